Context: an optimization exercise on an open-source flow, tuned for small area and a short achievable clock period. The choices shown serve that exercise and are no tape-out recipe. RTL that was checked went through simulation tests only; none was proved equivalent to the original. Order is by start time. A run may have started before the one above it ended, and the first run may already hold edits. The series may have gaps, and a smaller design here may also do less where the tests do not look. Function not checked in runs 3, 5 to 10, 18, 19, 23 and 27: the RTL went through the layout flow alone.

==> flow/design.v <==
module adc_mul                   
(
    input  logic         clk_i,                                                
    input  logic         rst_i,                                                
    input  logic [11:0]  x_i,                                                  
    input  logic [11:0]  y_i,                                                  
    input  logic [11:0]  z_i,                                                  
    output logic [11:0]  fp_o                                                  
); 
    logic [31:0]    x_fp;                                                        
    logic [31:0]    y_fp;                                                        
    logic [31:0]    z_fp;                                                        
    logic [31:0]    mul_o_fp;                                                    
    logic [31:0]    div_o_fp;                                                    
    logic [31:0]    x_ffp;                                                       
    fixed_to_float converter1 (	
								.clk_i	    (clk_i) ,
								.rst_i	    (rst_i) ,
                                .fixed_in   (x_i)  ,
                                .float_out  (x_fp)  
                               );    
    fixed_to_float converter2 (
	 							.clk_i	    (clk_i) ,
								.rst_i	    (rst_i) ,
                                .fixed_in   (y_i)   ,
                                .float_out  (y_fp)  
                              );
    fixed_to_float converter3 (
	 							.clk_i      (clk_i) ,
								.rst_i		(rst_i) ,
                                .fixed_in   (z_i)   ,
                                .float_out  (z_fp)  
                              );
    qdiv_f div1 (
		.clk_i		    (clk_i)		    ,
		.rst_i			(rst_i)		    ,
        .a_i            (y_fp)          ,
        .b_i            (z_fp)          ,
        .result_o       (div_o_fp)
    );
    always_ff @( posedge clk_i or posedge rst_i ) begin 
        if(rst_i)begin
            x_ffp <= '0;
        end
        else  begin
            x_ffp <= x_fp;
        end
    end    
    qmul_f mul1 (
		.clk_i 	    	(clk_i)			,
		.rst_i   		(rst_i)		    ,
        .a_i            (x_ffp)         ,
        .b_i            (div_o_fp)      ,
        .result_o       (mul_o_fp)
    );
    float_to_fixed converter4 (	
								.clk_i 		    (clk_i)		     ,
								.rst_i			(rst_i)			 ,
                                .float_input    (mul_o_fp)       ,
                                .fixed_out      (fp_o)
                              );
endmodule
module fixed_to_float ( 
                            input  logic        clk_i       ,
                            input  logic        rst_i       ,
                            input  logic [11:0] fixed_in    ,                                    
                            output logic [31:0] float_out                                        
                      );
    logic [7:0]  exponent;                                                                       
    logic [22:0] mantissa;                                                                       
    logic [11:0] temp_fixed;                                                                     
    logic [4:0]  leading_zeros;                                                                  
    always_comb begin
        temp_fixed = 12'b0;         
        leading_zeros = 5'b0;
        exponent = 8'b0;
        mantissa = 23'b0;
        if (fixed_in == 12'b0) begin
            leading_zeros = 5'd12;                                                                 
        end else begin
    if (fixed_in[11:6] != 6'b000000) begin
        if (fixed_in[11:9] != 3'b000)
            leading_zeros = (fixed_in[11]) ? 5'd0 : (fixed_in[10]) ? 5'd1 : 5'd2;
        else
            leading_zeros = (fixed_in[8]) ? 5'd3 : (fixed_in[7]) ? 5'd4 : 5'd5;
    end else begin
        if (fixed_in[5:3] != 3'b000)
            leading_zeros = (fixed_in[5]) ? 5'd6 : (fixed_in[4]) ? 5'd7 : 5'd8;
        else
            leading_zeros = (fixed_in[2]) ? 5'd9 : (fixed_in[1]) ? 5'd10 : 5'd11;
    end
        end
        if (fixed_in != 0) begin
            exponent = 8'd127 + (5'd11 - leading_zeros);
            temp_fixed = fixed_in << leading_zeros;                                            
            mantissa = temp_fixed[10:0] << 23'd12;    
        end
    end
    always_ff @( posedge clk_i or posedge rst_i ) begin 
        if  (rst_i) begin
            float_out <= 32'b0;
        end
        else  begin
            float_out <=  {1'b0, exponent, mantissa};                                                   
        end
    end
endmodule
 module qdiv_f #(
    parameter I = 9,
    parameter F = 23,
    parameter bias = 8'd127
)
(
    input  logic             clk_i,
    input  logic             rst_i,
    input  logic [(I+F-1):0] a_i,                                                
    input  logic [(I+F-1):0] b_i,                                                
    output logic [(I+F-1):0] result_o                                            
);
    logic                 sign_a;
    logic   [(I-2):0]     exp_a;
    logic   [(F-1):0]     mant_a;
    logic   [F:0]         mant_a_extended;
    logic                 sign_b;
    logic   [(I-2):0]     exp_b;
    logic   [(F-1):0]     mant_b;
    logic   [F:0]         mant_b_extended;
    logic                 result_sign;
    logic   [(I-2):0]     exp_diff;
    logic   [(2*F)+1:0]   mant_quotient;                                         
    logic   [(F-1):0]     result_mant;
    logic   [(I-2):0]     result_exp;
    logic   [(I+F-1):0]   result;
    logic   [(I+F-1):0] zero_result, infinity_result, NaN;
    assign zero_result     = {result_sign, 31'b0};                               
    assign infinity_result = {result_sign, 8'b11111111, 23'b0};                  
    assign NaN             = 32'h7FC00000;                                       
    assign sign_a          = a_i[(I+F-1)];
    assign exp_a           = a_i[(I+F-2):F];
    assign mant_a          = a_i[(F-1):0];
    assign mant_a_extended = (exp_a == 0) ? {1'b0, mant_a} : {1'b1, mant_a};
    assign sign_b          = b_i[(I+F-1)];
    assign exp_b           = b_i[(I+F-2):F];
    assign mant_b          = b_i[(F-1):0];
    assign mant_b_extended = (exp_b == 0) ? {1'b0, mant_b} : {1'b1, mant_b};
    assign result_sign = sign_a ^ sign_b;
    always_comb begin
        exp_diff = '0;
        mant_quotient = '0;                                        
        result_mant = '0;
        result_exp = '0;
        if (exp_a == 0 && mant_a == 0 && exp_b == 0 && mant_b == 0) begin
            result = NaN;
        end else if (exp_a == 0 && mant_a == 0) begin
            result = zero_result;
        end else if (exp_b == 0 && mant_b == 0) begin
            result = infinity_result;
        end else if (exp_a == 8'b11111111 || exp_b == 8'b11111111) begin
            if (exp_a == 8'b11111111 && exp_b == 8'b11111111) begin
                result = NaN;                                                    
            end else begin
                result = infinity_result;                                        
            end
        end else begin
            exp_diff = exp_a - exp_b + bias;
            mant_quotient = {mant_a_extended, {(F+1){1'b0}}} / mant_b_extended;    
            if (mant_quotient[F+1]) begin
                result_mant = mant_quotient[F:1];                                
                result_exp = exp_diff;                                           
            end else begin
                result_mant = mant_quotient[F-1:0];                              
                result_exp = exp_diff - 8'd1;                                    
            end
            if (result_exp >= 8'b11111111) begin         
                result = infinity_result;                                        
            end else if (result_exp <= 0) begin     
                result = zero_result;                                            
            end else begin
                result = {result_sign, result_exp, result_mant};                 
            end
        end
    end
    always_ff @( posedge clk_i or posedge rst_i ) begin 
        if (rst_i) begin
            result_o    <=   '0;            
        end
        else begin
            result_o    <=   result;
        end
    end
endmodule
module qmul_f #(
    parameter I     = 9,                                                                                            
    parameter F     = 23,                                                                                           
    parameter bias  = 8'd127                                                                                           
)(
    input  logic             clk_i,                                                                                 
    input  logic             rst_i,
    input  logic [(I+F-1):0] a_i,                                                                                   
    input  logic [(I+F-1):0] b_i,                                                                                   
    output logic [(I+F-1):0] result_o                                                                               
);
    logic sign_a;
    logic [(I-2):0] exp_a;
    logic [(F-1):0] mant_a;
    logic [F:0]     mant_a_extended;
    logic sign_b;
    logic [(I-2):0] exp_b;
    logic [(F-1):0] mant_b;
    logic [F:0]     mant_b_extended;
    logic               result_sign;
    logic [(I-2):0]     exp_sum;                                                                                     
    logic [(F*2)+1:0]   mant_product;                                                                                
    logic [(F-1):0]     result_mant;
    logic [(I-2):0]     result_exp;
    logic [(I+F-1):0]   result;
    logic [(I+F-1):0] zero_result, infinity_result, NaN;
    assign zero_result     = {1'b0, {(I+F-1){1'b0}}};                                                                
    assign infinity_result = {1'b0, 8'b11111111, {F{1'b0}}};                                                        
    assign NaN             = {1'b0, 8'b11111111, 23'b10000000};                                                      
    assign sign_a          = a_i[(I+F-1)];
    assign exp_a           = a_i[(I+F-2):F];
    assign mant_a          = a_i[(F-1):0];
    assign mant_a_extended = (exp_a == 0) ? {1'b0, mant_a} : {1'b1, mant_a};                                         
    assign sign_b          = b_i[(I+F-1)];
    assign exp_b           = b_i[(I+F-2):F];
    assign mant_b          = b_i[(F-1):0];
    assign mant_b_extended = (exp_b == 0) ? {1'b0, mant_b} : {1'b1, mant_b};                                         
    assign result_sign = sign_a ^ sign_b;
    always_comb begin
        exp_sum = '0;
        mant_product = '0;
        result_mant = '0;
        result_exp = '0;
        if ((exp_a == 0 && mant_a == 0) || (exp_b == 0 && mant_b == 0)) begin
            result = zero_result;                                                                                    
        end 
        else if ((exp_a == 8'b11111111 && mant_a == 0) || (exp_b == 8'b11111111 && mant_b == 0)) begin
            result = infinity_result;                                                                                
        end 
        else if ((exp_a == 8'b11111111 && mant_a != 0) || (exp_b == 8'b11111111 && mant_b != 0)) begin
            result = NaN;                                                                                            
        end 
        else begin
            exp_sum = exp_a + exp_b - bias;
            mant_product = mant_a_extended * mant_b_extended;
            if (mant_product[(2*F) + 1]) begin
                result_mant = mant_product[(2*F):(F+1)];                                                               
                result_exp = exp_sum + 8'd1;                                                                            
            end 
            else begin
                result_mant = mant_product[(2*F)-1:F];                                                               
                result_exp = exp_sum;                                                                                
            end
            if (result_exp >= 8'b11111111) begin
                result = infinity_result;                                                                            
            end 
            else if (result_exp <= 0) begin
                result = zero_result;                                                                                
            end 
            else begin
                result = {result_sign, result_exp, result_mant};                                                     
            end
        end
    end
    always_ff @( posedge clk_i or posedge rst_i ) begin
        if (rst_i) 
            result_o    <=   '0;
        else
            result_o    <=   result;
    end 
endmodule
module float_to_fixed
(
    input   logic        clk_i,
    input   logic        rst_i,
    input   logic [31:0] float_input,                                                                         
    output  logic [11:0] fixed_out                                                                            
);
    logic        sign;
    logic [7:0]  exponent;
    logic [23:0] mantissa;
    logic [23:0] temp_fixed;                                                                                  
    logic [7:0]  exponent_bias;                                                                               
    logic [8:0]  actual_exponent;
    logic [11:0] fixed_output;
    always_comb begin
        actual_exponent = 9'b0;
        exponent_bias = 8'd127;
        sign        = float_input[31];                                                                      
        exponent    = float_input[30:23];
        mantissa    = {1'b1, float_input[22:0]};                                                              
        temp_fixed  = 24'b0;
        if (exponent < exponent_bias) begin
            fixed_output = 12'b0;
        end else if (exponent == 8'hFF) begin
            fixed_output = (float_input[22:0] == 23'b0) ? 12'b111111111111 : 12'b000000000000;                        
        end else begin
            actual_exponent = exponent - exponent_bias;
            if (actual_exponent < 0 && sign == 1'b1 ) begin                                                                   
                fixed_output = 12'b0;                                                                        
            end else if (actual_exponent >= 12) begin                                                        
                fixed_output    = 12'b111111111111;                                                             
            end else begin                                                                                   
                temp_fixed = mantissa >> (9'd23 - actual_exponent);                                          
                fixed_output = temp_fixed[11:0];                                                             
            end
        end
    end
    always_ff @( posedge clk_i or posedge rst_i ) begin
        if (rst_i) begin
            fixed_out     <=   12'b0;
        end
        else begin
            fixed_out     <=   fixed_output;
        end        
    end
endmodule
==> flow/run.sh <==
#!/bin/bash
# synth_recipe.tcl (not shown) runs the flow's synth.tcl, then flattens the netlist and writes it again
# the make line also repeats each setting of config.mk as NAME=value (left out here)
make -C /OpenROAD-flow-scripts/flow DESIGN_CONFIG=/design/flow/config.mk WORK_HOME=/design/flow/orfs CLKGATE_MAP_FILE= SYNTH_SCRIPT=/design/flow/synth_recipe.tcl finish
==> flow/config.mk <==
export PLATFORM = sky130hd
export DESIGN_NAME = adc_mul
export DESIGN_NICKNAME = adc_mul
export VERILOG_FILES = /design/flow/design.v
export SDC_FILE = /design/flow/constraint.sdc
export NUM_CORES = 4
export LEC_CHECK = 0
export CAP_MARGIN = 20
export CORE_MARGIN = 2
export CORE_UTILIZATION = 40
export SLEW_MARGIN = 20
==> flow/constraint.sdc <==
create_clock -name core_clock -period 95.0 [get_ports {clk_i}]
set_input_delay 19.0000 -clock core_clock [delete_from_list [all_inputs] [get_ports {clk_i}]]
set_output_delay 19.0000 -clock core_clock [all_outputs]
set_load 0.01 [all_outputs]
==> reports/results.txt, run 1 <==
Cell Area, Synth - 49700 µm²
ANT cells - 0
share of cells above drive strength 1 - 0.183
CTS max path bufs - 2
Critical path origin - converter3.float_out[29]
Starting Density - 0.403
Root Driver - clkbuf_16
vias in the first global route - 47600
Hold Path Origin - converter1.float_out[18]
met2 GRT Util - 0.425
drt wl/cell - 19.9 µm
Buffers on Ports - 49
largest family of logic cells by synthesized area - simple AND/OR/NAND/NOR gates
CP Depth - 502
Ys Warns - 5
cell family with most CP delay - compound AO/OA/AOI/OAI gates
worst path bufs/invs - 22
Achievable Freq - 11.1 MHz
FF+latch count, synth - 146
post-DP HPWL - 127 mm
crit path DAT - 90480 ps
antenna violations before repair - 3
CTS H-tree depth - 4
sequential element share of the synthesized area - 0.0735
status - complete, no violations
top-area cell type share of the netlist area - 0.136
synth top area cells - ha_1, fa_1, dfrtp_1
Post-Synth Adder-Cell Area - 0.226
Hold EP - x_ffp[18]
total wire length - 166 mm
Num CTS Buffers - 17
full die area - 127000 µm²
clock latency on the worst-skew pair - 460 ps
RePlAce Congestion - 0.969
DRT iter0 DRCs - 3875
crit share post-route - 0.949
Hold Buf Count CTS - 0
Setup crit end - div1.result_o[0]
Register-to-Register Path Depth - 502
total grt overflow - 0
CP Data Required Time - 95360 ps
largest net degree at the start of global routing - 81
Via-to-Cell Ratio - 6.02
Max Fanout on Critical Path - 17
Core Box Area - 123000 µm²
GR Layer Usage met3 - 0.0208
CTS tree - built
die height - 357 µm
Synth Area in XOR/XNOR - 0.0632
Post-Place Setup Slack - -1850 ps
# DRC - 0
Ports - 50
r2r endpoint - div1.result_o[0]
actual slew at the worst max-slew pin - 1170 ps
clk slew on worst S/H paths - 90 ps
Yosys cell types - 186
post-synthesis compound-gate area fraction - 0.261
total track usage - 0.248
Synth Instances - 6465
MaxCap Viol Count - 0
setup ws final - 4870 ps
FF-to-FF Start - converter3.float_out[29]
mux cell area share after synthesis - 0.0450
crit path time final - 90130 ps
Largest stage delay, worst path - 600 ps
most numerous cell in the Yosys netlist - nor2_1
Setup violations, final - 0
Worst slew margin - 0.217
Async SR Flop Fraction - 1.00
max-slew violation count - 0
Final Hold Fails - 0
largest area contributor in the netlist - ha_1
R2R setup slack - 4870 ps
synth cell count leaders - nor2_1, nand2_1, ha_1
skew final - 26.2 ps
Setup CP Type - reg2reg
worst min path class - reg2reg
Slowest-stage cell, CP - or4_4
EDFF count, synth - 0
Antenna Violating Nets Remaining - 0
first drt pass iteration count - 6
syn avg cell area - 7.69 µm²
Worst Setup End Kind - register
layer with the highest usage - met2
hold depth - 0
DIE WIDTH - 357 µm
first-pass GRT wire length - 259 mm
cell mode on critical path - o21a_1
Via Count - 50200
Std-Cell Rows - 129
Setup crit start kind - register
final net count - 7492
Synth Flop Type - dfrtp_1
Post-Synth Simple-Gate Area - 0.271
Layout Area Growth over Synthesis - 12.8%
# clock sinks - 146
GR Util met1 - 0.329
==> layout by cell type, fill, tap and decap left out, types with 64 or more instances in the layout <==
| cell type | instances |
|---|---|
| nor2_1 | 570 |
| nand3_1 | 173 |
| nand4_1 | 85 |
| o31ai_1 | 64 |
| mux2_2 | 77 |
| nand2_1 | 560 |
| ha_1 | 503 |
| o21ai_0 | 272 |
| o21a_1 | 176 |
| xor2_1 | 125 |
| xnor2_1 | 208 |
| nand2b_1 | 94 |
| nor3_1 | 221 |
| a21o_1 | 165 |
| mux2i_1 | 98 |
| and2_1 | 171 |
| inv_1 | 390 |
| buf_4 | 372 |
| nor4_1 | 70 |
| dfrtp_1 | 143 |
| fa_1 | 223 |
| a21oi_1 | 368 |
| or2_2 | 78 |
==> layer usage <==
layer	wire length [µm]	part of all wire
met5	34	0.00021
met1	73100	0.44
met4	5150	0.031
met2	78800	0.48
met3	8540	0.052
==> final cells by class <==
type                            instances  area (µm²)
Timing Repair Buffer                  433        3420
Clock inverter                         10        77.6
Clock buffer                           20         457
Sequential cell                       146        3660
Inverter                              405        1530
Multi-Input combinational cell       5686       44900
Tap cell                             1637        2050
Fill cell                           12500       67400
==> sequential cells by signal, summed over array words and instances (netlist names) <==
register              count
x_ffp                    18
mul1.result_o            31
div1.result_o            31
converter1.float_out     18
converter4.fixed_out     12
converter2.float_out     18
converter3.float_out     18
==> worst max-delay path by stage <==
stage,end,slack (ps),cells past startpoint
after global placement,div1.result_o[0],-140,491
after detailed placement,div1.result_o[0],-1850,495
after floorplan,div1.result_o[0],2,556
==> metrics by stage <==
stage          cell area (µm²)  hold WS [ps]  utilization  setup TNS [ps]  cells
2_1_floorplan            50100           331            -               0   6465
3_3_place_gp             52600           332        0.426            -137   8112
3_5_place_dp             52600           335        0.426           -1850   8112
4_1_cts                  53300           349        0.431               0   8152
5_1_grt                  56100           354        0.454            -708   8337
6_report                 56100           345        0.454               0   8337
==> cell families after synthesis <==
family	Yosys count
xor+xnor	348
compound gates	1833
flops	146
mux	203
fa+ha+maj	765
simple gates	2530
buf+inv	640
==> repair_timing <==
action,in CTS,in global routing
resized for setup,18,280
setup endpoints to repair,1,3
pin swaps,5,150
buffers inserted,10,177
cloned,0,8
Power of run 1 is not shown: the default activity estimate is doubtful for this run.
==> run 2, diff against run 1 <==
==> flow/design.v (replaced) <==
module adc_mul
(
    input  logic         clk_i,
    input  logic         rst_i,
    input  logic [11:0]  x_i,
    input  logic [11:0]  y_i,
    input  logic [11:0]  z_i,
    output logic [11:0]  fp_o
);
    localparam int C2 = 10;    
    localparam int C3 = 20;    
    function automatic logic [3:0] lzc12(input logic [11:0] v);
        lzc12 = 4'd12;
        for (int i = 0; i < 12; i++)
            if (v[i]) lzc12 = 4'(11 - i);
    endfunction
    function automatic logic [29:0] srow(input logic [13:0] s, input logic [13:0] c,
                                         input logic [10:0] z);
        logic [3:0]  e;
        logic        qp, qn;
        logic [13:0] a, s2, c2, so, co;
        e  = s[13:10] + c[13:10];
        qp = ~e[3];
        qn = e[3] & ~(&e);
        a  = {qp, qp, qn, ({11{qp}} & ~z) | ({11{qn}} & z)};
        s2 = {s[12:0], 1'b0};
        c2 = {c[12:0], 1'b0};
        so = s2 ^ c2 ^ a;
        co = {(s2[12:0] & c2[12:0]) | (s2[12:0] & a[12:0]) | (c2[12:0] & a[12:0]), qp};
        srow = {qp, qn, so, co};
    endfunction
    logic [11:0] x1, y1, z1;
    always_ff @(posedge clk_i) begin
        x1 <= x_i;
        y1 <= y_i;
        z1 <= z_i;
    end
    logic [2:0] vld;
    always_ff @(posedge clk_i or posedge rst_i) begin
        if (rst_i) vld <= '0;
        else       vld <= {vld[1:0], 1'b1};
    end
    logic [3:0]  lzy, lzz;
    logic [11:0] ny, nz;
    logic [4:0]  s1;             
    always_comb begin
        lzy = lzc12(y1);
        lzz = lzc12(z1);
        ny  = y1 << lzy[3:0];
        nz  = z1 << lzz[3:0];
        if (y1 == 12'd0)      s1 = 5'd31;     
        else if (z1 == 12'd0) s1 = 5'd0;      
        else                  s1 = 5'(5'd12 + lzy - lzz);
    end
    logic [10:0] zf1;
    assign zf1 = nz[10:0];
    logic [13:0] ws [1:25];
    logic [13:0] wc [1:25];
    logic [24:0] dp, dn;         
    logic [13:0] yy1, zz1;
    assign yy1   = {2'b00, 1'b1, ny[10:0]};
    assign zz1   = ~{2'b00, 1'b1, zf1};
    assign ws[1] = yy1 ^ zz1;
    assign wc[1] = {yy1[12:0] & zz1[12:0], 1'b1};
    assign dp[24] = 1'b1;
    assign dn[24] = 1'b0;
    generate
        for (genvar j = 2; j <= C2; j++) begin : g_a
            logic [29:0] o;
            assign o = srow(ws[j-1], wc[j-1], zf1);
            assign {dp[25-j], dn[25-j], ws[j], wc[j]} = o;
        end
    endgenerate
    logic [11:0] x2;
    logic [13:0] s2r, c2r;
    logic [10:0] z2;
    logic [4:0]  sh2;
    logic [24:25-C2] p2, n2;
    always_ff @(posedge clk_i) begin
        x2  <= x1;
        s2r <= ws[C2];
        c2r <= wc[C2];
        z2  <= zf1;
        sh2 <= s1;
        p2  <= dp[24:25-C2];
        n2  <= dn[24:25-C2];
    end
    logic [13:0] wsb [C2:25];
    logic [13:0] wcb [C2:25];
    logic [24:0] dpb, dnb;
    assign wsb[C2] = s2r;
    assign wcb[C2] = c2r;
    generate
        for (genvar j = C2 + 1; j <= C3; j++) begin : g_b
            logic [29:0] o;
            assign o = srow(wsb[j-1], wcb[j-1], z2);
            assign {dpb[25-j], dnb[25-j], wsb[j], wcb[j]} = o;
        end
    endgenerate
    logic [11:0] x3;
    logic [13:0] s3r, c3r;
    logic [10:0] z3;
    logic [4:0]  sh3;
    logic [24:25-C3] p3, n3;
    always_ff @(posedge clk_i) begin
        x3  <= x2;
        s3r <= wsb[C3];
        c3r <= wcb[C3];
        z3  <= z2;
        sh3 <= sh2;
        p3  <= {p2, dpb[24-C2:25-C3]};
        n3  <= {n2, dnb[24-C2:25-C3]};
    end
    logic [13:0] wsc [C3:25];
    logic [13:0] wcc [C3:25];
    logic [24:0] pp, nn;
    assign wsc[C3] = s3r;
    assign wcc[C3] = c3r;
    assign pp[24:25-C3] = p3;
    assign nn[24:25-C3] = n3;
    generate
        for (genvar j = C3 + 1; j <= 25; j++) begin : g_c
            logic [29:0] o;
            assign o = srow(wsc[j-1], wcc[j-1], z3);
            assign {pp[25-j], nn[25-j], wsc[j], wcc[j]} = o;
        end
    endgenerate
    logic [13:0] wf;
    logic [24:0] q, qt;
    logic [36:0] p;
    logic [11:0] res;
    always_comb begin
        wf  = wsc[25] + wcc[25];
        q   = pp + ~nn + {24'd0, ~wf[13]};
        qt  = {q[24:1], q[0] & ~q[24]};
        p   = x3 * qt;
        res = ((p >> (6'd24 + 6'(sh3))) != 0) ? 12'hFFF : 12'(p >> (6'd12 + 6'(sh3)));
    end
    always_ff @(posedge clk_i or posedge rst_i) begin
        if (rst_i)       fp_o <= '0;
        else if (vld[2]) fp_o <= res;
        else             fp_o <= '0;
    end
endmodule
==> run 2 against run 1 <==
  * Clock skew decreased by 5.0 ps
  * Worst setup slack gained 63000 ps
  * Final cell count is 44% lower
  * Via count decreased by 50%
  * Design area is 39% lower
  * Register-to-register slack gained 63000 ps
==> reports/results.txt, run 2 <==
footprint of the multi-input gates - 24500 µm² (-45%)
Async SR Flop Fraction - 0.0698 (-0.930)
Hold Buf Count CTS - 0 (unchanged)
syn avg cell area - 8.53 µm² (+11%)
Std-Cell Rows - 103 (-20%)
largest net degree at the start of global routing - 44 (-46%)
max-slew violation count - 0 (unchanged)
Synth Area in XOR/XNOR - 0.0416 (-0.0216)
crit path DAT - 27820 ps (-62660 ps)
FF-to-FF Start - s2r[11]
dpl cells - 4657 (-43%)
Post-CTS Setup Bufs - 0 (-10)
Synth Flop Type - dfxtp_1
most numerous cell in the Yosys netlist - inv_1
worst min path class - reg2reg
Synth Instances - 3723 (-42%)
actual slew at the worst max-slew pin - 1130 ps (-39.6 ps)
CP Data Required Time - 95470 ps (+110 ps)
top-area cell type share of the netlist area - 0.312 (+0.176)
Setup CP Type - reg2reg
MaxCap Viol Count - 0 (unchanged)
worst path bufs/invs - 18 (-18%)
Via-to-Cell Ratio - 5.30 (-12%)
Largest regs - n3: 19 flops, p3: 19 flops
total track usage - 0.196 (-0.0517)
CTS max path bufs - 3 (+1)
largest family of logic cells by synthesized area - adder cells
setup ws final - 67650 ps (+62780 ps)
EDFF count, synth - 0 (unchanged)
fin util - 0.433 (-0.0207)
RePlAce Congestion - 0.947 (-2.3%)
commonest non-fill, non-tap cell in the layout - inv_1
final instance count without filler cells - 4705 (-44%)
total grt overflow - 0 (unchanged)
Ys Warns - 7 (+2)
Yosys cell types - 86 (-54%)
Largest stage delay, worst path - 810 ps (+210 ps)
Via Count - 24900 (-50%)
vias in the first global route - 25300 (-47%)
Critical path origin - s2r[11]
Final Hold Fails - 0 (unchanged)
drt wl/cell - 16.7 µm (-16%)
FF+latch count, synth - 215 (+47%)
# clock sinks - 215 (+47%)
crit path time final - 27350 ps (-62780 ps)
largest area contributor in the netlist - fa_1
Core Box Area - 78700 µm² (-36%)
Cell Area, Synth - 31800 µm² (-36%)
Max Fanout on Critical Path - 15 (-2)
Starting Density - 0.403 (+0.000735)
DRT iter0 DRCs - 1658 (-57%)
final net count - 4383 (-41%)
CTS H-tree depth - 1 (-3)
full die area - 81700 µm² (-36%)
CTS tree - built
synth cell count leaders - inv_1, fa_1, nand2_1
first-pass GRT wire length - 132 mm (-49%)
Worst slew margin - 0.239 (+0.0219)
Worst Setup End Kind - register
Num CTS Buffers - 26 (+9)
clk slew on worst S/H paths - 70 ps (-20 ps)
share of cells above drive strength 1 - 0.0427 (-0.141)
Post-Synth Simple-Gate Area - 0.149 (-0.122)
antenna violations before repair - 0 (-3)
crit share post-route - 0.288 (-0.661)
Ports - 50 (unchanged)
Post-Place Setup Slack - 67420 ps (+69270 ps)
die height - 286 µm (-20%)
Slowest-stage cell, CP - xnor2_1
ANT cells - 0 (unchanged)
Post-Synth Adder-Cell Area - 0.397 (+0.170)
sequential element share of the synthesized area - 0.138 (+0.0644)
total wire length - 78.7 mm (-53%)
commonest cells after routing, fill and taps aside - inv_1, fa_1, nand2_1
post-DP HPWL - 64.3 mm (-49%)
Setup crit start kind - register
Root Driver - clkbuf_16
Achievable Freq - 36.6 MHz (+230%)
synth top area cells - fa_1, dfxtp_1, ha_1
first drt pass iteration count - 5 (-1)
clock latency on the worst-skew pair - 580 ps (+120 ps)
total negative setup slack - 0 ps (unchanged)
skew final - 21.2 ps (-5.01 ps)
Buffers on Ports - 49 (unchanged)
# DRC - 0 (unchanged)
Layout Area Growth over Synthesis - 7.45%
Antenna Violating Nets Remaining - 0 (unchanged)
unrepaired setup endpoints after global routing - false
Reg area - 4380 µm² (+20%)
post_cts resized - 0 (-18)
Hold Path Origin - n2[2]
cell family with most CP delay - adder cells
status - complete, no violations
post-synthesis compound-gate area fraction - 0.140 (-0.121)
mux cell area share after synthesis - 0.0416 (-0.00335)
Setup violations, final - 0 (unchanged)
layout filler cell count - 7810 (-38%)
DIE WIDTH - 286 µm (-20%)
-- run 2: cell types whose count changed after synthesis, moves of 157 or more --
cell and change:
inv_1 +157, nor3_1 -196, ha_1 -327, a21oi_1 -184, dfxtp_1 +200, fa_1 +272, nor2_1 -371, o21a_1 -160
-- run 2: final timing paths --
| check | end | slack (ps) | cells after the start |
|---|---|---|---|
| max reg2reg | s3r[4] | 67650 | 99 |
| min in group asynchronous | vld[0] | 18770 | 2 |
| min | n3[12] | 320 | 0 |
| max in group asynchronous | fp_o[9] | 75870 | 2 |
| min reg2reg | n3[12] | 320 | 0 |
| max | s3r[4] | 67650 | 99 |
-- run 2: logic make-up (layout without fill, tap and decap cells) --
logic type	Yosys count	count (layout)
xor gates and xnor gates	151	151
adders and majority gates	710	710
and+or+nand+nor	1033	1033
AOI/OAI and AO/OA	707	707
other	1	1
buffers and inverters	787	719
muxes	119	119
DFF	215	215
-- run 2: area by class of cell --
| cell class | instances | share of cell area |
|---|---|---|
| Multi-Input combinational cell | 2721 | 0.717 |
| Sequential cell | 215 | 0.128 |
| Inverter | 563 | 0.0619 |
| Tap cell | 1050 | 0.0385 |
| Timing Repair Buffer | 108 | 0.0274 |
| Clock buffer | 34 | 0.0214 |
| Clock inverter | 14 | 0.00550 |
-- run 2: layer usage --
layer,vias up,wire length [µm],track usage
li1,11900,-,-
met3,90,3220,0.0189
met1,12300,36300,0.272
met5,-,0,0
met2,587,37700,0.333
met4,0,1500,0.0420
-- run 2: worst register-to-register path: cells and delay by family (launching register included) --
kind,cells,cell delay (ps)
compound gates,29,5050
flops,1,340
xor+xnor,23,7320
simple gates,9,4330
fa+ha+maj,20,7880
buf+inv,18,2350
-- run 2: stage by stage --
stage,hold WS [ps],instance area (µm²)
after CTS,317,34100
after global placement,309,33200
after floorplan,310,31800
after detailed placement,312,33200
final,317,34100
after global routing,327,34100
Power of run 2 is left out: the tool's default activity adds up to more than one toggle a clock period on the data nets, which glitch-free logic cannot reach.
==> run 3, diff against run 2 <==
==> flow/design.v (replaced) <==
module adc_mul
(
    input  logic         clk_i,
    input  logic         rst_i,
    input  logic [11:0]  x_i,
    input  logic [11:0]  y_i,
    input  logic [11:0]  z_i,
    output logic [11:0]  fp_o
);
    localparam int C2 = 10;    
    localparam int C3 = 20;    
    logic [11:0] x1, y1, z1;
    always_ff @(posedge clk_i) begin
        x1 <= x_i;
        y1 <= y_i;
        z1 <= z_i;
    end
    logic [2:0] vld;
    always_ff @(posedge clk_i or posedge rst_i) begin
        if (rst_i) vld <= '0;
        else       vld <= {vld[1:0], 1'b1};
    end
    logic [10:0] ny1, nz1;
    logic [4:0]  sh1;
    logic        ge1;
    adc_norm u_norm (.y(y1), .z(z1), .ny(ny1), .nz(nz1), .sh(sh1), .ge(ge1));
    logic [13:0] ws [1:25];
    logic [13:0] wc [1:25];
    logic [13:0] yy1, zz1;
    assign yy1   = {3'b001, ny1};
    assign zz1   = ~{3'b001, nz1};
    assign ws[1] = yy1 ^ zz1;
    assign wc[1] = {yy1[12:0] & zz1[12:0], 1'b1};
    logic [10:0] zt [1:3];
    logic [10:0] zb [1:3];
    assign zt[1] = nz1;
    assign zb[1] = ~nz1;
    logic [24:0] dp, dn;
    assign dp[24] = 1'b1;
    assign dn[24] = 1'b0;
    logic [13:0] rs [1:25];
    logic [13:0] rc [1:25];
    generate
        for (genvar j = 2; j <= 25; j++) begin : g_row
            localparam int ST = (j <= C2) ? 1 : (j <= C3) ? 2 : 3;
            srt_row #(.FIRST(j == 2)) u_row (
                .s(rs[j-1]), .c(rc[j-1]), .z(zt[ST]), .zb(zb[ST]),
                .qp(dp[25-j]), .qn(dn[25-j]), .so(ws[j]),
                .co({wc[j][13:2], wc[j][0]}));
            assign wc[j][1] = 1'b0;
        end
        for (genvar k = 1; k <= 25; k++) begin : g_in
            if (k != C2 && k != C3) begin : g_w
                assign rs[k] = ws[k];
                assign rc[k] = wc[k];
            end
        end
    endgenerate
    logic [11:0] x2;
    logic [13:0] s2r, c2r;
    logic [10:0] z2;
    logic [4:0]  sh2;
    logic        ge2;
    logic [24:25-C2] p2, n2;
    always_ff @(posedge clk_i) begin
        x2  <= x1;
        s2r <= ws[C2];
        c2r <= wc[C2];
        z2  <= nz1;
        sh2 <= sh1;
        ge2 <= ge1;
        p2  <= dp[24:25-C2];
        n2  <= dn[24:25-C2];
    end
    assign rs[C2] = s2r;
    assign rc[C2] = c2r;
    assign zt[2]  = z2;
    assign zb[2]  = ~z2;
    logic [11:0] x3;
    logic [13:0] s3r, c3r;
    logic [10:0] z3;
    logic [4:0]  sh3;
    logic        ge3;
    logic [24:25-C3] p3, n3;
    always_ff @(posedge clk_i) begin
        x3  <= x2;
        s3r <= ws[C3];
        c3r <= wc[C3];
        z3  <= z2;
        sh3 <= sh2;
        ge3 <= ge2;
        p3  <= {p2, dp[24-C2:25-C3]};
        n3  <= {n2, dn[24-C2:25-C3]};
    end
    assign rs[C3] = s3r;
    assign rc[C3] = c3r;
    assign zt[3]  = z3;
    assign zb[3]  = ~z3;
    logic [24:0] pp, nn, q;
    logic        neg;
    logic [36:0] p;
    logic [11:0] res;
    assign pp = {p3, dp[24-C3:0]};
    assign nn = {n3, dn[24-C3:0]};
    adc_sign  u_sign (.s(ws[25]), .c(wc[25]), .neg(neg));
    adc_conv #(.K(25 - C3)) u_conv (.p(pp[23:0]), .n(nn[23:0]), .neg(neg), .ge(ge3), .q(q));
    mul12x25  u_mul  (.x(x3), .q(q), .p(p));
    adc_shift u_shf  (.p(p[36:12]), .sh(sh3), .res(res));
    always_ff @(posedge clk_i or posedge rst_i) begin
        if (rst_i)       fp_o <= '0;
        else if (vld[2]) fp_o <= res;
        else             fp_o <= '0;
    end
endmodule
module adc_norm (input logic [11:0] y, input logic [11:0] z,
                 output logic [10:0] ny, output logic [10:0] nz,
                 output logic [4:0] sh, output logic ge);
    logic [3:0]  lzy, lzz;
    logic [11:0] ty, tz;
    adc_nrm12 u_y (.v(y), .n(ty), .lz(lzy));
    adc_nrm12 u_z (.v(z), .n(tz), .lz(lzz));
    assign ny = ty[10:0];
    assign nz = tz[10:0];
    assign ge = ny >= nz;
    always_comb begin
        if (y == 12'd0)      sh = 5'd31;     
        else if (z == 12'd0) sh = 5'd0;      
        else                 sh = 5'(5'd12 + lzy - lzz);
    end
endmodule
module adc_nrm12 (input logic [11:0] v, output logic [11:0] n, output logic [3:0] lz);
    logic [11:0] a, b, c;
    assign lz[3] = v[11:4] == 8'd0;
    assign a     = lz[3] ? {v[3:0], 8'd0} : v;
    assign lz[2] = a[11:8] == 4'd0;
    assign b     = lz[2] ? {a[7:0], 4'd0} : a;
    assign lz[1] = b[11:10] == 2'd0;
    assign c     = lz[1] ? {b[9:0], 2'd0} : b;
    assign lz[0] = ~c[11];
    assign n     = lz[0] ? {c[10:0], 1'b0} : c;
endmodule
module srt_row #(parameter bit FIRST = 0)
    (input  logic [13:0] s, input logic [13:0] c,
     input  logic [10:0] z, input logic [10:0] zb,
     output logic qp, output logic qn,
     output logic [13:0] so, output logic [12:0] co);
    srt_sel u_sel (.s(s[13:10]), .c(c[13:10]), .qp(qp), .qn(qn));
    logic [13:0] cw;
    assign co = {cw[13:2], cw[0]};
    assign so[0] = (qp & zb[0]) | (qn & z[0]);
    assign cw[0] = qp;
    srt_bit u_b1 (.s(s[0]), .c(c[0]), .z(z[1]), .zb(zb[1]), .qp(qp), .qn(qn),
                  .so(so[1]), .co(cw[2]));
    if (FIRST) begin : g_first
        srt_bit u_b2 (.s(s[1]), .c(c[1]), .z(z[2]), .zb(zb[2]), .qp(qp), .qn(qn),
                      .so(so[2]), .co(cw[3]));
    end else begin : g_next
        srt_bith u_b2 (.s(s[1]), .z(z[2]), .zb(zb[2]), .qp(qp), .qn(qn),
                       .so(so[2]), .co(cw[3]));
    end
    for (genvar i = 3; i <= 10; i++) begin : g_b
        srt_bit u_b (.s(s[i-1]), .c(c[i-1]), .z(z[i]), .zb(zb[i]), .qp(qp), .qn(qn),
                     .so(so[i]), .co(cw[i+1]));
    end
    adc_fa u_b11 (.a(s[10]), .b(c[10]), .c(qn), .s(so[11]), .co(cw[12]));
    adc_fa u_b12 (.a(s[11]), .b(c[11]), .c(qp), .s(so[12]), .co(cw[13]));
    assign so[13] = s[12] ^ c[12] ^ qp;
endmodule
module srt_sel (input logic [3:0] s, input logic [3:0] c, output logic qp, output logic qn);
    logic c3, x3, lo, e3;
    srt_cy3 u_cy (.s(s[2:0]), .c(c[2:0]), .cy(c3));
    srt_ne3 u_ne (.s(s[2:0]), .c(c[2:0]), .ne(lo));
    assign x3 = s[3] ^ c[3];
    assign e3 = x3 ^ c3;
    assign qp = ~e3;
    assign qn = e3 & ~(x3 & lo);
endmodule
module srt_cy3 (input logic [2:0] s, input logic [2:0] c, output logic cy);
    logic [2:0] g, t;
    assign g  = s & c;
    assign t  = s | c;
    assign cy = g[2] | (t[2] & (g[1] | (t[1] & g[0])));
endmodule
module srt_ne3 (input logic [2:0] s, input logic [2:0] c, output logic ne);
    assign ne = &(s ^ c);
endmodule
module srt_bit (input logic s, input logic c, input logic z, input logic zb,
                input logic qp, input logic qn, output logic so, output logic co);
    logic a;
    assign a = (qp & zb) | (qn & z);
    adc_fa u_fa (.a(s), .b(c), .c(a), .s(so), .co(co));
endmodule
module srt_bith (input logic s, input logic z, input logic zb,
                 input logic qp, input logic qn, output logic so, output logic co);
    logic a;
    assign a = (qp & zb) | (qn & z);
    adc_ha u_ha (.a(s), .b(a), .s(so), .co(co));
endmodule
module adc_sign (input logic [13:0] s, input logic [13:0] c, output logic neg);
    logic [12:0] g, t;
    logic [3:0]  g4, t4;
    logic        cy;
    assign g = s[12:0] & c[12:0];
    assign t = s[12:0] | c[12:0];
    always_comb begin
        for (int k = 0; k < 3; k++) begin
            g4[k] = g[4*k+3] | (t[4*k+3] & (g[4*k+2] | (t[4*k+2] & (g[4*k+1] | (t[4*k+1] & g[4*k])))));
            t4[k] = &t[4*k +: 4];
        end
        g4[3] = g[12];
        t4[3] = t[12];
        cy = g4[3] | (t4[3] & (g4[2] | (t4[2] & (g4[1] | (t4[1] & g4[0])))));
    end
    assign neg = s[13] ^ c[13] ^ cy;
endmodule
module adc_conv #(parameter int K = 5)
    (input logic [23:0] p, input logic [23:0] n, input logic neg,
     input logic ge, output logic [24:0] q);
    logic [23:0] t;
    logic [24:0] cy, gg, tt;
    assign t = ~(p | n);
    always_comb begin
        cy[0] = ~neg;
        for (int i = 0; i < K; i++)
            cy[i+1] = p[i] | (t[i] & cy[i]);
        gg[K] = 1'b0;
        tt[K] = 1'b1;
        for (int i = K; i < 24; i++) begin
            gg[i+1] = p[i] | (t[i] & gg[i]);
            tt[i+1] = t[i] & tt[i];
            cy[i+1] = gg[i+1] | (tt[i+1] & cy[K]);
        end
        for (int i = 0; i < K; i++) begin
            gg[i] = 1'b0;
            tt[i] = 1'b0;
        end
    end
    assign q = {cy[24], t[23:1] ^ cy[23:1], (t[0] ^ cy[0]) & ~ge};
endmodule
module adc_shift (input logic [36:12] p, input logic [4:0] sh, output logic [11:0] res);
    logic [55:0] t;
    logic        ovf;
    always_comb begin
        t   = {31'd0, p} >> sh;
        ovf = t[24:12] != 13'd0;
        res = ovf ? 12'hFFF : t[11:0];
    end
endmodule
module mul12x25 (input logic [11:0] x, input logic [24:0] q, output logic [36:0] p);
    logic [36:0] sb, cb;
    wire pb0_0 = ~(x[0] & q[0]);
    wire pb0_1 = ~(x[0] & q[1]);
    wire pb0_2 = ~(x[0] & q[2]);
    wire pb0_3 = ~(x[0] & q[3]);
    wire pb0_4 = ~(x[0] & q[4]);
    wire pb0_5 = ~(x[0] & q[5]);
    wire pb0_6 = ~(x[0] & q[6]);
    wire pb0_7 = ~(x[0] & q[7]);
    wire pb0_8 = ~(x[0] & q[8]);
    wire pb0_9 = ~(x[0] & q[9]);
    wire pb0_10 = ~(x[0] & q[10]);
    wire pb0_11 = ~(x[0] & q[11]);
    wire pb0_12 = ~(x[0] & q[12]);
    wire pb0_13 = ~(x[0] & q[13]);
    wire pb0_14 = ~(x[0] & q[14]);
    wire pb0_15 = ~(x[0] & q[15]);
    wire pb0_16 = ~(x[0] & q[16]);
    wire pb0_17 = ~(x[0] & q[17]);
    wire pb0_18 = ~(x[0] & q[18]);
    wire pb0_19 = ~(x[0] & q[19]);
    wire pb0_20 = ~(x[0] & q[20]);
    wire pb0_21 = ~(x[0] & q[21]);
    wire pb0_22 = ~(x[0] & q[22]);
    wire pb0_23 = ~(x[0] & q[23]);
    wire pb0_24 = ~(x[0] & q[24]);
    wire pb1_0 = ~(x[1] & q[0]);
    wire pb1_1 = ~(x[1] & q[1]);
    wire pb1_2 = ~(x[1] & q[2]);
    wire pb1_3 = ~(x[1] & q[3]);
    wire pb1_4 = ~(x[1] & q[4]);
    wire pb1_5 = ~(x[1] & q[5]);
    wire pb1_6 = ~(x[1] & q[6]);
    wire pb1_7 = ~(x[1] & q[7]);
    wire pb1_8 = ~(x[1] & q[8]);
    wire pb1_9 = ~(x[1] & q[9]);
    wire pb1_10 = ~(x[1] & q[10]);
    wire pb1_11 = ~(x[1] & q[11]);
    wire pb1_12 = ~(x[1] & q[12]);
    wire pb1_13 = ~(x[1] & q[13]);
    wire pb1_14 = ~(x[1] & q[14]);
    wire pb1_15 = ~(x[1] & q[15]);
    wire pb1_16 = ~(x[1] & q[16]);
    wire pb1_17 = ~(x[1] & q[17]);
    wire pb1_18 = ~(x[1] & q[18]);
    wire pb1_19 = ~(x[1] & q[19]);
    wire pb1_20 = ~(x[1] & q[20]);
    wire pb1_21 = ~(x[1] & q[21]);
    wire pb1_22 = ~(x[1] & q[22]);
    wire pb1_23 = ~(x[1] & q[23]);
    wire pb1_24 = ~(x[1] & q[24]);
    wire pb2_0 = ~(x[2] & q[0]);
    wire pb2_1 = ~(x[2] & q[1]);
    wire pb2_2 = ~(x[2] & q[2]);
    wire pb2_3 = ~(x[2] & q[3]);
    wire pb2_4 = ~(x[2] & q[4]);
    wire pb2_5 = ~(x[2] & q[5]);
    wire pb2_6 = ~(x[2] & q[6]);
    wire pb2_7 = ~(x[2] & q[7]);
    wire pb2_8 = ~(x[2] & q[8]);
    wire pb2_9 = ~(x[2] & q[9]);
    wire pb2_10 = ~(x[2] & q[10]);
    wire pb2_11 = ~(x[2] & q[11]);
    wire pb2_12 = ~(x[2] & q[12]);
    wire pb2_13 = ~(x[2] & q[13]);
    wire pb2_14 = ~(x[2] & q[14]);
    wire pb2_15 = ~(x[2] & q[15]);
    wire pb2_16 = ~(x[2] & q[16]);
    wire pb2_17 = ~(x[2] & q[17]);
    wire pb2_18 = ~(x[2] & q[18]);
    wire pb2_19 = ~(x[2] & q[19]);
    wire pb2_20 = ~(x[2] & q[20]);
    wire pb2_21 = ~(x[2] & q[21]);
    wire pb2_22 = ~(x[2] & q[22]);
    wire pb2_23 = ~(x[2] & q[23]);
    wire pb2_24 = ~(x[2] & q[24]);
    wire pb3_0 = ~(x[3] & q[0]);
    wire pb3_1 = ~(x[3] & q[1]);
    wire pb3_2 = ~(x[3] & q[2]);
    wire pb3_3 = ~(x[3] & q[3]);
    wire pb3_4 = ~(x[3] & q[4]);
    wire pb3_5 = ~(x[3] & q[5]);
    wire pb3_6 = ~(x[3] & q[6]);
    wire pb3_7 = ~(x[3] & q[7]);
    wire pb3_8 = ~(x[3] & q[8]);
    wire pb3_9 = ~(x[3] & q[9]);
    wire pb3_10 = ~(x[3] & q[10]);
    wire pb3_11 = ~(x[3] & q[11]);
    wire pb3_12 = ~(x[3] & q[12]);
    wire pb3_13 = ~(x[3] & q[13]);
    wire pb3_14 = ~(x[3] & q[14]);
    wire pb3_15 = ~(x[3] & q[15]);
    wire pb3_16 = ~(x[3] & q[16]);
    wire pb3_17 = ~(x[3] & q[17]);
    wire pb3_18 = ~(x[3] & q[18]);
    wire pb3_19 = ~(x[3] & q[19]);
    wire pb3_20 = ~(x[3] & q[20]);
    wire pb3_21 = ~(x[3] & q[21]);
    wire pb3_22 = ~(x[3] & q[22]);
    wire pb3_23 = ~(x[3] & q[23]);
    wire pb3_24 = ~(x[3] & q[24]);
    wire pb4_0 = ~(x[4] & q[0]);
    wire pb4_1 = ~(x[4] & q[1]);
    wire pb4_2 = ~(x[4] & q[2]);
    wire pb4_3 = ~(x[4] & q[3]);
    wire pb4_4 = ~(x[4] & q[4]);
    wire pb4_5 = ~(x[4] & q[5]);
    wire pb4_6 = ~(x[4] & q[6]);
    wire pb4_7 = ~(x[4] & q[7]);
    wire pb4_8 = ~(x[4] & q[8]);
    wire pb4_9 = ~(x[4] & q[9]);
    wire pb4_10 = ~(x[4] & q[10]);
    wire pb4_11 = ~(x[4] & q[11]);
    wire pb4_12 = ~(x[4] & q[12]);
    wire pb4_13 = ~(x[4] & q[13]);
    wire pb4_14 = ~(x[4] & q[14]);
    wire pb4_15 = ~(x[4] & q[15]);
    wire pb4_16 = ~(x[4] & q[16]);
    wire pb4_17 = ~(x[4] & q[17]);
    wire pb4_18 = ~(x[4] & q[18]);
    wire pb4_19 = ~(x[4] & q[19]);
    wire pb4_20 = ~(x[4] & q[20]);
    wire pb4_21 = ~(x[4] & q[21]);
    wire pb4_22 = ~(x[4] & q[22]);
    wire pb4_23 = ~(x[4] & q[23]);
    wire pb4_24 = ~(x[4] & q[24]);
    wire pb5_0 = ~(x[5] & q[0]);
    wire pb5_1 = ~(x[5] & q[1]);
    wire pb5_2 = ~(x[5] & q[2]);
    wire pb5_3 = ~(x[5] & q[3]);
    wire pb5_4 = ~(x[5] & q[4]);
    wire pb5_5 = ~(x[5] & q[5]);
    wire pb5_6 = ~(x[5] & q[6]);
    wire pb5_7 = ~(x[5] & q[7]);
    wire pb5_8 = ~(x[5] & q[8]);
    wire pb5_9 = ~(x[5] & q[9]);
    wire pb5_10 = ~(x[5] & q[10]);
    wire pb5_11 = ~(x[5] & q[11]);
    wire pb5_12 = ~(x[5] & q[12]);
    wire pb5_13 = ~(x[5] & q[13]);
    wire pb5_14 = ~(x[5] & q[14]);
    wire pb5_15 = ~(x[5] & q[15]);
    wire pb5_16 = ~(x[5] & q[16]);
    wire pb5_17 = ~(x[5] & q[17]);
    wire pb5_18 = ~(x[5] & q[18]);
    wire pb5_19 = ~(x[5] & q[19]);
    wire pb5_20 = ~(x[5] & q[20]);
    wire pb5_21 = ~(x[5] & q[21]);
    wire pb5_22 = ~(x[5] & q[22]);
    wire pb5_23 = ~(x[5] & q[23]);
    wire pb5_24 = ~(x[5] & q[24]);
    wire pb6_0 = ~(x[6] & q[0]);
    wire pb6_1 = ~(x[6] & q[1]);
    wire pb6_2 = ~(x[6] & q[2]);
    wire pb6_3 = ~(x[6] & q[3]);
    wire pb6_4 = ~(x[6] & q[4]);
    wire pb6_5 = ~(x[6] & q[5]);
    wire pb6_6 = ~(x[6] & q[6]);
    wire pb6_7 = ~(x[6] & q[7]);
    wire pb6_8 = ~(x[6] & q[8]);
    wire pb6_9 = ~(x[6] & q[9]);
    wire pb6_10 = ~(x[6] & q[10]);
    wire pb6_11 = ~(x[6] & q[11]);
    wire pb6_12 = ~(x[6] & q[12]);
    wire pb6_13 = ~(x[6] & q[13]);
    wire pb6_14 = ~(x[6] & q[14]);
    wire pb6_15 = ~(x[6] & q[15]);
    wire pb6_16 = ~(x[6] & q[16]);
    wire pb6_17 = ~(x[6] & q[17]);
    wire pb6_18 = ~(x[6] & q[18]);
    wire pb6_19 = ~(x[6] & q[19]);
    wire pb6_20 = ~(x[6] & q[20]);
    wire pb6_21 = ~(x[6] & q[21]);
    wire pb6_22 = ~(x[6] & q[22]);
    wire pb6_23 = ~(x[6] & q[23]);
    wire pb6_24 = ~(x[6] & q[24]);
    wire pb7_0 = ~(x[7] & q[0]);
    wire pb7_1 = ~(x[7] & q[1]);
    wire pb7_2 = ~(x[7] & q[2]);
    wire pb7_3 = ~(x[7] & q[3]);
    wire pb7_4 = ~(x[7] & q[4]);
    wire pb7_5 = ~(x[7] & q[5]);
    wire pb7_6 = ~(x[7] & q[6]);
    wire pb7_7 = ~(x[7] & q[7]);
    wire pb7_8 = ~(x[7] & q[8]);
    wire pb7_9 = ~(x[7] & q[9]);
    wire pb7_10 = ~(x[7] & q[10]);
    wire pb7_11 = ~(x[7] & q[11]);
    wire pb7_12 = ~(x[7] & q[12]);
    wire pb7_13 = ~(x[7] & q[13]);
    wire pb7_14 = ~(x[7] & q[14]);
    wire pb7_15 = ~(x[7] & q[15]);
    wire pb7_16 = ~(x[7] & q[16]);
    wire pb7_17 = ~(x[7] & q[17]);
    wire pb7_18 = ~(x[7] & q[18]);
    wire pb7_19 = ~(x[7] & q[19]);
    wire pb7_20 = ~(x[7] & q[20]);
    wire pb7_21 = ~(x[7] & q[21]);
    wire pb7_22 = ~(x[7] & q[22]);
    wire pb7_23 = ~(x[7] & q[23]);
    wire pb7_24 = ~(x[7] & q[24]);
    wire pb8_0 = ~(x[8] & q[0]);
    wire pb8_1 = ~(x[8] & q[1]);
    wire pb8_2 = ~(x[8] & q[2]);
    wire pb8_3 = ~(x[8] & q[3]);
    wire pb8_4 = ~(x[8] & q[4]);
    wire pb8_5 = ~(x[8] & q[5]);
    wire pb8_6 = ~(x[8] & q[6]);
    wire pb8_7 = ~(x[8] & q[7]);
    wire pb8_8 = ~(x[8] & q[8]);
    wire pb8_9 = ~(x[8] & q[9]);
    wire pb8_10 = ~(x[8] & q[10]);
    wire pb8_11 = ~(x[8] & q[11]);
    wire pb8_12 = ~(x[8] & q[12]);
    wire pb8_13 = ~(x[8] & q[13]);
    wire pb8_14 = ~(x[8] & q[14]);
    wire pb8_15 = ~(x[8] & q[15]);
    wire pb8_16 = ~(x[8] & q[16]);
    wire pb8_17 = ~(x[8] & q[17]);
    wire pb8_18 = ~(x[8] & q[18]);
    wire pb8_19 = ~(x[8] & q[19]);
    wire pb8_20 = ~(x[8] & q[20]);
    wire pb8_21 = ~(x[8] & q[21]);
    wire pb8_22 = ~(x[8] & q[22]);
    wire pb8_23 = ~(x[8] & q[23]);
    wire pb8_24 = ~(x[8] & q[24]);
    wire pb9_0 = ~(x[9] & q[0]);
    wire pb9_1 = ~(x[9] & q[1]);
    wire pb9_2 = ~(x[9] & q[2]);
    wire pb9_3 = ~(x[9] & q[3]);
    wire pb9_4 = ~(x[9] & q[4]);
    wire pb9_5 = ~(x[9] & q[5]);
    wire pb9_6 = ~(x[9] & q[6]);
    wire pb9_7 = ~(x[9] & q[7]);
    wire pb9_8 = ~(x[9] & q[8]);
    wire pb9_9 = ~(x[9] & q[9]);
    wire pb9_10 = ~(x[9] & q[10]);
    wire pb9_11 = ~(x[9] & q[11]);
    wire pb9_12 = ~(x[9] & q[12]);
    wire pb9_13 = ~(x[9] & q[13]);
    wire pb9_14 = ~(x[9] & q[14]);
    wire pb9_15 = ~(x[9] & q[15]);
    wire pb9_16 = ~(x[9] & q[16]);
    wire pb9_17 = ~(x[9] & q[17]);
    wire pb9_18 = ~(x[9] & q[18]);
    wire pb9_19 = ~(x[9] & q[19]);
    wire pb9_20 = ~(x[9] & q[20]);
    wire pb9_21 = ~(x[9] & q[21]);
    wire pb9_22 = ~(x[9] & q[22]);
    wire pb9_23 = ~(x[9] & q[23]);
    wire pb9_24 = ~(x[9] & q[24]);
    wire pb10_0 = ~(x[10] & q[0]);
    wire pb10_1 = ~(x[10] & q[1]);
    wire pb10_2 = ~(x[10] & q[2]);
    wire pb10_3 = ~(x[10] & q[3]);
    wire pb10_4 = ~(x[10] & q[4]);
    wire pb10_5 = ~(x[10] & q[5]);
    wire pb10_6 = ~(x[10] & q[6]);
    wire pb10_7 = ~(x[10] & q[7]);
    wire pb10_8 = ~(x[10] & q[8]);
    wire pb10_9 = ~(x[10] & q[9]);
    wire pb10_10 = ~(x[10] & q[10]);
    wire pb10_11 = ~(x[10] & q[11]);
    wire pb10_12 = ~(x[10] & q[12]);
    wire pb10_13 = ~(x[10] & q[13]);
    wire pb10_14 = ~(x[10] & q[14]);
    wire pb10_15 = ~(x[10] & q[15]);
    wire pb10_16 = ~(x[10] & q[16]);
    wire pb10_17 = ~(x[10] & q[17]);
    wire pb10_18 = ~(x[10] & q[18]);
    wire pb10_19 = ~(x[10] & q[19]);
    wire pb10_20 = ~(x[10] & q[20]);
    wire pb10_21 = ~(x[10] & q[21]);
    wire pb10_22 = ~(x[10] & q[22]);
    wire pb10_23 = ~(x[10] & q[23]);
    wire pb10_24 = ~(x[10] & q[24]);
    wire pb11_0 = ~(x[11] & q[0]);
    wire pb11_1 = ~(x[11] & q[1]);
    wire pb11_2 = ~(x[11] & q[2]);
    wire pb11_3 = ~(x[11] & q[3]);
    wire pb11_4 = ~(x[11] & q[4]);
    wire pb11_5 = ~(x[11] & q[5]);
    wire pb11_6 = ~(x[11] & q[6]);
    wire pb11_7 = ~(x[11] & q[7]);
    wire pb11_8 = ~(x[11] & q[8]);
    wire pb11_9 = ~(x[11] & q[9]);
    wire pb11_10 = ~(x[11] & q[10]);
    wire pb11_11 = ~(x[11] & q[11]);
    wire pb11_12 = ~(x[11] & q[12]);
    wire pb11_13 = ~(x[11] & q[13]);
    wire pb11_14 = ~(x[11] & q[14]);
    wire pb11_15 = ~(x[11] & q[15]);
    wire pb11_16 = ~(x[11] & q[16]);
    wire pb11_17 = ~(x[11] & q[17]);
    wire pb11_18 = ~(x[11] & q[18]);
    wire pb11_19 = ~(x[11] & q[19]);
    wire pb11_20 = ~(x[11] & q[20]);
    wire pb11_21 = ~(x[11] & q[21]);
    wire pb11_22 = ~(x[11] & q[22]);
    wire pb11_23 = ~(x[11] & q[23]);
    wire pb11_24 = ~(x[11] & q[24]);
    wire fs0, fc0;
    adc_fa u_fa0 (.a(pb0_9), .b(pb1_8), .c(1'b1), .s(fs0), .co(fc0));
    wire fs1, fc1;
    adc_fa u_fa1 (.a(pb0_10), .b(pb1_9), .c(pb2_8), .s(fs1), .co(fc1));
    wire fs2, fc2;
    adc_fa u_fa2 (.a(pb3_7), .b(pb4_6), .c(1'b1), .s(fs2), .co(fc2));
    wire fs3, fc3;
    adc_fa u_fa3 (.a(pb0_11), .b(pb1_10), .c(pb2_9), .s(fs3), .co(fc3));
    wire fs4, fc4;
    adc_fa u_fa4 (.a(pb3_8), .b(pb4_7), .c(pb5_6), .s(fs4), .co(fc4));
    wire fs5, fc5;
    adc_fa u_fa5 (.a(pb6_5), .b(pb7_4), .c(1'b1), .s(fs5), .co(fc5));
    wire fs6, fc6;
    adc_fa u_fa6 (.a(pb0_12), .b(pb1_11), .c(pb2_10), .s(fs6), .co(fc6));
    wire fs7, fc7;
    adc_fa u_fa7 (.a(pb3_9), .b(pb4_8), .c(pb5_7), .s(fs7), .co(fc7));
    wire fs8, fc8;
    adc_fa u_fa8 (.a(pb6_6), .b(pb7_5), .c(pb8_4), .s(fs8), .co(fc8));
    wire fs9, fc9;
    adc_fa u_fa9 (.a(pb0_13), .b(pb1_12), .c(pb2_11), .s(fs9), .co(fc9));
    wire fs10, fc10;
    adc_fa u_fa10 (.a(pb3_10), .b(pb4_9), .c(pb5_8), .s(fs10), .co(fc10));
    wire fs11, fc11;
    adc_fa u_fa11 (.a(pb6_7), .b(pb7_6), .c(pb8_5), .s(fs11), .co(fc11));
    wire fs12, fc12;
    adc_fa u_fa12 (.a(pb0_14), .b(pb1_13), .c(pb2_12), .s(fs12), .co(fc12));
    wire fs13, fc13;
    adc_fa u_fa13 (.a(pb3_11), .b(pb4_10), .c(pb5_9), .s(fs13), .co(fc13));
    wire fs14, fc14;
    adc_fa u_fa14 (.a(pb6_8), .b(pb7_7), .c(pb8_6), .s(fs14), .co(fc14));
    wire fs15, fc15;
    adc_fa u_fa15 (.a(pb0_15), .b(pb1_14), .c(pb2_13), .s(fs15), .co(fc15));
    wire fs16, fc16;
    adc_fa u_fa16 (.a(pb3_12), .b(pb4_11), .c(pb5_10), .s(fs16), .co(fc16));
    wire fs17, fc17;
    adc_fa u_fa17 (.a(pb6_9), .b(pb7_8), .c(pb8_7), .s(fs17), .co(fc17));
    wire fs18, fc18;
    adc_fa u_fa18 (.a(pb0_16), .b(pb1_15), .c(pb2_14), .s(fs18), .co(fc18));
    wire fs19, fc19;
    adc_fa u_fa19 (.a(pb3_13), .b(pb4_12), .c(pb5_11), .s(fs19), .co(fc19));
    wire fs20, fc20;
    adc_fa u_fa20 (.a(pb6_10), .b(pb7_9), .c(pb8_8), .s(fs20), .co(fc20));
    wire fs21, fc21;
    adc_fa u_fa21 (.a(pb0_17), .b(pb1_16), .c(pb2_15), .s(fs21), .co(fc21));
    wire fs22, fc22;
    adc_fa u_fa22 (.a(pb3_14), .b(pb4_13), .c(pb5_12), .s(fs22), .co(fc22));
    wire fs23, fc23;
    adc_fa u_fa23 (.a(pb6_11), .b(pb7_10), .c(pb8_9), .s(fs23), .co(fc23));
    wire fs24, fc24;
    adc_fa u_fa24 (.a(pb0_18), .b(pb1_17), .c(pb2_16), .s(fs24), .co(fc24));
    wire fs25, fc25;
    adc_fa u_fa25 (.a(pb3_15), .b(pb4_14), .c(pb5_13), .s(fs25), .co(fc25));
    wire fs26, fc26;
    adc_fa u_fa26 (.a(pb6_12), .b(pb7_11), .c(pb8_10), .s(fs26), .co(fc26));
    wire fs27, fc27;
    adc_fa u_fa27 (.a(pb0_19), .b(pb1_18), .c(pb2_17), .s(fs27), .co(fc27));
    wire fs28, fc28;
    adc_fa u_fa28 (.a(pb3_16), .b(pb4_15), .c(pb5_14), .s(fs28), .co(fc28));
    wire fs29, fc29;
    adc_fa u_fa29 (.a(pb6_13), .b(pb7_12), .c(pb8_11), .s(fs29), .co(fc29));
    wire fs30, fc30;
    adc_fa u_fa30 (.a(pb0_20), .b(pb1_19), .c(pb2_18), .s(fs30), .co(fc30));
    wire fs31, fc31;
    adc_fa u_fa31 (.a(pb3_17), .b(pb4_16), .c(pb5_15), .s(fs31), .co(fc31));
    wire fs32, fc32;
    adc_fa u_fa32 (.a(pb6_14), .b(pb7_13), .c(pb8_12), .s(fs32), .co(fc32));
    wire fs33, fc33;
    adc_fa u_fa33 (.a(pb0_21), .b(pb1_20), .c(pb2_19), .s(fs33), .co(fc33));
    wire fs34, fc34;
    adc_fa u_fa34 (.a(pb3_18), .b(pb4_17), .c(pb5_16), .s(fs34), .co(fc34));
    wire fs35, fc35;
    adc_fa u_fa35 (.a(pb6_15), .b(pb7_14), .c(pb8_13), .s(fs35), .co(fc35));
    wire fs36, fc36;
    adc_fa u_fa36 (.a(pb0_22), .b(pb1_21), .c(pb2_20), .s(fs36), .co(fc36));
    wire fs37, fc37;
    adc_fa u_fa37 (.a(pb3_19), .b(pb4_18), .c(pb5_17), .s(fs37), .co(fc37));
    wire fs38, fc38;
    adc_fa u_fa38 (.a(pb6_16), .b(pb7_15), .c(pb8_14), .s(fs38), .co(fc38));
    wire fs39, fc39;
    adc_fa u_fa39 (.a(pb0_23), .b(pb1_22), .c(pb2_21), .s(fs39), .co(fc39));
    wire fs40, fc40;
    adc_fa u_fa40 (.a(pb3_20), .b(pb4_19), .c(pb5_18), .s(fs40), .co(fc40));
    wire fs41, fc41;
    adc_fa u_fa41 (.a(pb6_17), .b(pb7_16), .c(pb8_15), .s(fs41), .co(fc41));
    wire fs42, fc42;
    adc_fa u_fa42 (.a(pb0_24), .b(pb1_23), .c(pb2_22), .s(fs42), .co(fc42));
    wire fs43, fc43;
    adc_fa u_fa43 (.a(pb3_21), .b(pb4_20), .c(pb5_19), .s(fs43), .co(fc43));
    wire fs44, fc44;
    adc_fa u_fa44 (.a(pb6_18), .b(pb7_17), .c(pb8_16), .s(fs44), .co(fc44));
    wire fs45, fc45;
    adc_fa u_fa45 (.a(pb1_24), .b(pb2_23), .c(pb3_22), .s(fs45), .co(fc45));
    wire fs46, fc46;
    adc_fa u_fa46 (.a(pb4_21), .b(pb5_20), .c(pb6_19), .s(fs46), .co(fc46));
    wire fs47, fc47;
    adc_fa u_fa47 (.a(pb7_18), .b(pb8_17), .c(1'b1), .s(fs47), .co(fc47));
    wire fs48, fc48;
    adc_fa u_fa48 (.a(pb2_24), .b(pb3_23), .c(pb4_22), .s(fs48), .co(fc48));
    wire fs49, fc49;
    adc_fa u_fa49 (.a(pb5_21), .b(pb6_20), .c(pb7_19), .s(fs49), .co(fc49));
    wire fs50, fc50;
    adc_fa u_fa50 (.a(pb3_24), .b(pb4_23), .c(pb5_22), .s(fs50), .co(fc50));
    wire fs51, fc51;
    adc_fa u_fa51 (.a(pb0_6), .b(pb1_5), .c(1'b1), .s(fs51), .co(fc51));
    wire fs52, fc52;
    adc_fa u_fa52 (.a(pb0_7), .b(pb1_6), .c(pb2_5), .s(fs52), .co(fc52));
    wire fs53, fc53;
    adc_fa u_fa53 (.a(pb3_4), .b(pb4_3), .c(1'b1), .s(fs53), .co(fc53));
    wire fs54, fc54;
    adc_fa u_fa54 (.a(pb0_8), .b(pb1_7), .c(pb2_6), .s(fs54), .co(fc54));
    wire fs55, fc55;
    adc_fa u_fa55 (.a(pb3_5), .b(pb4_4), .c(pb5_3), .s(fs55), .co(fc55));
    wire fs56, fc56;
    adc_fa u_fa56 (.a(pb6_2), .b(pb7_1), .c(1'b1), .s(fs56), .co(fc56));
    wire fs57, fc57;
    adc_fa u_fa57 (.a(fs0), .b(pb2_7), .c(pb3_6), .s(fs57), .co(fc57));
    wire fs58, fc58;
    adc_fa u_fa58 (.a(pb4_5), .b(pb5_4), .c(pb6_3), .s(fs58), .co(fc58));
    wire fs59, fc59;
    adc_fa u_fa59 (.a(pb7_2), .b(pb8_1), .c(pb9_0), .s(fs59), .co(fc59));
    wire fs60, fc60;
    adc_fa u_fa60 (.a(fc0), .b(fs1), .c(fs2), .s(fs60), .co(fc60));
    wire fs61, fc61;
    adc_fa u_fa61 (.a(pb5_5), .b(pb6_4), .c(pb7_3), .s(fs61), .co(fc61));
    wire fs62, fc62;
    adc_fa u_fa62 (.a(pb8_2), .b(pb9_1), .c(pb10_0), .s(fs62), .co(fc62));
    wire fs63, fc63;
    adc_fa u_fa63 (.a(fc1), .b(fc2), .c(fs3), .s(fs63), .co(fc63));
    wire fs64, fc64;
    adc_fa u_fa64 (.a(fs4), .b(fs5), .c(pb8_3), .s(fs64), .co(fc64));
    wire fs65, fc65;
    adc_fa u_fa65 (.a(pb9_2), .b(pb10_1), .c(pb11_0), .s(fs65), .co(fc65));
    wire fs66, fc66;
    adc_fa u_fa66 (.a(fc3), .b(fc4), .c(fc5), .s(fs66), .co(fc66));
    wire fs67, fc67;
    adc_fa u_fa67 (.a(fs6), .b(fs7), .c(fs8), .s(fs67), .co(fc67));
    wire fs68, fc68;
    adc_fa u_fa68 (.a(pb9_3), .b(pb10_2), .c(pb11_1), .s(fs68), .co(fc68));
    wire fs69, fc69;
    adc_fa u_fa69 (.a(fc6), .b(fc7), .c(fc8), .s(fs69), .co(fc69));
    wire fs70, fc70;
    adc_fa u_fa70 (.a(fs9), .b(fs10), .c(fs11), .s(fs70), .co(fc70));
    wire fs71, fc71;
    adc_fa u_fa71 (.a(pb9_4), .b(pb10_3), .c(pb11_2), .s(fs71), .co(fc71));
    wire fs72, fc72;
    adc_fa u_fa72 (.a(fc9), .b(fc10), .c(fc11), .s(fs72), .co(fc72));
    wire fs73, fc73;
    adc_fa u_fa73 (.a(fs12), .b(fs13), .c(fs14), .s(fs73), .co(fc73));
    wire fs74, fc74;
    adc_fa u_fa74 (.a(pb9_5), .b(pb10_4), .c(pb11_3), .s(fs74), .co(fc74));
    wire fs75, fc75;
    adc_fa u_fa75 (.a(fc12), .b(fc13), .c(fc14), .s(fs75), .co(fc75));
    wire fs76, fc76;
    adc_fa u_fa76 (.a(fs15), .b(fs16), .c(fs17), .s(fs76), .co(fc76));
    wire fs77, fc77;
    adc_fa u_fa77 (.a(pb9_6), .b(pb10_5), .c(pb11_4), .s(fs77), .co(fc77));
    wire fs78, fc78;
    adc_fa u_fa78 (.a(fc15), .b(fc16), .c(fc17), .s(fs78), .co(fc78));
    wire fs79, fc79;
    adc_fa u_fa79 (.a(fs18), .b(fs19), .c(fs20), .s(fs79), .co(fc79));
    wire fs80, fc80;
    adc_fa u_fa80 (.a(pb9_7), .b(pb10_6), .c(pb11_5), .s(fs80), .co(fc80));
    wire fs81, fc81;
    adc_fa u_fa81 (.a(fc18), .b(fc19), .c(fc20), .s(fs81), .co(fc81));
    wire fs82, fc82;
    adc_fa u_fa82 (.a(fs21), .b(fs22), .c(fs23), .s(fs82), .co(fc82));
    wire fs83, fc83;
    adc_fa u_fa83 (.a(pb9_8), .b(pb10_7), .c(pb11_6), .s(fs83), .co(fc83));
    wire fs84, fc84;
    adc_fa u_fa84 (.a(fc21), .b(fc22), .c(fc23), .s(fs84), .co(fc84));
    wire fs85, fc85;
    adc_fa u_fa85 (.a(fs24), .b(fs25), .c(fs26), .s(fs85), .co(fc85));
    wire fs86, fc86;
    adc_fa u_fa86 (.a(pb9_9), .b(pb10_8), .c(pb11_7), .s(fs86), .co(fc86));
    wire fs87, fc87;
    adc_fa u_fa87 (.a(fc24), .b(fc25), .c(fc26), .s(fs87), .co(fc87));
    wire fs88, fc88;
    adc_fa u_fa88 (.a(fs27), .b(fs28), .c(fs29), .s(fs88), .co(fc88));
    wire fs89, fc89;
    adc_fa u_fa89 (.a(pb9_10), .b(pb10_9), .c(pb11_8), .s(fs89), .co(fc89));
    wire fs90, fc90;
    adc_fa u_fa90 (.a(fc27), .b(fc28), .c(fc29), .s(fs90), .co(fc90));
    wire fs91, fc91;
    adc_fa u_fa91 (.a(fs30), .b(fs31), .c(fs32), .s(fs91), .co(fc91));
    wire fs92, fc92;
    adc_fa u_fa92 (.a(pb9_11), .b(pb10_10), .c(pb11_9), .s(fs92), .co(fc92));
    wire fs93, fc93;
    adc_fa u_fa93 (.a(fc30), .b(fc31), .c(fc32), .s(fs93), .co(fc93));
    wire fs94, fc94;
    adc_fa u_fa94 (.a(fs33), .b(fs34), .c(fs35), .s(fs94), .co(fc94));
    wire fs95, fc95;
    adc_fa u_fa95 (.a(pb9_12), .b(pb10_11), .c(pb11_10), .s(fs95), .co(fc95));
    wire fs96, fc96;
    adc_fa u_fa96 (.a(fc33), .b(fc34), .c(fc35), .s(fs96), .co(fc96));
    wire fs97, fc97;
    adc_fa u_fa97 (.a(fs36), .b(fs37), .c(fs38), .s(fs97), .co(fc97));
    wire fs98, fc98;
    adc_fa u_fa98 (.a(pb9_13), .b(pb10_12), .c(pb11_11), .s(fs98), .co(fc98));
    wire fs99, fc99;
    adc_fa u_fa99 (.a(fc36), .b(fc37), .c(fc38), .s(fs99), .co(fc99));
    wire fs100, fc100;
    adc_fa u_fa100 (.a(fs39), .b(fs40), .c(fs41), .s(fs100), .co(fc100));
    wire fs101, fc101;
    adc_fa u_fa101 (.a(pb9_14), .b(pb10_13), .c(pb11_12), .s(fs101), .co(fc101));
    wire fs102, fc102;
    adc_fa u_fa102 (.a(fc39), .b(fc40), .c(fc41), .s(fs102), .co(fc102));
    wire fs103, fc103;
    adc_fa u_fa103 (.a(fs42), .b(fs43), .c(fs44), .s(fs103), .co(fc103));
    wire fs104, fc104;
    adc_fa u_fa104 (.a(pb9_15), .b(pb10_14), .c(pb11_13), .s(fs104), .co(fc104));
    wire fs105, fc105;
    adc_fa u_fa105 (.a(fc42), .b(fc43), .c(fc44), .s(fs105), .co(fc105));
    wire fs106, fc106;
    adc_fa u_fa106 (.a(fs45), .b(fs46), .c(fs47), .s(fs106), .co(fc106));
    wire fs107, fc107;
    adc_fa u_fa107 (.a(pb9_16), .b(pb10_15), .c(pb11_14), .s(fs107), .co(fc107));
    wire fs108, fc108;
    adc_fa u_fa108 (.a(fc45), .b(fc46), .c(fc47), .s(fs108), .co(fc108));
    wire fs109, fc109;
    adc_fa u_fa109 (.a(fs48), .b(fs49), .c(pb8_18), .s(fs109), .co(fc109));
    wire fs110, fc110;
    adc_fa u_fa110 (.a(pb9_17), .b(pb10_16), .c(pb11_15), .s(fs110), .co(fc110));
    wire fs111, fc111;
    adc_fa u_fa111 (.a(fc48), .b(fc49), .c(fs50), .s(fs111), .co(fc111));
    wire fs112, fc112;
    adc_fa u_fa112 (.a(pb6_21), .b(pb7_20), .c(pb8_19), .s(fs112), .co(fc112));
    wire fs113, fc113;
    adc_fa u_fa113 (.a(pb9_18), .b(pb10_17), .c(pb11_16), .s(fs113), .co(fc113));
    wire fs114, fc114;
    adc_fa u_fa114 (.a(fc50), .b(pb4_24), .c(pb5_23), .s(fs114), .co(fc114));
    wire fs115, fc115;
    adc_fa u_fa115 (.a(pb6_22), .b(pb7_21), .c(pb8_20), .s(fs115), .co(fc115));
    wire fs116, fc116;
    adc_fa u_fa116 (.a(pb9_19), .b(pb10_18), .c(pb11_17), .s(fs116), .co(fc116));
    wire fs117, fc117;
    adc_fa u_fa117 (.a(pb5_24), .b(pb6_23), .c(pb7_22), .s(fs117), .co(fc117));
    wire fs118, fc118;
    adc_fa u_fa118 (.a(pb8_21), .b(pb9_20), .c(pb10_19), .s(fs118), .co(fc118));
    wire fs119, fc119;
    adc_fa u_fa119 (.a(pb6_24), .b(pb7_23), .c(pb8_22), .s(fs119), .co(fc119));
    wire fs120, fc120;
    adc_fa u_fa120 (.a(pb0_4), .b(pb1_3), .c(1'b1), .s(fs120), .co(fc120));
    wire fs121, fc121;
    adc_fa u_fa121 (.a(pb0_5), .b(pb1_4), .c(pb2_3), .s(fs121), .co(fc121));
    wire fs122, fc122;
    adc_fa u_fa122 (.a(pb3_2), .b(pb4_1), .c(1'b1), .s(fs122), .co(fc122));
    wire fs123, fc123;
    adc_fa u_fa123 (.a(fs51), .b(pb2_4), .c(pb3_3), .s(fs123), .co(fc123));
    wire fs124, fc124;
    adc_fa u_fa124 (.a(pb4_2), .b(pb5_1), .c(pb6_0), .s(fs124), .co(fc124));
    wire fs125, fc125;
    adc_fa u_fa125 (.a(fc51), .b(fs52), .c(fs53), .s(fs125), .co(fc125));
    wire fs126, fc126;
    adc_fa u_fa126 (.a(pb5_2), .b(pb6_1), .c(pb7_0), .s(fs126), .co(fc126));
    wire fs127, fc127;
    adc_fa u_fa127 (.a(fc52), .b(fc53), .c(fs54), .s(fs127), .co(fc127));
    wire fs128, fc128;
    adc_fa u_fa128 (.a(fs55), .b(fs56), .c(pb8_0), .s(fs128), .co(fc128));
    wire fs129, fc129;
    adc_fa u_fa129 (.a(fc54), .b(fc55), .c(fc56), .s(fs129), .co(fc129));
    wire fs130, fc130;
    adc_fa u_fa130 (.a(fs57), .b(fs58), .c(fs59), .s(fs130), .co(fc130));
    wire fs131, fc131;
    adc_fa u_fa131 (.a(fc57), .b(fc58), .c(fc59), .s(fs131), .co(fc131));
    wire fs132, fc132;
    adc_fa u_fa132 (.a(fs60), .b(fs61), .c(fs62), .s(fs132), .co(fc132));
    wire fs133, fc133;
    adc_fa u_fa133 (.a(fc60), .b(fc61), .c(fc62), .s(fs133), .co(fc133));
    wire fs134, fc134;
    adc_fa u_fa134 (.a(fs63), .b(fs64), .c(fs65), .s(fs134), .co(fc134));
    wire fs135, fc135;
    adc_fa u_fa135 (.a(fc63), .b(fc64), .c(fc65), .s(fs135), .co(fc135));
    wire fs136, fc136;
    adc_fa u_fa136 (.a(fs66), .b(fs67), .c(fs68), .s(fs136), .co(fc136));
    wire fs137, fc137;
    adc_fa u_fa137 (.a(fc66), .b(fc67), .c(fc68), .s(fs137), .co(fc137));
    wire fs138, fc138;
    adc_fa u_fa138 (.a(fs69), .b(fs70), .c(fs71), .s(fs138), .co(fc138));
    wire fs139, fc139;
    adc_fa u_fa139 (.a(fc69), .b(fc70), .c(fc71), .s(fs139), .co(fc139));
    wire fs140, fc140;
    adc_fa u_fa140 (.a(fs72), .b(fs73), .c(fs74), .s(fs140), .co(fc140));
    wire fs141, fc141;
    adc_fa u_fa141 (.a(fc72), .b(fc73), .c(fc74), .s(fs141), .co(fc141));
    wire fs142, fc142;
    adc_fa u_fa142 (.a(fs75), .b(fs76), .c(fs77), .s(fs142), .co(fc142));
    wire fs143, fc143;
    adc_fa u_fa143 (.a(fc75), .b(fc76), .c(fc77), .s(fs143), .co(fc143));
    wire fs144, fc144;
    adc_fa u_fa144 (.a(fs78), .b(fs79), .c(fs80), .s(fs144), .co(fc144));
    wire fs145, fc145;
    adc_fa u_fa145 (.a(fc78), .b(fc79), .c(fc80), .s(fs145), .co(fc145));
    wire fs146, fc146;
    adc_fa u_fa146 (.a(fs81), .b(fs82), .c(fs83), .s(fs146), .co(fc146));
    wire fs147, fc147;
    adc_fa u_fa147 (.a(fc81), .b(fc82), .c(fc83), .s(fs147), .co(fc147));
    wire fs148, fc148;
    adc_fa u_fa148 (.a(fs84), .b(fs85), .c(fs86), .s(fs148), .co(fc148));
    wire fs149, fc149;
    adc_fa u_fa149 (.a(fc84), .b(fc85), .c(fc86), .s(fs149), .co(fc149));
    wire fs150, fc150;
    adc_fa u_fa150 (.a(fs87), .b(fs88), .c(fs89), .s(fs150), .co(fc150));
    wire fs151, fc151;
    adc_fa u_fa151 (.a(fc87), .b(fc88), .c(fc89), .s(fs151), .co(fc151));
    wire fs152, fc152;
    adc_fa u_fa152 (.a(fs90), .b(fs91), .c(fs92), .s(fs152), .co(fc152));
    wire fs153, fc153;
    adc_fa u_fa153 (.a(fc90), .b(fc91), .c(fc92), .s(fs153), .co(fc153));
    wire fs154, fc154;
    adc_fa u_fa154 (.a(fs93), .b(fs94), .c(fs95), .s(fs154), .co(fc154));
    wire fs155, fc155;
    adc_fa u_fa155 (.a(fc93), .b(fc94), .c(fc95), .s(fs155), .co(fc155));
    wire fs156, fc156;
    adc_fa u_fa156 (.a(fs96), .b(fs97), .c(fs98), .s(fs156), .co(fc156));
    wire fs157, fc157;
    adc_fa u_fa157 (.a(fc96), .b(fc97), .c(fc98), .s(fs157), .co(fc157));
    wire fs158, fc158;
    adc_fa u_fa158 (.a(fs99), .b(fs100), .c(fs101), .s(fs158), .co(fc158));
    wire fs159, fc159;
    adc_fa u_fa159 (.a(fc99), .b(fc100), .c(fc101), .s(fs159), .co(fc159));
    wire fs160, fc160;
    adc_fa u_fa160 (.a(fs102), .b(fs103), .c(fs104), .s(fs160), .co(fc160));
    wire fs161, fc161;
    adc_fa u_fa161 (.a(fc102), .b(fc103), .c(fc104), .s(fs161), .co(fc161));
    wire fs162, fc162;
    adc_fa u_fa162 (.a(fs105), .b(fs106), .c(fs107), .s(fs162), .co(fc162));
    wire fs163, fc163;
    adc_fa u_fa163 (.a(fc105), .b(fc106), .c(fc107), .s(fs163), .co(fc163));
    wire fs164, fc164;
    adc_fa u_fa164 (.a(fs108), .b(fs109), .c(fs110), .s(fs164), .co(fc164));
    wire fs165, fc165;
    adc_fa u_fa165 (.a(fc108), .b(fc109), .c(fc110), .s(fs165), .co(fc165));
    wire fs166, fc166;
    adc_fa u_fa166 (.a(fs111), .b(fs112), .c(fs113), .s(fs166), .co(fc166));
    wire fs167, fc167;
    adc_fa u_fa167 (.a(fc111), .b(fc112), .c(fc113), .s(fs167), .co(fc167));
    wire fs168, fc168;
    adc_fa u_fa168 (.a(fs114), .b(fs115), .c(fs116), .s(fs168), .co(fc168));
    wire fs169, fc169;
    adc_fa u_fa169 (.a(fc114), .b(fc115), .c(fc116), .s(fs169), .co(fc169));
    wire fs170, fc170;
    adc_fa u_fa170 (.a(fs117), .b(fs118), .c(pb11_18), .s(fs170), .co(fc170));
    wire fs171, fc171;
    adc_fa u_fa171 (.a(fc117), .b(fc118), .c(fs119), .s(fs171), .co(fc171));
    wire fs172, fc172;
    adc_fa u_fa172 (.a(pb9_21), .b(pb10_20), .c(pb11_19), .s(fs172), .co(fc172));
    wire fs173, fc173;
    adc_fa u_fa173 (.a(fc119), .b(pb7_24), .c(pb8_23), .s(fs173), .co(fc173));
    wire fs174, fc174;
    adc_fa u_fa174 (.a(pb9_22), .b(pb10_21), .c(pb11_20), .s(fs174), .co(fc174));
    wire fs175, fc175;
    adc_fa u_fa175 (.a(pb8_24), .b(pb9_23), .c(pb10_22), .s(fs175), .co(fc175));
    wire fs176, fc176;
    adc_fa u_fa176 (.a(pb0_3), .b(pb1_2), .c(1'b1), .s(fs176), .co(fc176));
    wire fs177, fc177;
    adc_fa u_fa177 (.a(fs120), .b(pb2_2), .c(pb3_1), .s(fs177), .co(fc177));
    wire fs178, fc178;
    adc_fa u_fa178 (.a(fc120), .b(fs121), .c(fs122), .s(fs178), .co(fc178));
    wire fs179, fc179;
    adc_fa u_fa179 (.a(fc121), .b(fc122), .c(fs123), .s(fs179), .co(fc179));
    wire fs180, fc180;
    adc_fa u_fa180 (.a(fc123), .b(fc124), .c(fs125), .s(fs180), .co(fc180));
    wire fs181, fc181;
    adc_fa u_fa181 (.a(fc125), .b(fc126), .c(fs127), .s(fs181), .co(fc181));
    wire fs182, fc182;
    adc_fa u_fa182 (.a(fc127), .b(fc128), .c(fs129), .s(fs182), .co(fc182));
    wire fs183, fc183;
    adc_fa u_fa183 (.a(fc129), .b(fc130), .c(fs131), .s(fs183), .co(fc183));
    wire fs184, fc184;
    adc_fa u_fa184 (.a(fc131), .b(fc132), .c(fs133), .s(fs184), .co(fc184));
    wire fs185, fc185;
    adc_fa u_fa185 (.a(fc133), .b(fc134), .c(fs135), .s(fs185), .co(fc185));
    wire fs186, fc186;
    adc_fa u_fa186 (.a(fc135), .b(fc136), .c(fs137), .s(fs186), .co(fc186));
    wire fs187, fc187;
    adc_fa u_fa187 (.a(fc137), .b(fc138), .c(fs139), .s(fs187), .co(fc187));
    wire fs188, fc188;
    adc_fa u_fa188 (.a(fc139), .b(fc140), .c(fs141), .s(fs188), .co(fc188));
    wire fs189, fc189;
    adc_fa u_fa189 (.a(fc141), .b(fc142), .c(fs143), .s(fs189), .co(fc189));
    wire fs190, fc190;
    adc_fa u_fa190 (.a(fc143), .b(fc144), .c(fs145), .s(fs190), .co(fc190));
    wire fs191, fc191;
    adc_fa u_fa191 (.a(fc145), .b(fc146), .c(fs147), .s(fs191), .co(fc191));
    wire fs192, fc192;
    adc_fa u_fa192 (.a(fc147), .b(fc148), .c(fs149), .s(fs192), .co(fc192));
    wire fs193, fc193;
    adc_fa u_fa193 (.a(fc149), .b(fc150), .c(fs151), .s(fs193), .co(fc193));
    wire fs194, fc194;
    adc_fa u_fa194 (.a(fc151), .b(fc152), .c(fs153), .s(fs194), .co(fc194));
    wire fs195, fc195;
    adc_fa u_fa195 (.a(fc153), .b(fc154), .c(fs155), .s(fs195), .co(fc195));
    wire fs196, fc196;
    adc_fa u_fa196 (.a(fc155), .b(fc156), .c(fs157), .s(fs196), .co(fc196));
    wire fs197, fc197;
    adc_fa u_fa197 (.a(fc157), .b(fc158), .c(fs159), .s(fs197), .co(fc197));
    wire fs198, fc198;
    adc_fa u_fa198 (.a(fc159), .b(fc160), .c(fs161), .s(fs198), .co(fc198));
    wire fs199, fc199;
    adc_fa u_fa199 (.a(fc161), .b(fc162), .c(fs163), .s(fs199), .co(fc199));
    wire fs200, fc200;
    adc_fa u_fa200 (.a(fc163), .b(fc164), .c(fs165), .s(fs200), .co(fc200));
    wire fs201, fc201;
    adc_fa u_fa201 (.a(fc165), .b(fc166), .c(fs167), .s(fs201), .co(fc201));
    wire fs202, fc202;
    adc_fa u_fa202 (.a(fc167), .b(fc168), .c(fs169), .s(fs202), .co(fc202));
    wire fs203, fc203;
    adc_fa u_fa203 (.a(fc169), .b(fc170), .c(fs171), .s(fs203), .co(fc203));
    wire fs204, fc204;
    adc_fa u_fa204 (.a(fc171), .b(fc172), .c(fs173), .s(fs204), .co(fc204));
    wire fs205, fc205;
    adc_fa u_fa205 (.a(fc173), .b(fc174), .c(fs175), .s(fs205), .co(fc205));
    wire fs206, fc206;
    adc_fa u_fa206 (.a(fc175), .b(pb9_24), .c(pb10_23), .s(fs206), .co(fc206));
    wire fs207, fc207;
    adc_fa u_fa207 (.a(pb0_2), .b(pb1_1), .c(1'b1), .s(fs207), .co(fc207));
    wire fs208, fc208;
    adc_fa u_fa208 (.a(fs176), .b(pb2_1), .c(pb3_0), .s(fs208), .co(fc208));
    wire fs209, fc209;
    adc_fa u_fa209 (.a(fc176), .b(fs177), .c(pb4_0), .s(fs209), .co(fc209));
    wire fs210, fc210;
    adc_fa u_fa210 (.a(fc177), .b(fs178), .c(pb5_0), .s(fs210), .co(fc210));
    wire fs211, fc211;
    adc_fa u_fa211 (.a(fc178), .b(fs179), .c(fs124), .s(fs211), .co(fc211));
    wire fs212, fc212;
    adc_fa u_fa212 (.a(fc179), .b(fs180), .c(fs126), .s(fs212), .co(fc212));
    wire fs213, fc213;
    adc_fa u_fa213 (.a(fc180), .b(fs181), .c(fs128), .s(fs213), .co(fc213));
    wire fs214, fc214;
    adc_fa u_fa214 (.a(fc181), .b(fs182), .c(fs130), .s(fs214), .co(fc214));
    wire fs215, fc215;
    adc_fa u_fa215 (.a(fc182), .b(fs183), .c(fs132), .s(fs215), .co(fc215));
    wire fs216, fc216;
    adc_fa u_fa216 (.a(fc183), .b(fs184), .c(fs134), .s(fs216), .co(fc216));
    wire fs217, fc217;
    adc_fa u_fa217 (.a(fc184), .b(fs185), .c(fs136), .s(fs217), .co(fc217));
    wire fs218, fc218;
    adc_fa u_fa218 (.a(fc185), .b(fs186), .c(fs138), .s(fs218), .co(fc218));
    wire fs219, fc219;
    adc_fa u_fa219 (.a(fc186), .b(fs187), .c(fs140), .s(fs219), .co(fc219));
    wire fs220, fc220;
    adc_fa u_fa220 (.a(fc187), .b(fs188), .c(fs142), .s(fs220), .co(fc220));
    wire fs221, fc221;
    adc_fa u_fa221 (.a(fc188), .b(fs189), .c(fs144), .s(fs221), .co(fc221));
    wire fs222, fc222;
    adc_fa u_fa222 (.a(fc189), .b(fs190), .c(fs146), .s(fs222), .co(fc222));
    wire fs223, fc223;
    adc_fa u_fa223 (.a(fc190), .b(fs191), .c(fs148), .s(fs223), .co(fc223));
    wire fs224, fc224;
    adc_fa u_fa224 (.a(fc191), .b(fs192), .c(fs150), .s(fs224), .co(fc224));
    wire fs225, fc225;
    adc_fa u_fa225 (.a(fc192), .b(fs193), .c(fs152), .s(fs225), .co(fc225));
    wire fs226, fc226;
    adc_fa u_fa226 (.a(fc193), .b(fs194), .c(fs154), .s(fs226), .co(fc226));
    wire fs227, fc227;
    adc_fa u_fa227 (.a(fc194), .b(fs195), .c(fs156), .s(fs227), .co(fc227));
    wire fs228, fc228;
    adc_fa u_fa228 (.a(fc195), .b(fs196), .c(fs158), .s(fs228), .co(fc228));
    wire fs229, fc229;
    adc_fa u_fa229 (.a(fc196), .b(fs197), .c(fs160), .s(fs229), .co(fc229));
    wire fs230, fc230;
    adc_fa u_fa230 (.a(fc197), .b(fs198), .c(fs162), .s(fs230), .co(fc230));
    wire fs231, fc231;
    adc_fa u_fa231 (.a(fc198), .b(fs199), .c(fs164), .s(fs231), .co(fc231));
    wire fs232, fc232;
    adc_fa u_fa232 (.a(fc199), .b(fs200), .c(fs166), .s(fs232), .co(fc232));
    wire fs233, fc233;
    adc_fa u_fa233 (.a(fc200), .b(fs201), .c(fs168), .s(fs233), .co(fc233));
    wire fs234, fc234;
    adc_fa u_fa234 (.a(fc201), .b(fs202), .c(fs170), .s(fs234), .co(fc234));
    wire fs235, fc235;
    adc_fa u_fa235 (.a(fc202), .b(fs203), .c(fs172), .s(fs235), .co(fc235));
    wire fs236, fc236;
    adc_fa u_fa236 (.a(fc203), .b(fs204), .c(fs174), .s(fs236), .co(fc236));
    wire fs237, fc237;
    adc_fa u_fa237 (.a(fc204), .b(fs205), .c(pb11_21), .s(fs237), .co(fc237));
    wire fs238, fc238;
    adc_fa u_fa238 (.a(fc205), .b(fs206), .c(pb11_22), .s(fs238), .co(fc238));
    wire fs239, fc239;
    adc_fa u_fa239 (.a(fc206), .b(pb10_24), .c(pb11_23), .s(fs239), .co(fc239));
    assign sb[0] = pb0_0;
    assign cb[0] = 1'b1;
    assign sb[1] = pb0_1;
    assign cb[1] = pb1_0;
    assign sb[2] = fs207;
    assign cb[2] = pb2_0;
    assign sb[3] = fc207;
    assign cb[3] = fs208;
    assign sb[4] = fc208;
    assign cb[4] = fs209;
    assign sb[5] = fc209;
    assign cb[5] = fs210;
    assign sb[6] = fc210;
    assign cb[6] = fs211;
    assign sb[7] = fc211;
    assign cb[7] = fs212;
    assign sb[8] = fc212;
    assign cb[8] = fs213;
    assign sb[9] = fc213;
    assign cb[9] = fs214;
    assign sb[10] = fc214;
    assign cb[10] = fs215;
    assign sb[11] = fc215;
    assign cb[11] = fs216;
    assign sb[12] = fc216;
    assign cb[12] = fs217;
    assign sb[13] = fc217;
    assign cb[13] = fs218;
    assign sb[14] = fc218;
    assign cb[14] = fs219;
    assign sb[15] = fc219;
    assign cb[15] = fs220;
    assign sb[16] = fc220;
    assign cb[16] = fs221;
    assign sb[17] = fc221;
    assign cb[17] = fs222;
    assign sb[18] = fc222;
    assign cb[18] = fs223;
    assign sb[19] = fc223;
    assign cb[19] = fs224;
    assign sb[20] = fc224;
    assign cb[20] = fs225;
    assign sb[21] = fc225;
    assign cb[21] = fs226;
    assign sb[22] = fc226;
    assign cb[22] = fs227;
    assign sb[23] = fc227;
    assign cb[23] = fs228;
    assign sb[24] = fc228;
    assign cb[24] = fs229;
    assign sb[25] = fc229;
    assign cb[25] = fs230;
    assign sb[26] = fc230;
    assign cb[26] = fs231;
    assign sb[27] = fc231;
    assign cb[27] = fs232;
    assign sb[28] = fc232;
    assign cb[28] = fs233;
    assign sb[29] = fc233;
    assign cb[29] = fs234;
    assign sb[30] = fc234;
    assign cb[30] = fs235;
    assign sb[31] = fc235;
    assign cb[31] = fs236;
    assign sb[32] = fc236;
    assign cb[32] = fs237;
    assign sb[33] = fc237;
    assign cb[33] = fs238;
    assign sb[34] = fc238;
    assign cb[34] = fs239;
    assign sb[35] = fc239;
    assign cb[35] = pb11_24;
    assign sb[36] = 1'b1;
    assign cb[36] = 1'b1;
    assign p = ~(sb + cb + 37'd1);
endmodule
module adc_fa (input logic a, input logic b, input logic c, output logic s, output logic co);
    assign s  = a ^ b ^ c;
    assign co = (a & b) | (a & c) | (b & c);
endmodule
module adc_ha (input logic a, input logic b, output logic s, output logic co);
    assign s  = a ^ b;
    assign co = a & b;
endmodule
--- a/flow/config.mk
+++ b/flow/config.mk
@@ -9,3 +9,5 @@
 export CORE_MARGIN = 2
 export CORE_UTILIZATION = 40
 export SLEW_MARGIN = 20
+export SYNTH_HIERARCHICAL = 1
+export SYNTH_MINIMUM_KEEP_SIZE = 0
==> run 3 against run 2 <==
  * Register-to-register slack better by 6400 ps
  * Critical path depth fell by 26
  * Core utilization is 0.16 points higher
  * Synthesized cell count fell by 33%
  * Via count shrank 21%
  * Global-route usage is 1.3 points lower
  * Routed wire length decreased by 19%
  * First-iteration DRC count decreased by 32%
  * Largest cell class unchanged
==> reports/results.txt, run 3 <==
# clock sinks - 219 (+1.9%)
RePlAce Congestion - 0.878 (-7.3%)
actual slew at the worst max-slew pin - 1110 ps (-23.7 ps)
full die area - 71100 µm² (-13%)
Starting Density - 0.403 (-0.000572)
total grt overflow - 0 (unchanged)
DRT iter0 DRCs - 1130 (-32%)
Hold Buf Count CTS - 0 (unchanged)
CTS max path bufs - 3 (unchanged)
Via-to-Cell Ratio - 5.73 (+8.0%)
CTS tree - built
DIE WIDTH - 267 µm (-6.7%)
vias in the first global route - 21500 (-15%)
Post-Place Setup Slack - 73990 ps (+6570 ps)
Core Box Area - 68500 µm² (-13%)
clock latency on the worst-skew pair - 520 ps (-60 ps)
fin util - 0.435 (+0.00160)
Ys Warns - 23 (+16)
Achievable Freq - 47.6 MHz (+30%)
Largest stage delay, worst path - 810 ps (about the same)
crit path time final - 20990 ps (-6360 ps)
clk slew on worst S/H paths - 60 ps (about the same)
Std-Cell Rows - 96 (-6.8%)
worst min path class - reg2reg
Via Count - 19600 (-21%)
total wire length - 63.4 mm (-19%)
R2R setup slack - 74010 ps (+6360 ps)
Antenna Violating Nets Remaining - 0 (unchanged)
Root Driver - clkbuf_16
post_cts resized - 0 (unchanged)
r2r endpoint - fp_o[3]
Setup violations, final - 0 (unchanged)
Synth Instances - 2503 (-33%)
Layout Area Growth over Synthesis - 7.99%
footprint of the multi-input gates - 22400 µm² (-8.6%)
syn avg cell area - 11.0 µm² (+29%)
first-pass GRT wire length - 109 mm (-17%)
Worst slew margin - 0.259 (+0.0194)
Ports - 50 (unchanged)
final instance count without filler cells - 3425 (-27%)
total track usage - 0.183 (-0.0127)
Cell Area, Synth - 27600 µm² (-13%)
CTS H-tree depth - 1 (unchanged)
status - complete, no violations
Final Hold Fails - 0 (unchanged)
Hold EP - p3[12]
# DRC - 0 (unchanged)
drt wl/cell - 18.5 µm (+11%)
Largest regs - n3: 19 flops, p3: 19 flops
final net count - 3167 (-28%)
Post-CTS Setup Bufs - 0 (unchanged)
dpl cells - 3386 (-27%)
Reg area - 4470 µm² (+2.0%)
cell mode on critical path - fa_1
post-DP HPWL - 51.7 mm (-20%)
crit path DAT - 21400 ps (-6420 ps)
FF-to-FF Start - c3r[11]
commonest non-fill, non-tap cell in the layout - fa_1
crit share post-route - 0.221 (-0.0670)
max-slew violation count - 0 (unchanged)
Slowest-stage cell, CP - xor2_1
total negative setup slack - 0 ps (unchanged)
Hold Path Origin - p2[2]
first drt pass iteration count - 5 (unchanged)
commonest cells after routing, fill and taps aside - fa_1, nand2_1, a22o_1
Buffers on Ports - 49 (unchanged)
hold depth - 0 (unchanged)
Max Fanout on Critical Path - 13 (-2)
Setup crit start kind - register
share of cells above drive strength 1 - 0.106 (+0.0631)
MaxCap Viol Count - 0 (unchanged)
Setup CP Type - reg2reg
die height - 267 µm (-6.7%)
antenna violations before repair - 0 (unchanged)
Worst Setup End Kind - register
Num CTS Buffers - 23 (-12%)
CP Data Required Time - 95410 ps (-60 ps)
largest net degree at the start of global routing - 34 (-23%)
Register-to-Register Path Depth - 73 (-26%)
ANT cells - 0 (unchanged)
layout filler cell count - 6433 (-18%)
unrepaired setup endpoints after global routing - false
setup ws final - 74010 ps (+6360 ps)
skew final - 10.2 ps (-10.9 ps)
-- run 3: critical path, delay by kind of cell (launching register included) --
family	cells	cell delay, ps
fa+ha+maj	19	7500
xor+xnor	3	1150
mux	7	2700
flops	1	420
compound gates	22	4770
simple gates	20	4160
buf+inv	2	160
-- run 3: how the worst max path moves through the flow --
stage | cells after the start | to | startpoint | slack (ps)
after floorplan | 71 | fp_o[5] | s3r[11] | 75080
after global placement | 73 | fp_o[5] | s3r[11] | 74530
after detailed placement | 73 | fp_o[5] | c3r[11] | 73990
after CTS | 73 | fp_o[5] | c3r[11] | 73900
after global routing | 73 | fp_o[1] | c3r[11] | 72760
final | 73 | fp_o[3] | c3r[11] | 74010
-- run 3: layout make-up --
cell class | count | area share
Clock inverter | 10 | 0.00324
Multi-Input combinational cell | 2110 | 0.751
Sequential cell | 219 | 0.150
Inverter | 80 | 0.0101
Timing Repair Buffer | 95 | 0.0281
Clock buffer | 29 | 0.0211
Tap cell | 882 | 0.0371
-- run 3: per-layer routing --
metal | global-route usage | routed length (µm)
met5 | 0 | 0
met4 | 0.0418 | 1090
met1 | 0.247 | 27900
met3 | 0.0224 | 3110
met2 | 0.316 | 31300
-- run 3: metrics by stage --
step                cell area (µm²)  hold slack, ps
finish                        29800             320
global route                  29800             323
CTS                           29700             322
detailed placement            29000             312
global placement              29000             310
floorplan                     27700             310
Power of run 3 is left out for the same reason.
==> run 4, diff against run 3 <==
--- a/flow/design.v
+++ b/flow/design.v
@@ -144,7 +144,10 @@
      input  logic [10:0] z, input logic [10:0] zb,
      output logic qp, output logic qn,
      output logic [13:0] so, output logic [12:0] co);
-    srt_sel u_sel (.s(s[13:10]), .c(c[13:10]), .qp(qp), .qn(qn));
+    logic e3, nz3, qp1, qn1;
+    srt_sel u_sel (.s(s[13:10]), .c(c[13:10]), .e3(e3), .nz(nz3));
+    srt_drv u_d0 (.e3(e3), .nz(nz3), .qp(qp), .qn(qn));
+    srt_drv u_d1 (.e3(e3), .nz(nz3), .qp(qp1), .qn(qn1));
     logic [13:0] cw;
     assign co = {cw[13:2], cw[0]};
     assign so[0] = (qp & zb[0]) | (qn & z[0]);
@@ -159,21 +162,25 @@
                        .so(so[2]), .co(cw[3]));
     end
     for (genvar i = 3; i <= 10; i++) begin : g_b
-        srt_bit u_b (.s(s[i-1]), .c(c[i-1]), .z(z[i]), .zb(zb[i]), .qp(qp), .qn(qn),
+        srt_bit u_b (.s(s[i-1]), .c(c[i-1]), .z(z[i]), .zb(zb[i]),
+                     .qp(i < 7 ? qp : qp1), .qn(i < 7 ? qn : qn1),
                      .so(so[i]), .co(cw[i+1]));
     end
-    adc_fa u_b11 (.a(s[10]), .b(c[10]), .c(qn), .s(so[11]), .co(cw[12]));
-    adc_fa u_b12 (.a(s[11]), .b(c[11]), .c(qp), .s(so[12]), .co(cw[13]));
-    assign so[13] = s[12] ^ c[12] ^ qp;
+    adc_fa u_b11 (.a(s[10]), .b(c[10]), .c(qn1), .s(so[11]), .co(cw[12]));
+    adc_fa u_b12 (.a(s[11]), .b(c[11]), .c(qp1), .s(so[12]), .co(cw[13]));
+    assign so[13] = s[12] ^ c[12] ^ qp1;
 endmodule
-module srt_sel (input logic [3:0] s, input logic [3:0] c, output logic qp, output logic qn);
-    logic c3, x3, lo, e3;
+module srt_sel (input logic [3:0] s, input logic [3:0] c, output logic e3, output logic nz);
+    logic c3, x3, lo;
     srt_cy3 u_cy (.s(s[2:0]), .c(c[2:0]), .cy(c3));
     srt_ne3 u_ne (.s(s[2:0]), .c(c[2:0]), .ne(lo));
     assign x3 = s[3] ^ c[3];
     assign e3 = x3 ^ c3;
+    assign nz = ~(x3 & lo);
+endmodule
+module srt_drv (input logic e3, input logic nz, output logic qp, output logic qn);
     assign qp = ~e3;
-    assign qn = e3 & ~(x3 & lo);
+    assign qn = e3 & nz;
 endmodule
 module srt_cy3 (input logic [2:0] s, input logic [2:0] c, output logic cy);
     logic [2:0] g, t;
@@ -217,25 +224,39 @@
     (input logic [23:0] p, input logic [23:0] n, input logic neg,
      input logic ge, output logic [24:0] q);
     logic [23:0] t;
-    logic [24:0] cy, gg, tt;
+    logic [K:0]  c0, c1;
+    logic [24:0] gg, tt, h;
+    logic        ck;
     assign t = ~(p | n);
     always_comb begin
-        cy[0] = ~neg;
-        for (int i = 0; i < K; i++)
-            cy[i+1] = p[i] | (t[i] & cy[i]);
-        gg[K] = 1'b0;
+        c0[0] = 1'b0;           
+        c1[0] = 1'b1;           
+        for (int i = 0; i < K; i++) begin
+            c0[i+1] = p[i] | (t[i] & c0[i]);
+            c1[i+1] = p[i] | (t[i] & c1[i]);
+        end
+        gg = '0;
+        tt = '0;
         tt[K] = 1'b1;
         for (int i = K; i < 24; i++) begin
             gg[i+1] = p[i] | (t[i] & gg[i]);
             tt[i+1] = t[i] & tt[i];
-            cy[i+1] = gg[i+1] | (tt[i+1] & cy[K]);
-        end
-        for (int i = 0; i < K; i++) begin
-            gg[i] = 1'b0;
-            tt[i] = 1'b0;
         end
     end
-    assign q = {cy[24], t[23:1] ^ cy[23:1], (t[0] ^ cy[0]) & ~ge};
+    assign ck = neg ? c0[K] : c1[K];
+    always_comb begin
+        h = '0;
+        for (int i = 0; i < K; i++)
+            h[i] = neg ? c0[i] : c1[i];
+        for (int i = K; i <= 24; i++)
+            h[i] = gg[i] | (tt[i] & ck);
+    end
+    logic [24:0] d;
+    adc_xor25 u_x (.a({1'b0, t}), .b(h), .y(d));
+    assign q = {d[24:1], d[0] & ~ge};
+endmodule
+module adc_xor25 (input logic [24:0] a, input logic [24:0] b, output logic [24:0] y);
+    assign y = a ^ b;
 endmodule
 module adc_shift (input logic [36:12] p, input logic [4:0] sh, output logic [11:0] res);
     logic [55:0] t;
==> run 4 against run 3 <==
  * Critical path type is now reg2out
  * Via count is 1.2% higher
  * Fmax is 2.8% higher
  * Register-to-register slack better by 1500 ps
  * First-iteration DRC count is 1.1% lower
  * Still clean on timing, DRC and antenna
  * Clock skew is 3.7 ps higher
  * Worst setup slack better by 570 ps
  * Critical path depth is 72 lower
  * Synthesized cell count is 3.6% higher
  * Area after synthesis is 1.0% higher
  * Routed wire length is 1.0% higher
==> reports/results.txt, run 4 <==
status - complete, no violations
r2r endpoint - fp_o[8]
Cell Area, Synth - 27900 µm² (+1.0%)
drt wl/cell - 18.1 µm (-2.4%)
Ports - 50 (unchanged)
Synth Instances - 2593 (+3.6%)
Root Driver - clkbuf_16
largest net degree at the start of global routing - 34 (unchanged)
total wire length - 64.0 mm (+1.0%)
crit share post-route - 0.215 (-0.00600)
# DRC - 0 (unchanged)
actual slew at the worst max-slew pin - 1170 ps (+60.7 ps)
skew final - 14.0 ps (+3.72 ps)
Layout Area Growth over Synthesis - 8.08% (about the same)
Slowest-stage cell, CP - clkdlybuf4s50_1
Via-to-Cell Ratio - 5.60 (-2.3%)
max-slew violation count - 0 (unchanged)
CTS max path bufs - 3 (unchanged)
R2R setup slack - 75480 ps (+1470 ps)
Std-Cell Rows - 96 (unchanged)
first drt pass iteration count - 8 (+3)
Largest regs - n3: 19 flops, p3: 19 flops
Worst slew margin - 0.216 (-0.0421)
Setup CP Type - reg2out
vias in the first global route - 21800 (+1.2%)
CTS H-tree depth - 1 (unchanged)
clk slew on worst S/H paths - 60 ps (about the same)
Largest stage delay, worst path - 540 ps (-270 ps)
total grt overflow - 0 (unchanged)
Hold Slack - 324 ps (+4.63 ps)
final net count - 3228 (+1.9%)
CTS tree - built
share of cells above drive strength 1 - 0.0757 (-0.0301)
DIE WIDTH - 268 µm (+0.51%)
Buffers on Ports - 49 (unchanged)
Final Hold Fails - 0 (unchanged)
ANT cells - 0 (unchanged)
commonest non-fill, non-tap cell in the layout - fa_1
crit path DAT - 1420 ps (-19980 ps)
Ys Warns - 23 (unchanged)
Hold Buf Count CTS - 0 (unchanged)
clock latency on the worst-skew pair - 550 ps (+30 ps)
crit path time final - 20420 ps (-570 ps)
total track usage - 0.184 (+0.000750)
Register-to-Register Path Depth - 63 (-14%)
Antenna Violating Nets Remaining - 0 (unchanged)
DRT iter0 DRCs - 1118 (-1.1%)
cell family with most CP delay - buffers and inverters
Critical path origin - fp_o[6]
Worst Setup End Kind - primary output
Achievable Freq - 49.0 MHz (+2.8%)
worst min path class - reg2reg
first-pass GRT wire length - 110 mm (+0.97%)
Max Fanout on Critical Path - 1 (-12)
Setup crit end - fp_o[6]
commonest cells after routing, fill and taps aside - fa_1, nand2_1, a22o_1
Starting Density - 0.405 (+0.00204)
Num CTS Buffers - 25 (+8.7%)
full die area - 71800 µm² (+1.0%)
CP Depth - 1 (-99%)
Setup violations, final - 0 (unchanged)
Post-CTS Setup Bufs - 0 (unchanged)
# clock sinks - 219 (unchanged)
layout filler cell count - 6446 (+0.20%)
unrepaired setup endpoints after global routing - false
die height - 268 µm (+0.51%)
antenna violations before repair - 0 (unchanged)
FF-to-FF Start - s3r[11]
worst-path cell chain - clkdlybuf4s50_1
syn avg cell area - 10.7 µm² (-2.5%)
Via Count - 19800 (+1.2%)
Core Box Area - 68800 µm² (+0.53%)
Setup crit start kind - register
CP Data Required Time - 76000 ps (-19410 ps)
MaxCap Viol Count - 0 (unchanged)
post_cts resized - 0 (unchanged)
worst path bufs/invs - 1 (-1)
RePlAce Congestion - 0.855 (-2.5%)
post-DP HPWL - 52.4 mm (+1.3%)
total negative setup slack - 0 ps (unchanged)
## run 4: final cells by class
| type | instances | area, µm² | area share |
|---|---|---|---|
| tap | 931 | 1160 | 0.0387 |
| clock buffer | 35 | 713 | 0.0237 |
| sequential | 219 | 4470 | 0.148 |
| inverter | 138 | 518 | 0.0172 |
| clock inverter | 11 | 128 | 0.00424 |
| multi-input combinational | 2142 | 22500 | 0.746 |
| timing repair buffer | 70 | 648 | 0.0215 |
## run 4: per-stage QoR
step	util	setup slack, ps	instance area, µm²	std cells
after global placement	0.423	75160	29100	3499
after CTS	0.436	74540	30000	3546
final	0.438	74580	30100	3546
after global routing	0.438	74170	30100	3546
after floorplan	-	75620	28000	2619
after detailed placement	0.424	75140	29200	3500
## run 4: metal layers
metal	global-route usage	part of all wire	vias to the layer above
met5	0	0	-
met4	0.0349	0.016	0
met3	0.0177	0.037	85
met2	0.325	0.51	465
met1	0.248	0.44	10300
li1	-	-	8973
## run 4: worst min-delay path by stage
stage,from,to,cells after the start
finish,p2[6],p3[16],0
global route,p2[6],p3[16],0
global placement,p2[6],p3[16],0
CTS,p2[6],p3[16],0
floorplan,ge2,ge3,0
detailed placement,n2[6],n3[16],0
Power of run 4 is left out for the same reason.
==> run 5, diff against run 4 <==
==> flow/design.v (replaced) <==
module adc_mul
(
    input  logic         clk_i,
    input  logic         rst_i,
    input  logic [11:0]  x_i,
    input  logic [11:0]  y_i,
    input  logic [11:0]  z_i,
    output logic [11:0]  fp_o
);
    localparam int C2 = 9;     
    localparam int C3 = 20;    
    logic [11:0] x1, y1, z1;
    always_ff @(posedge clk_i) begin
        x1 <= x_i;
        y1 <= y_i;
        z1 <= z_i;
    end
    logic [2:0] vld;
    always_ff @(posedge clk_i or posedge rst_i) begin
        if (rst_i) vld <= '0;
        else       vld <= {vld[1:0], 1'b1};
    end
    logic [10:0] ny1, nz1;
    logic [4:0]  sh1;
    logic        ge1;
    adc_norm u_norm (.x(x1), .y(y1), .z(z1), .ny(ny1), .nz(nz1), .sh(sh1), .ge(ge1));
    logic [13:0] ws [1:24];
    logic [13:0] wc [1:24];
    logic [13:0] yy1, zz1;
    assign yy1   = ge1 ? {3'b001, ny1} : {2'b01, ny1, 1'b0};
    assign zz1   = ~{3'b001, nz1};
    assign ws[1] = yy1 ^ zz1;
    assign wc[1] = {yy1[12:0] & zz1[12:0], 1'b1};
    logic [10:0] zt [1:3];
    logic [10:0] zb [1:3];
    assign zt[1] = nz1;
    assign zb[1] = ~nz1;
    logic [22:0] dp, dn;
    logic [13:0] rs [1:24];
    logic [13:0] rc [1:24];
    generate
        for (genvar j = 2; j <= 24; j++) begin : g_row
            localparam int ST = (j <= C2) ? 1 : (j <= C3) ? 2 : 3;
            srt_row #(.FIRST(j == 2)) u_row (
                .s(rs[j-1]), .c(rc[j-1]), .z(zt[ST]), .zb(zb[ST]),
                .qp(dp[24-j]), .qn(dn[24-j]), .so(ws[j]),
                .co({wc[j][13:2], wc[j][0]}));
            assign wc[j][1] = 1'b0;
        end
        for (genvar k = 1; k <= 24; k++) begin : g_in
            if (k != C2 && k != C3) begin : g_w
                assign rs[k] = ws[k];
                assign rc[k] = wc[k];
            end
        end
    endgenerate
    logic [11:0] x2;
    logic [13:0] s2r, c2r;
    logic [10:0] z2;
    logic [4:0]  sh2;
    logic [22:24-C2] p2, n2;
    always_ff @(posedge clk_i) begin
        x2  <= x1;
        s2r <= ws[C2];
        c2r <= wc[C2];
        z2  <= nz1;
        sh2 <= sh1;
        p2  <= dp[22:24-C2];
        n2  <= dn[22:24-C2];
    end
    assign rs[C2] = s2r;
    assign rc[C2] = c2r;
    assign zt[2]  = z2;
    assign zb[2]  = ~z2;
    logic [11:0] x3;
    logic [13:0] s3r, c3r;
    logic [10:0] z3;
    logic [4:0]  sh3;
    logic [22:24-C3] p3, n3;
    always_ff @(posedge clk_i) begin
        x3  <= x2;
        s3r <= ws[C3];
        c3r <= wc[C3];
        z3  <= z2;
        sh3 <= sh2;
        p3  <= {p2, dp[23-C2:24-C3]};
        n3  <= {n2, dn[23-C2:24-C3]};
    end
    assign rs[C3] = s3r;
    assign rc[C3] = c3r;
    assign zt[3]  = z3;
    assign zb[3]  = ~z3;
    logic [22:0] pp, nn, m;
    logic        neg;
    logic [35:12] p;
    logic [11:0] res;
    assign pp = {p3, dp[23-C3:0]};
    assign nn = {n3, dn[23-C3:0]};
    adc_sign  u_sign (.s(ws[24]), .c(wc[24]), .neg(neg));
    adc_conv #(.K(24 - C3)) u_conv (.p(pp), .n(nn), .neg(neg), .m(m));
    mul12x24  u_mul  (.x(x3), .m(m), .p(p));
    adc_shift u_shf  (.p(p), .sh(sh3), .res(res));
    always_ff @(posedge clk_i or posedge rst_i) begin
        if (rst_i)       fp_o <= '0;
        else if (vld[2]) fp_o <= res;
        else             fp_o <= '0;
    end
endmodule
module adc_norm (input logic [11:0] x, input logic [11:0] y, input logic [11:0] z,
                 output logic [10:0] ny, output logic [10:0] nz,
                 output logic [4:0] sh, output logic ge);
    logic [3:0]  lzy, lzz;
    logic [11:0] ty, tz;
    adc_nrm12 u_y (.v(y), .n(ty), .lz(lzy));
    adc_nrm12 u_z (.v(z), .n(tz), .lz(lzz));
    assign ny = ty[10:0];
    assign nz = tz[10:0];
    assign ge = ny >= nz;
    always_comb begin
        if (x == 12'd0 || y == 12'd0) sh = 5'd31;
        else if (z == 12'd0)           sh = 5'd30;
        else                           sh = 5'(5'd12 + lzy - lzz - {4'd0, ge});
    end
endmodule
module adc_nrm12 (input logic [11:0] v, output logic [11:0] n, output logic [3:0] lz);
    logic [11:0] a, b, c;
    assign lz[3] = v[11:4] == 8'd0;
    assign a     = lz[3] ? {v[3:0], 8'd0} : v;
    assign lz[2] = a[11:8] == 4'd0;
    assign b     = lz[2] ? {a[7:0], 4'd0} : a;
    assign lz[1] = b[11:10] == 2'd0;
    assign c     = lz[1] ? {b[9:0], 2'd0} : b;
    assign lz[0] = ~c[11];
    assign n     = lz[0] ? {c[10:0], 1'b0} : c;
endmodule
module srt_row #(parameter bit FIRST = 0)
    (input  logic [13:0] s, input logic [13:0] c,
     input  logic [10:0] z, input logic [10:0] zb,
     output logic qp, output logic qn,
     output logic [13:0] so, output logic [12:0] co);
    logic e3, nz3, qp1, qn1;
    srt_sel u_sel (.s(s[13:10]), .c(c[13:10]), .e3(e3), .nz(nz3));
    srt_drv u_d0 (.e3(e3), .nz(nz3), .qp(qp), .qn(qn));
    srt_drv u_d1 (.e3(e3), .nz(nz3), .qp(qp1), .qn(qn1));
    logic [13:0] cw;
    assign co = {cw[13:2], cw[0]};
    assign so[0] = (qp & zb[0]) | (qn & z[0]);
    assign cw[0] = qp;
    srt_bit u_b1 (.s(s[0]), .c(c[0]), .z(z[1]), .zb(zb[1]), .qp(qp), .qn(qn),
                  .so(so[1]), .co(cw[2]));
    if (FIRST) begin : g_first
        srt_bit u_b2 (.s(s[1]), .c(c[1]), .z(z[2]), .zb(zb[2]), .qp(qp), .qn(qn),
                      .so(so[2]), .co(cw[3]));
    end else begin : g_next
        srt_bith u_b2 (.s(s[1]), .z(z[2]), .zb(zb[2]), .qp(qp), .qn(qn),
                       .so(so[2]), .co(cw[3]));
    end
    for (genvar i = 3; i <= 10; i++) begin : g_b
        srt_bit u_b (.s(s[i-1]), .c(c[i-1]), .z(z[i]), .zb(zb[i]),
                     .qp(i < 7 ? qp : qp1), .qn(i < 7 ? qn : qn1),
                     .so(so[i]), .co(cw[i+1]));
    end
    adc_fa u_b11 (.a(s[10]), .b(c[10]), .c(qn1), .s(so[11]), .co(cw[12]));
    adc_fa u_b12 (.a(s[11]), .b(c[11]), .c(qp1), .s(so[12]), .co(cw[13]));
    assign so[13] = s[12] ^ c[12] ^ qp1;
endmodule
module srt_sel (input logic [3:0] s, input logic [3:0] c, output logic e3, output logic nz);
    logic c3, x3, lo;
    srt_cy3 u_cy (.s(s[2:0]), .c(c[2:0]), .cy(c3));
    srt_ne3 u_ne (.s(s[2:0]), .c(c[2:0]), .ne(lo));
    assign x3 = s[3] ^ c[3];
    assign e3 = x3 ^ c3;
    assign nz = ~(x3 & lo);
endmodule
module srt_drv (input logic e3, input logic nz, output logic qp, output logic qn);
    assign qp = ~e3;
    assign qn = e3 & nz;
endmodule
module srt_cy3 (input logic [2:0] s, input logic [2:0] c, output logic cy);
    logic [2:0] g, t;
    assign g  = s & c;
    assign t  = s | c;
    assign cy = g[2] | (t[2] & (g[1] | (t[1] & g[0])));
endmodule
module srt_ne3 (input logic [2:0] s, input logic [2:0] c, output logic ne);
    assign ne = &(s ^ c);
endmodule
module srt_bit (input logic s, input logic c, input logic z, input logic zb,
                input logic qp, input logic qn, output logic so, output logic co);
    logic a;
    assign a = (qp & zb) | (qn & z);
    adc_fa u_fa (.a(s), .b(c), .c(a), .s(so), .co(co));
endmodule
module srt_bith (input logic s, input logic z, input logic zb,
                 input logic qp, input logic qn, output logic so, output logic co);
    logic a;
    assign a = (qp & zb) | (qn & z);
    adc_ha u_ha (.a(s), .b(a), .s(so), .co(co));
endmodule
module adc_sign (input logic [13:0] s, input logic [13:0] c, output logic neg);
    logic [12:0] g, t;
    logic [3:0]  g4, t4;
    logic        cy;
    assign g = s[12:0] & c[12:0];
    assign t = s[12:0] | c[12:0];
    always_comb begin
        for (int k = 0; k < 3; k++) begin
            g4[k] = g[4*k+3] | (t[4*k+3] & (g[4*k+2] | (t[4*k+2] & (g[4*k+1] | (t[4*k+1] & g[4*k])))));
            t4[k] = &t[4*k +: 4];
        end
        g4[3] = g[12];
        t4[3] = t[12];
        cy = g4[3] | (t4[3] & (g4[2] | (t4[2] & (g4[1] | (t4[1] & g4[0])))));
    end
    assign neg = s[13] ^ c[13] ^ cy;
endmodule
module adc_conv #(parameter int K = 5)
    (input logic [22:0] p, input logic [22:0] n, input logic neg,
     output logic [22:0] m);
    logic [22:0] t, gg, tt, h;
    logic [K:0]  c0, c1;
    logic        ck;
    assign t = ~(p | n);
    always_comb begin
        c0[0] = 1'b0;           
        c1[0] = 1'b1;           
        for (int i = 0; i < K; i++) begin
            c0[i+1] = p[i] | (t[i] & c0[i]);
            c1[i+1] = p[i] | (t[i] & c1[i]);
        end
        gg = '0;
        tt = '0;
        tt[K] = 1'b1;
        for (int i = K; i < 22; i++) begin
            gg[i+1] = p[i] | (t[i] & gg[i]);
            tt[i+1] = t[i] & tt[i];
        end
    end
    assign ck = neg ? c0[K] : c1[K];
    always_comb begin
        h = '0;
        for (int i = 0; i < K; i++)
            h[i] = neg ? c0[i] : c1[i];
        for (int i = K; i < 23; i++)
            h[i] = gg[i] | (tt[i] & ck);
    end
    adc_xor23 u_x (.a(t), .b(h), .y(m));
endmodule
module adc_xor23 (input logic [22:0] a, input logic [22:0] b, output logic [22:0] y);
    assign y = a ^ b;
endmodule
module adc_shift (input logic [35:12] p, input logic [4:0] sh, output logic [11:0] res);
    logic [26:0] a;      
    logic [18:0] b;      
    logic [14:0] c;      
    logic [12:0] d;      
    logic [11:0] e;      
    logic [11:0] o;      
    logic        ovf;
    always_comb begin
        for (int k = 0; k < 27; k++)
            a[k] = sh[4] ? ((k + 16 <= 23) ? p[28 + k] : 1'b0) : ((k <= 23) ? p[12 + k] : 1'b0);
        for (int k = 0; k < 19; k++) b[k] = sh[3] ? a[k + 8] : a[k];
        for (int k = 0; k < 15; k++) c[k] = sh[2] ? b[k + 4] : b[k];
        for (int k = 0; k < 13; k++) d[k] = sh[1] ? c[k + 2] : c[k];
        for (int k = 0; k < 12; k++) e[k] = sh[0] ? d[k + 1] : d[k];
        o[11] = p[35];
        for (int k = 10; k >= 0; k--) o[k] = o[k + 1] | p[24 + k];
        ovf = ((sh <= 5'd11) && o[sh[3:0]]) || (sh == 5'd30);
        res = e | {12{ovf}};
    end
endmodule
module mul12x24 (input logic [11:0] x, input logic [22:0] m, output logic [35:12] p);
    logic [35:0] sb, cb, xs, g, t, ps;
    wire pb0_0 = ~(x[0] & m[0]);
    wire pb0_1 = ~(x[0] & m[1]);
    wire pb0_2 = ~(x[0] & m[2]);
    wire pb0_3 = ~(x[0] & m[3]);
    wire pb0_4 = ~(x[0] & m[4]);
    wire pb0_5 = ~(x[0] & m[5]);
    wire pb0_6 = ~(x[0] & m[6]);
    wire pb0_7 = ~(x[0] & m[7]);
    wire pb0_8 = ~(x[0] & m[8]);
    wire pb0_9 = ~(x[0] & m[9]);
    wire pb0_10 = ~(x[0] & m[10]);
    wire pb0_11 = ~(x[0] & m[11]);
    wire pb0_12 = ~(x[0] & m[12]);
    wire pb0_13 = ~(x[0] & m[13]);
    wire pb0_14 = ~(x[0] & m[14]);
    wire pb0_15 = ~(x[0] & m[15]);
    wire pb0_16 = ~(x[0] & m[16]);
    wire pb0_17 = ~(x[0] & m[17]);
    wire pb0_18 = ~(x[0] & m[18]);
    wire pb0_19 = ~(x[0] & m[19]);
    wire pb0_20 = ~(x[0] & m[20]);
    wire pb0_21 = ~(x[0] & m[21]);
    wire pb0_22 = ~(x[0] & m[22]);
    wire pb0_23 = ~x[0];
    wire pb1_0 = ~(x[1] & m[0]);
    wire pb1_1 = ~(x[1] & m[1]);
    wire pb1_2 = ~(x[1] & m[2]);
    wire pb1_3 = ~(x[1] & m[3]);
    wire pb1_4 = ~(x[1] & m[4]);
    wire pb1_5 = ~(x[1] & m[5]);
    wire pb1_6 = ~(x[1] & m[6]);
    wire pb1_7 = ~(x[1] & m[7]);
    wire pb1_8 = ~(x[1] & m[8]);
    wire pb1_9 = ~(x[1] & m[9]);
    wire pb1_10 = ~(x[1] & m[10]);
    wire pb1_11 = ~(x[1] & m[11]);
    wire pb1_12 = ~(x[1] & m[12]);
    wire pb1_13 = ~(x[1] & m[13]);
    wire pb1_14 = ~(x[1] & m[14]);
    wire pb1_15 = ~(x[1] & m[15]);
    wire pb1_16 = ~(x[1] & m[16]);
    wire pb1_17 = ~(x[1] & m[17]);
    wire pb1_18 = ~(x[1] & m[18]);
    wire pb1_19 = ~(x[1] & m[19]);
    wire pb1_20 = ~(x[1] & m[20]);
    wire pb1_21 = ~(x[1] & m[21]);
    wire pb1_22 = ~(x[1] & m[22]);
    wire pb1_23 = ~x[1];
    wire pb2_0 = ~(x[2] & m[0]);
    wire pb2_1 = ~(x[2] & m[1]);
    wire pb2_2 = ~(x[2] & m[2]);
    wire pb2_3 = ~(x[2] & m[3]);
    wire pb2_4 = ~(x[2] & m[4]);
    wire pb2_5 = ~(x[2] & m[5]);
    wire pb2_6 = ~(x[2] & m[6]);
    wire pb2_7 = ~(x[2] & m[7]);
    wire pb2_8 = ~(x[2] & m[8]);
    wire pb2_9 = ~(x[2] & m[9]);
    wire pb2_10 = ~(x[2] & m[10]);
    wire pb2_11 = ~(x[2] & m[11]);
    wire pb2_12 = ~(x[2] & m[12]);
    wire pb2_13 = ~(x[2] & m[13]);
    wire pb2_14 = ~(x[2] & m[14]);
    wire pb2_15 = ~(x[2] & m[15]);
    wire pb2_16 = ~(x[2] & m[16]);
    wire pb2_17 = ~(x[2] & m[17]);
    wire pb2_18 = ~(x[2] & m[18]);
    wire pb2_19 = ~(x[2] & m[19]);
    wire pb2_20 = ~(x[2] & m[20]);
    wire pb2_21 = ~(x[2] & m[21]);
    wire pb2_22 = ~(x[2] & m[22]);
    wire pb2_23 = ~x[2];
    wire pb3_0 = ~(x[3] & m[0]);
    wire pb3_1 = ~(x[3] & m[1]);
    wire pb3_2 = ~(x[3] & m[2]);
    wire pb3_3 = ~(x[3] & m[3]);
    wire pb3_4 = ~(x[3] & m[4]);
    wire pb3_5 = ~(x[3] & m[5]);
    wire pb3_6 = ~(x[3] & m[6]);
    wire pb3_7 = ~(x[3] & m[7]);
    wire pb3_8 = ~(x[3] & m[8]);
    wire pb3_9 = ~(x[3] & m[9]);
    wire pb3_10 = ~(x[3] & m[10]);
    wire pb3_11 = ~(x[3] & m[11]);
    wire pb3_12 = ~(x[3] & m[12]);
    wire pb3_13 = ~(x[3] & m[13]);
    wire pb3_14 = ~(x[3] & m[14]);
    wire pb3_15 = ~(x[3] & m[15]);
    wire pb3_16 = ~(x[3] & m[16]);
    wire pb3_17 = ~(x[3] & m[17]);
    wire pb3_18 = ~(x[3] & m[18]);
    wire pb3_19 = ~(x[3] & m[19]);
    wire pb3_20 = ~(x[3] & m[20]);
    wire pb3_21 = ~(x[3] & m[21]);
    wire pb3_22 = ~(x[3] & m[22]);
    wire pb3_23 = ~x[3];
    wire pb4_0 = ~(x[4] & m[0]);
    wire pb4_1 = ~(x[4] & m[1]);
    wire pb4_2 = ~(x[4] & m[2]);
    wire pb4_3 = ~(x[4] & m[3]);
    wire pb4_4 = ~(x[4] & m[4]);
    wire pb4_5 = ~(x[4] & m[5]);
    wire pb4_6 = ~(x[4] & m[6]);
    wire pb4_7 = ~(x[4] & m[7]);
    wire pb4_8 = ~(x[4] & m[8]);
    wire pb4_9 = ~(x[4] & m[9]);
    wire pb4_10 = ~(x[4] & m[10]);
    wire pb4_11 = ~(x[4] & m[11]);
    wire pb4_12 = ~(x[4] & m[12]);
    wire pb4_13 = ~(x[4] & m[13]);
    wire pb4_14 = ~(x[4] & m[14]);
    wire pb4_15 = ~(x[4] & m[15]);
    wire pb4_16 = ~(x[4] & m[16]);
    wire pb4_17 = ~(x[4] & m[17]);
    wire pb4_18 = ~(x[4] & m[18]);
    wire pb4_19 = ~(x[4] & m[19]);
    wire pb4_20 = ~(x[4] & m[20]);
    wire pb4_21 = ~(x[4] & m[21]);
    wire pb4_22 = ~(x[4] & m[22]);
    wire pb4_23 = ~x[4];
    wire pb5_0 = ~(x[5] & m[0]);
    wire pb5_1 = ~(x[5] & m[1]);
    wire pb5_2 = ~(x[5] & m[2]);
    wire pb5_3 = ~(x[5] & m[3]);
    wire pb5_4 = ~(x[5] & m[4]);
    wire pb5_5 = ~(x[5] & m[5]);
    wire pb5_6 = ~(x[5] & m[6]);
    wire pb5_7 = ~(x[5] & m[7]);
    wire pb5_8 = ~(x[5] & m[8]);
    wire pb5_9 = ~(x[5] & m[9]);
    wire pb5_10 = ~(x[5] & m[10]);
    wire pb5_11 = ~(x[5] & m[11]);
    wire pb5_12 = ~(x[5] & m[12]);
    wire pb5_13 = ~(x[5] & m[13]);
    wire pb5_14 = ~(x[5] & m[14]);
    wire pb5_15 = ~(x[5] & m[15]);
    wire pb5_16 = ~(x[5] & m[16]);
    wire pb5_17 = ~(x[5] & m[17]);
    wire pb5_18 = ~(x[5] & m[18]);
    wire pb5_19 = ~(x[5] & m[19]);
    wire pb5_20 = ~(x[5] & m[20]);
    wire pb5_21 = ~(x[5] & m[21]);
    wire pb5_22 = ~(x[5] & m[22]);
    wire pb5_23 = ~x[5];
    wire pb6_0 = ~(x[6] & m[0]);
    wire pb6_1 = ~(x[6] & m[1]);
    wire pb6_2 = ~(x[6] & m[2]);
    wire pb6_3 = ~(x[6] & m[3]);
    wire pb6_4 = ~(x[6] & m[4]);
    wire pb6_5 = ~(x[6] & m[5]);
    wire pb6_6 = ~(x[6] & m[6]);
    wire pb6_7 = ~(x[6] & m[7]);
    wire pb6_8 = ~(x[6] & m[8]);
    wire pb6_9 = ~(x[6] & m[9]);
    wire pb6_10 = ~(x[6] & m[10]);
    wire pb6_11 = ~(x[6] & m[11]);
    wire pb6_12 = ~(x[6] & m[12]);
    wire pb6_13 = ~(x[6] & m[13]);
    wire pb6_14 = ~(x[6] & m[14]);
    wire pb6_15 = ~(x[6] & m[15]);
    wire pb6_16 = ~(x[6] & m[16]);
    wire pb6_17 = ~(x[6] & m[17]);
    wire pb6_18 = ~(x[6] & m[18]);
    wire pb6_19 = ~(x[6] & m[19]);
    wire pb6_20 = ~(x[6] & m[20]);
    wire pb6_21 = ~(x[6] & m[21]);
    wire pb6_22 = ~(x[6] & m[22]);
    wire pb6_23 = ~x[6];
    wire pb7_0 = ~(x[7] & m[0]);
    wire pb7_1 = ~(x[7] & m[1]);
    wire pb7_2 = ~(x[7] & m[2]);
    wire pb7_3 = ~(x[7] & m[3]);
    wire pb7_4 = ~(x[7] & m[4]);
    wire pb7_5 = ~(x[7] & m[5]);
    wire pb7_6 = ~(x[7] & m[6]);
    wire pb7_7 = ~(x[7] & m[7]);
    wire pb7_8 = ~(x[7] & m[8]);
    wire pb7_9 = ~(x[7] & m[9]);
    wire pb7_10 = ~(x[7] & m[10]);
    wire pb7_11 = ~(x[7] & m[11]);
    wire pb7_12 = ~(x[7] & m[12]);
    wire pb7_13 = ~(x[7] & m[13]);
    wire pb7_14 = ~(x[7] & m[14]);
    wire pb7_15 = ~(x[7] & m[15]);
    wire pb7_16 = ~(x[7] & m[16]);
    wire pb7_17 = ~(x[7] & m[17]);
    wire pb7_18 = ~(x[7] & m[18]);
    wire pb7_19 = ~(x[7] & m[19]);
    wire pb7_20 = ~(x[7] & m[20]);
    wire pb7_21 = ~(x[7] & m[21]);
    wire pb7_22 = ~(x[7] & m[22]);
    wire pb7_23 = ~x[7];
    wire pb8_0 = ~(x[8] & m[0]);
    wire pb8_1 = ~(x[8] & m[1]);
    wire pb8_2 = ~(x[8] & m[2]);
    wire pb8_3 = ~(x[8] & m[3]);
    wire pb8_4 = ~(x[8] & m[4]);
    wire pb8_5 = ~(x[8] & m[5]);
    wire pb8_6 = ~(x[8] & m[6]);
    wire pb8_7 = ~(x[8] & m[7]);
    wire pb8_8 = ~(x[8] & m[8]);
    wire pb8_9 = ~(x[8] & m[9]);
    wire pb8_10 = ~(x[8] & m[10]);
    wire pb8_11 = ~(x[8] & m[11]);
    wire pb8_12 = ~(x[8] & m[12]);
    wire pb8_13 = ~(x[8] & m[13]);
    wire pb8_14 = ~(x[8] & m[14]);
    wire pb8_15 = ~(x[8] & m[15]);
    wire pb8_16 = ~(x[8] & m[16]);
    wire pb8_17 = ~(x[8] & m[17]);
    wire pb8_18 = ~(x[8] & m[18]);
    wire pb8_19 = ~(x[8] & m[19]);
    wire pb8_20 = ~(x[8] & m[20]);
    wire pb8_21 = ~(x[8] & m[21]);
    wire pb8_22 = ~(x[8] & m[22]);
    wire pb8_23 = ~x[8];
    wire pb9_0 = ~(x[9] & m[0]);
    wire pb9_1 = ~(x[9] & m[1]);
    wire pb9_2 = ~(x[9] & m[2]);
    wire pb9_3 = ~(x[9] & m[3]);
    wire pb9_4 = ~(x[9] & m[4]);
    wire pb9_5 = ~(x[9] & m[5]);
    wire pb9_6 = ~(x[9] & m[6]);
    wire pb9_7 = ~(x[9] & m[7]);
    wire pb9_8 = ~(x[9] & m[8]);
    wire pb9_9 = ~(x[9] & m[9]);
    wire pb9_10 = ~(x[9] & m[10]);
    wire pb9_11 = ~(x[9] & m[11]);
    wire pb9_12 = ~(x[9] & m[12]);
    wire pb9_13 = ~(x[9] & m[13]);
    wire pb9_14 = ~(x[9] & m[14]);
    wire pb9_15 = ~(x[9] & m[15]);
    wire pb9_16 = ~(x[9] & m[16]);
    wire pb9_17 = ~(x[9] & m[17]);
    wire pb9_18 = ~(x[9] & m[18]);
    wire pb9_19 = ~(x[9] & m[19]);
    wire pb9_20 = ~(x[9] & m[20]);
    wire pb9_21 = ~(x[9] & m[21]);
    wire pb9_22 = ~(x[9] & m[22]);
    wire pb9_23 = ~x[9];
    wire pb10_0 = ~(x[10] & m[0]);
    wire pb10_1 = ~(x[10] & m[1]);
    wire pb10_2 = ~(x[10] & m[2]);
    wire pb10_3 = ~(x[10] & m[3]);
    wire pb10_4 = ~(x[10] & m[4]);
    wire pb10_5 = ~(x[10] & m[5]);
    wire pb10_6 = ~(x[10] & m[6]);
    wire pb10_7 = ~(x[10] & m[7]);
    wire pb10_8 = ~(x[10] & m[8]);
    wire pb10_9 = ~(x[10] & m[9]);
    wire pb10_10 = ~(x[10] & m[10]);
    wire pb10_11 = ~(x[10] & m[11]);
    wire pb10_12 = ~(x[10] & m[12]);
    wire pb10_13 = ~(x[10] & m[13]);
    wire pb10_14 = ~(x[10] & m[14]);
    wire pb10_15 = ~(x[10] & m[15]);
    wire pb10_16 = ~(x[10] & m[16]);
    wire pb10_17 = ~(x[10] & m[17]);
    wire pb10_18 = ~(x[10] & m[18]);
    wire pb10_19 = ~(x[10] & m[19]);
    wire pb10_20 = ~(x[10] & m[20]);
    wire pb10_21 = ~(x[10] & m[21]);
    wire pb10_22 = ~(x[10] & m[22]);
    wire pb10_23 = ~x[10];
    wire pb11_0 = ~(x[11] & m[0]);
    wire pb11_1 = ~(x[11] & m[1]);
    wire pb11_2 = ~(x[11] & m[2]);
    wire pb11_3 = ~(x[11] & m[3]);
    wire pb11_4 = ~(x[11] & m[4]);
    wire pb11_5 = ~(x[11] & m[5]);
    wire pb11_6 = ~(x[11] & m[6]);
    wire pb11_7 = ~(x[11] & m[7]);
    wire pb11_8 = ~(x[11] & m[8]);
    wire pb11_9 = ~(x[11] & m[9]);
    wire pb11_10 = ~(x[11] & m[10]);
    wire pb11_11 = ~(x[11] & m[11]);
    wire pb11_12 = ~(x[11] & m[12]);
    wire pb11_13 = ~(x[11] & m[13]);
    wire pb11_14 = ~(x[11] & m[14]);
    wire pb11_15 = ~(x[11] & m[15]);
    wire pb11_16 = ~(x[11] & m[16]);
    wire pb11_17 = ~(x[11] & m[17]);
    wire pb11_18 = ~(x[11] & m[18]);
    wire pb11_19 = ~(x[11] & m[19]);
    wire pb11_20 = ~(x[11] & m[20]);
    wire pb11_21 = ~(x[11] & m[21]);
    wire pb11_22 = ~(x[11] & m[22]);
    wire pb11_23 = ~x[11];
    wire fs0, fc0;
    adc_fa u_fa0 (.a(pb0_9), .b(pb1_8), .c(1'b1), .s(fs0), .co(fc0));
    wire fs1, fc1;
    adc_fa u_fa1 (.a(pb0_10), .b(pb1_9), .c(pb2_8), .s(fs1), .co(fc1));
    wire fs2, fc2;
    adc_fa u_fa2 (.a(pb3_7), .b(pb4_6), .c(1'b1), .s(fs2), .co(fc2));
    wire fs3, fc3;
    adc_fa u_fa3 (.a(pb0_11), .b(pb1_10), .c(pb2_9), .s(fs3), .co(fc3));
    wire fs4, fc4;
    adc_fa u_fa4 (.a(pb3_8), .b(pb4_7), .c(pb5_6), .s(fs4), .co(fc4));
    wire fs5, fc5;
    adc_fa u_fa5 (.a(pb6_5), .b(pb7_4), .c(1'b1), .s(fs5), .co(fc5));
    wire fs6, fc6;
    adc_fa u_fa6 (.a(pb0_12), .b(pb1_11), .c(pb2_10), .s(fs6), .co(fc6));
    wire fs7, fc7;
    adc_fa u_fa7 (.a(pb3_9), .b(pb4_8), .c(pb5_7), .s(fs7), .co(fc7));
    wire fs8, fc8;
    adc_fa u_fa8 (.a(pb6_6), .b(pb7_5), .c(pb8_4), .s(fs8), .co(fc8));
    wire fs9, fc9;
    adc_fa u_fa9 (.a(pb0_13), .b(pb1_12), .c(pb2_11), .s(fs9), .co(fc9));
    wire fs10, fc10;
    adc_fa u_fa10 (.a(pb3_10), .b(pb4_9), .c(pb5_8), .s(fs10), .co(fc10));
    wire fs11, fc11;
    adc_fa u_fa11 (.a(pb6_7), .b(pb7_6), .c(pb8_5), .s(fs11), .co(fc11));
    wire fs12, fc12;
    adc_fa u_fa12 (.a(pb0_14), .b(pb1_13), .c(pb2_12), .s(fs12), .co(fc12));
    wire fs13, fc13;
    adc_fa u_fa13 (.a(pb3_11), .b(pb4_10), .c(pb5_9), .s(fs13), .co(fc13));
    wire fs14, fc14;
    adc_fa u_fa14 (.a(pb6_8), .b(pb7_7), .c(pb8_6), .s(fs14), .co(fc14));
    wire fs15, fc15;
    adc_fa u_fa15 (.a(pb0_15), .b(pb1_14), .c(pb2_13), .s(fs15), .co(fc15));
    wire fs16, fc16;
    adc_fa u_fa16 (.a(pb3_12), .b(pb4_11), .c(pb5_10), .s(fs16), .co(fc16));
    wire fs17, fc17;
    adc_fa u_fa17 (.a(pb6_9), .b(pb7_8), .c(pb8_7), .s(fs17), .co(fc17));
    wire fs18, fc18;
    adc_fa u_fa18 (.a(pb0_16), .b(pb1_15), .c(pb2_14), .s(fs18), .co(fc18));
    wire fs19, fc19;
    adc_fa u_fa19 (.a(pb3_13), .b(pb4_12), .c(pb5_11), .s(fs19), .co(fc19));
    wire fs20, fc20;
    adc_fa u_fa20 (.a(pb6_10), .b(pb7_9), .c(pb8_8), .s(fs20), .co(fc20));
    wire fs21, fc21;
    adc_fa u_fa21 (.a(pb0_17), .b(pb1_16), .c(pb2_15), .s(fs21), .co(fc21));
    wire fs22, fc22;
    adc_fa u_fa22 (.a(pb3_14), .b(pb4_13), .c(pb5_12), .s(fs22), .co(fc22));
    wire fs23, fc23;
    adc_fa u_fa23 (.a(pb6_11), .b(pb7_10), .c(pb8_9), .s(fs23), .co(fc23));
    wire fs24, fc24;
    adc_fa u_fa24 (.a(pb0_18), .b(pb1_17), .c(pb2_16), .s(fs24), .co(fc24));
    wire fs25, fc25;
    adc_fa u_fa25 (.a(pb3_15), .b(pb4_14), .c(pb5_13), .s(fs25), .co(fc25));
    wire fs26, fc26;
    adc_fa u_fa26 (.a(pb6_12), .b(pb7_11), .c(pb8_10), .s(fs26), .co(fc26));
    wire fs27, fc27;
    adc_fa u_fa27 (.a(pb0_19), .b(pb1_18), .c(pb2_17), .s(fs27), .co(fc27));
    wire fs28, fc28;
    adc_fa u_fa28 (.a(pb3_16), .b(pb4_15), .c(pb5_14), .s(fs28), .co(fc28));
    wire fs29, fc29;
    adc_fa u_fa29 (.a(pb6_13), .b(pb7_12), .c(pb8_11), .s(fs29), .co(fc29));
    wire fs30, fc30;
    adc_fa u_fa30 (.a(pb0_20), .b(pb1_19), .c(pb2_18), .s(fs30), .co(fc30));
    wire fs31, fc31;
    adc_fa u_fa31 (.a(pb3_17), .b(pb4_16), .c(pb5_15), .s(fs31), .co(fc31));
    wire fs32, fc32;
    adc_fa u_fa32 (.a(pb6_14), .b(pb7_13), .c(pb8_12), .s(fs32), .co(fc32));
    wire fs33, fc33;
    adc_fa u_fa33 (.a(pb0_21), .b(pb1_20), .c(pb2_19), .s(fs33), .co(fc33));
    wire fs34, fc34;
    adc_fa u_fa34 (.a(pb3_18), .b(pb4_17), .c(pb5_16), .s(fs34), .co(fc34));
    wire fs35, fc35;
    adc_fa u_fa35 (.a(pb6_15), .b(pb7_14), .c(pb8_13), .s(fs35), .co(fc35));
    wire fs36, fc36;
    adc_fa u_fa36 (.a(pb0_22), .b(pb1_21), .c(pb2_20), .s(fs36), .co(fc36));
    wire fs37, fc37;
    adc_fa u_fa37 (.a(pb3_19), .b(pb4_18), .c(pb5_17), .s(fs37), .co(fc37));
    wire fs38, fc38;
    adc_fa u_fa38 (.a(pb6_16), .b(pb7_15), .c(pb8_14), .s(fs38), .co(fc38));
    wire fs39, fc39;
    adc_fa u_fa39 (.a(pb0_23), .b(pb1_22), .c(pb2_21), .s(fs39), .co(fc39));
    wire fs40, fc40;
    adc_fa u_fa40 (.a(pb3_20), .b(pb4_19), .c(pb5_18), .s(fs40), .co(fc40));
    wire fs41, fc41;
    adc_fa u_fa41 (.a(pb6_17), .b(pb7_16), .c(pb8_15), .s(fs41), .co(fc41));
    wire fs42, fc42;
    adc_fa u_fa42 (.a(pb1_23), .b(pb2_22), .c(pb3_21), .s(fs42), .co(fc42));
    wire fs43, fc43;
    adc_fa u_fa43 (.a(pb4_20), .b(pb5_19), .c(pb6_18), .s(fs43), .co(fc43));
    wire fs44, fc44;
    adc_fa u_fa44 (.a(pb7_17), .b(pb8_16), .c(1'b1), .s(fs44), .co(fc44));
    wire fs45, fc45;
    adc_fa u_fa45 (.a(pb2_23), .b(pb3_22), .c(pb4_21), .s(fs45), .co(fc45));
    wire fs46, fc46;
    adc_fa u_fa46 (.a(pb5_20), .b(pb6_19), .c(pb7_18), .s(fs46), .co(fc46));
    wire fs47, fc47;
    adc_fa u_fa47 (.a(pb3_23), .b(pb4_22), .c(pb5_21), .s(fs47), .co(fc47));
    wire fs48, fc48;
    adc_fa u_fa48 (.a(pb0_6), .b(pb1_5), .c(1'b1), .s(fs48), .co(fc48));
    wire fs49, fc49;
    adc_fa u_fa49 (.a(pb0_7), .b(pb1_6), .c(pb2_5), .s(fs49), .co(fc49));
    wire fs50, fc50;
    adc_fa u_fa50 (.a(pb3_4), .b(pb4_3), .c(1'b1), .s(fs50), .co(fc50));
    wire fs51, fc51;
    adc_fa u_fa51 (.a(pb0_8), .b(pb1_7), .c(pb2_6), .s(fs51), .co(fc51));
    wire fs52, fc52;
    adc_fa u_fa52 (.a(pb3_5), .b(pb4_4), .c(pb5_3), .s(fs52), .co(fc52));
    wire fs53, fc53;
    adc_fa u_fa53 (.a(pb6_2), .b(pb7_1), .c(1'b1), .s(fs53), .co(fc53));
    wire fs54, fc54;
    adc_fa u_fa54 (.a(fs0), .b(pb2_7), .c(pb3_6), .s(fs54), .co(fc54));
    wire fs55, fc55;
    adc_fa u_fa55 (.a(pb4_5), .b(pb5_4), .c(pb6_3), .s(fs55), .co(fc55));
    wire fs56, fc56;
    adc_fa u_fa56 (.a(pb7_2), .b(pb8_1), .c(pb9_0), .s(fs56), .co(fc56));
    wire fs57, fc57;
    adc_fa u_fa57 (.a(fc0), .b(fs1), .c(fs2), .s(fs57), .co(fc57));
    wire fs58, fc58;
    adc_fa u_fa58 (.a(pb5_5), .b(pb6_4), .c(pb7_3), .s(fs58), .co(fc58));
    wire fs59, fc59;
    adc_fa u_fa59 (.a(pb8_2), .b(pb9_1), .c(pb10_0), .s(fs59), .co(fc59));
    wire fs60, fc60;
    adc_fa u_fa60 (.a(fc1), .b(fc2), .c(fs3), .s(fs60), .co(fc60));
    wire fs61, fc61;
    adc_fa u_fa61 (.a(fs4), .b(fs5), .c(pb8_3), .s(fs61), .co(fc61));
    wire fs62, fc62;
    adc_fa u_fa62 (.a(pb9_2), .b(pb10_1), .c(pb11_0), .s(fs62), .co(fc62));
    wire fs63, fc63;
    adc_fa u_fa63 (.a(fc3), .b(fc4), .c(fc5), .s(fs63), .co(fc63));
    wire fs64, fc64;
    adc_fa u_fa64 (.a(fs6), .b(fs7), .c(fs8), .s(fs64), .co(fc64));
    wire fs65, fc65;
    adc_fa u_fa65 (.a(pb9_3), .b(pb10_2), .c(pb11_1), .s(fs65), .co(fc65));
    wire fs66, fc66;
    adc_fa u_fa66 (.a(fc6), .b(fc7), .c(fc8), .s(fs66), .co(fc66));
    wire fs67, fc67;
    adc_fa u_fa67 (.a(fs9), .b(fs10), .c(fs11), .s(fs67), .co(fc67));
    wire fs68, fc68;
    adc_fa u_fa68 (.a(pb9_4), .b(pb10_3), .c(pb11_2), .s(fs68), .co(fc68));
    wire fs69, fc69;
    adc_fa u_fa69 (.a(fc9), .b(fc10), .c(fc11), .s(fs69), .co(fc69));
    wire fs70, fc70;
    adc_fa u_fa70 (.a(fs12), .b(fs13), .c(fs14), .s(fs70), .co(fc70));
    wire fs71, fc71;
    adc_fa u_fa71 (.a(pb9_5), .b(pb10_4), .c(pb11_3), .s(fs71), .co(fc71));
    wire fs72, fc72;
    adc_fa u_fa72 (.a(fc12), .b(fc13), .c(fc14), .s(fs72), .co(fc72));
    wire fs73, fc73;
    adc_fa u_fa73 (.a(fs15), .b(fs16), .c(fs17), .s(fs73), .co(fc73));
    wire fs74, fc74;
    adc_fa u_fa74 (.a(pb9_6), .b(pb10_5), .c(pb11_4), .s(fs74), .co(fc74));
    wire fs75, fc75;
    adc_fa u_fa75 (.a(fc15), .b(fc16), .c(fc17), .s(fs75), .co(fc75));
    wire fs76, fc76;
    adc_fa u_fa76 (.a(fs18), .b(fs19), .c(fs20), .s(fs76), .co(fc76));
    wire fs77, fc77;
    adc_fa u_fa77 (.a(pb9_7), .b(pb10_6), .c(pb11_5), .s(fs77), .co(fc77));
    wire fs78, fc78;
    adc_fa u_fa78 (.a(fc18), .b(fc19), .c(fc20), .s(fs78), .co(fc78));
    wire fs79, fc79;
    adc_fa u_fa79 (.a(fs21), .b(fs22), .c(fs23), .s(fs79), .co(fc79));
    wire fs80, fc80;
    adc_fa u_fa80 (.a(pb9_8), .b(pb10_7), .c(pb11_6), .s(fs80), .co(fc80));
    wire fs81, fc81;
    adc_fa u_fa81 (.a(fc21), .b(fc22), .c(fc23), .s(fs81), .co(fc81));
    wire fs82, fc82;
    adc_fa u_fa82 (.a(fs24), .b(fs25), .c(fs26), .s(fs82), .co(fc82));
    wire fs83, fc83;
    adc_fa u_fa83 (.a(pb9_9), .b(pb10_8), .c(pb11_7), .s(fs83), .co(fc83));
    wire fs84, fc84;
    adc_fa u_fa84 (.a(fc24), .b(fc25), .c(fc26), .s(fs84), .co(fc84));
    wire fs85, fc85;
    adc_fa u_fa85 (.a(fs27), .b(fs28), .c(fs29), .s(fs85), .co(fc85));
    wire fs86, fc86;
    adc_fa u_fa86 (.a(pb9_10), .b(pb10_9), .c(pb11_8), .s(fs86), .co(fc86));
    wire fs87, fc87;
    adc_fa u_fa87 (.a(fc27), .b(fc28), .c(fc29), .s(fs87), .co(fc87));
    wire fs88, fc88;
    adc_fa u_fa88 (.a(fs30), .b(fs31), .c(fs32), .s(fs88), .co(fc88));
    wire fs89, fc89;
    adc_fa u_fa89 (.a(pb9_11), .b(pb10_10), .c(pb11_9), .s(fs89), .co(fc89));
    wire fs90, fc90;
    adc_fa u_fa90 (.a(fc30), .b(fc31), .c(fc32), .s(fs90), .co(fc90));
    wire fs91, fc91;
    adc_fa u_fa91 (.a(fs33), .b(fs34), .c(fs35), .s(fs91), .co(fc91));
    wire fs92, fc92;
    adc_fa u_fa92 (.a(pb9_12), .b(pb10_11), .c(pb11_10), .s(fs92), .co(fc92));
    wire fs93, fc93;
    adc_fa u_fa93 (.a(fc33), .b(fc34), .c(fc35), .s(fs93), .co(fc93));
    wire fs94, fc94;
    adc_fa u_fa94 (.a(fs36), .b(fs37), .c(fs38), .s(fs94), .co(fc94));
    wire fs95, fc95;
    adc_fa u_fa95 (.a(pb9_13), .b(pb10_12), .c(pb11_11), .s(fs95), .co(fc95));
    wire fs96, fc96;
    adc_fa u_fa96 (.a(fc36), .b(fc37), .c(fc38), .s(fs96), .co(fc96));
    wire fs97, fc97;
    adc_fa u_fa97 (.a(fs39), .b(fs40), .c(fs41), .s(fs97), .co(fc97));
    wire fs98, fc98;
    adc_fa u_fa98 (.a(pb9_14), .b(pb10_13), .c(pb11_12), .s(fs98), .co(fc98));
    wire fs99, fc99;
    adc_fa u_fa99 (.a(fc39), .b(fc40), .c(fc41), .s(fs99), .co(fc99));
    wire fs100, fc100;
    adc_fa u_fa100 (.a(fs42), .b(fs43), .c(fs44), .s(fs100), .co(fc100));
    wire fs101, fc101;
    adc_fa u_fa101 (.a(pb9_15), .b(pb10_14), .c(pb11_13), .s(fs101), .co(fc101));
    wire fs102, fc102;
    adc_fa u_fa102 (.a(fc42), .b(fc43), .c(fc44), .s(fs102), .co(fc102));
    wire fs103, fc103;
    adc_fa u_fa103 (.a(fs45), .b(fs46), .c(pb8_17), .s(fs103), .co(fc103));
    wire fs104, fc104;
    adc_fa u_fa104 (.a(pb9_16), .b(pb10_15), .c(pb11_14), .s(fs104), .co(fc104));
    wire fs105, fc105;
    adc_fa u_fa105 (.a(fc45), .b(fc46), .c(fs47), .s(fs105), .co(fc105));
    wire fs106, fc106;
    adc_fa u_fa106 (.a(pb6_20), .b(pb7_19), .c(pb8_18), .s(fs106), .co(fc106));
    wire fs107, fc107;
    adc_fa u_fa107 (.a(pb9_17), .b(pb10_16), .c(pb11_15), .s(fs107), .co(fc107));
    wire fs108, fc108;
    adc_fa u_fa108 (.a(fc47), .b(pb4_23), .c(pb5_22), .s(fs108), .co(fc108));
    wire fs109, fc109;
    adc_fa u_fa109 (.a(pb6_21), .b(pb7_20), .c(pb8_19), .s(fs109), .co(fc109));
    wire fs110, fc110;
    adc_fa u_fa110 (.a(pb9_18), .b(pb10_17), .c(pb11_16), .s(fs110), .co(fc110));
    wire fs111, fc111;
    adc_fa u_fa111 (.a(pb5_23), .b(pb6_22), .c(pb7_21), .s(fs111), .co(fc111));
    wire fs112, fc112;
    adc_fa u_fa112 (.a(pb8_20), .b(pb9_19), .c(pb10_18), .s(fs112), .co(fc112));
    wire fs113, fc113;
    adc_fa u_fa113 (.a(pb6_23), .b(pb7_22), .c(pb8_21), .s(fs113), .co(fc113));
    wire fs114, fc114;
    adc_fa u_fa114 (.a(pb0_4), .b(pb1_3), .c(1'b1), .s(fs114), .co(fc114));
    wire fs115, fc115;
    adc_fa u_fa115 (.a(pb0_5), .b(pb1_4), .c(pb2_3), .s(fs115), .co(fc115));
    wire fs116, fc116;
    adc_fa u_fa116 (.a(pb3_2), .b(pb4_1), .c(1'b1), .s(fs116), .co(fc116));
    wire fs117, fc117;
    adc_fa u_fa117 (.a(fs48), .b(pb2_4), .c(pb3_3), .s(fs117), .co(fc117));
    wire fs118, fc118;
    adc_fa u_fa118 (.a(pb4_2), .b(pb5_1), .c(pb6_0), .s(fs118), .co(fc118));
    wire fs119, fc119;
    adc_fa u_fa119 (.a(fc48), .b(fs49), .c(fs50), .s(fs119), .co(fc119));
    wire fs120, fc120;
    adc_fa u_fa120 (.a(pb5_2), .b(pb6_1), .c(pb7_0), .s(fs120), .co(fc120));
    wire fs121, fc121;
    adc_fa u_fa121 (.a(fc49), .b(fc50), .c(fs51), .s(fs121), .co(fc121));
    wire fs122, fc122;
    adc_fa u_fa122 (.a(fs52), .b(fs53), .c(pb8_0), .s(fs122), .co(fc122));
    wire fs123, fc123;
    adc_fa u_fa123 (.a(fc51), .b(fc52), .c(fc53), .s(fs123), .co(fc123));
    wire fs124, fc124;
    adc_fa u_fa124 (.a(fs54), .b(fs55), .c(fs56), .s(fs124), .co(fc124));
    wire fs125, fc125;
    adc_fa u_fa125 (.a(fc54), .b(fc55), .c(fc56), .s(fs125), .co(fc125));
    wire fs126, fc126;
    adc_fa u_fa126 (.a(fs57), .b(fs58), .c(fs59), .s(fs126), .co(fc126));
    wire fs127, fc127;
    adc_fa u_fa127 (.a(fc57), .b(fc58), .c(fc59), .s(fs127), .co(fc127));
    wire fs128, fc128;
    adc_fa u_fa128 (.a(fs60), .b(fs61), .c(fs62), .s(fs128), .co(fc128));
    wire fs129, fc129;
    adc_fa u_fa129 (.a(fc60), .b(fc61), .c(fc62), .s(fs129), .co(fc129));
    wire fs130, fc130;
    adc_fa u_fa130 (.a(fs63), .b(fs64), .c(fs65), .s(fs130), .co(fc130));
    wire fs131, fc131;
    adc_fa u_fa131 (.a(fc63), .b(fc64), .c(fc65), .s(fs131), .co(fc131));
    wire fs132, fc132;
    adc_fa u_fa132 (.a(fs66), .b(fs67), .c(fs68), .s(fs132), .co(fc132));
    wire fs133, fc133;
    adc_fa u_fa133 (.a(fc66), .b(fc67), .c(fc68), .s(fs133), .co(fc133));
    wire fs134, fc134;
    adc_fa u_fa134 (.a(fs69), .b(fs70), .c(fs71), .s(fs134), .co(fc134));
    wire fs135, fc135;
    adc_fa u_fa135 (.a(fc69), .b(fc70), .c(fc71), .s(fs135), .co(fc135));
    wire fs136, fc136;
    adc_fa u_fa136 (.a(fs72), .b(fs73), .c(fs74), .s(fs136), .co(fc136));
    wire fs137, fc137;
    adc_fa u_fa137 (.a(fc72), .b(fc73), .c(fc74), .s(fs137), .co(fc137));
    wire fs138, fc138;
    adc_fa u_fa138 (.a(fs75), .b(fs76), .c(fs77), .s(fs138), .co(fc138));
    wire fs139, fc139;
    adc_fa u_fa139 (.a(fc75), .b(fc76), .c(fc77), .s(fs139), .co(fc139));
    wire fs140, fc140;
    adc_fa u_fa140 (.a(fs78), .b(fs79), .c(fs80), .s(fs140), .co(fc140));
    wire fs141, fc141;
    adc_fa u_fa141 (.a(fc78), .b(fc79), .c(fc80), .s(fs141), .co(fc141));
    wire fs142, fc142;
    adc_fa u_fa142 (.a(fs81), .b(fs82), .c(fs83), .s(fs142), .co(fc142));
    wire fs143, fc143;
    adc_fa u_fa143 (.a(fc81), .b(fc82), .c(fc83), .s(fs143), .co(fc143));
    wire fs144, fc144;
    adc_fa u_fa144 (.a(fs84), .b(fs85), .c(fs86), .s(fs144), .co(fc144));
    wire fs145, fc145;
    adc_fa u_fa145 (.a(fc84), .b(fc85), .c(fc86), .s(fs145), .co(fc145));
    wire fs146, fc146;
    adc_fa u_fa146 (.a(fs87), .b(fs88), .c(fs89), .s(fs146), .co(fc146));
    wire fs147, fc147;
    adc_fa u_fa147 (.a(fc87), .b(fc88), .c(fc89), .s(fs147), .co(fc147));
    wire fs148, fc148;
    adc_fa u_fa148 (.a(fs90), .b(fs91), .c(fs92), .s(fs148), .co(fc148));
    wire fs149, fc149;
    adc_fa u_fa149 (.a(fc90), .b(fc91), .c(fc92), .s(fs149), .co(fc149));
    wire fs150, fc150;
    adc_fa u_fa150 (.a(fs93), .b(fs94), .c(fs95), .s(fs150), .co(fc150));
    wire fs151, fc151;
    adc_fa u_fa151 (.a(fc93), .b(fc94), .c(fc95), .s(fs151), .co(fc151));
    wire fs152, fc152;
    adc_fa u_fa152 (.a(fs96), .b(fs97), .c(fs98), .s(fs152), .co(fc152));
    wire fs153, fc153;
    adc_fa u_fa153 (.a(fc96), .b(fc97), .c(fc98), .s(fs153), .co(fc153));
    wire fs154, fc154;
    adc_fa u_fa154 (.a(fs99), .b(fs100), .c(fs101), .s(fs154), .co(fc154));
    wire fs155, fc155;
    adc_fa u_fa155 (.a(fc99), .b(fc100), .c(fc101), .s(fs155), .co(fc155));
    wire fs156, fc156;
    adc_fa u_fa156 (.a(fs102), .b(fs103), .c(fs104), .s(fs156), .co(fc156));
    wire fs157, fc157;
    adc_fa u_fa157 (.a(fc102), .b(fc103), .c(fc104), .s(fs157), .co(fc157));
    wire fs158, fc158;
    adc_fa u_fa158 (.a(fs105), .b(fs106), .c(fs107), .s(fs158), .co(fc158));
    wire fs159, fc159;
    adc_fa u_fa159 (.a(fc105), .b(fc106), .c(fc107), .s(fs159), .co(fc159));
    wire fs160, fc160;
    adc_fa u_fa160 (.a(fs108), .b(fs109), .c(fs110), .s(fs160), .co(fc160));
    wire fs161, fc161;
    adc_fa u_fa161 (.a(fc108), .b(fc109), .c(fc110), .s(fs161), .co(fc161));
    wire fs162, fc162;
    adc_fa u_fa162 (.a(fs111), .b(fs112), .c(pb11_17), .s(fs162), .co(fc162));
    wire fs163, fc163;
    adc_fa u_fa163 (.a(fc111), .b(fc112), .c(fs113), .s(fs163), .co(fc163));
    wire fs164, fc164;
    adc_fa u_fa164 (.a(pb9_20), .b(pb10_19), .c(pb11_18), .s(fs164), .co(fc164));
    wire fs165, fc165;
    adc_fa u_fa165 (.a(fc113), .b(pb7_23), .c(pb8_22), .s(fs165), .co(fc165));
    wire fs166, fc166;
    adc_fa u_fa166 (.a(pb9_21), .b(pb10_20), .c(pb11_19), .s(fs166), .co(fc166));
    wire fs167, fc167;
    adc_fa u_fa167 (.a(pb8_23), .b(pb9_22), .c(pb10_21), .s(fs167), .co(fc167));
    wire fs168, fc168;
    adc_fa u_fa168 (.a(pb0_3), .b(pb1_2), .c(1'b1), .s(fs168), .co(fc168));
    wire fs169, fc169;
    adc_fa u_fa169 (.a(fs114), .b(pb2_2), .c(pb3_1), .s(fs169), .co(fc169));
    wire fs170, fc170;
    adc_fa u_fa170 (.a(fc114), .b(fs115), .c(fs116), .s(fs170), .co(fc170));
    wire fs171, fc171;
    adc_fa u_fa171 (.a(fc115), .b(fc116), .c(fs117), .s(fs171), .co(fc171));
    wire fs172, fc172;
    adc_fa u_fa172 (.a(fc117), .b(fc118), .c(fs119), .s(fs172), .co(fc172));
    wire fs173, fc173;
    adc_fa u_fa173 (.a(fc119), .b(fc120), .c(fs121), .s(fs173), .co(fc173));
    wire fs174, fc174;
    adc_fa u_fa174 (.a(fc121), .b(fc122), .c(fs123), .s(fs174), .co(fc174));
    wire fs175, fc175;
    adc_fa u_fa175 (.a(fc123), .b(fc124), .c(fs125), .s(fs175), .co(fc175));
    wire fs176, fc176;
    adc_fa u_fa176 (.a(fc125), .b(fc126), .c(fs127), .s(fs176), .co(fc176));
    wire fs177, fc177;
    adc_fa u_fa177 (.a(fc127), .b(fc128), .c(fs129), .s(fs177), .co(fc177));
    wire fs178, fc178;
    adc_fa u_fa178 (.a(fc129), .b(fc130), .c(fs131), .s(fs178), .co(fc178));
    wire fs179, fc179;
    adc_fa u_fa179 (.a(fc131), .b(fc132), .c(fs133), .s(fs179), .co(fc179));
    wire fs180, fc180;
    adc_fa u_fa180 (.a(fc133), .b(fc134), .c(fs135), .s(fs180), .co(fc180));
    wire fs181, fc181;
    adc_fa u_fa181 (.a(fc135), .b(fc136), .c(fs137), .s(fs181), .co(fc181));
    wire fs182, fc182;
    adc_fa u_fa182 (.a(fc137), .b(fc138), .c(fs139), .s(fs182), .co(fc182));
    wire fs183, fc183;
    adc_fa u_fa183 (.a(fc139), .b(fc140), .c(fs141), .s(fs183), .co(fc183));
    wire fs184, fc184;
    adc_fa u_fa184 (.a(fc141), .b(fc142), .c(fs143), .s(fs184), .co(fc184));
    wire fs185, fc185;
    adc_fa u_fa185 (.a(fc143), .b(fc144), .c(fs145), .s(fs185), .co(fc185));
    wire fs186, fc186;
    adc_fa u_fa186 (.a(fc145), .b(fc146), .c(fs147), .s(fs186), .co(fc186));
    wire fs187, fc187;
    adc_fa u_fa187 (.a(fc147), .b(fc148), .c(fs149), .s(fs187), .co(fc187));
    wire fs188, fc188;
    adc_fa u_fa188 (.a(fc149), .b(fc150), .c(fs151), .s(fs188), .co(fc188));
    wire fs189, fc189;
    adc_fa u_fa189 (.a(fc151), .b(fc152), .c(fs153), .s(fs189), .co(fc189));
    wire fs190, fc190;
    adc_fa u_fa190 (.a(fc153), .b(fc154), .c(fs155), .s(fs190), .co(fc190));
    wire fs191, fc191;
    adc_fa u_fa191 (.a(fc155), .b(fc156), .c(fs157), .s(fs191), .co(fc191));
    wire fs192, fc192;
    adc_fa u_fa192 (.a(fc157), .b(fc158), .c(fs159), .s(fs192), .co(fc192));
    wire fs193, fc193;
    adc_fa u_fa193 (.a(fc159), .b(fc160), .c(fs161), .s(fs193), .co(fc193));
    wire fs194, fc194;
    adc_fa u_fa194 (.a(fc161), .b(fc162), .c(fs163), .s(fs194), .co(fc194));
    wire fs195, fc195;
    adc_fa u_fa195 (.a(fc163), .b(fc164), .c(fs165), .s(fs195), .co(fc195));
    wire fs196, fc196;
    adc_fa u_fa196 (.a(fc165), .b(fc166), .c(fs167), .s(fs196), .co(fc196));
    wire fs197, fc197;
    adc_fa u_fa197 (.a(fc167), .b(pb9_23), .c(pb10_22), .s(fs197), .co(fc197));
    wire fs198, fc198;
    adc_fa u_fa198 (.a(pb0_2), .b(pb1_1), .c(1'b1), .s(fs198), .co(fc198));
    wire fs199, fc199;
    adc_fa u_fa199 (.a(fs168), .b(pb2_1), .c(pb3_0), .s(fs199), .co(fc199));
    wire fs200, fc200;
    adc_fa u_fa200 (.a(fc168), .b(fs169), .c(pb4_0), .s(fs200), .co(fc200));
    wire fs201, fc201;
    adc_fa u_fa201 (.a(fc169), .b(fs170), .c(pb5_0), .s(fs201), .co(fc201));
    wire fs202, fc202;
    adc_fa u_fa202 (.a(fc170), .b(fs171), .c(fs118), .s(fs202), .co(fc202));
    wire fs203, fc203;
    adc_fa u_fa203 (.a(fc171), .b(fs172), .c(fs120), .s(fs203), .co(fc203));
    wire fs204, fc204;
    adc_fa u_fa204 (.a(fc172), .b(fs173), .c(fs122), .s(fs204), .co(fc204));
    wire fs205, fc205;
    adc_fa u_fa205 (.a(fc173), .b(fs174), .c(fs124), .s(fs205), .co(fc205));
    wire fs206, fc206;
    adc_fa u_fa206 (.a(fc174), .b(fs175), .c(fs126), .s(fs206), .co(fc206));
    wire fs207, fc207;
    adc_fa u_fa207 (.a(fc175), .b(fs176), .c(fs128), .s(fs207), .co(fc207));
    wire fs208, fc208;
    adc_fa u_fa208 (.a(fc176), .b(fs177), .c(fs130), .s(fs208), .co(fc208));
    wire fs209, fc209;
    adc_fa u_fa209 (.a(fc177), .b(fs178), .c(fs132), .s(fs209), .co(fc209));
    wire fs210, fc210;
    adc_fa u_fa210 (.a(fc178), .b(fs179), .c(fs134), .s(fs210), .co(fc210));
    wire fs211, fc211;
    adc_fa u_fa211 (.a(fc179), .b(fs180), .c(fs136), .s(fs211), .co(fc211));
    wire fs212, fc212;
    adc_fa u_fa212 (.a(fc180), .b(fs181), .c(fs138), .s(fs212), .co(fc212));
    wire fs213, fc213;
    adc_fa u_fa213 (.a(fc181), .b(fs182), .c(fs140), .s(fs213), .co(fc213));
    wire fs214, fc214;
    adc_fa u_fa214 (.a(fc182), .b(fs183), .c(fs142), .s(fs214), .co(fc214));
    wire fs215, fc215;
    adc_fa u_fa215 (.a(fc183), .b(fs184), .c(fs144), .s(fs215), .co(fc215));
    wire fs216, fc216;
    adc_fa u_fa216 (.a(fc184), .b(fs185), .c(fs146), .s(fs216), .co(fc216));
    wire fs217, fc217;
    adc_fa u_fa217 (.a(fc185), .b(fs186), .c(fs148), .s(fs217), .co(fc217));
    wire fs218, fc218;
    adc_fa u_fa218 (.a(fc186), .b(fs187), .c(fs150), .s(fs218), .co(fc218));
    wire fs219, fc219;
    adc_fa u_fa219 (.a(fc187), .b(fs188), .c(fs152), .s(fs219), .co(fc219));
    wire fs220, fc220;
    adc_fa u_fa220 (.a(fc188), .b(fs189), .c(fs154), .s(fs220), .co(fc220));
    wire fs221, fc221;
    adc_fa u_fa221 (.a(fc189), .b(fs190), .c(fs156), .s(fs221), .co(fc221));
    wire fs222, fc222;
    adc_fa u_fa222 (.a(fc190), .b(fs191), .c(fs158), .s(fs222), .co(fc222));
    wire fs223, fc223;
    adc_fa u_fa223 (.a(fc191), .b(fs192), .c(fs160), .s(fs223), .co(fc223));
    wire fs224, fc224;
    adc_fa u_fa224 (.a(fc192), .b(fs193), .c(fs162), .s(fs224), .co(fc224));
    wire fs225, fc225;
    adc_fa u_fa225 (.a(fc193), .b(fs194), .c(fs164), .s(fs225), .co(fc225));
    wire fs226, fc226;
    adc_fa u_fa226 (.a(fc194), .b(fs195), .c(fs166), .s(fs226), .co(fc226));
    wire fs227, fc227;
    adc_fa u_fa227 (.a(fc195), .b(fs196), .c(pb11_20), .s(fs227), .co(fc227));
    wire fs228, fc228;
    adc_fa u_fa228 (.a(fc196), .b(fs197), .c(pb11_21), .s(fs228), .co(fc228));
    wire fs229, fc229;
    adc_fa u_fa229 (.a(fc197), .b(pb10_23), .c(pb11_22), .s(fs229), .co(fc229));
    assign sb[0] = pb0_0;
    assign cb[0] = 1'b1;
    assign sb[1] = pb0_1;
    assign cb[1] = pb1_0;
    assign sb[2] = fs198;
    assign cb[2] = pb2_0;
    assign sb[3] = fc198;
    assign cb[3] = fs199;
    assign sb[4] = fc199;
    assign cb[4] = fs200;
    assign sb[5] = fc200;
    assign cb[5] = fs201;
    assign sb[6] = fc201;
    assign cb[6] = fs202;
    assign sb[7] = fc202;
    assign cb[7] = fs203;
    assign sb[8] = fc203;
    assign cb[8] = fs204;
    assign sb[9] = fc204;
    assign cb[9] = fs205;
    assign sb[10] = fc205;
    assign cb[10] = fs206;
    assign sb[11] = fc206;
    assign cb[11] = fs207;
    assign sb[12] = fc207;
    assign cb[12] = fs208;
    assign sb[13] = fc208;
    assign cb[13] = fs209;
    assign sb[14] = fc209;
    assign cb[14] = fs210;
    assign sb[15] = fc210;
    assign cb[15] = fs211;
    assign sb[16] = fc211;
    assign cb[16] = fs212;
    assign sb[17] = fc212;
    assign cb[17] = fs213;
    assign sb[18] = fc213;
    assign cb[18] = fs214;
    assign sb[19] = fc214;
    assign cb[19] = fs215;
    assign sb[20] = fc215;
    assign cb[20] = fs216;
    assign sb[21] = fc216;
    assign cb[21] = fs217;
    assign sb[22] = fc217;
    assign cb[22] = fs218;
    assign sb[23] = fc218;
    assign cb[23] = fs219;
    assign sb[24] = fc219;
    assign cb[24] = fs220;
    assign sb[25] = fc220;
    assign cb[25] = fs221;
    assign sb[26] = fc221;
    assign cb[26] = fs222;
    assign sb[27] = fc222;
    assign cb[27] = fs223;
    assign sb[28] = fc223;
    assign cb[28] = fs224;
    assign sb[29] = fc224;
    assign cb[29] = fs225;
    assign sb[30] = fc225;
    assign cb[30] = fs226;
    assign sb[31] = fc226;
    assign cb[31] = fs227;
    assign sb[32] = fc227;
    assign cb[32] = fs228;
    assign sb[33] = fc228;
    assign cb[33] = fs229;
    assign sb[34] = fc229;
    assign cb[34] = pb11_23;
    assign sb[35] = 1'b1;
    assign cb[35] = 1'b1;
    always_comb begin
        xs = sb ^ cb;
        g  = sb & cb;
        t  = xs;
        g[0] = g[0] | t[0];
        for (int d = 1; d < 36; d = d * 2)
            for (int i = 2 * d - 1; i < 36; i = i + 2 * d) begin
                g[i] = g[i] | (t[i] & g[i - d]);
                t[i] = t[i] & t[i - d];
            end
        for (int d = 16; d >= 1; d = d / 2)
            for (int i = 3 * d - 1; i < 36; i = i + 2 * d) begin
                g[i] = g[i] | (t[i] & g[i - d]);
                t[i] = t[i] & t[i - d];
            end
        ps = xs ^ {g[34:0], 1'b1};
    end
    assign p = ~ps[35:12];
endmodule
module adc_fa (input logic a, input logic b, input logic c, output logic s, output logic co);
    assign s  = a ^ b ^ c;
    assign co = (a & b) | (a & c) | (b & c);
endmodule
module adc_ha (input logic a, input logic b, output logic s, output logic co);
    assign s  = a ^ b;
    assign co = a & b;
endmodule
==> run 5 against run 4 <==
  * Still clean on timing, DRC and antenna
  * Non-clock buffer count increased by 3
  * Register-to-register slack improved by 1500 ps
  * Final cell count decreased by 5.5%
  * First-iteration DRC count decreased by 3.2%
  * Count of clock-buffer cells in the layout decreased by 5
  * Clock skew decreased by 1.2 ps
  * Die area decreased by 5.3%
  * Sequential share of layout area increased by 0.48 points
  * Core utilization decreased by 0.062 points
  * Global-route usage about the same
==> reports/results.txt, run 5 <==
status - complete, no violations
total grt overflow - 0 (unchanged)
Via Count - 18700 (-5.8%)
Largest stage delay, worst path - 530 ps (about the same)
crit share post-route - 0.215 (-0.000298)
cell family with most CP delay - buffers and inverters
Setup crit start kind - register
worst path bufs/invs - 1 (unchanged)
first drt pass iteration count - 5 (-3)
crit path DAT - 1390 ps (-30 ps)
Root Driver - clkbuf_16
RePlAce Congestion - 0.845 (-1.2%)
Setup CP Type - reg2out
worst min path class - reg2reg
post-DP HPWL - 49.3 mm (-5.8%)
Layout Area Growth over Synthesis - 8.52%
GR Layer Usage met3 - 0.0195 (+0.00184)
max-slew violation count - 0 (unchanged)
unrepaired setup endpoints after global routing - false
footprint of the multi-input gates - 21000 µm² (-6.6%)
Num CTS Buffers - 24 (-4.0%)
Achievable Freq - 49.0 MHz (+0.14%)
setup ws final - 74610 ps (+28.3 ps)
Worst Setup End Kind - primary output
antenna violations before repair - 0 (unchanged)
layout filler cell count - 6046 (-6.2%)
die height - 261 µm (-2.7%)
Antenna Violating Nets Remaining - 0 (unchanged)
MaxCap Viol Count - 0 (unchanged)
total track usage - 0.184 (-0.000424)
# clock sinks - 215 (-1.8%)
fin util - 0.437 (-0.000622)
Post-CTS Setup Bufs - 0 (unchanged)
clock latency on the worst-skew pair - 530 ps (-20 ps)
total wire length - 61.0 mm (-4.8%)
Largest regs - n3: 19 flops, p3: 19 flops
CP Data Required Time - 76000 ps (about the same)
total negative setup slack - 0 ps (unchanged)
Buffers on Ports - 49 (unchanged)
syn avg cell area - 10.8 µm² (+0.23%)
commonest cells after routing, fill and taps aside - fa_1, nand2_1, a22o_1
met2 GRT Util - 0.321 (-0.00335)
DRT iter0 DRCs - 1082 (-3.2%)
Max Fanout on Critical Path - 1 (unchanged)
CTS max path bufs - 3 (unchanged)
Hold Buf Count CTS - 0 (unchanged)
post_cts resized - 0 (unchanged)
first-pass GRT wire length - 104 mm (-5.2%)
Cell Area, Synth - 26400 µm² (-5.3%)
CTS H-tree depth - 1 (unchanged)
CTS tree - built
crit path time final - 20390 ps (-28.3 ps)
actual slew at the worst max-slew pin - 1190 ps (+14.9 ps)
Slowest-stage cell, CP - clkdlybuf4s50_1
commonest non-fill, non-tap cell in the layout - fa_1
drt wl/cell - 18.2 µm (+0.76%)
Via-to-Cell Ratio - 5.58 (-0.27%)
post-route cell area - 28600 µm² (-5.0%)
Ys Warns - 24 (+4.3%)
layer with the highest usage - met2
DIE WIDTH - 261 µm (-2.7%)
final net count - 3086 (-4.4%)
largest net degree at the start of global routing - 29 (-15%)
Reg area - 4380 µm² (-1.9%)
# DRC - 0 (unchanged)
clk slew on worst S/H paths - 60 ps (about the same)
skew final - 12.7 ps (-1.21 ps)
Setup violations, final - 0 (unchanged)
GR Util met1 - 0.244 (-0.00374)
Post-Place Setup Slack - 75150 ps (+11.6 ps)
share of cells above drive strength 1 - 0.0692 (-0.00656)
full die area - 68000 µm² (-5.3%)
Final Hold Fails - 0 (unchanged)
Synth Instances - 2449 (-5.6%)
Starting Density - 0.403 (-0.00222)
Ports - 50 (unchanged)
Std-Cell Rows - 94 (-2.1%)
worst-path cell chain - clkdlybuf4s50_1
vias in the first global route - 20800 (-4.3%)
ANT cells - 0 (unchanged)
Worst slew margin - 0.208 (-0.00837)
Core Box Area - 65500 µm² (-4.8%)
placed cell area - 27700 µm² (-5.0%)
==> run 5: stage by stage <==
| stage | cells | hold slack, ps |
|---|---|---|
| final | 3351 | 324 |
| after global routing | 3351 | 327 |
| after CTS | 3351 | 325 |
| after detailed placement | 3308 | 312 |
| after global placement | 3307 | 311 |
| after floorplan | 2466 | 310 |
==> run 5: path summary, 6_finish.rpt <==
| path | cells past startpoint | from | to | slack, ps |
|---|---|---|---|---|
| max in group asynchronous | 2 | rst_i | fp_o[3] | 75820 |
| min reg2reg | 0 | x2[11] | x3[11] | 320 |
| max | 1 | fp_o[9] | fp_o[9] | 74610 |
| min in group asynchronous | 2 | rst_i | fp_o[0] | 18820 |
| max reg2reg | 63 | z2[10] | s3r[1] | 76970 |
| min | 0 | x2[11] | x3[11] | 320 |
==> run 5: routing by layer <==
metal  wire (µm)  vias to the layer above
li1            -                     8424
met1       26600                     9656
met2       30500                      526
met3        2860                       97
met4         984                        0
met5           0                        -
==> run 5: area by class of cell <==
class | count | share of cell area
Sequential cell | 215 | 0.153
Timing Repair Buffer | 73 | 0.0237
Clock inverter | 13 | 0.00673
Tap cell | 864 | 0.0378
Clock buffer | 30 | 0.0236
Multi-Input combinational cell | 1990 | 0.733
Inverter | 166 | 0.0218
Power of run 5 is left out for the same reason.
==> run 6, diff against run 5 <==
--- a/flow/config.mk
+++ b/flow/config.mk
@@ -8,6 +8,7 @@
 export CAP_MARGIN = 20
 export CORE_MARGIN = 2
 export CORE_UTILIZATION = 40
+export CTS_BUF_LIST = sky130_fd_sc_hd__clkbuf_8
 export SLEW_MARGIN = 20
 export SYNTH_HIERARCHICAL = 1
 export SYNTH_MINIMUM_KEEP_SIZE = 0
==> run 6 against run 5 <==
  * Worst setup slack worse by 0.80 ps
  * Sequential cell count unchanged
  * Final cell count increased by 0.45%
  * Critical path depth stayed put
  * Register-to-register slack lost 60 ps
==> reports/results.txt, run 6 <==
Starting Density - 0.403 (unchanged)
hold depth - 0 (unchanged)
Setup violations, final - 0 (unchanged)
total track usage - 0.185 (+0.00153)
first-pass GRT wire length - 105 mm (+0.24%)
DRT iter0 DRCs - 1044 (-3.5%)
Layout Area Growth over Synthesis - 8.12%
Hold Slack - 322 ps (-1.66 ps)
Largest regs - n3: 19 flops, p3: 19 flops
Ys Warns - 24 (unchanged)
Register-to-Register Path Depth - 63 (unchanged)
commonest non-fill, non-tap cell in the layout - fa_1
Num CTS Buffers - 36 (+50%)
# clock sinks - 215 (unchanged)
Via Count - 18800 (+0.43%)
status - complete, no violations
r2r endpoint - s3r[1]
CTS H-tree depth - 2 (+1)
die height - 261 µm (unchanged)
Setup crit start kind - register
Post-Place Setup Slack - 75150 ps (unchanged)
post_cts resized - 0 (unchanged)
syn avg cell area - 10.8 µm² (unchanged)
largest net degree at the start of global routing - 29 (unchanged)
Root Driver - clkbuf_8
Post-CTS Setup Bufs - 0 (unchanged)
Via-to-Cell Ratio - 5.58 (about the same)
Core Box Area - 65500 µm² (unchanged)
Reg area - 4380 µm² (unchanged)
full die area - 68000 µm² (unchanged)
drt wl/cell - 18.2 µm (about the same)
antenna violations before repair - 0 (unchanged)
Worst slew margin - 0.209 (+0.000758)
CTS tree - built
FF-to-FF Start - z2[10]
CTS max path bufs - 3 (unchanged)
crit share post-route - 0.215 (about the same)
worst min path class - reg2reg
Max Fanout on Critical Path - 1 (unchanged)
Hold EP - x3[6]
max-slew violation count - 0 (unchanged)
GR Util met1 - 0.243 (-0.000644)
footprint of the multi-input gates - 21000 µm² (unchanged)
actual slew at the worst max-slew pin - 1190 ps (-1.13 ps)
Ports - 50 (unchanged)
Buffers on Ports - 49 (unchanged)
Setup CP Type - reg2out
crit path DAT - 1390 ps (about the same)
Worst Setup End Kind - primary output
total grt overflow - 0 (unchanged)
total wire length - 61.2 mm (+0.35%)
crit path time final - 20390 ps (+0.800 ps)
layout filler cell count - 6063 (+0.28%)
worst-path cell chain - clkdlybuf4s50_1
Achievable Freq - 49.0 MHz (about the same)
met2 GRT Util - 0.322 (about the same)
DIE WIDTH - 261 µm (unchanged)
ANT cells - 0 (unchanged)
post-DP HPWL - 49.3 mm (unchanged)
CP Data Required Time - 76000 ps (about the same)
Largest stage delay, worst path - 530 ps (about the same)
Antenna Violating Nets Remaining - 0 (unchanged)
setup ws final - 74610 ps (-0.800 ps)
vias in the first global route - 20900 (+0.32%)
Cell Area, Synth - 26400 µm² (unchanged)
R2R setup slack - 76910 ps (-60 ps)
clock latency on the worst-skew pair - 560 ps (+30 ps)
RePlAce Congestion - 0.845 (unchanged)
Hold Path Origin - x2[6]
Slowest-stage cell, CP - clkdlybuf4s50_1
MaxCap Viol Count - 0 (unchanged)
share of cells above drive strength 1 - 0.0727 (+0.00358)
total negative setup slack - 0 ps (unchanged)
unrepaired setup endpoints after global routing - false
layer with the highest usage - met2
clk slew on worst S/H paths - 60 ps (about the same)
first drt pass iteration count - 5 (unchanged)
Std-Cell Rows - 94 (unchanged)
skew final - 25.9 ps (+13.1 ps)
Hold Buf Count CTS - 0 (unchanged)
CP Depth - 1 (unchanged)
Final Hold Fails - 0 (unchanged)
Synth Instances - 2449 (unchanged)
commonest cells after routing, fill and taps aside - fa_1, nand2_1, a22o_1
final net count - 3098 (+0.39%)
worst path bufs/invs - 1 (unchanged)
cell family with most CP delay - buffers and inverters
GR Layer Usage met3 - 0.0240 (+0.00447)
# DRC - 0 (unchanged)
## run 6: cell types whose count changed in the layout (fill, tap and decap cells not counted)
| cell | before | now |
|---|---|---|
| inv_4 | 1 | 0 |
| clkbuf_1 | 2 | 0 |
| inv_1 | 162 | 169 |
| inv_8 | 3 | 0 |
| clkbuf_8 | 3 | 43 |
| clkbuf_16 | 25 | 0 |
| clkinv_4 | 2 | 1 |
## run 6: layout make-up
cell class / count / area share
Multi-Input combinational cell: 1990 / 0.736
Sequential cell: 215 / 0.154
Tap cell: 864 / 0.0379
Timing Repair Buffer: 73 / 0.0238
Inverter: 166 / 0.0219
Clock buffer: 43 / 0.0208
Clock inverter: 15 / 0.00597
## run 6: layer usage
| layer | wire length (µm) | share of wire |
|---|---|---|
| met1 | 26700 | 0.44 |
| met2 | 30600 | 0.50 |
| met3 | 2950 | 0.048 |
| met4 | 962 | 0.016 |
| met5 | 0 | 0 |
## run 6: worst reg2reg max path: cells and delay by family (launching register included)
kind,cells,cell delay [ps]
AO/OA/AOI/OAI,31,6030
adder cells (fa/ha/maj),11,5630
XOR/XNOR,10,2940
buffers and inverters,10,2260
flip-flops,1,710
AND/OR/NAND/NOR,1,360
## run 6: how the worst max path moves through the flow
stage	start	end	slack, ps
floorplan	fp_o[0]	fp_o[0]	75620
global placement	fp_o[2]	fp_o[2]	75170
detailed placement	fp_o[9]	fp_o[9]	75150
CTS	fp_o[9]	fp_o[9]	74550
global route	fp_o[9]	fp_o[9]	74530
finish	fp_o[9]	fp_o[9]	74610
## run 6: stage by stage
stage	cell area, µm²	utilization	cells
floorplan	26400	-	2466
finish	28500	0.435	3366
global placement	27700	0.423	3307
global route	28500	0.435	3366
detailed placement	27700	0.423	3308
CTS	28500	0.435	3366
Power of run 6 is left out for the same reason.
==> run 7, diff against run 6 <==
--- a/flow/config.mk
+++ b/flow/config.mk
@@ -8,7 +8,7 @@
 export CAP_MARGIN = 20
 export CORE_MARGIN = 2
 export CORE_UTILIZATION = 40
-export CTS_BUF_LIST = sky130_fd_sc_hd__clkbuf_8
+export CTS_BUF_LIST = sky130_fd_sc_hd__clkbuf_4
 export SLEW_MARGIN = 20
 export SYNTH_HIERARCHICAL = 1
 export SYNTH_MINIMUM_KEEP_SIZE = 0
==> run 7 against run 6 <==
  * Sequential cell count is the same
  * Via count rose by 0.50%
  * Die area unchanged
  * Critical path depth unchanged
  * Area after synthesis did not move
==> reports/results.txt, run 7 <==
Worst slew margin - 0.192 (-0.0167)
crit share post-route - 0.216 (+0.00159)
total wire length - 61.2 mm (about the same)
actual slew at the worst max-slew pin - 1210 ps (+25.1 ps)
Post-Place Setup Slack - 75150 ps (unchanged)
Slowest-stage cell, CP - clkdlybuf4s50_1
Setup violations, final - 0 (unchanged)
placed cell area - 27700 µm² (unchanged)
post-DP HPWL - 49.3 mm (unchanged)
worst min path class - reg2reg
die height - 261 µm (unchanged)
CP Data Required Time - 76000 ps (about the same)
worst-path cell chain - clkdlybuf4s50_1
worst path bufs/invs - 1 (unchanged)
full die area - 68000 µm² (unchanged)
Buffers on Ports - 49 (unchanged)
max-slew violation count - 0 (unchanged)
Achievable Freq - 48.7 MHz (-0.74%)
total negative setup slack - 0 ps (unchanged)
MaxCap Viol Count - 0 (unchanged)
total track usage - 0.185 (-0.000231)
Max Fanout on Critical Path - 1 (unchanged)
Critical path origin - fp_o[9]
Ys Warns - 24 (unchanged)
antenna violations before repair - 2 (+2)
Setup crit start kind - register
Hold Buf Count CTS - 0 (unchanged)
Ports - 50 (unchanged)
commonest cells after routing, fill and taps aside - fa_1, nand2_1, a22o_1
Post-CTS Setup Bufs - 0 (unchanged)
Layout Area Growth over Synthesis - 7.98%
Final Hold Fails - 0 (unchanged)
Via Count - 18900 (+0.50%)
Num CTS Buffers - 54 (+50%)
Via-to-Cell Ratio - 5.54 (-0.74%)
post_cts resized - 0 (unchanged)
total grt overflow - 0 (unchanged)
CTS max path bufs - 3 (unchanged)
crit path DAT - 1540 ps (+150 ps)
clk slew on worst S/H paths - 60 ps (about the same)
first-pass GRT wire length - 105 mm (about the same)
DIE WIDTH - 261 µm (unchanged)
FF-to-FF Start - z2[10]
status - complete, no violations
unrepaired setup endpoints after global routing - false
Worst Setup End Kind - primary output
Cell Area, Synth - 26400 µm² (unchanged)
Largest stage delay, worst path - 530 ps (about the same)
cell family with most CP delay - buffers and inverters
# clock sinks - 215 (unchanged)
DRT iter0 DRCs - 993 (-4.9%)
RePlAce Congestion - 0.845 (unchanged)
Setup CP Type - reg2out
Std-Cell Rows - 94 (unchanged)
syn avg cell area - 10.8 µm² (unchanged)
CTS H-tree depth - 2 (unchanged)
first drt pass iteration count - 5 (unchanged)
# DRC - 0 (unchanged)
Core Box Area - 65500 µm² (unchanged)
Hold Path Origin - p2[18]
Antenna Violating Nets Remaining - 0 (unchanged)
CTS tree - built
skew final - 77.3 ps (+51.4 ps)
clock latency on the worst-skew pair - 750 ps (+190 ps)
Root Driver - clkbuf_4
Largest regs - n3: 19 flops, p3: 19 flops
Synth Instances - 2449 (unchanged)
share of cells above drive strength 1 - 0.0862 (+0.0134)
Starting Density - 0.403 (unchanged)
post-route cell area - 28500 µm² (-0.13%)
final net count - 3116 (+0.58%)
drt wl/cell - 18.0 µm (-1.2%)
commonest non-fill, non-tap cell in the layout - fa_1
largest net degree at the start of global routing - 29 (unchanged)
vias in the first global route - 21000 (+0.69%)
crit path time final - 20540 ps (+151 ps)
setup ws final - 74460 ps (-151 ps)
-- run 7: changes by cell type in the layout (fill, tap and decap cells not counted) --
cell,previous run,this run
bufinv_16,4,2
clkbuf_4,0,78
clkbuf_8,43,0
clkinv_1,1,10
clkinv_2,3,7
clkinv_4,1,0
diode_2,0,3
inv_1,169,162
inv_2,3,4
-- run 7: per-layer routing --
layer | global-route usage | up-vias | routed length, µm
met5 | 0 | - | 0
li1 | - | 8535 | -
met3 | 0.0247 | 76 | 2780
met4 | 0.0465 | 0 | 854
met1 | 0.242 | 9774 | 26800
met2 | 0.323 | 492 | 30800
-- run 7: path summary, 6_finish.rpt --
kind                       cells after the start  slack [ps]        to
setup / recovery                               1       74460   fp_o[9]
hold / removal                                 0         270    p3[18]
setup reg to reg                              63       76910    s3r[1]
hold reg to reg                                0         270    p3[18]
max in group asynchronous                      2       75960   fp_o[1]
min in group asynchronous                      2       18660  fp_o[11]
-- run 7: through the flow --
| step | util | hold slack [ps] | instances |
|---|---|---|---|
| detailed placement | 0.423 | 312 | 3308 |
| floorplan | - | 310 | 2466 |
| global placement | 0.423 | 311 | 3307 |
| CTS | 0.434 | 270 | 3405 |
| global route | 0.435 | 305 | 3407 |
| finish | 0.435 | 270 | 3408 |
-- run 7: final cells by class --
cell class | instances | area [µm²]
clock inverters | 19 | 133
diodes | 3 | 7.51
clock buffers | 78 | 586
flip-flops and latches | 215 | 4380
inverters | 166 | 623
repair buffers | 73 | 678
well taps | 864 | 1080
fillers | 6091 | 37000
multi-input cells | 1990 | 21000
Power of run 7 is left out for the same reason.
==> run 8, diff against run 7 <==
==> flow/flow/run.sh (new file) <==
#!/bin/bash
# The standard layout (standard.sh), with the input and output ports
# buffered by sky130_fd_sc_hd__buf_2 cells instead of the cell buffer_ports picks
# by default. Everything else, synthesis included, is the standard flow.
set -euo pipefail
export BUFFER_PORTS_ARGS="-buffer_cell sky130_fd_sc_hd__buf_2"
bash standard.sh > standard.log 2>&1
==> flow/standard.sh (new file) <==
#!/bin/bash
# synth_recipe.tcl (not shown) runs the flow's synth.tcl, then flattens the netlist and writes it again
# the make line also repeats each setting of config.mk as NAME=value (left out here)
make -C /OpenROAD-flow-scripts/flow DESIGN_CONFIG=/design/flow/config.mk WORK_HOME=/design/flow/orfs CLKGATE_MAP_FILE= SYNTH_SCRIPT=/design/flow/synth_recipe.tcl "${@:-finish}"
--- a/flow/config.mk
+++ b/flow/config.mk
@@ -8,7 +8,7 @@
 export CAP_MARGIN = 20
 export CORE_MARGIN = 2
 export CORE_UTILIZATION = 40
-export CTS_BUF_LIST = sky130_fd_sc_hd__clkbuf_4
+export CTS_BUF_LIST = sky130_fd_sc_hd__clkbuf_8
 export SLEW_MARGIN = 20
 export SYNTH_HIERARCHICAL = 1
 export SYNTH_MINIMUM_KEEP_SIZE = 0
removed: flow/run.sh
==> run 8 against run 7 <==
  * Design area fell by 0.66%
  * Area after synthesis did not move
  * Critical endpoint is now fp_o[5]
  * Die area did not move
  * Largest cell class unchanged
  * Clock skew fell by 46 ps
  * Sequential cell count did not move
==> reports/results.txt, run 8 <==
Largest regs - n3: 19 flops, p3: 19 flops
Starting Density - 0.403 (unchanged)
Largest stage delay, worst path - 370 ps (-160 ps)
drt wl/cell - 18.4 µm (+2.6%)
worst min path class - reg2reg
status - complete, no violations
crit path time final - 20080 ps (-456 ps)
Ys Warns - 24 (unchanged)
Root Driver - clkbuf_8
total negative setup slack - 0 ps (unchanged)
total wire length - 62.0 mm (+1.4%)
CTS H-tree depth - 2 (unchanged)
clk slew on worst S/H paths - 70 ps (about the same)
CTS tree - built
die height - 261 µm (unchanged)
Slowest-stage cell, CP - dfrtp_1
skew final - 31.5 ps (-45.7 ps)
unrepaired setup endpoints after global routing - false
full die area - 68000 µm² (unchanged)
Setup crit start kind - register
crit path DAT - 1080 ps (-460 ps)
vias in the first global route - 20700 (-1.3%)
Achievable Freq - 49.8 MHz (+2.3%)
post-route cell area - 28300 µm² (-0.66%)
worst-path cell chain - buf_2
clock latency on the worst-skew pair - 590 ps (-160 ps)
largest net degree at the start of global routing - 29 (unchanged)
Hold Buf Count CTS - 0 (unchanged)
Final Hold Fails - 0 (unchanged)
max-slew violation count - 0 (unchanged)
worst path bufs/invs - 1 (unchanged)
Layout Area Growth over Synthesis - 7.27%
Antenna Violating Nets Remaining - 0 (unchanged)
CP Depth - 1 (unchanged)
total grt overflow - 0 (unchanged)
post_cts resized - 0 (unchanged)
CTS max path bufs - 3 (unchanged)
Ports - 50 (unchanged)
first drt pass iteration count - 5 (unchanged)
r2r endpoint - s3r[3]
DIE WIDTH - 261 µm (unchanged)
syn avg cell area - 10.8 µm² (unchanged)
Setup CP Type - reg2out
crit share post-route - 0.211 (-0.00480)
Cell Area, Synth - 26400 µm² (unchanged)
Register-to-Register Path Depth - 63 (unchanged)
Via-to-Cell Ratio - 5.58 (+0.72%)
ANT cells - 0 (-3)
Core Box Area - 65500 µm² (unchanged)
cell family with most CP delay - flip-flops
Via Count - 18800 (-0.41%)
Std-Cell Rows - 94 (unchanged)
Setup crit end - fp_o[5]
Critical path origin - fp_o[5]
placed cell area - 27400 µm² (-1.0%)
final net count - 3096 (-0.64%)
Num CTS Buffers - 37 (-31%)
MaxCap Viol Count - 0 (unchanged)
antenna violations before repair - 0 (-2)
R2R setup slack - 76820 ps (-90 ps)
DRT iter0 DRCs - 1095 (+10%)
Buffers on Ports - 49 (unchanged)
commonest non-fill, non-tap cell in the layout - fa_1
Worst Setup End Kind - primary output
first-pass GRT wire length - 105 mm (+0.48%)
# DRC - 0 (unchanged)
commonest cells after routing, fill and taps aside - fa_1, nand2_1, a22o_1
Max Fanout on Critical Path - 1 (unchanged)
Synth Instances - 2449 (unchanged)
total track usage - 0.187 (+0.00240)
Post-CTS Setup Bufs - 0 (unchanged)
RePlAce Congestion - 0.842 (-0.40%)
CP Data Required Time - 76000 ps (about the same)
FF-to-FF Start - z2[10]
Setup violations, final - 0 (unchanged)
Hold Slack - 304 ps (+34.1 ps)
post-DP HPWL - 49.8 mm (+0.97%)
Worst slew margin - 0.216 (+0.0242)
share of cells above drive strength 1 - 0.0938 (+0.00759)
actual slew at the worst max-slew pin - 1170 ps (-38.5 ps)
layout filler cell count - 6118 (+0.44%)
# clock sinks - 215 (unchanged)
==> run 8: final cells by class <==
cell class / instances / area, µm² / share of cell area
clock buffers: 42 / 578 / 0.0204
clock inverters: 23 / 230 / 0.00814
inverters: 166 / 623 / 0.0220
multi-input cells: 1990 / 21000 / 0.742
flip-flops and latches: 215 / 4390 / 0.155
well taps: 864 / 1080 / 0.0382
repair buffers: 70 / 403 / 0.0142
==> run 8: through the flow <==
| step | std cells | utilization | setup slack, ps |
|---|---|---|---|
| final | 3370 | 0.432 | 74920 |
| after global routing | 3370 | 0.432 | 74880 |
| after CTS | 3369 | 0.431 | 74870 |
| after detailed placement | 3304 | 0.419 | 75510 |
| after global placement | 3304 | 0.419 | 75530 |
| after floorplan | 2466 | - | 75620 |
==> run 8: worst min-delay path by stage <==
stage | startpoint | to | slack [ps] | cells past startpoint
detailed placement | n2[22] | n3[22] | 310 | 0
finish | sh2[3] | sh3[3] | 300 | 0
global placement | p2[22] | p3[22] | 310 | 0
CTS | sh2[3] | sh3[3] | 300 | 0
global route | p2[22] | p3[22] | 310 | 0
floorplan | n2[15] | n3[15] | 310 | 0
==> run 8: routing by layer <==
| layer | vias to the layer above | share of wire | track usage | wire length, µm |
|---|---|---|---|---|
| met5 | - | 0 | 0 | 0 |
| met4 | 0 | 0.021 | 0.0548 | 1280 |
| met3 | 107 | 0.046 | 0.0245 | 2830 |
| met2 | 492 | 0.50 | 0.324 | 30800 |
| met1 | 9751 | 0.44 | 0.245 | 27200 |
| li1 | 8450 | - | - | - |
Power of run 8 is left out for the same reason.
==> run 9, diff against run 8 <==
==> flow/flow/run.sh (replaced) <==
#!/bin/bash
# The standard layout (standard.sh), with the input and output ports
# buffered by sky130_fd_sc_hd__buf_1 cells instead of the cell buffer_ports picks
# by default. Everything else, synthesis included, is the standard flow.
set -euo pipefail
export BUFFER_PORTS_ARGS="-buffer_cell sky130_fd_sc_hd__buf_1"
bash standard.sh > standard.log 2>&1
==> run 9 against run 8 <==
  * Critical path type unchanged
  * Design area is essentially flat
  * Sequential cell count unchanged
  * Non-clock buffer count rose by 1
  * Critical path depth unchanged
  * Clock skew grew 15 ps
  * Via count is essentially flat
  * Sequential share of layout area about the same
  * Fmax is essentially flat
  * First-iteration DRC count rose by 5.7%
==> reports/results.txt, run 9 <==
largest net degree at the start of global routing - 29 (unchanged)
Worst slew margin - 0.221 (+0.00496)
first-pass GRT wire length - 104 mm (-0.60%)
Core Box Area - 65500 µm² (unchanged)
Post-Place Setup Slack - 75520 ps (+14.4 ps)
Via-to-Cell Ratio - 5.57 (-0.13%)
Starting Density - 0.403 (unchanged)
vias in the first global route - 20600 (-0.56%)
total track usage - 0.186 (-0.00108)
status - complete, no violations
Via Count - 18800 (-0.016%)
crit share post-route - 0.211 (about the same)
commonest non-fill, non-tap cell in the layout - fa_1
# DRC - 0 (unchanged)
max-slew violation count - 0 (unchanged)
unrepaired setup endpoints after global routing - false
commonest cells after routing, fill and taps aside - fa_1, nand2_1, a22o_1
antenna violations before repair - 0 (unchanged)
Cell Area, Synth - 26400 µm² (unchanged)
worst path bufs/invs - 1 (unchanged)
Slowest-stage cell, CP - dfrtp_1
crit path DAT - 1070 ps (about the same)
post_cts resized - 0 (unchanged)
share of cells above drive strength 1 - 0.0769 (-0.0169)
drt wl/cell - 18.3 µm (-0.84%)
actual slew at the worst max-slew pin - 1170 ps (-5.06 ps)
Final Hold Fails - 0 (unchanged)
Hold Slack - 318 ps (+13.7 ps)
worst min path class - reg2reg
Root Driver - clkbuf_8
Ys Warns - 24 (unchanged)
Hold Buf Count CTS - 0 (unchanged)
Achievable Freq - 49.8 MHz (about the same)
total wire length - 61.6 mm (-0.72%)
post-DP HPWL - 49.4 mm (-0.78%)
CP Data Required Time - 76000 ps (about the same)
Synth Instances - 2449 (unchanged)
first drt pass iteration count - 5 (unchanged)
total grt overflow - 0 (unchanged)
RePlAce Congestion - 0.841 (-0.12%)
CTS H-tree depth - 2 (unchanged)
crit path time final - 20070 ps (-11.6 ps)
skew final - 46.5 ps (+15.0 ps)
MaxCap Viol Count - 0 (unchanged)
Num CTS Buffers - 37 (unchanged)
Setup crit start kind - register
Antenna Violating Nets Remaining - 0 (unchanged)
Ports - 50 (unchanged)
full die area - 68000 µm² (unchanged)
final net count - 3097 (+0.032%)
DRT iter0 DRCs - 1157 (+5.7%)
Largest stage delay, worst path - 370 ps (about the same)
Setup CP Type - reg2out
Buffers on Ports - 49 (unchanged)
Layout Area Growth over Synthesis - 7.33% (about the same)
DIE WIDTH - 261 µm (unchanged)
syn avg cell area - 10.8 µm² (unchanged)
Largest regs - n3: 19 flops, p3: 19 flops
Setup violations, final - 0 (unchanged)
setup ws final - 74930 ps (+11.6 ps)
clk slew on worst S/H paths - 70 ps (about the same)
Post-CTS Setup Bufs - 0 (unchanged)
CTS tree - built
total negative setup slack - 0 ps (unchanged)
Worst Setup End Kind - primary output
# clock sinks - 215 (unchanged)
Max Fanout on Critical Path - 1 (unchanged)
cell family with most CP delay - flip-flops
CTS max path bufs - 3 (unchanged)
Std-Cell Rows - 94 (unchanged)
layout filler cell count - 6099 (-0.31%)
worst-path cell chain - buf_1
clock latency on the worst-skew pair - 590 ps (about the same)
die height - 261 µm (unchanged)
-- run 9: layout make-up --
cell class | instances | area [µm²] | share of cell area
Antenna cell | 1 | 2.50 | 0.0000884
Tap cell | 864 | 1080 | 0.0382
Sequential cell | 215 | 4390 | 0.155
Inverter | 166 | 623 | 0.0220
Clock buffer | 49 | 674 | 0.0238
Multi-Input combinational cell | 1990 | 21000 | 0.742
Timing Repair Buffer | 71 | 349 | 0.0123
Clock inverter | 18 | 198 | 0.00698
-- run 9: stage by stage --
step / utilization / instance area, µm² / std cells
6_report: 0.432 / 28300 / 3374
2_1_floorplan: - / 26400 / 2466
4_1_cts: 0.431 / 28200 / 3371
5_1_grt: 0.432 / 28300 / 3373
3_3_place_gp: 0.418 / 27400 / 3304
3_5_place_dp: 0.418 / 27400 / 3304
-- run 9: final timing paths --
kind / slack (ps) / endpoint / from / cells after the start
setup / recovery: 74930 / fp_o[5] / fp_o[5] / 1
hold / removal: 320 / sh3[3] / sh2[3] / 0
setup reg to reg: 77010 / s3r[6] / s2r[11] / 66
hold reg to reg: 320 / sh3[3] / sh2[3] / 0
max in group asynchronous: 76150 / fp_o[0] / rst_i / 2
min in group asynchronous: 18460 / fp_o[7] / rst_i / 2
-- run 9: metal layers --
metal | routed length (µm) | global-route usage
met1 | 27100 | 0.246
met2 | 30800 | 0.325
met3 | 2680 | 0.0234
met4 | 967 | 0.0452
met5 | 0 | 0
Power of run 9 is left out for the same reason.
==> run 10, diff against run 9 <==
--- a/flow/design.v
+++ b/flow/design.v
@@ -7,8 +7,8 @@
     input  logic [11:0]  z_i,
     output logic [11:0]  fp_o
 );
-    localparam int C2 = 9;     
-    localparam int C3 = 20;    
+    localparam int C2 = 8;     
+    localparam int C3 = 19;    
     logic [11:0] x1, y1, z1;
     always_ff @(posedge clk_i) begin
         x1 <= x_i;
@@ -55,39 +55,41 @@
         end
     endgenerate
     logic [11:0] x2;
-    logic [13:0] s2r, c2r;
+    logic [13:0] s2r;
+    logic [13:1] c2r;
     logic [10:0] z2;
     logic [4:0]  sh2;
     logic [22:24-C2] p2, n2;
     always_ff @(posedge clk_i) begin
         x2  <= x1;
         s2r <= ws[C2];
-        c2r <= wc[C2];
+        c2r <= wc[C2][13:1];
         z2  <= nz1;
         sh2 <= sh1;
         p2  <= dp[22:24-C2];
         n2  <= dn[22:24-C2];
     end
     assign rs[C2] = s2r;
-    assign rc[C2] = c2r;
+    assign rc[C2] = {c2r, p2[24-C2]};     
     assign zt[2]  = z2;
     assign zb[2]  = ~z2;
     logic [11:0] x3;
-    logic [13:0] s3r, c3r;
+    logic [13:0] s3r;
+    logic [13:1] c3r;
     logic [10:0] z3;
     logic [4:0]  sh3;
     logic [22:24-C3] p3, n3;
     always_ff @(posedge clk_i) begin
         x3  <= x2;
         s3r <= ws[C3];
-        c3r <= wc[C3];
+        c3r <= wc[C3][13:1];
         z3  <= z2;
         sh3 <= sh2;
         p3  <= {p2, dp[23-C2:24-C3]};
         n3  <= {n2, dn[23-C2:24-C3]};
     end
     assign rs[C3] = s3r;
-    assign rc[C3] = c3r;
+    assign rc[C3] = {c3r, p3[24-C3]};
     assign zt[3]  = z3;
     assign zb[3]  = ~z3;
     logic [22:0] pp, nn, m;
==> flow/flow/run.sh (replaced) <==
#!/bin/bash
# The standard layout (standard.sh), with the input and output ports
# buffered by sky130_fd_sc_hd__buf_2 cells instead of the cell buffer_ports picks
# by default. Everything else, synthesis included, is the standard flow.
set -euo pipefail
export BUFFER_PORTS_ARGS="-buffer_cell sky130_fd_sc_hd__buf_2"
bash standard.sh > standard.log 2>&1
==> run 10 against run 9 <==
  * Still clean on timing, DRC and antenna
  * Core utilization grew 0.17 points
  * Design area is 1.0% lower
  * Fmax is 0.12% higher
  * Critical path depth unchanged
  * Critical path type unchanged
  * Highest routed layer unchanged
==> reports/results.txt, run 10 <==
R2R setup slack - 75930 ps (-1080 ps)
Hold EP - p3[17]
Starting Density - 0.405 (+0.00217)
commonest non-fill, non-tap cell in the layout - fa_1
Slowest-stage cell, CP - dfrtp_1
max-slew violation count - 0 (unchanged)
Core Box Area - 64600 µm² (-1.4%)
commonest cells after routing, fill and taps aside - fa_1, nand2_1, a22o_1
CP Data Required Time - 76000 ps (about the same)
fin util - 0.434 (+0.00169)
DRT iter0 DRCs - 956 (-17%)
first drt pass iteration count - 6 (+1)
Post-CTS Setup Bufs - 0 (unchanged)
MaxCap Viol Count - 0 (unchanged)
Buffers on Ports - 49 (unchanged)
r2r endpoint - fp_o[2]
die height - 260 µm (-0.44%)
total wire length - 61.7 mm (+0.17%)
FF-to-FF Start - s3r[11]
clk slew on worst S/H paths - 60 ps (about the same)
Ys Warns - 24 (unchanged)
antenna violations before repair - 0 (unchanged)
setup ws final - 74950 ps (+23.7 ps)
share of cells above drive strength 1 - 0.0911 (+0.0142)
Worst Setup End Kind - primary output
Hold Slack - 305 ps (-12.7 ps)
Hold Buf Count CTS - 0 (unchanged)
layout filler cell count - 6082 (-0.28%)
post_cts resized - 0 (unchanged)
Std-Cell Rows - 93 (-1.1%)
clock latency on the worst-skew pair - 550 ps (-40 ps)
worst path bufs/invs - 1 (unchanged)
total track usage - 0.188 (+0.00178)
worst min path class - reg2reg
Ports - 50 (unchanged)
Cell Area, Synth - 26100 µm² (-0.89%)
Antenna Violating Nets Remaining - 0 (unchanged)
full die area - 67400 µm² (-0.88%)
Via Count - 18700 (-0.41%)
worst-path cell chain - buf_2
drt wl/cell - 18.4 µm (+1.0%)
crit share post-route - 0.211 (-0.000249)
Setup violations, final - 0 (unchanged)
crit path time final - 20050 ps (-23.7 ps)
total negative setup slack - 0 ps (unchanged)
status - complete, no violations
Post-Place Setup Slack - 75520 ps (-5.10 ps)
Max Fanout on Critical Path - 1 (unchanged)
vias in the first global route - 20800 (+0.98%)
Num CTS Buffers - 35 (-5.4%)
cell family with most CP delay - flip-flops
crit path DAT - 1050 ps (-20 ps)
Largest stage delay, worst path - 370 ps (about the same)
ANT cells - 0 (-1)
Largest regs - n3: 18 flops, p3: 18 flops
CTS max path bufs - 3 (unchanged)
CP Depth - 1 (unchanged)
# DRC - 0 (unchanged)
largest net degree at the start of global routing - 29 (unchanged)
actual slew at the worst max-slew pin - 1130 ps (-38.3 ps)
Setup CP Type - reg2out
Layout Area Growth over Synthesis - 7.17%
CTS tree - built
RePlAce Congestion - 0.844 (+0.33%)
Hold Path Origin - p2[17]
first-pass GRT wire length - 105 mm (+0.47%)
Root Driver - clkbuf_8
Final Hold Fails - 0 (unchanged)
Achievable Freq - 49.9 MHz (+0.12%)
unrepaired setup endpoints after global routing - false
Register-to-Register Path Depth - 66 (unchanged)
syn avg cell area - 10.7 µm² (-0.24%)
final net count - 3084 (-0.42%)
Via-to-Cell Ratio - 5.59 (+0.42%)
post-DP HPWL - 49.6 mm (+0.34%)
Worst slew margin - 0.245 (+0.0240)
skew final - 25.1 ps (-21.4 ps)
Setup crit start kind - register
Synth Instances - 2433 (-0.65%)
# clock sinks - 209 (-2.8%)
DIE WIDTH - 260 µm (-0.44%)
total grt overflow - 0 (unchanged)
CTS H-tree depth - 2 (unchanged)
hold depth - 0 (unchanged)
run 10: cell types whose count changed in the layout (fill, tap and decap cells not counted), sizes merged, moves of 3 or more:
cell,change
clkinv,+4
a21oi,-4
dfxtp,-6
nor2,-8
buf,+3
clkbuf,-10
nand2b,+4
run 10: worst max-delay path by stage:
stage                     slack, ps        to     from
after floorplan               75620   fp_o[0]  fp_o[0]
after global placement        75530   fp_o[2]  fp_o[2]
after detailed placement      75520  fp_o[10]    rst_i
after CTS                     74890   fp_o[5]  fp_o[5]
after global routing          74570   fp_o[6]  s3r[11]
final                         74950   fp_o[5]  fp_o[5]
run 10: final cells by class:
| cell class | instances | area (µm²) | share of cell area |
|---|---|---|---|
| clock inverters | 21 | 174 | 0.00621 |
| multi-input cells | 1983 | 20900 | 0.747 |
| repair buffers | 74 | 433 | 0.0155 |
| flip-flops and latches | 209 | 4260 | 0.152 |
| well taps | 855 | 1070 | 0.0382 |
| clock buffers | 39 | 537 | 0.0192 |
| inverters | 165 | 619 | 0.0221 |
run 10: stage by stage:
step	instances	area (µm²)
after floorplan	2450	26200
after global placement	3283	27200
after detailed placement	3284	27200
after CTS	3344	27900
after global routing	3346	28000
final	3346	28000
run 10: per-layer routing:
metal,global-route usage,up-vias,wire [µm]
li1,-,8408,-
met5,0,-,0
met1,0.246,9758,26800
met4,0.0495,0,1040
met2,0.327,463,31000
met3,0.0267,90,2820
Power of run 10 is left out for the same reason.
==> run 11, diff against run 10 <==
--- a/flow/design.v
+++ b/flow/design.v
@@ -7,7 +7,7 @@
     input  logic [11:0]  z_i,
     output logic [11:0]  fp_o
 );
-    localparam int C2 = 8;     
+    localparam int C2 = 9;     
     localparam int C3 = 19;    
     logic [11:0] x1, y1, z1;
     always_ff @(posedge clk_i) begin
@@ -101,11 +101,10 @@
     adc_sign  u_sign (.s(ws[24]), .c(wc[24]), .neg(neg));
     adc_conv #(.K(24 - C3)) u_conv (.p(pp), .n(nn), .neg(neg), .m(m));
     mul12x24  u_mul  (.x(x3), .m(m), .p(p));
-    adc_shift u_shf  (.p(p), .sh(sh3), .res(res));
+    adc_shift u_shf  (.p(p), .sh(sh3), .vld(vld[2]), .res(res));
     always_ff @(posedge clk_i or posedge rst_i) begin
         if (rst_i)       fp_o <= '0;
-        else if (vld[2]) fp_o <= res;
-        else             fp_o <= '0;
+        else             fp_o <= res;
     end
 endmodule
 module adc_norm (input logic [11:0] x, input logic [11:0] y, input logic [11:0] z,
@@ -251,7 +250,8 @@
 module adc_xor23 (input logic [22:0] a, input logic [22:0] b, output logic [22:0] y);
     assign y = a ^ b;
 endmodule
-module adc_shift (input logic [35:12] p, input logic [4:0] sh, output logic [11:0] res);
+module adc_shift (input logic [35:12] p, input logic [4:0] sh, input logic vld,
+                  output logic [11:0] res);
     logic [26:0] a;      
     logic [18:0] b;      
     logic [14:0] c;      
@@ -269,7 +269,7 @@
         o[11] = p[35];
         for (int k = 10; k >= 0; k--) o[k] = o[k + 1] | p[24 + k];
         ovf = ((sh <= 5'd11) && o[sh[3:0]]) || (sh == 5'd30);
-        res = e | {12{ovf}};
+        res = (e | {12{ovf}}) & {12{vld}};
     end
 endmodule
 module mul12x24 (input logic [11:0] x, input logic [22:0] m, output logic [35:12] p);
==> flow/run.sh (new file) <==
#!/bin/bash
# synth_recipe.tcl (not shown) runs the flow's synth.tcl, then flattens the netlist and writes it again
# the make line also repeats each setting of config.mk as NAME=value (left out here)
make -C /OpenROAD-flow-scripts/flow DESIGN_CONFIG=/design/flow/config.mk WORK_HOME=/design/flow/orfs CLKGATE_MAP_FILE= SYNTH_SCRIPT=/design/flow/synth_recipe.tcl finish
removed: flow/flow/run.sh
removed: flow/standard.sh
==> run 11 against run 10 <==
  * Sequential share of layout area barely moved
  * Worst setup slack got worse by 360 ps
  * Design area rose by 1.1%
  * Synthesized cell count fell by 0.99%
  * Critical path depth did not move
  * Fmax fell by 1.7%
  * Clock skew rose by 18 ps
  * First-iteration DRC count rose by 5.0%
  * Critical path type unchanged
  * Still clean
==> reports/results.txt, run 11 <==
total wire length - 61.0 mm (-1.1%)
Buffers on Ports - 49 (unchanged)
crit share post-route - 0.215 (+0.00375)
Worst slew margin - 0.201 (-0.0438)
Via-to-Cell Ratio - 5.60 (about the same)
DRT iter0 DRCs - 1004 (+5.0%)
# DRC - 0 (unchanged)
worst path bufs/invs - 1 (unchanged)
clock latency on the worst-skew pair - 570 ps (+20 ps)
total track usage - 0.184 (-0.00382)
post-DP HPWL - 49.3 mm (-0.56%)
Post-CTS Setup Bufs - 0 (unchanged)
syn avg cell area - 10.9 µm² (+1.2%)
total negative setup slack - 0 ps (unchanged)
CP Data Required Time - 76000 ps (about the same)
Antenna Violating Nets Remaining - 0 (unchanged)
Hold Path Origin - n2[22]
Slowest-stage cell, CP - clkdlybuf4s50_1
actual slew at the worst max-slew pin - 1190 ps (+65.4 ps)
CTS H-tree depth - 2 (unchanged)
crit path time final - 20410 ps (+356 ps)
dpl cells - 3267 (-0.52%)
commonest cells after routing, fill and taps aside - fa_1, nand2_1, a22o_1
first drt pass iteration count - 5 (-1)
DIE WIDTH - 260 µm (about the same)
clk slew on worst S/H paths - 60 ps (about the same)
cell family with most CP delay - buffers and inverters
hold depth - 0 (unchanged)
RePlAce Congestion - 0.850 (+0.77%)
max-slew violation count - 0 (unchanged)
Setup violations, final - 0 (unchanged)
Final Hold Fails - 0 (unchanged)
Num CTS Buffers - 35 (unchanged)
Starting Density - 0.405 (+0.000697)
Ys Warns - 24 (unchanged)
antenna violations before repair - 0 (unchanged)
Setup CP Type - reg2out
Via Count - 18600 (-0.45%)
worst-path cell chain - clkdlybuf4s50_1
Worst Setup End Kind - primary output
drt wl/cell - 18.3 µm (-0.62%)
worst min path class - reg2reg
Max Fanout on Critical Path - 1 (unchanged)
largest net degree at the start of global routing - 31 (+6.9%)
Synth Instances - 2409 (-0.99%)
MaxCap Viol Count - 0 (unchanged)
Achievable Freq - 49.0 MHz (-1.7%)
crit path DAT - 1410 ps (+360 ps)
commonest non-fill, non-tap cell in the layout - fa_1
final instance count without filler cells - 3330 (-0.48%)
Ports - 50 (unchanged)
Hold Buf Count CTS - 0 (unchanged)
r2r endpoint - fp_o[0]
Layout Area Growth over Synthesis - 8.19%
Largest regs - n3: 18 flops, p3: 18 flops
R2R setup slack - 76140 ps (+210 ps)
# clock sinks - 211 (+0.96%)
total grt overflow - 0 (unchanged)
Core Box Area - 64600 µm² (unchanged)
CTS max path bufs - 3 (unchanged)
Register-to-Register Path Depth - 64 (-3.0%)
share of cells above drive strength 1 - 0.0744 (-0.0168)
unrepaired setup endpoints after global routing - false
status - complete, no violations
Setup crit start kind - register
post_cts resized - 0 (unchanged)
Std-Cell Rows - 93 (unchanged)
Cell Area, Synth - 26200 µm² (+0.17%)
FF-to-FF Start - s3r[11]
Largest stage delay, worst path - 530 ps (+160 ps)
Hold EP - n3[22]
die height - 260 µm (about the same)
Root Driver - clkbuf_8
final net count - 3065 (-0.62%)
full die area - 67500 µm² (+0.17%)
CTS tree - built
first-pass GRT wire length - 103 mm (-2.0%)
skew final - 42.8 ps (+17.7 ps)
fin util - 0.439 (+0.00488)
vias in the first global route - 20200 (-2.9%)
[run 11: stage by stage]
step	instance area [µm²]	hold WS (ps)	worst slack (ps)
floorplan	26200	310	75620
global placement	27500	311	75170
detailed placement	27500	312	75150
CTS	28300	317	74530
global route	28300	318	74520
finish	28300	319	74590
[run 11: how the worst max path moves through the flow]
stage / cells past startpoint / start / slack [ps] / endpoint
after global routing: 1 / fp_o[5] / 74520 / fp_o[5]
after global placement: 1 / fp_o[1] / 75170 / fp_o[1]
after CTS: 1 / fp_o[6] / 74530 / fp_o[6]
after detailed placement: 1 / fp_o[1] / 75150 / fp_o[1]
final: 1 / fp_o[11] / 74590 / fp_o[11]
after floorplan: 0 / fp_o[0] / 75620 / fp_o[0]
[run 11: per-layer routing]
metal  vias to the layer above  global-route usage  part of all wire
li1                       8350                   -                 -
met4                         0              0.0447             0.016
met1                      9733               0.244              0.44
met2                       462               0.320              0.51
met5                         -                   0                 0
met3                        89              0.0227             0.041
[run 11: final cells by class]
type	instances	area (µm²)
Sequential cell	211	4300
Clock buffer	40	551
Multi-Input combinational cell	1960	20900
Fill cell	6007	36300
Antenna cell	1	2.50
Clock inverter	22	205
Tap cell	855	1070
Inverter	163	612
Timing Repair Buffer	78	708
Power of run 11 is left out for the same reason.
==> run 12, diff against run 11 <==
==> flow/flow/run.sh (new file) <==
#!/bin/bash
# The standard layout (standard.sh), with the input and output ports
# buffered by sky130_fd_sc_hd__buf_2 cells instead of the cell buffer_ports picks
# by default. Everything else, synthesis included, is the standard flow.
set -euo pipefail
export BUFFER_PORTS_ARGS="-buffer_cell sky130_fd_sc_hd__buf_2"
bash standard.sh > standard.log 2>&1
==> flow/standard.sh (new file) <==
#!/bin/bash
# synth_recipe.tcl (not shown) runs the flow's synth.tcl, then flattens the netlist and writes it again
# the make line also repeats each setting of config.mk as NAME=value (left out here)
make -C /OpenROAD-flow-scripts/flow DESIGN_CONFIG=/design/flow/config.mk WORK_HOME=/design/flow/orfs CLKGATE_MAP_FILE= SYNTH_SCRIPT=/design/flow/synth_recipe.tcl "${@:-finish}"
removed: flow/run.sh
==> run 12 against run 11 <==
  * Still clean
  * Non-clock buffer count rose by 5
  * Global-route usage barely moved
  * Area after synthesis did not move
  * Critical path depth did not move
  * Register-to-register slack got worse by 120 ps
  * Design area fell by 0.72%
  * Critical path type unchanged
==> reports/results.txt, run 12 <==
setup ws final - 74950 ps (+354 ps)
total track usage - 0.184 (about the same)
Post-CTS Setup Bufs - 0 (unchanged)
Setup crit start kind - register
dpl cells - 3270 (+0.092%)
Setup CP Type - reg2out
Std-Cell Rows - 93 (unchanged)
Root Driver - clkbuf_8
post_cts resized - 0 (unchanged)
Max Fanout on Critical Path - 1 (unchanged)
Post-Place Setup Slack - 75510 ps (+361 ps)
die height - 260 µm (unchanged)
status - complete, no violations
syn avg cell area - 10.9 µm² (unchanged)
final net count - 3071 (+0.20%)
Setup violations, final - 0 (unchanged)
Hold Buf Count CTS - 0 (unchanged)
cell family with most CP delay - flip-flops
Slowest-stage cell, CP - dfrtp_1
worst path bufs/invs - 1 (unchanged)
CTS H-tree depth - 2 (unchanged)
Buffers on Ports - 49 (unchanged)
Antenna Violating Nets Remaining - 0 (unchanged)
# clock sinks - 211 (unchanged)
skew final - 27.6 ps (-15.2 ps)
commonest non-fill, non-tap cell in the layout - fa_1
Core Box Area - 64600 µm² (unchanged)
Layout Area Growth over Synthesis - 7.42%
RePlAce Congestion - 0.869 (+2.2%)
placed cell area - 27300 µm² (-0.83%)
vias in the first global route - 20400 (+0.67%)
commonest cells after routing, fill and taps aside - fa_1, nand2_1, a22o_1
share of cells above drive strength 1 - 0.0957 (+0.0213)
Ports - 50 (unchanged)
MaxCap Viol Count - 0 (unchanged)
Worst slew margin - 0.239 (+0.0379)
crit share post-route - 0.211 (-0.00373)
drt wl/cell - 18.3 µm (about the same)
layout filler cell count - 6059 (+0.87%)
first drt pass iteration count - 5 (unchanged)
Ys Warns - 24 (unchanged)
# DRC - 0 (unchanged)
Largest regs - n3: 18 flops, p3: 18 flops
clk slew on worst S/H paths - 60 ps (about the same)
worst-path cell chain - buf_2
clock latency on the worst-skew pair - 560 ps (about the same)
CP Data Required Time - 76000 ps (about the same)
Num CTS Buffers - 36 (+2.9%)
antenna violations before repair - 1 (+1)
Synth Instances - 2409 (unchanged)
Final Hold Fails - 0 (unchanged)
crit path time final - 20050 ps (-354 ps)
total wire length - 61.1 mm (about the same)
full die area - 67500 µm² (unchanged)
post-DP HPWL - 49.3 mm (about the same)
CTS tree - built
first-pass GRT wire length - 103 mm (about the same)
unrepaired setup endpoints after global routing - false
final instance count without filler cells - 3333 (+0.090%)
total grt overflow - 0 (unchanged)
Cell Area, Synth - 26200 µm² (unchanged)
worst min path class - reg2reg
post-route cell area - 28100 µm² (-0.72%)
Via-to-Cell Ratio - 5.57 (-0.43%)
Achievable Freq - 49.9 MHz (+1.8%)
Via Count - 18600 (-0.34%)
largest net degree at the start of global routing - 31 (unchanged)
actual slew at the worst max-slew pin - 1140 ps (-56.7 ps)
DIE WIDTH - 260 µm (unchanged)
Largest stage delay, worst path - 370 ps (-160 ps)
max-slew violation count - 0 (unchanged)
DRT iter0 DRCs - 998 (-0.60%)
CTS max path bufs - 3 (unchanged)
total negative setup slack - 0 ps (unchanged)
crit path DAT - 1050 ps (-360 ps)
Worst Setup End Kind - primary output
Starting Density - 0.405 (unchanged)
==> run 12: through the flow <==
step | hold WS, ps | util
2_1_floorplan | 310 | -
3_3_place_gp | 311 | 0.423
3_5_place_dp | 313 | 0.423
4_1_cts | 319 | 0.435
5_1_grt | 329 | 0.436
6_report | 322 | 0.436
==> run 12: layout make-up <==
type / count / area [µm²] / share of cell area
diodes: 1 / 2.50 / 0.0000890
repair buffers: 83 / 498 / 0.0177
well taps: 855 / 1070 / 0.0380
inverters: 163 / 612 / 0.0218
flip-flops and latches: 211 / 4300 / 0.153
clock buffers: 45 / 619 / 0.0220
clock inverters: 15 / 159 / 0.00565
multi-input cells: 1960 / 20900 / 0.742
==> run 12: metal layers <==
metal	global-route usage	part of all wire	up-vias
li1	-	-	8354
met1	0.243	0.44	9667
met2	0.321	0.50	461
met3	0.0207	0.039	88
met4	0.0479	0.018	0
met5	0	0	-
==> run 12: path summary, 6_finish.rpt <==
| path | to | depth (start not counted) | slack [ps] | start |
|---|---|---|---|---|
| worst max-delay path | fp_o[7] | 1 | 74950 | fp_o[7] |
| worst min-delay path | x3[8] | 0 | 320 | x2[8] |
| worst max register to register | fp_o[0] | 64 | 76020 | s3r[11] |
| worst min register to register | x3[8] | 0 | 320 | x2[8] |
| max in group asynchronous | fp_o[11] | 2 | 76110 | rst_i |
| min in group asynchronous | fp_o[7] | 2 | 18510 | rst_i |
Power of run 12 is left out for the same reason.
==> run 13, diff against run 12 <==
--- a/flow/design.v
+++ b/flow/design.v
@@ -101,10 +101,11 @@
     adc_sign  u_sign (.s(ws[24]), .c(wc[24]), .neg(neg));
     adc_conv #(.K(24 - C3)) u_conv (.p(pp), .n(nn), .neg(neg), .m(m));
     mul12x24  u_mul  (.x(x3), .m(m), .p(p));
-    adc_shift u_shf  (.p(p), .sh(sh3), .vld(vld[2]), .res(res));
+    adc_shift u_shf  (.p(p), .sh(sh3), .res(res));
     always_ff @(posedge clk_i or posedge rst_i) begin
         if (rst_i)       fp_o <= '0;
-        else             fp_o <= res;
+        else if (vld[2]) fp_o <= res;
+        else             fp_o <= '0;
     end
 endmodule
 module adc_norm (input logic [11:0] x, input logic [11:0] y, input logic [11:0] z,
@@ -250,8 +251,7 @@
 module adc_xor23 (input logic [22:0] a, input logic [22:0] b, output logic [22:0] y);
     assign y = a ^ b;
 endmodule
-module adc_shift (input logic [35:12] p, input logic [4:0] sh, input logic vld,
-                  output logic [11:0] res);
+module adc_shift (input logic [35:12] p, input logic [4:0] sh, output logic [11:0] res);
     logic [26:0] a;      
     logic [18:0] b;      
     logic [14:0] c;      
@@ -269,7 +269,7 @@
         o[11] = p[35];
         for (int k = 10; k >= 0; k--) o[k] = o[k + 1] | p[24 + k];
         ovf = ((sh <= 5'd11) && o[sh[3:0]]) || (sh == 5'd30);
-        res = (e | {12{ovf}}) & {12{vld}};
+        res = e | {12{ovf}};
     end
 endmodule
 module mul12x24 (input logic [11:0] x, input logic [22:0] m, output logic [35:12] p);
==> run 13 against run 12 <==
  * Worst setup slack gained 10 ps
  * Final cell count grew 0.24%
  * Routed wire length is 0.38% higher
  * Critical path depth did not move
  * Synthesized cell count rose by 1.1%
  * Clock skew up 4.4 ps
  * Count of clock-buffer cells in the layout decreased by 1
  * Sequential share of layout area is 0.085 points higher
  * Design area down 0.41%
  * First-iteration DRC count decreased by 5.0%
  * Register-to-register slack got worse by 330 ps
  * Critical endpoint is now fp_o[10]
==> reports/results.txt, run 13 <==
Max Fanout on Critical Path - 1 (unchanged)
Achievable Freq - 49.9 MHz (about the same)
total track usage - 0.188 (+0.00327)
Hold Buf Count CTS - 0 (unchanged)
worst-path cell chain - buf_2
Buffers on Ports - 49 (unchanged)
MaxCap Viol Count - 0 (unchanged)
Highest Signal Layer - met4
Setup crit start kind - register
final net count - 3078 (+0.23%)
placed cell area - 27200 µm² (-0.29%)
Core Box Area - 64600 µm² (unchanged)
full die area - 67500 µm² (about the same)
Synth Instances - 2435 (+1.1%)
Worst Setup End Kind - primary output
Worst slew margin - 0.201 (-0.0383)
unrepaired setup endpoints after global routing - false
Ys Warns - 24 (unchanged)
Setup CP Type - reg2out
cell family with most CP delay - flip-flops
actual slew at the worst max-slew pin - 1190 ps (+57.3 ps)
largest net degree at the start of global routing - 29 (-6.5%)
crit path DAT - 1040 ps (about the same)
post-route cell area - 28000 µm² (-0.41%)
post-DP HPWL - 49.9 mm (+1.2%)
Largest regs - n3: 18 flops, p3: 18 flops
Largest stage delay, worst path - 370 ps (about the same)
DIE WIDTH - 260 µm (about the same)
commonest cells after routing, fill and taps aside - fa_1, nand2_1, a22o_1
# DRC - 0 (unchanged)
Post-Place Setup Slack - 75520 ps (+10.6 ps)
setup ws final - 74960 ps (+10.3 ps)
skew final - 32.0 ps (+4.40 ps)
Num CTS Buffers - 35 (-2.8%)
first-pass GRT wire length - 105 mm (+2.1%)
worst min path class - reg2reg
Via-to-Cell Ratio - 5.60 (+0.47%)
drt wl/cell - 18.3 µm (+0.14%)
CTS max path bufs - 3 (unchanged)
crit share post-route - 0.211 (about the same)
DRT iter0 DRCs - 948 (-5.0%)
Final Hold Fails - 0 (unchanged)
DR WL met3 - 2.77 mm (+16%)
status - complete, no violations
Starting Density - 0.405 (about the same)
DRT met1 WL - 26.6 mm (-1.7%)
die height - 260 µm (about the same)
total negative setup slack - 0 ps (unchanged)
RePlAce Congestion - 0.847 (-2.6%)
commonest non-fill, non-tap cell in the layout - fa_1
max-slew violation count - 0 (unchanged)
Post-CTS Setup Bufs - 0 (unchanged)
first drt pass iteration count - 7 (+2)
final instance count without filler cells - 3341 (+0.24%)
syn avg cell area - 10.8 µm² (-1.1%)
# clock sinks - 211 (unchanged)
post_cts resized - 0 (unchanged)
antenna violations before repair - 1 (unchanged)
clk slew on worst S/H paths - 60 ps (about the same)
Slowest-stage cell, CP - dfrtp_1
Root Driver - clkbuf_8
CP Data Required Time - 76000 ps (about the same)
metal2 WL - 30.7 mm (+0.62%)
Cell Area, Synth - 26200 µm² (about the same)
dpl cells - 3280 (+0.31%)
total wire length - 61.3 mm (+0.38%)
crit path time final - 20040 ps (-10.3 ps)
total grt overflow - 0 (unchanged)
Via Count - 18700 (+0.71%)
Std-Cell Rows - 93 (unchanged)
R2R setup slack - 75690 ps (-330 ps)
CTS tree - built
worst path bufs/invs - 1 (unchanged)
CTS H-tree depth - 2 (unchanged)
share of cells above drive strength 1 - 0.0901 (-0.00554)
Layout Area Growth over Synthesis - 7.00%
vias in the first global route - 20600 (+0.94%)
clock latency on the worst-skew pair - 570 ps (about the same)
Antenna Violating Nets Remaining - 0 (unchanged)
Ports - 50 (unchanged)
Setup violations, final - 0 (unchanged)
-- run 13: cell count changes in the layout (fill, tap and decap cells not counted), sizes merged, moves of 4 or more --
cell and change:
and2 +12, a21boi -13, buf -16, o22ai +6
mux4 -9, a22oi +4, a211oi +5
-- run 13: layout make-up --
| type | instances | area (µm²) |
|---|---|---|
| multi-input cells | 1983 | 20900 |
| clock buffers | 44 | 606 |
| inverters | 165 | 619 |
| fillers | 6122 | 36600 |
| flip-flops and latches | 211 | 4310 |
| well taps | 855 | 1070 |
| clock inverters | 16 | 138 |
| repair buffers | 66 | 373 |
| diodes | 1 | 2.50 |
-- run 13: per-layer routing --
metal	track usage	up-vias
met5	0	-
met4	0.0504	0
met3	0.0249	94
met2	0.326	483
met1	0.245	9723
li1	-	8402
-- run 13: worst paths after layout --
kind / from / to / depth (start not counted)
max: fp_o[10] / fp_o[10] / 1
min: x2[4] / x3[4] / 0
max reg2reg: s3r[11] / fp_o[2] / 66
min reg2reg: x2[4] / x3[4] / 0
max in group asynchronous: rst_i / vld[2] / 2
min in group asynchronous: rst_i / fp_o[5] / 2
-- run 13: stage by stage --
step                      hold slack [ps]  utilization
final                                 319        0.434
after global routing                  328        0.434
after CTS                             323        0.433
after detailed placement              312        0.422
after global placement                312        0.421
after floorplan                       310            -
Power of run 13 is left out for the same reason.
==> run 14, diff against run 13 <==
--- a/flow/config.mk
+++ b/flow/config.mk
@@ -8,7 +8,8 @@
 export CAP_MARGIN = 20
 export CORE_MARGIN = 2
 export CORE_UTILIZATION = 40
-export CTS_BUF_LIST = sky130_fd_sc_hd__clkbuf_8
+export CTS_BUF_LIST = sky130_fd_sc_hd__clkbuf_16
+export CTS_CLUSTER_SIZE = 20
 export SLEW_MARGIN = 20
 export SYNTH_HIERARCHICAL = 1
 export SYNTH_MINIMUM_KEEP_SIZE = 0
==> run 14 against run 13 <==
  * Register-to-register slack better by 30 ps
  * Non-clock buffer count did not move
  * Sequential cell count did not move
  * Count of clock-buffer cells in the layout is 18 lower
  * First-iteration DRC count increased by 4.0%
  * Sequential share of layout area down 0.053 points
  * Critical path depth did not move
==> reports/results.txt, run 14 <==
Num CTS Buffers - 24 (-31%)
crit share post-route - 0.211 (about the same)
actual slew at the worst max-slew pin - 1210 ps (+17.2 ps)
Via-to-Cell Ratio - 5.61 (+0.30%)
Hold Slack - 322 ps (+2.69 ps)
full die area - 67500 µm² (unchanged)
commonest non-fill, non-tap cell in the layout - fa_1
CTS max path bufs - 3 (unchanged)
cell family with most CP delay - flip-flops
# DRC - 0 (unchanged)
vias in the first global route - 20500 (-0.26%)
post-DP HPWL - 49.9 mm (unchanged)
MaxCap Viol Count - 0 (unchanged)
drt wl/cell - 18.5 µm (+0.93%)
total negative setup slack - 0 ps (unchanged)
Synth Instances - 2435 (unchanged)
Register-to-Register Path Depth - 66 (unchanged)
max-slew violation count - 0 (unchanged)
footprint of the multi-input gates - 20900 µm² (unchanged)
Largest regs - n3: 18 flops, p3: 18 flops
post_cts resized - 0 (unchanged)
ANT cells - 0 (-1)
Std-Cell Rows - 93 (unchanged)
final net count - 3067 (-0.36%)
Hold Path Origin - p2[21]
unrepaired setup endpoints after global routing - false
first-pass GRT wire length - 105 mm (+0.17%)
Via Count - 18700 (-0.21%)
# clock sinks - 211 (unchanged)
RePlAce Congestion - 0.847 (unchanged)
Largest stage delay, worst path - 370 ps (about the same)
crit path DAT - 1040 ps (about the same)
Core Box Area - 64600 µm² (unchanged)
CP Data Required Time - 76000 ps (about the same)
CP Depth - 1 (unchanged)
CTS H-tree depth - 1 (-1)
Root Driver - clkbuf_16
Setup crit start kind - register
Achievable Freq - 49.9 MHz (about the same)
FF-to-FF Start - s3r[11]
total track usage - 0.187 (-0.000835)
DIE WIDTH - 260 µm (unchanged)
Reg area - 4310 µm² (unchanged)
DRT iter0 DRCs - 986 (+4.0%)
Ports - 50 (unchanged)
CTS tree - built
clock latency on the worst-skew pair - 530 ps (-40 ps)
antenna violations before repair - 0 (-1)
first drt pass iteration count - 7 (unchanged)
Buffers on Ports - 49 (unchanged)
Ys Warns - 24 (unchanged)
syn avg cell area - 10.8 µm² (unchanged)
worst-path cell chain - buf_2
layout filler cell count - 6097 (-0.41%)
crit path time final - 20040 ps (-6.10 ps)
Setup CP Type - reg2out
status - complete, no violations
largest net degree at the start of global routing - 29 (unchanged)
Cell Area, Synth - 26200 µm² (unchanged)
worst min path class - reg2reg
Starting Density - 0.405 (unchanged)
hold depth - 0 (unchanged)
share of cells above drive strength 1 - 0.0846 (-0.00549)
Worst slew margin - 0.190 (-0.0115)
Max Fanout on Critical Path - 1 (unchanged)
Final Hold Fails - 0 (unchanged)
Layout Area Growth over Synthesis - 7.37%
Antenna Violating Nets Remaining - 0 (unchanged)
clk slew on worst S/H paths - 60 ps (about the same)
Hold Buf Count CTS - 0 (unchanged)
Worst Setup End Kind - primary output
die height - 260 µm (unchanged)
total wire length - 61.6 mm (+0.41%)
Slowest-stage cell, CP - dfrtp_1
commonest cells after routing, fill and taps aside - fa_1, nand2_1, a22o_1
Post-CTS Setup Bufs - 0 (unchanged)
skew final - 14.2 ps (-17.8 ps)
worst path bufs/invs - 1 (unchanged)
Critical path origin - fp_o[10]
total grt overflow - 0 (unchanged)
Setup violations, final - 0 (unchanged)
run 14: layer usage:
layer	routed length [µm]	part of all wire	global-route usage	vias up
li1	-	-	-	8380
met1	27000	0.44	0.246	9745
met2	31000	0.50	0.329	452
met3	2650	0.043	0.0201	86
met4	983	0.016	0.0423	0
met5	0	0	0	-
run 14: worst paths after layout:
| kind | end | slack (ps) |
|---|---|---|
| worst max register to register | fp_o[2] | 75720 |
| max in group asynchronous | vld[2] | 76140 |
| worst max-delay path | fp_o[10] | 74960 |
| worst min-delay path | p3[21] | 320 |
| worst min register to register | p3[21] | 320 |
| min in group asynchronous | fp_o[4] | 18500 |
run 14: final cells by class:
| type | count | share of cell area |
|---|---|---|
| sequential | 211 | 0.153 |
| clock inverter | 18 | 0.00685 |
| clock buffer | 26 | 0.0231 |
| tap | 855 | 0.0381 |
| inverter | 165 | 0.0220 |
| timing repair buffer | 66 | 0.0133 |
| multi-input combinational | 1983 | 0.743 |
run 14: stage by stage:
stage | utilization | worst slack [ps] | cells | cell area [µm²]
2_1_floorplan | - | 75620 | 2452 | 26200
6_report | 0.435 | 74960 | 3324 | 28100
4_1_cts | 0.435 | 74940 | 3324 | 28100
5_1_grt | 0.435 | 74580 | 3324 | 28100
3_3_place_gp | 0.421 | 75530 | 3280 | 27200
3_5_place_dp | 0.422 | 75520 | 3280 | 27200
Power of run 14 is left out for the same reason.
==> run 15, diff against run 14 <==
--- a/flow/config.mk
+++ b/flow/config.mk
@@ -7,9 +7,8 @@
 export LEC_CHECK = 0
 export CAP_MARGIN = 20
 export CORE_MARGIN = 2
-export CORE_UTILIZATION = 40
-export CTS_BUF_LIST = sky130_fd_sc_hd__clkbuf_16
-export CTS_CLUSTER_SIZE = 20
+export CORE_UTILIZATION = 65
+export CTS_BUF_LIST = sky130_fd_sc_hd__clkbuf_8
 export SLEW_MARGIN = 20
 export SYNTH_HIERARCHICAL = 1
 export SYNTH_MINIMUM_KEEP_SIZE = 0
==> run 15 against run 14 <==
  * Largest cell class unchanged
  * Still clean
  * Die area decreased by 38%
  * Critical path depth unchanged
  * Routed wire length decreased by 5.8%
  * Worst setup slack got worse by 66 ps
  * Clock skew increased by 20 ps
  * Core utilization increased by 26 points
  * Count of clock-buffer cells in the layout increased by 15
==> reports/results.txt, run 15 <==
fin util - 0.695 (+0.260)
CP Data Required Time - 76000 ps (about the same)
total track usage - 0.290 (+0.103)
commonest cells after routing, fill and taps aside - fa_1, nand2_1, a22o_1
total grt overflow - 0 (unchanged)
Reg area - 4300 µm² (about the same)
crit path time final - 20100 ps (+66.1 ps)
Worst slew margin - 0.206 (+0.0163)
Synth Instances - 2435 (unchanged)
total wire length - 58.0 mm (-5.8%)
RePlAce Congestion - 0.913 (+7.8%)
Layout Area Growth over Synthesis - 5.51%
CTS max path bufs - 3 (unchanged)
Hold Buf Count CTS - 0 (unchanged)
drt wl/cell - 19.2 µm (+3.9%)
Post-CTS Setup Bufs - 0 (unchanged)
share of cells above drive strength 1 - 0.0887 (+0.00407)
Setup violations, final - 0 (unchanged)
worst-path cell chain - buf_2
# DRC - 0 (unchanged)
commonest non-fill, non-tap cell in the layout - fa_1
post-DP HPWL - 46.7 mm (-6.5%)
ANT cells - 0 (unchanged)
post_cts resized - 0 (unchanged)
Ports - 50 (unchanged)
CTS H-tree depth - 2 (+1)
Buffers on Ports - 49 (unchanged)
worst path bufs/invs - 1 (unchanged)
Setup crit start kind - register
layout filler cell count - 3047 (-50%)
Core Box Area - 39700 µm² (-38%)
status - complete, no violations
clk slew on worst S/H paths - 60 ps (about the same)
Achievable Freq - 49.7 MHz (-0.33%)
antenna violations before repair - 0 (unchanged)
Antenna Violating Nets Remaining - 0 (unchanged)
first drt pass iteration count - 6 (-1)
Max Fanout on Critical Path - 1 (unchanged)
DRT iter0 DRCs - 1207 (+22%)
unrepaired setup endpoints after global routing - false
# clock sinks - 211 (unchanged)
Num CTS Buffers - 36 (+50%)
MaxCap Viol Count - 0 (unchanged)
vias in the first global route - 20100 (-2.0%)
actual slew at the worst max-slew pin - 1190 ps (-22.0 ps)
Via Count - 18600 (-0.19%)
cell family with most CP delay - flip-flops
Setup CP Type - reg2out
worst min path class - reg2reg
Final Hold Fails - 0 (unchanged)
first-pass GRT wire length - 98.6 mm (-6.2%)
Worst Setup End Kind - primary output
Starting Density - 0.659 (+0.254)
placed cell area - 26800 µm² (-1.6%)
largest net degree at the start of global routing - 29 (unchanged)
full die area - 41900 µm² (-38%)
post-route cell area - 27600 µm² (-1.7%)
clock latency on the worst-skew pair - 600 ps (+70 ps)
footprint of the multi-input gates - 20900 µm² (about the same)
crit path DAT - 1100 ps (+60 ps)
Via-to-Cell Ratio - 6.18 (+10%)
crit share post-route - 0.212 (+0.000696)
Std-Cell Rows - 73 (-22%)
Largest regs - n3: 18 flops, p3: 18 flops
Slowest-stage cell, CP - dfrtp_1
Root Driver - clkbuf_8
Ys Warns - 24 (unchanged)
DIE WIDTH - 205 µm (-21%)
syn avg cell area - 10.8 µm² (unchanged)
max-slew violation count - 0 (unchanged)
CTS tree - built
total negative setup slack - 0 ps (unchanged)
skew final - 34.4 ps (+20.2 ps)
Cell Area, Synth - 26200 µm² (unchanged)
die height - 205 µm (-21%)
Largest stage delay, worst path - 370 ps (about the same)
final net count - 3081 (+0.46%)
==> run 15: metrics by stage <==
stage | setup slack (ps) | hold slack, ps | instances
finish | 74900 | 322 | 3016
global route | 74680 | 324 | 3016
CTS | 74870 | 320 | 3015
detailed placement | 75520 | 312 | 2951
global placement | 75530 | 311 | 2951
floorplan | 75620 | 310 | 2452
==> run 15: layout make-up <==
class	instances	share of cell area
well taps	525	0.0238
multi-input cells	1983	0.756
inverters	165	0.0224
flip-flops and latches	211	0.156
repair buffers	68	0.0140
clock inverters	23	0.00743
clock buffers	41	0.0204
==> run 15: metal layers <==
metal | share of wire | wire length (µm) | GRT usage | up-vias
met4 | 0.017 | 988 | 0.0735 | 0
met5 | 0 | 0 | 0 | -
li1 | - | - | - | 8416
met1 | 0.43 | 24900 | 0.390 | 9610
met2 | 0.50 | 29300 | 0.502 | 508
met3 | 0.049 | 2820 | 0.0344 | 94
==> run 15: path summary, 6_finish.rpt <==
check	start	endpoint	slack (ps)	cells after the start
max in group asynchronous	rst_i	fp_o[9]	76220	2
hold reg to reg	p2[21]	p3[21]	320	0
setup reg to reg	s3r[11]	fp_o[6]	75910	66
hold / removal	p2[21]	p3[21]	320	0
setup / recovery	fp_o[6]	fp_o[6]	74900	1
min in group asynchronous	rst_i	fp_o[8]	18430	2
Power of run 15 is left out for the same reason.
==> run 16, diff against run 15 <==
--- a/flow/config.mk
+++ b/flow/config.mk
@@ -7,8 +7,9 @@
 export LEC_CHECK = 0
 export CAP_MARGIN = 20
 export CORE_MARGIN = 2
-export CORE_UTILIZATION = 65
+export CORE_UTILIZATION = 55
 export CTS_BUF_LIST = sky130_fd_sc_hd__clkbuf_8
+export PLACE_DENSITY = 0.7
 export SLEW_MARGIN = 20
 export SYNTH_HIERARCHICAL = 1
 export SYNTH_MINIMUM_KEEP_SIZE = 0
==> run 16 against run 15 <==
  * Hold slack got worse by 21 ps
  * Clock skew increased by 12 ps
  * Synthesized cell count is the same
  * Non-clock buffer count up 1
  * Sequential share of layout area about the same
  * Via count increased by 1.6%
  * Final cell count is 2.5% higher
==> reports/results.txt, run 16 <==
first-pass GRT wire length - 101 mm (+2.7%)
ANT cells - 0 (unchanged)
Layout Area Growth over Synthesis - 5.73%
FF-to-FF Start - s3r[11]
status - complete, no violations
commonest non-fill, non-tap cell in the layout - fa_1
die height - 222 µm (+8.5%)
Antenna Violating Nets Remaining - 0 (unchanged)
Setup violations, final - 0 (unchanged)
Achievable Freq - 49.7 MHz (about the same)
Num CTS Buffers - 34 (-5.6%)
share of cells above drive strength 1 - 0.0886 (-0.000117)
# DRC - 0 (unchanged)
Ports - 50 (unchanged)
Root Driver - clkbuf_8
post_cts resized - 0 (unchanged)
Largest stage delay, worst path - 380 ps (about the same)
Starting Density - 0.560 (-0.0990)
Worst Setup End Kind - primary output
Synth Instances - 2435 (unchanged)
total wire length - 59.7 mm (+2.8%)
CTS H-tree depth - 2 (unchanged)
Hold Path Origin - x2[2]
Largest regs - n3: 18 flops, p3: 18 flops
# clock sinks - 211 (unchanged)
worst min path class - reg2reg
max-slew violation count - 0 (unchanged)
clock latency on the worst-skew pair - 590 ps (about the same)
Register-to-Register Path Depth - 66 (unchanged)
Worst slew margin - 0.245 (+0.0391)
syn avg cell area - 10.8 µm² (unchanged)
r2r endpoint - fp_o[2]
Hold Buf Count CTS - 0 (unchanged)
first drt pass iteration count - 7 (+1)
cell family with most CP delay - flip-flops
Final Hold Fails - 0 (unchanged)
Buffers on Ports - 49 (unchanged)
DIE WIDTH - 222 µm (+8.5%)
worst path bufs/invs - 1 (unchanged)
total negative setup slack - 0 ps (unchanged)
Hold EP - x3[2]
Via Count - 18900 (+1.6%)
Std-Cell Rows - 79 (+8.2%)
total track usage - 0.249 (-0.0411)
skew final - 46.1 ps (+11.7 ps)
CP Data Required Time - 76000 ps (about the same)
post-DP HPWL - 47.1 mm (+0.92%)
final net count - 3080 (-0.032%)
full die area - 49400 µm² (+18%)
hold depth - 0 (unchanged)
R2R setup slack - 75780 ps (-130 ps)
crit path DAT - 1110 ps (about the same)
Cell Area, Synth - 26200 µm² (unchanged)
largest net degree at the start of global routing - 29 (unchanged)
CTS tree - built
Slowest-stage cell, CP - dfrtp_1
commonest cells after routing, fill and taps aside - fa_1, nand2_1, a22o_1
Post-CTS Setup Bufs - 0 (unchanged)
unrepaired setup endpoints after global routing - false
Ys Warns - 24 (unchanged)
crit share post-route - 0.212 (about the same)
Core Box Area - 46800 µm² (+18%)
DRT iter0 DRCs - 1212 (+0.41%)
Max Fanout on Critical Path - 1 (unchanged)
actual slew at the worst max-slew pin - 1130 ps (-58.6 ps)
Via-to-Cell Ratio - 6.12 (-0.88%)
total grt overflow - 0 (unchanged)
clk slew on worst S/H paths - 60 ps (about the same)
MaxCap Viol Count - 0 (unchanged)
crit path time final - 20110 ps (+3.90 ps)
drt wl/cell - 19.3 µm (+0.38%)
RePlAce Congestion - 0.883 (-3.3%)
vias in the first global route - 20500 (+1.9%)
worst-path cell chain - buf_2
antenna violations before repair - 0 (unchanged)
CTS max path bufs - 3 (unchanged)
Setup crit start kind - register
Setup CP Type - reg2out
==> run 16: worst max-delay path by stage <==
stage             from  endpoint  cells after the start
6_report       fp_o[7]   fp_o[7]                      1
5_1_grt        s3r[11]   fp_o[2]                     66
4_1_cts        fp_o[7]   fp_o[7]                      1
3_5_place_dp   fp_o[7]   fp_o[7]                      1
3_3_place_gp   fp_o[1]   fp_o[1]                      1
2_1_floorplan  fp_o[0]   fp_o[0]                      0
==> run 16: area by class of cell <==
type	instances	area, µm²
clock inverter	18	196
multi-input combinational	1983	20900
sequential	211	4310
tap	607	759
timing repair buffer	69	395
inverter	165	619
clock buffer	37	509
fill	3872	19100
==> run 16: layer usage <==
layer,GRT usage,vias to the layer above,share of wire
li1,-,8412,-
met4,0.0822,0,0.026
met3,0.0382,121,0.057
met2,0.429,629,0.50
met5,0,-,0
met1,0.323,9756,0.42
==> run 16: through the flow <==
| step | area [µm²] | hold slack, ps | std cells | setup slack (ps) | utilization |
|---|---|---|---|---|---|
| after floorplan | 26200 | 310 | 2452 | 75620 | - |
| after global placement | 26900 | 312 | 3034 | 75530 | 0.576 |
| after detailed placement | 26900 | 312 | 3034 | 75500 | 0.576 |
| after CTS | 27600 | 301 | 3089 | 74860 | 0.591 |
| after global routing | 27700 | 308 | 3090 | 74670 | 0.592 |
| final | 27700 | 301 | 3090 | 74890 | 0.592 |
==> run 16: worst reg2reg max path: cells and delay by family (launching register included) <==
kind / cells / cell delay [ps]
adders and majority gates: 15 / 6790
xor gates and xnor gates: 7 / 2460
DFF: 1 / 360
buffers and inverters: 7 / 1180
AOI/OAI and AO/OA: 27 / 5400
and+or+nand+nor: 10 / 2910
Power of run 16 is left out for the same reason.
==> run 17, diff against run 16 <==
==> flow/flow/run.sh (replaced) <==
#!/bin/bash
# The standard layout (standard.sh), with the input and output ports
# buffered by sky130_fd_sc_hd__buf_2 cells instead of the cell buffer_ports picks
# by default, and clock tree synthesis asked for larger sink clusters so that
# the tree has fewer levels. Everything else, synthesis included, is the
# standard flow.
set -euo pipefail
export BUFFER_PORTS_ARGS="-buffer_cell sky130_fd_sc_hd__buf_2"
export CTS_ARGS="-sink_clustering_enable -repair_clock_nets -buf_list sky130_fd_sc_hd__clkbuf_16 -root_buf sky130_fd_sc_hd__clkbuf_16 -sink_clustering_size 24 -sink_clustering_max_diameter 90 -sink_clustering_levels 1"
bash standard.sh > standard.log 2>&1
--- a/flow/config.mk
+++ b/flow/config.mk
@@ -7,9 +7,7 @@
 export LEC_CHECK = 0
 export CAP_MARGIN = 20
 export CORE_MARGIN = 2
-export CORE_UTILIZATION = 55
-export CTS_BUF_LIST = sky130_fd_sc_hd__clkbuf_8
-export PLACE_DENSITY = 0.7
+export CORE_UTILIZATION = 40
 export SLEW_MARGIN = 20
 export SYNTH_HIERARCHICAL = 1
 export SYNTH_MINIMUM_KEEP_SIZE = 0
==> run 17 against run 16 <==
  * Routed wire length up 2.6%
  * Critical path depth unchanged
  * Fmax up 0.42%
  * First-iteration DRC count shrank 21%
  * Clock skew down 18 ps
  * Final cell count rose by 7.0%
  * Count of clock-buffer cells in the layout down 20
  * Global-route usage decreased by 6.3 points
  * Sequential share of layout area down 0.085 points
  * Hold slack better by 26 ps
  * Critical endpoint is now fp_o[10]
==> reports/results.txt, run 17 <==
CTS tree - built
post-DP HPWL - 49.9 mm (+6.0%)
commonest non-fill, non-tap cell in the layout - fa_1
Setup crit start kind - register
Ys Warns - 24 (unchanged)
Synth Instances - 2435 (unchanged)
share of cells above drive strength 1 - 0.0788 (-0.00983)
Hold Slack - 327 ps (+26.3 ps)
ANT cells - 0 (unchanged)
skew final - 27.8 ps (-18.3 ps)
Antenna Violating Nets Remaining - 0 (unchanged)
CTS H-tree depth - 1 (-1)
post_cts resized - 0 (unchanged)
actual slew at the worst max-slew pin - 1210 ps (+83.5 ps)
largest net degree at the start of global routing - 29 (unchanged)
Ports - 50 (unchanged)
clock latency on the worst-skew pair - 510 ps (-80 ps)
total grt overflow - 0 (unchanged)
vias in the first global route - 20400 (-0.47%)
Slowest-stage cell, CP - dfrtp_1
CTS max path bufs - 3 (unchanged)
Worst Setup End Kind - primary output
antenna violations before repair - 0 (unchanged)
Hold Buf Count CTS - 0 (unchanged)
clk slew on worst S/H paths - 90 ps (+30 ps)
final net count - 3059 (-0.68%)
syn avg cell area - 10.8 µm² (unchanged)
MaxCap Viol Count - 0 (unchanged)
layout filler cell count - 6124 (+58%)
Buffers on Ports - 49 (unchanged)
DRT iter0 DRCs - 963 (-21%)
# clock sinks - 211 (unchanged)
worst min path class - reg2reg
Starting Density - 0.405 (-0.155)
unrepaired setup endpoints after global routing - false
R2R setup slack - 75700 ps (-80 ps)
Core Box Area - 64600 µm² (+38%)
cell family with most CP delay - flip-flops
Via Count - 18600 (-1.7%)
DIE WIDTH - 260 µm (+17%)
Std-Cell Rows - 93 (+18%)
Post-CTS Setup Bufs - 0 (unchanged)
Root Driver - clkbuf_16
die height - 260 µm (+17%)
first-pass GRT wire length - 104 mm (+3.1%)
Max Fanout on Critical Path - 1 (unchanged)
Setup CP Type - reg2out
full die area - 67500 µm² (+37%)
total wire length - 61.2 mm (+2.6%)
CP Data Required Time - 76000 ps (about the same)
worst path bufs/invs - 1 (unchanged)
commonest cells after routing, fill and taps aside - fa_1, nand2_1, a22o_1
max-slew violation count - 0 (unchanged)
first drt pass iteration count - 5 (-2)
worst-path cell chain - buf_2
Final Hold Fails - 0 (unchanged)
Setup violations, final - 0 (unchanged)
Cell Area, Synth - 26200 µm² (unchanged)
drt wl/cell - 18.5 µm (-4.1%)
status - complete, no violations
RePlAce Congestion - 0.847 (-4.1%)
Largest regs - n3: 18 flops, p3: 18 flops
crit share post-route - 0.211 (-0.000892)
Achievable Freq - 49.9 MHz (+0.42%)
Largest stage delay, worst path - 370 ps (about the same)
crit path DAT - 1020 ps (-90 ps)
total negative setup slack - 0 ps (unchanged)
crit path time final - 20020 ps (-84.7 ps)
Layout Area Growth over Synthesis - 6.24%
total track usage - 0.186 (-0.0634)
Worst slew margin - 0.189 (-0.0558)
Via-to-Cell Ratio - 5.63 (-8.1%)
# DRC - 0 (unchanged)
Num CTS Buffers - 16 (-53%)
## run 17: final timing paths
path	start	to	depth (start not counted)
setup / recovery	fp_o[10]	fp_o[10]	1
hold reg to reg	x2[6]	x3[6]	0
setup reg to reg	s3r[11]	fp_o[2]	66
min in group asynchronous	rst_i	vld[1]	2
hold / removal	x2[6]	x3[6]	0
max in group asynchronous	rst_i	vld[2]	2
## run 17: area by class of cell
| class | count | area, µm² | share of cell area |
|---|---|---|---|
| repair buffers | 66 | 373 | 0.0134 |
| inverters | 165 | 619 | 0.0223 |
| well taps | 855 | 1070 | 0.0385 |
| clock inverters | 8 | 123 | 0.00441 |
| clock buffers | 17 | 425 | 0.0153 |
| flip-flops and latches | 211 | 4310 | 0.155 |
| multi-input cells | 1983 | 20900 | 0.751 |
## run 17: per-stage QoR
| step | cell area (µm²) | instances | worst slack, ps | util |
|---|---|---|---|---|
| after global routing | 27800 | 3305 | 74590 | 0.431 |
| after floorplan | 26200 | 2452 | 75620 | - |
| after global placement | 27200 | 3280 | 75530 | 0.421 |
| after detailed placement | 27200 | 3280 | 75520 | 0.422 |
| final | 27800 | 3305 | 74980 | 0.431 |
| after CTS | 27800 | 3305 | 74950 | 0.430 |
## run 17: routing by layer
layer  share of wire  track usage  routed length [µm]  up-vias
met2            0.50        0.327               30800      447
li1                -            -                   -     8346
met4           0.019       0.0426                1140        0
met3           0.043       0.0196                2600       82
met1            0.44        0.245               26700     9717
met5               0            0                   0        -
Power of run 17 is left out for the same reason.
==> run 18, diff against run 17 <==
--- a/flow/design.v
+++ b/flow/design.v
@@ -9,6 +9,7 @@
 );
     localparam int C2 = 9;     
     localparam int C3 = 19;    
+    localparam logic [24:0] DUPROW = 25'h0000000;
     logic [11:0] x1, y1, z1;
     always_ff @(posedge clk_i) begin
         x1 <= x_i;
@@ -41,7 +42,7 @@
     generate
         for (genvar j = 2; j <= 24; j++) begin : g_row
             localparam int ST = (j <= C2) ? 1 : (j <= C3) ? 2 : 3;
-            srt_row #(.FIRST(j == 2)) u_row (
+            srt_row #(.FIRST(j == 2), .DUP(DUPROW[j])) u_row (
                 .s(rs[j-1]), .c(rc[j-1]), .z(zt[ST]), .zb(zb[ST]),
                 .qp(dp[24-j]), .qn(dn[24-j]), .so(ws[j]),
                 .co({wc[j][13:2], wc[j][0]}));
@@ -135,7 +136,7 @@
     assign lz[0] = ~c[11];
     assign n     = lz[0] ? {c[10:0], 1'b0} : c;
 endmodule
-module srt_row #(parameter bit FIRST = 0)
+module srt_row #(parameter bit FIRST = 0, parameter bit DUP = 1)
     (input  logic [13:0] s, input logic [13:0] c,
      input  logic [10:0] z, input logic [10:0] zb,
      output logic qp, output logic qn,
@@ -143,7 +144,12 @@
     logic e3, nz3, qp1, qn1;
     srt_sel u_sel (.s(s[13:10]), .c(c[13:10]), .e3(e3), .nz(nz3));
     srt_drv u_d0 (.e3(e3), .nz(nz3), .qp(qp), .qn(qn));
-    srt_drv u_d1 (.e3(e3), .nz(nz3), .qp(qp1), .qn(qn1));
+    if (DUP) begin : g_dup
+        srt_drv u_d1 (.e3(e3), .nz(nz3), .qp(qp1), .qn(qn1));
+    end else begin : g_one
+        assign qp1 = qp;
+        assign qn1 = qn;
+    end
     logic [13:0] cw;
     assign co = {cw[13:2], cw[0]};
     assign so[0] = (qp & zb[0]) | (qn & z[0]);
--- a/flow/flow/run.sh
+++ b/flow/flow/run.sh
@@ -6,5 +6,5 @@
 # standard flow.
 set -euo pipefail
 export BUFFER_PORTS_ARGS="-buffer_cell sky130_fd_sc_hd__buf_2"
-export CTS_ARGS="-sink_clustering_enable -repair_clock_nets -buf_list sky130_fd_sc_hd__clkbuf_16 -root_buf sky130_fd_sc_hd__clkbuf_16 -sink_clustering_size 24 -sink_clustering_max_diameter 90 -sink_clustering_levels 1"
+export CTS_ARGS="-sink_clustering_enable -repair_clock_nets -buf_list sky130_fd_sc_hd__clkbuf_16 -root_buf sky130_fd_sc_hd__clkbuf_16 -sink_clustering_size 30 -sink_clustering_max_diameter 120"
 bash standard.sh > standard.log 2>&1
==> run 18 against run 17 <==
  * Critical path type unchanged
  * Sequential share of layout area rose by 0.17 points
  * Register-to-register slack got worse by 560 ps
  * Fmax barely moved
==> reports/results.txt, run 18 <==
first drt pass iteration count - 5 (unchanged)
Setup violations, final - 0 (unchanged)
Worst slew margin - 0.215 (+0.0260)
worst path bufs/invs - 1 (unchanged)
Layout Area Growth over Synthesis - 5.76%
drt wl/cell - 18.5 µm (about the same)
DRT iter0 DRCs - 1029 (+6.9%)
crit path time final - 20010 ps (-5.70 ps)
post_cts resized - 0 (unchanged)
syn avg cell area - 10.9 µm² (+1.1%)
total grt overflow - 0 (unchanged)
die height - 259 µm (-0.38%)
CTS max path bufs - 3 (unchanged)
MaxCap Viol Count - 0 (unchanged)
actual slew at the worst max-slew pin - 1180 ps (-38.9 ps)
skew final - 24.0 ps (-3.78 ps)
Antenna Violating Nets Remaining - 0 (unchanged)
first-pass GRT wire length - 103 mm (-1.1%)
Hold Buf Count CTS - 0 (unchanged)
total track usage - 0.185 (-0.000551)
Num CTS Buffers - 11 (-5)
ANT cells - 0 (unchanged)
Cell Area, Synth - 26000 µm² (-0.77%)
Core Box Area - 64300 µm² (-0.36%)
commonest non-fill, non-tap cell in the layout - fa_1
clk slew on worst S/H paths - 100 ps (about the same)
antenna violations before repair - 0 (unchanged)
full die area - 67000 µm² (-0.76%)
# clock sinks - 211 (unchanged)
worst min path class - reg2reg
commonest cells after routing, fill and taps aside - fa_1, nand2_1, a22o_1
Worst Setup End Kind - primary output
vias in the first global route - 20000 (-1.7%)
total wire length - 60.4 mm (-1.3%)
crit path DAT - 1010 ps (about the same)
post-DP HPWL - 48.8 mm (-2.3%)
status - complete, no violations
Buffers on Ports - 49 (unchanged)
largest net degree at the start of global routing - 31 (+6.9%)
Starting Density - 0.404 (-0.00166)
Root Driver - clkbuf_16
Ports - 50 (unchanged)
Std-Cell Rows - 93 (unchanged)
Post-CTS Setup Bufs - 0 (unchanged)
Largest regs - n3: 18 flops, p3: 18 flops
crit share post-route - 0.211 (about the same)
Achievable Freq - 50.0 MHz (about the same)
unrepaired setup endpoints after global routing - false
DIE WIDTH - 259 µm (-0.38%)
final net count - 3019 (-1.3%)
worst-path cell chain - buf_2
Largest stage delay, worst path - 390 ps (+20 ps)
cell family with most CP delay - flip-flops
share of cells above drive strength 1 - 0.0881 (+0.00937)
Via-to-Cell Ratio - 5.60 (-0.37%)
Slowest-stage cell, CP - dfrtp_1
max-slew violation count - 0 (unchanged)
RePlAce Congestion - 0.852 (+0.66%)
total negative setup slack - 0 ps (unchanged)
Setup crit start kind - register
Ys Warns - 24 (unchanged)
Via Count - 18300 (-1.7%)
Setup CP Type - reg2out
CP Data Required Time - 76000 ps (about the same)
clock latency on the worst-skew pair - 490 ps (-20 ps)
# DRC - 0 (unchanged)
CTS tree - built
Final Hold Fails - 0 (unchanged)
Synth Instances - 2389 (-1.9%)
CTS H-tree depth - 1 (unchanged)
Max Fanout on Critical Path - 1 (unchanged)
[run 18: worst register-to-register path: cells and delay by family (launching register included)]
kind | cells | cell delay (ps)
buffers and inverters | 2 | 200
adders and majority gates | 15 | 6540
xor gates and xnor gates | 7 | 2000
and+or+nand+nor | 15 | 5330
DFF | 1 | 370
AOI/OAI and AO/OA | 27 | 5300
[run 18: final timing paths]
check                         from  endpoint  slack (ps)  cells after the start
hold / removal               x2[9]     x3[9]         330                      0
setup reg to reg           s3r[11]   fp_o[2]       75140                     66
min in group asynchronous    rst_i    vld[2]       18540                      2
hold reg to reg              x2[9]     x3[9]         330                      0
max in group asynchronous    rst_i   fp_o[7]       76100                      2
setup / recovery           fp_o[3]   fp_o[3]       74990                      1
[run 18: per-stage QoR]
stage	hold WS [ps]	utilization	instance area [µm²]	worst slack (ps)	std cells
2_1_floorplan	310	-	26000	75620	2406
3_3_place_gp	311	0.421	27100	75530	3245
3_5_place_dp	312	0.421	27100	75290	3245
4_1_cts	337	0.426	27400	74960	3260
5_1_grt	341	0.427	27500	73910	3260
6_report	329	0.427	27500	74990	3260
[run 18: metal layers]
metal  global-route usage  up-vias  wire length [µm]
met5                    0        -                 0
met4               0.0395        0               951
met3               0.0151       68              2060
met2                0.326      395             30400
met1                0.249     9571             27000
li1                     -     8237                 -
[run 18: final cells by class]
type	instances	area, µm²
clock buffer	11	275
inverter	142	533
timing repair buffer	77	455
tap	855	1070
multi-input combinational	1960	20800
fill	6151	36900
clock inverter	4	61.3
sequential	211	4300
Power of run 18 is left out for the same reason.
==> run 19, diff against run 18 <==
--- a/flow/design.v
+++ b/flow/design.v
@@ -8,7 +8,7 @@
     output logic [11:0]  fp_o
 );
     localparam int C2 = 9;     
-    localparam int C3 = 19;    
+    localparam int C3 = 20;    
     localparam logic [24:0] DUPROW = 25'h0000000;
     logic [11:0] x1, y1, z1;
     always_ff @(posedge clk_i) begin
==> run 19 against run 18 <==
  * Still clean
  * Die area up 0.53%
  * Via count rose by 0.42%
  * Sequential share of layout area up 0.053 points
  * Non-clock buffer count down 4
  * Global-route usage shrank 0.21 points
  * Design area rose by 0.71%
  * Synthesized cell count increased by 0.42%
  * Critical path type unchanged
==> reports/results.txt, run 19 <==
# clock sinks - 213 (+0.95%)
clk slew on worst S/H paths - 110 ps (about the same)
Reg area - 4350 µm² (+1.0%)
max-slew violation count - 0 (unchanged)
worst min path class - reg2reg
Register-to-Register Path Depth - 66 (unchanged)
fin util - 0.429 (+0.00224)
share of cells above drive strength 1 - 0.0940 (+0.00589)
post-DP HPWL - 48.3 mm (-0.98%)
commonest cells after routing, fill and taps aside - fa_1, nand2_1, a22o_1
DIE WIDTH - 260 µm (+0.26%)
skew final - 24.6 ps (+0.602 ps)
footprint of the multi-input gates - 20900 µm² (+0.58%)
Num CTS Buffers - 12 (+1)
total track usage - 0.183 (-0.00206)
antenna violations before repair - 0 (unchanged)
Worst slew margin - 0.217 (+0.00177)
Final Hold Fails - 0 (unchanged)
Setup crit start kind - register
cell family with most CP delay - flip-flops
crit path DAT - 990 ps (-20 ps)
worst-path cell chain - buf_2
Via Count - 18300 (+0.42%)
crit share post-route - 0.210 (-0.000253)
Root Driver - clkbuf_16
DRT iter0 DRCs - 1120 (+8.8%)
Core Box Area - 64500 µm² (+0.18%)
RePlAce Congestion - 0.852 (about the same)
die height - 260 µm (+0.26%)
Buffers on Ports - 49 (unchanged)
post_cts resized - 0 (unchanged)
CP Depth - 1 (unchanged)
Cell Area, Synth - 26100 µm² (+0.53%)
hold depth - 0 (unchanged)
full die area - 67400 µm² (+0.53%)
CTS H-tree depth - 1 (unchanged)
drt wl/cell - 18.3 µm (-1.0%)
crit path time final - 19990 ps (-24.0 ps)
Hold Buf Count CTS - 0 (unchanged)
worst path bufs/invs - 1 (unchanged)
Synth Instances - 2399 (+0.42%)
Slowest-stage cell, CP - dfrtp_1
Achievable Freq - 50.0 MHz (+0.12%)
status - complete, no violations
ANT cells - 0 (unchanged)
total negative setup slack - 0 ps (unchanged)
Worst Setup End Kind - primary output
Setup CP Type - reg2out
total grt overflow - 0 (unchanged)
first drt pass iteration count - 5 (unchanged)
layout filler cell count - 6168 (+0.28%)
Largest regs - n3: 19 flops, p3: 19 flops
Ports - 50 (unchanged)
Starting Density - 0.405 (+0.00143)
CP Data Required Time - 76000 ps (about the same)
vias in the first global route - 20200 (+0.75%)
total wire length - 59.9 mm (-0.77%)
unrepaired setup endpoints after global routing - false
clock latency on the worst-skew pair - 500 ps (about the same)
Via-to-Cell Ratio - 5.61 (+0.14%)
actual slew at the worst max-slew pin - 1170 ps (-5.02 ps)
Setup violations, final - 0 (unchanged)
Post-CTS Setup Bufs - 0 (unchanged)
first-pass GRT wire length - 103 mm (-0.23%)
# DRC - 0 (unchanged)
syn avg cell area - 10.9 µm² (+0.12%)
largest net degree at the start of global routing - 31 (unchanged)
MaxCap Viol Count - 0 (unchanged)
Std-Cell Rows - 93 (unchanged)
final net count - 3026 (+0.23%)
Ys Warns - 24 (unchanged)
Largest stage delay, worst path - 380 ps (about the same)
Max Fanout on Critical Path - 1 (unchanged)
CTS max path bufs - 3 (unchanged)
Layout Area Growth over Synthesis - 5.94%
commonest non-fill, non-tap cell in the layout - fa_1
Antenna Violating Nets Remaining - 0 (unchanged)
CTS tree - built
## run 19: cell count changes in the layout (fill, tap and decap cells not counted), sizes merged, moves of 4 or more
| cell | before | now |
|---|---|---|
| buf | 77 | 73 |
| inv | 143 | 147 |
| nor2 | 63 | 71 |
| a21oi | 57 | 61 |
| nand2b | 36 | 32 |
## run 19: area by class of cell
class / count / share of cell area
repair buffers: 73 / 0.0154
clock inverters: 5 / 0.00235
clock buffers: 13 / 0.0118
flip-flops and latches: 213 / 0.157
well taps: 855 / 0.0387
multi-input cells: 1967 / 0.755
inverters: 143 / 0.0194
## run 19: layer usage
metal,GRT usage,part of all wire
met1,0.246,0.44
met4,0.0390,0.014
met3,0.0208,0.045
met2,0.318,0.50
met5,0,0
## run 19: worst register-to-register path, delay by kind of cell (launching register included)
kind | cells | cell delay (ps)
and+or+nand+nor | 11 | 5100
AOI/OAI and AO/OA | 33 | 5760
DFF | 1 | 430
adders and majority gates | 11 | 5260
xor gates and xnor gates | 11 | 2080
## run 19: per-stage QoR
| stage | cell area [µm²] | hold WS, ps | std cells | worst slack [ps] |
|---|---|---|---|---|
| after floorplan | 26200 | 310 | 2416 | 75620 |
| after global placement | 27200 | 311 | 3251 | 75530 |
| after detailed placement | 27200 | 312 | 3251 | 75520 |
| after CTS | 27600 | 337 | 3269 | 74980 |
| after global routing | 27700 | 332 | 3269 | 74470 |
| final | 27700 | 333 | 3269 | 75010 |
## run 19: final timing paths
| path | startpoint | end | slack, ps |
|---|---|---|---|
| worst min register to register | x2[4] | x3[4] | 330 |
| worst max register to register | s2r[11] | s3r[8] | 76210 |
| max in group asynchronous | rst_i | fp_o[10] | 76090 |
| worst max-delay path | fp_o[0] | fp_o[0] | 75010 |
| min in group asynchronous | rst_i | fp_o[11] | 18540 |
| worst min-delay path | x2[4] | x3[4] | 330 |
Power of run 19 is left out for the same reason.
==> run 20, diff against run 19 <==
--- a/flow/design.v
+++ b/flow/design.v
@@ -8,8 +8,7 @@
     output logic [11:0]  fp_o
 );
     localparam int C2 = 9;     
-    localparam int C3 = 20;    
-    localparam logic [24:0] DUPROW = 25'h0000000;
+    localparam int C3 = 19;    
     logic [11:0] x1, y1, z1;
     always_ff @(posedge clk_i) begin
         x1 <= x_i;
@@ -42,7 +41,7 @@
     generate
         for (genvar j = 2; j <= 24; j++) begin : g_row
             localparam int ST = (j <= C2) ? 1 : (j <= C3) ? 2 : 3;
-            srt_row #(.FIRST(j == 2), .DUP(DUPROW[j])) u_row (
+            srt_row #(.FIRST(j == 2)) u_row (
                 .s(rs[j-1]), .c(rc[j-1]), .z(zt[ST]), .zb(zb[ST]),
                 .qp(dp[24-j]), .qn(dn[24-j]), .so(ws[j]),
                 .co({wc[j][13:2], wc[j][0]}));
@@ -136,7 +135,7 @@
     assign lz[0] = ~c[11];
     assign n     = lz[0] ? {c[10:0], 1'b0} : c;
 endmodule
-module srt_row #(parameter bit FIRST = 0, parameter bit DUP = 1)
+module srt_row #(parameter bit FIRST = 0)
     (input  logic [13:0] s, input logic [13:0] c,
      input  logic [10:0] z, input logic [10:0] zb,
      output logic qp, output logic qn,
@@ -144,12 +143,7 @@
     logic e3, nz3, qp1, qn1;
     srt_sel u_sel (.s(s[13:10]), .c(c[13:10]), .e3(e3), .nz(nz3));
     srt_drv u_d0 (.e3(e3), .nz(nz3), .qp(qp), .qn(qn));
-    if (DUP) begin : g_dup
-        srt_drv u_d1 (.e3(e3), .nz(nz3), .qp(qp1), .qn(qn1));
-    end else begin : g_one
-        assign qp1 = qp;
-        assign qn1 = qn;
-    end
+    srt_drv u_d1 (.e3(e3), .nz(nz3), .qp(qp1), .qn(qn1));
     logic [13:0] cw;
     assign co = {cw[13:2], cw[0]};
     assign so[0] = (qp & zb[0]) | (qn & z[0]);
==> run 20 against run 19 <==
  * Critical path depth did not move
  * Critical path type unchanged
  * Core utilization fell by 0.22 points
  * Critical endpoint is now fp_o[10]
  * Final cell count rose by 0.80%
  * Via count rose by 1.1%
  * Sequential cell count fell by 2
  * Global-route usage rose by 0.25 points
  * Clock skew fell by 8.2 ps
  * Count of clock-buffer cells in the layout fell by 2
  * Hold slack got worse by 7.6 ps
  * Worst setup slack got worse by 8.3 ps
==> reports/results.txt, run 20 <==
clk slew on worst S/H paths - 110 ps (about the same)
first drt pass iteration count - 5 (unchanged)
CTS tree - built
Starting Density - 0.405 (about the same)
ANT cells - 0 (unchanged)
Setup crit start kind - register
Layout Area Growth over Synthesis - 5.34%
Register-to-Register Path Depth - 66 (unchanged)
worst min path class - reg2reg
DIE WIDTH - 260 µm (+0.12%)
MaxCap Viol Count - 0 (unchanged)
Root Driver - clkbuf_16
DRT iter0 DRCs - 1018 (-9.1%)
Largest regs - n3: 18 flops, p3: 18 flops
commonest non-fill, non-tap cell in the layout - fa_1
actual slew at the worst max-slew pin - 1180 ps (+13.8 ps)
CP Data Required Time - 76000 ps (about the same)
largest net degree at the start of global routing - 31 (unchanged)
CP Depth - 1 (unchanged)
worst-path cell chain - buf_2
Via-to-Cell Ratio - 5.63 (+0.35%)
Cell Area, Synth - 26200 µm² (+0.24%)
placed cell area - 27200 µm² (about the same)
antenna violations before repair - 0 (unchanged)
commonest cells after routing, fill and taps aside - fa_1, nand2_1, a22o_1
fin util - 0.427 (-0.00219)
Setup violations, final - 0 (unchanged)
clock latency on the worst-skew pair - 500 ps (about the same)
dpl cells - 3280 (+0.89%)
syn avg cell area - 10.8 µm² (-1.2%)
crit share post-route - 0.211 (about the same)
RePlAce Congestion - 0.847 (-0.56%)
post-DP HPWL - 49.9 mm (+3.4%)
Antenna Violating Nets Remaining - 0 (unchanged)
Worst slew margin - 0.209 (-0.00760)
Hold EP - x3[7]
Achievable Freq - 50.0 MHz (about the same)
die height - 260 µm (+0.12%)
Num CTS Buffers - 11 (-1)
r2r endpoint - fp_o[2]
post_cts resized - 0 (unchanged)
worst path bufs/invs - 1 (unchanged)
final net count - 3054 (+0.93%)
Worst Setup End Kind - primary output
total negative setup slack - 0 ps (unchanged)
Std-Cell Rows - 93 (unchanged)
CTS max path bufs - 3 (unchanged)
CTS H-tree depth - 1 (unchanged)
Core Box Area - 64600 µm² (+0.18%)
Slowest-stage cell, CP - dfrtp_1
post-route cell area - 27600 µm² (-0.33%)
final instance count without filler cells - 3295 (+0.80%)
Final Hold Fails - 0 (unchanged)
Ys Warns - 24 (unchanged)
full die area - 67500 µm² (+0.24%)
# clock sinks - 211 (-0.94%)
Hold Buf Count CTS - 0 (unchanged)
crit path time final - 20000 ps (+8.30 ps)
Ports - 50 (unchanged)
total grt overflow - 0 (unchanged)
crit path DAT - 1000 ps (about the same)
status - complete, no violations
vias in the first global route - 20300 (+0.56%)
hold depth - 0 (unchanged)
Via Count - 18600 (+1.1%)
Synth Instances - 2435 (+1.5%)
Buffers on Ports - 49 (unchanged)
# DRC - 0 (unchanged)
Setup CP Type - reg2out
first-pass GRT wire length - 104 mm (+1.1%)
cell family with most CP delay - flip-flops
skew final - 16.4 ps (-8.16 ps)
unrepaired setup endpoints after global routing - false
Max Fanout on Critical Path - 1 (unchanged)
R2R setup slack - 75680 ps (-530 ps)
total track usage - 0.185 (+0.00246)
Largest stage delay, worst path - 380 ps (about the same)
total wire length - 61.1 mm (+1.9%)
share of cells above drive strength 1 - 0.0754 (-0.0186)
Post-CTS Setup Bufs - 0 (unchanged)
FF-to-FF Start - s3r[11]
max-slew violation count - 0 (unchanged)
drt wl/cell - 18.5 µm (+1.1%)
Hold Path Origin - x2[7]
[run 20: stage by stage]
step                      setup WS (ps)  hold slack [ps]
after floorplan                   75620              310
after global placement            75530              312
after detailed placement          75520              312
after CTS                         74980              325
after global routing              74580              337
final                             75000              325
[run 20: per-layer routing]
metal  global-route usage  part of all wire
met3               0.0193             0.043
met5                    0                 0
met2                0.327              0.50
met1                0.245              0.44
met4               0.0417             0.019
[run 20: how the worst max path moves through the flow]
stage | start | endpoint | slack [ps]
final | fp_o[10] | fp_o[10] | 75000
after global routing | s3r[11] | fp_o[6] | 74580
after CTS | fp_o[10] | fp_o[10] | 74980
after detailed placement | fp_o[10] | fp_o[10] | 75520
after global placement | fp_o[2] | fp_o[2] | 75530
after floorplan | fp_o[0] | fp_o[0] | 75620
[run 20: layout make-up]
class	instances	area (µm²)
clock buffers	11	275
clock inverters	4	36.3
fillers	6151	37000
inverters	165	619
multi-input cells	1983	20900
flip-flops and latches	211	4310
well taps	855	1070
repair buffers	66	373
Power of run 20 is left out for the same reason.
==> run 21, diff against run 20 <==
--- a/flow/flow/run.sh
+++ b/flow/flow/run.sh
@@ -6,5 +6,5 @@
 # standard flow.
 set -euo pipefail
 export BUFFER_PORTS_ARGS="-buffer_cell sky130_fd_sc_hd__buf_2"
-export CTS_ARGS="-sink_clustering_enable -repair_clock_nets -buf_list sky130_fd_sc_hd__clkbuf_16 -root_buf sky130_fd_sc_hd__clkbuf_16 -sink_clustering_size 30 -sink_clustering_max_diameter 120"
+export CTS_ARGS="-sink_clustering_enable -repair_clock_nets -buf_list sky130_fd_sc_hd__clkbuf_8 -root_buf sky130_fd_sc_hd__clkbuf_16 -sink_clustering_size 18 -sink_clustering_max_diameter 90"
 bash standard.sh > standard.log 2>&1
==> run 21 against run 20 <==
  * Still clean
  * Fmax about the same
  * Core utilization increased by 0.095 points
  * Routed wire length increased by 0.24%
  * Clock skew grew 11 ps
  * Design area is 0.22% higher
  * Register-to-register slack gained 20 ps
  * Synthesized cell count did not move
  * Global-route usage barely moved
  * Sequential cell count unchanged
  * Non-clock buffer count did not move
  * Critical path type unchanged
  * Largest cell class unchanged
==> reports/results.txt, run 21 <==
status - complete, no violations
Antenna Violating Nets Remaining - 0 (unchanged)
MaxCap Viol Count - 0 (unchanged)
CTS max path bufs - 3 (unchanged)
setup ws final - 74980 ps (-17.6 ps)
crit share post-route - 0.211 (about the same)
R2R setup slack - 75700 ps (+20 ps)
Via-to-Cell Ratio - 5.61 (-0.41%)
actual slew at the worst max-slew pin - 1180 ps (-6.13 ps)
Layout Area Growth over Synthesis - 5.57%
final net count - 3060 (+0.20%)
total negative setup slack - 0 ps (unchanged)
skew final - 27.9 ps (+11.5 ps)
vias in the first global route - 20400 (+0.48%)
CTS tree - built
syn avg cell area - 10.8 µm² (unchanged)
Worst slew margin - 0.212 (+0.00250)
Ys Warns - 24 (unchanged)
Achievable Freq - 50.0 MHz (about the same)
full die area - 67500 µm² (unchanged)
Std-Cell Rows - 93 (unchanged)
Reg area - 4310 µm² (unchanged)
Setup CP Type - reg2out
clk slew on worst S/H paths - 110 ps (about the same)
total wire length - 61.2 mm (+0.24%)
Root Driver - clkbuf_16
Final Hold Fails - 0 (unchanged)
crit path time final - 20020 ps (+17.6 ps)
Post-Place Setup Slack - 75520 ps (unchanged)
worst-path cell chain - buf_2
CP Data Required Time - 76000 ps (about the same)
fin util - 0.428 (+0.000949)
share of cells above drive strength 1 - 0.0784 (+0.00299)
commonest non-fill, non-tap cell in the layout - fa_1
clock latency on the worst-skew pair - 500 ps (about the same)
post-DP HPWL - 49.9 mm (unchanged)
max-slew violation count - 0 (unchanged)
die height - 260 µm (unchanged)
Core Box Area - 64600 µm² (unchanged)
Largest stage delay, worst path - 380 ps (about the same)
Hold Buf Count CTS - 0 (unchanged)
Slowest-stage cell, CP - dfrtp_1
ANT cells - 0 (unchanged)
layout filler cell count - 6148 (-0.049%)
Largest regs - n3: 18 flops, p3: 18 flops
total grt overflow - 0 (unchanged)
antenna violations before repair - 0 (unchanged)
first drt pass iteration count - 5 (unchanged)
DRT iter0 DRCs - 960 (-5.7%)
RePlAce Congestion - 0.847 (unchanged)
drt wl/cell - 18.5 µm (about the same)
Cell Area, Synth - 26200 µm² (unchanged)
Synth Instances - 2435 (unchanged)
Ports - 50 (unchanged)
worst path bufs/invs - 1 (unchanged)
CTS H-tree depth - 1 (unchanged)
unrepaired setup endpoints after global routing - false
post_cts resized - 0 (unchanged)
Via Count - 18500 (-0.13%)
Setup violations, final - 0 (unchanged)
Post-CTS Setup Bufs - 0 (unchanged)
commonest cells after routing, fill and taps aside - fa_1, nand2_1, a22o_1
cell family with most CP delay - flip-flops
first-pass GRT wire length - 105 mm (+0.29%)
Max Fanout on Critical Path - 1 (unchanged)
Setup crit start kind - register
crit path DAT - 1020 ps (+20 ps)
# DRC - 0 (unchanged)
# clock sinks - 211 (unchanged)
Num CTS Buffers - 17 (+6)
Buffers on Ports - 49 (unchanged)
worst min path class - reg2reg
Worst Setup End Kind - primary output
Starting Density - 0.405 (unchanged)
total track usage - 0.186 (+0.000497)
DIE WIDTH - 260 µm (unchanged)
footprint of the multi-input gates - 20900 µm² (unchanged)
largest net degree at the start of global routing - 29 (-6.5%)
## run 21: area by class of cell
class | count | area share
multi-input cells | 1983 | 0.756
flip-flops and latches | 211 | 0.156
repair buffers | 66 | 0.0135
clock buffers | 17 | 0.00969
inverters | 165 | 0.0224
well taps | 855 | 0.0387
clock inverters | 7 | 0.00380
## run 21: metal layers
metal  up-vias  part of all wire  GRT usage
met4         0             0.017     0.0418
met5         -                 0          0
met3        86             0.044     0.0193
li1       8348                 -          -
met2       469              0.50      0.327
met1      9629              0.44      0.246
## run 21: through the flow
step	std cells	area, µm²	hold slack (ps)
after floorplan	2452	26200	310
after global placement	3280	27200	312
after CTS	3304	27600	331
after global routing	3304	27600	320
after detailed placement	3280	27200	312
final	3304	27600	331
## run 21: worst paths after layout
kind,from,cells after the start,to
worst max-delay path,fp_o[10],1,fp_o[10]
worst min-delay path,x2[6],0,x3[6]
worst max register to register,s3r[11],66,fp_o[2]
worst min register to register,x2[6],0,x3[6]
max in group asynchronous,rst_i,2,vld[2]
min in group asynchronous,rst_i,2,vld[1]
Power of run 21 is left out for the same reason.
==> run 22, diff against run 21 <==
--- a/flow/design.v
+++ b/flow/design.v
@@ -113,15 +113,27 @@
                  output logic [4:0] sh, output logic ge);
     logic [3:0]  lzy, lzz;
     logic [11:0] ty, tz;
+    logic [10:0] g, t;
+    logic [2:0]  gb, tb;
     adc_nrm12 u_y (.v(y), .n(ty), .lz(lzy));
     adc_nrm12 u_z (.v(z), .n(tz), .lz(lzz));
     assign ny = ty[10:0];
     assign nz = tz[10:0];
-    assign ge = ny >= nz;
+    assign g = ny & ~nz;
+    assign t = ny | ~nz;
     always_comb begin
-        if (x == 12'd0 || y == 12'd0) sh = 5'd31;
-        else if (z == 12'd0)           sh = 5'd30;
-        else                           sh = 5'(5'd12 + lzy - lzz - {4'd0, ge});
+        for (int k = 0; k < 2; k++) begin
+            gb[k] = g[4*k+3] | (t[4*k+3] & (g[4*k+2] | (t[4*k+2] & (g[4*k+1] | (t[4*k+1] & g[4*k])))));
+            tb[k] = &t[4*k +: 4];
+        end
+        gb[2] = g[10] | (t[10] & (g[9] | (t[9] & g[8])));
+        tb[2] = &t[10:8];
+        ge = gb[2] | (tb[2] & (gb[1] | (tb[1] & (gb[0] | tb[0]))));
+    end
+    always_comb begin
+        if (x == 12'd0 || !ty[11]) sh = 5'd31;
+        else if (!tz[11])           sh = 5'd30;
+        else                        sh = 5'(5'd12 + lzy - lzz - {4'd0, ge});
     end
 endmodule
 module adc_nrm12 (input logic [11:0] v, output logic [11:0] n, output logic [3:0] lz);
@@ -164,7 +176,12 @@
     end
     adc_fa u_b11 (.a(s[10]), .b(c[10]), .c(qn1), .s(so[11]), .co(cw[12]));
     adc_fa u_b12 (.a(s[11]), .b(c[11]), .c(qp1), .s(so[12]), .co(cw[13]));
-    assign so[13] = s[12] ^ c[12] ^ qp1;
+    logic x12;
+    adc_xor1 u_x13 (.a(s[12]), .b(c[12]), .y(x12));
+    assign so[13] = x12 ^ qp1;
+endmodule
+module adc_xor1 (input logic a, input logic b, output logic y);
+    assign y = a ^ b;
 endmodule
 module srt_sel (input logic [3:0] s, input logic [3:0] c, output logic e3, output logic nz);
     logic c3, x3, lo;
==> flow/flow/run.sh (replaced) <==
#!/bin/bash
# The standard layout (standard.sh), with the input and output ports
# buffered by sky130_fd_sc_hd__buf_2 cells instead of the cell buffer_ports picks
# by default, and clock tree synthesis asked for larger sink clusters (fewer
# clock buffers, clkbuf_16 throughout). Everything else, synthesis included, is the
# standard flow.
set -euo pipefail
export BUFFER_PORTS_ARGS="-buffer_cell sky130_fd_sc_hd__buf_2"
export CTS_ARGS="-sink_clustering_enable -repair_clock_nets -buf_list sky130_fd_sc_hd__clkbuf_16 -root_buf sky130_fd_sc_hd__clkbuf_16 -sink_clustering_size 30 -sink_clustering_max_diameter 120"
bash standard.sh > standard.log 2>&1
==> run 22 against run 21 <==
  * Global-route usage fell by 0.38 points
  * Sequential share of layout area rose by 0.095 points
  * Sequential cell count stayed put
  * First-iteration DRC count increased by 15%
  * Fmax is essentially flat
  * Area after synthesis shrank 1.0%
  * Via count down 1.2%
  * Hold slack gained 4.2 ps
  * Design area down 0.69%
  * Core utilization down 0.065 points
  * Register-to-register slack improved by 120 ps
==> reports/results.txt, run 22 <==
full die area - 66800 µm² (-1.0%)
largest net degree at the start of global routing - 31 (+6.9%)
MaxCap Viol Count - 0 (unchanged)
worst-path cell chain - buf_2
Setup violations, final - 0 (unchanged)
max-slew violation count - 0 (unchanged)
crit path time final - 20000 ps (-15.2 ps)
Register-to-Register Path Depth - 66 (unchanged)
status - complete, no violations
worst min path class - reg2reg
r2r endpoint - fp_o[2]
first-pass GRT wire length - 102 mm (-2.4%)
footprint of the multi-input gates - 20700 µm² (-0.99%)
total track usage - 0.182 (-0.00381)
setup ws final - 75000 ps (+15.2 ps)
Hold Buf Count CTS - 0 (unchanged)
Setup crit start kind - register
Largest stage delay, worst path - 380 ps (about the same)
Slowest-stage cell, CP - dfrtp_1
die height - 259 µm (-0.51%)
worst path bufs/invs - 1 (unchanged)
hold depth - 0 (unchanged)
layout filler cell count - 6124 (-0.39%)
Setup CP Type - reg2out
total wire length - 59.7 mm (-2.4%)
CP Data Required Time - 76000 ps (about the same)
R2R setup slack - 75820 ps (+120 ps)
Max Fanout on Critical Path - 1 (unchanged)
# DRC - 0 (unchanged)
Final Hold Fails - 0 (unchanged)
final net count - 3052 (-0.26%)
DIE WIDTH - 259 µm (-0.51%)
post_cts resized - 0 (unchanged)
Num CTS Buffers - 12 (-5)
skew final - 21.6 ps (-6.28 ps)
RePlAce Congestion - 0.862 (+1.8%)
vias in the first global route - 20100 (-1.5%)
Core Box Area - 64200 µm² (-0.54%)
Hold Path Origin - p2[16]
Worst Setup End Kind - primary output
antenna violations before repair - 0 (unchanged)
Highest Signal Layer - met4
share of cells above drive strength 1 - 0.0779 (-0.000472)
syn avg cell area - 10.6 µm² (-1.4%)
DR WL met3 - 2.09 mm (-22%)
Buffers on Ports - 49 (unchanged)
drt wl/cell - 18.1 µm (-2.4%)
DRT iter0 DRCs - 1100 (+15%)
total grt overflow - 0 (unchanged)
Root Driver - clkbuf_16
commonest non-fill, non-tap cell in the layout - fa_1
total negative setup slack - 0 ps (unchanged)
Hold EP - p3[16]
Antenna Violating Nets Remaining - 0 (unchanged)
Cell Area, Synth - 25900 µm² (-1.0%)
metal2 WL - 30.0 mm (-2.3%)
clk slew on worst S/H paths - 100 ps (about the same)
CTS max path bufs - 3 (unchanged)
Ys Warns - 24 (unchanged)
unrepaired setup endpoints after global routing - false
first drt pass iteration count - 5 (unchanged)
Starting Density - 0.403 (-0.00200)
post-DP HPWL - 48.9 mm (-2.1%)
Worst slew margin - 0.204 (-0.00738)
Synth Instances - 2443 (+0.33%)
# clock sinks - 211 (unchanged)
Post-Place Setup Slack - 75510 ps (-13.5 ps)
Achievable Freq - 50.0 MHz (about the same)
CTS tree - built
crit path DAT - 1000 ps (-20 ps)
CTS H-tree depth - 1 (unchanged)
Post-CTS Setup Bufs - 0 (unchanged)
crit share post-route - 0.211 (about the same)
FF-to-FF Start - s3r[11]
Via-to-Cell Ratio - 5.54 (-1.3%)
Ports - 50 (unchanged)
clock latency on the worst-skew pair - 500 ps (about the same)
Largest regs - n3: 18 flops, p3: 18 flops
Via Count - 18300 (-1.2%)
ANT cells - 0 (unchanged)
actual slew at the worst max-slew pin - 1190 ps (+13.4 ps)
DRT met1 WL - 26.5 mm (-0.63%)
Layout Area Growth over Synthesis - 5.94%
commonest cells after routing, fill and taps aside - fa_1, nand2_1, a22o_1
Reg area - 4300 µm² (about the same)
Std-Cell Rows - 93 (unchanged)
cell family with most CP delay - flip-flops
==> run 22: per-stage QoR <==
step | area [µm²] | hold slack, ps | instances | utilization
finish | 27400 | 335 | 3306 | 0.427
floorplan | 26000 | 310 | 2460 | -
detailed placement | 27000 | 312 | 3288 | 0.420
CTS | 27400 | 337 | 3306 | 0.426
global placement | 26900 | 310 | 3288 | 0.419
global route | 27400 | 341 | 3306 | 0.427
==> run 22: worst max-delay path by stage <==
stage | from | endpoint | slack, ps | cells after the start
global route | s3r[11] | fp_o[6] | 74400 | 66
global placement | fp_o[1] | fp_o[1] | 75530 | 1
CTS | fp_o[2] | fp_o[2] | 74970 | 1
finish | fp_o[2] | fp_o[2] | 75000 | 1
detailed placement | fp_o[2] | fp_o[2] | 75510 | 1
floorplan | fp_o[0] | fp_o[0] | 75620 | 0
==> run 22: cell type report <==
cell class / instances / share of cell area
clock buffer: 13 / 0.0119
clock inverter: 5 / 0.00269
inverter: 163 / 0.0223
multi-input combinational: 1993 / 0.754
sequential: 211 / 0.157
tap: 855 / 0.0390
timing repair buffer: 66 / 0.0136
==> run 22: per-layer routing <==
metal	vias to the layer above	track usage
met1	9502	0.243
met3	79	0.0134
met5	-	0
li1	8322	-
met2	400	0.323
met4	0	0.0414
Power of run 22 is left out for the same reason.
==> run 23, diff against run 22 <==
--- a/flow/design.v
+++ b/flow/design.v
@@ -152,10 +152,10 @@
      input  logic [10:0] z, input logic [10:0] zb,
      output logic qp, output logic qn,
      output logic [13:0] so, output logic [12:0] co);
-    logic e3, nz3, qp1, qn1;
-    srt_sel u_sel (.s(s[13:10]), .c(c[13:10]), .e3(e3), .nz(nz3));
-    srt_drv u_d0 (.e3(e3), .nz(nz3), .qp(qp), .qn(qn));
-    srt_drv u_d1 (.e3(e3), .nz(nz3), .qp(qp1), .qn(qn1));
+    logic x3, g3, g31, qp1, qn1;
+    srt_sel u_sel (.s(s[13:10]), .c(c[13:10]), .x3(x3), .g(g3), .g1(g31));
+    srt_drv u_d0 (.x3(x3), .g(g3), .g1(g31), .qp(qp), .qn(qn));
+    srt_drv u_d1 (.x3(x3), .g(g3), .g1(g31), .qp(qp1), .qn(qn1));
     logic [13:0] cw;
     assign co = {cw[13:2], cw[0]};
     assign so[0] = (qp & zb[0]) | (qn & z[0]);
@@ -183,17 +183,11 @@
 module adc_xor1 (input logic a, input logic b, output logic y);
     assign y = a ^ b;
 endmodule
-module srt_sel (input logic [3:0] s, input logic [3:0] c, output logic e3, output logic nz);
-    logic c3, x3, lo;
-    srt_cy3 u_cy (.s(s[2:0]), .c(c[2:0]), .cy(c3));
-    srt_ne3 u_ne (.s(s[2:0]), .c(c[2:0]), .ne(lo));
+module srt_sel (input logic [3:0] s, input logic [3:0] c,
+                output logic x3, output logic g, output logic g1);
+    srt_cy3  u_cy  (.s(s[2:0]), .c(c[2:0]), .cy(g));
+    srt_cy3i u_cyi (.s(s[2:0]), .c(c[2:0]), .cy(g1));
     assign x3 = s[3] ^ c[3];
-    assign e3 = x3 ^ c3;
-    assign nz = ~(x3 & lo);
-endmodule
-module srt_drv (input logic e3, input logic nz, output logic qp, output logic qn);
-    assign qp = ~e3;
-    assign qn = e3 & nz;
 endmodule
 module srt_cy3 (input logic [2:0] s, input logic [2:0] c, output logic cy);
     logic [2:0] g, t;
@@ -201,8 +195,15 @@
     assign t  = s | c;
     assign cy = g[2] | (t[2] & (g[1] | (t[1] & g[0])));
 endmodule
-module srt_ne3 (input logic [2:0] s, input logic [2:0] c, output logic ne);
-    assign ne = &(s ^ c);
+module srt_cy3i (input logic [2:0] s, input logic [2:0] c, output logic cy);
+    logic [2:0] g, t;
+    assign g  = s & c;
+    assign t  = s | c;
+    assign cy = g[2] | (t[2] & (g[1] | (t[1] & (g[0] | t[0]))));
+endmodule
+module srt_drv (input logic x3, input logic g, input logic g1, output logic qp, output logic qn);
+    assign qp = ~(x3 ^ g);
+    assign qn = x3 ^ g1;
 endmodule
 module srt_bit (input logic s, input logic c, input logic z, input logic zb,
                 input logic qp, input logic qn, output logic so, output logic co);
==> run 23 against run 22 <==
  * Critical path depth did not move
  * Synthesized cell count fell by 1.9%
  * Count of clock-buffer cells in the layout did not move
  * Area after synthesis fell by 1.2%
  * Hold slack got worse by 2.1 ps
  * Fmax barely moved
  * Critical path type unchanged
  * Highest routed layer unchanged
==> reports/results.txt, run 23 <==
Ys Warns - 24 (unchanged)
post_cts resized - 0 (unchanged)
CTS H-tree depth - 1 (unchanged)
first-pass GRT wire length - 102 mm (+0.39%)
fin util - 0.430 (+0.00223)
post-DP HPWL - 49.0 mm (+0.34%)
Ports - 50 (unchanged)
DRT iter0 DRCs - 1173 (+6.6%)
Starting Density - 0.405 (+0.00160)
clock latency on the worst-skew pair - 500 ps (about the same)
total wire length - 60.4 mm (+1.1%)
final net count - 3013 (-1.3%)
crit path time final - 19990 ps (-15.1 ps)
Register-to-Register Path Depth - 61 (-7.6%)
Core Box Area - 63200 µm² (-1.6%)
Antenna Violating Nets Remaining - 0 (unchanged)
antenna violations before repair - 0 (unchanged)
unrepaired setup endpoints after global routing - false
share of cells above drive strength 1 - 0.0713 (-0.00662)
Via-to-Cell Ratio - 5.69 (+2.7%)
Worst Setup End Kind - primary output
cell family with most CP delay - flip-flops
largest net degree at the start of global routing - 31 (unchanged)
Achievable Freq - 50.0 MHz (about the same)
Largest stage delay, worst path - 370 ps (about the same)
# clock sinks - 211 (unchanged)
Hold Buf Count CTS - 0 (unchanged)
Cell Area, Synth - 25600 µm² (-1.2%)
drt wl/cell - 18.5 µm (+2.6%)
CTS tree - built
Setup violations, final - 0 (unchanged)
placed cell area - 26700 µm² (-1.0%)
Final Hold Fails - 0 (unchanged)
total track usage - 0.186 (+0.00369)
CP Depth - 1 (unchanged)
DIE WIDTH - 257 µm (-0.60%)
skew final - 20.2 ps (-1.44 ps)
full die area - 66000 µm² (-1.2%)
Setup crit start kind - register
post-route cell area - 27100 µm² (-1.1%)
Buffers on Ports - 49 (unchanged)
vias in the first global route - 20000 (-0.36%)
CP Data Required Time - 76000 ps (about the same)
total negative setup slack - 0 ps (unchanged)
worst path bufs/invs - 1 (unchanged)
Setup CP Type - reg2out
Layout Area Growth over Synthesis - 6.07%
CTS max path bufs - 3 (unchanged)
first drt pass iteration count - 5 (unchanged)
actual slew at the worst max-slew pin - 1120 ps (-66.7 ps)
crit share post-route - 0.210 (about the same)
R2R setup slack - 75550 ps (-270 ps)
crit path DAT - 990 ps (about the same)
Synth Instances - 2397 (-1.9%)
Worst slew margin - 0.245 (+0.0405)
commonest cells after routing, fill and taps aside - fa_1, nand2_1, a22o_1
hold depth - 0 (unchanged)
worst min path class - reg2reg
dpl cells - 3240 (-1.5%)
ANT cells - 0 (unchanged)
max-slew violation count - 0 (unchanged)
Num CTS Buffers - 12 (unchanged)
# DRC - 0 (unchanged)
Slowest-stage cell, CP - dfrtp_1
syn avg cell area - 10.7 µm² (+0.67%)
die height - 257 µm (-0.60%)
status - complete, no violations
Largest regs - n3: 18 flops, p3: 18 flops
final instance count without filler cells - 3258 (-1.5%)
worst-path cell chain - buf_2
layout filler cell count - 5915 (-3.4%)
MaxCap Viol Count - 0 (unchanged)
Max Fanout on Critical Path - 1 (unchanged)
clk slew on worst S/H paths - 110 ps (about the same)
total grt overflow - 0 (unchanged)
commonest non-fill, non-tap cell in the layout - fa_1
Root Driver - clkbuf_16
RePlAce Congestion - 0.857 (-0.53%)
Post-CTS Setup Bufs - 0 (unchanged)
Std-Cell Rows - 92 (-1.1%)
Via Count - 18500 (+1.2%)
-- run 23: worst paths after layout --
check                        start       to
min reg2reg                  x2[5]    x3[5]
min in group asynchronous    rst_i   vld[2]
max reg2reg                s3r[11]  fp_o[2]
max                        fp_o[3]  fp_o[3]
max in group asynchronous    rst_i  fp_o[1]
min                          x2[5]    x3[5]
-- run 23: area by class of cell --
cell class              instances  area (µm²)  area share
clock buffers                  13         325      0.0120
well taps                     846        1060      0.0390
clock inverters                 5        78.8     0.00290
inverters                     117         439      0.0162
multi-input cells            1994       20500       0.756
flip-flops and latches        211        4300       0.159
repair buffers                 72         418      0.0154
-- run 23: stage by stage --
stage	hold WS [ps]	setup slack [ps]
3_5_place_dp	312	75520
6_report	333	75010
5_1_grt	343	74300
2_1_floorplan	310	75620
4_1_cts	337	74980
3_3_place_gp	311	75530
-- run 23: metal layers --
layer / wire, µm / track usage
met1: 26400 / 0.246
met2: 30300 / 0.327
met3: 2560 / 0.0158
met4: 1190 / 0.0473
met5: 0 / 0
Power of run 23 is left out for the same reason.
==> run 24, diff against run 23 <==
--- a/flow/design.v
+++ b/flow/design.v
@@ -9,6 +9,7 @@
 );
     localparam int C2 = 9;     
     localparam int C3 = 19;    
+    localparam logic [24:0] DUPROW = ~25'b0000000001111110000111000;
     logic [11:0] x1, y1, z1;
     always_ff @(posedge clk_i) begin
         x1 <= x_i;
@@ -41,7 +42,7 @@
     generate
         for (genvar j = 2; j <= 24; j++) begin : g_row
             localparam int ST = (j <= C2) ? 1 : (j <= C3) ? 2 : 3;
-            srt_row #(.FIRST(j == 2)) u_row (
+            srt_row #(.FIRST(j == 2), .DUP(DUPROW[j])) u_row (
                 .s(rs[j-1]), .c(rc[j-1]), .z(zt[ST]), .zb(zb[ST]),
                 .qp(dp[24-j]), .qn(dn[24-j]), .so(ws[j]),
                 .co({wc[j][13:2], wc[j][0]}));
@@ -147,7 +148,7 @@
     assign lz[0] = ~c[11];
     assign n     = lz[0] ? {c[10:0], 1'b0} : c;
 endmodule
-module srt_row #(parameter bit FIRST = 0)
+module srt_row #(parameter bit FIRST = 0, parameter bit DUP = 1)
     (input  logic [13:0] s, input logic [13:0] c,
      input  logic [10:0] z, input logic [10:0] zb,
      output logic qp, output logic qn,
@@ -155,7 +156,12 @@
     logic x3, g3, g31, qp1, qn1;
     srt_sel u_sel (.s(s[13:10]), .c(c[13:10]), .x3(x3), .g(g3), .g1(g31));
     srt_drv u_d0 (.x3(x3), .g(g3), .g1(g31), .qp(qp), .qn(qn));
-    srt_drv u_d1 (.x3(x3), .g(g3), .g1(g31), .qp(qp1), .qn(qn1));
+    if (DUP) begin : g_dup
+        srt_drv u_d1 (.x3(x3), .g(g3), .g1(g31), .qp(qp1), .qn(qn1));
+    end else begin : g_one
+        assign qp1 = qp;
+        assign qn1 = qn;
+    end
     logic [13:0] cw;
     assign co = {cw[13:2], cw[0]};
     assign so[0] = (qp & zb[0]) | (qn & z[0]);
==> run 24 against run 23 <==
  * Critical path depth unchanged
  * Non-clock buffer count is 10 higher
  * Final cell count down 0.34%
  * Highest routed layer unchanged
  * First-iteration DRC count fell by 7.4%
  * Sequential share of layout area up 0.077 points
  * Core utilization shrank 0.063 points
  * Die area shrank 0.61%
  * Still clean
==> reports/results.txt, run 24 <==
Final Hold Fails - 0 (unchanged)
final net count - 3004 (-0.30%)
ANT cells - 0 (unchanged)
first-pass GRT wire length - 101 mm (-1.4%)
Worst Setup End Kind - primary output
unrepaired setup endpoints after global routing - false
Via-to-Cell Ratio - 5.68 (-0.14%)
post-DP HPWL - 47.9 mm (-2.3%)
largest net degree at the start of global routing - 31 (unchanged)
footprint of the multi-input gates - 20400 µm² (-0.59%)
Slowest-stage cell, CP - dfrtp_1
CTS H-tree depth - 1 (unchanged)
crit path DAT - 1000 ps (about the same)
Largest stage delay, worst path - 380 ps (about the same)
# DRC - 0 (unchanged)
antenna violations before repair - 0 (unchanged)
CTS tree - built
Starting Density - 0.404 (-0.00102)
Post-Place Setup Slack - 75510 ps (-7.50 ps)
Ports - 50 (unchanged)
Root Driver - clkbuf_16
skew final - 20.7 ps (+0.477 ps)
total grt overflow - 0 (unchanged)
Setup CP Type - reg2out
Hold Buf Count CTS - 0 (unchanged)
Register-to-Register Path Depth - 61 (unchanged)
# clock sinks - 211 (unchanged)
total negative setup slack - 0 ps (unchanged)
MaxCap Viol Count - 0 (unchanged)
commonest non-fill, non-tap cell in the layout - fa_1
Reg area - 4300 µm² (about the same)
cell family with most CP delay - flip-flops
Ys Warns - 24 (unchanged)
Largest regs - n3: 18 flops, p3: 18 flops
max-slew violation count - 0 (unchanged)
status - complete, no violations
crit path time final - 20000 ps (+15.7 ps)
full die area - 65600 µm² (-0.61%)
post_cts resized - 0 (unchanged)
crit share post-route - 0.211 (about the same)
Setup violations, final - 0 (unchanged)
Synth Instances - 2379 (-0.75%)
Worst slew margin - 0.203 (-0.0424)
worst path bufs/invs - 1 (unchanged)
die height - 256 µm (-0.30%)
layout filler cell count - 5973 (+0.98%)
setup ws final - 75000 ps (-15.7 ps)
Num CTS Buffers - 11 (-1)
clk slew on worst S/H paths - 110 ps (about the same)
total track usage - 0.182 (-0.00404)
Achievable Freq - 50.0 MHz (about the same)
worst min path class - reg2reg
CTS max path bufs - 3 (unchanged)
vias in the first global route - 19900 (-0.74%)
Std-Cell Rows - 92 (unchanged)
DRT iter0 DRCs - 1086 (-7.4%)
Core Box Area - 63000 µm² (-0.36%)
hold depth - 0 (unchanged)
drt wl/cell - 18.2 µm (-1.8%)
Post-CTS Setup Bufs - 0 (unchanged)
Cell Area, Synth - 25400 µm² (-0.62%)
DIE WIDTH - 256 µm (-0.30%)
share of cells above drive strength 1 - 0.0758 (+0.00449)
total wire length - 59.2 mm (-2.1%)
clock latency on the worst-skew pair - 490 ps (about the same)
CP Depth - 1 (unchanged)
Max Fanout on Critical Path - 1 (unchanged)
CP Data Required Time - 76000 ps (about the same)
Hold Slack - 332 ps (-1.77 ps)
worst-path cell chain - buf_2
commonest cells after routing, fill and taps aside - fa_1, nand2_1, a22o_1
actual slew at the worst max-slew pin - 1190 ps (+69.5 ps)
Setup crit start kind - register
Buffers on Ports - 49 (unchanged)
syn avg cell area - 10.7 µm² (+0.14%)
RePlAce Congestion - 0.857 (about the same)
Layout Area Growth over Synthesis - 6.18%
Antenna Violating Nets Remaining - 0 (unchanged)
first drt pass iteration count - 5 (unchanged)
Via Count - 18400 (-0.48%)
## run 24: cell count changes in the layout (fill, tap and decap cells not counted), moves of 2 or more
cell       before  now
xnor2_1        52   43
xor2_1        138  123
buf_4          23   33
xor2_2          7   13
clkbuf_16      13   11
## run 24: final timing paths
path	startpoint	to	slack [ps]
max	fp_o[10]	fp_o[10]	75000
min	x2[5]	x3[5]	330
max reg2reg	s3r[11]	fp_o[2]	75660
min reg2reg	x2[5]	x3[5]	330
max in group asynchronous	rst_i	fp_o[9]	76070
min in group asynchronous	rst_i	fp_o[3]	18560
## run 24: layer usage
layer | vias up | GRT usage | routed length, µm
met5 | - | 0 | 0
met4 | 0 | 0.0390 | 820
met3 | 77 | 0.0136 | 2350
met2 | 484 | 0.321 | 29800
met1 | 9593 | 0.244 | 26200
li1 | 8280 | - | -
## run 24: final cells by class
cell class,count,area share
multi-input cells,1976,0.755
flip-flops and latches,211,0.159
clock buffers,11,0.0102
clock inverters,4,0.00134
well taps,846,0.0392
repair buffers,82,0.0183
inverters,117,0.0163
## run 24: per-stage QoR
step / instance area [µm²] / util / cells
global route: 27000 / 0.429 / 3247
detailed placement: 26600 / 0.422 / 3232
global placement: 26600 / 0.422 / 3230
CTS: 26900 / 0.427 / 3247
floorplan: 25500 / - / 2397
finish: 27000 / 0.429 / 3247
Power of run 24 is left out for the same reason.
==> run 25, diff against run 24 <==
==> flow/flow/run.sh (replaced) <==
#!/bin/bash
# The standard layout (standard.sh), with the input and output ports
# buffered by sky130_fd_sc_hd__buf_1 cells instead of the cell buffer_ports picks
# by default, and clock tree synthesis asked for larger sink clusters (fewer
# clock buffers, clkbuf_16 throughout). Everything else, synthesis included, is the
# standard flow.
set -euo pipefail
export BUFFER_PORTS_ARGS="-buffer_cell sky130_fd_sc_hd__buf_1"
export CTS_ARGS="-sink_clustering_enable -repair_clock_nets -buf_list sky130_fd_sc_hd__clkbuf_16 -root_buf sky130_fd_sc_hd__clkbuf_16 -sink_clustering_size 30 -sink_clustering_max_diameter 120"
bash standard.sh > standard.log 2>&1
==> run 25 against run 24 <==
  * Global-route usage rose by 0.069 points
  * Highest routed layer unchanged
  * Design area shrank 0.13%
  * Worst setup slack better by 11 ps
  * Synthesized cell count unchanged
  * Sequential share of layout area hardly changed
  * First-iteration DRC count decreased by 1.4%
  * Die area unchanged
  * Critical endpoint is now fp_o[11]
  * Routed wire length is the same
  * Still clean on timing, DRC and antenna
==> reports/results.txt, run 25 <==
crit share post-route - 0.210 (about the same)
Ports - 50 (unchanged)
worst-path cell chain - buf_1
fin util - 0.428 (-0.000557)
footprint of the multi-input gates - 20400 µm² (+0.15%)
cell family with most CP delay - flip-flops
Std-Cell Rows - 92 (unchanged)
Core Box Area - 63000 µm² (unchanged)
Post-CTS Setup Bufs - 0 (unchanged)
Ys Warns - 24 (unchanged)
hold depth - 0 (unchanged)
clk slew on worst S/H paths - 110 ps (about the same)
Largest regs - n3: 18 flops, p3: 18 flops
Via Count - 18400 (+0.043%)
worst path bufs/invs - 1 (unchanged)
max-slew violation count - 0 (unchanged)
post-DP HPWL - 47.9 mm (about the same)
Num CTS Buffers - 11 (unchanged)
CTS tree - built
first-pass GRT wire length - 101 mm (about the same)
status - complete, no violations
Antenna Violating Nets Remaining - 0 (unchanged)
post_cts resized - 0 (unchanged)
FF-to-FF Start - s3r[11]
full die area - 65600 µm² (unchanged)
Hold Path Origin - x2[2]
worst min path class - reg2reg
final net count - 3003 (-0.033%)
largest net degree at the start of global routing - 31 (unchanged)
antenna violations before repair - 0 (unchanged)
# clock sinks - 211 (unchanged)
Setup violations, final - 0 (unchanged)
Largest stage delay, worst path - 380 ps (about the same)
commonest non-fill, non-tap cell in the layout - fa_1
post-route cell area - 27000 µm² (-0.13%)
CP Data Required Time - 76000 ps (about the same)
CTS max path bufs - 3 (unchanged)
Via-to-Cell Ratio - 5.68 (about the same)
Worst Setup End Kind - primary output
actual slew at the worst max-slew pin - 1130 ps (-60.6 ps)
total negative setup slack - 0 ps (unchanged)
Buffers on Ports - 49 (unchanged)
Achievable Freq - 50.0 MHz (about the same)
total wire length - 59.2 mm (unchanged)
Hold EP - x3[2]
layout filler cell count - 6026 (+0.89%)
Max Fanout on Critical Path - 1 (unchanged)
unrepaired setup endpoints after global routing - false
Final Hold Fails - 0 (unchanged)
R2R setup slack - 75590 ps (-70 ps)
Register-to-Register Path Depth - 61 (unchanged)
skew final - 21.0 ps (+0.295 ps)
Worst slew margin - 0.241 (+0.0389)
Hold Slack - 335 ps (+3.14 ps)
Layout Area Growth over Synthesis - 6.04%
die height - 256 µm (unchanged)
r2r endpoint - fp_o[2]
clock latency on the worst-skew pair - 490 ps (about the same)
Cell Area, Synth - 25400 µm² (unchanged)
CTS H-tree depth - 1 (unchanged)
Hold Buf Count CTS - 0 (unchanged)
crit path time final - 19990 ps (-10.9 ps)
MaxCap Viol Count - 0 (unchanged)
share of cells above drive strength 1 - 0.0579 (-0.0179)
Root Driver - clkbuf_16
Synth Instances - 2379 (unchanged)
placed cell area - 26500 µm² (-0.26%)
Setup crit start kind - register
Setup CP Type - reg2out
Reg area - 4310 µm² (about the same)
total track usage - 0.182 (+0.000686)
first drt pass iteration count - 8 (+3)
syn avg cell area - 10.7 µm² (unchanged)
ANT cells - 0 (unchanged)
Slowest-stage cell, CP - dfrtp_1
Starting Density - 0.404 (unchanged)
DIE WIDTH - 256 µm (unchanged)
RePlAce Congestion - 0.859 (+0.16%)
commonest cells after routing, fill and taps aside - fa_1, nand2_1, a22o_1
crit path DAT - 990 ps (about the same)
DRT iter0 DRCs - 1071 (-1.4%)
drt wl/cell - 18.2 µm (about the same)
vias in the first global route - 19900 (+0.27%)
total grt overflow - 0 (unchanged)
# DRC - 0 (unchanged)
-- run 25: worst max path at each step --
stage,slack [ps],end,start,depth (start not counted)
after floorplan,75620,fp_o[0],fp_o[0],0
after global placement,75540,fp_o[2],fp_o[2],1
after detailed placement,75520,fp_o[11],fp_o[11],1
after CTS,74980,fp_o[11],fp_o[11],1
after global routing,74300,fp_o[6],s3r[11],61
final,75010,fp_o[11],fp_o[11],1
-- run 25: cell type report --
class                      instances  area share
clock buffer                      11      0.0102
clock inverter                     4     0.00139
inverter                         117      0.0163
multi-input combinational       1976       0.758
sequential                       211       0.160
tap                              846      0.0392
timing repair buffer              81      0.0157
-- run 25: layer usage --
metal	routed length, µm	track usage	vias up	share of wire
met5	0	0	-	0
met4	852	0.0400	0	0.014
met3	2270	0.0205	69	0.038
met2	29600	0.323	430	0.50
met1	26400	0.240	9646	0.45
li1	-	-	8297	-
-- run 25: per-stage QoR --
stage	setup slack, ps	instances
3_5_place_dp	75520	3231
4_1_cts	74980	3246
2_1_floorplan	75620	2397
3_3_place_gp	75540	3230
5_1_grt	74300	3246
6_report	75010	3246
Power of run 25 is left out for the same reason.
==> run 26, diff against run 25 <==
--- a/flow/design.v
+++ b/flow/design.v
@@ -9,7 +9,7 @@
 );
     localparam int C2 = 9;     
     localparam int C3 = 19;    
-    localparam logic [24:0] DUPROW = ~25'b0000000001111110000111000;
+    localparam logic [24:0] DUPROW = ~25'b0000000111111110011111000;
     logic [11:0] x1, y1, z1;
     always_ff @(posedge clk_i) begin
         x1 <= x_i;
==> run 26 against run 25 <==
  * Still clean on timing, DRC and antenna
  * Fmax about the same
  * Non-clock buffer count increased by 8
  * Via count down 0.18%
  * Sequential cell count unchanged
==> reports/results.txt, run 26 <==
status - complete, no violations
total track usage - 0.184 (+0.00130)
antenna violations before repair - 0 (unchanged)
Ys Warns - 24 (unchanged)
CTS H-tree depth - 1 (unchanged)
Core Box Area - 62900 µm² (-0.18%)
Cell Area, Synth - 25400 µm² (-0.28%)
share of cells above drive strength 1 - 0.0571 (-0.000833)
ANT cells - 0 (unchanged)
Largest regs - n3: 18 flops, p3: 18 flops
total grt overflow - 0 (unchanged)
Max Fanout on Critical Path - 1 (unchanged)
DRT iter0 DRCs - 1152 (+7.6%)
RePlAce Congestion - 0.835 (-2.8%)
largest net degree at the start of global routing - 31 (unchanged)
worst path bufs/invs - 1 (unchanged)
CTS tree - built
Final Hold Fails - 0 (unchanged)
Post-CTS Setup Bufs - 0 (unchanged)
total negative setup slack - 0 ps (unchanged)
unrepaired setup endpoints after global routing - false
Ports - 50 (unchanged)
actual slew at the worst max-slew pin - 1150 ps (+13.5 ps)
Starting Density - 0.404 (about the same)
Achievable Freq - 50.0 MHz (about the same)
Worst Setup End Kind - primary output
layout filler cell count - 6069 (+0.71%)
Hold Buf Count CTS - 0 (unchanged)
drt wl/cell - 18.3 µm (+0.46%)
worst-path cell chain - buf_1
post-DP HPWL - 48.1 mm (+0.46%)
total wire length - 59.4 mm (+0.46%)
# DRC - 0 (unchanged)
crit path time final - 19990 ps (-5.20 ps)
CTS max path bufs - 3 (unchanged)
Antenna Violating Nets Remaining - 0 (unchanged)
Root Driver - clkbuf_16
dpl cells - 3231 (unchanged)
Via-to-Cell Ratio - 5.67 (-0.18%)
Setup violations, final - 0 (unchanged)
full die area - 65400 µm² (-0.27%)
commonest cells after routing, fill and taps aside - fa_1, nand2_1, a22o_1
final net count - 3003 (unchanged)
Largest stage delay, worst path - 380 ps (about the same)
first-pass GRT wire length - 102 mm (+0.80%)
MaxCap Viol Count - 0 (unchanged)
CP Data Required Time - 76000 ps (about the same)
crit share post-route - 0.210 (about the same)
# clock sinks - 211 (unchanged)
max-slew violation count - 0 (unchanged)
clock latency on the worst-skew pair - 500 ps (about the same)
Synth Instances - 2371 (-0.34%)
cell family with most CP delay - flip-flops
crit path DAT - 990 ps (about the same)
skew final - 25.9 ps (+4.93 ps)
commonest non-fill, non-tap cell in the layout - fa_1
Buffers on Ports - 49 (unchanged)
Worst slew margin - 0.232 (-0.00902)
Slowest-stage cell, CP - dfrtp_1
clk slew on worst S/H paths - 110 ps (about the same)
Layout Area Growth over Synthesis - 6.12% (about the same)
Setup CP Type - reg2out
syn avg cell area - 10.7 µm² (about the same)
die height - 256 µm (-0.14%)
Num CTS Buffers - 11 (unchanged)
post_cts resized - 0 (unchanged)
Setup crit start kind - register
worst min path class - reg2reg
Via Count - 18400 (-0.18%)
DIE WIDTH - 256 µm (-0.14%)
final instance count without filler cells - 3246 (unchanged)
vias in the first global route - 20000 (+0.16%)
first drt pass iteration count - 5 (-3)
Std-Cell Rows - 92 (unchanged)
## run 26: per-layer routing
layer / up-vias / part of all wire / global-route usage
li1: 8292 / - / -
met1: 9654 / 0.44 / 0.245
met2: 389 / 0.51 / 0.326
met3: 74 / 0.035 / 0.0143
met4: 0 / 0.017 / 0.0406
met5: - / 0 / 0
## run 26: worst paths after layout
path,cells after the start,endpoint,start,slack (ps)
setup reg to reg,61,fp_o[2],s3r[11],75630
hold / removal,0,p3[20],p2[20],330
setup / recovery,1,fp_o[4],fp_o[4],75010
max in group asynchronous,2,fp_o[0],rst_i,76130
hold reg to reg,0,p3[20],p2[20],330
min in group asynchronous,2,vld[1],rst_i,18520
## run 26: final cells by class
class	instances	area, µm²	area share
clock buffers	11	275	0.0102
repair buffers	89	484	0.0180
well taps	846	1060	0.0393
inverters	117	439	0.0163
clock inverters	4	40.0	0.00149
flip-flops and latches	211	4300	0.160
multi-input cells	1968	20300	0.755
## run 26: stage by stage
stage               worst slack [ps]  area (µm²)  hold slack (ps)   util
CTS                            74980       26800              332  0.427
finish                         75010       26900              333  0.428
global placement               75540       26500              312  0.422
detailed placement             75520       26500              312  0.422
floorplan                      75620       25400              310      -
global route                   74610       26900              339  0.428
Power of run 26 is left out for the same reason.
==> run 27, diff against run 26 <==
--- a/flow/design.v
+++ b/flow/design.v
@@ -9,7 +9,7 @@
 );
     localparam int C2 = 9;     
     localparam int C3 = 19;    
-    localparam logic [24:0] DUPROW = ~25'b0000000111111110011111000;
+    localparam logic [24:0] DUPROW = ~25'b0000011111111111111111000;
     logic [11:0] x1, y1, z1;
     always_ff @(posedge clk_i) begin
         x1 <= x_i;
==> run 27 against run 26 <==
  * Final cell count about the same
  * Sequential share of layout area about the same
  * Clock skew down 12 ps
  * Area after synthesis down 0.28%
  * Design area about the same
  * Routed wire length down 0.44%
  * Global-route usage down 0.17 points
  * Sequential cell count unchanged
  * Synthesized cell count down 0.34%
  * Register-to-register slack worse by 30 ps
==> reports/results.txt, run 27 <==
actual slew at the worst max-slew pin - 1180 ps (+28.0 ps)
Slowest-stage cell, CP - dfrtp_1
# DRC - 0 (unchanged)
Antenna Violating Nets Remaining - 0 (unchanged)
share of cells above drive strength 1 - 0.0625 (+0.00539)
unrepaired setup endpoints after global routing - false
Cell Area, Synth - 25300 µm² (-0.28%)
die height - 255 µm (-0.13%)
syn avg cell area - 10.7 µm² (about the same)
Critical path origin - fp_o[6]
cell family with most CP delay - flip-flops
Num CTS Buffers - 11 (unchanged)
Via Count - 18600 (+0.84%)
Via-to-Cell Ratio - 5.72 (+0.81%)
commonest non-fill, non-tap cell in the layout - fa_1
crit path DAT - 980 ps (about the same)
Core Box Area - 62900 µm² (unchanged)
commonest cells after routing, fill and taps aside - fa_1, nand2_1, a22o_1
max-slew violation count - 0 (unchanged)
antenna violations before repair - 0 (unchanged)
total wire length - 59.2 mm (-0.44%)
DRT iter0 DRCs - 1177 (+2.2%)
total grt overflow - 0 (unchanged)
RePlAce Congestion - 0.848 (+1.6%)
Largest regs - n3: 18 flops, p3: 18 flops
full die area - 65300 µm² (-0.27%)
status - complete, no violations
Worst slew margin - 0.215 (-0.0171)
clock latency on the worst-skew pair - 490 ps (about the same)
Setup crit start kind - register
crit share post-route - 0.210 (about the same)
Achievable Freq - 50.0 MHz (about the same)
worst min path class - reg2reg
drt wl/cell - 18.2 µm (-0.47%)
CTS max path bufs - 3 (unchanged)
Layout Area Growth over Synthesis - 6.51%
Root Driver - clkbuf_16
Buffers on Ports - 49 (unchanged)
clk slew on worst S/H paths - 100 ps (about the same)
total track usage - 0.182 (-0.00175)
vias in the first global route - 20000 (+0.040%)
Post-CTS Setup Bufs - 0 (unchanged)
CP Data Required Time - 76000 ps (about the same)
final net count - 3004 (+0.033%)
first-pass GRT wire length - 101 mm (-0.81%)
ANT cells - 0 (unchanged)
largest net degree at the start of global routing - 31 (unchanged)
Max Fanout on Critical Path - 1 (unchanged)
Setup violations, final - 0 (unchanged)
Std-Cell Rows - 92 (unchanged)
R2R setup slack - 75600 ps (-30 ps)
# clock sinks - 211 (unchanged)
CTS tree - built
DIE WIDTH - 255 µm (-0.13%)
Starting Density - 0.402 (-0.00111)
post_cts resized - 0 (unchanged)
MaxCap Viol Count - 0 (unchanged)
Ports - 50 (unchanged)
total negative setup slack - 0 ps (unchanged)
worst path bufs/invs - 1 (unchanged)
Setup CP Type - reg2out
Worst Setup End Kind - primary output
CTS H-tree depth - 1 (unchanged)
worst-path cell chain - buf_1
Final Hold Fails - 0 (unchanged)
crit path time final - 19980 ps (-3.60 ps)
Hold Buf Count CTS - 0 (unchanged)
Synth Instances - 2363 (-0.34%)
skew final - 13.5 ps (-12.4 ps)
post-DP HPWL - 47.8 mm (-0.76%)
Largest stage delay, worst path - 380 ps (about the same)
FF-to-FF Start - s3r[11]
Hold Path Origin - n2[21]
first drt pass iteration count - 6 (+1)
Ys Warns - 24 (unchanged)
-- run 27: cell count changes in the layout (fill, tap and decap cells not counted), sizes merged --
cell / delta
buf: +5
xor2: -4
clkinvlp: +1
clkinv: -1
xnor2: -4
clkbuf: +4
-- run 27: path summary, 6_finish.rpt --
path / end / depth (start not counted)
min in group asynchronous: vld[1] / 2
max in group asynchronous: fp_o[8] / 2
worst min-delay path: n3[21] / 0
worst max register to register: fp_o[6] / 61
worst max-delay path: fp_o[6] / 1
worst min register to register: n3[21] / 0
-- run 27: layer usage --
layer | part of all wire | global-route usage
met5 | 0 | 0
met1 | 0.43 | 0.239
met2 | 0.50 | 0.323
met4 | 0.021 | 0.0437
met3 | 0.044 | 0.0186
-- run 27: final cells by class --
cell class	instances	area, µm²
inverters	117	439
clock inverters	4	36.3
repair buffers	98	552
well taps	846	1060
clock buffers	11	275
multi-input cells	1960	20300
flip-flops and latches	211	4300
fillers	6047	35900
-- run 27: through the flow --
| step | util | cells | cell area (µm²) | setup WS (ps) | hold slack (ps) |
|---|---|---|---|---|---|
| global route | 0.429 | 3247 | 26900 | 74310 | 343 |
| detailed placement | 0.421 | 3228 | 26500 | 75530 | 312 |
| floorplan | - | 2381 | 25400 | 75620 | 310 |
| global placement | 0.421 | 3228 | 26500 | 75540 | 311 |
| CTS | 0.426 | 3243 | 26800 | 74990 | 331 |
| finish | 0.429 | 3247 | 26900 | 75020 | 327 |
Power of run 27 is left out for the same reason.

port drivers added, routing unchanged:
In the flow no input, the clock included, has a driving cell. The finished layouts below were timed again as built, in two steps. Step 1, drivers: a clkbuf_16 drives clk_i and a buf_2 each remaining input, both assumed. Step 2 moves the port delays by t, midway between the first and last clock arrival at a register: inputs arrive t later, outputs are due t later. That takes back most of the time a late clock gives input paths. a / b / c = no drivers / after step 1 / after step 2; a / b = the first two.
run | t (ns) | setup slack, ns | worst data-port slew with drivers (ns)
run 1 | 0.502 | 4.874 / 4.874 / 4.874 | 0.04
run 2 | 0.629 | 67.653 / 67.653 / 67.653 | 0.05
run 3 | 0.571 | 74.013 / 74.013 / 74.013 | 0.04
run 4 | 0.601 | 74.583 / 74.525 / 75.125 | 0.04
run 5 | 0.583 | 74.611 / 74.551 / 75.134 | 0.04
run 6 | 0.597 | 74.610 / 74.556 / 75.152 | 0.04
run 7 | 0.758 | 74.459 / 74.408 / 75.166 | 0.04
run 8 | 0.633 | 74.915 / 74.861 / 75.495 | 0.03
run 9 | 0.617 | 74.927 / 74.872 / 75.488 | 0.04
run 10 | 0.593 | 74.951 / 74.899 / 75.492 | 0.04
run 11 | 0.615 | 74.594 / 74.533 / 75.148 | 0.04
run 12 | 0.611 | 74.948 / 74.888 / 75.499 | 0.04
run 13 | 0.614 | 74.959 / 74.897 / 75.511 | 0.04
run 14 | 0.592 | 74.965 / 74.900 / 75.492 | 0.04
run 15 | 0.629 | 74.899 / 74.848 / 75.477 | 0.04
run 16 | 0.622 | 74.895 / 74.847 / 75.469 | 0.04
run 17 | 0.553 | 74.979 / 74.925 / 75.478 | 0.04
run 18 | 0.538 | 74.985 / 74.929 / 75.138 | 0.07
run 19 | 0.546 | 75.009 / 74.954 / 75.500 | 0.05
run 20 | 0.540 | 75.001 / 74.947 / 75.487 | 0.04
run 21 | 0.542 | 74.983 / 74.925 / 75.467 | 0.04
run 22 | 0.550 | 74.998 / 74.940 / 75.490 | 0.04
run 23 | 0.548 | 75.014 / 74.957 / 75.505 | 0.03
run 24 | 0.536 | 74.998 / 74.943 / 75.479 | 0.03
run 25 | 0.536 | 75.009 / 74.955 / 75.491 | 0.03
run 26 | 0.541 | 75.014 / 74.958 / 75.499 | 0.03
run 27 | 0.531 | 75.018 / 74.965 / 75.496 | 0.04
After both steps every run listed still meets setup and hold.
